This is an optimization exercise on Yosys and OpenROAD, whose aim is small area and a short achievable clock period, not a production implementation.
RTL that was checked went through simulation tests only; none was proved equivalent to the original.
Order is by start time. A run may have started before the one above it ended, and the first run may already hold edits.
Some runs may be left out. An edit can pass the tests and still lose a function that they never use.
Only the layout flow was run in runs 3, 4 and 11; the RTL was not checked for function there.
No activity file was given, so power comes from the tool's default toggle rates.

==> flow/design.v <==
module fetch #(parameter PC_WIDTH=12, PMEM_WIDTH=16, PC_INCREMENT=2)
           (
            input                        clock,
            input                        reset,
            input      [  PC_WIDTH-1:0]  in_branch_pc,         
            input                        in_flush,             
            input      [PMEM_WIDTH-1:0]  in_instr,             
            input                        in_set_pc,            
            input                        in_stall,             
            output reg [PMEM_WIDTH-1:0]  out_instr,            
            output reg                   out_instr_is_bubble,  
            output     [  PC_WIDTH-1:0]  out_pc,               
            output     [  PC_WIDTH-1:0]  out_pmem_addr         
           );
    reg  [PMEM_WIDTH-1:0]  instr_ff;
    reg  [  PC_WIDTH-1:0] pc_next;
    reg  [  PC_WIDTH-1:0] pc_next_int;
    wire [  PC_WIDTH-1:0] pc_next_ext;
    reg  [  PC_WIDTH-1:0] pc_ff;
    reg  [  PC_WIDTH-1:0] pc_ff2;
    localparam MAX_PC = ((1<<PC_WIDTH)-PC_INCREMENT);
    assign pc_next_ext   = in_branch_pc;
    assign out_pc        = in_stall ? pc_ff2 : pc_ff;
    assign out_pmem_addr = pc_next;
    always @(posedge clock or posedge reset)
    begin
        if (!reset) begin
            instr_ff <= in_instr;
            pc_ff    <= pc_next;
            pc_ff2   <= pc_ff;
        end
        else begin
            instr_ff <= 0;
            pc_ff    <= MAX_PC;
            pc_ff2   <= 0;
        end
    end
    always @(posedge clock or posedge reset)
    begin
        if (!reset) begin
            out_instr_is_bubble <= in_flush;
        end
        else begin
            out_instr_is_bubble <= 0;
        end
    end
    always @(*)
    begin
        pc_next_int = pc_ff + PC_INCREMENT;
    end
    always @(*)
    begin
        if (in_stall) begin
            pc_next = pc_ff;
        end
        else if (in_set_pc == 1) begin
            pc_next = pc_next_ext;
        end
        else begin
            pc_next = pc_next_int;
        end
    end
    always @(*)
    begin
        if (in_flush == 1)
            out_instr = 0;
        else if (in_stall == 1)
            out_instr = instr_ff;
        else
            out_instr = in_instr;
    end
endmodule
module decoder #(parameter OPCODE_WIDTH    =  4,
                           PMEM_ADDR_WIDTH = 12,
                           PMEM_WORD_WIDTH = 16,
                           IALU_WORD_WIDTH = 16,
                           REG_IDX_WIDTH   =  4,
                           PC_WIDTH        = 12)
       (
       input                         clock,
       input                         reset,
       input                         in_flush,                           
       input  [PMEM_WORD_WIDTH-1:0]  in_instr,                           
       input                         in_instr_is_bubble,                 
       input  [       PC_WIDTH-1:0]  in_pc,                              
       input  [IALU_WORD_WIDTH-1:0]  in_res_EX,                          
       input  [IALU_WORD_WIDTH-1:0]  in_res_MEM,                         
       input  [  REG_IDX_WIDTH-1:0]  in_res_reg_idx_EX,                  
       input  [  REG_IDX_WIDTH-1:0]  in_res_reg_idx_MEM,                 
       input                         in_res_valid_EX,                    
       input                         in_res_valid_MEM,                   
       input  [IALU_WORD_WIDTH-1:0]  in_src1,                            
       input  [IALU_WORD_WIDTH-1:0]  in_src2,                            
       output reg                    out_act_branch_ialu_res_ff_eq0,     
       output reg                    out_act_branch_ialu_res_ff_gt0,     
       output reg                    out_act_branch_ialu_res_ff_lt0,     
       output reg                    out_act_ex_incr_pc_is_res,          
       output reg                    out_act_ialu_add,                   
       output reg                    out_act_ialu_and,                   
       output reg                    out_act_ialu_mul,                   
       output reg                    out_act_ialu_neg_src2,              
       output reg                    out_act_ialu_or,                    
       output reg                    out_act_ialu_sll,                   
       output reg                    out_act_ialu_sra,                   
       output reg                    out_act_ialu_src2_is_res,           
       output reg                    out_act_ialu_srl,                   
       output reg                    out_act_ialu_xor,                   
       output reg                    out_act_jump_to_ialu_res,           
       output reg                    out_act_load_dmem_byte_signed,      
       output reg                    out_act_load_dmem_byte_unsigned,    
       output reg                    out_act_load_dmem_word,             
       output reg                    out_act_store_dmem_byte,            
       output reg                    out_act_store_dmem_word,            
       output reg                    out_act_write_res_to_reg,           
       output                 [2:0]  out_cycle_in_instr,                 
       output [PMEM_WORD_WIDTH-1:0]  out_instr,                          
       output                        out_instr_is_bubble,                
       output [       PC_WIDTH-1:0]  out_pc,                             
       output [  REG_IDX_WIDTH-1:0]  out_res_reg_idx,                    
       output reg                    out_res_valid_EX,                   
       output reg                    out_res_valid_MEM,                  
       output reg [IALU_WORD_WIDTH-1:0]  out_src1,                           
       output [  REG_IDX_WIDTH-1:0]  out_src1_reg_idx,                   
       output reg [IALU_WORD_WIDTH-1:0]  out_src2,                           
       output [  REG_IDX_WIDTH-1:0]  out_src2_reg_idx,                   
       output reg [IALU_WORD_WIDTH-1:0]  out_src3,                           
       output                        out_stall                           
       );
    localparam IMMA_WIDTH  = 4;
    localparam IMMB_WITHD  = 16;
    localparam FUNC1_WIDTH = 4;
    localparam FUNC2_WIDTH = 4;
    localparam FUNC3_WIDTH = 4;
    reg  [                2:0]  cycle_in_instr_next;
    reg  [                2:0]  cycle_in_instr_ff;
    reg                         flush_ff;
    wire [PMEM_WORD_WIDTH-1:0]  instr_1st_word;      
    reg  [PMEM_WORD_WIDTH-1:0]  instr_ff;            
    reg  [PMEM_WORD_WIDTH-1:0]  instr_ff2;           
    reg                         instr_is_bubble_ff;
    reg  [PMEM_ADDR_WIDTH-1:0]  jump_offset;
    reg  [       PC_WIDTH-1:0]  pc_ff;
    reg  [       PC_WIDTH-1:0]  pc_ff2;
    reg  [IALU_WORD_WIDTH-1:0]  src1_mod;            
    reg                         src1_stall;          
    reg                         src1_used;           
    reg  [IALU_WORD_WIDTH-1:0]  src2_mod;            
    reg                         src2_stall;          
    reg                         src2_used;           
    wire [   OPCODE_WIDTH-1:0]  opcode           = instr_1st_word [OPCODE_WIDTH-1:0];
    wire [  REG_IDX_WIDTH-1:0]  res_reg_idx      = instr_1st_word [7:4];
    wire [  REG_IDX_WIDTH-1:0]  src1_reg_idx     = instr_1st_word [11:8];
    wire [  REG_IDX_WIDTH-1:0]  src2_reg_idx_pre = instr_1st_word [15:12];
    wire [  REG_IDX_WIDTH-1:0]  src2_reg_idx;
    wire [    FUNC1_WIDTH-1:0]  func1            = instr_1st_word [7:4];
    wire [    FUNC2_WIDTH-1:0]  func2            = instr_1st_word [11:8];
    wire [    FUNC3_WIDTH-1:0]  func3            = instr_1st_word [15:12];
    wire [                3:0]  immA             = instr_1st_word [15:12];
    wire [PMEM_WORD_WIDTH-1:0]  immB             = instr_ff;  
    assign out_cycle_in_instr  = cycle_in_instr_ff; 
    assign out_instr           = (src1_stall || src2_stall) ? {{12{1'b0}}, 4'b0000} : instr_ff;  
    assign out_instr_is_bubble = (src1_stall || src2_stall || flush_ff || instr_is_bubble_ff ) ? 1 : 0;
    assign out_pc              = pc_ff;
    assign out_res_reg_idx     = res_reg_idx;
    assign out_src1_reg_idx    = src1_reg_idx;
    assign out_src2_reg_idx    = src2_reg_idx;
    assign out_stall           = src1_stall | src2_stall;
    assign src2_reg_idx        = (opcode != 4'b0001) ? src2_reg_idx_pre : res_reg_idx;
    always @(posedge clock or posedge reset)
    begin
        if (!reset) begin
            cycle_in_instr_ff  <= cycle_in_instr_next;
            flush_ff           <= in_flush;
            instr_ff           <= in_instr;
            instr_ff2          <= instr_ff;
            instr_is_bubble_ff <= in_instr_is_bubble;
            pc_ff              <= in_pc;
            pc_ff2             <= pc_ff;
        end
        else begin
            cycle_in_instr_ff  <= 0;
            flush_ff           <= 0;
            instr_ff           <= 0;
            instr_ff2          <= 0;
            instr_is_bubble_ff <= 0;
            pc_ff              <= 0;
            pc_ff2             <= 0;
        end
    end
    assign instr_1st_word = (cycle_in_instr_ff == 0) ? instr_ff : instr_ff2;
    always @(*)
    begin
        if ((src1_reg_idx == in_res_reg_idx_EX) && in_res_valid_EX)
        begin
            src1_mod = in_res_EX;
            src1_stall = 0;
        end
        else if ((src1_reg_idx == in_res_reg_idx_MEM) && in_res_valid_MEM)
        begin
            src1_mod = in_res_MEM;
            src1_stall = 0;
        end
        else if ((src1_reg_idx == in_res_reg_idx_EX) && !in_res_valid_EX && in_res_valid_MEM && cycle_in_instr_ff == 0 && src1_used)
        begin
            src1_mod   = 0;
            src1_stall = 1;
        end
        else
        begin
            src1_mod = in_src1;
            src1_stall = 0;
        end
    end
    always @(*)
    begin
        if ((src2_reg_idx == in_res_reg_idx_EX) && in_res_valid_EX)
        begin
            src2_mod = in_res_EX;
            src2_stall = 0;
        end
        else if ((src2_reg_idx == in_res_reg_idx_MEM) && in_res_valid_MEM)
        begin
            src2_mod = in_res_MEM;
            src2_stall = 0;
        end
        else if ((src2_reg_idx == in_res_reg_idx_EX) && !in_res_valid_EX && in_res_valid_MEM && cycle_in_instr_ff == 0 && src2_used)
        begin
            src2_mod   = 0;
            src2_stall = 1;
        end
        else
        begin
            src2_mod = in_src2;
            src2_stall = 0;
        end
    end
    always @(*)
    begin
        case (opcode)
            4'b0011,
            4'b0110,
            4'b0111,
            4'b1000,
            4'b1001,
            4'b1010,
            4'b1011,
            4'b1100,
            4'b1101 ,
            4'b1110:
            begin
                src1_used = 1;
                src2_used = 1;
            end
            4'b0010:
            begin
                src1_used = 1;
                src2_used = 0;
            end
            default:
            begin
                src1_used = 0;
                src2_used = 0;
            end
        endcase
    end
    always @(*)
    begin
        cycle_in_instr_next      = 0;
        out_act_branch_ialu_res_ff_eq0  = 0;
        out_act_branch_ialu_res_ff_gt0  = 0;
        out_act_branch_ialu_res_ff_lt0  = 0;
        out_act_ex_incr_pc_is_res       = 0;
        out_act_ialu_add                = 0;
        out_act_ialu_and                = 0;
        out_act_ialu_mul                = 0;
        out_act_ialu_neg_src2           = 0;
        out_act_ialu_or                 = 0;
        out_act_ialu_sll                = 0;
        out_act_ialu_sra                = 0;
        out_act_ialu_src2_is_res        = 0;
        out_act_ialu_srl                = 0;
        out_act_ialu_xor                = 0;
        out_act_jump_to_ialu_res        = 0;
        out_act_load_dmem_byte_signed   = 0;
        out_act_load_dmem_byte_unsigned = 0;
        out_act_load_dmem_word          = 0;
        out_act_store_dmem_byte         = 0;
        out_act_store_dmem_word         = 0;
        out_act_write_res_to_reg        = 0;
        out_res_valid_EX                = 0;
        out_res_valid_MEM               = 0;
        out_src1                        = 0;
        out_src2                        = 0;
        out_src3                        = 0;
        if (flush_ff == 1 || src1_stall == 1 || src2_stall == 1) begin
            cycle_in_instr_next      = 0;
            out_act_branch_ialu_res_ff_eq0  = 0;
            out_act_branch_ialu_res_ff_gt0  = 0;
            out_act_branch_ialu_res_ff_lt0  = 0;
            out_act_ex_incr_pc_is_res       = 0;
            out_act_ialu_add                = 0;
            out_act_ialu_and                = 0;
            out_act_ialu_mul                = 0;
            out_act_ialu_neg_src2           = 0;
            out_act_ialu_or                 = 0;
            out_act_ialu_sll                = 0;
            out_act_ialu_sra                = 0;
            out_act_ialu_src2_is_res        = 0;
            out_act_ialu_srl                = 0;
            out_act_ialu_xor                = 0;
            out_act_jump_to_ialu_res        = 0;
            out_act_load_dmem_byte_signed   = 0;
            out_act_load_dmem_byte_unsigned = 0;
            out_act_load_dmem_word          = 0;
            out_act_store_dmem_byte         = 0;
            out_act_store_dmem_word         = 0;
            out_act_write_res_to_reg        = 0;
            out_res_valid_EX                = 0;
            out_res_valid_MEM               = 0;
            out_src1                        = 0;
            out_src2                        = 0;
            out_src3                        = 0;
        end
        else if (opcode == 4'b0001)
        begin
            case (func2)
                4'b0000:
                begin
                    if (cycle_in_instr_ff == 1) begin
                        cycle_in_instr_next                    = 0;
                        out_act_branch_ialu_res_ff_eq0         = 0;
                        out_act_branch_ialu_res_ff_gt0         = 0;
                        out_act_branch_ialu_res_ff_lt0         = 0;
                        out_act_ex_incr_pc_is_res              = 1;
                        out_act_ialu_add                       = 0;
                        out_act_ialu_and                       = 0;
                        out_act_ialu_mul                       = 0;
                        out_act_ialu_neg_src2                  = 0;
                        out_act_ialu_or                        = 0;
                        out_act_ialu_sll                       = 0; 
                        out_act_ialu_sra                       = 0; 
                        out_act_ialu_src2_is_res               = 1;
                        out_act_ialu_srl                       = 0; 
                        out_act_ialu_xor                       = 0;
                        out_act_jump_to_ialu_res               = 1;
                        out_act_load_dmem_byte_signed          = 0;
                        out_act_load_dmem_byte_unsigned        = 0;
                        out_act_load_dmem_word                 = 0;
                        out_act_store_dmem_byte                = 0;
                        out_act_store_dmem_word                = 0;
                        out_act_write_res_to_reg               = 1;
                        out_res_valid_EX                       = 0;     
                        out_res_valid_MEM                      = 0;     
                        out_src1                               = 0;
                        out_src2                               = immB;
                        out_src3                               = 0;
                    end
                    else begin
                        cycle_in_instr_next                    = 1;
                        out_act_branch_ialu_res_ff_eq0  = 0;
                        out_act_branch_ialu_res_ff_gt0  = 0;
                        out_act_branch_ialu_res_ff_lt0  = 0;
                        out_act_ex_incr_pc_is_res       = 0;
                        out_act_ialu_add                = 0;
                        out_act_ialu_and                = 0;
                        out_act_ialu_mul                = 0;
                        out_act_ialu_neg_src2           = 0;
                        out_act_ialu_or                 = 0;
                        out_act_ialu_sll                = 0;
                        out_act_ialu_sra                = 0;
                        out_act_ialu_src2_is_res        = 0;
                        out_act_ialu_srl                = 0;
                        out_act_ialu_xor                = 0;
                        out_act_jump_to_ialu_res        = 0;
                        out_act_load_dmem_byte_signed   = 0;
                        out_act_load_dmem_byte_unsigned = 0;
                        out_act_load_dmem_word          = 0;
                        out_act_store_dmem_byte         = 0;
                        out_act_store_dmem_word         = 0;
                        out_act_write_res_to_reg        = 0;
                        out_res_valid_EX                = 0;
                        out_res_valid_MEM               = 0;
                        out_src1                        = 0;
                        out_src2                        = 0;
                        out_src3                        = 0;
                    end
                end
                4'b0001:
                begin
                    if (cycle_in_instr_ff == 1) begin
                        cycle_in_instr_next                    = 0;
                        out_act_branch_ialu_res_ff_eq0         = 0;
                        out_act_branch_ialu_res_ff_gt0         = 0;
                        out_act_branch_ialu_res_ff_lt0         = 0;
                        out_act_ex_incr_pc_is_res              = 0;
                        out_act_ialu_add                       = 1;
                        out_act_ialu_and                       = 0;
                        out_act_ialu_mul                       = 0;
                        out_act_ialu_neg_src2                  = 0;
                        out_act_ialu_or                        = 0;
                        out_act_ialu_sll                       = 0; 
                        out_act_ialu_sra                       = 0; 
                        out_act_ialu_src2_is_res               = 0;
                        out_act_ialu_srl                       = 0; 
                        out_act_ialu_xor                       = 0;
                        out_act_jump_to_ialu_res               = 0;
                        out_act_load_dmem_byte_signed          = 0;
                        out_act_load_dmem_byte_unsigned        = 0;
                        out_act_load_dmem_word                 = 0;
                        out_act_store_dmem_byte                = 0;
                        out_act_store_dmem_word                = 0;
                        out_act_write_res_to_reg               = 1;
                        out_res_valid_EX                       = 1;          
                        out_res_valid_MEM                      = 1;          
                        out_src1                               = immB;       
                        out_src2                               = src2_mod;   
                        out_src3                               = 0;
                    end
                    else begin
                        cycle_in_instr_next                    = 1;
                        out_act_branch_ialu_res_ff_eq0  = 0;
                        out_act_branch_ialu_res_ff_gt0  = 0;
                        out_act_branch_ialu_res_ff_lt0  = 0;
                        out_act_ex_incr_pc_is_res       = 0;
                        out_act_ialu_add                = 0;
                        out_act_ialu_and                = 0;
                        out_act_ialu_mul                = 0;
                        out_act_ialu_neg_src2           = 0;
                        out_act_ialu_or                 = 0;
                        out_act_ialu_sll                = 0;
                        out_act_ialu_sra                = 0;
                        out_act_ialu_src2_is_res        = 0;
                        out_act_ialu_srl                = 0;
                        out_act_ialu_xor                = 0;
                        out_act_jump_to_ialu_res        = 0;
                        out_act_load_dmem_byte_signed   = 0;
                        out_act_load_dmem_byte_unsigned = 0;
                        out_act_load_dmem_word          = 0;
                        out_act_store_dmem_byte         = 0;
                        out_act_store_dmem_word         = 0;
                        out_act_write_res_to_reg        = 0;
                        out_res_valid_EX                = 0;
                        out_res_valid_MEM               = 0;
                        out_src1                        = 0;
                        out_src2                        = 0;
                        out_src3                        = 0;
                    end
                end
                4'b0010:
                begin
                        cycle_in_instr_next                    = 0;
                        out_act_branch_ialu_res_ff_eq0         = 0;
                        out_act_branch_ialu_res_ff_gt0         = 0;
                        out_act_branch_ialu_res_ff_lt0         = 0;
                        out_act_ex_incr_pc_is_res              = 0;
                        out_act_ialu_add                       = 1;
                        out_act_ialu_and                       = 0;
                        out_act_ialu_mul                       = 0;
                        out_act_ialu_neg_src2                  = 0;
                        out_act_ialu_or                        = 0;
                        out_act_ialu_sll                       = 0; 
                        out_act_ialu_sra                       = 0; 
                        out_act_ialu_src2_is_res               = 0;
                        out_act_ialu_srl                       = 0; 
                        out_act_ialu_xor                       = 0;
                        out_act_jump_to_ialu_res               = 0;
                        out_act_load_dmem_byte_signed          = 0;
                        out_act_load_dmem_byte_unsigned        = 0;
                        out_act_load_dmem_word                 = 0;
                        out_act_store_dmem_byte                = 0;
                        out_act_store_dmem_word                = 0;
                        out_act_write_res_to_reg               = 1;
                        out_res_valid_EX                       = 1;                       
                        out_res_valid_MEM                      = 1;                       
                        out_src1                               = {{12{immA[3]}}, immA};   
                        out_src2                               = src2_mod;                
                        out_src3                               = 0;
                end
                4'b0011:
                begin
                    if (cycle_in_instr_ff == 1) begin
                        cycle_in_instr_next                    = 0;
                        out_act_branch_ialu_res_ff_eq0         = 0;
                        out_act_branch_ialu_res_ff_gt0         = 0;
                        out_act_branch_ialu_res_ff_lt0         = 0;
                        out_act_ex_incr_pc_is_res              = 0;
                        out_act_ialu_add                       = 0;
                        out_act_ialu_and                       = 0;
                        out_act_ialu_mul                       = 0;
                        out_act_ialu_neg_src2                  = 0;
                        out_act_ialu_or                        = 0;
                        out_act_ialu_sll                       = 0; 
                        out_act_ialu_sra                       = 0; 
                        out_act_ialu_src2_is_res               = 1;
                        out_act_ialu_srl                       = 0; 
                        out_act_ialu_xor                       = 0;
                        out_act_jump_to_ialu_res               = 0;
                        out_act_load_dmem_byte_signed          = 0;
                        out_act_load_dmem_byte_unsigned        = 0;
                        out_act_load_dmem_word                 = 0;
                        out_act_store_dmem_byte                = 0;
                        out_act_store_dmem_word                = 0;
                        out_act_write_res_to_reg               = 1;
                        out_res_valid_EX                       = 1;     
                        out_res_valid_MEM                      = 1;
                        out_src1                               = 0;
                        out_src2                               = immB;
                        out_src3                               = 0;
                    end
                    else begin
                        cycle_in_instr_next                    = 1;
                        out_act_branch_ialu_res_ff_eq0  = 0;
                        out_act_branch_ialu_res_ff_gt0  = 0;
                        out_act_branch_ialu_res_ff_lt0  = 0;
                        out_act_ex_incr_pc_is_res       = 0;
                        out_act_ialu_add                = 0;
                        out_act_ialu_and                = 0;
                        out_act_ialu_mul                = 0;
                        out_act_ialu_neg_src2           = 0;
                        out_act_ialu_or                 = 0;
                        out_act_ialu_sll                = 0;
                        out_act_ialu_sra                = 0;
                        out_act_ialu_src2_is_res        = 0;
                        out_act_ialu_srl                = 0;
                        out_act_ialu_xor                = 0;
                        out_act_jump_to_ialu_res        = 0;
                        out_act_load_dmem_byte_signed   = 0;
                        out_act_load_dmem_byte_unsigned = 0;
                        out_act_load_dmem_word          = 0;
                        out_act_store_dmem_byte         = 0;
                        out_act_store_dmem_word         = 0;
                        out_act_write_res_to_reg        = 0;
                        out_res_valid_EX                = 0;
                        out_res_valid_MEM               = 0;
                        out_src1                        = 0;
                        out_src2                        = 0;
                        out_src3                        = 0;
                    end
                end
                4'b0100:
                begin
                        cycle_in_instr_next                    = 0;
                        out_act_branch_ialu_res_ff_eq0         = 0;
                        out_act_branch_ialu_res_ff_gt0         = 0;
                        out_act_branch_ialu_res_ff_lt0         = 0;
                        out_act_ex_incr_pc_is_res              = 0;
                        out_act_ialu_add                       = 0;
                        out_act_ialu_and                       = 0;
                        out_act_ialu_mul                       = 0;
                        out_act_ialu_neg_src2                  = 0;
                        out_act_ialu_or                        = 0;
                        out_act_ialu_sll                       = 0; 
                        out_act_ialu_sra                       = 0; 
                        out_act_ialu_src2_is_res               = 1;
                        out_act_ialu_srl                       = 0; 
                        out_act_ialu_xor                       = 0;
                        out_act_jump_to_ialu_res               = 0;
                        out_act_load_dmem_byte_signed          = 0;
                        out_act_load_dmem_byte_unsigned        = 0;
                        out_act_load_dmem_word                 = 0;
                        out_act_store_dmem_byte                = 0;
                        out_act_store_dmem_word                = 0;
                        out_act_write_res_to_reg               = 1;
                        out_res_valid_EX                       = 1;     
                        out_res_valid_MEM                      = 1;
                        out_src1                               = 0;
                        out_src2[IMMA_WIDTH-1:0]               = immA;
                        out_src2[IALU_WORD_WIDTH-1:IMMA_WIDTH] = 0;
                        out_src3                               = 0;
                end
                4'b0101:
                begin
                    if (cycle_in_instr_ff == 1) begin
                        cycle_in_instr_next                    = 0;
                        out_act_branch_ialu_res_ff_eq0         = 0;
                        out_act_branch_ialu_res_ff_gt0         = 0;
                        out_act_branch_ialu_res_ff_lt0         = 0;
                        out_act_ex_incr_pc_is_res              = 0;
                        out_act_ialu_add                       = 1;
                        out_act_ialu_and                       = 0;
                        out_act_ialu_mul                       = 0;
                        out_act_ialu_neg_src2                  = 0;
                        out_act_ialu_or                        = 0;
                        out_act_ialu_sll                       = 0; 
                        out_act_ialu_sra                       = 0; 
                        out_act_ialu_src2_is_res               = 0;
                        out_act_ialu_srl                       = 0; 
                        out_act_ialu_xor                       = 0;
                        out_act_jump_to_ialu_res               = 0;
                        out_act_load_dmem_byte_signed          = 0;
                        out_act_load_dmem_byte_unsigned        = 0;
                        out_act_load_dmem_word                 = 0;
                        out_act_store_dmem_byte                = 0;
                        out_act_store_dmem_word                = 0;
                        out_act_write_res_to_reg               = 1;
                        out_res_valid_EX                       = 1;              
                        out_res_valid_MEM                      = 1;              
                        out_src1[IALU_WORD_WIDTH-1:PC_WIDTH]   = 0;
                        out_src1[PC_WIDTH-1:0]                 = pc_ff2;         
                        out_src2                               = immB;           
                        out_src3                               = 0;
                    end
                    else begin
                        cycle_in_instr_next                    = 1;
                        out_act_branch_ialu_res_ff_eq0  = 0;
                        out_act_branch_ialu_res_ff_gt0  = 0;
                        out_act_branch_ialu_res_ff_lt0  = 0;
                        out_act_ex_incr_pc_is_res       = 0;
                        out_act_ialu_add                = 0;
                        out_act_ialu_and                = 0;
                        out_act_ialu_mul                = 0;
                        out_act_ialu_neg_src2           = 0;
                        out_act_ialu_or                 = 0;
                        out_act_ialu_sll                = 0;
                        out_act_ialu_sra                = 0;
                        out_act_ialu_src2_is_res        = 0;
                        out_act_ialu_srl                = 0;
                        out_act_ialu_xor                = 0;
                        out_act_jump_to_ialu_res        = 0;
                        out_act_load_dmem_byte_signed   = 0;
                        out_act_load_dmem_byte_unsigned = 0;
                        out_act_load_dmem_word          = 0;
                        out_act_store_dmem_byte         = 0;
                        out_act_store_dmem_word         = 0;
                        out_act_write_res_to_reg        = 0;
                        out_res_valid_EX                = 0;
                        out_res_valid_MEM               = 0;
                        out_src1                        = 0;
                        out_src2                        = 0;
                        out_src3                        = 0;
                    end
                end
                default:
                begin
                        cycle_in_instr_next                    = 0;
                        out_act_branch_ialu_res_ff_eq0  = 0;
                        out_act_branch_ialu_res_ff_gt0  = 0;
                        out_act_branch_ialu_res_ff_lt0  = 0;
                        out_act_ex_incr_pc_is_res       = 0;
                        out_act_ialu_add                = 0;
                        out_act_ialu_and                = 0;
                        out_act_ialu_mul                = 0;
                        out_act_ialu_neg_src2           = 0;
                        out_act_ialu_or                 = 0;
                        out_act_ialu_sll                = 0;
                        out_act_ialu_sra                = 0;
                        out_act_ialu_src2_is_res        = 0;
                        out_act_ialu_srl                = 0;
                        out_act_ialu_xor                = 0;
                        out_act_jump_to_ialu_res        = 0;
                        out_act_load_dmem_byte_signed   = 0;
                        out_act_load_dmem_byte_unsigned = 0;
                        out_act_load_dmem_word          = 0;
                        out_act_store_dmem_byte         = 0;
                        out_act_store_dmem_word         = 0;
                        out_act_write_res_to_reg        = 0;
                        out_res_valid_EX                = 0;
                        out_res_valid_MEM               = 0;
                        out_src1                        = 0;
                        out_src2                        = 0;
                        out_src3                        = 0;
                end
            endcase
        end   
        else if (opcode == 4'b0011)
        begin
            case (func1)
                4'b0000:
                begin
                        out_act_branch_ialu_res_ff_eq0         = 1;
                        out_act_branch_ialu_res_ff_gt0         = 0;
                        out_act_branch_ialu_res_ff_lt0         = 0;
                        out_act_ex_incr_pc_is_res              = 0;
                        out_act_ialu_add                       = 1;
                        out_act_ialu_and                       = 0;
                        out_act_ialu_mul                       = 0;
                        out_act_ialu_or                        = 0;
                        out_act_ialu_sll                       = 0; 
                        out_act_ialu_sra                       = 0; 
                        out_act_ialu_src2_is_res               = 0;
                        out_act_ialu_srl                       = 0; 
                        out_act_ialu_xor                       = 0;
                        out_act_jump_to_ialu_res               = 0;
                        out_act_load_dmem_byte_signed          = 0;
                        out_act_load_dmem_byte_unsigned        = 0;
                        out_act_load_dmem_word                 = 0;
                        out_act_store_dmem_byte                = 0;
                        out_act_store_dmem_word                = 0;
                        out_act_write_res_to_reg               = 0;
                        out_res_valid_EX                       = 0;     
                        out_res_valid_MEM                      = 0;
                    if (cycle_in_instr_ff == 0) begin
                        cycle_in_instr_next                    = 1;
                        out_act_ialu_neg_src2                  = 1;
                        out_src1                               = src1_mod;
                        out_src2                               = src2_mod;
                        out_src3                               = 0;
                    end
                    else if (cycle_in_instr_ff == 1) begin
                        cycle_in_instr_next                    = 0;
                        out_act_ialu_neg_src2                  = 0;
                        out_src1                               = immB;
                        out_src2[PC_WIDTH-1:0]                 = pc_ff2;
                        out_src2[IALU_WORD_WIDTH-1:PC_WIDTH]   = 0;
                        out_src3                               = 0;
                    end
                end
                4'b0001:
                begin
                        out_act_branch_ialu_res_ff_eq0         = 0;
                        out_act_branch_ialu_res_ff_gt0         = 1;
                        out_act_branch_ialu_res_ff_lt0         = 1;
                        out_act_ex_incr_pc_is_res              = 0;
                        out_act_ialu_add                       = 1;
                        out_act_ialu_and                       = 0;
                        out_act_ialu_mul                       = 0;
                        out_act_ialu_or                        = 0;
                        out_act_ialu_sll                       = 0; 
                        out_act_ialu_sra                       = 0; 
                        out_act_ialu_src2_is_res               = 0;
                        out_act_ialu_srl                       = 0; 
                        out_act_ialu_xor                       = 0;
                        out_act_jump_to_ialu_res               = 0;
                        out_act_load_dmem_byte_signed          = 0;
                        out_act_load_dmem_byte_unsigned        = 0;
                        out_act_load_dmem_word                 = 0;
                        out_act_store_dmem_byte                = 0;
                        out_act_store_dmem_word                = 0;
                        out_act_write_res_to_reg               = 0;
                        out_res_valid_EX                       = 0;     
                        out_res_valid_MEM                      = 0;
                    if (cycle_in_instr_ff == 0) begin
                        cycle_in_instr_next                    = 1;
                        out_act_ialu_neg_src2                  = 1;
                        out_src1                               = src1_mod;
                        out_src2                               = src2_mod;
                        out_src3                               = 0;
                    end
                    else if (cycle_in_instr_ff == 1) begin
                        cycle_in_instr_next                    = 0;
                        out_act_ialu_neg_src2                  = 0;
                        out_src1                               = immB;
                        out_src2[PC_WIDTH-1:0]                 = pc_ff2;
                        out_src2[IALU_WORD_WIDTH-1:PC_WIDTH]   = 0;
                        out_src3                               = 0;
                    end
                end
                4'b0010:
                begin
                        out_act_branch_ialu_res_ff_eq0         = 1;
                        out_act_branch_ialu_res_ff_gt0         = 1;
                        out_act_branch_ialu_res_ff_lt0         = 0;
                        out_act_ex_incr_pc_is_res              = 0;
                        out_act_ialu_add                       = 1;
                        out_act_ialu_and                       = 0;
                        out_act_ialu_mul                       = 0;
                        out_act_ialu_or                        = 0;
                        out_act_ialu_sll                       = 0; 
                        out_act_ialu_sra                       = 0; 
                        out_act_ialu_src2_is_res               = 0;
                        out_act_ialu_srl                       = 0; 
                        out_act_ialu_xor                       = 0;
                        out_act_jump_to_ialu_res               = 0;
                        out_act_load_dmem_byte_signed          = 0;
                        out_act_load_dmem_byte_unsigned        = 0;
                        out_act_load_dmem_word                 = 0;
                        out_act_store_dmem_byte                = 0;
                        out_act_store_dmem_word                = 0;
                        out_act_write_res_to_reg               = 0;
                        out_res_valid_EX                       = 0;     
                        out_res_valid_MEM                      = 0;
                    if (cycle_in_instr_ff == 0) begin
                        cycle_in_instr_next                    = 1;
                        out_act_ialu_neg_src2                  = 1;
                        out_src1                               = src1_mod;
                        out_src2                               = src2_mod;
                        out_src3                               = 0;
                    end
                    else if (cycle_in_instr_ff == 1) begin
                        cycle_in_instr_next                    = 0;
                        out_act_ialu_neg_src2                  = 0;
                        out_src1                               = immB;
                        out_src2[PC_WIDTH-1:0]                 = pc_ff2;
                        out_src2[IALU_WORD_WIDTH-1:PC_WIDTH]   = 0;
                        out_src3                               = 0;
                    end
                end
                4'b0011:
                begin
                        out_act_branch_ialu_res_ff_eq0         = 0;
                        out_act_branch_ialu_res_ff_gt0         = 0;
                        out_act_branch_ialu_res_ff_lt0         = 1;
                        out_act_ex_incr_pc_is_res              = 0;
                        out_act_ialu_add                       = 1;
                        out_act_ialu_and                       = 0;
                        out_act_ialu_mul                       = 0;
                        out_act_ialu_or                        = 0;
                        out_act_ialu_sll                       = 0; 
                        out_act_ialu_sra                       = 0; 
                        out_act_ialu_src2_is_res               = 0;
                        out_act_ialu_srl                       = 0; 
                        out_act_ialu_xor                       = 0;
                        out_act_jump_to_ialu_res               = 0;
                        out_act_load_dmem_byte_signed          = 0;
                        out_act_load_dmem_byte_unsigned        = 0;
                        out_act_load_dmem_word                 = 0;
                        out_act_store_dmem_byte                = 0;
                        out_act_store_dmem_word                = 0;
                        out_act_write_res_to_reg               = 0;
                        out_res_valid_EX                       = 0;     
                        out_res_valid_MEM                      = 0;
                    if (cycle_in_instr_ff == 0) begin
                        cycle_in_instr_next                    = 1;
                        out_act_ialu_neg_src2                  = 1;
                        out_src1                               = src1_mod;
                        out_src2                               = src2_mod;
                        out_src3                               = 0;
                    end
                    else if (cycle_in_instr_ff == 1) begin
                        cycle_in_instr_next                    = 0;
                        out_act_ialu_neg_src2                  = 0;
                        out_src1                               = immB;
                        out_src2[PC_WIDTH-1:0]                 = pc_ff2;
                        out_src2[IALU_WORD_WIDTH-1:PC_WIDTH]   = 0;
                        out_src3                               = 0;
                    end
                end
                4'b0100:
                begin
                        cycle_in_instr_next                    = 0;
                        out_act_branch_ialu_res_ff_eq0         = 0;
                        out_act_branch_ialu_res_ff_gt0         = 0;
                        out_act_branch_ialu_res_ff_lt0         = 0;
                        out_act_ex_incr_pc_is_res              = 0;
                        out_act_ialu_add                       = 0;
                        out_act_ialu_and                       = 0;
                        out_act_ialu_mul                       = 0;
                        out_act_ialu_neg_src2                  = 0;
                        out_act_ialu_or                        = 0;
                        out_act_ialu_sll                       = 0; 
                        out_act_ialu_sra                       = 0; 
                        out_act_ialu_src2_is_res               = 1;
                        out_act_ialu_srl                       = 0; 
                        out_act_ialu_xor                       = 0;
                        out_act_jump_to_ialu_res               = 0;
                        out_act_load_dmem_byte_signed          = 0;
                        out_act_load_dmem_byte_unsigned        = 0;
                        out_act_load_dmem_word                 = 0;
                        out_act_store_dmem_byte                = 0;
                        out_act_store_dmem_word                = 1;
                        out_act_write_res_to_reg               = 0;
                        out_res_valid_EX                       = 0;          
                        out_res_valid_MEM                      = 0;
                        out_src1                               = 0;          
                        out_src2                               = src2_mod;   
                        out_src3                               = src1_mod;   
                end
                4'b0101:
                begin
                    if (cycle_in_instr_ff == 1) begin
                        cycle_in_instr_next                    = 0;
                        out_act_branch_ialu_res_ff_eq0         = 0;
                        out_act_branch_ialu_res_ff_gt0         = 0;
                        out_act_branch_ialu_res_ff_lt0         = 0;
                        out_act_ex_incr_pc_is_res              = 0;
                        out_act_ialu_add                       = 1;
                        out_act_ialu_and                       = 0;
                        out_act_ialu_mul                       = 0;
                        out_act_ialu_neg_src2                  = 0;
                        out_act_ialu_or                        = 0;
                        out_act_ialu_sll                       = 0; 
                        out_act_ialu_sra                       = 0; 
                        out_act_ialu_src2_is_res               = 0;
                        out_act_ialu_srl                       = 0; 
                        out_act_ialu_xor                       = 0;
                        out_act_jump_to_ialu_res               = 0;
                        out_act_load_dmem_byte_signed          = 0;
                        out_act_load_dmem_byte_unsigned        = 0;
                        out_act_load_dmem_word                 = 0;
                        out_act_store_dmem_byte                = 0;
                        out_act_store_dmem_word                = 1;
                        out_act_write_res_to_reg               = 0;
                        out_res_valid_EX                       = 0;          
                        out_res_valid_MEM                      = 0;
                        out_src1                               = immB;       
                        out_src2                               = src2_mod;   
                        out_src3                               = src1_mod;   
                    end
                    else begin
                        cycle_in_instr_next                    = 1;
                        out_act_branch_ialu_res_ff_eq0  = 0;
                        out_act_branch_ialu_res_ff_gt0  = 0;
                        out_act_branch_ialu_res_ff_lt0  = 0;
                        out_act_ex_incr_pc_is_res       = 0;
                        out_act_ialu_add                = 0;
                        out_act_ialu_and                = 0;
                        out_act_ialu_mul                = 0;
                        out_act_ialu_neg_src2           = 0;
                        out_act_ialu_or                 = 0;
                        out_act_ialu_sll                = 0;
                        out_act_ialu_sra                = 0;
                        out_act_ialu_src2_is_res        = 0;
                        out_act_ialu_srl                = 0;
                        out_act_ialu_xor                = 0;
                        out_act_jump_to_ialu_res        = 0;
                        out_act_load_dmem_byte_signed   = 0;
                        out_act_load_dmem_byte_unsigned = 0;
                        out_act_load_dmem_word          = 0;
                        out_act_store_dmem_byte         = 0;
                        out_act_store_dmem_word         = 0;
                        out_act_write_res_to_reg        = 0;
                        out_res_valid_EX                = 0;
                        out_res_valid_MEM               = 0;
                        out_src1                        = 0;
                        out_src2                        = 0;
                        out_src3                        = 0;
                    end
                end
                4'b0110:
                begin
                        cycle_in_instr_next                    = 0;
                        out_act_branch_ialu_res_ff_eq0         = 0;
                        out_act_branch_ialu_res_ff_gt0         = 0;
                        out_act_branch_ialu_res_ff_lt0         = 0;
                        out_act_ex_incr_pc_is_res              = 0;
                        out_act_ialu_add                       = 0;
                        out_act_ialu_and                       = 0;
                        out_act_ialu_mul                       = 0;
                        out_act_ialu_neg_src2                  = 0;
                        out_act_ialu_or                        = 0;
                        out_act_ialu_sll                       = 0; 
                        out_act_ialu_sra                       = 0; 
                        out_act_ialu_src2_is_res               = 1;
                        out_act_ialu_srl                       = 0; 
                        out_act_ialu_xor                       = 0;
                        out_act_jump_to_ialu_res               = 0;
                        out_act_load_dmem_byte_signed          = 0;
                        out_act_load_dmem_byte_unsigned        = 0;
                        out_act_load_dmem_word                 = 0;
                        out_act_store_dmem_byte                = 1;
                        out_act_store_dmem_word                = 0;
                        out_act_write_res_to_reg               = 0;
                        out_res_valid_EX                       = 0;          
                        out_res_valid_MEM                      = 0;
                        out_src1                               = 0;          
                        out_src2                               = src2_mod;   
                        out_src3                               = src1_mod;   
                end
                4'b0111:
                begin
                    if (cycle_in_instr_ff == 1) begin
                        cycle_in_instr_next                    = 0;
                        out_act_branch_ialu_res_ff_eq0         = 0;
                        out_act_branch_ialu_res_ff_gt0         = 0;
                        out_act_branch_ialu_res_ff_lt0         = 0;
                        out_act_ex_incr_pc_is_res              = 0;
                        out_act_ialu_add                       = 1;
                        out_act_ialu_and                       = 0;
                        out_act_ialu_mul                       = 0;
                        out_act_ialu_neg_src2                  = 0;
                        out_act_ialu_or                        = 0;
                        out_act_ialu_sll                       = 0; 
                        out_act_ialu_sra                       = 0; 
                        out_act_ialu_src2_is_res               = 0;
                        out_act_ialu_srl                       = 0; 
                        out_act_ialu_xor                       = 0;
                        out_act_jump_to_ialu_res               = 0;
                        out_act_load_dmem_byte_signed          = 0;
                        out_act_load_dmem_byte_unsigned        = 0;
                        out_act_load_dmem_word                 = 0;
                        out_act_store_dmem_byte                = 1;
                        out_act_store_dmem_word                = 0;
                        out_act_write_res_to_reg               = 0;
                        out_res_valid_EX                       = 0;          
                        out_res_valid_MEM                      = 0;
                        out_src1                               = immB;       
                        out_src2                               = src2_mod;   
                        out_src3                               = src1_mod;   
                    end
                    else begin
                        cycle_in_instr_next                    = 1;
                        out_act_branch_ialu_res_ff_eq0  = 0;
                        out_act_branch_ialu_res_ff_gt0  = 0;
                        out_act_branch_ialu_res_ff_lt0  = 0;
                        out_act_ex_incr_pc_is_res       = 0;
                        out_act_ialu_add                = 0;
                        out_act_ialu_and                = 0;
                        out_act_ialu_mul                = 0;
                        out_act_ialu_neg_src2           = 0;
                        out_act_ialu_or                 = 0;
                        out_act_ialu_sll                = 0;
                        out_act_ialu_sra                = 0;
                        out_act_ialu_src2_is_res        = 0;
                        out_act_ialu_srl                = 0;
                        out_act_ialu_xor                = 0;
                        out_act_jump_to_ialu_res        = 0;
                        out_act_load_dmem_byte_signed   = 0;
                        out_act_load_dmem_byte_unsigned = 0;
                        out_act_load_dmem_word          = 0;
                        out_act_store_dmem_byte         = 0;
                        out_act_store_dmem_word         = 0;
                        out_act_write_res_to_reg        = 0;
                        out_res_valid_EX                = 0;
                        out_res_valid_MEM               = 0;
                        out_src1                        = 0;
                        out_src2                        = 0;
                        out_src3                        = 0;
                    end
                end
                default:
                begin
                    cycle_in_instr_next       = 0;
                    out_act_branch_ialu_res_ff_eq0  = 0;
                    out_act_branch_ialu_res_ff_gt0  = 0;
                    out_act_branch_ialu_res_ff_lt0  = 0;
                    out_act_ex_incr_pc_is_res       = 0;
                    out_act_ialu_add                = 0;
                    out_act_ialu_and                = 0;
                    out_act_ialu_mul                = 0;
                    out_act_ialu_neg_src2           = 0;
                    out_act_ialu_or                 = 0;
                    out_act_ialu_sll                = 0;
                    out_act_ialu_sra                = 0;
                    out_act_ialu_src2_is_res        = 0;
                    out_act_ialu_srl                = 0;
                    out_act_ialu_xor                = 0;
                    out_act_jump_to_ialu_res        = 0;
                    out_act_load_dmem_byte_signed   = 0;
                    out_act_load_dmem_byte_unsigned = 0;
                    out_act_load_dmem_word          = 0;
                    out_act_store_dmem_byte         = 0;
                    out_act_store_dmem_word         = 0;
                    out_act_write_res_to_reg        = 0;
                    out_res_valid_EX                = 0;
                    out_res_valid_MEM               = 0;
                    out_src1                        = 0;
                    out_src2                        = 0;
                    out_src3                        = 0;
                end
            endcase
        end
        else if (opcode == 4'b0010)
        begin
            case (func3)
                4'b0001:
                begin
                        cycle_in_instr_next                    = 0;
                        out_act_branch_ialu_res_ff_eq0         = 0;
                        out_act_branch_ialu_res_ff_gt0         = 0;
                        out_act_branch_ialu_res_ff_lt0         = 0;
                        out_act_ex_incr_pc_is_res              = 1;
                        out_act_ialu_add                       = 0;
                        out_act_ialu_and                       = 0;
                        out_act_ialu_mul                       = 0;
                        out_act_ialu_neg_src2                  = 0;
                        out_act_ialu_or                        = 0;
                        out_act_ialu_sll                       = 0; 
                        out_act_ialu_sra                       = 0; 
                        out_act_ialu_src2_is_res               = 1;
                        out_act_ialu_srl                       = 0; 
                        out_act_ialu_xor                       = 0;
                        out_act_jump_to_ialu_res               = 1;
                        out_act_load_dmem_byte_signed          = 0;
                        out_act_load_dmem_byte_unsigned        = 0;
                        out_act_load_dmem_word                 = 0;
                        out_act_store_dmem_byte                = 0;
                        out_act_store_dmem_word                = 0;
                        out_act_write_res_to_reg               = 1;
                        out_res_valid_EX                       = 0;     
                        out_res_valid_MEM                      = 0;     
                        out_src1                               = 0;
                        out_src2                               = src1_mod;
                        out_src3                               = 0;
                end
                4'b0010:
                begin
                        cycle_in_instr_next                    = 0;
                        out_act_branch_ialu_res_ff_eq0         = 0;
                        out_act_branch_ialu_res_ff_gt0         = 0;
                        out_act_branch_ialu_res_ff_lt0         = 0;
                        out_act_ex_incr_pc_is_res              = 0;
                        out_act_ialu_add                       = 0;
                        out_act_ialu_and                       = 0;
                        out_act_ialu_mul                       = 0;
                        out_act_ialu_neg_src2                  = 0;
                        out_act_ialu_or                        = 0;
                        out_act_ialu_sll                       = 0; 
                        out_act_ialu_sra                       = 0; 
                        out_act_ialu_src2_is_res               = 1;
                        out_act_ialu_srl                       = 0; 
                        out_act_ialu_xor                       = 0;
                        out_act_jump_to_ialu_res               = 0;
                        out_act_load_dmem_byte_signed          = 0;
                        out_act_load_dmem_byte_unsigned        = 0;
                        out_act_load_dmem_word                 = 1;
                        out_act_store_dmem_byte                = 0;
                        out_act_store_dmem_word                = 0;
                        out_act_write_res_to_reg               = 1;
                        out_res_valid_EX                       = 0;              
                        out_res_valid_MEM                      = 1;              
                        out_src1                               = 0;
                        out_src2                               = src1_mod;       
                        out_src3                               = 0;
                end
                4'b0011:
                begin
                    if (cycle_in_instr_ff == 1) begin
                        cycle_in_instr_next                    = 0;
                        out_act_branch_ialu_res_ff_eq0         = 0;
                        out_act_branch_ialu_res_ff_gt0         = 0;
                        out_act_branch_ialu_res_ff_lt0         = 0;
                        out_act_ex_incr_pc_is_res              = 0;
                        out_act_ialu_add                       = 1;
                        out_act_ialu_and                       = 0;
                        out_act_ialu_mul                       = 0;
                        out_act_ialu_neg_src2                  = 0;
                        out_act_ialu_or                        = 0;
                        out_act_ialu_sll                       = 0; 
                        out_act_ialu_sra                       = 0; 
                        out_act_ialu_src2_is_res               = 0;
                        out_act_ialu_srl                       = 0; 
                        out_act_ialu_xor                       = 0;
                        out_act_jump_to_ialu_res               = 0;
                        out_act_load_dmem_byte_signed          = 0;
                        out_act_load_dmem_byte_unsigned        = 0;
                        out_act_load_dmem_word                 = 1;
                        out_act_store_dmem_byte                = 0;
                        out_act_store_dmem_word                = 0;
                        out_act_write_res_to_reg               = 1;
                        out_res_valid_EX                       = 0;              
                        out_res_valid_MEM                      = 1;              
                        out_src1                               = src1_mod;
                        out_src2                               = immB;
                        out_src3                               = 0;
                    end
                    else begin
                        cycle_in_instr_next                    = 1;
                        out_act_branch_ialu_res_ff_eq0  = 0;
                        out_act_branch_ialu_res_ff_gt0  = 0;
                        out_act_branch_ialu_res_ff_lt0  = 0;
                        out_act_ex_incr_pc_is_res       = 0;
                        out_act_ialu_add                = 0;
                        out_act_ialu_and                = 0;
                        out_act_ialu_mul                = 0;
                        out_act_ialu_neg_src2           = 0;
                        out_act_ialu_or                 = 0;
                        out_act_ialu_sll                = 0;
                        out_act_ialu_sra                = 0;
                        out_act_ialu_src2_is_res        = 0;
                        out_act_ialu_srl                = 0;
                        out_act_ialu_xor                = 0;
                        out_act_jump_to_ialu_res        = 0;
                        out_act_load_dmem_byte_signed   = 0;
                        out_act_load_dmem_byte_unsigned = 0;
                        out_act_load_dmem_word          = 0;
                        out_act_store_dmem_byte         = 0;
                        out_act_store_dmem_word         = 0;
                        out_act_write_res_to_reg        = 0;
                        out_res_valid_EX                = 0;
                        out_res_valid_MEM               = 0;
                        out_src1                        = 0;
                        out_src2                        = 0;
                        out_src3                        = 0;
                    end
                end
                4'b0101:
                begin
                        cycle_in_instr_next                    = 0;
                        out_act_branch_ialu_res_ff_eq0         = 0;
                        out_act_branch_ialu_res_ff_gt0         = 0;
                        out_act_branch_ialu_res_ff_lt0         = 0;
                        out_act_ex_incr_pc_is_res              = 0;
                        out_act_ialu_add                       = 0;
                        out_act_ialu_and                       = 0;
                        out_act_ialu_mul                       = 0;
                        out_act_ialu_neg_src2                  = 0;
                        out_act_ialu_or                        = 0;
                        out_act_ialu_sll                       = 0; 
                        out_act_ialu_sra                       = 0; 
                        out_act_ialu_src2_is_res               = 1;
                        out_act_ialu_srl                       = 0; 
                        out_act_ialu_xor                       = 0;
                        out_act_jump_to_ialu_res               = 0;
                        out_act_load_dmem_byte_signed          = 1;
                        out_act_load_dmem_byte_unsigned        = 0;
                        out_act_load_dmem_word                 = 0;
                        out_act_store_dmem_byte                = 0;
                        out_act_store_dmem_word                = 0;
                        out_act_write_res_to_reg               = 1;
                        out_res_valid_EX                       = 0;              
                        out_res_valid_MEM                      = 1;              
                        out_src1                               = 0;
                        out_src2                               = src1_mod;       
                        out_src3                               = 0;
                end
                4'b0110:
                begin
                    if (cycle_in_instr_ff == 1) begin
                        cycle_in_instr_next                    = 0;
                        out_act_branch_ialu_res_ff_eq0         = 0;
                        out_act_branch_ialu_res_ff_gt0         = 0;
                        out_act_branch_ialu_res_ff_lt0         = 0;
                        out_act_ex_incr_pc_is_res              = 0;
                        out_act_ialu_add                       = 1;
                        out_act_ialu_and                       = 0;
                        out_act_ialu_mul                       = 0;
                        out_act_ialu_neg_src2                  = 0;
                        out_act_ialu_or                        = 0;
                        out_act_ialu_sll                       = 0; 
                        out_act_ialu_sra                       = 0; 
                        out_act_ialu_src2_is_res               = 0;
                        out_act_ialu_srl                       = 0; 
                        out_act_ialu_xor                       = 0;
                        out_act_jump_to_ialu_res               = 0;
                        out_act_load_dmem_byte_signed          = 1;
                        out_act_load_dmem_byte_unsigned        = 0;
                        out_act_load_dmem_word                 = 0;
                        out_act_store_dmem_byte                = 0;
                        out_act_store_dmem_word                = 0;
                        out_act_write_res_to_reg               = 1;
                        out_res_valid_EX                       = 0;              
                        out_res_valid_MEM                      = 1;              
                        out_src1                               = src1_mod;
                        out_src2                               = immB;
                        out_src3                               = 0;
                    end
                    else begin
                        cycle_in_instr_next                    = 1;
                        out_act_branch_ialu_res_ff_eq0  = 0;
                        out_act_branch_ialu_res_ff_gt0  = 0;
                        out_act_branch_ialu_res_ff_lt0  = 0;
                        out_act_ex_incr_pc_is_res       = 0;
                        out_act_ialu_add                = 0;
                        out_act_ialu_and                = 0;
                        out_act_ialu_mul                = 0;
                        out_act_ialu_neg_src2           = 0;
                        out_act_ialu_or                 = 0;
                        out_act_ialu_sll                = 0;
                        out_act_ialu_sra                = 0;
                        out_act_ialu_src2_is_res        = 0;
                        out_act_ialu_srl                = 0;
                        out_act_ialu_xor                = 0;
                        out_act_jump_to_ialu_res        = 0;
                        out_act_load_dmem_byte_signed   = 0;
                        out_act_load_dmem_byte_unsigned = 0;
                        out_act_load_dmem_word          = 0;
                        out_act_store_dmem_byte         = 0;
                        out_act_store_dmem_word         = 0;
                        out_act_write_res_to_reg        = 0;
                        out_res_valid_EX                = 0;
                        out_res_valid_MEM               = 0;
                        out_src1                        = 0;
                        out_src2                        = 0;
                        out_src3                        = 0;
                    end
                end
                4'b0111:
                begin
                        cycle_in_instr_next                    = 0;
                        out_act_branch_ialu_res_ff_eq0         = 0;
                        out_act_branch_ialu_res_ff_gt0         = 0;
                        out_act_branch_ialu_res_ff_lt0         = 0;
                        out_act_ex_incr_pc_is_res              = 0;
                        out_act_ialu_add                       = 0;
                        out_act_ialu_and                       = 0;
                        out_act_ialu_mul                       = 0;
                        out_act_ialu_neg_src2                  = 0;
                        out_act_ialu_or                        = 0;
                        out_act_ialu_sll                       = 0; 
                        out_act_ialu_sra                       = 0; 
                        out_act_ialu_src2_is_res               = 1;
                        out_act_ialu_srl                       = 0; 
                        out_act_ialu_xor                       = 0;
                        out_act_jump_to_ialu_res               = 0;
                        out_act_load_dmem_byte_signed          = 0;
                        out_act_load_dmem_byte_unsigned        = 1;
                        out_act_load_dmem_word                 = 0;
                        out_act_store_dmem_byte                = 0;
                        out_act_store_dmem_word                = 0;
                        out_act_write_res_to_reg               = 1;
                        out_res_valid_EX                       = 0;              
                        out_res_valid_MEM                      = 1;              
                        out_src1                               = 0;
                        out_src2                               = src1_mod;       
                        out_src3                               = 0;
                end
                4'b1000:
                begin
                    if (cycle_in_instr_ff == 1) begin
                        cycle_in_instr_next                    = 0;
                        out_act_branch_ialu_res_ff_eq0         = 0;
                        out_act_branch_ialu_res_ff_gt0         = 0;
                        out_act_branch_ialu_res_ff_lt0         = 0;
                        out_act_ex_incr_pc_is_res              = 0;
                        out_act_ialu_add                       = 1;
                        out_act_ialu_and                       = 0;
                        out_act_ialu_mul                       = 0;
                        out_act_ialu_neg_src2                  = 0;
                        out_act_ialu_or                        = 0;
                        out_act_ialu_sll                       = 0; 
                        out_act_ialu_sra                       = 0; 
                        out_act_ialu_src2_is_res               = 0;
                        out_act_ialu_srl                       = 0; 
                        out_act_ialu_xor                       = 0;
                        out_act_jump_to_ialu_res               = 0;
                        out_act_load_dmem_byte_signed          = 0;
                        out_act_load_dmem_byte_unsigned        = 1;
                        out_act_load_dmem_word                 = 0;
                        out_act_store_dmem_byte                = 0;
                        out_act_store_dmem_word                = 0;
                        out_act_write_res_to_reg               = 1;
                        out_res_valid_EX                       = 0;              
                        out_res_valid_MEM                      = 1;              
                        out_src1                               = src1_mod;
                        out_src2                               = immB;
                        out_src3                               = 0;
                    end
                    else begin
                        cycle_in_instr_next                    = 1;
                        out_act_branch_ialu_res_ff_eq0  = 0;
                        out_act_branch_ialu_res_ff_gt0  = 0;
                        out_act_branch_ialu_res_ff_lt0  = 0;
                        out_act_ex_incr_pc_is_res       = 0;
                        out_act_ialu_add                = 0;
                        out_act_ialu_and                = 0;
                        out_act_ialu_mul                = 0;
                        out_act_ialu_neg_src2           = 0;
                        out_act_ialu_or                 = 0;
                        out_act_ialu_sll                = 0;
                        out_act_ialu_sra                = 0;
                        out_act_ialu_src2_is_res        = 0;
                        out_act_ialu_srl                = 0;
                        out_act_ialu_xor                = 0;
                        out_act_jump_to_ialu_res        = 0;
                        out_act_load_dmem_byte_signed   = 0;
                        out_act_load_dmem_byte_unsigned = 0;
                        out_act_load_dmem_word          = 0;
                        out_act_store_dmem_byte         = 0;
                        out_act_store_dmem_word         = 0;
                        out_act_write_res_to_reg        = 0;
                        out_res_valid_EX                = 0;
                        out_res_valid_MEM               = 0;
                        out_src1                        = 0;
                        out_src2                        = 0;
                        out_src3                        = 0;
                    end
                end
                4'b0100:
                begin
                        cycle_in_instr_next                    = 0;
                        out_act_branch_ialu_res_ff_eq0         = 0;
                        out_act_branch_ialu_res_ff_gt0         = 0;
                        out_act_branch_ialu_res_ff_lt0         = 0;
                        out_act_ex_incr_pc_is_res              = 0;
                        out_act_ialu_add                       = 1;
                        out_act_ialu_and                       = 0;
                        out_act_ialu_mul                       = 0;
                        out_act_ialu_neg_src2                  = 0;
                        out_act_ialu_or                        = 0;
                        out_act_ialu_sll                       = 0; 
                        out_act_ialu_sra                       = 0; 
                        out_act_ialu_src2_is_res               = 0;
                        out_act_ialu_srl                       = 0; 
                        out_act_ialu_xor                       = 0;
                        out_act_jump_to_ialu_res               = 0;
                        out_act_load_dmem_byte_signed          = 0;
                        out_act_load_dmem_byte_unsigned        = 0;
                        out_act_load_dmem_word                 = 0;
                        out_act_store_dmem_byte                = 0;
                        out_act_store_dmem_word                = 0;
                        out_act_write_res_to_reg               = 1;
                        out_res_valid_EX                       = 1;              
                        out_res_valid_MEM                      = 1;              
                        out_src1                               = src1_mod;       
                        out_src2[IALU_WORD_WIDTH-1:PC_WIDTH]   = 0;
                        out_src2[PC_WIDTH-1:0]                 = pc_ff;          
                        out_src3                               = 0;
                end
                default:
                begin
                        cycle_in_instr_next                    = 0;
                        out_act_branch_ialu_res_ff_eq0  = 0;
                        out_act_branch_ialu_res_ff_gt0  = 0;
                        out_act_branch_ialu_res_ff_lt0  = 0;
                        out_act_ex_incr_pc_is_res       = 0;
                        out_act_ialu_add                = 0;
                        out_act_ialu_and                = 0;
                        out_act_ialu_mul                = 0;
                        out_act_ialu_neg_src2           = 0;
                        out_act_ialu_or                 = 0;
                        out_act_ialu_sll                = 0;
                        out_act_ialu_sra                = 0;
                        out_act_ialu_src2_is_res        = 0;
                        out_act_ialu_srl                = 0;
                        out_act_ialu_xor                = 0;
                        out_act_jump_to_ialu_res        = 0;
                        out_act_load_dmem_byte_signed   = 0;
                        out_act_load_dmem_byte_unsigned = 0;
                        out_act_load_dmem_word          = 0;
                        out_act_store_dmem_byte         = 0;
                        out_act_store_dmem_word         = 0;
                        out_act_write_res_to_reg        = 0;
                        out_res_valid_EX                = 0;
                        out_res_valid_MEM               = 0;
                        out_src1                        = 0;
                        out_src2                        = 0;
                        out_src3                        = 0;
                end
            endcase
        end
        else if (opcode == 4'b0110) begin
                cycle_in_instr_next                    = 0;
                out_act_branch_ialu_res_ff_eq0         = 0;
                out_act_branch_ialu_res_ff_gt0         = 0;
                out_act_branch_ialu_res_ff_lt0         = 0;
                out_act_ex_incr_pc_is_res              = 0;
                out_act_ialu_add                       = 1;
                out_act_ialu_and                       = 0;
                out_act_ialu_mul                       = 0;
                out_act_ialu_neg_src2                  = 0;
                out_act_ialu_or                        = 0;
                out_act_ialu_sll                       = 0; 
                out_act_ialu_sra                       = 0; 
                out_act_ialu_src2_is_res               = 0;
                out_act_ialu_srl                       = 0; 
                out_act_ialu_xor                       = 0;
                out_act_jump_to_ialu_res               = 0;
                out_act_load_dmem_byte_signed          = 0;
                out_act_load_dmem_byte_unsigned        = 0;
                out_act_load_dmem_word                 = 0;
                out_act_store_dmem_byte                = 0;
                out_act_store_dmem_word                = 0;
                out_act_write_res_to_reg               = 1;
                out_res_valid_EX                       = 1;              
                out_res_valid_MEM                      = 1;              
                out_src1                               = src1_mod;       
                out_src2                               = src2_mod;       
                out_src3                               = 0;
        end
        else if (opcode == 4'b0111) begin
                cycle_in_instr_next                    = 0;
                out_act_branch_ialu_res_ff_eq0         = 0;
                out_act_branch_ialu_res_ff_gt0         = 0;
                out_act_branch_ialu_res_ff_lt0         = 0;
                out_act_ex_incr_pc_is_res              = 0;
                out_act_ialu_add                       = 1;
                out_act_ialu_and                       = 0;
                out_act_ialu_mul                       = 0;
                out_act_ialu_neg_src2                  = 1;
                out_act_ialu_or                        = 0;
                out_act_ialu_sll                       = 0; 
                out_act_ialu_sra                       = 0; 
                out_act_ialu_src2_is_res               = 0;
                out_act_ialu_srl                       = 0; 
                out_act_ialu_xor                       = 0;
                out_act_jump_to_ialu_res               = 0;
                out_act_load_dmem_byte_signed          = 0;
                out_act_load_dmem_byte_unsigned        = 0;
                out_act_load_dmem_word                 = 0;
                out_act_store_dmem_byte                = 0;
                out_act_store_dmem_word                = 0;
                out_act_write_res_to_reg               = 1;
                out_res_valid_EX                       = 1;              
                out_res_valid_MEM                      = 1;              
                out_src1                               = src1_mod;       
                out_src2                               = src2_mod;       
                out_src3                               = 0;
        end
        else if (opcode == 4'b1000) begin
                cycle_in_instr_next                    = 0;
                out_act_branch_ialu_res_ff_eq0         = 0;
                out_act_branch_ialu_res_ff_gt0         = 0;
                out_act_branch_ialu_res_ff_lt0         = 0;
                out_act_ex_incr_pc_is_res              = 0;
                out_act_ialu_add                       = 0;
                out_act_ialu_and                       = 0;
                out_act_ialu_mul                       = 1;
                out_act_ialu_neg_src2                  = 0;
                out_act_ialu_or                        = 0;
                out_act_ialu_sll                       = 0; 
                out_act_ialu_sra                       = 0; 
                out_act_ialu_src2_is_res               = 0;
                out_act_ialu_srl                       = 0; 
                out_act_ialu_xor                       = 0;
                out_act_jump_to_ialu_res               = 0;
                out_act_load_dmem_byte_signed          = 0;
                out_act_load_dmem_byte_unsigned        = 0;
                out_act_load_dmem_word                 = 0;
                out_act_store_dmem_byte                = 0;
                out_act_store_dmem_word                = 0;
                out_act_write_res_to_reg               = 1;
                out_res_valid_EX                       = 1;              
                out_res_valid_MEM                      = 1;              
                out_src1                               = src1_mod;       
                out_src2                               = src2_mod;       
                out_src3                               = 0;
        end
        else if (opcode == 4'b1001) begin
                cycle_in_instr_next                    = 0;
                out_act_branch_ialu_res_ff_eq0         = 0;
                out_act_branch_ialu_res_ff_gt0         = 0;
                out_act_branch_ialu_res_ff_lt0         = 0;
                out_act_ex_incr_pc_is_res              = 0;
                out_act_ialu_add                       = 0;
                out_act_ialu_and                       = 0;
                out_act_ialu_mul                       = 0;
                out_act_ialu_neg_src2                  = 0;
                out_act_ialu_or                        = 0;
                out_act_ialu_sll                       = 1; 
                out_act_ialu_sra                       = 0; 
                out_act_ialu_src2_is_res               = 0;
                out_act_ialu_srl                       = 0; 
                out_act_ialu_xor                       = 0;
                out_act_jump_to_ialu_res               = 0;
                out_act_load_dmem_byte_signed          = 0;
                out_act_load_dmem_byte_unsigned        = 0;
                out_act_load_dmem_word                 = 0;
                out_act_store_dmem_byte                = 0;
                out_act_store_dmem_word                = 0;
                out_act_write_res_to_reg               = 1;
                out_res_valid_EX                       = 1;              
                out_res_valid_MEM                      = 1;              
                out_src1                               = src1_mod;       
                out_src2                               = src2_mod;       
                out_src3                               = 0;
        end
        else if (opcode == 4'b1010) begin
                cycle_in_instr_next                    = 0;
                out_act_branch_ialu_res_ff_eq0         = 0;
                out_act_branch_ialu_res_ff_gt0         = 0;
                out_act_branch_ialu_res_ff_lt0         = 0;
                out_act_ex_incr_pc_is_res              = 0;
                out_act_ialu_add                       = 0;
                out_act_ialu_and                       = 0;
                out_act_ialu_mul                       = 0;
                out_act_ialu_neg_src2                  = 0;
                out_act_ialu_or                        = 0;
                out_act_ialu_sll                       = 0; 
                out_act_ialu_sra                       = 0; 
                out_act_ialu_src2_is_res               = 0;
                out_act_ialu_srl                       = 1; 
                out_act_ialu_xor                       = 0;
                out_act_jump_to_ialu_res               = 0;
                out_act_load_dmem_byte_signed          = 0;
                out_act_load_dmem_byte_unsigned        = 0;
                out_act_load_dmem_word                 = 0;
                out_act_store_dmem_byte                = 0;
                out_act_store_dmem_word                = 0;
                out_act_write_res_to_reg               = 1;
                out_res_valid_EX                       = 1;              
                out_res_valid_MEM                      = 1;              
                out_src1                               = src1_mod;       
                out_src2                               = src2_mod;       
                out_src3                               = 0;
        end
        else if (opcode == 4'b1011) begin
                cycle_in_instr_next                    = 0;
                out_act_branch_ialu_res_ff_eq0         = 0;
                out_act_branch_ialu_res_ff_gt0         = 0;
                out_act_branch_ialu_res_ff_lt0         = 0;
                out_act_ex_incr_pc_is_res              = 0;
                out_act_ialu_add                       = 0;
                out_act_ialu_and                       = 0;
                out_act_ialu_mul                       = 0;
                out_act_ialu_neg_src2                  = 0;
                out_act_ialu_or                        = 0;
                out_act_ialu_sll                       = 0; 
                out_act_ialu_sra                       = 1; 
                out_act_ialu_src2_is_res               = 0;
                out_act_ialu_srl                       = 0; 
                out_act_ialu_xor                       = 0;
                out_act_jump_to_ialu_res               = 0;
                out_act_load_dmem_byte_signed          = 0;
                out_act_load_dmem_byte_unsigned        = 0;
                out_act_load_dmem_word                 = 0;
                out_act_store_dmem_byte                = 0;
                out_act_store_dmem_word                = 0;
                out_act_write_res_to_reg               = 1;
                out_res_valid_EX                       = 1;              
                out_res_valid_MEM                      = 1;              
                out_src1                               = src1_mod;       
                out_src2                               = src2_mod;       
                out_src3                               = 0;
        end
        else if (opcode == 4'b1100) begin
                cycle_in_instr_next                    = 0;
                out_act_branch_ialu_res_ff_eq0         = 0;
                out_act_branch_ialu_res_ff_gt0         = 0;
                out_act_branch_ialu_res_ff_lt0         = 0;
                out_act_ex_incr_pc_is_res              = 0;
                out_act_ialu_add                       = 0;
                out_act_ialu_and                       = 1;
                out_act_ialu_mul                       = 0;
                out_act_ialu_neg_src2                  = 0;
                out_act_ialu_or                        = 0;
                out_act_ialu_sll                       = 0; 
                out_act_ialu_sra                       = 0; 
                out_act_ialu_src2_is_res               = 0;
                out_act_ialu_srl                       = 0; 
                out_act_ialu_xor                       = 0;
                out_act_jump_to_ialu_res               = 0;
                out_act_load_dmem_byte_signed          = 0;
                out_act_load_dmem_byte_unsigned        = 0;
                out_act_load_dmem_word                 = 0;
                out_act_store_dmem_byte                = 0;
                out_act_store_dmem_word                = 0;
                out_act_write_res_to_reg               = 1;
                out_res_valid_EX                       = 1;              
                out_res_valid_MEM                      = 1;              
                out_src1                               = src1_mod;       
                out_src2                               = src2_mod;       
                out_src3                               = 0;
        end
        else if (opcode == 4'b1101) begin
                cycle_in_instr_next                    = 0;
                out_act_branch_ialu_res_ff_eq0         = 0;
                out_act_branch_ialu_res_ff_gt0         = 0;
                out_act_branch_ialu_res_ff_lt0         = 0;
                out_act_ex_incr_pc_is_res              = 0;
                out_act_ialu_add                       = 0;
                out_act_ialu_and                       = 0;
                out_act_ialu_mul                       = 0;
                out_act_ialu_neg_src2                  = 0;
                out_act_ialu_or                        = 1;
                out_act_ialu_sll                       = 0; 
                out_act_ialu_sra                       = 0; 
                out_act_ialu_src2_is_res               = 0;
                out_act_ialu_srl                       = 0; 
                out_act_ialu_xor                       = 0;
                out_act_jump_to_ialu_res               = 0;
                out_act_load_dmem_byte_signed          = 0;
                out_act_load_dmem_byte_unsigned        = 0;
                out_act_load_dmem_word                 = 0;
                out_act_store_dmem_byte                = 0;
                out_act_store_dmem_word                = 0;
                out_act_write_res_to_reg               = 1;
                out_res_valid_EX                       = 1;              
                out_res_valid_MEM                      = 1;              
                out_src1                               = src1_mod;       
                out_src2                               = src2_mod;       
                out_src3                               = 0;
        end
        else if (opcode == 4'b1110) begin
                cycle_in_instr_next                    = 0;
                out_act_branch_ialu_res_ff_eq0         = 0;
                out_act_branch_ialu_res_ff_gt0         = 0;
                out_act_branch_ialu_res_ff_lt0         = 0;
                out_act_ex_incr_pc_is_res              = 0;
                out_act_ialu_add                       = 0;
                out_act_ialu_and                       = 0;
                out_act_ialu_mul                       = 0;
                out_act_ialu_neg_src2                  = 0;
                out_act_ialu_or                        = 0;
                out_act_ialu_sll                       = 0; 
                out_act_ialu_sra                       = 0; 
                out_act_ialu_src2_is_res               = 0;
                out_act_ialu_srl                       = 0; 
                out_act_ialu_xor                       = 1;
                out_act_jump_to_ialu_res               = 0;
                out_act_load_dmem_byte_signed          = 0;
                out_act_load_dmem_byte_unsigned        = 0;
                out_act_load_dmem_word                 = 0;
                out_act_store_dmem_byte                = 0;
                out_act_store_dmem_word                = 0;
                out_act_write_res_to_reg               = 1;
                out_res_valid_EX                       = 1;              
                out_res_valid_MEM                      = 1;              
                out_src1                               = src1_mod;       
                out_src2                               = src2_mod;       
                out_src3                               = 0;
        end
        else if (opcode == 4'b0000) begin
            cycle_in_instr_next       = 0;
            out_act_branch_ialu_res_ff_eq0  = 0;
            out_act_branch_ialu_res_ff_gt0  = 0;
            out_act_branch_ialu_res_ff_lt0  = 0;
            out_act_ex_incr_pc_is_res       = 0;
            out_act_ialu_add                = 0;
            out_act_ialu_and                = 0;
            out_act_ialu_mul                = 0;
            out_act_ialu_neg_src2           = 0;
            out_act_ialu_or                 = 0;
            out_act_ialu_sll                = 0;
            out_act_ialu_sra                = 0;
            out_act_ialu_src2_is_res        = 0;
            out_act_ialu_srl                = 0;
            out_act_ialu_xor                = 0;
            out_act_jump_to_ialu_res        = 0;
            out_act_load_dmem_byte_signed   = 0;
            out_act_load_dmem_byte_unsigned = 0;
            out_act_load_dmem_word          = 0;
            out_act_store_dmem_byte         = 0;
            out_act_store_dmem_word         = 0;
            out_act_write_res_to_reg        = 0;
            out_res_valid_EX                = 0;
            out_res_valid_MEM               = 0;
            out_src1                        = 0;
            out_src2                        = 0;
            out_src3                        = 0;
        end
        else begin
            cycle_in_instr_next       = 0;
            out_act_branch_ialu_res_ff_eq0  = 0;
            out_act_branch_ialu_res_ff_gt0  = 0;
            out_act_branch_ialu_res_ff_lt0  = 0;
            out_act_ex_incr_pc_is_res       = 0;
            out_act_ialu_add                = 0;
            out_act_ialu_and                = 0;
            out_act_ialu_mul                = 0;
            out_act_ialu_neg_src2           = 0;
            out_act_ialu_or                 = 0;
            out_act_ialu_sll                = 0;
            out_act_ialu_sra                = 0;
            out_act_ialu_src2_is_res        = 0;
            out_act_ialu_srl                = 0;
            out_act_ialu_xor                = 0;
            out_act_jump_to_ialu_res        = 0;
            out_act_load_dmem_byte_signed   = 0;
            out_act_load_dmem_byte_unsigned = 0;
            out_act_load_dmem_word          = 0;
            out_act_store_dmem_byte         = 0;
            out_act_store_dmem_word         = 0;
            out_act_write_res_to_reg        = 0;
            out_res_valid_EX                = 0;
            out_res_valid_MEM               = 0;
            out_src1                        = 0;
            out_src2                        = 0;
            out_src3                        = 0;
        end
    end
endmodule
module exec #(parameter DMEM_ADDR_WIDTH = 12,
                        DMEM_WORD_WIDTH = 16,
                        IALU_WORD_WIDTH = 16,
                        OPCODE_WIDTH    =  4,
                        PC_INCREMENT    =  2,
                        PC_WIDTH        = 12,
                        PMEM_ADDR_WIDTH = 12,
                        PMEM_WORD_WIDTH = 16,
                        REG_IDX_WIDTH   =  4)
             (
             input                         clock,
             input                         reset,
             input                         in_act_branch_ialu_res_ff_eq0,
             input                         in_act_branch_ialu_res_ff_gt0,
             input                         in_act_branch_ialu_res_ff_lt0,
             input                         in_act_ex_incr_pc_is_res,
             input                         in_act_ialu_add,
             input                         in_act_ialu_and,
             input                         in_act_ialu_mul,
             input                         in_act_ialu_neg_src2,
             input                         in_act_ialu_or,
             input                         in_act_ialu_sll,
             input                         in_act_ialu_sra,
             input                         in_act_ialu_src2_is_res,
             input                         in_act_ialu_srl,
             input                         in_act_ialu_xor,
             input                         in_act_jump_to_ialu_res,
             input                         in_act_load_dmem_byte_signed,
             input                         in_act_load_dmem_byte_unsigned,
             input                         in_act_load_dmem_word,
             input                         in_act_store_dmem_byte,
             input                         in_act_store_dmem_word,
             input                         in_act_write_res_to_reg,
             input                  [2:0]  in_cycle_in_instr,
             input                         in_flush,
             input  [PMEM_WORD_WIDTH-1:0]  in_instr,
             input                         in_instr_is_bubble,
             input  [       PC_WIDTH-1:0]  in_pc,
             input  [  REG_IDX_WIDTH-1:0]  in_res_reg_idx,
             input                         in_res_valid_EX,
             input                         in_res_valid_MEM,
             input  [IALU_WORD_WIDTH-1:0]  in_src1,
             input  [IALU_WORD_WIDTH-1:0]  in_src2,
             input  [IALU_WORD_WIDTH-1:0]  in_src3,
             output reg                    out_act_load_dmem_byte_signed,
             output reg                    out_act_load_dmem_byte_unsigned,
             output reg                    out_act_load_dmem_word,
             output reg                    out_act_store_dmem_byte,
             output reg                    out_act_store_dmem_word,
             output reg                    out_act_write_res_to_reg,
             output reg [PMEM_ADDR_WIDTH-1:0]  out_branch_pc,
             output                 [2:0]  out_cycle_in_instr,
             output reg [DMEM_ADDR_WIDTH-1:0]  out_dmem_rd_addr,
             output reg [DMEM_ADDR_WIDTH-1:0]  out_dmem_wr_addr,
             output reg [DMEM_WORD_WIDTH-1:0]  out_dmem_wr_word,
             output reg                    out_flush_DC_and_EX,
             output reg                    out_flush_IF,
             output reg [PMEM_WORD_WIDTH-1:0]  out_instr,
             output                        out_instr_is_bubble,
             output reg [       PC_WIDTH-1:0]  out_pc,
             output reg [IALU_WORD_WIDTH-1:0]  out_res,
             output reg [  REG_IDX_WIDTH-1:0]  out_res_reg_idx,
             output                        out_res_valid_EX,
             output                        out_res_valid_MEM,
             output reg                    out_set_pc
             );
    reg                                act_branch_ialu_res_ff_eq0_ff;
    reg                                act_branch_ialu_res_ff_gt0_ff;
    reg                                act_branch_ialu_res_ff_lt0_ff;
    reg                                act_ex_incr_pc_is_res_ff;
    reg                                act_ialu_add_ff;
    reg                                act_ialu_and_ff;
    reg                                act_ialu_mul_ff;
    reg                                act_ialu_neg_src2_ff;
    reg                                act_ialu_or_ff;
    reg                                act_ialu_sll_ff;
    reg                                act_ialu_sra_ff;
    reg                                act_ialu_srl_ff;
    reg                                act_ialu_src2_is_res_ff;
    reg                                act_ialu_xor_ff;
    reg                                act_jump_to_ialu_res_ff;
    reg                                act_load_dmem_byte_signed_ff;
    reg                                act_load_dmem_byte_unsigned_ff;
    reg                                act_load_dmem_word_ff;
    reg                                act_store_dmem_byte_ff;
    reg                                act_store_dmem_word_ff;
    reg                                act_write_res_to_reg_ff;
    reg                         [2:0]  cycle_in_instr_ff;
    reg                                flush_ff;
    reg         [PMEM_WORD_WIDTH-1:0]  instr_ff;
    reg                                instr_is_bubble_ff;
    reg         [       PC_WIDTH-1:0]  pc_ff;
    reg         [  REG_IDX_WIDTH-1:0]  res_reg_idx_ff;
    reg                                res_valid_EX_ff;
    reg                                res_valid_MEM_ff;
    reg  signed [IALU_WORD_WIDTH-1:0]  src1_ff;
    reg  signed [IALU_WORD_WIDTH-1:0]  src2_ff;
    reg         [IALU_WORD_WIDTH-1:0]  src3_ff;
    wire [IALU_WORD_WIDTH-1:0]  src2_mod;
    assign src2_mod = (act_ialu_neg_src2_ff == 0) ? src2_ff : (~src2_ff + 1'b1);
    assign out_instr_is_bubble = (instr_is_bubble_ff | flush_ff);
    assign out_res_valid_EX    = res_valid_EX_ff;
    assign out_res_valid_MEM   = res_valid_MEM_ff;
    assign out_cycle_in_instr  = cycle_in_instr_ff;
    reg  [IALU_WORD_WIDTH-1:0]  ialu_res;
    reg  [IALU_WORD_WIDTH-1:0]  ialu_res_ff;
    always @(posedge clock or posedge reset)
    begin
        if (!reset) begin
            act_branch_ialu_res_ff_eq0_ff  <= in_act_branch_ialu_res_ff_eq0;
            act_branch_ialu_res_ff_gt0_ff  <= in_act_branch_ialu_res_ff_gt0;
            act_branch_ialu_res_ff_lt0_ff  <= in_act_branch_ialu_res_ff_lt0;
            act_ex_incr_pc_is_res_ff       <= in_act_ex_incr_pc_is_res;
            act_ialu_add_ff                <= in_act_ialu_add;
            act_ialu_and_ff                <= in_act_ialu_and;
            act_ialu_mul_ff                <= in_act_ialu_mul;
            act_ialu_neg_src2_ff           <= in_act_ialu_neg_src2;
            act_ialu_or_ff                 <= in_act_ialu_or;
            act_ialu_sll_ff                <= in_act_ialu_sll;
            act_ialu_sra_ff                <= in_act_ialu_sra;
            act_ialu_src2_is_res_ff        <= in_act_ialu_src2_is_res;
            act_ialu_srl_ff                <= in_act_ialu_srl;
            act_ialu_xor_ff                <= in_act_ialu_xor;
            act_jump_to_ialu_res_ff        <= in_act_jump_to_ialu_res;
            act_load_dmem_byte_signed_ff   <= in_act_load_dmem_byte_signed;
            act_load_dmem_byte_unsigned_ff <= in_act_load_dmem_byte_unsigned;
            act_load_dmem_word_ff          <= in_act_load_dmem_word;
            act_store_dmem_byte_ff         <= in_act_store_dmem_byte;
            act_store_dmem_word_ff         <= in_act_store_dmem_word;
            act_write_res_to_reg_ff        <= in_act_write_res_to_reg;
            cycle_in_instr_ff              <= in_cycle_in_instr;
            flush_ff                       <= in_flush;
            instr_ff                       <= in_instr;
            instr_is_bubble_ff             <= in_instr_is_bubble;
            pc_ff                          <= in_pc;
            res_reg_idx_ff                 <= in_res_reg_idx;
            res_valid_EX_ff                <= in_res_valid_EX;
            res_valid_MEM_ff               <= in_res_valid_MEM;
            src1_ff                        <= in_src1;
            src2_ff                        <= in_src2;
            src3_ff                        <= in_src3;
        end
        else begin
            act_branch_ialu_res_ff_eq0_ff  <= 0;
            act_branch_ialu_res_ff_gt0_ff  <= 0;
            act_branch_ialu_res_ff_lt0_ff  <= 0;
            act_ex_incr_pc_is_res_ff       <= 0;
            act_ialu_add_ff                <= 0;
            act_ialu_and_ff                <= 0;
            act_ialu_mul_ff                <= 0;
            act_ialu_neg_src2_ff           <= 0;
            act_ialu_or_ff                 <= 0;
            act_ialu_sll_ff                <= 0;
            act_ialu_sra_ff                <= 0;
            act_ialu_src2_is_res_ff        <= 0;
            act_ialu_srl_ff                <= 0;
            act_ialu_xor_ff                <= 0;
            act_jump_to_ialu_res_ff        <= 0;
            act_load_dmem_byte_signed_ff   <= 0;
            act_load_dmem_byte_unsigned_ff <= 0;
            act_load_dmem_word_ff          <= 0;
            act_store_dmem_byte_ff         <= 0;
            act_store_dmem_word_ff         <= 0;
            act_write_res_to_reg_ff        <= 0;
            cycle_in_instr_ff              <= 0;
            flush_ff                       <= 0;
            instr_ff                       <= 0;
            instr_is_bubble_ff             <= 0;
            pc_ff                          <= 0;
            res_reg_idx_ff                 <= 0;
            res_valid_EX_ff                <= 0;
            res_valid_MEM_ff               <= 0;
            src1_ff                        <= 0;
            src2_ff                        <= 0;
            src3_ff                        <= 0;
        end
    end
    always @(*)
    begin
        if (flush_ff == 0) begin
            out_act_load_dmem_byte_signed   = act_load_dmem_byte_signed_ff;
            out_act_load_dmem_byte_unsigned = act_load_dmem_byte_unsigned_ff;
            out_act_load_dmem_word          = act_load_dmem_word_ff;
            out_act_store_dmem_byte         = act_store_dmem_byte_ff;
            out_act_store_dmem_word         = act_store_dmem_word_ff;
            out_act_write_res_to_reg        = act_write_res_to_reg_ff;
            out_instr                       = instr_ff;
            out_pc                          = pc_ff;
            out_res_reg_idx                 = res_reg_idx_ff;
        end
        else begin
            out_act_load_dmem_byte_signed   = 0;
            out_act_load_dmem_byte_unsigned = 0;
            out_act_load_dmem_word          = 0;
            out_act_store_dmem_byte         = 0;
            out_act_store_dmem_word         = 0;
            out_act_write_res_to_reg        = 0;
            out_instr                       = 0;
            out_pc                          = 0;
            out_res_reg_idx                 = 0;
        end
    end
    always @(*)
    begin
        if (flush_ff == 1) begin
            ialu_res = 0;
        end
        else if (act_ialu_add_ff) begin
            ialu_res = src1_ff + src2_mod;
        end
        else if (act_ialu_mul_ff) begin
           ialu_res = src1_ff * src2_mod;
        end
        else if (act_ialu_sll_ff) begin
            ialu_res = src1_ff << src2_mod;
        end
        else if (act_ialu_srl_ff) begin
            ialu_res = src1_ff >> src2_mod;
        end
        else if (act_ialu_sra_ff) begin
            ialu_res = src1_ff >>> src2_mod;
        end
        else if (act_ialu_and_ff) begin
            ialu_res = src1_ff & src2_mod;
        end
        else if (act_ialu_or_ff) begin
            ialu_res = src1_ff | src2_mod;
        end
        else if (act_ialu_xor_ff) begin
            ialu_res = src1_ff ^ src2_mod;
        end
        else if (act_ialu_src2_is_res_ff) begin
            ialu_res = src2_mod;
        end
        else begin
            ialu_res = 0;
        end
    end
    always @(posedge clock or posedge reset)
    begin
        if (!reset) begin
            ialu_res_ff <= ialu_res;
        end
        else begin
            ialu_res_ff <= 0;
        end
    end
    always @(*)
    begin
        if (flush_ff == 1) begin
            out_flush_DC_and_EX = 0;
            out_flush_IF        = 0;
            out_set_pc          = 0;
            out_branch_pc       = 0;
        end
        else if (act_jump_to_ialu_res_ff) begin
            out_flush_DC_and_EX = 1;
            out_flush_IF        = 1;
            out_set_pc          = 1;
            out_branch_pc       = ialu_res[PMEM_ADDR_WIDTH-1:0];
        end
        else if (    ((cycle_in_instr_ff == 0) && (act_branch_ialu_res_ff_eq0_ff == 1) && (ialu_res == 0))
                  || ((cycle_in_instr_ff == 0) && (act_branch_ialu_res_ff_gt0_ff == 1) && (ialu_res[IALU_WORD_WIDTH-1] == 1'b0) && (ialu_res[IALU_WORD_WIDTH-2:0] != 0))
                  || ((cycle_in_instr_ff == 0) && (act_branch_ialu_res_ff_lt0_ff == 1) && (ialu_res[IALU_WORD_WIDTH-1] == 1'b1))
                )
        begin
            out_flush_DC_and_EX = 0;
            out_flush_IF        = 1;
            out_set_pc          = 0;
            out_branch_pc       = 0;
        end
        else if (    ((cycle_in_instr_ff == 1) && (act_branch_ialu_res_ff_eq0_ff == 1) && (ialu_res_ff == 0))
                  || ((cycle_in_instr_ff == 1) && (act_branch_ialu_res_ff_gt0_ff == 1) && (ialu_res_ff[IALU_WORD_WIDTH-1] == 1'b0) && (ialu_res_ff[IALU_WORD_WIDTH-2:0] != 0))
                  || ((cycle_in_instr_ff == 1) && (act_branch_ialu_res_ff_lt0_ff == 1) && (ialu_res_ff[IALU_WORD_WIDTH-1] == 1'b1))
                )
        begin
            out_flush_DC_and_EX = 1;
            out_flush_IF        = 1;
            out_set_pc          = 1;
            out_branch_pc       = ialu_res[PMEM_ADDR_WIDTH-1:0];
        end
        else begin
            out_flush_DC_and_EX = 0;
            out_flush_IF        = 0;
            out_set_pc          = 0;
            out_branch_pc       = 0;
        end
    end
    always @(*)
    begin
        if (flush_ff == 1) begin
            out_dmem_rd_addr = 0;
        end
        else if (act_load_dmem_word_ff | act_load_dmem_byte_signed_ff | act_load_dmem_byte_unsigned_ff) begin
            out_dmem_rd_addr = ialu_res[DMEM_ADDR_WIDTH-1:0];
        end
        else begin
            out_dmem_rd_addr = 0;
        end
        if (flush_ff == 1) begin
            out_dmem_wr_addr = 0;
            out_dmem_wr_word = 0;
        end
        if (act_store_dmem_word_ff | act_store_dmem_byte_ff) begin
            out_dmem_wr_addr = ialu_res[DMEM_ADDR_WIDTH-1:0];
            out_dmem_wr_word = src3_ff;
        end
        else begin
            out_dmem_wr_addr = 0;
            out_dmem_wr_word = 0;
        end
    end
    always @(*)
    begin
        if (act_ex_incr_pc_is_res_ff) begin
            out_res[IALU_WORD_WIDTH-1:PC_WIDTH] = 0;
            out_res[       PC_WIDTH-1:       0] = pc_ff+PC_INCREMENT;
        end
        else begin
            out_res = ialu_res;           
        end
    end
endmodule
module mem #(parameter DMEM_ADDR_WIDTH = 12,
                       DMEM_WORD_WIDTH = 16,
                       IALU_WORD_WIDTH = 16,
                       OPCODE_WIDTH    =  4,
                       PC_WIDTH        = 12,
                       PMEM_ADDR_WIDTH = 12,
                       PMEM_WORD_WIDTH = 16,
                       REG_IDX_WIDTH   =  4)
           (
           input                             clock,
           input                             reset,
           input                             in_act_load_dmem_byte_signed,
           input                             in_act_load_dmem_byte_unsigned,
           input                             in_act_load_dmem_word,
           input                             in_act_store_dmem_byte,
           input                             in_act_store_dmem_word,
           input                             in_act_write_res_to_reg,
           input      [                2:0]  in_cycle_in_instr,
           input      [PMEM_WORD_WIDTH-1:0]  in_instr,
           input                             in_instr_is_bubble,
           input      [DMEM_ADDR_WIDTH-1:0]  in_mem_rd_addr,
           input      [DMEM_WORD_WIDTH-1:0]  in_mem_rd_word,   
           input      [DMEM_ADDR_WIDTH-1:0]  in_mem_wr_addr,
           input      [DMEM_WORD_WIDTH-1:0]  in_mem_wr_word,
           input      [       PC_WIDTH-1:0]  in_pc,
           input      [IALU_WORD_WIDTH-1:0]  in_res,
           input      [  REG_IDX_WIDTH-1:0]  in_res_reg_idx,
           input                             in_res_valid_MEM,
           output reg                        out_act_write_res_to_reg,
           output reg [                2:0]  out_cycle_in_instr,
           output     [PMEM_WORD_WIDTH-1:0]  out_instr,
           output reg                        out_instr_is_bubble,
           output     [DMEM_ADDR_WIDTH-1:0]  out_mem_rd_addr,
           output     [DMEM_ADDR_WIDTH-1:0]  out_mem_wr_addr,
           output     [DMEM_WORD_WIDTH-1:0]  out_mem_wr_word,
           output                            out_mem_write_en,
           output     [       PC_WIDTH-1:0]  out_pc,
           output reg [IALU_WORD_WIDTH-1:0]  out_res,
           output reg [  REG_IDX_WIDTH-1:0]  out_res_reg_idx,
           output reg                        out_res_valid_MEM
           );
    reg                         act_load_dmem_word_ff;
    reg                         act_load_dmem_byte_signed_ff;
    reg                         act_load_dmem_byte_unsigned_ff;
    reg                         act_store_dmem_word_ff;
    reg  [       PC_WIDTH-1:0]  pc_ff;
    reg  [PMEM_WORD_WIDTH-1:0]  instr_ff;
    reg  [DMEM_ADDR_WIDTH-1:0]  mem_rd_addr_ff;
    reg  [IALU_WORD_WIDTH-1:0]  res_ff;
    reg  [DMEM_WORD_WIDTH-1:0]  mem_postp;
    assign out_mem_rd_addr  = in_mem_rd_addr;
    assign out_mem_wr_addr  = in_mem_wr_addr;
    assign out_mem_wr_word  = in_mem_wr_word;
    assign out_mem_write_en = in_act_store_dmem_word;
    assign out_instr        = instr_ff;
    assign out_pc           = pc_ff;
    always @(posedge clock or posedge reset) begin
        if (!reset) begin
            instr_ff                 <= in_instr;
            out_act_write_res_to_reg <= in_act_write_res_to_reg;
            out_cycle_in_instr       <= in_cycle_in_instr;
            out_instr_is_bubble      <= in_instr_is_bubble;
            out_res_reg_idx          <= in_res_reg_idx;
            out_res_valid_MEM        <= in_res_valid_MEM;
            pc_ff                    <= in_pc;
            res_ff                   <= in_res;
        end
        else begin
            instr_ff                 <= 0;
            out_act_write_res_to_reg <= 0;
            out_cycle_in_instr       <= 0;
            out_instr_is_bubble      <= 0;
            out_res_reg_idx          <= 0;
            out_res_valid_MEM        <= 0;
            pc_ff                    <= 0;
            res_ff                   <= 0;
        end
    end
    always @(posedge clock or posedge reset) begin
        if (!reset) begin
            act_load_dmem_byte_signed_ff   <= in_act_load_dmem_byte_signed;
            act_load_dmem_byte_unsigned_ff <= in_act_load_dmem_byte_unsigned;
            act_load_dmem_word_ff          <= in_act_load_dmem_word;
            act_store_dmem_word_ff         <= in_act_store_dmem_word;
            mem_rd_addr_ff                 <= in_mem_rd_addr;
        end
        else begin
            act_load_dmem_byte_signed_ff   <= 0;
            act_load_dmem_byte_unsigned_ff <= 0;
            act_load_dmem_word_ff          <= 0;
            act_store_dmem_word_ff         <= 0;
            mem_rd_addr_ff                 <= 0;
        end
    end
    always @(*)
    begin
        if (act_load_dmem_word_ff) begin
            mem_postp = in_mem_rd_word;
        end
        else begin
            if (mem_rd_addr_ff[0] == 0) begin
                mem_postp[7:0] = in_mem_rd_word[7:0];
            end
            else begin
                mem_postp[7:0] = in_mem_rd_word[15:8];
            end
            if (act_load_dmem_byte_signed_ff) begin
                mem_postp[15:8] = {8{in_mem_rd_word[7]}};
            end
            else begin
                mem_postp[15:8] = {8{1'b0}};
            end
        end
    end
    always @(*)
    begin
        if (act_load_dmem_word_ff | act_load_dmem_byte_signed_ff | act_load_dmem_byte_unsigned_ff) begin
            out_res = mem_postp;
        end
        else begin
            out_res = res_ff;
        end
    end
endmodule
module writeback #(parameter OPCODE_WIDTH    =  4,
                             PMEM_ADDR_WIDTH = 12,
                             PMEM_WORD_WIDTH = 16,
                             IALU_WORD_WIDTH = 16,
                             REG_IDX_WIDTH   =  4,
                             PC_WIDTH        = 12)
           (
           input                         clock,
           input                         reset,
           input                         in_act_write_res_to_reg,
           input  [PMEM_WORD_WIDTH-1:0]  in_instr,
           input  [       PC_WIDTH-1:0]  in_pc,
           input  [IALU_WORD_WIDTH-1:0]  in_res,
           input  [  REG_IDX_WIDTH-1:0]  in_res_reg_idx,
           output                        out_act_write_res_to_reg,
           output [IALU_WORD_WIDTH-1:0]  out_res,
           output [  REG_IDX_WIDTH-1:0]  out_res_reg_idx
           );
    reg [PMEM_WORD_WIDTH-1:0]  instr_ff;
    reg [       PC_WIDTH-1:0]  pc_ff;
    assign out_act_write_res_to_reg = in_act_write_res_to_reg;
    assign out_res                  = in_res;
    assign out_res_reg_idx          = in_res_reg_idx;
    always @(posedge clock or posedge reset) begin
        if (!reset) begin
            instr_ff                <= in_instr;
            pc_ff                   <= in_pc;
        end
        else begin
            instr_ff                <= 0;
            pc_ff                   <= 0;
        end
    end
endmodule
module regfile #(parameter WORD_WIDTH=16, IDX_WIDTH=4) 
       (
       input                   clock,
       input                   reset,
       input                   in_write,
       input  [IDX_WIDTH-1:0]  in_src1_idx,
       input  [IDX_WIDTH-1:0]  in_src2_idx,
       input  [IDX_WIDTH-1:0]  in_dst_idx,
       input  [WORD_WIDTH-1:0] in_dst,
       output reg [WORD_WIDTH-1:0] out_src1,
       output reg [WORD_WIDTH-1:0] out_src2
       );
    localparam NUM_REGS = (1<<IDX_WIDTH);
    integer i;
    reg [WORD_WIDTH-1:0] registers [NUM_REGS-1:0];
    always @(*)
    begin
        out_src1 = registers[in_src1_idx];
    end
    always @(*)
    begin
        out_src2 = registers[in_src2_idx];
    end
    always @(posedge clock or posedge reset)
    begin
        if (!reset)
        begin
            if (in_write)
            begin
                if (in_dst_idx > 0) begin
                    registers[in_dst_idx] <= in_dst;
                end
            end
        end
        else
        begin
            for (i=0; i<NUM_REGS; i=i+1)
            begin
                registers[i] = 0;
            end
        end
    end
endmodule
module swt16_top  #(parameter DMEM_ADDR_WIDTH = 12, 
                              DMEM_WORD_WIDTH = 16,
                              DMEM_NUM_WORDS  = 2048,
                              PMEM_ADDR_WIDTH = 12, 
                              PMEM_WORD_WIDTH = 16,
                              PMEM_NUM_WORDS  = 2048,
                              OPCODE_WIDTH    = 4,
                              REG_IDX_WIDTH   = 4,
                              REG_WORD_WIDTH  = 16,
                              IALU_WORD_WIDTH = 16,
                              PC_WIDTH        = 12,
                              PC_INCREMENT    =  2
                              ) 
                   (input                          clock,
                    input                          reset,
                    output [PMEM_ADDR_WIDTH-1 : 0] out_pmem_addr,
                    input  [PMEM_WORD_WIDTH-1 : 0] in_pmem_word,
                    output [DMEM_ADDR_WIDTH-1 : 0] out_dmem_rd_addr,
                    input  [DMEM_WORD_WIDTH-1 : 0] in_dmem_rd_word,
                    output [DMEM_ADDR_WIDTH-1 : 0] out_dmem_wr_addr,
                    output [DMEM_WORD_WIDTH-1 : 0] out_dmem_wr_word,
                    output                         out_dmem_write_en,
                    output                         out_nop_in_WB
);
   wire                         set_pc;
   wire                         flush_DC_and_EX;
   wire                         flush_IF;
   wire [PMEM_ADDR_WIDTH-1 : 0] branch_pc;
   wire [PMEM_ADDR_WIDTH-1 : 0] pmem_addr;
   wire [PMEM_WORD_WIDTH-1 : 0] pmem_word;
   wire [DMEM_ADDR_WIDTH-1 : 0] dmem_rd_addr;
   wire [DMEM_WORD_WIDTH-1 : 0] dmem_rd_word; 
   wire [DMEM_ADDR_WIDTH-1 : 0] dmem_wr_addr;
   wire [DMEM_WORD_WIDTH-1 : 0] dmem_wr_word; 
   wire                         dmem_write_en;
   wire [PMEM_WORD_WIDTH-1 : 0] instr_IF_DC;
   wire                         instr_is_bubble_IF_DC;
   wire [PMEM_ADDR_WIDTH-1 : 0] pc_IF_DC;
   wire                         act_branch_ialu_res_ff_eq0_DC_EX;
   wire                         act_branch_ialu_res_ff_gt0_DC_EX;
   wire                         act_branch_ialu_res_ff_lt0_DC_EX;
   wire                         act_ex_incr_pc_is_res_DC_EX;
   wire                         act_ialu_add_DC_EX;
   wire                         act_ialu_and_DC_EX;
   wire                         act_ialu_mul_DC_EX;
   wire                         act_ialu_neg_src2_DC_EX;
   wire                         act_ialu_or_DC_EX;
   wire                         act_ialu_sll_DC_EX;
   wire                         act_ialu_sra_DC_EX;
   wire                         act_ialu_srl_DC_EX;
   wire                         act_ialu_src2_is_res_DC_EX;
   wire                         act_ialu_xor_DC_EX;
   wire                         act_jump_to_ialu_res_DC_EX;
   wire                         act_load_dmem_byte_signed_DC_EX;
   wire                         act_load_dmem_byte_unsigned_DC_EX;
   wire                         act_load_dmem_word_DC_EX;
   wire                         act_store_dmem_byte_DC_EX;
   wire                         act_store_dmem_word_DC_EX;
   wire                         act_write_res_to_reg_DC_EX;
   wire [                2 : 0] cycle_in_instr_DC_EX;
   wire [PMEM_WORD_WIDTH-1 : 0] instr_DC_EX;
   wire                         instr_is_bubble_DC_EX;
   wire                         instr_is_bubble_EX_MEM;
   wire                         instr_is_bubble_MEM_WB;
   wire [PMEM_ADDR_WIDTH-1 : 0] pc_DC_EX;
   wire [  REG_IDX_WIDTH-1 : 0] res_reg_idx_DC_EX;
   wire                         res_valid_EX_DC_EX;
   wire                         res_valid_MEM_DC_EX;
   wire [IALU_WORD_WIDTH-1 : 0] src1_DC_EX;
   wire [IALU_WORD_WIDTH-1 : 0] src2_DC_EX;
   wire [IALU_WORD_WIDTH-1 : 0] src3_DC_EX;
   wire                         act_load_dmem_byte_signed_EX_MEM;
   wire                         act_load_dmem_byte_unsigned_EX_MEM;
   wire                         act_load_dmem_word_EX_MEM;
   wire                         act_store_dmem_byte_EX_MEM;
   wire                         act_store_dmem_word_EX_MEM;
   wire                         act_write_res_to_reg_EX_MEM;
   wire [                2 : 0] cycle_in_instr_EX_MEM;
   wire [DMEM_ADDR_WIDTH-1 : 0] dmem_rd_addr_EX_MEM;
   wire [DMEM_ADDR_WIDTH-1 : 0] dmem_wr_addr_EX_MEM;
   wire [DMEM_WORD_WIDTH-1 : 0] dmem_wr_word_EX_MEM;
   wire [PMEM_WORD_WIDTH-1 : 0] instr_EX_MEM;
   wire [PMEM_ADDR_WIDTH-1 : 0] pc_EX_MEM;
   wire [IALU_WORD_WIDTH-1 : 0] res_EX_MEM;
   wire [  REG_IDX_WIDTH-1 : 0] res_reg_idx_EX_MEM;
   wire                         res_valid_MEM_EX_MEM;
   wire                         act_write_res_to_reg_MEM_WB;
   wire [                2 : 0] cycle_in_instr_MEM_WB;
   wire [PMEM_WORD_WIDTH-1 : 0] instr_MEM_WB;
   wire [PMEM_ADDR_WIDTH-1 : 0] pc_MEM_WB;
   wire [IALU_WORD_WIDTH-1 : 0] res_MEM_WB;
   wire [  REG_IDX_WIDTH-1 : 0] res_reg_idx_MEM_WB;
   wire [ REG_WORD_WIDTH-1 : 0] dst;
   wire [  REG_IDX_WIDTH-1 : 0] dst_idx;
   wire                         reg_write;
   wire [  REG_IDX_WIDTH-1 : 0] src1_idx;
   wire [  REG_IDX_WIDTH-1 : 0] src2_idx;
   wire [ REG_WORD_WIDTH-1 : 0] src1;
   wire [ REG_WORD_WIDTH-1 : 0] src2;
   wire                         res_valid_EX_DC;
   wire                         res_valid_MEM_DC;
   wire                         stall_DC_IF;
   assign out_nop_in_WB = (instr_MEM_WB == {{12{1'b0}}, 4'b0000} && instr_is_bubble_MEM_WB == 0 && cycle_in_instr_MEM_WB == 0) ? 1 : 0;
   regfile #(.IDX_WIDTH(REG_IDX_WIDTH), .WORD_WIDTH(IALU_WORD_WIDTH)) regfile_inst
   (
      .clock       (clock),
      .reset       (reset),
      .in_write    (reg_write),
      .in_src1_idx (src1_idx),
      .in_src2_idx (src2_idx),
      .in_dst_idx  (dst_idx),
      .in_dst      (dst),
      .out_src1    (src1),
      .out_src2    (src2)
   );
   assign out_pmem_addr     = pmem_addr;
   assign pmem_word         = in_pmem_word;
   assign out_dmem_rd_addr  = dmem_rd_addr;
   assign dmem_rd_word      = in_dmem_rd_word;
   assign out_dmem_wr_addr  = dmem_wr_addr;
   assign out_dmem_wr_word  = dmem_wr_word;
   assign out_dmem_write_en = dmem_write_en;
   fetch #(.PC_WIDTH    (PC_WIDTH       ),
           .PMEM_WIDTH  (PMEM_WORD_WIDTH),
           .PC_INCREMENT(PC_INCREMENT   )  ) fetch_inst
   (
      .clock               ( clock ),
      .reset               ( reset ),
      .in_branch_pc        ( branch_pc ),
      .in_set_pc           ( set_pc ),
      .in_flush            ( flush_IF ),
      .in_instr            ( pmem_word ),
      .in_stall            ( stall_DC_IF ),
      .out_instr           ( instr_IF_DC ),
      .out_instr_is_bubble ( instr_is_bubble_IF_DC ),
      .out_pc              ( pc_IF_DC ),
      .out_pmem_addr       ( pmem_addr )
   );
   decoder #(.OPCODE_WIDTH   (OPCODE_WIDTH   ),
             .PMEM_ADDR_WIDTH(PMEM_ADDR_WIDTH),
             .PMEM_WORD_WIDTH(PMEM_WORD_WIDTH),
             .IALU_WORD_WIDTH(IALU_WORD_WIDTH),
             .REG_IDX_WIDTH  (REG_IDX_WIDTH  ),
             .PC_WIDTH       (PC_WIDTH       )) decoder_inst
   (
      .clock                           ( clock ),
      .reset                           ( reset ),
      .in_flush                        ( flush_DC_and_EX ),
      .in_instr                        ( instr_IF_DC ),
      .in_instr_is_bubble              ( instr_is_bubble_IF_DC ),
      .in_pc                           ( pc_IF_DC ),
      .in_res_EX                       ( res_EX_MEM ),
      .in_res_MEM                      ( res_MEM_WB ),
      .in_res_reg_idx_EX               ( res_reg_idx_EX_MEM ),
      .in_res_reg_idx_MEM              ( res_reg_idx_MEM_WB ),
      .in_res_valid_EX                 ( res_valid_EX_DC ),
      .in_res_valid_MEM                ( res_valid_MEM_DC ),
      .in_src1                         ( src1 ),
      .in_src2                         ( src2 ),
      .out_act_branch_ialu_res_ff_eq0  ( act_branch_ialu_res_ff_eq0_DC_EX ),
      .out_act_branch_ialu_res_ff_gt0  ( act_branch_ialu_res_ff_gt0_DC_EX ),
      .out_act_branch_ialu_res_ff_lt0  ( act_branch_ialu_res_ff_lt0_DC_EX ),
      .out_act_ex_incr_pc_is_res       ( act_ex_incr_pc_is_res_DC_EX ),
      .out_act_ialu_add                ( act_ialu_add_DC_EX ),
      .out_act_ialu_and                ( act_ialu_and_DC_EX ),
      .out_act_ialu_mul                ( act_ialu_mul_DC_EX ),
      .out_act_ialu_neg_src2           ( act_ialu_neg_src2_DC_EX ),
      .out_act_ialu_or                 ( act_ialu_or_DC_EX ),
      .out_act_ialu_sll                ( act_ialu_sll_DC_EX ),
      .out_act_ialu_sra                ( act_ialu_sra_DC_EX ),
      .out_act_ialu_src2_is_res        ( act_ialu_src2_is_res_DC_EX ),
      .out_act_ialu_srl                ( act_ialu_srl_DC_EX ),
      .out_act_ialu_xor                ( act_ialu_xor_DC_EX ),
      .out_act_jump_to_ialu_res        ( act_jump_to_ialu_res_DC_EX ),
      .out_act_load_dmem_byte_signed   ( act_load_dmem_byte_signed_DC_EX ),
      .out_act_load_dmem_byte_unsigned ( act_load_dmem_byte_unsigned_DC_EX ),
      .out_act_load_dmem_word          ( act_load_dmem_word_DC_EX ),
      .out_act_store_dmem_byte         ( act_store_dmem_byte_DC_EX ),
      .out_act_store_dmem_word         ( act_store_dmem_word_DC_EX ),
      .out_act_write_res_to_reg        ( act_write_res_to_reg_DC_EX ),
      .out_cycle_in_instr              ( cycle_in_instr_DC_EX ),
      .out_instr                       ( instr_DC_EX ),
      .out_instr_is_bubble             ( instr_is_bubble_DC_EX ),
      .out_pc                          ( pc_DC_EX ),
      .out_res_reg_idx                 ( res_reg_idx_DC_EX ),
      .out_res_valid_EX                ( res_valid_EX_DC_EX ),
      .out_res_valid_MEM               ( res_valid_MEM_DC_EX ),
      .out_src1                        ( src1_DC_EX ),
      .out_src1_reg_idx                ( src1_idx ),
      .out_src2                        ( src2_DC_EX ),
      .out_src2_reg_idx                ( src2_idx ),
      .out_src3                        ( src3_DC_EX ),
      .out_stall                       ( stall_DC_IF )
   );
   exec    #(.DMEM_ADDR_WIDTH(DMEM_ADDR_WIDTH),
             .DMEM_WORD_WIDTH(DMEM_WORD_WIDTH),
             .IALU_WORD_WIDTH(IALU_WORD_WIDTH),
             .OPCODE_WIDTH   (OPCODE_WIDTH   ),
             .PC_INCREMENT   (PC_INCREMENT   ),
             .PC_WIDTH       (PC_WIDTH       ),
             .PMEM_ADDR_WIDTH(PMEM_ADDR_WIDTH),
             .PMEM_WORD_WIDTH(PMEM_WORD_WIDTH),
             .REG_IDX_WIDTH  (REG_IDX_WIDTH  )) exec_inst
   (
       .clock                          ( clock ),
       .reset                          ( reset ),
       .in_act_branch_ialu_res_ff_eq0  ( act_branch_ialu_res_ff_eq0_DC_EX ),
       .in_act_branch_ialu_res_ff_gt0  ( act_branch_ialu_res_ff_gt0_DC_EX ),
       .in_act_branch_ialu_res_ff_lt0  ( act_branch_ialu_res_ff_lt0_DC_EX ),
       .in_act_ex_incr_pc_is_res       ( act_ex_incr_pc_is_res_DC_EX ),
       .in_act_ialu_add                ( act_ialu_add_DC_EX ),
       .in_act_ialu_and                ( act_ialu_and_DC_EX ),
       .in_act_ialu_mul                ( act_ialu_mul_DC_EX ),
       .in_act_ialu_neg_src2           ( act_ialu_neg_src2_DC_EX ),
       .in_act_ialu_or                 ( act_ialu_or_DC_EX ),
       .in_act_ialu_sll                ( act_ialu_sll_DC_EX ),
       .in_act_ialu_sra                ( act_ialu_sra_DC_EX ),
       .in_act_ialu_src2_is_res        ( act_ialu_src2_is_res_DC_EX ),
       .in_act_ialu_srl                ( act_ialu_srl_DC_EX ),
       .in_act_ialu_xor                ( act_ialu_xor_DC_EX ),
       .in_act_jump_to_ialu_res        ( act_jump_to_ialu_res_DC_EX ),
       .in_act_load_dmem_byte_signed   ( act_load_dmem_byte_signed_DC_EX ),
       .in_act_load_dmem_byte_unsigned ( act_load_dmem_byte_unsigned_DC_EX ),
       .in_act_load_dmem_word          ( act_load_dmem_word_DC_EX ),
       .in_act_store_dmem_byte         ( act_store_dmem_byte_DC_EX ),
       .in_act_store_dmem_word         ( act_store_dmem_word_DC_EX ),
       .in_act_write_res_to_reg        ( act_write_res_to_reg_DC_EX ),
       .in_cycle_in_instr              ( cycle_in_instr_DC_EX ),
       .in_flush                       ( flush_DC_and_EX ),
       .in_instr                       ( instr_DC_EX ),
       .in_instr_is_bubble             ( instr_is_bubble_DC_EX ),
       .in_pc                          ( pc_DC_EX ),
       .in_res_reg_idx                 ( res_reg_idx_DC_EX ),
       .in_res_valid_EX                ( res_valid_EX_DC_EX ),
       .in_res_valid_MEM               ( res_valid_MEM_DC_EX ),
       .in_src1                        ( src1_DC_EX ),
       .in_src2                        ( src2_DC_EX ),
       .in_src3                        ( src3_DC_EX ),
       .out_act_load_dmem_byte_signed  ( act_load_dmem_byte_signed_EX_MEM ),
       .out_act_load_dmem_byte_unsigned( act_load_dmem_byte_unsigned_EX_MEM ),
       .out_act_load_dmem_word         ( act_load_dmem_word_EX_MEM ),
       .out_act_store_dmem_byte        ( act_store_dmem_byte_EX_MEM ),
       .out_act_store_dmem_word        ( act_store_dmem_word_EX_MEM ),
       .out_act_write_res_to_reg       ( act_write_res_to_reg_EX_MEM ),
       .out_branch_pc                  ( branch_pc ),
       .out_cycle_in_instr             ( cycle_in_instr_EX_MEM ),
       .out_dmem_rd_addr               ( dmem_rd_addr_EX_MEM ),
       .out_dmem_wr_addr               ( dmem_wr_addr_EX_MEM ),
       .out_dmem_wr_word               ( dmem_wr_word_EX_MEM ),
       .out_flush_DC_and_EX            ( flush_DC_and_EX ),
       .out_flush_IF                   ( flush_IF ),
       .out_instr                      ( instr_EX_MEM ),
       .out_instr_is_bubble            ( instr_is_bubble_EX_MEM ),
       .out_pc                         ( pc_EX_MEM ),
       .out_res                        ( res_EX_MEM ),
       .out_res_reg_idx                ( res_reg_idx_EX_MEM ),
       .out_res_valid_EX               ( res_valid_EX_DC ),
       .out_res_valid_MEM              ( res_valid_MEM_EX_MEM ),
       .out_set_pc                     ( set_pc )
   );
   mem     #(.DMEM_ADDR_WIDTH(DMEM_ADDR_WIDTH),
             .DMEM_WORD_WIDTH(DMEM_WORD_WIDTH),
             .IALU_WORD_WIDTH(IALU_WORD_WIDTH),
             .OPCODE_WIDTH   (OPCODE_WIDTH   ),
             .PC_WIDTH       (PC_WIDTH       ),
             .PMEM_ADDR_WIDTH(PMEM_ADDR_WIDTH),
             .PMEM_WORD_WIDTH(PMEM_WORD_WIDTH),
             .REG_IDX_WIDTH  (REG_IDX_WIDTH  )) mem_inst
   (
       .clock                          ( clock ),
       .reset                          ( reset ),
       .in_act_load_dmem_byte_signed   ( act_load_dmem_byte_signed_EX_MEM ),
       .in_act_load_dmem_byte_unsigned ( act_load_dmem_byte_unsigned_EX_MEM ),
       .in_act_load_dmem_word          ( act_load_dmem_word_EX_MEM ),
       .in_act_store_dmem_byte         ( act_store_dmem_byte_EX_MEM ),
       .in_act_store_dmem_word         ( act_store_dmem_word_EX_MEM ),
       .in_act_write_res_to_reg        ( act_write_res_to_reg_EX_MEM ),
       .in_cycle_in_instr              ( cycle_in_instr_EX_MEM ),
       .in_instr                       ( instr_EX_MEM ),
       .in_instr_is_bubble             ( instr_is_bubble_EX_MEM ),
       .in_mem_rd_addr                 ( dmem_rd_addr_EX_MEM ),
       .in_mem_rd_word                 ( dmem_rd_word ),
       .in_mem_wr_addr                 ( dmem_wr_addr_EX_MEM ),
       .in_mem_wr_word                 ( dmem_wr_word_EX_MEM ),
       .in_pc                          ( pc_EX_MEM ),
       .in_res                         ( res_EX_MEM ),
       .in_res_reg_idx                 ( res_reg_idx_EX_MEM ),
       .in_res_valid_MEM               ( res_valid_MEM_EX_MEM ),
       .out_act_write_res_to_reg       ( act_write_res_to_reg_MEM_WB ),
       .out_cycle_in_instr             ( cycle_in_instr_MEM_WB ),
       .out_instr                      ( instr_MEM_WB ),
       .out_instr_is_bubble            ( instr_is_bubble_MEM_WB ),
       .out_mem_rd_addr                ( dmem_rd_addr ),
       .out_mem_wr_addr                ( dmem_wr_addr ),
       .out_mem_wr_word                ( dmem_wr_word ),
       .out_mem_write_en               ( dmem_write_en ),
       .out_pc                         ( pc_MEM_WB ),
       .out_res                        ( res_MEM_WB ),
       .out_res_reg_idx                ( res_reg_idx_MEM_WB ),
       .out_res_valid_MEM              ( res_valid_MEM_DC )
   );
   writeback #(.OPCODE_WIDTH   (OPCODE_WIDTH   ),
               .PMEM_ADDR_WIDTH(PMEM_ADDR_WIDTH),
               .PMEM_WORD_WIDTH(PMEM_WORD_WIDTH),
               .IALU_WORD_WIDTH(IALU_WORD_WIDTH),
               .REG_IDX_WIDTH  (REG_IDX_WIDTH  ),
               .PC_WIDTH       (PC_WIDTH       )) writeback_inst
   (
       .clock                    ( clock ),
       .reset                    ( reset ),
       .in_act_write_res_to_reg  ( act_write_res_to_reg_MEM_WB ),
       .in_instr                 ( instr_MEM_WB ),
       .in_pc                    ( pc_MEM_WB ),
       .in_res                   ( res_MEM_WB ),
       .in_res_reg_idx           ( res_reg_idx_MEM_WB ),
       .out_act_write_res_to_reg ( reg_write ),
       .out_res                  ( dst ),
       .out_res_reg_idx          ( dst_idx )
   );
endmodule
==> flow/run.sh <==
#!/bin/bash
# synth_recipe.tcl (not shown) runs the flow's synth.tcl, then flattens the netlist and writes it again
# the make line also repeats each setting of config.mk as NAME=value (left out here)
make -C /OpenROAD-flow-scripts/flow DESIGN_CONFIG=/design/flow/config.mk WORK_HOME=/design/flow/orfs CLKGATE_MAP_FILE= SYNTH_SCRIPT=/design/flow/synth_recipe.tcl finish
==> flow/config.mk <==
export PLATFORM = sky130hd
export DESIGN_NAME = swt16_top
export DESIGN_NICKNAME = swt16_top
export VERILOG_FILES = /design/flow/design.v
export SDC_FILE = /design/flow/constraint.sdc
export NUM_CORES = 4
export LEC_CHECK = 0
export CAP_MARGIN = 20
export CORE_MARGIN = 2
export CORE_UTILIZATION = 40
export SLEW_MARGIN = 20
==> flow/constraint.sdc <==
create_clock -name core_clock -period 10.5 [get_ports {clock}]
set_input_delay 2.1000 -clock core_clock [delete_from_list [all_inputs] [get_ports {clock}]]
set_output_delay 2.1000 -clock core_clock [all_outputs]
set_load 0.01 [all_outputs]
==> flow_summary.yaml, run 1 <==
run_status:
  status: "finished clean"
global_route:
  grt_max_degree: 153
  grt_overflow_total: 0
  track_usage_pct: 32.4
  grt_use_met2_pct: 47.8
  met1_usage_pct: 45.2
  antenna_found_initial: 2
  grt_most_used_layer: "met2"
  grtUsageMet3_pct: 7.26
  grt_pass1_wl_mm: 200
  grt_pass1_vias: 29500
critical_path:
  worstSetupStartpoint: "exec_inst.src2_ff[0]"
  cp.required_ns: 8.40
  end_kind: "primary output"
  cp_data_arrival_time_ns: 8.20
  start_kind: "register"
  path_buf_inv: 8
  reg2reg_from: "exec_inst.src2_ff[1]"
  path_max_fanout: 36
  crit_family: "adder cells"
  crit_type: "register to primary output"
  slowest_stage: "or4_4"
  slowest_delay_ns: 0.66
routing:
  via_per_inst: 6.36
  drt_wl_total_mm: 136
  dr.pass1.iters: 9
  antenna_left: 0
  drc_errors: 0
  via_count: 30700
  first_iter_violations: 4384
  wire_per_inst_um: 28.1
finish:
  stdcell_count: 4824
  drive_above_1_share_pct: 9.91
  antenna_cells: 0
  syn2layout_area_growth_pct: 13.0
  top_register: "regfile_inst.registers"
  final_cell_area_um2: 36500
  largest_reg_flops: 240
  final_net_count: 3925
synth:
  yosys.area.top_type: "dfrtp_1"
  synth_flop_cell: "dfrtp_1"
  synth_warnings: 7
  synthTopCellsByArea: "dfrtp_1 37%, o21ai_0 6.2%, nand2_1 6.0%"
  synth_area_um2: 32300
  synth-async-reset-ratio_pct: 100
  ys_ff_latch: 492
  synth_edf_count: 0
  synthTopCellsByCount: "520 x nand2_1, 481 x dfrtp_1, 397 x o21ai_0"
  yosysMostFrequentCell: "nand2_1"
  synth-seq-area-share_pct: 38.2
  synth_fp_nets: 3909
  synth_top_area_share_pct: 37.3
  avgSynthCellArea_um2: 8.70
  synthCells: 3709
  yosys.cell_types.count: 100
clock_tree:
  clkLatencyLatePin_ns: 0.62
  cts_tree: "done"
  root_buffer: "clkbuf_16"
  path_clk_slew_ns: 0.06
  postCtsHoldBufs: 0
  cts-buffers-inserted: 52
  clk_path_buf_depth: 3
  numClockSinks: 492
  ctsHtreeMaxLevel: 2
floorplanning:
  core_area_um2: 80200
  dieArea_um2: 83000
  initial_core_util_pct: 40.3
  die-width_um: 288
  num_rows: 104
  die_height_um: 288
  io_pins: 88
placed_design:
  routabilityCongestion: 0.998
  dp.cells: 4722
  dp_hpwl_mm: 95.0
  port_buffers: 87
  placed_cell_area_um2: 34600
run:
  max-cap-violations: 0
pwr:
  clkPwrFrac_pct: 15.8
  switchingPower_uw: 5880
  combPwrFrac_pct: 56.1
  switching_share_pct: 49.7
  power_leakage_uw: 0.0157
  ir_drop_mv: 0.161
  power_density_nw_per_um2: 324
  pwr-share-seq_pct: 28.1
  p_int_uw: 5940
sta:
  rsz0062_at_grt: "yes"
  worstMarginPinSlew_ns: 1.23
  relSlewSlack_pct: 18.2
  slew_viol_final: 0
  setup_viol: 0
  fin_skew_ns: 0.0365
  finalHoldViolCount: 0
  timing.hold.ws_ns: 0.358
  finalCriticalPeriod_ns: 10.30
  min_period_over_period_pct: 98.1
  max_clock_freq_ghz: 0.0971
hold_path:
  hold_path.class: "register to register"
  hp-start: "exec_inst.res_valid_MEM_ff"
-- metal layers --
layer	share of wire, %	vias to the layer above
met3	11	401
met4	5.1	2
met5	0.047	-
met2	43	1902
met1	41	15000
li1	-	13300
-- area by class of cell --
type                       count  area [µm²]
clock inverter                15         195
inverter                     219         828
fill                        7903       43700
multi-input combinational   2726       18300
sequential                   492       12300
tap                         1060        1330
timing repair buffer         234        2010
clock buffer                  78        1510
-- cells by family after synthesis --
logic type,count (synthesis),share of synthesized area [%]
simple gates,1214,17.4
compound gates,1145,23.5
flops,492,38.2
buf+inv,491,5.93
fa+ha+maj,166,8.30
mux,123,4.35
xor+xnor,78,2.40
-- cell usage in the layout (no fill, tap or decap), types with 58 or more instances in the layout --
cell and count:
ha_1 84, a22oi_1 128, nand3_1 75, fa_1 80, a21oi_1 171, nor3_1 58, clkdlybuf4s50_1 84, nor2b_1 70
nor2_1 265, inv_1 207, mux2i_1 79, nand2_1 519, buf_4 145, dfrtp_1 479, a221oi_1 70, o21ai_0 394
-- power by group through the flow --
stage                     Sequential, µW  Clock [µW]  Combinational [µW]
after CTS                           3290        1900                6390
after detailed placement            3310           0                6340
after floorplan                     3020           0                4120
after global routing                3390        1970                7110
final                               3320        1860                6630
after global placement              3310           0                6310
-- final timing paths --
| kind | to | slack (ns) | cells past startpoint |
|---|---|---|---|
| worst max-delay path | out_pmem_addr[9] | 0.20 | 26 |
| worst min-delay path | mem_inst.out_res_valid_MEM | 0.36 | 0 |
| worst max register to register | decoder_inst.instr_ff[4] | 0.91 | 28 |
| worst min register to register | mem_inst.out_res_valid_MEM | 0.36 | 0 |
| max in group asynchronous | mem_inst.instr_ff[6] | 6.88 | 4 |
| min in group asynchronous | regfile_inst.registers[6][13] | 2.16 | 3 |
-- metrics by stage --
stage	power, µW	setup slack [ns]	setup TNS, ns	utilization, %
global placement	9620	0.422	0	43.2
floorplan	7130	0.239	0	-
detailed placement	9660	0.303	0	43.2
finish	11800	0.204	0	45.5
global route	12500	-0.0753	-0.162	45.5
CTS	11600	0.000911	0	45.4
-- what timing repair did --
action                                  CTS  global route
endpoints found under the setup margin    5            11
gates resized for setup                   4            17
pin swaps                                 2             2
buffers inserted                          2             7
==> run 2: changes to the inputs <==
==> flow/design.v (replaced) <==
module swt16_top (
    input             clock,
    input             reset,
    output     [11:0] out_pmem_addr,
    input      [15:0] in_pmem_word,
    output     [11:0] out_dmem_rd_addr,
    input      [15:0] in_dmem_rd_word,
    output     [11:0] out_dmem_wr_addr,
    output     [15:0] out_dmem_wr_word,
    output            out_dmem_write_en,
    output            out_nop_in_WB
);
    reg [11:0] f_pc;         
    reg        f_bub;        
    reg [15:0] f_iw;         
    reg        f_stl;        
    reg [15:0] d_iw;         
    reg [15:0] d_imm;        
    reg [11:0] d_pc;         
    reg        d_cyc;        
    reg        d_flush;
    reg        d_bub;
    reg [15:0] e_a, e_b, e_c;
    reg        e_add, e_neg, e_mul, e_sll, e_srl, e_sra, e_and, e_or, e_xor;
    reg        e_beq, e_bgt, e_blt, e_br1, e_jmp;
    reg        e_ldw, e_ldbs, e_ldbu, e_stw, e_stb, e_wr, e_vex, e_vmem;
    reg [3:0]  e_rd;
    reg        e_flush, e_nop, e_c0;
    reg [15:0] m_res;
    reg [3:0]  m_rd;
    reg        m_wr, m_vmem, m_ldw, m_ldbs, m_ldbu, m_a0, m_nop;
    wire [255:0] rf_flat;
    wire [15:0] b_eff = e_b ^ {16{e_neg}};
    wire [15:0] sum   = e_a + b_eff + {15'd0, e_neg};
    wire        sum_z = (sum == 16'd0);
    wire        sum_n = sum[15];
    wire c0 = (e_beq & sum_z) | (e_bgt & ~sum_n & ~sum_z) | (e_blt & sum_n);
    wire set_pc   = ~e_flush & (e_jmp | (e_br1 & e_c0));
    wire flush_dx = set_pc;
    wire flush_if = set_pc | (~e_flush & c0);
    wire [15:0] prod = e_a * e_b;
    function [15:0] rev16(input [15:0] x);
        integer k;
        for (k = 0; k < 16; k = k + 1) rev16[k] = x[15-k];
    endfunction
    wire        sh_fill = e_sra & e_a[15];
    wire [15:0] sh_x    = e_sll ? rev16(e_a) : e_a;
    wire        sh_big  = |e_b[15:4];
    wire [31:0] sh_w    = {{16{sh_fill}}, sh_x} >> e_b[3:0];
    wire [15:0] sh_y    = sh_big ? {16{sh_fill}} : sh_w[15:0];
    wire [15:0] sh_res  = e_sll ? rev16(sh_y) : sh_y;
    wire s_add = e_add & ~e_flush & ~e_jmp;
    wire s_mul = e_mul & ~e_flush;
    wire s_shf = (e_sll | e_srl | e_sra) & ~e_flush;
    wire s_and = e_and & ~e_flush;
    wire s_or  = e_or  & ~e_flush;
    wire s_xor = e_xor & ~e_flush;
    wire [15:0] e_res = ({16{s_add}} & sum)
                      | ({16{s_mul}} & prod)
                      | ({16{s_shf}} & sh_res)
                      | ({16{s_and}} & (e_a & e_b))
                      | ({16{s_or}}  & (e_a | e_b))
                      | ({16{s_xor}} & (e_a ^ e_b))
                      | ({16{e_jmp}} & e_c);
    wire        e_ld  = e_ldw | e_ldbs | e_ldbu;
    wire        e_st  = e_stw | e_stb;
    wire [3:0]  e_rdx = e_flush ? 4'd0 : e_rd;
    assign out_dmem_rd_addr  = (~e_flush & e_ld) ? sum[11:0] : 12'd0;
    assign out_dmem_wr_addr  = (~e_flush & e_st) ? sum[11:0] : 12'd0;
    assign out_dmem_wr_word  = e_st ? e_c : 16'd0;
    assign out_dmem_write_en = e_stw & ~e_flush;
    wire        m_ld = m_ldw | m_ldbs | m_ldbu;
    wire [15:0] m_ldval = m_ldw ? in_dmem_rd_word
                        : {{8{m_ldbs & in_dmem_rd_word[7]}},
                           (m_a0 ? in_dmem_rd_word[15:8] : in_dmem_rd_word[7:0])};
    wire [15:0] m_out = m_ld ? m_ldval : m_res;
    assign out_nop_in_WB = m_nop;
    wire [3:0] opc  = d_iw[3:0];
    wire [3:0] f_rd = d_iw[7:4];
    wire [3:0] rs1  = d_iw[11:8];
    wire [3:0] f_hi = d_iw[15:12];
    wire       isU  = (opc == 4'b0001);
    wire       isJ  = (opc == 4'b0010);
    wire       isS  = (opc == 4'b0011);
    wire       isR  = (opc >= 4'b0110) && (opc <= 4'b1110);
    wire [3:0] rs2  = isU ? f_rd : f_hi;
    wire       used1 = isS | isR | isJ;
    wire       used2 = isS | isR;
    wire [15:0] rf1 = rf_flat[rs1*16 +: 16];
    wire [15:0] rf2 = rf_flat[rs2*16 +: 16];
    wire eq1E = (rs1 == e_rdx);
    wire eq2E = (rs2 == e_rdx);
    wire hitE1 = eq1E & e_vex;
    wire hitE2 = eq2E & e_vex;
    wire hitM1 = (rs1 == m_rd) & m_vmem;
    wire hitM2 = (rs2 == m_rd) & m_vmem;
    wire [15:0] s1 = hitE1 ? e_res : hitM1 ? m_out : rf1;
    wire [15:0] s2 = hitE2 ? e_res : hitM2 ? m_out : rf2;
    wire stall1 = eq1E & ~e_vex & ~hitM1 & m_vmem & ~d_cyc & used1;
    wire stall2 = eq2E & ~e_vex & ~hitM2 & m_vmem & ~d_cyc & used2;
    wire stall  = stall1 | stall2;
    wire kill   = d_flush | stall;
    wire c1 = d_cyc;
    wire u_jal  = isU & (d_iw[11:8] == 4'b0000);
    wire u_inc  = isU & (d_iw[11:8] == 4'b0001);
    wire u_incl = isU & (d_iw[11:8] == 4'b0010);
    wire u_li   = isU & (d_iw[11:8] == 4'b0011);
    wire u_lil  = isU & (d_iw[11:8] == 4'b0100);
    wire u_apci = isU & (d_iw[11:8] == 4'b0101);
    wire s_br   = isS & (d_iw[7:6] == 2'b00);
    wire s_beq  = isS & (d_iw[7:4] == 4'b0000);
    wire s_bne  = isS & (d_iw[7:4] == 4'b0001);
    wire s_bge  = isS & (d_iw[7:4] == 4'b0010);
    wire s_blt  = isS & (d_iw[7:4] == 4'b0011);
    wire s_sth  = isS & (d_iw[7:4] == 4'b0100);
    wire s_sho  = isS & (d_iw[7:4] == 4'b0101);
    wire s_sb   = isS & (d_iw[7:4] == 4'b0110);
    wire s_sbo  = isS & (d_iw[7:4] == 4'b0111);
    wire j_jalr = isJ & (f_hi == 4'b0001);
    wire j_lh   = isJ & (f_hi == 4'b0010);
    wire j_lho  = isJ & (f_hi == 4'b0011);
    wire j_apc  = isJ & (f_hi == 4'b0100);
    wire j_lb   = isJ & (f_hi == 4'b0101);
    wire j_lbo  = isJ & (f_hi == 4'b0110);
    wire j_lbu  = isJ & (f_hi == 4'b0111);
    wire j_lbuo = isJ & (f_hi == 4'b1000);
    wire r_add  = (opc == 4'b0110);
    wire r_sub  = (opc == 4'b0111);
    wire r_mul  = (opc == 4'b1000);
    wire r_sll  = (opc == 4'b1001);
    wire r_srl  = (opc == 4'b1010);
    wire r_sra  = (opc == 4'b1011);
    wire r_and  = (opc == 4'b1100);
    wire r_or   = (opc == 4'b1101);
    wire r_xor  = (opc == 4'b1110);
    wire two    = u_jal | u_inc | u_li | u_apci | s_br | s_sho | s_sbo | j_lho | j_lbo | j_lbuo;
    wire cyc_next = ~kill & ~c1 & two;
    wire o_jal  = u_jal  & c1;
    wire o_inc  = u_inc  & c1;
    wire o_li   = u_li   & c1;
    wire o_apci = u_apci & c1;
    wire o_br0  = s_br   & ~c1;
    wire o_br1  = s_br   & c1;
    wire o_sho  = s_sho  & c1;
    wire o_sbo  = s_sbo  & c1;
    wire o_lho  = j_lho  & c1;
    wire o_lbo  = j_lbo  & c1;
    wire o_lbuo = j_lbuo & c1;
    wire o_ldw  = j_lh | o_lho;
    wire o_ldbs = j_lb | o_lbo;
    wire o_ldbu = j_lbu | o_lbuo;
    wire o_ld   = o_ldw | o_ldbs | o_ldbu;
    wire o_stw  = s_sth | o_sho;
    wire o_stb  = s_sb | o_sbo;
    wire o_jmp  = o_jal | j_jalr;
    wire o_rop  = r_add | r_sub | r_mul | r_sll | r_srl | r_sra | r_and | r_or | r_xor;
    wire o_addu = o_inc | u_incl | o_li | u_lil | o_apci | j_apc;     
    wire o_add  = o_addu | r_add | r_sub | o_br0 | o_br1 | o_stw | o_stb | o_jmp | o_ld;
    wire o_wr   = o_addu | o_rop | o_jmp | o_ld;
    wire o_vex  = o_addu | o_rop;
    wire o_vmem = o_addu | o_rop | o_ld;
    wire a_s1   = o_br0 | o_lho | o_lbo | o_lbuo | j_apc | o_rop;
    wire a_imm  = o_inc | o_br1 | o_sho | o_sbo;
    wire a_immA = u_incl;
    wire a_pc   = o_apci;
    wire b_s2   = o_inc | u_incl | o_br0 | o_stw | o_stb | o_rop;
    wire b_imm  = o_jal | o_li | o_apci | o_lho | o_lbo | o_lbuo;
    wire b_s1   = j_jalr | j_lh | j_lb | j_lbu;
    wire b_immA = u_lil;
    wire b_pc   = o_br1 | j_apc;
    wire c_s1   = o_stw | o_stb;
    wire [3:0]  immA = d_iw[15:12];
    wire [11:0] link = c1 ? f_pc : d_pc + 12'd2;
    wire [15:0] a_nx = ({16{a_s1}}   & s1)
                     | ({16{a_imm}}  & d_imm)
                     | ({16{a_immA}} & {{12{immA[3]}}, immA})
                     | ({16{a_pc}}   & {4'd0, d_pc});
    wire [15:0] b_nx = ({16{b_s2}}   & s2)
                     | ({16{b_imm}}  & d_imm)
                     | ({16{b_s1}}   & s1)
                     | ({16{b_immA}} & {12'd0, immA})
                     | ({16{b_pc}}   & {4'd0, d_pc});
    wire [15:0] c_nx = ({16{c_s1}}   & s1)
                     | ({16{o_jmp}}  & {4'd0, link});
    wire [11:0] pc_next = stall ? f_pc : set_pc ? sum[11:0] : f_pc + 12'd2;
    assign out_pmem_addr = pc_next;
    wire [15:0] f_out   = flush_if ? 16'd0 : stall ? f_iw : in_pmem_word;
    always @(posedge clock or posedge reset) begin
        if (reset) begin
            f_pc    <= 12'hFFE;
            f_bub   <= 1'b0;
            f_iw    <= 16'd0;
            f_stl   <= 1'b0;
            d_iw    <= 16'd0;
            d_imm   <= 16'd0;
            d_pc    <= 12'd0;
            d_cyc   <= 1'b0;
            d_flush <= 1'b0;
            d_bub   <= 1'b0;
        end else begin
            f_pc    <= pc_next;
            f_bub   <= flush_if;
            f_iw    <= in_pmem_word;
            f_stl   <= stall;
            d_iw    <= cyc_next ? d_iw : f_out;
            d_imm   <= f_out;
            d_pc    <= (cyc_next | (stall & ~f_stl)) ? d_pc : f_pc;
            d_cyc   <= cyc_next;
            d_flush <= flush_dx;
            d_bub   <= f_bub;
        end
    end
    always @(posedge clock or posedge reset) begin
        if (reset) begin
            e_a <= 16'd0; e_b <= 16'd0; e_c <= 16'd0;
            e_add <= 1'b0; e_neg <= 1'b0; e_mul <= 1'b0; e_sll <= 1'b0; e_srl <= 1'b0;
            e_sra <= 1'b0; e_and <= 1'b0; e_or <= 1'b0; e_xor <= 1'b0;
            e_beq <= 1'b0; e_bgt <= 1'b0; e_blt <= 1'b0; e_br1 <= 1'b0; e_jmp <= 1'b0;
            e_ldw <= 1'b0; e_ldbs <= 1'b0; e_ldbu <= 1'b0; e_stw <= 1'b0; e_stb <= 1'b0;
            e_wr <= 1'b0; e_vex <= 1'b0; e_vmem <= 1'b0;
            e_rd <= 4'd0;
            e_flush <= 1'b0; e_nop <= 1'b1; e_c0 <= 1'b0;
        end else begin
            e_a    <= kill ? 16'd0 : a_nx;
            e_b    <= kill ? 16'd0 : b_nx;
            e_c    <= kill ? 16'd0 : c_nx;
            e_add  <= ~kill & o_add;
            e_neg  <= ~kill & (r_sub | o_br0);
            e_mul  <= ~kill & r_mul;
            e_sll  <= ~kill & r_sll;
            e_srl  <= ~kill & r_srl;
            e_sra  <= ~kill & r_sra;
            e_and  <= ~kill & r_and;
            e_or   <= ~kill & r_or;
            e_xor  <= ~kill & r_xor;
            e_beq  <= ~kill & o_br0 & (s_beq | s_bge);
            e_bgt  <= ~kill & o_br0 & (s_bne | s_bge);
            e_blt  <= ~kill & o_br0 & (s_bne | s_blt);
            e_br1  <= ~kill & o_br1;
            e_jmp  <= ~kill & o_jmp;
            e_ldw  <= ~kill & o_ldw;
            e_ldbs <= ~kill & o_ldbs;
            e_ldbu <= ~kill & o_ldbu;
            e_stw  <= ~kill & o_stw;
            e_stb  <= ~kill & o_stb;
            e_wr   <= ~kill & o_wr;
            e_vex  <= ~kill & o_vex;
            e_vmem <= ~kill & o_vmem;
            e_rd   <= f_rd;
            e_flush <= flush_dx;
            e_nop  <= (d_imm == 16'd0) & ~stall & ~d_flush & ~d_bub & ~d_cyc;
            e_c0   <= ~e_flush & c0;
        end
    end
    always @(posedge clock or posedge reset) begin
        if (reset) begin
            m_res <= 16'd0; m_rd <= 4'd0;
            m_wr <= 1'b0; m_vmem <= 1'b0; m_ldw <= 1'b0; m_ldbs <= 1'b0; m_ldbu <= 1'b0;
            m_a0 <= 1'b0; m_nop <= 1'b1;
        end else begin
            m_res  <= e_res;
            m_rd   <= e_rdx;
            m_wr   <= e_wr & ~e_flush;
            m_vmem <= e_vmem;
            m_ldw  <= e_ldw  & ~e_flush;
            m_ldbs <= e_ldbs & ~e_flush;
            m_ldbu <= e_ldbu & ~e_flush;
            m_a0   <= sum[0];
            m_nop  <= e_nop & ~e_flush;
        end
    end
    assign rf_flat[15:0] = 16'd0;
    genvar g;
    generate
        for (g = 1; g < 16; g = g + 1) begin : regs
            reg [15:0] q;
            always @(posedge clock or posedge reset) begin
                if (reset)
                    q <= 16'd0;
                else if (m_wr && m_rd == g)
                    q <= m_out;
            end
            assign rf_flat[g*16 +: 16] = q;
        end
    endgenerate
endmodule
==> flow_summary.yaml, run 2 <==
run_status:
  status: "finished clean"
routing:
  first_iter_violations: 2905
  via_count: 24700
  antenna_left: 0
  drc_errors: 0
  drt_wl_total_mm: 101
  via_per_inst: 5.88
  wire_per_inst_um: 24.0
  dr.pass1.iters: 6
clock_tree:
  post_cts_resized: 0
  cts_tree: "done"
  postCtsHoldBufs: 0
  cts-buffers-inserted: 46
  clkLatencyLatePin_ns: 0.61
  numClockSinks: 420
  post_cts_buffers: 0
  root_buffer: "clkbuf_16"
  clk_path_buf_depth: 3
  path_clk_slew_ns: 0.06
  ctsHtreeMaxLevel: 2
critical_path:
  rrSetupSlack_ns: 3.59
  cp_cell_sequence: "nor4b_4 -> mux2i_4 -> buf_4 -> xnor2_1 -> nor2_1 -> and4_4 -> nor3_4 -> o21a_2 -> buf_4 -> nand2b_1 -> a21oi_1 -> clkdlybuf4s50_1"
  r2r_cells: 22
  start_kind: "register"
  cp.required_ns: 8.40
  slowest_delay_ns: 0.82
  worstSetupPathDepth: 12
  cpMostUsedCell: "buf_4"
  cp_data_arrival_time_ns: 5.00
  slowest_stage: "nor4b_4"
  path_buf_inv: 3
  path_max_fanout: 41
  r2r_end: "e_a[13]"
  reg2reg_from: "e_b[1]"
  end_kind: "primary output"
  crit_family: "simple AND/OR/NAND/NOR gates"
  crit_type: "register to primary output"
sta:
  rsz0062_at_grt: "no"
  finalHoldViolCount: 0
  worstMarginPinSlew_ns: 1.02
  fin_skew_ns: 0.0316
  setup_viol: 0
  min_period_over_period_pct: 67.6
  max_clock_freq_ghz: 0.141
  slew_viol_final: 0
  relSlewSlack_pct: 31.8
  finalCriticalPeriod_ns: 7.10
  finalSetupTns_ns: 0
finish:
  largest_reg_flops: 240
  top_register: "regs.q"
  final_net_count: 3429
  final_cell_mix: "628 x nand2_1, 405 x dfrtp_1, 338 x o21ai_0"
  syn2layout_area_growth_pct: 11.4
  final_common_cell: "nand2_1"
  drive_above_1_share_pct: 9.28
  antenna_cells: 0
  final_cell_area_um2: 31800
  stdcell_count: 4193
synth:
  yosysMostFrequentCell: "nand2_1"
  synth_warnings: 1
  avgSynthCellArea_um2: 8.78
  ys_ff_latch: 420
  yosys.cell_types.count: 89
  synth-seq-area-share_pct: 36.9
  synth_top_area_share_pct: 35.7
  synth-async-reset-ratio_pct: 100
  synth_fp_nets: 3464
  synthCells: 3252
  synth_area_um2: 28600
  synth_flop_cell: "dfrtp_1"
  synthTopCellsByArea: "dfrtp_1 36%, nand2_1 8.3%, mux4_2 6.5%"
  synthTopCellsByCount: "629 x nand2_1, 407 x dfrtp_1, 338 x o21ai_0"
  synth_edf_count: 0
  yosys.area.top_type: "dfrtp_1"
pwr:
  ir_drop_mv: 0.276
  power_density_nw_per_um2: 303
  power_leakage_uw: 0.0136
placed_design:
  routabilityCongestion: 0.986
  port_buffers: 87
  dp.cells: 4108
  dp_hpwl_mm: 71.1
  placed_cell_area_um2: 30300
floorplanning:
  die-width_um: 271
  core_area_um2: 70400
  io_pins: 88
  die_height_um: 271
  dieArea_um2: 73500
  initial_core_util_pct: 40.6
  num_rows: 97
global_route:
  grt_pass1_vias: 23900
  grt_pass1_wl_mm: 154
  grt_overflow_total: 0
  antenna_found_initial: 0
  grt_max_degree: 161
  track_usage_pct: 27.2
hold_path:
  hp-start: "f_bub"
  hold_depth: 0
  min_to: "d_bub"
  hold_path.class: "register to register"
run:
  max-cap-violations: 0
run 2: through the flow:
stage | setup slack, ns | utilization [%] | hold slack (ns) | total power (µW)
finish | 3.40 | 45.2 | 0.348 | 9650
floorplan | 2.75 | - | 0.331 | 6120
global placement | 3.75 | 43.0 | 0.334 | 7870
global route | 3.07 | 45.2 | 0.357 | 10300
detailed placement | 3.69 | 43.0 | 0.335 | 7920
CTS | 3.34 | 45.1 | 0.349 | 9560
run 2: how the worst max path moves through the flow:
stage          startpoint  slack (ns)          endpoint
3_3_place_gp       e_b[1]        3.75           e_a[14]
5_1_grt           d_iw[2]        3.07  out_pmem_addr[0]
6_report          d_iw[2]        3.40  out_pmem_addr[7]
2_1_floorplan       reset        2.75             d_bub
3_5_place_dp       e_b[1]        3.69           e_a[14]
4_1_cts           d_iw[2]        3.34  out_pmem_addr[0]
run 2: logic make-up (layout without fill, tap and decap cells):
family / Yosys count / after routing / synth area share, %
flops: 420 / 420 / 36.9
fa+ha+maj: 178 / 178 / 9.93
mux: 173 / 173 / 9.82
xor+xnor: 86 / 86 / 2.64
simple gates: 1171 / 1171 / 17.7
buf+inv: 420 / 421 / 5.80
compound gates: 804 / 804 / 17.2
run 2: per-layer routing:
metal	global-route usage, %	part of all wire (%)	vias to the layer above
li1	-	-	11200
met1	38.3	43	12200
met2	43.6	46	1080
met3	3.62	7.2	187
met4	8.96	3.2	0
met5	0	0	-
run 2: area by class of cell:
cell class | instances | area, µm²
clock inverters | 18 | 163
inverters | 178 | 672
repair buffers | 159 | 1480
multi-input cells | 2412 | 16400
flip-flops and latches | 420 | 10500
clock buffers | 66 | 1340
fillers | 6908 | 38600
well taps | 940 | 1180
run 2: power breakdown:
part / total (µW) / internal, µW / switching [µW]
sequential: 2900 / 2230 / 673
combinational: 5120 / 1920 / 3200
clock: 1620 / 915 / 707
total: 9650 / 5060 / 4580
==> run 3: changes to the inputs <==
--- a/flow/design.v
+++ b/flow/design.v
@@ -1,3 +1,209 @@
+module mul16lo (input [15:0] a, input [15:0] b, output [15:0] p);
+    wire neg0 = b[1];
+    wire one0 = b[0] ^ 1'b0;
+    wire two0 = (b[1] & ~b[0] & ~1'b0) | (~b[1] & b[0] & 1'b0);
+    wire pp0_0 = ((one0 & a[0]) | (two0 & 1'b0)) ^ neg0;
+    wire pp0_1 = ((one0 & a[1]) | (two0 & a[0])) ^ neg0;
+    wire pp0_2 = ((one0 & a[2]) | (two0 & a[1])) ^ neg0;
+    wire pp0_3 = ((one0 & a[3]) | (two0 & a[2])) ^ neg0;
+    wire pp0_4 = ((one0 & a[4]) | (two0 & a[3])) ^ neg0;
+    wire pp0_5 = ((one0 & a[5]) | (two0 & a[4])) ^ neg0;
+    wire pp0_6 = ((one0 & a[6]) | (two0 & a[5])) ^ neg0;
+    wire pp0_7 = ((one0 & a[7]) | (two0 & a[6])) ^ neg0;
+    wire pp0_8 = ((one0 & a[8]) | (two0 & a[7])) ^ neg0;
+    wire pp0_9 = ((one0 & a[9]) | (two0 & a[8])) ^ neg0;
+    wire pp0_10 = ((one0 & a[10]) | (two0 & a[9])) ^ neg0;
+    wire pp0_11 = ((one0 & a[11]) | (two0 & a[10])) ^ neg0;
+    wire pp0_12 = ((one0 & a[12]) | (two0 & a[11])) ^ neg0;
+    wire pp0_13 = ((one0 & a[13]) | (two0 & a[12])) ^ neg0;
+    wire pp0_14 = ((one0 & a[14]) | (two0 & a[13])) ^ neg0;
+    wire pp0_15 = ((one0 & a[15]) | (two0 & a[14])) ^ neg0;
+    wire neg1 = b[3];
+    wire one1 = b[2] ^ b[1];
+    wire two1 = (b[3] & ~b[2] & ~b[1]) | (~b[3] & b[2] & b[1]);
+    wire pp1_0 = ((one1 & a[0]) | (two1 & 1'b0)) ^ neg1;
+    wire pp1_1 = ((one1 & a[1]) | (two1 & a[0])) ^ neg1;
+    wire pp1_2 = ((one1 & a[2]) | (two1 & a[1])) ^ neg1;
+    wire pp1_3 = ((one1 & a[3]) | (two1 & a[2])) ^ neg1;
+    wire pp1_4 = ((one1 & a[4]) | (two1 & a[3])) ^ neg1;
+    wire pp1_5 = ((one1 & a[5]) | (two1 & a[4])) ^ neg1;
+    wire pp1_6 = ((one1 & a[6]) | (two1 & a[5])) ^ neg1;
+    wire pp1_7 = ((one1 & a[7]) | (two1 & a[6])) ^ neg1;
+    wire pp1_8 = ((one1 & a[8]) | (two1 & a[7])) ^ neg1;
+    wire pp1_9 = ((one1 & a[9]) | (two1 & a[8])) ^ neg1;
+    wire pp1_10 = ((one1 & a[10]) | (two1 & a[9])) ^ neg1;
+    wire pp1_11 = ((one1 & a[11]) | (two1 & a[10])) ^ neg1;
+    wire pp1_12 = ((one1 & a[12]) | (two1 & a[11])) ^ neg1;
+    wire pp1_13 = ((one1 & a[13]) | (two1 & a[12])) ^ neg1;
+    wire neg2 = b[5];
+    wire one2 = b[4] ^ b[3];
+    wire two2 = (b[5] & ~b[4] & ~b[3]) | (~b[5] & b[4] & b[3]);
+    wire pp2_0 = ((one2 & a[0]) | (two2 & 1'b0)) ^ neg2;
+    wire pp2_1 = ((one2 & a[1]) | (two2 & a[0])) ^ neg2;
+    wire pp2_2 = ((one2 & a[2]) | (two2 & a[1])) ^ neg2;
+    wire pp2_3 = ((one2 & a[3]) | (two2 & a[2])) ^ neg2;
+    wire pp2_4 = ((one2 & a[4]) | (two2 & a[3])) ^ neg2;
+    wire pp2_5 = ((one2 & a[5]) | (two2 & a[4])) ^ neg2;
+    wire pp2_6 = ((one2 & a[6]) | (two2 & a[5])) ^ neg2;
+    wire pp2_7 = ((one2 & a[7]) | (two2 & a[6])) ^ neg2;
+    wire pp2_8 = ((one2 & a[8]) | (two2 & a[7])) ^ neg2;
+    wire pp2_9 = ((one2 & a[9]) | (two2 & a[8])) ^ neg2;
+    wire pp2_10 = ((one2 & a[10]) | (two2 & a[9])) ^ neg2;
+    wire pp2_11 = ((one2 & a[11]) | (two2 & a[10])) ^ neg2;
+    wire neg3 = b[7];
+    wire one3 = b[6] ^ b[5];
+    wire two3 = (b[7] & ~b[6] & ~b[5]) | (~b[7] & b[6] & b[5]);
+    wire pp3_0 = ((one3 & a[0]) | (two3 & 1'b0)) ^ neg3;
+    wire pp3_1 = ((one3 & a[1]) | (two3 & a[0])) ^ neg3;
+    wire pp3_2 = ((one3 & a[2]) | (two3 & a[1])) ^ neg3;
+    wire pp3_3 = ((one3 & a[3]) | (two3 & a[2])) ^ neg3;
+    wire pp3_4 = ((one3 & a[4]) | (two3 & a[3])) ^ neg3;
+    wire pp3_5 = ((one3 & a[5]) | (two3 & a[4])) ^ neg3;
+    wire pp3_6 = ((one3 & a[6]) | (two3 & a[5])) ^ neg3;
+    wire pp3_7 = ((one3 & a[7]) | (two3 & a[6])) ^ neg3;
+    wire pp3_8 = ((one3 & a[8]) | (two3 & a[7])) ^ neg3;
+    wire pp3_9 = ((one3 & a[9]) | (two3 & a[8])) ^ neg3;
+    wire neg4 = b[9];
+    wire one4 = b[8] ^ b[7];
+    wire two4 = (b[9] & ~b[8] & ~b[7]) | (~b[9] & b[8] & b[7]);
+    wire pp4_0 = ((one4 & a[0]) | (two4 & 1'b0)) ^ neg4;
+    wire pp4_1 = ((one4 & a[1]) | (two4 & a[0])) ^ neg4;
+    wire pp4_2 = ((one4 & a[2]) | (two4 & a[1])) ^ neg4;
+    wire pp4_3 = ((one4 & a[3]) | (two4 & a[2])) ^ neg4;
+    wire pp4_4 = ((one4 & a[4]) | (two4 & a[3])) ^ neg4;
+    wire pp4_5 = ((one4 & a[5]) | (two4 & a[4])) ^ neg4;
+    wire pp4_6 = ((one4 & a[6]) | (two4 & a[5])) ^ neg4;
+    wire pp4_7 = ((one4 & a[7]) | (two4 & a[6])) ^ neg4;
+    wire neg5 = b[11];
+    wire one5 = b[10] ^ b[9];
+    wire two5 = (b[11] & ~b[10] & ~b[9]) | (~b[11] & b[10] & b[9]);
+    wire pp5_0 = ((one5 & a[0]) | (two5 & 1'b0)) ^ neg5;
+    wire pp5_1 = ((one5 & a[1]) | (two5 & a[0])) ^ neg5;
+    wire pp5_2 = ((one5 & a[2]) | (two5 & a[1])) ^ neg5;
+    wire pp5_3 = ((one5 & a[3]) | (two5 & a[2])) ^ neg5;
+    wire pp5_4 = ((one5 & a[4]) | (two5 & a[3])) ^ neg5;
+    wire pp5_5 = ((one5 & a[5]) | (two5 & a[4])) ^ neg5;
+    wire neg6 = b[13];
+    wire one6 = b[12] ^ b[11];
+    wire two6 = (b[13] & ~b[12] & ~b[11]) | (~b[13] & b[12] & b[11]);
+    wire pp6_0 = ((one6 & a[0]) | (two6 & 1'b0)) ^ neg6;
+    wire pp6_1 = ((one6 & a[1]) | (two6 & a[0])) ^ neg6;
+    wire pp6_2 = ((one6 & a[2]) | (two6 & a[1])) ^ neg6;
+    wire pp6_3 = ((one6 & a[3]) | (two6 & a[2])) ^ neg6;
+    wire neg7 = b[15];
+    wire one7 = b[14] ^ b[13];
+    wire two7 = (b[15] & ~b[14] & ~b[13]) | (~b[15] & b[14] & b[13]);
+    wire pp7_0 = ((one7 & a[0]) | (two7 & 1'b0)) ^ neg7;
+    wire pp7_1 = ((one7 & a[1]) | (two7 & a[0])) ^ neg7;
+    wire s1 = pp0_10 ^ pp1_8;
+    wire c2 = pp0_10 & pp1_8;
+    wire s3 = pp0_11 ^ pp1_9;
+    wire c4 = pp0_11 & pp1_9;
+    wire s5 = pp0_12 ^ pp1_10 ^ pp2_8;
+    wire c6 = (pp0_12 & pp1_10) | (pp0_12 & pp2_8) | (pp1_10 & pp2_8);
+    wire s7 = pp3_6 ^ pp4_4;
+    wire c8 = pp3_6 & pp4_4;
+    wire s9 = pp0_13 ^ pp1_11 ^ pp2_9;
+    wire c10 = (pp0_13 & pp1_11) | (pp0_13 & pp2_9) | (pp1_11 & pp2_9);
+    wire s11 = pp3_7 ^ pp4_5;
+    wire c12 = pp3_7 & pp4_5;
+    wire s13 = pp0_14 ^ pp1_12 ^ pp2_10;
+    wire c14 = (pp0_14 & pp1_12) | (pp0_14 & pp2_10) | (pp1_12 & pp2_10);
+    wire s15 = pp3_8 ^ pp4_6 ^ pp5_4;
+    wire c16 = (pp3_8 & pp4_6) | (pp3_8 & pp5_4) | (pp4_6 & pp5_4);
+    wire s17 = pp6_2 ^ pp7_0;
+    wire c18 = pp6_2 & pp7_0;
+    wire s19 = pp0_15 ^ pp1_13 ^ pp2_11;
+    wire s21 = pp3_9 ^ pp4_7 ^ pp5_5;
+    wire s23 = pp6_3 ^ pp7_1;
+    wire s25 = pp0_6 ^ pp1_4;
+    wire c26 = pp0_6 & pp1_4;
+    wire s27 = pp0_7 ^ pp1_5;
+    wire c28 = pp0_7 & pp1_5;
+    wire s29 = pp0_8 ^ pp1_6 ^ pp2_4;
+    wire c30 = (pp0_8 & pp1_6) | (pp0_8 & pp2_4) | (pp1_6 & pp2_4);
+    wire s31 = pp3_2 ^ pp4_0;
+    wire c32 = pp3_2 & pp4_0;
+    wire s33 = pp0_9 ^ pp1_7 ^ pp2_5;
+    wire c34 = (pp0_9 & pp1_7) | (pp0_9 & pp2_5) | (pp1_7 & pp2_5);
+    wire s35 = pp3_3 ^ pp4_1;
+    wire c36 = pp3_3 & pp4_1;
+    wire s37 = pp2_6 ^ pp3_4 ^ pp4_2;
+    wire c38 = (pp2_6 & pp3_4) | (pp2_6 & pp4_2) | (pp3_4 & pp4_2);
+    wire s39 = pp5_0 ^ neg5 ^ s1;
+    wire c40 = (pp5_0 & neg5) | (pp5_0 & s1) | (neg5 & s1);
+    wire s41 = pp2_7 ^ pp3_5 ^ pp4_3;
+    wire c42 = (pp2_7 & pp3_5) | (pp2_7 & pp4_3) | (pp3_5 & pp4_3);
+    wire s43 = pp5_1 ^ s3 ^ c2;
+    wire c44 = (pp5_1 & s3) | (pp5_1 & c2) | (s3 & c2);
+    wire s45 = pp5_2 ^ pp6_0 ^ neg6;
+    wire c46 = (pp5_2 & pp6_0) | (pp5_2 & neg6) | (pp6_0 & neg6);
+    wire s47 = s5 ^ s7 ^ c4;
+    wire c48 = (s5 & s7) | (s5 & c4) | (s7 & c4);
+    wire s49 = pp5_3 ^ pp6_1 ^ s9;
+    wire c50 = (pp5_3 & pp6_1) | (pp5_3 & s9) | (pp6_1 & s9);
+    wire s51 = s11 ^ c6 ^ c8;
+    wire c52 = (s11 & c6) | (s11 & c8) | (c6 & c8);
+    wire s53 = neg7 ^ s13 ^ s15;
+    wire c54 = (neg7 & s13) | (neg7 & s15) | (s13 & s15);
+    wire s55 = s17 ^ c10 ^ c12;
+    wire c56 = (s17 & c10) | (s17 & c12) | (c10 & c12);
+    wire s57 = s19 ^ s21 ^ s23;
+    wire s59 = c14 ^ c16 ^ c18;
+    wire s61 = pp0_4 ^ pp1_2;
+    wire c62 = pp0_4 & pp1_2;
+    wire s63 = pp0_5 ^ pp1_3;
+    wire c64 = pp0_5 & pp1_3;
+    wire s65 = pp2_2 ^ pp3_0 ^ neg3;
+    wire c66 = (pp2_2 & pp3_0) | (pp2_2 & neg3) | (pp3_0 & neg3);
+    wire s67 = pp2_3 ^ pp3_1 ^ s27;
+    wire c68 = (pp2_3 & pp3_1) | (pp2_3 & s27) | (pp3_1 & s27);
+    wire s69 = neg4 ^ s29 ^ s31;
+    wire c70 = (neg4 & s29) | (neg4 & s31) | (s29 & s31);
+    wire s71 = s33 ^ s35 ^ c30;
+    wire c72 = (s33 & s35) | (s33 & c30) | (s35 & c30);
+    wire s73 = s37 ^ s39 ^ c34;
+    wire c74 = (s37 & s39) | (s37 & c34) | (s39 & c34);
+    wire s75 = s41 ^ s43 ^ c38;
+    wire c76 = (s41 & s43) | (s41 & c38) | (s43 & c38);
+    wire s77 = s45 ^ s47 ^ c42;
+    wire c78 = (s45 & s47) | (s45 & c42) | (s47 & c42);
+    wire s79 = s49 ^ s51 ^ c46;
+    wire c80 = (s49 & s51) | (s49 & c46) | (s51 & c46);
+    wire s81 = s53 ^ s55 ^ c50;
+    wire c82 = (s53 & s55) | (s53 & c50) | (s55 & c50);
+    wire s83 = s57 ^ s59 ^ c54;
+    wire s85 = pp0_2 ^ pp1_0;
+    wire c86 = pp0_2 & pp1_0;
+    wire s87 = pp0_3 ^ pp1_1;
+    wire c88 = pp0_3 & pp1_1;
+    wire s89 = pp2_0 ^ neg2 ^ s61;
+    wire c90 = (pp2_0 & neg2) | (pp2_0 & s61) | (neg2 & s61);
+    wire s91 = pp2_1 ^ s63 ^ c62;
+    wire c92 = (pp2_1 & s63) | (pp2_1 & c62) | (s63 & c62);
+    wire s93 = s25 ^ s65 ^ c64;
+    wire c94 = (s25 & s65) | (s25 & c64) | (s65 & c64);
+    wire s95 = c26 ^ s67 ^ c66;
+    wire c96 = (c26 & s67) | (c26 & c66) | (s67 & c66);
+    wire s97 = c28 ^ s69 ^ c68;
+    wire c98 = (c28 & s69) | (c28 & c68) | (s69 & c68);
+    wire s99 = c32 ^ s71 ^ c70;
+    wire c100 = (c32 & s71) | (c32 & c70) | (s71 & c70);
+    wire s101 = c36 ^ s73 ^ c72;
+    wire c102 = (c36 & s73) | (c36 & c72) | (s73 & c72);
+    wire s103 = c40 ^ s75 ^ c74;
+    wire c104 = (c40 & s75) | (c40 & c74) | (s75 & c74);
+    wire s105 = c44 ^ s77 ^ c76;
+    wire c106 = (c44 & s77) | (c44 & c76) | (s77 & c76);
+    wire s107 = c48 ^ s79 ^ c78;
+    wire c108 = (c48 & s79) | (c48 & c78) | (s79 & c78);
+    wire s109 = c52 ^ s81 ^ c80;
+    wire c110 = (c52 & s81) | (c52 & c80) | (s81 & c80);
+    wire s111 = c56 ^ s83 ^ c82;
+    wire [15:0] r0 = {s111, s109, s107, s105, s103, s101, s99, s97, s95, s93, s91, s89, s87, neg1, pp0_1, pp0_0};
+    wire [15:0] r1 = {c110, c108, c106, c104, c102, c100, c98, c96, c94, c92, c90, c88, c86, s85, 1'b0, neg0};
+    assign p = r0 + r1;
+endmodule
 module swt16_top (
     input             clock,
     input             reset,
@@ -20,6 +226,11 @@
     reg        d_cyc;        
     reg        d_flush;
     reg        d_bub;
+    reg [3:0]  d_rs2;        
+    reg        d_u1, d_u2;   
+    reg        p_e1, p_e2;   
+    reg        p_z1, p_z2;   
+    reg        p_m1, p_m2;   
     reg [15:0] e_a, e_b, e_c;
     reg        e_add, e_neg, e_mul, e_sll, e_srl, e_sra, e_and, e_or, e_xor;
     reg        e_beq, e_bgt, e_blt, e_br1, e_jmp;
@@ -30,6 +241,7 @@
     reg [3:0]  m_rd;
     reg        m_wr, m_vmem, m_ldw, m_ldbs, m_ldbu, m_a0, m_nop;
     wire [255:0] rf_flat;
+    wire [15:0]  rf_vld;
     wire [15:0] b_eff = e_b ^ {16{e_neg}};
     wire [15:0] sum   = e_a + b_eff + {15'd0, e_neg};
     wire        sum_z = (sum == 16'd0);
@@ -38,7 +250,8 @@
     wire set_pc   = ~e_flush & (e_jmp | (e_br1 & e_c0));
     wire flush_dx = set_pc;
     wire flush_if = set_pc | (~e_flush & c0);
-    wire [15:0] prod = e_a * e_b;
+    wire [15:0] prod;
+    mul16lo u_mul (.a(e_a), .b(e_b), .p(prod));
     function [15:0] rev16(input [15:0] x);
         integer k;
         for (k = 0; k < 16; k = k + 1) rev16[k] = x[15-k];
@@ -83,21 +296,29 @@
     wire       isJ  = (opc == 4'b0010);
     wire       isS  = (opc == 4'b0011);
     wire       isR  = (opc >= 4'b0110) && (opc <= 4'b1110);
-    wire [3:0] rs2  = isU ? f_rd : f_hi;
-    wire       used1 = isS | isR | isJ;
-    wire       used2 = isS | isR;
-    wire [15:0] rf1 = rf_flat[rs1*16 +: 16];
-    wire [15:0] rf2 = rf_flat[rs2*16 +: 16];
-    wire eq1E = (rs1 == e_rdx);
-    wire eq2E = (rs2 == e_rdx);
+    wire [3:0] rs2  = d_rs2;
+    reg  [15:0] rf1, rf2;
+    reg         rv1, rv2;
+    integer k;
+    always @(*) begin
+        rf1 = 16'd0; rf2 = 16'd0;
+        for (k = 1; k < 16; k = k + 1) begin
+            rf1 = rf1 | ({16{rs1 == k}} & rf_flat[k*16 +: 16]);
+            rf2 = rf2 | ({16{rs2 == k}} & rf_flat[k*16 +: 16]);
+        end
+        rv1 = |(rf_vld & (16'd1 << rs1));
+        rv2 = |(rf_vld & (16'd1 << rs2));
+    end
+    wire eq1E = e_flush ? p_z1 : p_e1;
+    wire eq2E = e_flush ? p_z2 : p_e2;
     wire hitE1 = eq1E & e_vex;
     wire hitE2 = eq2E & e_vex;
-    wire hitM1 = (rs1 == m_rd) & m_vmem;
-    wire hitM2 = (rs2 == m_rd) & m_vmem;
-    wire [15:0] s1 = hitE1 ? e_res : hitM1 ? m_out : rf1;
-    wire [15:0] s2 = hitE2 ? e_res : hitM2 ? m_out : rf2;
-    wire stall1 = eq1E & ~e_vex & ~hitM1 & m_vmem & ~d_cyc & used1;
-    wire stall2 = eq2E & ~e_vex & ~hitM2 & m_vmem & ~d_cyc & used2;
+    wire hitM1 = p_m1 & m_vmem;
+    wire hitM2 = p_m2 & m_vmem;
+    wire [15:0] s1 = hitE1 ? e_res : hitM1 ? m_out : rv1 ? rf1 : 16'd0;
+    wire [15:0] s2 = hitE2 ? e_res : hitM2 ? m_out : rv2 ? rf2 : 16'd0;
+    wire stall1 = eq1E & ~e_vex & ~p_m1 & m_vmem & ~d_cyc & d_u1;
+    wire stall2 = eq2E & ~e_vex & ~p_m2 & m_vmem & ~d_cyc & d_u2;
     wire stall  = stall1 | stall2;
     wire kill   = d_flush | stall;
     wire c1 = d_cyc;
@@ -185,6 +406,12 @@
     wire [11:0] pc_next = stall ? f_pc : set_pc ? sum[11:0] : f_pc + 12'd2;
     assign out_pmem_addr = pc_next;
     wire [15:0] f_out   = flush_if ? 16'd0 : stall ? f_iw : in_pmem_word;
+    wire [15:0] iw_n   = cyc_next ? d_iw : f_out;
+    wire [3:0]  rs1_n  = iw_n[11:8];
+    wire        isU_n  = (iw_n[3:0] == 4'b0001);
+    wire        isR_n  = (iw_n[3:0] >= 4'b0110) && (iw_n[3:0] <= 4'b1110);
+    wire        isSR_n = (iw_n[3:0] == 4'b0011) | isR_n;
+    wire [3:0]  rs2_n  = isU_n ? iw_n[7:4] : iw_n[15:12];
     always @(posedge clock or posedge reset) begin
         if (reset) begin
             f_pc    <= 12'hFFE;
@@ -197,12 +424,30 @@
             d_cyc   <= 1'b0;
             d_flush <= 1'b0;
             d_bub   <= 1'b0;
+            d_rs2   <= 4'd0;
+            d_u1    <= 1'b0;
+            d_u2    <= 1'b0;
+            p_e1    <= 1'b1;
+            p_e2    <= 1'b1;
+            p_z1    <= 1'b1;
+            p_z2    <= 1'b1;
+            p_m1    <= 1'b1;
+            p_m2    <= 1'b1;
         end else begin
             f_pc    <= pc_next;
             f_bub   <= flush_if;
             f_iw    <= in_pmem_word;
             f_stl   <= stall;
-            d_iw    <= cyc_next ? d_iw : f_out;
+            d_iw    <= iw_n;
+            d_rs2   <= rs2_n;
+            d_u1    <= isSR_n | (iw_n[3:0] == 4'b0010);
+            d_u2    <= isSR_n;
+            p_e1    <= (rs1_n == f_rd);
+            p_e2    <= (rs2_n == f_rd);
+            p_z1    <= (rs1_n == 4'd0);
+            p_z2    <= (rs2_n == 4'd0);
+            p_m1    <= (rs1_n == e_rdx);
+            p_m2    <= (rs2_n == e_rdx);
             d_imm   <= f_out;
             d_pc    <= (cyc_next | (stall & ~f_stl)) ? d_pc : f_pc;
             d_cyc   <= cyc_next;
@@ -270,17 +515,24 @@
         end
     end
     assign rf_flat[15:0] = 16'd0;
+    assign rf_vld[0] = 1'b0;
     genvar g;
     generate
         for (g = 1; g < 16; g = g + 1) begin : regs
             reg [15:0] q;
+            reg        v;
+            always @(posedge clock) begin
+                if (m_wr && m_rd == g)
+                    q <= m_out;
+            end
             always @(posedge clock or posedge reset) begin
                 if (reset)
-                    q <= 16'd0;
+                    v <= 1'b0;
                 else if (m_wr && m_rd == g)
-                    q <= m_out;
+                    v <= 1'b1;
             end
             assign rf_flat[g*16 +: 16] = q;
+            assign rf_vld[g] = v;
         end
     endgenerate
 endmodule
--- a/flow/config.mk
+++ b/flow/config.mk
@@ -5,7 +5,9 @@
 export SDC_FILE = /design/flow/constraint.sdc
 export NUM_CORES = 4
 export LEC_CHECK = 0
+export ABC_CLOCK_PERIOD_IN_PS = 5000
 export CAP_MARGIN = 20
 export CORE_MARGIN = 2
 export CORE_UTILIZATION = 40
+export SETUP_SLACK_MARGIN = 5
 export SLEW_MARGIN = 20
==> flow_summary.yaml, run 3 <==
run_status:
  status: "finished clean"
finish:
  drive_above_1_share_pct: 14.8
  top_register: "regs.q"
  regArea_um2: 12400
  final_common_cell: "nor2_1"
  largest_reg_flops: 240
  final_cell_mix: "245 x nor2_1, 240 x edfxtp_1, 201 x nand2_1"
  final_net_count: 2993
  multiInputGateArea_um2: 14200
  final_cell_area_um2: 31900
  num-fill-cells: 6302
  syn2layout_area_growth_pct: 16.3
sta:
  min_period_over_period_pct: 52.3
  relSlewSlack_pct: 23.3
  worstMarginPinSlew_ns: 1.15
  max_clock_freq_ghz: 0.182
  finalHoldViolCount: 0
  slew_viol_final: 0
  setup_viol: 0
  rsz0062_at_grt: "yes"
  fin_skew_ns: 0.0424
  finalSetupTns_ns: 0
  finalCriticalPeriod_ns: 5.50
synth:
  synth-async-reset-ratio_pct: 46.3
  synthTopCellsByArea: "edfxtp_1 26%, dfrtp_1 17%, a22oi_1 4.7%"
  synthTopCellsByCount: "261 x nor2_1, 240 x edfxtp_1, 205 x nand2_1"
  yosysMostFrequentCell: "nor2_1"
  synth_fp_nets: 2925
  synth_flop_cell: "edfxtp_1"
  synth-seq-area-share_pct: 45.2
  synthCells: 2782
  synth_area_um2: 27500
  synth_warnings: 1
  avgSynthCellArea_um2: 9.87
  synth_edf_count: 240
  yosys.cell_types.count: 98
  synth_top_area_share_pct: 26.3
  ys_ff_latch: 447
  yosys.area.top_type: "edfxtp_1"
floorplanning:
  dieArea_um2: 70700
  num_rows: 96
  initial_core_util_pct: 40.2
  die-width_um: 266
  die_height_um: 266
  core_area_um2: 68200
  io_pins: 88
critical_path:
  end_kind: "primary output"
  crit_type: "register to primary output"
  cp_data_arrival_time_ns: 3.40
  path_max_fanout: 9
  cp.required_ns: 8.40
  r2r_cells: 18
  start_kind: "register"
routing:
  dr.pass1.iters: 10
  wire_per_inst_um: 29.9
  antenna_left: 0
  via_per_inst: 6.73
  drc_errors: 0
  drt_wl_total_mm: 113
  via_count: 25300
  first_iter_violations: 4010
pwr:
  combPwrFrac_pct: 53.7
  clkPwrFrac_pct: 16.9
  ir_drop_mv: 0.147
  p_int_uw: 5010
  pwr-share-seq_pct: 29.4
  switchingPower_uw: 4440
  power_leakage_uw: 0.0120
  power_density_nw_per_um2: 296
  switching_share_pct: 47.0
clock_tree:
  ctsHtreeMaxLevel: 2
  clkLatencyLatePin_ns: 0.59
  cts_tree: "done"
  clk_path_buf_depth: 3
  root_buffer: "clkbuf_16"
  cts-buffers-inserted: 44
  numClockSinks: 447
  path_clk_slew_ns: 0.07
placed_design:
  dp_hpwl_mm: 72.8
  routabilityCongestion: 0.975
  port_buffers: 87
  placed_cell_area_um2: 29400
hold_path:
  hold_path.class: "register to register"
  hold_depth: 0
global_route:
  grt_pass1_vias: 24200
  antenna_found_initial: 0
  grt_max_degree: 77
  grt_overflow_total: 0
  grt_pass1_wl_mm: 161
  track_usage_pct: 30.6
run:
  max-cap-violations: 0
run 3: changes by cell type after synthesis, moves of 48 or more:
cell      delta
nand2_1    -424
fa_1        -48
mux4_2      -67
dfrtp_1    -219
a22oi_1    +154
o21ai_0    -225
edfxtp_1   +240
run 3: path summary, 6_finish.rpt:
path | slack, ns | endpoint | startpoint
max | 5.00 | out_pmem_addr[9] | e_neg
min | 0.35 | d_bub | f_bub
max reg2reg | 5.14 | e_b[12] | e_b[3]
min reg2reg | 0.35 | d_bub | f_bub
max in group asynchronous | 6.78 | e_b[6] | reset
min in group asynchronous | 1.82 | m_res[0] | reset
run 3: power groups by stage:
stage / sequential [µW] / clock (µW) / combinational, µW
2_1_floorplan: 2520 / 0 / 3190
3_3_place_gp: 2770 / 0 / 4570
3_5_place_dp: 2780 / 0 / 4610
4_1_cts: 2750 / 1620 / 4760
5_1_grt: 2800 / 1680 / 5390
6_report: 2780 / 1600 / 5080
run 3: area by class of cell:
type | instances | area share [%]
Multi-Input combinational cell | 1991 | 44.5
Sequential cell | 447 | 39.0
Timing Repair Buffer | 237 | 7.01
Clock buffer | 57 | 3.66
Tap cell | 882 | 3.46
Inverter | 128 | 1.56
Clock inverter | 24 | 0.839
Timing Repair inverter | 1 | 0.0157
Antenna cell | 1 | 0.00784
run 3: cell families after synthesis:
group | count (synthesis) | share of synthesized area [%]
compound gates | 948 | 24.6
xor+xnor | 88 | 2.81
fa+ha+maj | 109 | 5.87
buf+inv | 344 | 4.87
flops | 447 | 45.2
mux | 73 | 3.45
simple gates | 773 | 13.2
run 3: layer usage:
layer,global-route usage [%],wire length (µm),share of wire [%],vias to the layer above
met4,13.4,5700,5.1,0
met2,47.4,50000,44,1814
met5,0,0,0,-
met1,41.9,44100,39,12400
li1,-,-,-,10700
met3,5.82,12800,11,388
run 3: per-stage QoR:
stage	total power, µW	setup slack, ns	hold slack [ns]	cells	utilization, %
after floorplan	5700	5.01	0.331	2782	-
after global placement	7340	3.92	0.332	3621	43.0
after detailed placement	7400	3.80	0.336	3621	43.0
after CTS	9130	4.77	0.349	3732	45.9
after global routing	9870	4.89	0.355	3767	46.8
final	9450	5.00	0.348	3768	46.8
run 3: repair_timing:
action,CTS,global route
endpoints found under the setup margin,71,48
pin swaps,18,23
resized for setup,88,79
setup buffers,28,30
hold buffers,0,0
cloned,2,5
run 3: worst max-delay path, stage by stage, from the launching register on:
cell and delay (ns):
dfrtp_1 0.40, buf_12 0.16, xor2_1 0.17, ha_1 0.33, a21o_1 0.19, a221o_1 0.38
o41ai_4 0.37, xor2_2 0.13, buf_4 0.17, nor2_2 0.10, a21oi_1 0.06, o21ai_1 0.20
buf_2 0.16
==> run 4: changes to the inputs <==
--- a/flow/design.v
+++ b/flow/design.v
@@ -221,7 +221,6 @@
     reg [15:0] f_iw;         
     reg        f_stl;        
     reg [15:0] d_iw;         
-    reg [15:0] d_imm;        
     reg [11:0] d_pc;         
     reg        d_cyc;        
     reg        d_flush;
@@ -391,6 +390,7 @@
     wire b_pc   = o_br1 | j_apc;
     wire c_s1   = o_stw | o_stb;
     wire [3:0]  immA = d_iw[15:12];
+    wire [15:0] d_imm = f_bub ? 16'd0 : f_iw;
     wire [11:0] link = c1 ? f_pc : d_pc + 12'd2;
     wire [15:0] a_nx = ({16{a_s1}}   & s1)
                      | ({16{a_imm}}  & d_imm)
@@ -419,7 +419,6 @@
             f_iw    <= 16'd0;
             f_stl   <= 1'b0;
             d_iw    <= 16'd0;
-            d_imm   <= 16'd0;
             d_pc    <= 12'd0;
             d_cyc   <= 1'b0;
             d_flush <= 1'b0;
@@ -448,7 +447,6 @@
             p_z2    <= (rs2_n == 4'd0);
             p_m1    <= (rs1_n == e_rdx);
             p_m2    <= (rs2_n == e_rdx);
-            d_imm   <= f_out;
             d_pc    <= (cyc_next | (stall & ~f_stl)) ? d_pc : f_pc;
             d_cyc   <= cyc_next;
             d_flush <= flush_dx;
@@ -493,7 +491,7 @@
             e_vmem <= ~kill & o_vmem;
             e_rd   <= f_rd;
             e_flush <= flush_dx;
-            e_nop  <= (d_imm == 16'd0) & ~stall & ~d_flush & ~d_bub & ~d_cyc;
+            e_nop  <= (d_iw == 16'd0) & ~stall & ~d_flush & ~d_bub & ~d_cyc;
             e_c0   <= ~e_flush & c0;
         end
     end
--- a/flow/config.mk
+++ b/flow/config.mk
@@ -8,6 +8,6 @@
 export ABC_CLOCK_PERIOD_IN_PS = 5000
 export CAP_MARGIN = 20
 export CORE_MARGIN = 2
-export CORE_UTILIZATION = 40
+export CORE_UTILIZATION = 60
 export SETUP_SLACK_MARGIN = 5
 export SLEW_MARGIN = 20
==> flow_summary.yaml, run 4 <==
run_status:
  status: "finished clean"
global_route:
  grt_pass1_vias: 23600
  track_usage_pct: 43.2
  grt_overflow_total: 0
  grt_pass1_wl_mm: 150
  antenna_found_initial: 0
  grt_max_degree: 78
finish:
  final_net_count: 2928
  drive_above_1_share_pct: 17.0
  multiInputGateArea_um2: 14000
  antenna_cells: 0
  top_register: "regs.q"
  syn2layout_area_growth_pct: 17.2
  largest_reg_flops: 240
  final_common_cell: "edfxtp_1"
  final_cell_area_um2: 31300
  final_cell_mix: "240 x edfxtp_1, 218 x nor2_1, 189 x a22oi_1"
  num-fill-cells: 3234
  regArea_um2: 12000
clock_tree:
  clkLatencyLatePin_ns: 0.61
  path_clk_slew_ns: 0.07
  ctsHtreeMaxLevel: 2
  cts_tree: "done"
  root_buffer: "clkbuf_16"
  clk_path_buf_depth: 3
  cts-buffers-inserted: 45
  numClockSinks: 431
routing:
  dr.pass1.iters: 10
  via_per_inst: 7.31
  wire_per_inst_um: 30.3
  first_iter_violations: 4723
  antenna_left: 0
  drc_errors: 0
  drt_wl_total_mm: 103
  via_count: 24900
floorplanning:
  num_rows: 77
  core_area_um2: 44000
  dieArea_um2: 46200
  die-width_um: 215
  io_pins: 88
  initial_core_util_pct: 60.6
  die_height_um: 215
run:
  max-cap-violations: 0
synth:
  synthTopCellsByCount: "240 x edfxtp_1, 234 x nor2_1, 189 x a22oi_1"
  synth-async-reset-ratio_pct: 44.3
  yosysMostFrequentCell: "edfxtp_1"
  yosys.cell_types.count: 88
  synth_top_area_share_pct: 27.0
  avgSynthCellArea_um2: 9.90
  yosys.area.top_type: "edfxtp_1"
  synth_edf_count: 240
  synthTopCellsByArea: "edfxtp_1 27%, dfrtp_1 16%, a22oi_1 5.3%"
  synth_warnings: 1
  synth-seq-area-share_pct: 45.0
  synthCells: 2694
  synth_fp_nets: 2837
  synth_flop_cell: "edfxtp_1"
  synth_area_um2: 26700
  ys_ff_latch: 431
pwr:
  ir_drop_mv: 0.220
  power_leakage_uw: 0.0120
  power_density_nw_per_um2: 326
sta:
  max_clock_freq_ghz: 0.180
  slew_viol_final: 0
  rsz0062_at_grt: "yes"
  finalHoldViolCount: 0
  finalCriticalPeriod_ns: 5.56
  finalSetupTns_ns: 0
  fin_skew_ns: 0.0395
  min_period_over_period_pct: 53.0
  relSlewSlack_pct: 33.5
  worstMarginPinSlew_ns: 0.998
  setup_viol: 0
critical_path:
  start_kind: "register"
  cp_data_arrival_time_ns: 3.46
  cp.required_ns: 8.40
  path_max_fanout: 12
  crit_type: "register to primary output"
  end_kind: "primary output"
placed_design:
  dp_hpwl_mm: 66.5
  placed_cell_area_um2: 28200
  routabilityCongestion: 1.02
  port_buffers: 87
hold_path:
  hold_path.class: "register to register"
==> run 4: cell count changes in the layout (fill, tap and decap cells not counted), sizes merged, moves of 9 or more <==
cell    delta
nor2      -27
dfrtp     -16
inv       -12
nand2b    +20
nand3     +18
a21oi     -27
a22oi     +18
buf       +17
nand2     -26
xor2       +9
==> run 4: final cells by class <==
type,instances,share of cell area (%)
Tap cell,592,2.37
Timing Repair inverter,1,0.0240
Sequential cell,431,38.5
Multi-Input combinational cell,1928,44.8
Timing Repair Buffer,255,7.55
Clock inverter,22,1.17
Clock buffer,60,4.00
Inverter,123,1.58
==> run 4: kinds of logic after synthesis <==
group | after synthesis | share of synthesized area [%]
AOI/OAI and AO/OA | 899 | 24.0
and+or+nand+nor | 747 | 13.3
DFF | 431 | 45.0
buffers and inverters | 336 | 4.79
adders and majority gates | 109 | 6.04
xor gates and xnor gates | 100 | 3.28
muxes | 72 | 3.61
==> run 4: critical path, stage by stage, from the launching register on <==
cell and delay, ns:
dfrtp_2 0.44, buf_12 0.17, xor2_1 0.15, ha_2 0.21, a21o_1 0.23, or3_1 0.31, or3_4 0.37, a2111oi_4 0.37
nor3b_2 0.13, nand2_1 0.07, o21ai_0 0.08, a21oi_1 0.19, buf_2 0.17
==> run 4: per-layer routing <==
layer	up-vias	track usage (%)	routed length [µm]
met5	-	0	0
met4	0	25.2	7750
li1	10400	-	-
met2	2176	67.1	45700
met1	11800	56.0	36100
met3	551	9.87	13800
==> run 4: path summary, 6_finish.rpt <==
path | from | endpoint | slack, ns | cells after the start
worst max-delay path | e_b[5] | out_pmem_addr[9] | 4.94 | 12
worst min-delay path | e_vmem | m_vmem | 0.34 | 0
worst max register to register | e_b[2] | e_a[11] | 5.07 | 18
worst min register to register | e_vmem | m_vmem | 0.34 | 0
max in group asynchronous | reset | e_a[9] | 6.88 | 3
min in group asynchronous | reset | m_res[12] | 2.03 | 2
==> run 4: where the power goes <==
group | switching [µW] | leakage, µW | internal (µW) | total [µW]
clock | 697 | 0.000784 | 1040 | 1740
sequential | 451 | 0.00457 | 2250 | 2700
combinational | 3630 | 0.00667 | 2130 | 5760
total | 4780 | 0.0120 | 5420 | 10200
==> run 4: timing repair <==
item | 4_1_cts | 5_1_grt
pin swaps | 22 | 27
gates resized for setup | 107 | 99
buffers inserted | 27 | 47
gates cloned | 3 | 6
setup endpoints to repair | 57 | 44
hold buffers | 0 | 0
==> run 4: per-stage QoR <==
stage	power (µW)	std cells	util, %	hold slack (ns)	setup slack, ns
4_1_cts	9690	3359	69.1	0.337	4.78
6_report	10200	3412	71.0	0.343	4.94
3_3_place_gp	7630	3247	64.2	0.335	4.29
5_1_grt	10600	3412	71.0	0.355	4.80
3_5_place_dp	7720	3247	64.2	0.337	4.27
2_1_floorplan	5920	2694	-	0.331	5.01
==> run 5: changes to the inputs <==
==> flow/design.v (replaced) <==
module mul16lo (input [15:0] a, input [15:0] b, output [15:0] p);
    wire pp0_0 = a[0] & b[0];
    wire pp0_1 = a[1] & b[0];
    wire pp0_2 = a[2] & b[0];
    wire pp0_3 = a[3] & b[0];
    wire pp0_4 = a[4] & b[0];
    wire pp0_5 = a[5] & b[0];
    wire pp0_6 = a[6] & b[0];
    wire pp0_7 = a[7] & b[0];
    wire pp0_8 = a[8] & b[0];
    wire pp0_9 = a[9] & b[0];
    wire pp0_10 = a[10] & b[0];
    wire pp0_11 = a[11] & b[0];
    wire pp0_12 = a[12] & b[0];
    wire pp0_13 = a[13] & b[0];
    wire pp0_14 = a[14] & b[0];
    wire pp0_15 = a[15] & b[0];
    wire pp1_0 = a[0] & b[1];
    wire pp1_1 = a[1] & b[1];
    wire pp1_2 = a[2] & b[1];
    wire pp1_3 = a[3] & b[1];
    wire pp1_4 = a[4] & b[1];
    wire pp1_5 = a[5] & b[1];
    wire pp1_6 = a[6] & b[1];
    wire pp1_7 = a[7] & b[1];
    wire pp1_8 = a[8] & b[1];
    wire pp1_9 = a[9] & b[1];
    wire pp1_10 = a[10] & b[1];
    wire pp1_11 = a[11] & b[1];
    wire pp1_12 = a[12] & b[1];
    wire pp1_13 = a[13] & b[1];
    wire pp1_14 = a[14] & b[1];
    wire pp2_0 = a[0] & b[2];
    wire pp2_1 = a[1] & b[2];
    wire pp2_2 = a[2] & b[2];
    wire pp2_3 = a[3] & b[2];
    wire pp2_4 = a[4] & b[2];
    wire pp2_5 = a[5] & b[2];
    wire pp2_6 = a[6] & b[2];
    wire pp2_7 = a[7] & b[2];
    wire pp2_8 = a[8] & b[2];
    wire pp2_9 = a[9] & b[2];
    wire pp2_10 = a[10] & b[2];
    wire pp2_11 = a[11] & b[2];
    wire pp2_12 = a[12] & b[2];
    wire pp2_13 = a[13] & b[2];
    wire pp3_0 = a[0] & b[3];
    wire pp3_1 = a[1] & b[3];
    wire pp3_2 = a[2] & b[3];
    wire pp3_3 = a[3] & b[3];
    wire pp3_4 = a[4] & b[3];
    wire pp3_5 = a[5] & b[3];
    wire pp3_6 = a[6] & b[3];
    wire pp3_7 = a[7] & b[3];
    wire pp3_8 = a[8] & b[3];
    wire pp3_9 = a[9] & b[3];
    wire pp3_10 = a[10] & b[3];
    wire pp3_11 = a[11] & b[3];
    wire pp3_12 = a[12] & b[3];
    wire pp4_0 = a[0] & b[4];
    wire pp4_1 = a[1] & b[4];
    wire pp4_2 = a[2] & b[4];
    wire pp4_3 = a[3] & b[4];
    wire pp4_4 = a[4] & b[4];
    wire pp4_5 = a[5] & b[4];
    wire pp4_6 = a[6] & b[4];
    wire pp4_7 = a[7] & b[4];
    wire pp4_8 = a[8] & b[4];
    wire pp4_9 = a[9] & b[4];
    wire pp4_10 = a[10] & b[4];
    wire pp4_11 = a[11] & b[4];
    wire pp5_0 = a[0] & b[5];
    wire pp5_1 = a[1] & b[5];
    wire pp5_2 = a[2] & b[5];
    wire pp5_3 = a[3] & b[5];
    wire pp5_4 = a[4] & b[5];
    wire pp5_5 = a[5] & b[5];
    wire pp5_6 = a[6] & b[5];
    wire pp5_7 = a[7] & b[5];
    wire pp5_8 = a[8] & b[5];
    wire pp5_9 = a[9] & b[5];
    wire pp5_10 = a[10] & b[5];
    wire pp6_0 = a[0] & b[6];
    wire pp6_1 = a[1] & b[6];
    wire pp6_2 = a[2] & b[6];
    wire pp6_3 = a[3] & b[6];
    wire pp6_4 = a[4] & b[6];
    wire pp6_5 = a[5] & b[6];
    wire pp6_6 = a[6] & b[6];
    wire pp6_7 = a[7] & b[6];
    wire pp6_8 = a[8] & b[6];
    wire pp6_9 = a[9] & b[6];
    wire pp7_0 = a[0] & b[7];
    wire pp7_1 = a[1] & b[7];
    wire pp7_2 = a[2] & b[7];
    wire pp7_3 = a[3] & b[7];
    wire pp7_4 = a[4] & b[7];
    wire pp7_5 = a[5] & b[7];
    wire pp7_6 = a[6] & b[7];
    wire pp7_7 = a[7] & b[7];
    wire pp7_8 = a[8] & b[7];
    wire pp8_0 = a[0] & b[8];
    wire pp8_1 = a[1] & b[8];
    wire pp8_2 = a[2] & b[8];
    wire pp8_3 = a[3] & b[8];
    wire pp8_4 = a[4] & b[8];
    wire pp8_5 = a[5] & b[8];
    wire pp8_6 = a[6] & b[8];
    wire pp8_7 = a[7] & b[8];
    wire pp9_0 = a[0] & b[9];
    wire pp9_1 = a[1] & b[9];
    wire pp9_2 = a[2] & b[9];
    wire pp9_3 = a[3] & b[9];
    wire pp9_4 = a[4] & b[9];
    wire pp9_5 = a[5] & b[9];
    wire pp9_6 = a[6] & b[9];
    wire pp10_0 = a[0] & b[10];
    wire pp10_1 = a[1] & b[10];
    wire pp10_2 = a[2] & b[10];
    wire pp10_3 = a[3] & b[10];
    wire pp10_4 = a[4] & b[10];
    wire pp10_5 = a[5] & b[10];
    wire pp11_0 = a[0] & b[11];
    wire pp11_1 = a[1] & b[11];
    wire pp11_2 = a[2] & b[11];
    wire pp11_3 = a[3] & b[11];
    wire pp11_4 = a[4] & b[11];
    wire pp12_0 = a[0] & b[12];
    wire pp12_1 = a[1] & b[12];
    wire pp12_2 = a[2] & b[12];
    wire pp12_3 = a[3] & b[12];
    wire pp13_0 = a[0] & b[13];
    wire pp13_1 = a[1] & b[13];
    wire pp13_2 = a[2] & b[13];
    wire pp14_0 = a[0] & b[14];
    wire pp14_1 = a[1] & b[14];
    wire pp15_0 = a[0] & b[15];
    wire s1 = pp0_13 ^ pp1_12;
    wire c2 = pp0_13 & pp1_12;
    wire s3 = pp0_14 ^ pp1_13 ^ pp2_12;
    wire c4 = (pp0_14 & pp1_13) | (pp0_14 & pp2_12) | (pp1_13 & pp2_12);
    wire s5 = pp3_11 ^ pp4_10;
    wire c6 = pp3_11 & pp4_10;
    wire s7 = pp0_15 ^ pp1_14 ^ pp2_13;
    wire s9 = pp3_12 ^ pp4_11 ^ pp5_10;
    wire s11 = pp6_9 ^ pp7_8;
    wire s13 = pp0_9 ^ pp1_8;
    wire c14 = pp0_9 & pp1_8;
    wire s15 = pp0_10 ^ pp1_9 ^ pp2_8;
    wire c16 = (pp0_10 & pp1_9) | (pp0_10 & pp2_8) | (pp1_9 & pp2_8);
    wire s17 = pp3_7 ^ pp4_6;
    wire c18 = pp3_7 & pp4_6;
    wire s19 = pp0_11 ^ pp1_10 ^ pp2_9;
    wire c20 = (pp0_11 & pp1_10) | (pp0_11 & pp2_9) | (pp1_10 & pp2_9);
    wire s21 = pp3_8 ^ pp4_7 ^ pp5_6;
    wire c22 = (pp3_8 & pp4_7) | (pp3_8 & pp5_6) | (pp4_7 & pp5_6);
    wire s23 = pp6_5 ^ pp7_4;
    wire c24 = pp6_5 & pp7_4;
    wire s25 = pp0_12 ^ pp1_11 ^ pp2_10;
    wire c26 = (pp0_12 & pp1_11) | (pp0_12 & pp2_10) | (pp1_11 & pp2_10);
    wire s27 = pp3_9 ^ pp4_8 ^ pp5_7;
    wire c28 = (pp3_9 & pp4_8) | (pp3_9 & pp5_7) | (pp4_8 & pp5_7);
    wire s29 = pp6_6 ^ pp7_5 ^ pp8_4;
    wire c30 = (pp6_6 & pp7_5) | (pp6_6 & pp8_4) | (pp7_5 & pp8_4);
    wire s31 = pp9_3 ^ pp10_2;
    wire c32 = pp9_3 & pp10_2;
    wire s33 = pp2_11 ^ pp3_10 ^ pp4_9;
    wire c34 = (pp2_11 & pp3_10) | (pp2_11 & pp4_9) | (pp3_10 & pp4_9);
    wire s35 = pp5_8 ^ pp6_7 ^ pp7_6;
    wire c36 = (pp5_8 & pp6_7) | (pp5_8 & pp7_6) | (pp6_7 & pp7_6);
    wire s37 = pp8_5 ^ pp9_4 ^ pp10_3;
    wire c38 = (pp8_5 & pp9_4) | (pp8_5 & pp10_3) | (pp9_4 & pp10_3);
    wire s39 = pp11_2 ^ pp12_1 ^ pp13_0;
    wire c40 = (pp11_2 & pp12_1) | (pp11_2 & pp13_0) | (pp12_1 & pp13_0);
    wire s41 = pp5_9 ^ pp6_8 ^ pp7_7;
    wire c42 = (pp5_9 & pp6_8) | (pp5_9 & pp7_7) | (pp6_8 & pp7_7);
    wire s43 = pp8_6 ^ pp9_5 ^ pp10_4;
    wire c44 = (pp8_6 & pp9_5) | (pp8_6 & pp10_4) | (pp9_5 & pp10_4);
    wire s45 = pp11_3 ^ pp12_2 ^ pp13_1;
    wire c46 = (pp11_3 & pp12_2) | (pp11_3 & pp13_1) | (pp12_2 & pp13_1);
    wire s47 = pp14_0 ^ s3 ^ s5;
    wire c48 = (pp14_0 & s3) | (pp14_0 & s5) | (s3 & s5);
    wire s49 = pp8_7 ^ pp9_6 ^ pp10_5;
    wire s51 = pp11_4 ^ pp12_3 ^ pp13_2;
    wire s53 = pp14_1 ^ pp15_0 ^ s7;
    wire s55 = s9 ^ s11 ^ c4;
    wire s57 = pp0_6 ^ pp1_5;
    wire c58 = pp0_6 & pp1_5;
    wire s59 = pp0_7 ^ pp1_6 ^ pp2_5;
    wire c60 = (pp0_7 & pp1_6) | (pp0_7 & pp2_5) | (pp1_6 & pp2_5);
    wire s61 = pp3_4 ^ pp4_3;
    wire c62 = pp3_4 & pp4_3;
    wire s63 = pp0_8 ^ pp1_7 ^ pp2_6;
    wire c64 = (pp0_8 & pp1_7) | (pp0_8 & pp2_6) | (pp1_7 & pp2_6);
    wire s65 = pp3_5 ^ pp4_4 ^ pp5_3;
    wire c66 = (pp3_5 & pp4_4) | (pp3_5 & pp5_3) | (pp4_4 & pp5_3);
    wire s67 = pp6_2 ^ pp7_1;
    wire c68 = pp6_2 & pp7_1;
    wire s69 = pp2_7 ^ pp3_6 ^ pp4_5;
    wire c70 = (pp2_7 & pp3_6) | (pp2_7 & pp4_5) | (pp3_6 & pp4_5);
    wire s71 = pp5_4 ^ pp6_3 ^ pp7_2;
    wire c72 = (pp5_4 & pp6_3) | (pp5_4 & pp7_2) | (pp6_3 & pp7_2);
    wire s73 = pp8_1 ^ pp9_0 ^ s13;
    wire c74 = (pp8_1 & pp9_0) | (pp8_1 & s13) | (pp9_0 & s13);
    wire s75 = pp5_5 ^ pp6_4 ^ pp7_3;
    wire c76 = (pp5_5 & pp6_4) | (pp5_5 & pp7_3) | (pp6_4 & pp7_3);
    wire s77 = pp8_2 ^ pp9_1 ^ pp10_0;
    wire c78 = (pp8_2 & pp9_1) | (pp8_2 & pp10_0) | (pp9_1 & pp10_0);
    wire s79 = s15 ^ s17 ^ c14;
    wire c80 = (s15 & s17) | (s15 & c14) | (s17 & c14);
    wire s81 = pp8_3 ^ pp9_2 ^ pp10_1;
    wire c82 = (pp8_3 & pp9_2) | (pp8_3 & pp10_1) | (pp9_2 & pp10_1);
    wire s83 = pp11_0 ^ s19 ^ s21;
    wire c84 = (pp11_0 & s19) | (pp11_0 & s21) | (s19 & s21);
    wire s85 = s23 ^ c16 ^ c18;
    wire c86 = (s23 & c16) | (s23 & c18) | (c16 & c18);
    wire s87 = pp11_1 ^ pp12_0 ^ s25;
    wire c88 = (pp11_1 & pp12_0) | (pp11_1 & s25) | (pp12_0 & s25);
    wire s89 = s27 ^ s29 ^ s31;
    wire c90 = (s27 & s29) | (s27 & s31) | (s29 & s31);
    wire s91 = c20 ^ c22 ^ c24;
    wire c92 = (c20 & c22) | (c20 & c24) | (c22 & c24);
    wire s93 = s1 ^ s33 ^ s35;
    wire c94 = (s1 & s33) | (s1 & s35) | (s33 & s35);
    wire s95 = s37 ^ s39 ^ c26;
    wire c96 = (s37 & s39) | (s37 & c26) | (s39 & c26);
    wire s97 = c28 ^ c30 ^ c32;
    wire c98 = (c28 & c30) | (c28 & c32) | (c30 & c32);
    wire s99 = c2 ^ s41 ^ s43;
    wire c100 = (c2 & s41) | (c2 & s43) | (s41 & s43);
    wire s101 = s45 ^ s47 ^ c34;
    wire c102 = (s45 & s47) | (s45 & c34) | (s47 & c34);
    wire s103 = c36 ^ c38 ^ c40;
    wire c104 = (c36 & c38) | (c36 & c40) | (c38 & c40);
    wire s105 = c6 ^ s49 ^ s51;
    wire s107 = s53 ^ s55 ^ c42;
    wire s109 = c44 ^ c46 ^ c48;
    wire s111 = pp0_4 ^ pp1_3;
    wire c112 = pp0_4 & pp1_3;
    wire s113 = pp0_5 ^ pp1_4 ^ pp2_3;
    wire c114 = (pp0_5 & pp1_4) | (pp0_5 & pp2_3) | (pp1_4 & pp2_3);
    wire s115 = pp3_2 ^ pp4_1;
    wire c116 = pp3_2 & pp4_1;
    wire s117 = pp2_4 ^ pp3_3 ^ pp4_2;
    wire c118 = (pp2_4 & pp3_3) | (pp2_4 & pp4_2) | (pp3_3 & pp4_2);
    wire s119 = pp5_1 ^ pp6_0 ^ s57;
    wire c120 = (pp5_1 & pp6_0) | (pp5_1 & s57) | (pp6_0 & s57);
    wire s121 = pp5_2 ^ pp6_1 ^ pp7_0;
    wire c122 = (pp5_2 & pp6_1) | (pp5_2 & pp7_0) | (pp6_1 & pp7_0);
    wire s123 = s59 ^ s61 ^ c58;
    wire c124 = (s59 & s61) | (s59 & c58) | (s61 & c58);
    wire s125 = pp8_0 ^ s63 ^ s65;
    wire c126 = (pp8_0 & s63) | (pp8_0 & s65) | (s63 & s65);
    wire s127 = s67 ^ c60 ^ c62;
    wire c128 = (s67 & c60) | (s67 & c62) | (c60 & c62);
    wire s129 = s69 ^ s71 ^ s73;
    wire c130 = (s69 & s71) | (s69 & s73) | (s71 & s73);
    wire s131 = c64 ^ c66 ^ c68;
    wire c132 = (c64 & c66) | (c64 & c68) | (c66 & c68);
    wire s133 = s75 ^ s77 ^ s79;
    wire c134 = (s75 & s77) | (s75 & s79) | (s77 & s79);
    wire s135 = c70 ^ c72 ^ c74;
    wire c136 = (c70 & c72) | (c70 & c74) | (c72 & c74);
    wire s137 = s81 ^ s83 ^ s85;
    wire c138 = (s81 & s83) | (s81 & s85) | (s83 & s85);
    wire s139 = c76 ^ c78 ^ c80;
    wire c140 = (c76 & c78) | (c76 & c80) | (c78 & c80);
    wire s141 = s87 ^ s89 ^ s91;
    wire c142 = (s87 & s89) | (s87 & s91) | (s89 & s91);
    wire s143 = c82 ^ c84 ^ c86;
    wire c144 = (c82 & c84) | (c82 & c86) | (c84 & c86);
    wire s145 = s93 ^ s95 ^ s97;
    wire c146 = (s93 & s95) | (s93 & s97) | (s95 & s97);
    wire s147 = c88 ^ c90 ^ c92;
    wire c148 = (c88 & c90) | (c88 & c92) | (c90 & c92);
    wire s149 = s99 ^ s101 ^ s103;
    wire c150 = (s99 & s101) | (s99 & s103) | (s101 & s103);
    wire s151 = c94 ^ c96 ^ c98;
    wire c152 = (c94 & c96) | (c94 & c98) | (c96 & c98);
    wire s153 = s105 ^ s107 ^ s109;
    wire s155 = c100 ^ c102 ^ c104;
    wire s157 = pp0_3 ^ pp1_2;
    wire c158 = pp0_3 & pp1_2;
    wire s159 = pp2_2 ^ pp3_1 ^ pp4_0;
    wire c160 = (pp2_2 & pp3_1) | (pp2_2 & pp4_0) | (pp3_1 & pp4_0);
    wire s161 = pp5_0 ^ s113 ^ s115;
    wire c162 = (pp5_0 & s113) | (pp5_0 & s115) | (s113 & s115);
    wire s163 = s117 ^ s119 ^ c114;
    wire c164 = (s117 & s119) | (s117 & c114) | (s119 & c114);
    wire s165 = s121 ^ s123 ^ c118;
    wire c166 = (s121 & s123) | (s121 & c118) | (s123 & c118);
    wire s167 = s125 ^ s127 ^ c122;
    wire c168 = (s125 & s127) | (s125 & c122) | (s127 & c122);
    wire s169 = s129 ^ s131 ^ c126;
    wire c170 = (s129 & s131) | (s129 & c126) | (s131 & c126);
    wire s171 = s133 ^ s135 ^ c130;
    wire c172 = (s133 & s135) | (s133 & c130) | (s135 & c130);
    wire s173 = s137 ^ s139 ^ c134;
    wire c174 = (s137 & s139) | (s137 & c134) | (s139 & c134);
    wire s175 = s141 ^ s143 ^ c138;
    wire c176 = (s141 & s143) | (s141 & c138) | (s143 & c138);
    wire s177 = s145 ^ s147 ^ c142;
    wire c178 = (s145 & s147) | (s145 & c142) | (s147 & c142);
    wire s179 = s149 ^ s151 ^ c146;
    wire c180 = (s149 & s151) | (s149 & c146) | (s151 & c146);
    wire s181 = s153 ^ s155 ^ c150;
    wire s183 = pp0_2 ^ pp1_1;
    wire c184 = pp0_2 & pp1_1;
    wire s185 = pp2_1 ^ pp3_0 ^ s157;
    wire c186 = (pp2_1 & pp3_0) | (pp2_1 & s157) | (pp3_0 & s157);
    wire s187 = s111 ^ s159 ^ c158;
    wire c188 = (s111 & s159) | (s111 & c158) | (s159 & c158);
    wire s189 = c112 ^ s161 ^ c160;
    wire c190 = (c112 & s161) | (c112 & c160) | (s161 & c160);
    wire s191 = c116 ^ s163 ^ c162;
    wire c192 = (c116 & s163) | (c116 & c162) | (s163 & c162);
    wire s193 = c120 ^ s165 ^ c164;
    wire c194 = (c120 & s165) | (c120 & c164) | (s165 & c164);
    wire s195 = c124 ^ s167 ^ c166;
    wire c196 = (c124 & s167) | (c124 & c166) | (s167 & c166);
    wire s197 = c128 ^ s169 ^ c168;
    wire c198 = (c128 & s169) | (c128 & c168) | (s169 & c168);
    wire s199 = c132 ^ s171 ^ c170;
    wire c200 = (c132 & s171) | (c132 & c170) | (s171 & c170);
    wire s201 = c136 ^ s173 ^ c172;
    wire c202 = (c136 & s173) | (c136 & c172) | (s173 & c172);
    wire s203 = c140 ^ s175 ^ c174;
    wire c204 = (c140 & s175) | (c140 & c174) | (s175 & c174);
    wire s205 = c144 ^ s177 ^ c176;
    wire c206 = (c144 & s177) | (c144 & c176) | (s177 & c176);
    wire s207 = c148 ^ s179 ^ c178;
    wire c208 = (c148 & s179) | (c148 & c178) | (s179 & c178);
    wire s209 = c152 ^ s181 ^ c180;
    wire [15:0] r0 = {s209, s207, s205, s203, s201, s199, s197, s195, s193, s191, s189, s187, s185, pp2_0, pp0_1, pp0_0};
    wire [15:0] r1 = {c208, c206, c204, c202, c200, c198, c196, c194, c192, c190, c188, c186, c184, s183, pp1_0, 1'b0};
    assign p = r0 + r1;
endmodule
module swt16_top (
    input             clock,
    input             reset,
    output     [11:0] out_pmem_addr,
    input      [15:0] in_pmem_word,
    output     [11:0] out_dmem_rd_addr,
    input      [15:0] in_dmem_rd_word,
    output     [11:0] out_dmem_wr_addr,
    output     [15:0] out_dmem_wr_word,
    output            out_dmem_write_en,
    output            out_nop_in_WB
);
    reg [11:0] f_pc;         
    reg        f_bub;        
    reg [15:0] f_iw;         
    reg        f_stl;        
    reg [15:0] d_iw;         
    reg [11:0] d_pc;         
    reg        d_cyc;        
    reg        d_flush;
    reg        d_bub;
    reg [3:0]  d_rs2;        
    reg        d_u1, d_u2;   
    reg        p_e1, p_e2;   
    reg        p_z1, p_z2;   
    reg        p_m1, p_m2;   
    reg [15:0] e_a, e_b, e_c;
    reg        e_add, e_neg, e_mul, e_sll, e_srl, e_sra, e_and, e_or, e_xor;
    reg        e_beq, e_bgt, e_blt, e_br1, e_jmp;
    reg        e_ldw, e_ldbs, e_ldbu, e_stw, e_stb, e_wr, e_vex, e_vmem;
    reg [3:0]  e_rd;
    reg        e_flush, e_nop, e_c0;
    reg [15:0] m_res;
    reg [3:0]  m_rd;
    reg        m_wr, m_vmem, m_ldw, m_ldbs, m_ldbu, m_a0, m_nop;
    wire [255:0] rf_flat;
    wire [15:0]  rf_vld;
    wire [15:0] b_eff = e_b ^ {16{e_neg}};
    wire [15:0] sum   = e_a + b_eff + {15'd0, e_neg};
    wire        sum_z = (sum == 16'd0);
    wire [11:0] addr  = e_a[11:0] + e_b[11:0];
    wire        sum_n = sum[15];
    wire c0 = (e_beq & sum_z) | (e_bgt & ~sum_n & ~sum_z) | (e_blt & sum_n);
    wire set_pc   = ~e_flush & (e_jmp | (e_br1 & e_c0));
    wire flush_dx = set_pc;
    wire flush_if = set_pc | (~e_flush & c0);
    wire [15:0] prod;
    mul16lo u_mul (.a(e_a), .b(e_b), .p(prod));
    function [15:0] rev16(input [15:0] x);
        integer k;
        for (k = 0; k < 16; k = k + 1) rev16[k] = x[15-k];
    endfunction
    wire        sh_fill = e_sra & e_a[15];
    wire [15:0] sh_x    = e_sll ? rev16(e_a) : e_a;
    wire        sh_big  = |e_b[15:4];
    wire [31:0] sh_w    = {{16{sh_fill}}, sh_x} >> e_b[3:0];
    wire [15:0] sh_y    = sh_big ? {16{sh_fill}} : sh_w[15:0];
    wire [15:0] sh_res  = e_sll ? rev16(sh_y) : sh_y;
    wire s_add = e_add & ~e_flush & ~e_jmp;
    wire s_mul = e_mul & ~e_flush;
    wire s_shf = (e_sll | e_srl | e_sra) & ~e_flush;
    wire s_and = e_and & ~e_flush;
    wire s_or  = e_or  & ~e_flush;
    wire s_xor = e_xor & ~e_flush;
    wire [15:0] e_rest = ({16{s_add}} & sum)
                      | ({16{s_shf}} & sh_res)
                      | ({16{s_and}} & (e_a & e_b))
                      | ({16{s_or}}  & (e_a | e_b))
                      | ({16{s_xor}} & (e_a ^ e_b))
                      | ({16{e_jmp}} & e_c);
    wire [15:0] e_res = ({16{s_mul}} & prod) | e_rest;
    wire        e_ld  = e_ldw | e_ldbs | e_ldbu;
    wire        e_st  = e_stw | e_stb;
    wire [3:0]  e_rdx = e_flush ? 4'd0 : e_rd;
    assign out_dmem_rd_addr  = (~e_flush & e_ld) ? addr : 12'd0;
    assign out_dmem_wr_addr  = (~e_flush & e_st) ? addr : 12'd0;
    assign out_dmem_wr_word  = e_st ? e_c : 16'd0;
    assign out_dmem_write_en = e_stw & ~e_flush;
    wire        m_ld = m_ldw | m_ldbs | m_ldbu;
    wire [15:0] m_ldval = m_ldw ? in_dmem_rd_word
                        : {{8{m_ldbs & in_dmem_rd_word[7]}},
                           (m_a0 ? in_dmem_rd_word[15:8] : in_dmem_rd_word[7:0])};
    wire [15:0] m_out = m_ld ? m_ldval : m_res;
    assign out_nop_in_WB = m_nop;
    wire [3:0] opc  = d_iw[3:0];
    wire [3:0] f_rd = d_iw[7:4];
    wire [3:0] rs1  = d_iw[11:8];
    wire [3:0] f_hi = d_iw[15:12];
    wire       isU  = (opc == 4'b0001);
    wire       isJ  = (opc == 4'b0010);
    wire       isS  = (opc == 4'b0011);
    wire       isR  = (opc >= 4'b0110) && (opc <= 4'b1110);
    wire [3:0] rs2  = d_rs2;
    reg  [15:0] rf1, rf2;
    reg         rv1, rv2;
    integer k;
    always @(*) begin
        rf1 = 16'd0; rf2 = 16'd0;
        for (k = 1; k < 16; k = k + 1) begin
            rf1 = rf1 | ({16{rs1 == k}} & rf_flat[k*16 +: 16]);
            rf2 = rf2 | ({16{rs2 == k}} & rf_flat[k*16 +: 16]);
        end
        rv1 = |(rf_vld & (16'd1 << rs1));
        rv2 = |(rf_vld & (16'd1 << rs2));
    end
    wire eq1E = e_flush ? p_z1 : p_e1;
    wire eq2E = e_flush ? p_z2 : p_e2;
    wire hitE1 = eq1E & e_vex;
    wire hitE2 = eq2E & e_vex;
    wire hitM1 = p_m1 & m_vmem;
    wire hitM2 = p_m2 & m_vmem;
    wire [15:0] s1 = hitE1 ? e_res : hitM1 ? m_out : rv1 ? rf1 : 16'd0;
    wire [15:0] s2 = hitE2 ? e_res : hitM2 ? m_out : rv2 ? rf2 : 16'd0;
    wire stall1 = eq1E & ~e_vex & ~p_m1 & m_vmem & ~d_cyc & d_u1;
    wire stall2 = eq2E & ~e_vex & ~p_m2 & m_vmem & ~d_cyc & d_u2;
    wire stall  = stall1 | stall2;
    wire kill   = d_flush | stall;
    wire c1 = d_cyc;
    wire u_jal  = isU & (d_iw[11:8] == 4'b0000);
    wire u_inc  = isU & (d_iw[11:8] == 4'b0001);
    wire u_incl = isU & (d_iw[11:8] == 4'b0010);
    wire u_li   = isU & (d_iw[11:8] == 4'b0011);
    wire u_lil  = isU & (d_iw[11:8] == 4'b0100);
    wire u_apci = isU & (d_iw[11:8] == 4'b0101);
    wire s_br   = isS & (d_iw[7:6] == 2'b00);
    wire s_beq  = isS & (d_iw[7:4] == 4'b0000);
    wire s_bne  = isS & (d_iw[7:4] == 4'b0001);
    wire s_bge  = isS & (d_iw[7:4] == 4'b0010);
    wire s_blt  = isS & (d_iw[7:4] == 4'b0011);
    wire s_sth  = isS & (d_iw[7:4] == 4'b0100);
    wire s_sho  = isS & (d_iw[7:4] == 4'b0101);
    wire s_sb   = isS & (d_iw[7:4] == 4'b0110);
    wire s_sbo  = isS & (d_iw[7:4] == 4'b0111);
    wire j_jalr = isJ & (f_hi == 4'b0001);
    wire j_lh   = isJ & (f_hi == 4'b0010);
    wire j_lho  = isJ & (f_hi == 4'b0011);
    wire j_apc  = isJ & (f_hi == 4'b0100);
    wire j_lb   = isJ & (f_hi == 4'b0101);
    wire j_lbo  = isJ & (f_hi == 4'b0110);
    wire j_lbu  = isJ & (f_hi == 4'b0111);
    wire j_lbuo = isJ & (f_hi == 4'b1000);
    wire r_add  = (opc == 4'b0110);
    wire r_sub  = (opc == 4'b0111);
    wire r_mul  = (opc == 4'b1000);
    wire r_sll  = (opc == 4'b1001);
    wire r_srl  = (opc == 4'b1010);
    wire r_sra  = (opc == 4'b1011);
    wire r_and  = (opc == 4'b1100);
    wire r_or   = (opc == 4'b1101);
    wire r_xor  = (opc == 4'b1110);
    wire two    = u_jal | u_inc | u_li | u_apci | s_br | s_sho | s_sbo | j_lho | j_lbo | j_lbuo;
    wire cyc_next = ~kill & ~c1 & two;
    wire o_jal  = u_jal  & c1;
    wire o_inc  = u_inc  & c1;
    wire o_li   = u_li   & c1;
    wire o_apci = u_apci & c1;
    wire o_br0  = s_br   & ~c1;
    wire o_br1  = s_br   & c1;
    wire o_sho  = s_sho  & c1;
    wire o_sbo  = s_sbo  & c1;
    wire o_lho  = j_lho  & c1;
    wire o_lbo  = j_lbo  & c1;
    wire o_lbuo = j_lbuo & c1;
    wire o_ldw  = j_lh | o_lho;
    wire o_ldbs = j_lb | o_lbo;
    wire o_ldbu = j_lbu | o_lbuo;
    wire o_ld   = o_ldw | o_ldbs | o_ldbu;
    wire o_stw  = s_sth | o_sho;
    wire o_stb  = s_sb | o_sbo;
    wire o_jmp  = o_jal | j_jalr;
    wire o_rop  = r_add | r_sub | r_mul | r_sll | r_srl | r_sra | r_and | r_or | r_xor;
    wire o_addu = o_inc | u_incl | o_li | u_lil | o_apci | j_apc;     
    wire o_add  = o_addu | r_add | r_sub | o_br0 | o_br1 | o_stw | o_stb | o_jmp | o_ld;
    wire o_wr   = o_addu | o_rop | o_jmp | o_ld;
    wire o_vex  = o_addu | o_rop;
    wire o_vmem = o_addu | o_rop | o_ld;
    wire a_s1   = o_br0 | o_lho | o_lbo | o_lbuo | j_apc | o_rop;
    wire a_imm  = o_inc | o_br1 | o_sho | o_sbo;
    wire a_immA = u_incl;
    wire a_pc   = o_apci;
    wire b_s2   = o_inc | u_incl | o_br0 | o_stw | o_stb | o_rop;
    wire b_imm  = o_jal | o_li | o_apci | o_lho | o_lbo | o_lbuo;
    wire b_s1   = j_jalr | j_lh | j_lb | j_lbu;
    wire b_immA = u_lil;
    wire b_pc   = o_br1 | j_apc;
    wire c_s1   = o_stw | o_stb;
    wire [3:0]  immA = d_iw[15:12];
    wire [15:0] d_imm = f_bub ? 16'd0 : f_iw;
    wire [11:0] link = c1 ? f_pc : d_pc + 12'd2;
    wire [15:0] s1e = hitM1 ? m_out : rv1 ? rf1 : 16'd0;    
    wire [15:0] s2e = hitM2 ? m_out : rv2 ? rf2 : 16'd0;
    wire ka_1x = ~kill & a_s1 & hitE1;
    wire kb_2x = ~kill & b_s2 & hitE2;
    wire kb_1x = ~kill & b_s1 & hitE1;
    wire kc_1x = ~kill & c_s1 & hitE1;
    wire ka_e  = ka_1x;
    wire kb_e  = kb_2x | kb_1x;
    wire kc_e  = kc_1x;
    wire [15:0] a_early = {16{~kill}} & (({16{a_s1 & ~hitE1}} & s1e)
                     | ({16{a_imm}}  & d_imm)
                     | ({16{a_immA}} & {{12{immA[3]}}, immA})
                     | ({16{a_pc}}   & {4'd0, d_pc}));
    wire [15:0] b_early = {16{~kill}} & (({16{b_s2 & ~hitE2}} & s2e)
                     | ({16{b_imm}}  & d_imm)
                     | ({16{b_s1 & ~hitE1}} & s1e)
                     | ({16{b_immA}} & {12'd0, immA})
                     | ({16{b_pc}}   & {4'd0, d_pc}));
    wire [15:0] c_early = {16{~kill}} & (({16{c_s1 & ~hitE1}} & s1e)
                     | ({16{o_jmp}}  & {4'd0, link}));
    wire [15:0] a_nx = ({16{ka_e & s_mul}} & prod) | ({16{ka_e}} & e_rest) | a_early;
    wire [15:0] b_nx = ({16{kb_e & s_mul}} & prod) | ({16{kb_e}} & e_rest) | b_early;
    wire [15:0] c_nx = ({16{kc_e & s_mul}} & prod) | ({16{kc_e}} & e_rest) | c_early;
    wire [11:0] pc_next = stall ? f_pc : set_pc ? addr : f_pc + 12'd2;
    assign out_pmem_addr = pc_next;
    wire [15:0] f_out   = flush_if ? 16'd0 : stall ? f_iw : in_pmem_word;
    wire [15:0] iw_n   = cyc_next ? d_iw : f_out;
    wire [3:0]  rs1_n  = iw_n[11:8];
    wire        isU_n  = (iw_n[3:0] == 4'b0001);
    wire        isR_n  = (iw_n[3:0] >= 4'b0110) && (iw_n[3:0] <= 4'b1110);
    wire        isSR_n = (iw_n[3:0] == 4'b0011) | isR_n;
    wire [3:0]  rs2_n  = isU_n ? iw_n[7:4] : iw_n[15:12];
    always @(posedge clock or posedge reset) begin
        if (reset) begin
            f_pc    <= 12'hFFE;
            f_bub   <= 1'b0;
            f_iw    <= 16'd0;
            f_stl   <= 1'b0;
            d_iw    <= 16'd0;
            d_pc    <= 12'd0;
            d_cyc   <= 1'b0;
            d_flush <= 1'b0;
            d_bub   <= 1'b0;
            d_rs2   <= 4'd0;
            d_u1    <= 1'b0;
            d_u2    <= 1'b0;
            p_e1    <= 1'b1;
            p_e2    <= 1'b1;
            p_z1    <= 1'b1;
            p_z2    <= 1'b1;
            p_m1    <= 1'b1;
            p_m2    <= 1'b1;
        end else begin
            f_pc    <= pc_next;
            f_bub   <= flush_if;
            f_iw    <= in_pmem_word;
            f_stl   <= stall;
            d_iw    <= iw_n;
            d_rs2   <= rs2_n;
            d_u1    <= isSR_n | (iw_n[3:0] == 4'b0010);
            d_u2    <= isSR_n;
            p_e1    <= (rs1_n == f_rd);
            p_e2    <= (rs2_n == f_rd);
            p_z1    <= (rs1_n == 4'd0);
            p_z2    <= (rs2_n == 4'd0);
            p_m1    <= (rs1_n == e_rdx);
            p_m2    <= (rs2_n == e_rdx);
            d_pc    <= (cyc_next | (stall & ~f_stl)) ? d_pc : f_pc;
            d_cyc   <= cyc_next;
            d_flush <= flush_dx;
            d_bub   <= f_bub;
        end
    end
    always @(posedge clock or posedge reset) begin
        if (reset) begin
            e_a <= 16'd0; e_b <= 16'd0; e_c <= 16'd0;
            e_add <= 1'b0; e_neg <= 1'b0; e_mul <= 1'b0; e_sll <= 1'b0; e_srl <= 1'b0;
            e_sra <= 1'b0; e_and <= 1'b0; e_or <= 1'b0; e_xor <= 1'b0;
            e_beq <= 1'b0; e_bgt <= 1'b0; e_blt <= 1'b0; e_br1 <= 1'b0; e_jmp <= 1'b0;
            e_ldw <= 1'b0; e_ldbs <= 1'b0; e_ldbu <= 1'b0; e_stw <= 1'b0; e_stb <= 1'b0;
            e_wr <= 1'b0; e_vex <= 1'b0; e_vmem <= 1'b0;
            e_rd <= 4'd0;
            e_flush <= 1'b0; e_nop <= 1'b1; e_c0 <= 1'b0;
        end else begin
            e_a    <= a_nx;
            e_b    <= b_nx;
            e_c    <= c_nx;
            e_add  <= ~kill & o_add;
            e_neg  <= ~kill & (r_sub | o_br0);
            e_mul  <= ~kill & r_mul;
            e_sll  <= ~kill & r_sll;
            e_srl  <= ~kill & r_srl;
            e_sra  <= ~kill & r_sra;
            e_and  <= ~kill & r_and;
            e_or   <= ~kill & r_or;
            e_xor  <= ~kill & r_xor;
            e_beq  <= ~kill & o_br0 & (s_beq | s_bge);
            e_bgt  <= ~kill & o_br0 & (s_bne | s_bge);
            e_blt  <= ~kill & o_br0 & (s_bne | s_blt);
            e_br1  <= ~kill & o_br1;
            e_jmp  <= ~kill & o_jmp;
            e_ldw  <= ~kill & o_ldw;
            e_ldbs <= ~kill & o_ldbs;
            e_ldbu <= ~kill & o_ldbu;
            e_stw  <= ~kill & o_stw;
            e_stb  <= ~kill & o_stb;
            e_wr   <= ~kill & o_wr;
            e_vex  <= ~kill & o_vex;
            e_vmem <= ~kill & o_vmem;
            e_rd   <= f_rd;
            e_flush <= flush_dx;
            e_nop  <= (d_iw == 16'd0) & ~stall & ~d_flush & ~d_bub & ~d_cyc;
            e_c0   <= ~e_flush & c0;
        end
    end
    always @(posedge clock or posedge reset) begin
        if (reset) begin
            m_res <= 16'd0; m_rd <= 4'd0;
            m_wr <= 1'b0; m_vmem <= 1'b0; m_ldw <= 1'b0; m_ldbs <= 1'b0; m_ldbu <= 1'b0;
            m_a0 <= 1'b0; m_nop <= 1'b1;
        end else begin
            m_res  <= e_res;
            m_rd   <= e_rdx;
            m_wr   <= e_wr & ~e_flush;
            m_vmem <= e_vmem;
            m_ldw  <= e_ldw  & ~e_flush;
            m_ldbs <= e_ldbs & ~e_flush;
            m_ldbu <= e_ldbu & ~e_flush;
            m_a0   <= addr[0];
            m_nop  <= e_nop & ~e_flush;
        end
    end
    assign rf_flat[15:0] = 16'd0;
    assign rf_vld[0] = 1'b0;
    genvar g;
    generate
        for (g = 1; g < 16; g = g + 1) begin : regs
            reg [15:0] q;
            reg        v;
            always @(posedge clock) begin
                if (m_wr && m_rd == g)
                    q <= m_out;
            end
            always @(posedge clock or posedge reset) begin
                if (reset)
                    v <= 1'b0;
                else if (m_wr && m_rd == g)
                    v <= 1'b1;
            end
            assign rf_flat[g*16 +: 16] = q;
            assign rf_vld[g] = v;
        end
    endgenerate
endmodule
--- a/flow/config.mk
+++ b/flow/config.mk
@@ -5,7 +5,7 @@
 export SDC_FILE = /design/flow/constraint.sdc
 export NUM_CORES = 4
 export LEC_CHECK = 0
-export ABC_CLOCK_PERIOD_IN_PS = 5000
+export ABC_CLOCK_PERIOD_IN_PS = 4000
 export CAP_MARGIN = 20
 export CORE_MARGIN = 2
 export CORE_UTILIZATION = 60
==> flow_summary.yaml, run 5 <==
critical_path:
  cpMostUsedCell: "a21oi_2"
  slowest_stage: "dfrtp_4"
  path_buf_inv: 4
  slowest_delay_ns: 0.53
  crit_type: "register to primary output"
  crit_family: "compound AO/OA/AOI/OAI gates"
  cp.required_ns: 8.40
  cp_cell_sequence: "clkinv_4 -> buf_12 -> ha_4 -> a21o_1 -> a21oi_2 -> o21ai_2 -> a21oi_2 -> o21ai_2 -> a21oi_2 -> nand2b_4 -> a21boi_4 -> o41ai_2 -> xor2_1 -> buf_4 -> o31ai_4 -> buf_2"
  path_max_fanout: 3
  cp_data_arrival_time_ns: 3.53
  end_kind: "primary output"
  start_kind: "register"
synth:
  ys_ff_latch: 431
  synthTopCellsByCount: "280 x nor2_1, 240 x edfxtp_1, 182 x nand2_1"
  synth_top_area_share_pct: 27.0
  synth_area_um2: 26700
  synth-seq-area-share_pct: 45.0
  synth_top_family_by_area: "compound AO/OA/AOI/OAI gates"
  synth_flop_cell: "edfxtp_1"
  synth-simple-area-share_pct: 13.9
  synthCells: 2589
  yosys.cell_types.count: 93
  synth_edf_count: 240
  synth_warnings: 1
  yosysMostFrequentCell: "nor2_1"
  synth-xor-area-share_pct: 2.85
  synthAdderAreaFrac_pct: 9.74
  synth.area.mux_share_pct: 4.27
  yosys.area.top_type: "edfxtp_1"
  synthTopCellsByArea: "edfxtp_1 27%, dfrtp_1 16%, fa_1 6.1%"
  synth_compound_gate_area_share_pct: 19.8
  avgSynthCellArea_um2: 10.3
  synth-async-reset-ratio_pct: 44.3
  synth_fp_nets: 2782
run:
  max-cap-violations: 0
floorplanning:
  io_pins: 88
  dieArea_um2: 46200
  die-width_um: 215
  num_rows: 77
  core_area_um2: 44000
  initial_core_util_pct: 60.6
  die_height_um: 215
run_status:
  status: "finished clean"
routing:
  antenna_left: 0
  via_per_inst: 7.30
  wire_per_inst_um: 30.7
  wl_met3_mm: 16.0
  dr.pass1.iters: 9
  via_count: 24400
  drc_errors: 0
  top_layer: "met5"
  first_iter_violations: 4737
  drt_wl_total_mm: 103
  wl_met2_mm: 43.2
  wl_met1_mm: 36.8
finish:
  final_core_util_pct: 70.8
  syn2layout_area_growth_pct: 16.9
  top_register: "regs.q"
  final_net_count: 2908
  final_cell_area_um2: 31200
  final_common_cell: "nor2_1"
  antenna_cells: 0
  final_cell_mix: "258 x nor2_1, 240 x edfxtp_1, 177 x nand2_1"
  largest_reg_flops: 240
  drive_above_1_share_pct: 17.3
pwr:
  power_density_nw_per_um2: 268
  power_leakage_uw: 0.0122
  ir_drop_mv: 0.236
  finalPower_uw: 8370
sta:
  fin_skew_ns: 0.0154
  max_clock_freq_ghz: 0.178
  finalCriticalPeriod_ns: 5.63
  finalSetupTns_ns: 0
  relSlewSlack_pct: 25.2
  setup_viol: 0
  worstMarginPinSlew_ns: 1.11
  rsz0062_at_grt: "yes"
  finalHoldViolCount: 0
  min_period_over_period_pct: 53.6
  final.setup.worst_slack_ns: 4.87
  slew_viol_final: 0
global_route:
  grt_max_degree: 174
  grt_overflow_total: 0
  grt_pass1_vias: 23500
  grt_pass1_wl_mm: 150
  antenna_found_initial: 1
  track_usage_pct: 44.0
clock_tree:
  ctsHtreeMaxLevel: 2
  clkLatencyLatePin_ns: 0.60
  path_clk_slew_ns: 0.07
  numClockSinks: 431
  clk_path_buf_depth: 3
  root_buffer: "clkbuf_16"
  cts-buffers-inserted: 46
  cts_tree: "done"
placed_design:
  dp_slack_ns: 4.10
  dp_hpwl_mm: 67.2
  routabilityCongestion: 0.989
  port_buffers: 87
  placed_cell_area_um2: 28400
hold_path:
  hold_path.class: "register to register"
run 5: cell count changes after synthesis, moves of 30 or more:
| cell | change |
|---|---|
| clkbuf_1 | -55 |
| fa_1 | +48 |
| nor2_1 | +46 |
| a22oi_1 | -34 |
| a31oi_1 | -31 |
| inv_1 | +30 |
| o221ai_1 | -30 |
run 5: metrics by stage:
stage,std cells,hold WS [ns]
after CTS,3314,0.359
after detailed placement,3193,0.338
final,3345,0.359
after global placement,3192,0.335
after global routing,3345,0.368
after floorplan,2589,0.331
run 5: kinds of logic (layout without fill, tap and decap cells):
kind of cell | after synthesis | count (layout)
and+or+nand+nor | 788 | 788
AOI/OAI and AO/OA | 733 | 733
DFF | 431 | 431
buffers and inverters | 304 | 468
adders and majority gates | 159 | 159
muxes | 88 | 88
xor gates and xnor gates | 86 | 86
run 5: report_power, final:
part,internal (µW),switching [µW]
combinational,1350,2620
clock,1030,704
sequential,2240,415
total,4630,3740
run 5: routing by layer:
layer  vias to the layer above  track usage (%)
met3                       529             14.0
met2                      2218             64.0
met5                         -                0
li1                       9894                -
met1                     11800             59.7
met4                         2             21.6
run 5: layout make-up:
class	count	area, µm²
Clock buffer	63	1350
Clock inverter	23	279
Fill cell	3254	12800
Inverter	159	656
Multi-Input combinational cell	1854	14100
Sequential cell	431	12000
Tap cell	592	741
Timing Repair Buffer	222	2050
Timing Repair inverter	1	7.51
run 5: final timing paths:
| kind | depth (start not counted) | start | end | slack, ns |
|---|---|---|---|---|
| worst max-delay path | 16 | e_b[1] | out_pmem_addr[11] | 4.87 |
| max in group asynchronous | 3 | reset | e_a[5] | 7.27 |
| min in group asynchronous | 2 | reset | m_res[2] | 1.90 |
| worst max register to register | 19 | e_a[11] | e_b[15] | 5.00 |
| worst min register to register | 0 | e_vmem | m_vmem | 0.36 |
| worst min-delay path | 0 | e_vmem | m_vmem | 0.36 |
run 5: repair_timing:
item,4_1_cts,5_1_grt
setup endpoints to repair,60,48
buffers inserted,31,31
pin swaps,17,37
gates resized for setup,122,81
hold buffers,0,0
cloned,4,0
==> run 6: changes to the inputs <==
==> flow/flow/run.sh (new file) <==
#!/bin/bash
# Standard ORFS flow with two layout changes: port buffers use the smallest
# buffer cell (the resizer upsizes where needed), and clock tree synthesis
# adds no dummy loads.
set -uo pipefail
export BUFFER_PORTS_ARGS="-buffer_cell sky130_fd_sc_hd__buf_1"
export CTS_ARGS="-sink_clustering_enable -repair_clock_nets -dont_use_dummy_load -buf_list sky130_fd_sc_hd__clkbuf_8"
bash standard.sh synth > synth.log 2>&1 || exit 1
bash standard.sh finish > layout.log 2>&1 || exit 1
==> flow/standard.sh (new file) <==
#!/bin/bash
# synth_recipe.tcl (not shown) runs the flow's synth.tcl, then flattens the netlist and writes it again
# the make line also repeats each setting of config.mk as NAME=value (left out here)
make -C /OpenROAD-flow-scripts/flow DESIGN_CONFIG=/design/flow/config.mk WORK_HOME=/design/flow/orfs CLKGATE_MAP_FILE= SYNTH_SCRIPT=/design/flow/synth_recipe.tcl "${@:-finish}"
removed: flow/run.sh
==> flow_summary.yaml, run 6 <==
critical_path:
  cp_cell_sequence: "inv_8 -> ha_4 -> a21o_1 -> a21oi_2 -> o21ai_1 -> a21oi_2 -> o21ai_2 -> a21oi_2 -> buf_4 -> buf_6 -> buf_6 -> buf_6 -> xor2_4 -> o22ai_2 -> a22o_1 -> buf_2"
  end_kind: "primary output"
  r2r_end: "e_a[15]"
  crit_type: "register to primary output"
  rrSetupSlack_ns: 5.02
  cp_data_arrival_time_ns: 3.46
  start_kind: "register"
  reg2reg_from: "e_b[1]"
  slowest_stage: "dfrtp_4"
  path_max_fanout: 4
  slowest_delay_ns: 0.55
  r2r_cells: 20
  cp.required_ns: 8.40
synth:
  synthTopCellsByArea: "edfxtp_1 27%, dfrtp_1 16%, fa_1 6.1%"
  synth-seq-area-share_pct: 45.0
  synth-async-reset-ratio_pct: 44.3
  synth-simple-area-share_pct: 13.9
  synth_top_area_share_pct: 27.0
  avgSynthCellArea_um2: 10.3
  synth_flop_cell: "edfxtp_1"
  synth_warnings: 1
  synth_top_family_by_area: "compound AO/OA/AOI/OAI gates"
  synth_fp_nets: 2782
  synthTopCellsByCount: "280 x nor2_1, 240 x edfxtp_1, 182 x nand2_1"
  ys_ff_latch: 431
  synthAdderAreaFrac_pct: 9.74
  yosys.cell_types.count: 93
  synth_edf_count: 240
  synthCells: 2589
  synth.area.mux_share_pct: 4.27
  synth_area_um2: 26700
  synth_compound_gate_area_share_pct: 19.8
  synth-xor-area-share_pct: 2.85
  yosys.area.top_type: "edfxtp_1"
  yosysMostFrequentCell: "nor2_1"
finish:
  largest_reg_flops: 240
  syn2layout_area_growth_pct: 11.7
  final_cell_area_um2: 29800
  num-fill-cells: 3470
  regArea_um2: 12000
  final_net_count: 2934
  multiInputGateArea_um2: 13800
  final_common_cell: "nor2_1"
  top_register: "regs.q"
  drive_above_1_share_pct: 16.0
  final_cell_mix: "262 x nor2_1, 240 x edfxtp_1, 180 x nand2_1"
sta:
  finalCriticalPeriod_ns: 5.56
  worstMarginPinSlew_ns: 1.10
  finalSetupTns_ns: 0
  max_clock_freq_ghz: 0.180
  timing.hold.ws_ns: 0.350
  slew_viol_final: 0
  relSlewSlack_pct: 26.7
  fin_skew_ns: 0.0769
  setup_viol: 0
  finalHoldViolCount: 0
  rsz0062_at_grt: "yes"
  min_period_over_period_pct: 52.9
floorplanning:
  num_rows: 77
  core_area_um2: 44000
  die_height_um: 215
  initial_core_util_pct: 60.6
  dieArea_um2: 46200
  die-width_um: 215
  io_pins: 88
clock_tree:
  ctsHtreeMaxLevel: 3
  postCtsHoldBufs: 0
  cts-buffers-inserted: 72
  root_buffer: "clkbuf_8"
  cts_tree: "done"
  clk_path_buf_depth: 3
  path_clk_slew_ns: 0.06
  numClockSinks: 431
  clkLatencyLatePin_ns: 0.66
placed_design:
  dp_hpwl_mm: 68.0
  port_buffers: 87
  placed_cell_area_um2: 27800
  routabilityCongestion: 0.972
run:
  max-cap-violations: 0
routing:
  via_per_inst: 7.25
  first_iter_violations: 4488
  drc_errors: 0
  antenna_left: 0
  via_count: 24200
  dr.pass1.iters: 10
  wire_per_inst_um: 31.1
  drt_wl_total_mm: 104
pwr:
  finalPower_uw: 7810
  power_density_nw_per_um2: 262
  power_leakage_uw: 0.0116
  ir_drop_mv: 0.278
hold_path:
  hold_path.class: "register to register"
  min_to: "m_vmem"
  hold_depth: 0
  hp-start: "e_vmem"
global_route:
  grt_overflow_total: 0
  grt_pass1_wl_mm: 151
  antenna_found_initial: 4
  grt_pass1_vias: 22800
  track_usage_pct: 44.6
  grt_max_degree: 177
run_status:
  status: "finished clean"
run 6: cell types whose count changed in the layout (fill, tap and decap cells not counted), sizes merged:
cell / previous run / this run
buf: 137 / 216
bufbuf: 3 / 2
bufinv: 5 / 0
clkbuf: 64 / 76
clkdlybuf4s15: 3 / 0
clkdlybuf4s50: 72 / 0
clkinv: 16 / 6
clkinvlp: 14 / 9
diode: 0 / 6
dlygate4sd2: 2 / 0
dlymetal6s2s: 4 / 0
inv: 148 / 145
run 6: final cells by class:
cell class              instances  area share (%)
inverters                     159            2.22
diodes                          6          0.0504
repair buffers                222            5.15
clock buffers                  72            3.32
repair inverters                1          0.0168
multi-input cells            1854            46.3
flip-flops and latches        431            40.4
well taps                     592            2.48
run 6: worst max-delay path: cells and delay by family (launching register included):
family,cells,cell delay [ns]
XOR/XNOR,1,0.22
adder cells (fa/ha/maj),1,0.19
flip-flops,1,0.55
buffers and inverters,6,0.65
AO/OA/AOI/OAI,8,1.22
run 6: power by group:
group	total, µW	switching (µW)	internal [µW]	leakage (µW)
sequential	2670	420	2250	0.00459
combinational	3920	2630	1290	0.00648
clock	1220	614	603	0.000518
total	7810	3660	4140	0.0116
run 6: through the flow:
stage	instances	worst slack, ns	utilization (%)
3_3_place_gp	3191	4.58	63.2
5_1_grt	3333	4.84	67.7
3_5_place_dp	3191	4.48	63.2
4_1_cts	3299	4.93	66.7
2_1_floorplan	2589	5.01	-
6_report	3337	4.94	67.7
run 6: layer usage:
metal	vias up	track usage, %	routed length, µm
li1	9910	-	-
met1	11700	61.2	37500
met2	2143	63.8	44300
met3	451	14.7	16000
met4	0	21.7	6130
met5	-	0.625	0
run 6: cell families after synthesis:
| kind of cell | count (synthesis) |
|---|---|
| AOI/OAI and AO/OA | 733 |
| xor gates and xnor gates | 86 |
| adders and majority gates | 159 |
| buffers and inverters | 304 |
| DFF | 431 |
| muxes | 88 |
| and+or+nand+nor | 788 |
run 6: worst max-delay path by stage:
stage / startpoint / endpoint / slack, ns / cells past startpoint
after floorplan: e_b[2] / e_a[15] / 5.01 / 22
after global placement: e_b[1] / e_a[14] / 4.58 / 19
after detailed placement: e_b[1] / e_a[14] / 4.48 / 19
after CTS: e_b[1] / out_pmem_addr[11] / 4.93 / 15
after global routing: e_b[0] / out_pmem_addr[10] / 4.84 / 16
final: e_b[1] / out_pmem_addr[7] / 4.94 / 16
run 6: timing repair:
| action | CTS | global route |
|---|---|---|
| buffers inserted | 33 | 29 |
| endpoints found under the setup margin | 51 | 33 |
| gates cloned | 3 | 2 |
| pin swaps | 14 | 32 |
| hold endpoints to repair | 0 | 0 |
| resized for setup | 73 | 53 |
==> run 7: changes to the inputs <==
--- a/flow/design.v
+++ b/flow/design.v
@@ -375,7 +375,6 @@
     wire [15:0] b_eff = e_b ^ {16{e_neg}};
     wire [15:0] sum   = e_a + b_eff + {15'd0, e_neg};
     wire        sum_z = (sum == 16'd0);
-    wire [11:0] addr  = e_a[11:0] + e_b[11:0];
     wire        sum_n = sum[15];
     wire c0 = (e_beq & sum_z) | (e_bgt & ~sum_n & ~sum_z) | (e_blt & sum_n);
     wire set_pc   = ~e_flush & (e_jmp | (e_br1 & e_c0));
@@ -399,18 +398,18 @@
     wire s_and = e_and & ~e_flush;
     wire s_or  = e_or  & ~e_flush;
     wire s_xor = e_xor & ~e_flush;
-    wire [15:0] e_rest = ({16{s_add}} & sum)
+    wire [15:0] e_res = ({16{s_add}} & sum)
+                      | ({16{s_mul}} & prod)
                       | ({16{s_shf}} & sh_res)
                       | ({16{s_and}} & (e_a & e_b))
                       | ({16{s_or}}  & (e_a | e_b))
                       | ({16{s_xor}} & (e_a ^ e_b))
                       | ({16{e_jmp}} & e_c);
-    wire [15:0] e_res = ({16{s_mul}} & prod) | e_rest;
     wire        e_ld  = e_ldw | e_ldbs | e_ldbu;
     wire        e_st  = e_stw | e_stb;
     wire [3:0]  e_rdx = e_flush ? 4'd0 : e_rd;
-    assign out_dmem_rd_addr  = (~e_flush & e_ld) ? addr : 12'd0;
-    assign out_dmem_wr_addr  = (~e_flush & e_st) ? addr : 12'd0;
+    assign out_dmem_rd_addr  = (~e_flush & e_ld) ? sum[11:0] : 12'd0;
+    assign out_dmem_wr_addr  = (~e_flush & e_st) ? sum[11:0] : 12'd0;
     assign out_dmem_wr_word  = e_st ? e_c : 16'd0;
     assign out_dmem_write_en = e_stw & ~e_flush;
     wire        m_ld = m_ldw | m_ldbs | m_ldbu;
@@ -524,30 +523,18 @@
     wire [3:0]  immA = d_iw[15:12];
     wire [15:0] d_imm = f_bub ? 16'd0 : f_iw;
     wire [11:0] link = c1 ? f_pc : d_pc + 12'd2;
-    wire [15:0] s1e = hitM1 ? m_out : rv1 ? rf1 : 16'd0;    
-    wire [15:0] s2e = hitM2 ? m_out : rv2 ? rf2 : 16'd0;
-    wire ka_1x = ~kill & a_s1 & hitE1;
-    wire kb_2x = ~kill & b_s2 & hitE2;
-    wire kb_1x = ~kill & b_s1 & hitE1;
-    wire kc_1x = ~kill & c_s1 & hitE1;
-    wire ka_e  = ka_1x;
-    wire kb_e  = kb_2x | kb_1x;
-    wire kc_e  = kc_1x;
-    wire [15:0] a_early = {16{~kill}} & (({16{a_s1 & ~hitE1}} & s1e)
+    wire [15:0] a_nx = ({16{a_s1}}   & s1)
                      | ({16{a_imm}}  & d_imm)
                      | ({16{a_immA}} & {{12{immA[3]}}, immA})
-                     | ({16{a_pc}}   & {4'd0, d_pc}));
-    wire [15:0] b_early = {16{~kill}} & (({16{b_s2 & ~hitE2}} & s2e)
+                     | ({16{a_pc}}   & {4'd0, d_pc});
+    wire [15:0] b_nx = ({16{b_s2}}   & s2)
                      | ({16{b_imm}}  & d_imm)
-                     | ({16{b_s1 & ~hitE1}} & s1e)
+                     | ({16{b_s1}}   & s1)
                      | ({16{b_immA}} & {12'd0, immA})
-                     | ({16{b_pc}}   & {4'd0, d_pc}));
-    wire [15:0] c_early = {16{~kill}} & (({16{c_s1 & ~hitE1}} & s1e)
-                     | ({16{o_jmp}}  & {4'd0, link}));
-    wire [15:0] a_nx = ({16{ka_e & s_mul}} & prod) | ({16{ka_e}} & e_rest) | a_early;
-    wire [15:0] b_nx = ({16{kb_e & s_mul}} & prod) | ({16{kb_e}} & e_rest) | b_early;
-    wire [15:0] c_nx = ({16{kc_e & s_mul}} & prod) | ({16{kc_e}} & e_rest) | c_early;
-    wire [11:0] pc_next = stall ? f_pc : set_pc ? addr : f_pc + 12'd2;
+                     | ({16{b_pc}}   & {4'd0, d_pc});
+    wire [15:0] c_nx = ({16{c_s1}}   & s1)
+                     | ({16{o_jmp}}  & {4'd0, link});
+    wire [11:0] pc_next = stall ? f_pc : set_pc ? sum[11:0] : f_pc + 12'd2;
     assign out_pmem_addr = pc_next;
     wire [15:0] f_out   = flush_if ? 16'd0 : stall ? f_iw : in_pmem_word;
     wire [15:0] iw_n   = cyc_next ? d_iw : f_out;
@@ -560,38 +547,16 @@
         if (reset) begin
             f_pc    <= 12'hFFE;
             f_bub   <= 1'b0;
-            f_iw    <= 16'd0;
             f_stl   <= 1'b0;
             d_iw    <= 16'd0;
-            d_pc    <= 12'd0;
             d_cyc   <= 1'b0;
             d_flush <= 1'b0;
             d_bub   <= 1'b0;
-            d_rs2   <= 4'd0;
-            d_u1    <= 1'b0;
-            d_u2    <= 1'b0;
-            p_e1    <= 1'b1;
-            p_e2    <= 1'b1;
-            p_z1    <= 1'b1;
-            p_z2    <= 1'b1;
-            p_m1    <= 1'b1;
-            p_m2    <= 1'b1;
         end else begin
             f_pc    <= pc_next;
             f_bub   <= flush_if;
-            f_iw    <= in_pmem_word;
             f_stl   <= stall;
             d_iw    <= iw_n;
-            d_rs2   <= rs2_n;
-            d_u1    <= isSR_n | (iw_n[3:0] == 4'b0010);
-            d_u2    <= isSR_n;
-            p_e1    <= (rs1_n == f_rd);
-            p_e2    <= (rs2_n == f_rd);
-            p_z1    <= (rs1_n == 4'd0);
-            p_z2    <= (rs2_n == 4'd0);
-            p_m1    <= (rs1_n == e_rdx);
-            p_m2    <= (rs2_n == e_rdx);
-            d_pc    <= (cyc_next | (stall & ~f_stl)) ? d_pc : f_pc;
             d_cyc   <= cyc_next;
             d_flush <= flush_dx;
             d_bub   <= f_bub;
@@ -599,18 +564,13 @@
     end
     always @(posedge clock or posedge reset) begin
         if (reset) begin
-            e_a <= 16'd0; e_b <= 16'd0; e_c <= 16'd0;
             e_add <= 1'b0; e_neg <= 1'b0; e_mul <= 1'b0; e_sll <= 1'b0; e_srl <= 1'b0;
             e_sra <= 1'b0; e_and <= 1'b0; e_or <= 1'b0; e_xor <= 1'b0;
             e_beq <= 1'b0; e_bgt <= 1'b0; e_blt <= 1'b0; e_br1 <= 1'b0; e_jmp <= 1'b0;
             e_ldw <= 1'b0; e_ldbs <= 1'b0; e_ldbu <= 1'b0; e_stw <= 1'b0; e_stb <= 1'b0;
             e_wr <= 1'b0; e_vex <= 1'b0; e_vmem <= 1'b0;
-            e_rd <= 4'd0;
             e_flush <= 1'b0; e_nop <= 1'b1; e_c0 <= 1'b0;
         end else begin
-            e_a    <= a_nx;
-            e_b    <= b_nx;
-            e_c    <= c_nx;
             e_add  <= ~kill & o_add;
             e_neg  <= ~kill & (r_sub | o_br0);
             e_mul  <= ~kill & r_mul;
@@ -633,7 +593,6 @@
             e_wr   <= ~kill & o_wr;
             e_vex  <= ~kill & o_vex;
             e_vmem <= ~kill & o_vmem;
-            e_rd   <= f_rd;
             e_flush <= flush_dx;
             e_nop  <= (d_iw == 16'd0) & ~stall & ~d_flush & ~d_bub & ~d_cyc;
             e_c0   <= ~e_flush & c0;
@@ -641,21 +600,37 @@
     end
     always @(posedge clock or posedge reset) begin
         if (reset) begin
-            m_res <= 16'd0; m_rd <= 4'd0;
             m_wr <= 1'b0; m_vmem <= 1'b0; m_ldw <= 1'b0; m_ldbs <= 1'b0; m_ldbu <= 1'b0;
-            m_a0 <= 1'b0; m_nop <= 1'b1;
+            m_nop <= 1'b1;
         end else begin
-            m_res  <= e_res;
-            m_rd   <= e_rdx;
             m_wr   <= e_wr & ~e_flush;
             m_vmem <= e_vmem;
             m_ldw  <= e_ldw  & ~e_flush;
             m_ldbs <= e_ldbs & ~e_flush;
             m_ldbu <= e_ldbu & ~e_flush;
-            m_a0   <= addr[0];
             m_nop  <= e_nop & ~e_flush;
         end
     end
+    always @(posedge clock) begin
+        f_iw   <= in_pmem_word;
+        d_rs2   <= rs2_n;
+        d_u1    <= isSR_n | (iw_n[3:0] == 4'b0010);
+        d_u2    <= isSR_n;
+        p_e1    <= (rs1_n == f_rd);
+        p_e2    <= (rs2_n == f_rd);
+        p_z1    <= (rs1_n == 4'd0);
+        p_z2    <= (rs2_n == 4'd0);
+        p_m1    <= (rs1_n == e_rdx);
+        p_m2    <= (rs2_n == e_rdx);
+        d_pc    <= (cyc_next | (stall & ~f_stl)) ? d_pc : f_pc;
+        e_a    <= a_nx;
+        e_b    <= b_nx;
+        e_c    <= c_nx;
+        e_rd   <= f_rd;
+        m_res  <= e_res;
+        m_rd   <= e_rdx;
+        m_a0   <= sum[0];
+    end
     assign rf_flat[15:0] = 16'd0;
     assign rf_vld[0] = 1'b0;
     genvar g;
==> flow_summary.yaml, run 7 <==
synth:
  synth_flop_cell: "edfxtp_1"
  yosys.cell_types.count: 84
  avgSynthCellArea_um2: 10.2
  synth_warnings: 1
  synth_area_um2: 25300
  synth_top_area_share_pct: 30.0
  synth-async-reset-ratio_pct: 18.1
  synth_fp_nets: 2662
  yosys.area.top_type: "edfxtp_1"
  synthTopCellsByArea: "edfxtp_1 30%, dfxtp_1 8.0%, dfrtp_1 6.4%"
  synthCells: 2473
  synth-seq-area-share_pct: 45.8
  ys_ff_latch: 431
  synth_edf_count: 252
  synthTopCellsByCount: "252 x edfxtp_1, 239 x nor2_1, 202 x nand2_1"
  yosysMostFrequentCell: "edfxtp_1"
critical_path:
  crit_type: "register to primary output"
  start_kind: "register"
  cp_cell_sequence: "buf_4 -> xor2_2 -> ha_4 -> nand4_1 -> nor2_1 -> nor2_1 -> a311oi_2 -> xnor2_2 -> nand2_1 -> o31ai_1 -> a21oi_1 -> buf_1"
  end_kind: "primary output"
  slowest_delay_ns: 0.54
  cpMostUsedCell: "nor2_1"
  path_max_fanout: 11
  path_buf_inv: 2
  cp.required_ns: 8.40
  crit_family: "compound AO/OA/AOI/OAI gates"
  slowest_stage: "dfrtp_4"
  cp_data_arrival_time_ns: 3.43
floorplanning:
  dieArea_um2: 43800
  core_area_um2: 41800
  initial_core_util_pct: 60.5
  io_pins: 88
  num_rows: 75
  die-width_um: 209
  die_height_um: 209
finish:
  final_cell_mix: "252 x edfxtp_1, 225 x nor2_1, 201 x nand2_1"
  multiInputGateArea_um2: 12900
  top_register: "regs.q"
  largest_reg_flops: 240
  final_common_cell: "edfxtp_1"
  syn2layout_area_growth_pct: 11.4
  final_net_count: 2779
  final_cell_area_um2: 28100
  drive_above_1_share_pct: 14.1
  num-fill-cells: 3343
  regArea_um2: 11600
global_route:
  antenna_found_initial: 4
  grt_pass1_vias: 21700
  grt_max_degree: 79
  grt_use_met2_pct: 66.9
  grt_overflow_total: 0
  grtUsageMet3_pct: 10.2
  met1_usage_pct: 54.6
  grt_pass1_wl_mm: 138
  grt_most_used_layer: "met2"
  track_usage_pct: 43.1
sta:
  rsz0062_at_grt: "yes"
  fin_skew_ns: 0.0820
  finalCriticalPeriod_ns: 5.53
  relSlewSlack_pct: 23.2
  setup_viol: 0
  max_clock_freq_ghz: 0.181
  worstMarginPinSlew_ns: 1.15
  finalHoldViolCount: 0
  final.setup.worst_slack_ns: 4.97
  finalSetupTns_ns: 0
  slew_viol_final: 0
  min_period_over_period_pct: 52.6
clock_tree:
  cts_tree: "done"
  clkLatencyLatePin_ns: 0.66
  ctsHtreeMaxLevel: 3
  root_buffer: "clkbuf_8"
  numClockSinks: 431
  path_clk_slew_ns: 0.06
  cts-buffers-inserted: 70
  clk_path_buf_depth: 3
placed_design:
  dp_slack_ns: 4.08
  placed_cell_area_um2: 26300
  dp_hpwl_mm: 63.3
  routabilityCongestion: 1.01
  port_buffers: 87
routing:
  via_count: 22800
  antenna_left: 0
  drt_wl_total_mm: 95.2
  via_per_inst: 7.27
  drc_errors: 0
  wire_per_inst_um: 30.4
  first_iter_violations: 3918
  dr.pass1.iters: 9
pwr:
  power_leakage_uw: 0.0105
  power_density_nw_per_um2: 276
  ir_drop_mv: 0.169
run_status:
  status: "finished clean"
run:
  max-cap-violations: 0
hold_path:
  hold_path.class: "register to register"
==> run 7: layout make-up <==
cell class | count | area share [%]
Inverter | 155 | 2.16
Sequential cell | 431 | 41.2
Multi-Input combinational cell | 1728 | 45.9
Tap cell | 539 | 2.40
Timing Repair Buffer | 203 | 4.81
Clock buffer | 70 | 3.42
Timing Repair inverter | 1 | 0.0178
Antenna cell | 4 | 0.0356
==> run 7: final timing paths <==
| path | start | endpoint | slack (ns) | cells after the start |
|---|---|---|---|---|
| setup / recovery | e_neg | out_pmem_addr[7] | 4.97 | 12 |
| hold / removal | e_vmem | m_vmem | 0.36 | 0 |
| setup reg to reg | e_b[2] | e_c[8] | 5.11 | 17 |
| hold reg to reg | e_vmem | m_vmem | 0.36 | 0 |
| max in group asynchronous | reset | f_pc[11] | 8.32 | 4 |
| min in group asynchronous | reset | regs[7].v | 1.49 | 3 |
==> run 7: what timing repair did <==
action	CTS	global route
setup endpoints to repair	60	41
hold buffers	0	0
pin swaps	12	24
buffers inserted	20	24
cloned	3	1
hold endpoints to repair	0	0
resized for setup	71	45
==> run 7: worst register-to-register path: cells and delay by family (launching register included) <==
| kind | cells | cell delay (ns) |
|---|---|---|
| flops | 1 | 0.39 |
| xor+xnor | 1 | 0.16 |
| compound gates | 4 | 1.73 |
| fa+ha+maj | 5 | 2.36 |
| simple gates | 2 | 0.19 |
| buf+inv | 5 | 0.48 |
==> run 7: cell families (layout without fill, tap and decap cells) <==
kind of cell | count (synthesis) | in the layout | share of synthesized area, %
DFF | 431 | 431 | 45.8
adders and majority gates | 155 | 155 | 10.1
other | 0 | 4 | 0
buffers and inverters | 314 | 429 | 4.73
xor gates and xnor gates | 91 | 91 | 3.19
muxes | 51 | 51 | 2.79
and+or+nand+nor | 724 | 724 | 13.3
AOI/OAI and AO/OA | 707 | 707 | 20.2
==> run 7: where the power goes <==
group	leakage [µW]	internal [µW]	switching [µW]
clock	0.000503	588	594
sequential	0.00413	2290	443
combinational	0.00585	1270	2590
total	0.0105	4150	3620
==> run 7: routing by layer <==
| metal | part of all wire (%) | vias up |
|---|---|---|
| li1 | - | 9402 |
| met5 | 0 | - |
| met2 | 44 | 1982 |
| met4 | 7.9 | 0 |
| met1 | 35 | 10800 |
| met3 | 13 | 538 |
==> run 7: metrics by stage <==
step	std cells	total power, µW	hold slack [ns]	utilization [%]
6_report	3131	7770	0.358	67.4
5_1_grt	3129	8070	0.374	67.4
4_1_cts	3100	7500	0.360	66.4
3_5_place_dp	3007	6200	0.349	62.9
3_3_place_gp	3007	6160	0.337	62.9
2_1_floorplan	2473	4840	0.331	-
==> run 8: changes to the inputs <==
==> flow/flow/run.sh (replaced) <==
#!/bin/bash
# Standard ORFS flow with two layout changes: port buffers use the smallest
# buffer cell (the resizer upsizes where needed), and clock tree synthesis
# adds no dummy loads.
set -uo pipefail
export BUFFER_PORTS_ARGS="-buffer_cell sky130_fd_sc_hd__buf_1"
export CTS_ARGS="-sink_clustering_enable -repair_clock_nets -dont_use_dummy_load -buf_list sky130_fd_sc_hd__clkbuf_4"
bash standard.sh synth > synth.log 2>&1 || exit 1
bash standard.sh finish > layout.log 2>&1 || exit 1
==> flow_summary.yaml, run 8 <==
critical_path:
  cp_data_arrival_time_ns: 3.68
  end_kind: "primary output"
  crit_type: "register to primary output"
  worstSetupStartpoint: "e_neg"
  reg2reg_from: "e_neg"
  r2r_cells: 15
  path_max_fanout: 7
  critical_path.endpoint: "out_pmem_addr[10]"
  r2r_end: "d_u2"
  cp.required_ns: 8.40
  rrSetupSlack_ns: 5.08
  start_kind: "register"
finish:
  final_core_util_pct: 68.0
  drive_above_1_share_pct: 17.2
  final_cell_mix: "252 x edfxtp_1, 221 x nor2_1, 199 x nand2_1"
  largest_reg_flops: 240
  regArea_um2: 11600
  top_register: "regs.q"
  num-fill-cells: 3331
  final_common_cell: "edfxtp_1"
  stdcell_count: 3186
  multiInputGateArea_um2: 13100
  syn2layout_area_growth_pct: 12.4
  final_net_count: 2835
synth:
  synth_fp_nets: 2662
  synth_top_area_share_pct: 30.0
  yosys.area.top_type: "edfxtp_1"
  avgSynthCellArea_um2: 10.2
  yosys.cell_types.count: 84
  synthTopCellsByArea: "edfxtp_1 30%, dfxtp_1 8.0%, dfrtp_1 6.4%"
  synth_flop_cell: "edfxtp_1"
  synthCells: 2473
  synthTopCellsByCount: "252 x edfxtp_1, 239 x nor2_1, 202 x nand2_1"
  synth_warnings: 1
  yosysMostFrequentCell: "edfxtp_1"
  ys_ff_latch: 431
  synth-async-reset-ratio_pct: 18.1
  synth_area_um2: 25300
  synth-seq-area-share_pct: 45.8
  synth_edf_count: 252
sta:
  rsz0062_at_grt: "yes"
  worstMarginPinSlew_ns: 1.13
  min_period_over_period_pct: 55.1
  slew_viol_final: 0
  finalHoldViolCount: 0
  fin_skew_ns: 0.149
  relSlewSlack_pct: 24.6
  finalSetupTns_ns: 0
  finalCriticalPeriod_ns: 5.78
  max_clock_freq_ghz: 0.173
  setup_viol: 0
run:
  max-cap-violations: 0
pwr:
  power_leakage_uw: 0.0106
  combPwrFrac_pct: 51.3
  p_int_uw: 4100
  ir_drop_mv: 0.157
  clkPwrFrac_pct: 13.5
  pwr-share-seq_pct: 35.2
  power_density_nw_per_um2: 274
  switchingPower_uw: 3670
  switching_share_pct: 47.3
clock_tree:
  postCtsHoldBufs: 0
  root_buffer: "clkbuf_4"
  numClockSinks: 431
  clk_path_buf_depth: 3
  cts-buffers-inserted: 107
  ctsHtreeMaxLevel: 3
  path_clk_slew_ns: 0.06
  cts_tree: "done"
  clkLatencyLatePin_ns: 0.89
routing:
  wire_per_inst_um: 30.1
  drc_errors: 0
  top_layer: "met5"
  first_iter_violations: 3871
  via_count: 23000
  wl_met2_mm: 42.2
  via_per_inst: 7.22
  drt_wl_total_mm: 95.8
  antenna_left: 0
  dr.pass1.iters: 10
  wl_met1_mm: 33.4
  wl_met3_mm: 12.8
floorplanning:
  initial_core_util_pct: 60.5
  num_rows: 75
  die-width_um: 209
  dieArea_um2: 43800
  core_area_um2: 41800
  io_pins: 88
  die_height_um: 209
placed_design:
  routabilityCongestion: 1.01
  dp_hpwl_mm: 63.3
  dp.cells: 3007
  port_buffers: 87
global_route:
  grt_overflow_total: 0
  grt_max_degree: 79
  grt_pass1_wl_mm: 138
  track_usage_pct: 43.2
  antenna_found_initial: 5
  grt_pass1_vias: 21900
hold_path:
  hp-start: "e_vmem"
  hold_path.class: "register to register"
run_status:
  status: "finished clean"
run 8: power by group through the flow:
stage,registers [µW],clock network (µW),logic [µW]
after CTS,2700,1060,3600
after floorplan,2460,0,2370
after global routing,2750,1130,4190
final,2730,1050,3990
after detailed placement,2720,0,3480
after global placement,2720,0,3440
run 8: final cells by class:
cell class | count | area share (%)
multi-input cells | 1728 | 46.2
flip-flops and latches | 431 | 40.9
repair buffers | 222 | 5.47
clock buffers | 107 | 2.83
well taps | 539 | 2.37
inverters | 155 | 2.17
diodes | 3 | 0.0264
repair inverters | 1 | 0.0176
run 8: how the worst min path moves through the flow:
stage	to	slack, ns	cells past startpoint
2_1_floorplan	m_vmem	0.33	0
3_3_place_gp	m_vmem	0.34	0
3_5_place_dp	m_vmem	0.35	0
4_1_cts	m_vmem	0.36	0
5_1_grt	m_vmem	0.37	0
6_report	m_vmem	0.36	0
run 8: logic make-up after synthesis:
family,Yosys count,share of synthesized area (%)
xor+xnor,91,3.19
simple gates,724,13.3
flops,431,45.8
fa+ha+maj,155,10.1
compound gates,707,20.2
buf+inv,314,4.73
mux,51,2.79
run 8: repair_timing:
action                                  CTS  global route
buffers inserted                         18            45
cloned                                    3             1
endpoints found under the setup margin   62            47
pin swaps                                14            42
gates resized for setup                  75           105
run 8: metal layers:
metal | GRT usage, % | up-vias
met4 | 28.1 | 2
met2 | 66.6 | 2065
met1 | 53.9 | 10800
li1 | - | 9544
met5 | 0 | -
met3 | 11.5 | 548
run 8: metrics by stage:
stage | setup slack [ns] | instance area (µm²) | total power [µW] | hold WS (ns)
3_3_place_gp | 4.31 | 26300 | 6160 | 0.337
6_report | 4.72 | 28400 | 7770 | 0.358
4_1_cts | 4.79 | 27600 | 7360 | 0.361
3_5_place_dp | 4.08 | 26300 | 6200 | 0.349
2_1_floorplan | 5.01 | 25300 | 4840 | 0.331
5_1_grt | 4.64 | 28400 | 8070 | 0.373
run 8: worst max-delay path: stages (launching register included):
cell,delay (ns)
dfrtp_4,0.53
buf_6,0.16
buf_4,0.15
xor2_1,0.14
ha_2,0.22
buf_4,0.14
or2_2,0.29
o22ai_1,0.20
a21oi_2,0.06
a21o_1,0.18
a21oi_2,0.21
xnor2_2,0.16
o22ai_1,0.12
a21oi_2,0.18
buf_2,0.16
==> run 9: changes to the inputs <==
==> flow/flow/run.sh (replaced) <==
#!/bin/bash
# Standard ORFS flow with two layout changes: port buffers use the smallest
# buffer cell (the resizer upsizes where needed), and clock tree synthesis
# adds no dummy loads.
set -uo pipefail
export BUFFER_PORTS_ARGS="-buffer_cell sky130_fd_sc_hd__buf_1"
export CTS_ARGS="-sink_clustering_enable -repair_clock_nets -dont_use_dummy_load -buf_list sky130_fd_sc_hd__clkbuf_8"
bash standard.sh synth > synth.log 2>&1 || exit 1
bash standard.sh finish > layout.log 2>&1 || exit 1
--- a/flow/config.mk
+++ b/flow/config.mk
@@ -6,8 +6,8 @@
 export NUM_CORES = 4
 export LEC_CHECK = 0
 export ABC_CLOCK_PERIOD_IN_PS = 4000
-export CAP_MARGIN = 20
+export CAP_MARGIN = 10
 export CORE_MARGIN = 2
-export CORE_UTILIZATION = 60
+export CORE_UTILIZATION = 70
 export SETUP_SLACK_MARGIN = 5
-export SLEW_MARGIN = 20
+export SLEW_MARGIN = 10
==> flow_summary.yaml, run 9 <==
synth:
  yosys.cell_types.count: 84
  yosysMostFrequentCell: "edfxtp_1"
  synth_area_um2: 25300
  ys_ff_latch: 431
  synth_edf_count: 252
  synth_warnings: 1
  synth-async-reset-ratio_pct: 18.1
  synthTopCellsByCount: "252 x edfxtp_1, 239 x nor2_1, 202 x nand2_1"
  avgSynthCellArea_um2: 10.2
  synth-seq-area-share_pct: 45.8
  synthCells: 2473
  synth_top_area_share_pct: 30.0
  synth_fp_nets: 2662
  yosys.area.top_type: "edfxtp_1"
  synthTopCellsByArea: "edfxtp_1 30%, dfxtp_1 8.0%, dfrtp_1 6.4%"
  synth_flop_cell: "edfxtp_1"
floorplanning:
  die_height_um: 194
  dieArea_um2: 37600
  core_area_um2: 35600
  die-width_um: 194
  io_pins: 88
  initial_core_util_pct: 71.0
  num_rows: 69
global_route:
  grt_overflow_total: 0
  grt_use_met2_pct: 72.8
  grt_max_degree: 79
  grtUsageMet3_pct: 15.1
  antenna_found_initial: 4
  grt_pass1_vias: 22500
  grt_pass1_wl_mm: 137
  track_usage_pct: 48.7
  met1_usage_pct: 60.3
  grt_most_used_layer: "met2"
clock_tree:
  numClockSinks: 431
  root_buffer: "clkbuf_8"
  postCtsHoldBufs: 0
  clk_path_buf_depth: 3
  path_clk_slew_ns: 0.06
  cts_tree: "done"
  clkLatencyLatePin_ns: 0.65
  ctsHtreeMaxLevel: 3
  cts-buffers-inserted: 68
finish:
  final_cell_mix: "252 x edfxtp_1, 225 x nor2_1, 202 x nand2_1"
  stdcell_count: 3047
  syn2layout_area_growth_pct: 10.6
  drive_above_1_share_pct: 13.9
  final_common_cell: "edfxtp_1"
  final_net_count: 2771
  top_register: "regs.q"
  final_core_util_pct: 78.6
  largest_reg_flops: 240
run_status:
  status: "finished clean"
critical_path:
  start_kind: "register"
  crit_type: "register to primary output"
  path_max_fanout: 7
  end_kind: "primary output"
  r2r_cells: 16
  r2r_end: "e_b[7]"
  reg2reg_from: "e_b[0]"
  rrSetupSlack_ns: 5.00
  cp.required_ns: 8.40
  cp_data_arrival_time_ns: 3.44
routing:
  drt_wl_total_mm: 93.2
  drc_errors: 0
  via_count: 23200
  first_iter_violations: 4092
  antenna_left: 0
  wire_per_inst_um: 30.6
  via_per_inst: 7.62
  dr.pass1.iters: 10
placed_design:
  dp_hpwl_mm: 61.2
  port_buffers: 87
  dp.cells: 2929
  routabilityCongestion: 1.03
sta:
  finalCriticalPeriod_ns: 5.54
  setup_viol: 0
  worstMarginPinSlew_ns: 1.11
  rsz0062_at_grt: "yes"
  slew_viol_final: 0
  fin_skew_ns: 0.114
  relSlewSlack_pct: 25.3
  min_period_over_period_pct: 52.7
  finalSetupTns_ns: 0
  max_clock_freq_ghz: 0.181
  finalHoldViolCount: 0
hold_path:
  hp-start: "e_vmem"
  min_to: "m_vmem"
  hold_path.class: "register to register"
  hold_depth: 0
pwr:
  power_leakage_uw: 0.0104
  power_density_nw_per_um2: 278
  ir_drop_mv: 0.226
run:
  max-cap-violations: 0
==> run 9: cell counts after synthesis <==
Identical to the previous run, type by type.
==> run 9: cells by family after synthesis <==
| family | count (synthesis) | synth area share (%) |
|---|---|---|
| multiplexers | 51 | 2.79 |
| buffers and inverters | 314 | 4.73 |
| AND/OR/NAND/NOR | 724 | 13.3 |
| XOR/XNOR | 91 | 3.19 |
| adder cells (fa/ha/maj) | 155 | 10.1 |
| AO/OA/AOI/OAI | 707 | 20.2 |
| flip-flops | 431 | 45.8 |
==> run 9: worst max-delay path by stage <==
stage | to | cells after the start | slack, ns | start
after detailed placement | e_c[14] | 19 | 4.41 | e_b[1]
after global routing | out_pmem_addr[10] | 12 | 4.88 | e_neg
after CTS | out_pmem_addr[10] | 12 | 4.95 | e_neg
after floorplan | e_a[15] | 17 | 5.01 | e_b[1]
final | out_pmem_addr[10] | 12 | 4.96 | e_neg
after global placement | e_a[15] | 16 | 4.62 | e_b[1]
==> run 9: layer usage <==
metal / share of wire, % / routed length [µm]
met4: 9.1 / 8510
met2: 43 / 39900
met3: 16 / 14900
met5: 0.028 / 26
met1: 32 / 29900
==> run 9: worst max-delay path: stages, from the launching register on <==
cell      delay [ns]
dfrtp_4         0.55
buf_8           0.18
xor2_4          0.16
fa_2            0.37
a21o_1          0.23
a221oi_4        0.29
a21oi_2         0.12
a21o_1          0.18
a21oi_2         0.21
xnor2_2         0.15
o22ai_2         0.10
a21oi_2         0.19
buf_2           0.16
==> run 9: area by class of cell <==
type	count	area (µm²)
timing repair buffer	198	1290
tap	461	577
sequential	431	11600
fill	2311	7620
clock buffer	68	936
inverter	155	614
antenna	6	15.0
multi-input combinational	1728	12900
==> run 9: what timing repair did <==
| item | in CTS | in global routing |
|---|---|---|
| cloned | 2 | 1 |
| setup endpoints to repair | 54 | 34 |
| pin swaps | 9 | 26 |
| gates resized for setup | 64 | 49 |
| setup buffers | 17 | 24 |
==> run 9: per-stage QoR <==
stage / worst slack [ns] / hold WS [ns] / cell area, µm² / power [µW]
floorplan: 5.01 / 0.331 / 25300 / 4840
global placement: 4.62 / 0.338 / 26200 / 6070
detailed placement: 4.41 / 0.337 / 26200 / 6150
CTS: 4.95 / 0.350 / 27500 / 7400
global route: 4.88 / 0.359 / 27900 / 8000
finish: 4.96 / 0.355 / 27900 / 7770
==> run 9: report_power, final <==
part           internal [µW]  total [µW]  switching [µW]
logic                   1280        3850            2570
registers               2290        2750             459
clock network            572        1170             599
total                   4140        7770            3630
==> run 10: changes to the inputs <==
--- a/flow/config.mk
+++ b/flow/config.mk
@@ -6,8 +6,9 @@
 export NUM_CORES = 4
 export LEC_CHECK = 0
 export ABC_CLOCK_PERIOD_IN_PS = 4000
-export CAP_MARGIN = 10
+export CAP_MARGIN = 20
 export CORE_MARGIN = 2
-export CORE_UTILIZATION = 70
+export CORE_UTILIZATION = 60
 export SETUP_SLACK_MARGIN = 5
-export SLEW_MARGIN = 10
+export SLEW_MARGIN = 20
+export TNS_END_PERCENT = 20
==> flow_summary.yaml, run 10 <==
run_status:
  status: "finished clean"
hold_path:
  hold_depth: 0
  hold_path.class: "register to register"
finish:
  multiInputGateArea_um2: 12900
  num-fill-cells: 3352
  final_common_cell: "edfxtp_1"
  syn2layout_area_growth_pct: 11.3
  drive_above_1_share_pct: 14.0
  final_cell_area_um2: 28100
  regArea_um2: 11600
  final_cell_mix: "252 x edfxtp_1, 225 x nor2_1, 202 x nand2_1"
  largest_reg_flops: 240
  top_register: "regs.q"
  final_net_count: 2776
clock_tree:
  cts-buffers-inserted: 70
  ctsHtreeMaxLevel: 3
  cts_tree: "done"
  clk_path_buf_depth: 3
  path_clk_slew_ns: 0.06
  clkLatencyLatePin_ns: 0.66
  postCtsHoldBufs: 0
  numClockSinks: 431
  root_buffer: "clkbuf_8"
critical_path:
  cpMostUsedCell: "a21oi_2"
  cp_cell_sequence: "buf_6 -> xor2_2 -> fa_2 -> a21o_1 -> a221oi_4 -> a21oi_2 -> a21o_1 -> a21oi_2 -> xnor2_2 -> o22ai_2 -> a21oi_2 -> buf_2"
  crit_type: "register to primary output"
  path_max_fanout: 7
  end_kind: "primary output"
  slowest_delay_ns: 0.55
  cp_data_arrival_time_ns: 3.44
  slowest_stage: "dfrtp_4"
  cp.required_ns: 8.40
  start_kind: "register"
  r2r_cells: 19
floorplanning:
  core_area_um2: 41800
  initial_core_util_pct: 60.5
  num_rows: 75
  die_height_um: 209
  dieArea_um2: 43800
  die-width_um: 209
  io_pins: 88
sta:
  fin_skew_ns: 0.0835
  slew_viol_final: 0
  rsz0062_at_grt: "yes"
  finalSetupTns_ns: 0
  min_period_over_period_pct: 52.8
  final.setup.worst_slack_ns: 4.96
  relSlewSlack_pct: 24.4
  worstMarginPinSlew_ns: 1.13
  max_clock_freq_ghz: 0.180
  timing.hold.ws_ns: 0.358
  finalCriticalPeriod_ns: 5.54
  finalHoldViolCount: 0
  setup_viol: 0
routing:
  drt_wl_total_mm: 95.2
  via_per_inst: 7.25
  wire_per_inst_um: 30.4
  first_iter_violations: 3921
  drc_errors: 0
  antenna_left: 0
  via_count: 22700
  dr.pass1.iters: 10
synth:
  avgSynthCellArea_um2: 10.2
  synth-async-reset-ratio_pct: 18.1
  yosysMostFrequentCell: "edfxtp_1"
  synth_area_um2: 25300
  ys_ff_latch: 431
  yosys.cell_types.count: 84
  synth-seq-area-share_pct: 45.8
  synth_fp_nets: 2662
  yosys.area.top_type: "edfxtp_1"
  synth_flop_cell: "edfxtp_1"
  synthTopCellsByCount: "252 x edfxtp_1, 239 x nor2_1, 202 x nand2_1"
  synth_warnings: 1
  synthCells: 2473
  synth_edf_count: 252
  synth_top_area_share_pct: 30.0
  synthTopCellsByArea: "edfxtp_1 30%, dfxtp_1 8.0%, dfrtp_1 6.4%"
pwr:
  finalPower_uw: 7780
  power_density_nw_per_um2: 277
  power_leakage_uw: 0.0104
  ir_drop_mv: 0.168
placed_design:
  placed_cell_area_um2: 26300
  dp_slack_ns: 4.08
  dp_hpwl_mm: 63.3
  routabilityCongestion: 1.01
  port_buffers: 87
global_route:
  track_usage_pct: 43.1
  antenna_found_initial: 4
  grt_overflow_total: 0
  grt_max_degree: 79
  grt_pass1_wl_mm: 138
  grt_pass1_vias: 21700
run:
  max-cap-violations: 0
==> run 10: cell counts after synthesis <==
No cell type changed its count.
==> run 10: routing by layer <==
layer  part of all wire [%]  track usage [%]  wire length, µm  vias to the layer above
li1                       -                -                -                     9397
met4                    7.6             27.6             7240                        0
met5                      0                0                0                        -
met2                     44             66.8            42200                     1974
met1                     35             54.5            33200                    10800
met3                     13             10.5            12500                      522
==> run 10: kinds of logic after synthesis <==
group | count (synthesis) | synth area share, %
AO/OA/AOI/OAI | 707 | 20.2
buffers and inverters | 314 | 4.73
adder cells (fa/ha/maj) | 155 | 10.1
XOR/XNOR | 91 | 3.19
multiplexers | 51 | 2.79
flip-flops | 431 | 45.8
AND/OR/NAND/NOR | 724 | 13.3
==> run 10: critical path: cells and delay by family (launching register included) <==
kind	cells	cell delay, ns
flip-flops	1	0.55
AO/OA/AOI/OAI	7	1.30
XOR/XNOR	2	0.31
buffers and inverters	2	0.31
adder cells (fa/ha/maj)	1	0.37
==> run 10: layout make-up <==
| type | instances | share of cell area [%] |
|---|---|---|
| Antenna cell | 5 | 0.0445 |
| Clock buffer | 70 | 3.43 |
| Inverter | 155 | 2.17 |
| Multi-Input combinational cell | 1728 | 45.9 |
| Sequential cell | 431 | 41.3 |
| Tap cell | 539 | 2.40 |
| Timing Repair Buffer | 200 | 4.73 |
| Timing Repair inverter | 1 | 0.0178 |
==> run 10: through the flow <==
stage               utilization (%)  cells
CTS                            66.3   3097
detailed placement             62.9   3007
global route                   67.3   3126
floorplan                         -   2473
finish                         67.3   3129
global placement               62.9   3007
==> run 10: path summary, 6_finish.rpt <==
| check | to | slack, ns | from |
|---|---|---|---|
| worst max register to register | e_c[11] | 5.06 | e_b[2] |
| worst min register to register | m_vmem | 0.36 | e_vmem |
| max in group asynchronous | f_pc[11] | 8.33 | reset |
| min in group asynchronous | regs[7].v | 1.49 | reset |
| worst max-delay path | out_pmem_addr[10] | 4.96 | e_neg |
| worst min-delay path | m_vmem | 0.36 | e_vmem |
==> run 10: where the power goes <==
group | switching [µW] | internal, µW | leakage, µW
registers | 443 | 2290 | 0.00413
logic | 2590 | 1270 | 0.00582
clock network | 597 | 588 | 0.000503
total | 3630 | 4150 | 0.0104
==> run 10: repair_timing <==
item                       in CTS  in global routing
pin swaps                       9                 24
setup endpoints to repair      60                 39
gates cloned                    3                  1
gates resized for setup        69                 41
buffers inserted               17                 24
==> run 11: changes to the inputs <==
--- a/flow/design.v
+++ b/flow/design.v
@@ -375,6 +375,7 @@
     wire [15:0] b_eff = e_b ^ {16{e_neg}};
     wire [15:0] sum   = e_a + b_eff + {15'd0, e_neg};
     wire        sum_z = (sum == 16'd0);
+    wire [11:0] addr  = e_a[11:0] + e_b[11:0];
     wire        sum_n = sum[15];
     wire c0 = (e_beq & sum_z) | (e_bgt & ~sum_n & ~sum_z) | (e_blt & sum_n);
     wire set_pc   = ~e_flush & (e_jmp | (e_br1 & e_c0));
@@ -408,8 +409,8 @@
     wire        e_ld  = e_ldw | e_ldbs | e_ldbu;
     wire        e_st  = e_stw | e_stb;
     wire [3:0]  e_rdx = e_flush ? 4'd0 : e_rd;
-    assign out_dmem_rd_addr  = (~e_flush & e_ld) ? sum[11:0] : 12'd0;
-    assign out_dmem_wr_addr  = (~e_flush & e_st) ? sum[11:0] : 12'd0;
+    assign out_dmem_rd_addr  = (~e_flush & e_ld) ? addr : 12'd0;
+    assign out_dmem_wr_addr  = (~e_flush & e_st) ? addr : 12'd0;
     assign out_dmem_wr_word  = e_st ? e_c : 16'd0;
     assign out_dmem_write_en = e_stw & ~e_flush;
     wire        m_ld = m_ldw | m_ldbs | m_ldbu;
@@ -534,7 +535,7 @@
                      | ({16{b_pc}}   & {4'd0, d_pc});
     wire [15:0] c_nx = ({16{c_s1}}   & s1)
                      | ({16{o_jmp}}  & {4'd0, link});
-    wire [11:0] pc_next = stall ? f_pc : set_pc ? sum[11:0] : f_pc + 12'd2;
+    wire [11:0] pc_next = stall ? f_pc : set_pc ? addr : f_pc + 12'd2;
     assign out_pmem_addr = pc_next;
     wire [15:0] f_out   = flush_if ? 16'd0 : stall ? f_iw : in_pmem_word;
     wire [15:0] iw_n   = cyc_next ? d_iw : f_out;
@@ -629,7 +630,7 @@
         e_rd   <= f_rd;
         m_res  <= e_res;
         m_rd   <= e_rdx;
-        m_a0   <= sum[0];
+        m_a0   <= addr[0];
     end
     assign rf_flat[15:0] = 16'd0;
     assign rf_vld[0] = 1'b0;
==> flow/flow/run.sh (replaced) <==
#!/bin/bash
# Standard ORFS flow with two layout changes: port buffers use the smallest
# buffer cell (the resizer upsizes where needed), and clock tree synthesis
# adds no dummy loads.
set -uo pipefail
export BUFFER_PORTS_ARGS="-buffer_cell sky130_fd_sc_hd__buf_1"
export CTS_ARGS="-sink_clustering_enable -repair_clock_nets -dont_use_dummy_load -buf_list sky130_fd_sc_hd__clkbuf_8 -sink_clustering_size 14 -sink_clustering_max_diameter 60"
bash standard.sh synth > synth.log 2>&1 || exit 1
bash standard.sh finish > layout.log 2>&1 || exit 1
--- a/flow/config.mk
+++ b/flow/config.mk
@@ -11,4 +11,3 @@
 export CORE_UTILIZATION = 60
 export SETUP_SLACK_MARGIN = 5
 export SLEW_MARGIN = 20
-export TNS_END_PERCENT = 20
==> flow_summary.yaml, run 11 <==
placed_design:
  dp_hpwl_mm: 64.3
  port_buffers: 87
  routabilityCongestion: 1.01
  placed_cell_area_um2: 26400
synth:
  synth_warnings: 1
  synth-seq-area-share_pct: 45.8
  synth_fp_nets: 2616
  yosys.area.top_type: "edfxtp_1"
  avgSynthCellArea_um2: 10.4
  synthCells: 2426
  synth_area_um2: 25200
  synthTopCellsByArea: "edfxtp_1 30%, dfxtp_1 8.0%, dfrtp_1 6.4%"
  yosys.cell_types.count: 85
  synth_top_area_share_pct: 30.0
  synth_flop_cell: "edfxtp_1"
  yosysMostFrequentCell: "edfxtp_1"
  synth_edf_count: 252
  synthTopCellsByCount: "252 x edfxtp_1, 227 x nor2_1, 176 x nand2_1"
  ys_ff_latch: 431
  synth-async-reset-ratio_pct: 18.1
global_route:
  grt_most_used_layer: "met2"
  grt_pass1_vias: 21400
  grt_overflow_total: 0
  track_usage_pct: 43.0
  antenna_found_initial: 1
  grtUsageMet3_pct: 9.15
  grt_max_degree: 79
  grt_use_met2_pct: 68.0
  grt_pass1_wl_mm: 138
  met1_usage_pct: 54.3
critical_path:
  r2r_end: "e_b[15]"
  end_kind: "primary output"
  cp_cell_sequence: "clkinvlp_4 -> buf_12 -> ha_4 -> a21o_1 -> a21oi_4 -> o21ai_2 -> a21oi_2 -> o21ai_2 -> a21oi_2 -> o21ai_1 -> a21oi_1 -> o21bai_1 -> a21oi_2 -> nor4_2 -> or3_1 -> buf_2"
  cpMostUsedCell: "a21oi_2"
  cp.required_ns: 8.40
  cp_data_arrival_time_ns: 3.56
  rrSetupSlack_ns: 4.95
  reg2reg_from: "e_b[7]"
  path_buf_inv: 3
  crit_type: "register to primary output"
  crit_family: "compound AO/OA/AOI/OAI gates"
  path_max_fanout: 5
  slowest_stage: "or3_1"
  slowest_delay_ns: 0.38
  r2r_cells: 17
  start_kind: "register"
clock_tree:
  clkLatencyLatePin_ns: 0.65
  root_buffer: "clkbuf_8"
  ctsHtreeMaxLevel: 2
  postCtsHoldBufs: 0
  cts-buffers-inserted: 40
  path_clk_slew_ns: 0.09
  clk_path_buf_depth: 3
  numClockSinks: 431
  cts_tree: "done"
pwr:
  ir_drop_mv: 0.171
  power_leakage_uw: 0.0104
  power_density_nw_per_um2: 246
floorplanning:
  die-width_um: 209
  dieArea_um2: 43700
  io_pins: 88
  core_area_um2: 41800
  initial_core_util_pct: 60.4
  num_rows: 75
  die_height_um: 209
sta:
  slew_viol_final: 0
  max_clock_freq_ghz: 0.177
  timing.hold.ws_ns: 0.404
  finalSetupTns_ns: 0
  finalCriticalPeriod_ns: 5.66
  fin_skew_ns: 0.107
  setup_viol: 0
  finalHoldViolCount: 0
  min_period_over_period_pct: 53.9
  worstMarginPinSlew_ns: 1.24
  rsz0062_at_grt: "yes"
  relSlewSlack_pct: 16.5
hold_path:
  hold_depth: 0
  hp-start: "e_vmem"
  min_to: "m_vmem"
  hold_path.class: "register to register"
routing:
  drt_wl_total_mm: 95.5
  first_iter_violations: 3926
  wire_per_inst_um: 31.0
  via_per_inst: 7.23
  antenna_left: 0
  via_count: 22300
  dr.pass1.iters: 9
  drc_errors: 0
finish:
  drive_above_1_share_pct: 14.7
  syn2layout_area_growth_pct: 11.1
  final_core_util_pct: 67.1
  final_common_cell: "edfxtp_1"
  largest_reg_flops: 240
  final_net_count: 2731
  final_cell_area_um2: 28000
  final_cell_mix: "252 x edfxtp_1, 212 x nor2_1, 176 x nand2_1"
  top_register: "regs.q"
run_status:
  status: "finished clean"
run:
  max-cap-violations: 0
## run 11: cell types whose count changed after synthesis, moves of 7 or more
| cell | change |
|---|---|
| xnor2_1 | +10 |
| o21ai_0 | -10 |
| nand2_1 | -26 |
| clkbuf_1 | -11 |
| a221oi_1 | -8 |
| mux2i_1 | +8 |
| and3_1 | +10 |
| nand3_1 | -9 |
| a21oi_1 | -21 |
| nor2_1 | -12 |
| nor3_1 | +7 |
## run 11: cell families (layout without fill, tap and decap cells)
logic type	Yosys count	in the layout	share of synthesized area, %
compound gates	676	676	19.7
xor+xnor	105	105	3.64
buf+inv	299	412	4.52
mux	63	63	3.29
simple gates	696	696	12.9
other cells	0	1	0
flops	431	431	45.8
fa+ha+maj	156	156	10.1
## run 11: layer usage
| layer | vias up | share of wire, % |
|---|---|---|
| met5 | - | 0 |
| met4 | 0 | 7.9 |
| met3 | 498 | 12 |
| met2 | 1886 | 45 |
| met1 | 10700 | 35 |
| li1 | 9229 | - |
## run 11: final cells by class
cell class                 count  area (µm²)
fill                        3251       13700
inverter                     153         618
tap                          539         674
multi-input combinational   1696       13000
timing repair buffer         219        1570
sequential                   431       11600
antenna                        1        2.50
clock buffer                  40         551
## run 11: what timing repair did
action,CTS,global route
pin swaps,22,43
endpoints found under the setup margin,61,46
buffers inserted,34,21
gates resized for setup,83,68
gates cloned,1,2
## run 11: how the worst max path moves through the flow
| stage | startpoint | to | cells past startpoint |
|---|---|---|---|
| floorplan | e_b[2] | e_a[15] | 20 |
| global placement | e_b[1] | out_pmem_addr[11] | 16 |
| detailed placement | e_b[1] | e_c[11] | 17 |
| CTS | e_b[1] | out_pmem_addr[11] | 16 |
| global route | e_b[1] | out_pmem_addr[11] | 16 |
| finish | e_b[1] | out_pmem_addr[11] | 16 |
## run 11: power by group
group	switching [µW]	internal, µW
Combinational	2250	1160
Clock	549	340
Sequential	385	2220
## run 11: stage by stage
stage,instances,total power [µW],setup slack (ns)
floorplan,2426,4430,5.01
global placement,2979,5610,4.30
detailed placement,2979,5650,4.20
CTS,3054,6620,4.79
global route,3078,7150,4.66
finish,3079,6900,4.84
==> run 12: changes to the inputs <==
--- a/flow/design.v
+++ b/flow/design.v
@@ -375,7 +375,6 @@
     wire [15:0] b_eff = e_b ^ {16{e_neg}};
     wire [15:0] sum   = e_a + b_eff + {15'd0, e_neg};
     wire        sum_z = (sum == 16'd0);
-    wire [11:0] addr  = e_a[11:0] + e_b[11:0];
     wire        sum_n = sum[15];
     wire c0 = (e_beq & sum_z) | (e_bgt & ~sum_n & ~sum_z) | (e_blt & sum_n);
     wire set_pc   = ~e_flush & (e_jmp | (e_br1 & e_c0));
@@ -409,8 +408,8 @@
     wire        e_ld  = e_ldw | e_ldbs | e_ldbu;
     wire        e_st  = e_stw | e_stb;
     wire [3:0]  e_rdx = e_flush ? 4'd0 : e_rd;
-    assign out_dmem_rd_addr  = (~e_flush & e_ld) ? addr : 12'd0;
-    assign out_dmem_wr_addr  = (~e_flush & e_st) ? addr : 12'd0;
+    assign out_dmem_rd_addr  = (~e_flush & e_ld) ? sum[11:0] : 12'd0;
+    assign out_dmem_wr_addr  = (~e_flush & e_st) ? sum[11:0] : 12'd0;
     assign out_dmem_wr_word  = e_st ? e_c : 16'd0;
     assign out_dmem_write_en = e_stw & ~e_flush;
     wire        m_ld = m_ldw | m_ldbs | m_ldbu;
@@ -535,7 +534,7 @@
                      | ({16{b_pc}}   & {4'd0, d_pc});
     wire [15:0] c_nx = ({16{c_s1}}   & s1)
                      | ({16{o_jmp}}  & {4'd0, link});
-    wire [11:0] pc_next = stall ? f_pc : set_pc ? addr : f_pc + 12'd2;
+    wire [11:0] pc_next = stall ? f_pc : set_pc ? sum[11:0] : f_pc + 12'd2;
     assign out_pmem_addr = pc_next;
     wire [15:0] f_out   = flush_if ? 16'd0 : stall ? f_iw : in_pmem_word;
     wire [15:0] iw_n   = cyc_next ? d_iw : f_out;
@@ -630,7 +629,7 @@
         e_rd   <= f_rd;
         m_res  <= e_res;
         m_rd   <= e_rdx;
-        m_a0   <= addr[0];
+        m_a0   <= sum[0];
     end
     assign rf_flat[15:0] = 16'd0;
     assign rf_vld[0] = 1'b0;
==> flow_summary.yaml, run 12 <==
critical_path:
  r2r_cells: 18
  worstSetupStartpoint: "e_neg"
  crit_type: "register to primary output"
  cp_data_arrival_time_ns: 3.47
  critical_path.endpoint: "out_pmem_addr[10]"
  cp.required_ns: 8.40
  path_max_fanout: 6
  start_kind: "register"
  reg2reg_from: "e_a[3]"
  end_kind: "primary output"
  rrSetupSlack_ns: 5.06
  r2r_end: "e_a[15]"
run_status:
  status: "finished clean"
clock_tree:
  path_clk_slew_ns: 0.09
  cts-buffers-inserted: 40
  ctsHtreeMaxLevel: 2
  cts_tree: "done"
  numClockSinks: 431
  clk_path_buf_depth: 3
  root_buffer: "clkbuf_8"
  clkLatencyLatePin_ns: 0.68
  postCtsHoldBufs: 0
routing:
  drt_wl_total_mm: 94.3
  first_iter_violations: 4069
  via_per_inst: 7.25
  dr.pass1.iters: 10
  via_count: 22400
  drc_errors: 0
  antenna_left: 0
  wire_per_inst_um: 30.5
pwr:
  power_density_nw_per_um2: 270
  ir_drop_mv: 0.164
  finalPower_uw: 7480
  power_leakage_uw: 0.0102
synth:
  synthTopCellsByArea: "edfxtp_1 30%, dfxtp_1 8.0%, dfrtp_1 6.4%"
  synth_area_um2: 25300
  synth_fp_nets: 2662
  synth-seq-area-share_pct: 45.8
  synth_top_area_share_pct: 30.0
  yosys.cell_types.count: 84
  yosys.area.top_type: "edfxtp_1"
  synth_flop_cell: "edfxtp_1"
  synth_warnings: 1
  synth_edf_count: 252
  ys_ff_latch: 431
  synthTopCellsByCount: "252 x edfxtp_1, 239 x nor2_1, 202 x nand2_1"
  avgSynthCellArea_um2: 10.2
  yosysMostFrequentCell: "edfxtp_1"
  synth-async-reset-ratio_pct: 18.1
  synthCells: 2473
finish:
  final_cell_mix: "252 x edfxtp_1, 223 x nor2_1, 202 x nand2_1"
  syn2layout_area_growth_pct: 9.81
  largest_reg_flops: 240
  top_register: "regs.q"
  drive_above_1_share_pct: 13.0
  final_net_count: 2745
  final_common_cell: "edfxtp_1"
global_route:
  grt_max_degree: 79
  grt_pass1_wl_mm: 137
  grt_pass1_vias: 21400
  antenna_found_initial: 3
  track_usage_pct: 42.6
  grt_overflow_total: 0
sta:
  finalHoldViolCount: 0
  setup_viol: 0
  finalCriticalPeriod_ns: 5.57
  max_clock_freq_ghz: 0.179
  min_period_over_period_pct: 53.1
  rsz0062_at_grt: "yes"
  worstMarginPinSlew_ns: 1.11
  final.setup.worst_slack_ns: 4.93
  fin_skew_ns: 0.159
  finalSetupTns_ns: 0
  slew_viol_final: 0
  relSlewSlack_pct: 25.8
floorplanning:
  initial_core_util_pct: 60.5
  io_pins: 88
  dieArea_um2: 43800
  die-width_um: 209
  core_area_um2: 41800
  num_rows: 75
  die_height_um: 209
run:
  max-cap-violations: 0
placed_design:
  routabilityCongestion: 1.01
  dp_hpwl_mm: 63.3
  port_buffers: 87
  dp_slack_ns: 4.08
hold_path:
  hold_path.class: "register to register"
run 12: cell families (layout without fill, tap and decap cells):
logic type / after synthesis / after routing / share of synthesized area, %
multiplexers: 51 / 51 / 2.79
AND/OR/NAND/NOR: 724 / 724 / 13.3
adder cells (fa/ha/maj): 155 / 155 / 10.1
AO/OA/AOI/OAI: 707 / 707 / 20.2
buffers and inverters: 314 / 395 / 4.73
flip-flops: 431 / 431 / 45.8
other: 0 / 2 / 0
XOR/XNOR: 91 / 91 / 3.19
run 12: final cells by class:
type                            count  area [µm²]
Sequential cell                   431       11600
Inverter                          155         609
Clock buffer                       40         551
Antenna cell                        2        5.00
Timing Repair Buffer              199        1330
Multi-Input combinational cell   1728       12900
Fill cell                        3388       14000
Tap cell                          539         674
Timing Repair inverter              1        5.00
run 12: where the power goes:
group	leakage (µW)	switching [µW]	internal, µW
Clock	0.000288	534	339
Combinational	0.00583	2580	1300
Sequential	0.00413	441	2280
Total	0.0102	3560	3920
run 12: what timing repair did:
action	in CTS	in global routing
setup buffers	13	27
resized for setup	69	49
endpoints found under the setup margin	59	39
pin swaps	8	30
cloned	2	2
run 12: routing by layer:
layer | global-route usage, % | share of wire (%) | wire length [µm]
met5 | 0 | 0.012 | 11
met1 | 54.9 | 36 | 33700
met2 | 65.7 | 44 | 41600
met3 | 9.35 | 13 | 11800
met4 | 27.4 | 7.6 | 7160
run 12: worst min-delay path by stage:
stage          startpoint      to  slack (ns)  depth (start not counted)
3_3_place_gp       e_vmem  m_vmem        0.34                          0
6_report           e_vmem  m_vmem        0.36                          0
2_1_floorplan      e_vmem  m_vmem        0.33                          0
4_1_cts            e_vmem  m_vmem        0.36                          0
5_1_grt            e_vmem  m_vmem        0.38                          0
3_5_place_dp       e_vmem  m_vmem        0.35                          0
run 12: per-stage QoR:
step | hold WS (ns) | std cells | util (%) | area, µm²
2_1_floorplan | 0.331 | 2473 | - | 25300
3_3_place_gp | 0.337 | 3007 | 62.9 | 26300
3_5_place_dp | 0.349 | 3007 | 62.9 | 26300
4_1_cts | 0.363 | 3062 | 65.2 | 27200
5_1_grt | 0.376 | 3094 | 66.4 | 27700
6_report | 0.360 | 3095 | 66.4 | 27700
run 12: critical path, stage by stage, from the launching register on:
cell      delay (ns)
dfrtp_4         0.55
buf_6           0.16
xor2_4          0.15
fa_2            0.39
a21o_1          0.24
a221oi_4        0.30
a21oi_2         0.09
a21o_1          0.18
a21oi_2         0.20
xnor2_2         0.16
o22ai_2         0.11
a21oi_2         0.21
buf_2           0.16
==> run 13: changes to the inputs <==
==> flow/flow/run.sh (replaced) <==
#!/bin/bash
# Standard ORFS flow with two layout changes: port buffers use the smallest
# buffer cell (the resizer upsizes where needed), and clock tree synthesis
# adds no dummy loads.
set -uo pipefail
export BUFFER_PORTS_ARGS="-buffer_cell sky130_fd_sc_hd__buf_1"
export CTS_ARGS="-sink_clustering_enable -repair_clock_nets -dont_use_dummy_load -buf_list sky130_fd_sc_hd__clkbuf_8 -sink_clustering_size 17 -sink_clustering_max_diameter 70"
bash standard.sh synth > synth.log 2>&1 || exit 1
bash standard.sh finish > layout.log 2>&1 || exit 1
==> flow_summary.yaml, run 13 <==
run_status:
  status: "finished clean"
critical_path:
  start_kind: "register"
  cp.required_ns: 8.40
  path_max_fanout: 10
  end_kind: "primary output"
  crit_type: "register to primary output"
  cp_data_arrival_time_ns: 3.47
sta:
  min_period_over_period_pct: 53.1
  timing.hold.ws_ns: 0.365
  slew_viol_final: 0
  finalCriticalPeriod_ns: 5.57
  finalHoldViolCount: 0
  relSlewSlack_pct: 26.9
  max_clock_freq_ghz: 0.179
  worstMarginPinSlew_ns: 1.09
  setup_viol: 0
  fin_skew_ns: 0.0733
  finalSetupTns_ns: 0
  rsz0062_at_grt: "yes"
floorplanning:
  dieArea_um2: 43800
  die_height_um: 209
  initial_core_util_pct: 60.5
  io_pins: 88
  die-width_um: 209
  core_area_um2: 41800
  num_rows: 75
routing:
  drc_errors: 0
  antenna_left: 0
  via_count: 22500
  via_per_inst: 7.27
  wire_per_inst_um: 30.6
  first_iter_violations: 4090
  drt_wl_total_mm: 94.5
  dr.pass1.iters: 7
global_route:
  grt_max_degree: 79
  grt_pass1_vias: 21200
  grt_overflow_total: 0
  antenna_found_initial: 1
  track_usage_pct: 42.6
  grt_pass1_wl_mm: 137
pwr:
  finalPower_uw: 7450
  ir_drop_mv: 0.173
  power_density_nw_per_um2: 269
  power_leakage_uw: 0.0102
synth:
  synthTopCellsByArea: "edfxtp_1 30%, dfxtp_1 8.0%, dfrtp_1 6.4%"
  yosysMostFrequentCell: "edfxtp_1"
  ys_ff_latch: 431
  synthTopCellsByCount: "252 x edfxtp_1, 239 x nor2_1, 202 x nand2_1"
  synthCells: 2473
  synth_fp_nets: 2662
  yosys.area.top_type: "edfxtp_1"
  synth-seq-area-share_pct: 45.8
  yosys.cell_types.count: 84
  synth_warnings: 1
  synth_edf_count: 252
  synth_flop_cell: "edfxtp_1"
  synth_top_area_share_pct: 30.0
  synth_area_um2: 25300
  avgSynthCellArea_um2: 10.2
  synth-async-reset-ratio_pct: 18.1
placed_design:
  dp_hpwl_mm: 63.3
  placed_cell_area_um2: 26300
  dp.cells: 3007
  routabilityCongestion: 1.01
  port_buffers: 87
hold_path:
  hold_path.class: "register to register"
finish:
  top_register: "regs.q"
  stdcell_count: 3088
  final_common_cell: "edfxtp_1"
  num-fill-cells: 3417
  final_cell_mix: "252 x edfxtp_1, 224 x nor2_1, 201 x nand2_1"
  syn2layout_area_growth_pct: 9.56
  final_net_count: 2737
  final_cell_area_um2: 27700
  drive_above_1_share_pct: 13.1
  largest_reg_flops: 240
run:
  max-cap-violations: 0
clock_tree:
  cts_tree: "done"
  cts-buffers-inserted: 34
  root_buffer: "clkbuf_8"
  numClockSinks: 431
  ctsHtreeMaxLevel: 2
  path_clk_slew_ns: 0.11
  clkLatencyLatePin_ns: 0.65
  clk_path_buf_depth: 3
run 13: cell counts after synthesis:
No cell type changed its count.
run 13: critical path, stage by stage, from the launching register on:
cell and delay, ns:
dfrtp_4 0.56, buf_6 0.18, xor2_1 0.15, ha_2 0.39
o21ai_1 0.15, a22o_2 0.32, or2_2 0.29, o211a_4 0.25
nor2_1 0.11, a21oi_1 0.05, o21ai_1 0.20, buf_2 0.16
run 13: path summary, 6_finish.rpt:
| kind | startpoint | end | slack, ns | cells past startpoint |
|---|---|---|---|---|
| max | e_neg | out_pmem_addr[9] | 4.93 | 11 |
| min | e_vmem | m_vmem | 0.37 | 0 |
| max reg2reg | e_a[3] | e_b[7] | 5.08 | 17 |
| min reg2reg | e_vmem | m_vmem | 0.37 | 0 |
| max in group asynchronous | reset | f_pc[1] | 8.38 | 4 |
| min in group asynchronous | reset | regs[7].v | 1.46 | 3 |
run 13: final cells by class:
type,count,area (µm²),share of cell area [%]
timing repair inverter,1,5.00,0.0181
inverter,155,612,2.21
multi-input combinational,1728,13000,46.9
tap,539,674,2.44
sequential,431,11600,41.9
antenna,3,7.51,0.0271
timing repair buffer,197,1310,4.74
clock buffer,34,468,1.69
run 13: layer usage:
metal / up-vias / wire [µm] / track usage [%]
li1: 9309 / - / -
met4: 0 / 7200 / 26.3
met2: 1924 / 41600 / 66.1
met5: - / 0 / 0
met1: 10700 / 33700 / 54.3
met3: 514 / 12000 / 10.4
run 13: repair_timing:
item,4_1_cts,5_1_grt
cloned,2,2
buffers inserted,16,22
gates resized for setup,75,54
endpoints found under the setup margin,64,46
pin swaps,15,22
hold buffers,0,0
run 13: per-stage QoR:
| step | util (%) | setup WS [ns] |
|---|---|---|
| after global routing | 66.3 | 4.83 |
| final | 66.3 | 4.93 |
| after global placement | 62.9 | 4.31 |
| after floorplan | - | 5.01 |
| after detailed placement | 62.9 | 4.08 |
| after CTS | 65.1 | 4.96 |
run 13: cell families (layout without fill, tap and decap cells):
group	Yosys count	after routing	share of synthesized area, %
fa+ha+maj	155	155	10.1
simple gates	724	724	13.3
flops	431	431	45.8
mux	51	51	2.79
other cells	0	3	0
xor+xnor	91	91	3.19
compound gates	707	707	20.2
buf+inv	314	387	4.73
run 13: power breakdown:
group / leakage (µW) / total (µW) / internal, µW / switching, µW
clock: 0.000244 / 821 / 292 / 529
combinational: 0.00582 / 3900 / 1310 / 2590
sequential: 0.00413 / 2730 / 2280 / 444
==> run 14: changes to the inputs <==
==> flow/flow/run.sh (replaced) <==
#!/bin/bash
# Standard ORFS flow with two layout changes: port buffers use the smallest
# buffer cell (the resizer upsizes where needed), and clock tree synthesis
# adds no dummy loads.
set -uo pipefail
export BUFFER_PORTS_ARGS="-buffer_cell sky130_fd_sc_hd__buf_1"
export CTS_ARGS="-sink_clustering_enable -repair_clock_nets -dont_use_dummy_load -buf_list sky130_fd_sc_hd__clkbuf_8 -sink_clustering_size 14 -sink_clustering_max_diameter 60"
bash standard.sh synth > synth.log 2>&1 || exit 1
bash standard.sh finish > layout.log 2>&1 || exit 1
--- a/flow/config.mk
+++ b/flow/config.mk
@@ -5,7 +5,7 @@
 export SDC_FILE = /design/flow/constraint.sdc
 export NUM_CORES = 4
 export LEC_CHECK = 0
-export ABC_CLOCK_PERIOD_IN_PS = 4000
+export ABC_CLOCK_PERIOD_IN_PS = 5000
 export CAP_MARGIN = 20
 export CORE_MARGIN = 2
 export CORE_UTILIZATION = 60
==> flow_summary.yaml, run 14 <==
synth:
  synth_top_area_share_pct: 30.0
  synthTopCellsByCount: "252 x edfxtp_1, 239 x nor2_1, 202 x nand2_1"
  synth-seq-area-share_pct: 45.8
  synth_top_family_by_area: "compound AO/OA/AOI/OAI gates"
  synth_compound_gate_area_share_pct: 20.2
  synth.area.mux_share_pct: 2.79
  ys_ff_latch: 431
  synth_area_um2: 25300
  avgSynthCellArea_um2: 10.2
  synth_flop_cell: "edfxtp_1"
  synth-simple-area-share_pct: 13.3
  synthAdderAreaFrac_pct: 10.1
  synthCells: 2473
  synth_warnings: 1
  synth-xor-area-share_pct: 3.19
  synth-async-reset-ratio_pct: 18.1
  yosysMostFrequentCell: "edfxtp_1"
  synth_fp_nets: 2662
  yosys.area.top_type: "edfxtp_1"
  yosys.cell_types.count: 84
  synth_edf_count: 252
  synthTopCellsByArea: "edfxtp_1 30%, dfxtp_1 8.0%, dfrtp_1 6.4%"
routing:
  drc_errors: 0
  antenna_left: 0
  via_per_inst: 7.25
  dr.pass1.iters: 10
  first_iter_violations: 4069
  drt_wl_total_mm: 94.3
  wire_per_inst_um: 30.5
  via_count: 22400
critical_path:
  cp.required_ns: 8.40
  path_max_fanout: 6
  rrSetupSlack_ns: 5.06
  start_kind: "register"
  end_kind: "primary output"
  crit_type: "register to primary output"
  cp_data_arrival_time_ns: 3.47
floorplanning:
  dieArea_um2: 43800
  die-width_um: 209
  io_pins: 88
  core_area_um2: 41800
  initial_core_util_pct: 60.5
  num_rows: 75
  die_height_um: 209
clock_tree:
  root_buffer: "clkbuf_8"
  path_clk_slew_ns: 0.09
  postCtsHoldBufs: 0
  cts-buffers-inserted: 40
  cts_tree: "done"
  numClockSinks: 431
  ctsHtreeMaxLevel: 2
  clkLatencyLatePin_ns: 0.68
  clk_path_buf_depth: 3
global_route:
  antenna_found_initial: 3
  grt_pass1_vias: 21400
  grt_max_degree: 79
  grt_pass1_wl_mm: 137
  track_usage_pct: 42.6
  grt_overflow_total: 0
run_status:
  status: "finished clean"
finish:
  final_net_count: 2745
  top_register: "regs.q"
  final_core_util_pct: 66.4
  final_common_cell: "edfxtp_1"
  syn2layout_area_growth_pct: 9.81
  final_cell_area_um2: 27700
  largest_reg_flops: 240
  stdcell_count: 3095
  final_cell_mix: "252 x edfxtp_1, 223 x nor2_1, 202 x nand2_1"
  num-fill-cells: 3388
  drive_above_1_share_pct: 13.0
pwr:
  power_leakage_uw: 0.0102
  power_density_nw_per_um2: 270
  ir_drop_mv: 0.164
  finalPower_uw: 7480
sta:
  finalCriticalPeriod_ns: 5.57
  finalSetupTns_ns: 0
  relSlewSlack_pct: 25.8
  max_clock_freq_ghz: 0.179
  setup_viol: 0
  worstMarginPinSlew_ns: 1.11
  slew_viol_final: 0
  rsz0062_at_grt: "yes"
  min_period_over_period_pct: 53.1
  fin_skew_ns: 0.159
  finalHoldViolCount: 0
placed_design:
  port_buffers: 87
  dp_hpwl_mm: 63.3
  dp.cells: 3007
  placed_cell_area_um2: 26300
  routabilityCongestion: 1.01
hold_path:
  hold_path.class: "register to register"
run:
  max-cap-violations: 0
[run 14: kinds of logic (layout without fill, tap and decap cells)]
logic type / after synthesis / after routing
other: 0 / 2
AO/OA/AOI/OAI: 707 / 707
flip-flops: 431 / 431
multiplexers: 51 / 51
AND/OR/NAND/NOR: 724 / 724
XOR/XNOR: 91 / 91
adder cells (fa/ha/maj): 155 / 155
buffers and inverters: 314 / 395
[run 14: critical path, cell delays in order, from the launching register on]
cell and delay (ns):
dfrtp_4 0.55, buf_6 0.16, xor2_4 0.15, fa_2 0.39
a21o_1 0.24, a221oi_4 0.30, a21oi_2 0.09, a21o_1 0.18
a21oi_2 0.20, xnor2_2 0.16, o22ai_2 0.11, a21oi_2 0.21
buf_2 0.16
[run 14: path summary, 6_finish.rpt]
check | from | cells past startpoint | to
worst min register to register | e_vmem | 0 | m_vmem
worst max register to register | e_a[3] | 18 | e_a[15]
max in group asynchronous | reset | 4 | f_pc[11]
worst min-delay path | e_vmem | 0 | m_vmem
min in group asynchronous | reset | 3 | regs[10].v
worst max-delay path | e_neg | 12 | out_pmem_addr[10]
[run 14: cell type report]
class                      instances  area, µm²  share of cell area, %
sequential                       431      11600                   41.9
multi-input combinational       1728      12900                   46.7
clock buffer                      40        551                   1.98
timing repair inverter             1       5.00                 0.0180
tap                              539        674                   2.43
inverter                         155        609                   2.20
antenna                            2       5.00                 0.0180
timing repair buffer             199       1330                   4.80
[run 14: power by group]
group | leakage (µW) | switching [µW] | internal (µW)
logic | 0.00583 | 2580 | 1300
registers | 0.00413 | 441 | 2280
clock network | 0.000288 | 534 | 339
total | 0.0102 | 3560 | 3920
[run 14: timing repair]
item                                    in CTS  in global routing
gates resized for setup                     69                 49
setup buffers                               13                 27
hold endpoints to repair                     0                  0
cloned                                       2                  2
pin swaps                                    8                 30
endpoints found under the setup margin      59                 39
[run 14: routing by layer]
metal	vias to the layer above	track usage [%]	share of wire, %
met1	10700	54.9	36
met5	-	0	0.012
met2	1877	65.7	44
li1	9326	-	-
met4	2	27.4	7.6
met3	514	9.35	13
[run 14: metrics by stage]
stage,setup WS [ns],hold slack [ns]
floorplan,5.01,0.331
global placement,4.31,0.337
detailed placement,4.08,0.349
CTS,4.96,0.363
global route,4.84,0.376
finish,4.93,0.360
==> run 15: changes to the inputs <==
--- a/flow/design.v
+++ b/flow/design.v
@@ -398,13 +398,13 @@
     wire s_and = e_and & ~e_flush;
     wire s_or  = e_or  & ~e_flush;
     wire s_xor = e_xor & ~e_flush;
-    wire [15:0] e_res = ({16{s_add}} & sum)
-                      | ({16{s_mul}} & prod)
+    wire [15:0] e_rest = ({16{s_add}} & sum)
                       | ({16{s_shf}} & sh_res)
                       | ({16{s_and}} & (e_a & e_b))
                       | ({16{s_or}}  & (e_a | e_b))
                       | ({16{s_xor}} & (e_a ^ e_b))
                       | ({16{e_jmp}} & e_c);
+    wire [15:0] e_res = ({16{s_mul}} & prod) | e_rest;
     wire        e_ld  = e_ldw | e_ldbs | e_ldbu;
     wire        e_st  = e_stw | e_stb;
     wire [3:0]  e_rdx = e_flush ? 4'd0 : e_rd;
@@ -445,8 +445,6 @@
     wire hitE2 = eq2E & e_vex;
     wire hitM1 = p_m1 & m_vmem;
     wire hitM2 = p_m2 & m_vmem;
-    wire [15:0] s1 = hitE1 ? e_res : hitM1 ? m_out : rv1 ? rf1 : 16'd0;
-    wire [15:0] s2 = hitE2 ? e_res : hitM2 ? m_out : rv2 ? rf2 : 16'd0;
     wire stall1 = eq1E & ~e_vex & ~p_m1 & m_vmem & ~d_cyc & d_u1;
     wire stall2 = eq2E & ~e_vex & ~p_m2 & m_vmem & ~d_cyc & d_u2;
     wire stall  = stall1 | stall2;
@@ -523,17 +521,25 @@
     wire [3:0]  immA = d_iw[15:12];
     wire [15:0] d_imm = f_bub ? 16'd0 : f_iw;
     wire [11:0] link = c1 ? f_pc : d_pc + 12'd2;
-    wire [15:0] a_nx = ({16{a_s1}}   & s1)
+    wire [15:0] s1e = hitM1 ? m_out : rv1 ? rf1 : 16'd0;    
+    wire [15:0] s2e = hitM2 ? m_out : rv2 ? rf2 : 16'd0;
+    wire ka = a_s1 & hitE1;
+    wire kb = (b_s2 & hitE2) | (b_s1 & hitE1);
+    wire kc = c_s1 & hitE1;
+    wire [15:0] a_early = ({16{a_s1 & ~hitE1}} & s1e)
                      | ({16{a_imm}}  & d_imm)
                      | ({16{a_immA}} & {{12{immA[3]}}, immA})
                      | ({16{a_pc}}   & {4'd0, d_pc});
-    wire [15:0] b_nx = ({16{b_s2}}   & s2)
+    wire [15:0] b_early = ({16{b_s2 & ~hitE2}} & s2e)
                      | ({16{b_imm}}  & d_imm)
-                     | ({16{b_s1}}   & s1)
+                     | ({16{b_s1 & ~hitE1}} & s1e)
                      | ({16{b_immA}} & {12'd0, immA})
                      | ({16{b_pc}}   & {4'd0, d_pc});
-    wire [15:0] c_nx = ({16{c_s1}}   & s1)
+    wire [15:0] c_early = ({16{c_s1 & ~hitE1}} & s1e)
                      | ({16{o_jmp}}  & {4'd0, link});
+    wire [15:0] a_nx = ({16{ka & s_mul}} & prod) | ({16{ka}} & e_rest) | a_early;
+    wire [15:0] b_nx = ({16{kb & s_mul}} & prod) | ({16{kb}} & e_rest) | b_early;
+    wire [15:0] c_nx = ({16{kc & s_mul}} & prod) | ({16{kc}} & e_rest) | c_early;
     wire [11:0] pc_next = stall ? f_pc : set_pc ? sum[11:0] : f_pc + 12'd2;
     assign out_pmem_addr = pc_next;
     wire [15:0] f_out   = flush_if ? 16'd0 : stall ? f_iw : in_pmem_word;
--- a/flow/config.mk
+++ b/flow/config.mk
@@ -5,7 +5,7 @@
 export SDC_FILE = /design/flow/constraint.sdc
 export NUM_CORES = 4
 export LEC_CHECK = 0
-export ABC_CLOCK_PERIOD_IN_PS = 5000
+export ABC_CLOCK_PERIOD_IN_PS = 4000
 export CAP_MARGIN = 20
 export CORE_MARGIN = 2
 export CORE_UTILIZATION = 60
==> flow_summary.yaml, run 15 <==
sta:
  setup_viol: 0
  relSlewSlack_pct: 24.1
  slew_viol_final: 0
  max_clock_freq_ghz: 0.183
  worstMarginPinSlew_ns: 1.14
  rsz0062_at_grt: "yes"
  finalHoldViolCount: 0
  fin_skew_ns: 0.104
  finalCriticalPeriod_ns: 5.48
  finalSetupTns_ns: 0
  min_period_over_period_pct: 52.1
  final.setup.worst_slack_ns: 5.02
synth:
  avgSynthCellArea_um2: 10.2
  synthTopCellsByArea: "edfxtp_1 30%, dfxtp_1 7.9%, dfrtp_1 6.4%"
  synth_compound_gate_area_share_pct: 19.5
  synth-seq-area-share_pct: 45.4
  yosys.area.top_type: "edfxtp_1"
  ys_ff_latch: 431
  synthCells: 2505
  yosysMostFrequentCell: "nor2_1"
  synth_fp_nets: 2697
  synth.area.mux_share_pct: 3.57
  synth_flop_cell: "edfxtp_1"
  synth_area_um2: 25400
  synth_top_area_share_pct: 29.8
  synth_edf_count: 252
  synth_warnings: 1
  synth_top_family_by_area: "compound AO/OA/AOI/OAI gates"
  synth-simple-area-share_pct: 14.2
  synthTopCellsByCount: "293 x nor2_1, 252 x edfxtp_1, 167 x a22oi_1, 167 x nand2_1, 149 x inv_1"
  synth-async-reset-ratio_pct: 18.1
  yosys.cell_types.count: 84
  synth-xor-area-share_pct: 2.75
  synthAdderAreaFrac_pct: 10.1
routing:
  first_iter_violations: 3992
  antenna_left: 0
  drt_wl_total_mm: 96.2
  drc_errors: 0
  via_per_inst: 7.29
  dr.pass1.iters: 10
  wire_per_inst_um: 30.8
  via_count: 22700
critical_path:
  cp_data_arrival_time_ns: 3.38
  end_kind: "primary output"
  rrSetupSlack_ns: 5.14
  cpMostUsedCell: "o21ai_0"
  path_max_fanout: 6
  cp.required_ns: 8.40
  worstSetupStartpoint: "e_b[5]"
  crit_type: "register to primary output"
  start_kind: "register"
  cp_cell_sequence: "xor2_1 -> ha_1 -> a2111o_1 -> o21a_1 -> xnor2_2 -> and2_1 -> a31oi_1 -> o21ai_0 -> o21ai_0 -> buf_1"
  critical_path.endpoint: "out_pmem_addr[7]"
  reg2reg_from: "e_a[14]"
  r2r_cells: 19
  slowest_delay_ns: 0.64
  r2r_end: "e_a[14]"
  slowest_stage: "dfxtp_1"
clock_tree:
  ctsHtreeMaxLevel: 2
  cts_tree: "done"
  clkLatencyLatePin_ns: 0.66
  clk_path_buf_depth: 3
  root_buffer: "clkbuf_8"
  cts-buffers-inserted: 43
  path_clk_slew_ns: 0.09
  numClockSinks: 431
  postCtsHoldBufs: 0
pwr:
  power_leakage_uw: 0.0104
  power_density_nw_per_um2: 273
  ir_drop_mv: 0.166
  finalPower_uw: 7510
global_route:
  antenna_found_initial: 2
  grt_max_degree: 79
  track_usage_pct: 43.8
  grt_pass1_wl_mm: 142
  grt_overflow_total: 0
  grt_pass1_vias: 21900
hold_path:
  hp-start: "e_vmem"
  hold_path.class: "register to register"
finish:
  final_net_count: 2773
  syn2layout_area_growth_pct: 8.29
  largest_reg_flops: 240
  regArea_um2: 11600
  antenna_cells: 0
  multiInputGateArea_um2: 13000
  num-fill-cells: 3362
  final_core_util_pct: 65.8
  final_cell_mix: "275 x nor2_1, 252 x edfxtp_1, 167 x a22oi_1"
  final_common_cell: "nor2_1"
  top_register: "regs.q"
  drive_above_1_share_pct: 11.4
floorplanning:
  core_area_um2: 41900
  io_pins: 88
  num_rows: 75
  initial_core_util_pct: 60.8
  die_height_um: 210
  die-width_um: 210
  dieArea_um2: 44100
placed_design:
  routabilityCongestion: 1.05
  dp_slack_ns: 4.61
  port_buffers: 87
  dp_hpwl_mm: 65.8
run_status:
  status: "finished clean"
run:
  max-cap-violations: 0
## run 15: cell types whose count changed in the layout (fill, tap and decap cells not counted), sizes merged, moves of 8 or more
cell,delta
buf,-26
nor3,+12
o211ai,-18
o21ai,+16
and2,+14
a311oi,+10
mux2i,+23
a221oi,-8
nand2,-36
o221ai,-28
and3,+11
o22ai,+13
nor2,+54
## run 15: worst min path at each step
stage | end | cells past startpoint | slack, ns
after floorplan | m_vmem | 0 | 0.33
after global placement | m_vmem | 0 | 0.33
after detailed placement | m_vmem | 0 | 0.34
after CTS | m_vmem | 0 | 0.36
after global routing | m_vmem | 0 | 0.37
final | m_vmem | 0 | 0.36
## run 15: layer usage
metal	global-route usage, %	share of wire (%)	up-vias
li1	-	-	9403
met1	58.0	35	10800
met2	66.4	43	1987
met3	9.22	13	524
met4	27.2	8.1	2
met5	0	0.019	-
## run 15: final cells by class
cell class,instances,share of cell area (%)
clock buffers,43,2.15
inverters,159,2.28
multi-input cells,1774,47.2
flip-flops and latches,431,42.1
well taps,539,2.45
repair buffers,172,3.82
## run 15: through the flow
stage / cell area (µm²) / std cells / hold slack (ns)
after floorplan: 25400 / 2505 / 0.331
after global placement: 26500 / 3053 / 0.334
after detailed placement: 26500 / 3053 / 0.340
after CTS: 27300 / 3107 / 0.357
after global routing: 27500 / 3118 / 0.368
final: 27500 / 3118 / 0.357
## run 15: timing repair
action / in CTS / in global routing
pin swaps: 2 / 16
endpoints found under the setup margin: 40 / 29
gates cloned: 1 / 1
gates resized for setup: 38 / 42
buffers inserted: 10 / 10
## run 15: kinds of logic after synthesis
logic type / after synthesis
compound gates: 688
xor+xnor: 80
fa+ha+maj: 158
buf+inv: 300
flops: 431
mux: 72
simple gates: 776
## run 15: worst max-delay path, delay by kind of cell (launching register included)
family          cells  cell delay (ns)
fa+ha+maj           1             0.30
compound gates      5             0.93
flops               1             0.64
simple gates        1             0.21
xor+xnor            2             0.50
buf+inv             1             0.18
## run 15: power breakdown
part | switching, µW | internal, µW | leakage, µW
logic | 2620 | 1230 | 0.00597
clock network | 554 | 364 | 0.000309
registers | 454 | 2290 | 0.00413
total | 3630 | 3880 | 0.0104
==> run 16: changes to the inputs <==
==> flow/flow/run.sh (replaced) <==
#!/bin/bash
# Standard ORFS flow (standard.sh, standard synthesis) with layout
# changes only: port buffers use the smallest buffer cell (the resizer upsizes
# where needed), and clock tree synthesis adds no dummy loads and uses
# clkbuf_8 buffers with sink clusters of up to 14 flip-flops.
set -uo pipefail
export BUFFER_PORTS_ARGS="-buffer_cell sky130_fd_sc_hd__buf_1"
export CTS_ARGS="-sink_clustering_enable -repair_clock_nets -dont_use_dummy_load -buf_list sky130_fd_sc_hd__clkbuf_8 -sink_clustering_size 14 -sink_clustering_max_diameter 60"
bash standard.sh synth > synth.log 2>&1 || exit 1
bash standard.sh finish > layout.log 2>&1 || exit 1
==> flow_summary.yaml, run 16 <==
critical_path:
  r2r_cells: 19
  cp.required_ns: 8.40
  start_kind: "register"
  crit_type: "register to primary output"
  rrSetupSlack_ns: 5.14
  r2r_end: "e_a[14]"
  reg2reg_from: "e_a[14]"
  path_max_fanout: 6
  cp_data_arrival_time_ns: 3.38
  end_kind: "primary output"
finish:
  multiInputGateArea_um2: 13000
  drive_above_1_share_pct: 11.4
  largest_reg_flops: 240
  final_cell_mix: "275 x nor2_1, 252 x edfxtp_1, 167 x a22oi_1"
  syn2layout_area_growth_pct: 8.29
  top_register: "regs.q"
  final_common_cell: "nor2_1"
  final_net_count: 2773
  regArea_um2: 11600
  antenna_cells: 0
  num-fill-cells: 3362
sta:
  finalCriticalPeriod_ns: 5.48
  timing.hold.ws_ns: 0.357
  slew_viol_final: 0
  max_clock_freq_ghz: 0.183
  finalSetupTns_ns: 0
  rsz0062_at_grt: "yes"
  fin_skew_ns: 0.104
  relSlewSlack_pct: 24.1
  min_period_over_period_pct: 52.1
  worstMarginPinSlew_ns: 1.14
  setup_viol: 0
  finalHoldViolCount: 0
synth:
  synthTopCellsByCount: "293 x nor2_1, 252 x edfxtp_1, 167 x a22oi_1, 167 x nand2_1, 149 x inv_1"
  synth_warnings: 1
  synth-async-reset-ratio_pct: 18.1
  avgSynthCellArea_um2: 10.2
  synth-seq-area-share_pct: 45.4
  synth_top_area_share_pct: 29.8
  synth_flop_cell: "edfxtp_1"
  synthCells: 2505
  yosysMostFrequentCell: "nor2_1"
  synthTopCellsByArea: "edfxtp_1 30%, dfxtp_1 7.9%, dfrtp_1 6.4%"
  synth_fp_nets: 2697
  yosys.area.top_type: "edfxtp_1"
  synth_edf_count: 252
  yosys.cell_types.count: 84
  synth_area_um2: 25400
  ys_ff_latch: 431
run_status:
  status: "finished clean"
placed_design:
  dp_hpwl_mm: 65.8
  routabilityCongestion: 1.05
  port_buffers: 87
run:
  max-cap-violations: 0
routing:
  wire_per_inst_um: 30.8
  via_count: 22700
  via_per_inst: 7.29
  drt_wl_total_mm: 96.2
  antenna_left: 0
  dr.pass1.iters: 10
  first_iter_violations: 3992
  drc_errors: 0
pwr:
  switchingPower_uw: 3630
  clkPwrFrac_pct: 12.2
  power_leakage_uw: 0.0104
  combPwrFrac_pct: 51.3
  pwr-share-seq_pct: 36.5
  p_int_uw: 3880
  power_density_nw_per_um2: 273
  switching_share_pct: 48.4
  ir_drop_mv: 0.166
global_route:
  grt_max_degree: 79
  grt_most_used_layer: "met2"
  grtUsageMet3_pct: 9.22
  grt_pass1_vias: 21900
  grt_overflow_total: 0
  track_usage_pct: 43.8
  grt_use_met2_pct: 66.4
  antenna_found_initial: 2
  met1_usage_pct: 58.0
  grt_pass1_wl_mm: 142
hold_path:
  min_to: "m_vmem"
  hold_path.class: "register to register"
  hp-start: "e_vmem"
  hold_depth: 0
clock_tree:
  cts-buffers-inserted: 43
  cts_tree: "done"
  ctsHtreeMaxLevel: 2
  clkLatencyLatePin_ns: 0.66
  path_clk_slew_ns: 0.09
  root_buffer: "clkbuf_8"
  postCtsHoldBufs: 0
  numClockSinks: 431
  clk_path_buf_depth: 3
floorplanning:
  core_area_um2: 41900
  die_height_um: 210
  num_rows: 75
  dieArea_um2: 44100
  die-width_um: 210
  initial_core_util_pct: 60.8
  io_pins: 88
==> run 16: kinds of logic (layout without fill, tap and decap cells) <==
logic type,count (synthesis),in the layout,synth area share (%)
buffers and inverters,300,374,4.48
multiplexers,72,72,3.57
AND/OR/NAND/NOR,776,776,14.2
flip-flops,431,431,45.4
AO/OA/AOI/OAI,688,688,19.5
adder cells (fa/ha/maj),158,158,10.1
XOR/XNOR,80,80,2.75
==> run 16: metal layers <==
metal,routed length (µm),vias to the layer above
li1,-,9403
met2,41400,1987
met5,18,-
met4,7750,2
met1,34000,10800
met3,13000,524
==> run 16: power by group through the flow <==
| stage | registers (µW) | logic, µW | clock network [µW] |
|---|---|---|---|
| 5_1_grt | 2760 | 4030 | 972 |
| 2_1_floorplan | 2470 | 2370 | 0 |
| 3_5_place_dp | 2730 | 3560 | 0 |
| 4_1_cts | 2700 | 3630 | 918 |
| 6_report | 2740 | 3850 | 919 |
| 3_3_place_gp | 2730 | 3520 | 0 |
==> run 16: critical path, stage by stage (launching register included) <==
cell and delay [ns]:
dfxtp_1 0.64, xor2_1 0.15, ha_1 0.30, a2111o_1 0.37, o21a_1 0.26, xnor2_2 0.35, and2_1 0.21, a31oi_1 0.04
o21ai_0 0.13, o21ai_0 0.13, buf_1 0.18
==> run 16: what timing repair did <==
item / CTS / global route
cloned: 1 / 1
pin swaps: 2 / 16
setup endpoints to repair: 40 / 29
buffers inserted: 10 / 10
resized for setup: 38 / 42
==> run 16: cell type report <==
type | instances | area share, %
Clock buffer | 43 | 2.15
Inverter | 159 | 2.28
Multi-Input combinational cell | 1774 | 47.2
Sequential cell | 431 | 42.1
Tap cell | 539 | 2.45
Timing Repair Buffer | 172 | 3.82
==> run 16: metrics by stage <==
stage | setup slack [ns] | utilization (%) | total power [µW] | area, µm² | std cells
after floorplan | 5.00 | - | 4850 | 25400 | 2505
after global placement | 4.72 | 63.3 | 6250 | 26500 | 3053
after detailed placement | 4.61 | 63.3 | 6290 | 26500 | 3053
after CTS | 5.00 | 65.2 | 7250 | 27300 | 3107
after global routing | 4.88 | 65.8 | 7760 | 27500 | 3118
final | 5.02 | 65.8 | 7510 | 27500 | 3118
==> run 16: worst max path at each step <==
stage / from / endpoint / slack (ns)
after floorplan: e_b[2] / e_a[14] / 5.00
after global placement: e_b[1] / e_c[10] / 4.72
after detailed placement: e_b[1] / e_c[10] / 4.61
after CTS: e_flush / out_pmem_addr[10] / 5.00
after global routing: e_neg / out_pmem_addr[7] / 4.88
final: e_b[5] / out_pmem_addr[7] / 5.02

[re-timing with driven ports]
In the flow no input, the clock included, has a driving cell. The finished layouts below were timed again as built, in two steps.
Step 1 assumes that a clkbuf_16 drives the clock port and a buf_2 every other input.
Step 2 also shifts input and output timing later by t, the mid clock arrival at the registers, as if the neighbouring blocks saw the same clock.
a / b / c = ideal / step 1 / step 2; a / b = the first two.
run | t, ns | setup slack, ns | worst setup path after step 2 | worst slew at a driven data input, ns
run 1 | 0.669 | 0.204 / 0.140 / 0.809 | register to output | 0.06
run 2 | 0.651 | 3.403 / 3.340 / 3.592 | register to register | 0.05
run 3 | 0.619 | 5.004 / 4.949 / 5.139 | register to register | 0.11
run 4 | 0.655 | 4.937 / 4.872 / 5.066 | register to register | 0.05
run 5 | 0.655 | 4.871 / 4.812 / 4.851 | input to register | 0.05
run 6 | 0.680 | 4.942 / 4.882 / 5.023 | register to register | 0.10
run 7 | 0.669 | 4.973 / 4.918 / 5.113 | register to register | 0.10
run 8 | 0.867 | 4.718 / 4.665 / 5.076 | register to register | 0.10
run 9 | 0.646 | 4.963 / 4.909 / 5.001 | register to register | 0.10
run 10 | 0.676 | 4.959 / 4.905 / 5.057 | register to register | 0.11
run 11 | 0.651 | 4.836 / 4.781 / 4.949 | register to register | 0.04
run 12 | 0.658 | 4.929 / 4.872 / 5.057 | register to register | 0.09
run 13 | 0.667 | 4.926 / 4.869 / 5.080 | register to register | 0.10
run 14 | 0.658 | 4.929 / 4.872 / 5.057 | register to register | 0.09
run 15 | 0.665 | 5.025 / 4.968 / 5.135 | register to register | 0.06
run 16 | 0.665 | 5.025 / 4.968 / 5.135 | register to register | 0.06
After both steps every run listed still meets setup and hold. The setup slack of run 5, which loses most, moves by -0.059 ns with the drivers and by -0.020 ns with both steps.
